Context: an optimization exercise on an open-source flow, tuned for small area, a short achievable clock period and few clock cycles. The choices shown serve that exercise and are no tape-out recipe. RTL that was checked went through simulation tests only; none was proved equivalent to the original. The runs stand in the order in which they began. Some may have run side by side, so a run need not build on the results above it, and the first need not be the original design. The series may have gaps, and a smaller design here may also do less where the tests do not look. The RTL of runs 5, 6, 9, 11 to 13, 16, 17, 25, 28, 30, 31, 42 to 44 and 51 was laid out without a check of its function. The clock cells of runs 17 to 51 come from the design's own scripts or RTL, not from TritonCTS. The clock port is modelled as an ideal driver, which makes a skipped or thinned clock tree look cheaper than it is; a real chip needs a root buffer or a tree. Power is estimated from default activity; no workload was simulated.

File: run.sh
#!/bin/bash
# synth_recipe.tcl (not shown) runs the flow's synth.tcl, then flattens the netlist and writes it again
# the make line also repeats each setting of config.mk as NAME=value (left out here)
make -C /OpenROAD-flow-scripts/flow DESIGN_CONFIG=/design/flow/config.mk WORK_HOME=/design/flow/orfs CLKGATE_MAP_FILE= SYNTH_SCRIPT=/design/flow/synth_recipe.tcl finish
File: config.mk
export PLATFORM = sky130hd
export DESIGN_NAME = day3_part2_top
export DESIGN_NICKNAME = day3_part2_top
export VERILOG_FILES = /design/flow/design.v
export SDC_FILE = /design/flow/constraint.sdc
export NUM_CORES = 4
export LEC_CHECK = 0
export CAP_MARGIN = 20
export CORE_MARGIN = 2
export CORE_UTILIZATION = 40
export SLEW_MARGIN = 20
File: constraint.sdc
create_clock -name core_clock -period 4.0 [get_ports {clk}]
set_input_delay 0.8000 -clock core_clock [delete_from_list [all_inputs] [get_ports {clk}]]
set_output_delay 0.8000 -clock core_clock [all_outputs]
set_load 0.01 [all_outputs]
File: design.v
`timescale 1ns / 1ps
module day3_part2_top( clk, rst, rom_addr, rom_data, sum, done );
    input clk;
    input rst;
    output [13:0] rom_addr;
    input [7:0] rom_data;
    output [31:0] sum;
    output done;
    reg [13:0] addr;
    wire [7:0] rom_out;
    reg [63:0] sub_group1;
    reg [63:0] sub_group2;
    reg [63:0] sub_group3;
    reg [63:0] comparator;
    reg [7:0] value;
    reg [31:0] sum_triples;
    localparam READ_1 = 3'b000, READ_2 = 3'b001, READ_3 = 3'b010, COMPARE = 3'b011, GET_VAL = 3'b100, CHECK = 3'b101, DONE = 3'b110;
    reg [2:0] state;
    reg int_done;
    assign sum = sum_triples;
    assign done = int_done;
    assign rom_addr = addr;
    assign rom_out = rom_data;
    always @ (posedge clk)
    begin
    if (rst)
    begin
        addr <= 14'b0;
        sub_group1 <= 64'b0;
        sub_group2 <= 64'b0;
        sub_group3 <= 64'b0;
        comparator <= 64'b0;
        value <= 8'b0;
        sum_triples <= 32'b0;
        state <= READ_1;
        int_done <= 1'b0;
    end
    else
    case (state)
    READ_1:
    begin
        addr <= addr + 1;
        if (rom_out == 8'b0)
            state <= READ_2;
        else
            sub_group1[rom_out] <= 1'b1;
    end
    READ_2:
    begin
        addr <= addr + 1;
        if (rom_out == 8'b0)
            state <= READ_3;
        else
            sub_group2[rom_out] <= 1'b1;
    end
    READ_3:
    begin
        addr <= addr + 1;
        if (rom_out == 8'b0)
            state <= COMPARE;
        else
            sub_group3[rom_out] <= 1'b1;
    end
    COMPARE:
    begin
        comparator <= sub_group1 & sub_group2 & sub_group3;
        if ((sub_group1 & sub_group2 & sub_group3) != 64'b0)
        begin
            value <= 8'b0;
            state <= GET_VAL;
        end
        else
        begin
            state <= CHECK;
        end
    end
    GET_VAL:
    begin
        comparator <= comparator >> 1;
        value <= value + 1;
        if (comparator == 1'b1)
        begin
            state <= CHECK;
            sum_triples <= sum_triples + value;
        end
    end
    CHECK:
    begin
        if (rom_out == 8'b0)
            state <= DONE;
        else
        begin
            state <= READ_1;
            sub_group1 <= 64'b0;
            sub_group2 <= 64'b0;
            sub_group3 <= 64'b0;
            comparator <= 64'b0;
        end
    end
    DONE:
    begin
        int_done <= 1'b1;
    end
    endcase
    end
endmodule
==> load_flow_metrics.sql, run 1 <==
INSERT INTO impl_metrics (metric_group, metric, value, unit) VALUES
('yosys', 'synth_flop_cell', 'dfxtp_1', ''),
('detailed_routing', 'vias_per_cell', '5.78', ''),
('yosys', 'yosys-top-cells-area', 'dfxtp_1 49%, nor2_1 8.5%, a22o_1 5.5%', ''),
('grt', 'grt_pass1_vias', '10100', ''),
('sta', 'timing_hold_violations_final', '0', ''),
('setup_path', 'regToRegSetupSlack', '1.15', 'ns'),
('setup_path', 'crit_buf_inv', '2', ''),
('finish', 'layout_commonest_cell', 'dfxtp_1', ''),
('setup_path', 'r2r-end', 'sum_triples[25]', ''),
('pwr', 'p_leak', '5.40', 'nW'),
('setup_path', 'worstPathMaxFanout', '26', ''),
('detailed_routing', 'wl_met1', '17.5', 'mm'),
('finish', 'layout.cells.most_common_list', '314 x dfxtp_1, 292 x nor2_1, 134 x a21oi_1', ''),
('finish', 'layout.nets', '1548', ''),
('min_path', 'worstHoldPathType', 'reg -> reg', ''),
('placed_design', 'dpl.hpwl', '25.1', 'mm'),
('pwr', 'power_switching_share', '0.219', ''),
('sta', 'grt_setup_unrepaired', 'false', ''),
('cts', 'clkLatencyLatePin', '0.53', 'ns'),
('finish', 'final_layout_size_suffix_gt1_frac', '0.0818', ''),
('min_path', 'hold-path-endpoint', 'sub_group2[0]', ''),
('detailed_routing', 'top_layer_used', 'met4', ''),
('grt', 'grt_antenna_before_repair', '1', ''),
('pwr', 'comb_power_share', '0.032', ''),
('pwr', 'clock_power_share', '0.499', ''),
('yosys', 'postSynthRegisterBits', '314', ''),
('floorplan', 'floorplan.core_area', '31600', 'um2'),
('sta', 'achievable-frequency', '301', 'MHz'),
('cts', 'cts.htree.levels', '2', ''),
('grt', 'grt.total_usage', '0.214', ''),
('yosys', 'post_synth.cell_area_avg', '8.63', 'um2'),
('yosys', 'yosysSeqAreaShare', '0.488', ''),
('setup_path', 'crit_required', '4.44', 'ns'),
('yosys', 'asyncSetResetFlopFracSynth', '0', ''),
('placed_design', 'routabilityCongestion', '0.905', ''),
('cts', 'tritoncts.num_buffers', '36', ''),
('setup_path', 'timing.reg2reg.worst_path_depth', '7', ''),
('sta', 'totalNegativeSetupSlack', '0', 'ns'),
('yosys', 'synth_enable_flop_cells', '0', ''),
('sta', 'min_clock_period_post_route', '3.32', 'ns'),
('cts', 'clock_sink_count', '314', ''),
('status', 'run_status', 'no timing/DRC/antenna violations', ''),
('setup_path', 'element_type_at_the_critical_path_start', 'input pin', ''),
('pwr', 'ir_worst_vdd', '302', 'uV'),
('yosys', 'synthDistinctLibCells', '64', ''),
('cts', 'cts-resized-gates', '0', ''),
('placed_design', 'io_buffers', '56', ''),
('cts', 'holdBufCountCts', '0', ''),
('detailed_routing', 'num_vias', '11300', ''),
('sta', 'relative_slew_slack', '0.443', ''),
('floorplan', 'fp-row-count', '65', ''),
('yosys', 'netlist_instances', '1493', ''),
('cts', 'clk_path_buf_depth', '3', ''),
('setup_path', 'path_delay_family', 'simple AND/OR/NAND/NOR gates', ''),
('detailed_routing', 'first_pass_iteration_count_of_the_detailed_router', '5', ''),
('finish', 'synthToLayoutAreaGrowth', '17.2', '%'),
('detailed_routing', 'drt_drc_violations_left', '0', ''),
('grt', 'grt_max_degree', '86', ''),
('sta', 'final_count_of_pins_violating_max_slew', '0', ''),
('detailed_routing', 'detailedRoute.firstIterationViolations', '1217', ''),
('pwr', 'switchingPower', '1.47', 'mW'),
('setup_path', 'setup.worst_path.class', 'in -> reg', ''),
('detailed_routing', 'wl_met3', '1.77', 'mm'),
('setup_path', 'slowest_stage', 'nor2_1', ''),
('detailed_routing', 'routed_wl', '36.2', 'mm'),
('cts', 'clk_root_buffer_cell', 'clkbuf_16', ''),
('floorplan', 'die_width', '184', 'um'),
('min_path', 'worst_hold_startpoint', 'sub_group2[0]', ''),
('detailed_routing', 'detailroute.wirelength.met2', '16.3', 'mm'),
('yosys', 'mappedNetlistArea', '12900', 'um2'),
('detailed_routing', 'detail-route-antenna-nets', '0', '');
sequential cells by signal, summed over array words and instances, names as in the netlist:
register,count
addr,14
sub_group3,64
sub_group1,64
value,8
sub_group2,64
comparator,64
int_done,1
state,3
sum_triples,32
routing by layer:
layer | vias up | GRT usage
met5 | - | 0
met4 | 0 | 0.0557
met3 | 52 | 0.0303
met2 | 290 | 0.331
met1 | 5423 | 0.311
li1 | 5534 | -
cell families after synthesis:
group / after synthesis / share of synthesized area
buffers and inverters: 115 / 0.0363
multiplexers: 10 / 0.00796
AND/OR/NAND/NOR: 606 / 0.230
AO/OA/AOI/OAI: 411 / 0.209
adder cells (fa/ha/maj): 12 / 0.0122
XOR/XNOR: 25 / 0.0170
flip-flops: 314 / 0.488
how the worst max path moves through the flow:
stage,startpoint,to,slack (ns),cells after the start
floorplan,rom_data[0],sub_group1[44],0.88,10
global placement,rom_data[1],sub_group1[40],0.26,8
global route,rom_data[1],sub_group3[36],0.55,8
finish,rom_data[1],sub_group1[57],0.68,8
detailed placement,rom_data[1],sub_group1[44],0.22,8
CTS,rom_data[1],sub_group1[57],0.74,8
per-stage QoR:
step                hold slack, ns  instance area (um2)  std cells  setup WS (ns)  utilization
global placement             0.433                13900       1890          0.260        0.439
global route                 0.484                15100       1955          0.551        0.477
CTS                          0.460                15100       1955          0.741        0.477
finish                       0.458                15100       1956          0.682        0.477
detailed placement           0.446                13900       1890          0.224        0.439
floorplan                    0.425                12900       1493          0.884            -
cell type report:
cell class | count | area (um2)
well taps | 402 | 503
flip-flops and latches | 314 | 6290
inverters | 17 | 63.8
clock buffers | 48 | 1010
diodes | 1 | 2.50
multi-input cells | 1064 | 6170
fillers | 2987 | 16500
clock inverters | 17 | 210
repair buffers | 93 | 861
synth_stat cells, drive strengths merged, types with 6 or more instances:
cell type and instances:
a211oi 63, a21oi 134, a22o 81, a31oi 69, and2 9, and3 11, buf 25, clkbuf 73
dfxtp 314, ha 11, inv 17, mux2i 8, nand2 45, nand2b 8, nand3 87, nand4 30
nor2 292, nor3 27, nor3b 6, nor4 38, o21ai 41, or3 26, xnor2 12, xor2 13
power by group through the flow:
stage               clock [mW]  combinational (mW)  sequential [mW]
floorplan                    0               0.142             3.22
global placement             0               0.212             3.22
detailed placement           0               0.213             3.22
CTS                       3.41               0.213             3.15
global route              3.55               0.232             3.15
finish                    3.35               0.214             3.15
Testbench counts, summed over its fixed seeds: cycles 228,771.
==> run 2, diff against run 1 <==
==> design.v (replaced) <==
`timescale 1ns / 1ps
module day3_part2_top( clk, rst, rom_addr, rom_data, sum, done );
    input clk;
    input rst;
    output [13:0] rom_addr;
    input [7:0] rom_data;
    output [31:0] sum;
    output done;
    reg [13:0] addr;
    reg [5:0]  d;           
    reg        pz;          
    reg [1:0]  line;        
    reg [52:1] seen1;
    reg [52:1] seen2;
    reg [5:0]  badge;
    reg [5:0]  sum_lo;
    reg        carry;
    reg [11:0] sum_hi;
    reg        int_done;
    wire zero = (d == 6'd0);
    wire last = zero & (line == 2'd2);           
    wire [63:0] onehot = 64'd1 << d;
    wire found = |(seen1 & seen2 & onehot[52:1]);
    assign rom_addr = addr;
    assign sum = {14'd0, sum_hi, sum_lo};
    assign done = int_done;
    always @(posedge clk) begin
        addr <= rst ? 14'd0 : addr + 14'd1;
        d <= rst ? 6'd63 : rom_data[5:0];
        pz <= zero;
        if (rst)
            line <= 2'd0;
        else if (zero & ~pz)
            line <= last ? 2'd0 : line + 2'd1;
        if (rst | last) begin
            seen1 <= 52'd0;
            seen2 <= 52'd0;
        end else begin
            if (line == 2'd0) seen1 <= seen1 | onehot[52:1];
            if (line == 2'd1) seen2 <= seen2 | onehot[52:1];
        end
        if (line == 2'd2 && found)
            badge <= d;
        if (rst) begin
            sum_lo <= 6'd0;
            carry <= 1'b0;
            sum_hi <= 12'd0;
        end else begin
            if (last & ~int_done)
                {carry, sum_lo} <= {1'b0, sum_lo} + {1'b0, badge};
            else
                carry <= 1'b0;
            sum_hi <= sum_hi + {11'd0, carry};
        end
        int_done <= ~rst & (int_done | (zero & pz));
    end
endmodule
==> run 2 against run 1 <==
Routed wire length down 61%. Area after synthesis down 52%. Worst hold slack better by 0.00054 ns. Register-to-register slack worse by 0.17 ns. Die area down 51%. Utilization about the same. Combinational power down 51%. Critical path type is now reg -> reg. Largest cell class unchanged. Highest routed layer unchanged.
==> load_flow_metrics.sql, run 2 <==
INSERT INTO impl_metrics (metric_group, metric, value, unit) VALUES
('setup_path', 'crit_required', '4.14', 'ns'),
('cts', 'cts.htree.levels', '4', ''),
('yosys', 'post_synth.cell_area_avg', '8.81', 'um2'),
('yosys', 'yosys-top-cells-area', 'dfxtp_1 47%, a21oi_1 9.4%, nor2_1 8.0%', ''),
('placed_design', 'dpl.hpwl', '9.30', 'mm'),
('setup_path', 'worstPathMaxFanout', '25', ''),
('floorplan', 'fp-row-count', '45', ''),
('detailed_routing', 'num_vias', '4910', ''),
('cts', 'holdBufCountCts', '0', ''),
('cts', 'clock_sink_count', '153', ''),
('cts', 'clk_path_buf_depth', '2', ''),
('floorplan', 'floorplan.core_area', '15200', 'um2'),
('grt', 'grt_max_degree', '105', ''),
('finish', 'multi_input_area', '2750', 'um2'),
('finish', 'reg.largest.list', 'seen1: 52 flops, seen2: 52 flops, addr: 14 flops', ''),
('placed_design', 'routabilityCongestion', '0.753', ''),
('yosys', 'postSynthRegisterBits', '153', ''),
('min_path', 'worst_hold_startpoint', 'addr[0]', ''),
('pwr', 'clock_power_share', '0.482', ''),
('finish', 'instances_no_fill', '923', ''),
('finish', 'layout.cells.most_common_list', '147 x dfxtp_1, 132 x nor2_1, 117 x a21oi_1', ''),
('sta', 'holdWs', '0.459', 'ns'),
('detailed_routing', 'detail-route-antenna-nets', '0', ''),
('status', 'run_status', 'no timing/DRC/antenna violations', ''),
('cts', 'cts-resized-gates', '0', ''),
('placed_design', 'detailed_place.area', '6670', 'um2'),
('pwr', 'p_leak', '2.85', 'nW'),
('setup_path', 'setup.worst_path.class', 'reg -> reg', ''),
('setup_path', 'path_delay_family', 'flip-flops', ''),
('detailed_routing', 'detailedRoute.firstIterationViolations', '400', ''),
('grt', 'grt_pass1_vias', '4555', ''),
('setup_path', 'element_type_at_the_critical_path_start', 'register', ''),
('setup_path', 'slowest_stage', 'dfxtp_1', ''),
('setup_path', 'r2r-end', 'badge[5]', '');
==> run 2: cell types whose count changed in the layout (fill, tap and decap cells not counted), moves of 20 or more <==
cell | before | now
nor2_1 | 292 | 132
nand4_1 | 30 | 9
buf_4 | 36 | 14
o21ai_0 | 39 | 19
nand3_1 | 87 | 24
a31oi_1 | 68 | 2
a211oi_1 | 63 | 1
dfxtp_1 | 314 | 147
nor4_1 | 36 | 0
nand2_1 | 45 | 17
a22o_1 | 81 | 2
==> run 2: kinds of logic (layout without fill, tap and decap cells) <==
| group | Yosys count | after routing | synth area share |
|---|---|---|---|
| AO/OA/AOI/OAI | 164 | 164 | 0.147 |
| XOR/XNOR | 17 | 17 | 0.0240 |
| adder cells (fa/ha/maj) | 13 | 13 | 0.0274 |
| buffers and inverters | 81 | 99 | 0.0617 |
| flip-flops | 153 | 153 | 0.504 |
| multiplexers | 2 | 2 | 0.00323 |
| other | 1 | 14 | 0.000605 |
| AND/OR/NAND/NOR | 273 | 273 | 0.232 |
==> run 2: per-layer routing <==
| metal | vias up | global-route usage | share of wire |
|---|---|---|---|
| li1 | 2437 | - | - |
| met1 | 2328 | 0.230 | 0.46 |
| met2 | 126 | 0.292 | 0.48 |
| met3 | 19 | 0.0395 | 0.048 |
| met4 | 0 | 0.0729 | 0.015 |
| met5 | - | 0 | 0 |
==> run 2: power groups by stage <==
stage / clock [mW] / combinational [mW] / sequential, mW
after floorplan: 0 / 0.0887 / 1.59
after global placement: 0 / 0.100 / 1.60
after detailed placement: 0 / 0.103 / 1.60
after CTS: 1.59 / 0.103 / 1.56
after global routing: 1.66 / 0.114 / 1.57
final: 1.55 / 0.104 / 1.57
==> run 2: layout make-up <==
class                           count  share of cell area
Timing Repair Buffer               55              0.0724
Inverter                           12             0.00621
Tap cell                          188              0.0324
Clock inverter                     11              0.0153
Multi-Input combinational cell    483               0.378
Clock buffer                       21              0.0650
Sequential cell                   153               0.430
==> run 2: worst max path at each step <==
stage | start | to | slack [ns] | depth (start not counted)
after floorplan | d[3] | badge[0] | 1.69 | 6
after global placement | d[0] | badge[0] | 1.02 | 7
after detailed placement | d[2] | badge[0] | 1.01 | 6
after CTS | d[2] | badge[5] | 1.01 | 6
after global routing | d[3] | badge[5] | 0.85 | 5
final | d[2] | badge[5] | 0.98 | 6
Testbench counts for the RTL of run 2, summed over its fixed seeds: cycles 164,523.
==> run 3, diff against run 2 <==
--- a/config.mk
+++ b/config.mk
@@ -5,7 +5,9 @@
 export SDC_FILE = /design/flow/constraint.sdc
 export NUM_CORES = 4
 export LEC_CHECK = 0
+export ABC_CLOCK_PERIOD_IN_PS = 1500
 export CAP_MARGIN = 20
 export CORE_MARGIN = 2
 export CORE_UTILIZATION = 40
+export SETUP_SLACK_MARGIN = 2.5
 export SLEW_MARGIN = 20
==> run 3 against run 2 <==
Still clean on timing, DRC and antenna. Register-to-register slack better by 0.56 ns. Global-route usage is 4.8 points higher. Clock skew grew 0.0010 ns. Flip-flop and latch count stayed put. Maximum frequency rose by 23%. Die area is the same. Area after synthesis did not move. Clock power rose by 5%. Sequential share of layout area decreased by 9.7 points. Final cell count is 12% higher. Count of clock-buffer cells in the layout shrank 1.
==> load_flow_metrics.sql, run 3 <==
INSERT INTO impl_metrics (metric_group, metric, value, unit) VALUES
('status', 'run_status', 'no timing/DRC/antenna violations', ''),
('sta', 'achievable-frequency', '406', 'MHz'),
('yosys', 'yosys-top-cells-area', 'dfxtp_1 47%, a21oi_1 9.4%, nor2_1 8.0%', ''),
('detailed_routing', 'detailedRoute.firstIterationViolations', '498', ''),
('finish', 'finish.utilization', '0.634', ''),
('yosys', 'postSynthRegisterBits', '153', ''),
('detailed_routing', 'drt_drc_violations_left', '0', ''),
('detailed_routing', 'vias_per_cell', '5.73', ''),
('finish', 'layout_commonest_cell', 'a21oi_1', ''),
('grt', 'grt_antenna_before_repair', '0', ''),
('cts', 'clkLatencyLatePin', '0.44', 'ns'),
('floorplan', 'die_width', '129', 'um'),
('sta', 'final_count_of_pins_violating_max_slew', '0', ''),
('pwr', 'ir_worst_vdd', '308', 'uV'),
('sta', 'grt_setup_unrepaired', 'true', ''),
('detailed_routing', 'num_vias', '5922', ''),
('grt', 'grt.total_usage', '0.227', ''),
('floorplan', 'fp-row-count', '45', ''),
('finish', 'layout.nets', '855', ''),
('cts', 'clk_path_buf_depth', '2', ''),
('setup_path', 'element_type_at_the_critical_path_start', 'register', ''),
('yosys', 'asyncSetResetFlopFracSynth', '0', ''),
('yosys', 'post-synth-top-count-cell', 'dfxtp_1', ''),
('detailed_routing', 'routed_wl', '20.7', 'mm'),
('yosys', 'netlist_instances', '704', ''),
('setup_path', 'crit_required', '4.20', 'ns'),
('grt', 'grt_pass1_vias', '5555', ''),
('yosys', 'synth_enable_flop_cells', '6', ''),
('yosys', 'yosysSeqAreaShare', '0.504', ''),
('grt', 'grt_max_degree', '27', ''),
('floorplan', 'floorplan.core_area', '15200', 'um2'),
('sta', 'postLayoutSetupSlackWorst', '1.54', 'ns'),
('placed_design', 'dpl.hpwl', '9.23', 'mm'),
('detailed_routing', 'detail-route-antenna-nets', '0', '');
==> run 3: repair_timing <==
action	4_1_cts	5_1_grt
endpoints found under the setup margin	185	159
setup buffers	67	29
pin swaps	10	107
gates resized for setup	261	235
hold buffers	0	0
gates cloned	15	1
endpoints found under the hold margin	0	0
==> run 3: kinds of logic after synthesis <==
kind of cell	synth area share
compound gates	0.147
xor+xnor	0.0240
fa+ha+maj	0.0274
buf+inv	0.0617
flops	0.504
mux	0.00323
other cells	0.000605
simple gates	0.232
==> run 3: area by class of cell <==
type	instances	area, um2	share of cell area
tap	188	235	0.0244
clock inverter	12	139	0.0144
clock buffer	20	457	0.0474
timing repair buffer	165	1920	0.199
sequential	153	3210	0.333
inverter	12	47.5	0.00494
multi-input combinational	483	3630	0.377
==> run 3: routing by layer <==
layer / share of wire / GRT usage / up-vias / routed length [um]
met4: 0.042 / 0.102 / 0 / 872
li1: - / - / 2677 / -
met1: 0.39 / 0.283 / 2879 / 8160
met5: 0 / 0 / - / 0
met2: 0.49 / 0.383 / 294 / 10200
met3: 0.069 / 0.0437 / 72 / 1420
==> run 3: where the power goes <==
part | total [mW] | internal (mW) | switching (mW)
registers | 1.55 | 1.54 | 0.0148
clock network | 1.62 | 0.958 | 0.661
logic | 0.280 | 0.130 | 0.150
total | 3.45 | 2.63 | 0.826
==> run 3: worst paths after layout <==
path | start | to | slack (ns) | cells after the start
setup / recovery | d[4] | badge[3] | 1.54 | 8
hold / removal | seen2[29] | seen2[29] | 0.46 | 2
setup reg to reg | d[4] | badge[3] | 1.54 | 8
hold reg to reg | seen2[29] | seen2[29] | 0.46 | 2
==> run 3: stage by stage <==
stage | power [mW] | cell area [um2] | std cells
2_1_floorplan | 1.68 | 6360 | 717
3_3_place_gp | 1.70 | 6680 | 889
3_5_place_dp | 1.70 | 6680 | 889
4_1_cts | 3.40 | 8540 | 1003
5_1_grt | 3.54 | 9630 | 1033
6_report | 3.45 | 9630 | 1033
==> run 3: critical path: cells and delay by family, from the launching register on <==
kind | cells | cell delay (ns)
compound gates | 2 | 0.61
simple gates | 3 | 0.87
flops | 1 | 0.36
buf+inv | 3 | 0.38
==> run 4, diff against run 3 <==
--- a/config.mk
+++ b/config.mk
@@ -5,9 +5,9 @@
 export SDC_FILE = /design/flow/constraint.sdc
 export NUM_CORES = 4
 export LEC_CHECK = 0
-export ABC_CLOCK_PERIOD_IN_PS = 1500
+export ABC_CLOCK_PERIOD_IN_PS = 2000
 export CAP_MARGIN = 20
 export CORE_MARGIN = 2
 export CORE_UTILIZATION = 40
-export SETUP_SLACK_MARGIN = 2.5
+export SETUP_SLACK_MARGIN = 2.0
 export SLEW_MARGIN = 20
==> run 4 against run 3 <==
Maximum frequency up 1.4%. First-iteration DRC count down 2.2%. Worst hold slack worse by 0.0067 ns. Still clean on timing, DRC and antenna. Critical endpoint is now badge[0]. Global-route usage down 4.1 points. Utilization down 13 points. Final cell count down 7.6%. Count of clock-buffer cells in the layout up 2. Highest routed layer unchanged.
==> load_flow_metrics.sql, run 4 <==
INSERT INTO impl_metrics (metric_group, metric, value, unit) VALUES
('sta', 'relative_slew_slack', '0.559', ''),
('grt', 'grt.met3_usage', '0.0470', ''),
('placed_design', 'dpl.hpwl', '8.98', 'mm'),
('grt', 'grt.total_usage', '0.186', ''),
('setup_path', 'worstPathMaxFanout', '11', ''),
('cts', 'clk_root_buffer_cell', 'clkbuf_16', ''),
('finish', 'nFillCells', '1374', ''),
('finish', 'num_antenna_cells', '0', ''),
('placed_design', 'io_buffers', '40', ''),
('yosys', 'synth_flop_cell', 'dfxtp_1', ''),
('detailed_routing', 'detailedRoute.firstIterationViolations', '487', ''),
('yosys', 'yosysSeqAreaShare', '0.504', ''),
('cts', 'clk_path_buf_depth', '2', ''),
('finish', 'layout.cells.most_common_list', '137 x dfxtp_1, 132 x nor2_1, 117 x a21oi_1', ''),
('yosys', 'post-synth-top-count-cell', 'dfxtp_1', ''),
('grt', 'grt_antenna_before_repair', '0', ''),
('finish', 'reg.largest.list', 'seen1: 52 flops, seen2: 52 flops, addr: 14 flops', ''),
('placed_design', 'placed_cells_incl_taps', '887', ''),
('setup_path', 'crit_buf_inv', '1', ''),
('yosys', 'postSynthRegisterBits', '153', ''),
('pwr', 'p_leak', '3.23', 'nW'),
('yosys', 'asyncSetResetFlopFracSynth', '0', ''),
('setup_path', 'element_type_at_the_critical_path_start', 'register', ''),
('status', 'run_status', 'no timing/DRC/antenna violations', ''),
('cts', 'tritoncts.num_buffers', '17', ''),
('floorplan', 'fp-row-count', '45', ''),
('sta', 'achievable-frequency', '412', 'MHz'),
('floorplan', 'die_width', '129', 'um'),
('cts', 'holdBufCountCts', '0', ''),
('setup_path', 'path_delay_family', 'simple AND/OR/NAND/NOR gates', ''),
('grt', 'grt.met2_usage', '0.304', ''),
('finish', 'synthToLayoutAreaGrowth', '23.5', '%'),
('pwr', 'ir_worst_vdd', '305', 'uV'),
('pwr', 'power.sequential.fraction', '0.470', '');
## run 4: cell counts after synthesis
Identical to the previous run, type by type.
## run 4: logic make-up after synthesis
logic type,count (synthesis),synth area share
mux,2,0.00323
buf+inv,81,0.0617
flops,153,0.504
other cells,1,0.000605
fa+ha+maj,13,0.0274
compound gates,164,0.147
xor+xnor,17,0.0240
simple gates,273,0.232
## run 4: final timing paths
kind / end / startpoint / slack (ns) / cells past startpoint
setup / recovery: badge[0] / d[1] / 1.57 / 6
hold reg to reg: addr[0] / addr[0] / 0.46 / 1
hold / removal: addr[0] / addr[0] / 0.46 / 1
setup reg to reg: badge[0] / d[1] / 1.57 / 6
## run 4: final cells by class
type,instances,area [um2],share of cell area
multi-input combinational,483,2790,0.364
tap,188,235,0.0307
clock inverter,10,116,0.0152
timing repair buffer,86,852,0.111
clock buffer,22,474,0.0619
inverter,12,45.0,0.00588
sequential,153,3150,0.411
## run 4: timing repair
action                     CTS  global route
setup endpoints to repair  151           113
gates cloned                 0             5
buffers inserted            29             1
resized for setup           63            11
pin swaps                    7             7
## run 4: power by group through the flow
stage	combinational, mW	sequential, mW	clock (mW)
3_3_place_gp	0.0940	1.60	0
4_1_cts	0.136	1.55	1.62
5_1_grt	0.169	1.56	1.68
3_5_place_dp	0.0957	1.60	0
2_1_floorplan	0.0892	1.59	0
6_report	0.158	1.56	1.60
## run 4: routing by layer
| metal | routed length, um | up-vias | share of wire |
|---|---|---|---|
| li1 | - | 2509 | - |
| met1 | 7170 | 2542 | 0.45 |
| met2 | 7440 | 156 | 0.47 |
| met3 | 909 | 19 | 0.058 |
| met4 | 260 | 0 | 0.016 |
| met5 | 0 | - | 0 |
## run 4: metrics by stage
step	instance area, um2	power, mW	util	setup WS [ns]
after global placement	6650	1.70	0.437	0.922
after floorplan	6260	1.67	-	1.74
after detailed placement	6650	1.70	0.437	0.951
after global routing	7660	3.41	0.504	1.53
after CTS	7520	3.31	0.495	1.60
final	7660	3.31	0.504	1.57
==> run 5, diff against run 4 <==
==> design.v (replaced) <==
`timescale 1ns / 1ps
module day3_part2_top( clk, rst, rom_addr, rom_data, sum, done );
    input clk;
    input rst;
    output [13:0] rom_addr;
    input [7:0] rom_data;
    output [31:0] sum;
    output done;
    reg [13:0] addr;
    reg        pz;          
    reg [1:0]  line;        
    reg [52:1] seen1;
    reg [52:1] seen2;
    reg [5:0]  badge;
    reg        add;         
    reg [5:0]  sum_lo;
    reg        carry;
    reg [11:0] sum_hi;
    reg        fin;         
    reg        int_done;
    wire [5:0] v = rom_data[5:0];
    wire zero = (v == 6'd0);
    wire eol = zero & ~pz;                        
    wire last = eol & (line == 2'd2);             
    wire [63:0] onehot = 64'd1 << v;
    wire [52:1] hit = onehot[52:1];
    reg [5:0] enc;
    integer i;
    always @(*) begin
        enc = 6'd0;
        for (i = 1; i <= 52; i = i + 1)
            if (seen1[i]) enc = enc | i[5:0];
    end
    assign rom_addr = addr;
    assign sum = {14'd0, sum_hi, sum_lo};
    assign done = int_done;
    always @(posedge clk) begin
        addr <= rst ? 14'd0 : addr + 14'd1;
        pz <= zero;
        if (rst)
            line <= 2'd0;
        else if (eol)
            line <= last ? 2'd0 : line + 2'd1;
        if (rst | (eol & line[1]) | (eol & line[0]))
            seen1 <= 52'd0;
        else if (line == 2'd0)
            seen1 <= seen1 | hit;
        else if (line == 2'd2)
            seen1 <= seen1 | (hit & seen2);
        if (rst | last)
            seen2 <= 52'd0;
        else if (line == 2'd1)
            seen2 <= seen2 | (hit & seen1);
        badge <= enc;
        add <= ~rst & last & ~int_done;
        if (rst) begin
            sum_lo <= 6'd0;
            carry <= 1'b0;
            sum_hi <= 12'd0;
        end else begin
            if (add)
                {carry, sum_lo} <= {1'b0, sum_lo} + {1'b0, badge};
            else
                carry <= 1'b0;
            sum_hi <= sum_hi + {11'd0, carry};
        end
        fin <= ~rst & zero & pz;
        int_done <= ~rst & (int_done | fin);
    end
endmodule
--- a/config.mk
+++ b/config.mk
@@ -5,9 +5,9 @@
 export SDC_FILE = /design/flow/constraint.sdc
 export NUM_CORES = 4
 export LEC_CHECK = 0
-export ABC_CLOCK_PERIOD_IN_PS = 2000
+export ABC_CLOCK_PERIOD_IN_PS = 1800
 export CAP_MARGIN = 20
 export CORE_MARGIN = 2
 export CORE_UTILIZATION = 40
-export SETUP_SLACK_MARGIN = 2.0
+export SETUP_SLACK_MARGIN = 2.2
 export SLEW_MARGIN = 20
==> run 5 against run 4 <==
Via count rose by 10%. Power rose by 4.1%. Sequential share of layout area fell by 3.6 points. Area after synthesis fell by 0.71%. Final cell count rose by 2.0%. Global-route usage rose by 3.9 points. Flip-flop and latch count fell by 4. Non-clock buffer count rose by 15. Critical path depth rose by 1. Die area fell by 0.68%. Cell area rose by 5.9%. Worst setup slack improved by 0.59 ns. Critical path type is now in -> reg. Critical endpoint is now seen1[4]. Largest cell class is now multi-input combinational cells.
==> load_flow_metrics.sql, run 5 <==
INSERT INTO impl_metrics (metric_group, metric, value, unit) VALUES
('detailed_routing', 'wl_met3', '1.96', 'mm'),
('sta', 'min_clock_period_post_route', '1.84', 'ns'),
('sta', 'final_count_of_pins_violating_max_slew', '0', ''),
('cts', 'clkLatencyLatePin', '0.43', 'ns'),
('sta', 'achievable-frequency', '544', 'MHz'),
('detailed_routing', 'detail-route-antenna-nets', '0', ''),
('cts', 'clk_root_buffer_cell', 'clkbuf_16', ''),
('detailed_routing', 'first_pass_iteration_count_of_the_detailed_router', '6', ''),
('grt', 'grt_max_degree', '43', ''),
('cts', 'holdBufCountCts', '0', ''),
('sta', 'grt_setup_unrepaired', 'true', ''),
('cts', 'tritoncts.num_buffers', '17', ''),
('finish', 'reg.largest.list', 'seen1: 52 flops, seen2: 52 flops, addr: 14 flops', ''),
('sta', 'relative_slew_slack', '0.514', ''),
('setup_path', 'path_delay_family', 'simple AND/OR/NAND/NOR gates', ''),
('detailed_routing', 'num_vias', '5765', ''),
('yosys', 'post-synth-top-count-cell', 'dfxtp_1', ''),
('finish', 'synthToLayoutAreaGrowth', '31.7', '%'),
('detailed_routing', 'vias_per_cell', '5.92', ''),
('setup_path', 'element_type_at_the_critical_path_start', 'input pin', ''),
('setup_path', 'crit_required', '4.35', 'ns'),
('setup_path', 'worstPathMaxFanout', '9', ''),
('yosys', 'yosys-top-cells-area', 'dfxtp_1 48%, a31oi_1 10%, nor2_1 8.9%', ''),
('yosys', 'synth_enable_flop_cells', '0', ''),
('yosys', 'netlist_instances', '694', ''),
('placed_design', 'dpl.hpwl', '10.7', 'mm'),
('detailed_routing', 'top_layer_used', 'met4', ''),
('finish', 'multi_input_area', '3090', 'um2'),
('status', 'run_status', 'no timing/DRC/antenna violations', ''),
('detailed_routing', 'routed_wl', '19.3', 'mm'),
('setup_path', 'setup.worst_path.class', 'in -> reg', ''),
('grt', 'grt_antenna_before_repair', '0', ''),
('yosys', 'synth_flop_cell', 'dfxtp_1', ''),
('placed_design', 'routabilityCongestion', '0.870', '');
## run 5: changes by cell type in the layout (fill, tap and decap cells not counted), sizes merged, moves of 13 or more
cell,change
nand3,-16
nor2,+15
o21ai,-13
a31oi,+101
dlygate4sd2,-33
buf,+36
a21oi,-110
nor4,+16
nand2b,+54
## run 5: logic make-up after synthesis
logic type | Yosys count | share of synthesized area
buf+inv | 63 | 0.0577
flops | 149 | 0.484
xor+xnor | 19 | 0.0270
other cells | 1 | 0.000609
simple gates | 320 | 0.271
fa+ha+maj | 10 | 0.0215
mux | 3 | 0.00488
compound gates | 129 | 0.132
## run 5: metrics by stage
step / util / setup WS [ns] / power, mW / std cells / area, um2
after floorplan: - / 2.18 / 1.68 / 707 / 6240
after global placement: 0.435 / 0.978 / 1.71 / 887 / 6590
after detailed placement: 0.435 / 0.918 / 1.72 / 887 / 6590
after CTS: 0.525 / 2.20 / 3.42 / 964 / 7960
after global routing: 0.535 / 2.15 / 3.55 / 973 / 8110
final: 0.535 / 2.16 / 3.45 / 973 / 8110
## run 5: final timing paths
check / to / from / slack [ns] / cells past startpoint
worst min-delay path: addr[0] / addr[0] / 0.44 / 1
worst max-delay path: seen1[4] / rom_data[5] / 2.16 / 7
worst min register to register: addr[0] / addr[0] / 0.44 / 1
worst max register to register: badge[1] / seen1[19] / 2.22 / 3
## run 5: what timing repair did
action	4_1_cts	5_1_grt
setup buffers	38	2
gates resized for setup	229	43
pin swaps	8	4
setup endpoints to repair	143	125
endpoints found under the hold margin	0	0
cloned	7	7
## run 5: area by class of cell
type	instances	share of cell area
Sequential cell	149	0.375
Clock buffer	22	0.0585
Timing Repair Buffer	101	0.135
Tap cell	188	0.0290
Multi-Input combinational cell	495	0.381
Inverter	8	0.00370
Clock inverter	10	0.0179
## run 5: worst register-to-register path, stage by stage (launching register included)
cell,delay [ns]
dfxtp_1,0.35
or4_1,0.54
nor4_1,0.43
nand4_1,0.27
## run 5: power by group
part / leakage [nW] / internal, mW / switching (mW)
Combinational: 1.66 / 0.108 / 0.151
Clock: 0.297 / 1.04 / 0.632
Sequential: 1.22 / 1.50 / 0.0166
## run 5: routing by layer
| metal | vias to the layer above | global-route usage |
|---|---|---|
| li1 | 2607 | - |
| met3 | 72 | 0.0760 |
| met4 | 0 | 0.105 |
| met1 | 2774 | 0.282 |
| met2 | 312 | 0.350 |
| met5 | - | 0 |
==> run 6, diff against run 5 <==
--- a/config.mk
+++ b/config.mk
@@ -5,9 +5,9 @@
 export SDC_FILE = /design/flow/constraint.sdc
 export NUM_CORES = 4
 export LEC_CHECK = 0
-export ABC_CLOCK_PERIOD_IN_PS = 1800
+export ABC_CLOCK_PERIOD_IN_PS = 1600
 export CAP_MARGIN = 20
 export CORE_MARGIN = 2
 export CORE_UTILIZATION = 40
-export SETUP_SLACK_MARGIN = 2.2
+export SETUP_SLACK_MARGIN = 2.4
 export SLEW_MARGIN = 20
==> run 6 against run 5 <==
Still clean. Power grew 1.1%. Clock skew is 0.0011 ns lower. Combinational power increased by 22%.
==> load_flow_metrics.sql, run 6 <==
INSERT INTO impl_metrics (metric_group, metric, value, unit) VALUES
('sta', 'grt_setup_unrepaired', 'true', ''),
('placed_design', 'io_buffers', '40', ''),
('pwr', 'comb_power_share', '0.091', ''),
('pwr', 'clock_power_share', '0.473', ''),
('yosys', 'netlist_instances', '694', ''),
('cts', 'tritoncts.num_buffers', '17', ''),
('cts', 'clk_path_buf_depth', '2', ''),
('setup_path', 'r2r-end', 'badge[3]', ''),
('yosys', 'yosys-top-cells-count', '149 x dfxtp_1, 146 x nor2_1, 103 x a31oi_1', ''),
('grt', 'grt_max_degree', '36', ''),
('status', 'run_status', 'no timing/DRC/antenna violations', ''),
('detailed_routing', 'drt_drc_violations_left', '0', ''),
('sta', 'timing_hold_violations_final', '0', ''),
('cts', 'clkLatencyLatePin', '0.42', 'ns'),
('yosys', 'synthDistinctLibCells', '48', ''),
('sta', 'achievable-frequency', '576', 'MHz'),
('detailed_routing', 'num_vias', '5969', ''),
('sta', 'totalNegativeSetupSlack', '0', 'ns'),
('pwr', 'switchingPower', '0.798', 'mW'),
('pwr', 'power.sequential.fraction', '0.436', ''),
('finish', 'layout.nets', '816', ''),
('setup_path', 'timing.reg2reg.worst_path_depth', '3', ''),
('finish', 'layout_commonest_cell', 'dfxtp_1', ''),
('cts', 'cts.htree.levels', '4', ''),
('placed_design', 'dpl.hpwl', '10.6', 'mm'),
('setup_path', 'crit_required', '4.36', 'ns'),
('grt', 'grt_pass1_vias', '5666', ''),
('floorplan', 'floorplan.core_area', '15100', 'um2'),
('finish', 'final_layout_size_suffix_gt1_frac', '0.348', ''),
('sta', 'min_clock_period_post_route', '1.74', 'ns'),
('setup_path', 'timing.critical_path.to', 'seen1[27]', ''),
('finish', 'nFillCells', '1230', ''),
('setup_path', 'startpoint', 'rom_data[5]', ''),
('pwr', 'cellInternalPower', '2.69', 'mW');
run 6: timing repair:
action,in CTS,in global routing
gates resized for setup,320,78
gates cloned,11,4
pin swaps,11,23
hold buffers,0,0
buffers inserted,52,11
setup endpoints to repair,150,145
run 6: worst min-delay path, cell delays in order (launching register included):
cell     delay [ns]
dfxtp_1        0.31
nor2_1         0.04
nor2_1         0.07
run 6: through the flow:
stage | util | area, um2 | setup WS, ns | instances
after global routing | 0.582 | 8820 | 2.25 | 996
after floorplan | - | 6380 | 2.23 | 707
final | 0.582 | 8820 | 2.26 | 996
after detailed placement | 0.439 | 6660 | 0.922 | 887
after CTS | 0.550 | 8330 | 2.29 | 981
after global placement | 0.439 | 6660 | 0.971 | 887
run 6: cell type report:
class                   count  area [um2]  share of cell area
inverters                   8        30.0             0.00340
repair buffers            125        1570               0.178
clock buffers              22         484              0.0549
flip-flops and latches    149        3040               0.345
clock inverters             9         125              0.0142
multi-input cells         495        3330               0.377
well taps                 188         235              0.0267
run 6: worst min-delay path by stage:
| stage | to | startpoint | slack (ns) | depth (start not counted) |
|---|---|---|---|---|
| after global placement | int_done | fin | 0.43 | 2 |
| after detailed placement | int_done | fin | 0.44 | 2 |
| after CTS | int_done | fin | 0.46 | 2 |
| after floorplan | int_done | fin | 0.42 | 2 |
| after global routing | seen2[11] | seen2[11] | 0.49 | 2 |
| final | int_done | fin | 0.45 | 2 |
run 6: cells by family after synthesis:
group | synth area share
adders and majority gates | 0.0215
AOI/OAI and AO/OA | 0.132
buffers and inverters | 0.0577
xor gates and xnor gates | 0.0270
muxes | 0.00488
and+or+nand+nor | 0.271
DFF | 0.484
other | 0.000609
run 6: layer usage:
metal | part of all wire | GRT usage | up-vias
li1 | - | - | 2659
met1 | 0.41 | 0.288 | 2887
met2 | 0.47 | 0.399 | 329
met3 | 0.072 | 0.0501 | 94
met4 | 0.048 | 0.134 | 0
met5 | 0 | 0 | -
run 6: power by group through the flow:
| stage | logic [mW] | registers (mW) | clock network, mW |
|---|---|---|---|
| final | 0.317 | 1.52 | 1.65 |
| after global routing | 0.328 | 1.52 | 1.73 |
| after CTS | 0.260 | 1.52 | 1.65 |
| after detailed placement | 0.167 | 1.56 | 0 |
| after global placement | 0.162 | 1.55 | 0 |
| after floorplan | 0.139 | 1.55 | 0 |
==> run 7, diff against run 6 <==
--- a/design.v
+++ b/design.v
@@ -11,6 +11,8 @@
     reg [1:0]  line;        
     reg [52:1] seen1;
     reg [52:1] seen2;
+    reg        clr1;        
+    reg        clr2;        
     reg [5:0]  badge;
     reg        add;         
     reg [5:0]  sum_lo;
@@ -41,16 +43,11 @@
             line <= 2'd0;
         else if (eol)
             line <= last ? 2'd0 : line + 2'd1;
-        if (rst | (eol & line[1]) | (eol & line[0]))
-            seen1 <= 52'd0;
-        else if (line == 2'd0)
-            seen1 <= seen1 | hit;
-        else if (line == 2'd2)
-            seen1 <= seen1 | (hit & seen2);
-        if (rst | last)
-            seen2 <= 52'd0;
-        else if (line == 2'd1)
-            seen2 <= seen2 | (hit & seen1);
+        clr1 <= rst | (eol & (line != 2'd0));
+        clr2 <= rst | last;
+        seen1 <= (clr1 ? 52'd0 : seen1)
+               | (hit & (line == 2'd0 ? {52{1'b1}} : line == 2'd2 ? seen2 : 52'd0));
+        seen2 <= (clr2 ? 52'd0 : seen2) | (hit & (line == 2'd1 ? seen1 : 52'd0));
         badge <= enc;
         add <= ~rst & last & ~int_done;
         if (rst) begin
--- a/config.mk
+++ b/config.mk
@@ -5,9 +5,9 @@
 export SDC_FILE = /design/flow/constraint.sdc
 export NUM_CORES = 4
 export LEC_CHECK = 0
-export ABC_CLOCK_PERIOD_IN_PS = 1600
+export ABC_CLOCK_PERIOD_IN_PS = 1800
 export CAP_MARGIN = 20
 export CORE_MARGIN = 2
 export CORE_UTILIZATION = 40
-export SETUP_SLACK_MARGIN = 2.4
+export SETUP_SLACK_MARGIN = 2.2
 export SLEW_MARGIN = 20
==> run 7 against run 6 <==
Maximum frequency decreased by 2.2%. Largest power group is now sequential cells. Clock skew decreased by 0.0010 ns. Routed wire length decreased by 17%. Flip-flop and latch count increased by 2. Combinational power decreased by 35%. Global-route usage decreased by 2.8 points. Utilization decreased by 9.9 points. First-iteration DRC count decreased by 24%. Sequential power increased by 3%.
==> load_flow_metrics.sql, run 7 <==
INSERT INTO impl_metrics (metric_group, metric, value, unit) VALUES
('detailed_routing', 'drt_drc_violations_left', '0', ''),
('cts', 'cts.htree.levels', '4', ''),
('placed_design', 'routabilityCongestion', '0.902', ''),
('pwr', 'p_leak', '2.77', 'nW'),
('yosys', 'mappedNetlistArea', '6200', 'um2'),
('pwr', 'clock_power_share', '0.465', ''),
('sta', 'postLayoutSetupSlackWorst', '2.23', 'ns'),
('detailed_routing', 'vias_per_cell', '5.74', ''),
('detailed_routing', 'detailedRoute.firstIterationViolations', '410', ''),
('cts', 'clk_root_buffer_cell', 'clkbuf_16', ''),
('floorplan', 'die_width', '129', 'um'),
('yosys', 'synth_enable_flop_cells', '0', ''),
('finish', 'layout_commonest_cell', 'dfxtp_1', ''),
('setup_path', 'path_delay_family', 'simple AND/OR/NAND/NOR gates', ''),
('setup_path', 'element_type_at_the_critical_path_start', 'input pin', ''),
('yosys', 'asyncSetResetFlopFracSynth', '0', ''),
('grt', 'grt_util_met1', '0.275', ''),
('placed_design', 'dpl.hpwl', '11.1', 'mm'),
('detailed_routing', 'num_vias', '5369', ''),
('cts', 'clkLatencyLatePin', '0.43', 'ns'),
('floorplan', 'fp-row-count', '45', ''),
('finish', 'nFillCells', '1418', ''),
('grt', 'grt.met3_usage', '0.0603', ''),
('finish', 'area.sequential', '3080', 'um2'),
('pwr', 'power.total', '3.30', 'mW'),
('pwr', 'comb_power_share', '0.063', ''),
('floorplan', 'floorplan.core_area', '15200', 'um2'),
('pwr', 'cellInternalPower', '2.50', 'mW'),
('status', 'run_status', 'no timing/DRC/antenna violations', ''),
('sta', 'totalNegativeSetupSlack', '0', 'ns'),
('finish', 'synthToLayoutAreaGrowth', '18.4', '%'),
('finish', 'layout.nets', '755', ''),
('setup_path', 'slowest_stage', 'and3b_2', ''),
('detailed_routing', 'first_pass_iteration_count_of_the_detailed_router', '8', '');
==> run 7: changes by cell type after synthesis, sizes merged, moves of 33 or more <==
cell | previous run | this run
o32ai | 0 | 46
a31oi | 103 | 0
nand2b | 54 | 6
a32o | 0 | 33
nor2 | 147 | 86
inv | 8 | 75
==> run 7: area by class of cell <==
cell class | count | area share
clock buffers | 21 | 0.0641
clock inverters | 10 | 0.0133
inverters | 76 | 0.0392
multi-input cells | 422 | 0.373
flip-flops and latches | 151 | 0.420
well taps | 188 | 0.0320
repair buffers | 67 | 0.0588
==> run 7: cell families after synthesis <==
family / count (synthesis) / synth area share
AOI/OAI and AO/OA: 147 / 0.187
xor gates and xnor gates: 17 / 0.0240
adders and majority gates: 10 / 0.0214
buffers and inverters: 127 / 0.0876
DFF: 151 / 0.487
muxes: 5 / 0.00827
other: 1 / 0.000605
and+or+nand+nor: 229 / 0.183
==> run 7: repair_timing <==
action                                  CTS  global route
endpoints found under the setup margin  145            55
gates cloned                              0             0
pin swaps                                 1             0
gates resized for setup                 186            31
setup buffers                            21             0
==> run 7: power by group through the flow <==
stage | sequential, mW | combinational [mW] | clock (mW)
2_1_floorplan | 1.58 | 0.148 | 0
3_3_place_gp | 1.59 | 0.193 | 0
3_5_place_dp | 1.59 | 0.197 | 0
4_1_cts | 1.55 | 0.200 | 1.56
5_1_grt | 1.56 | 0.227 | 1.62
6_report | 1.56 | 0.207 | 1.53
==> run 7: routing by layer <==
layer / part of all wire / vias up
li1: - / 2540
met1: 0.45 / 2598
met2: 0.46 / 194
met3: 0.071 / 37
met4: 0.025 / 0
met5: 0 / -
==> run 7: worst paths after layout <==
kind                    start         to  slack [ns]  depth (start not counted)
setup / recovery  rom_data[5]  seen2[41]        2.23                          5
hold / removal       int_done        add        0.43                          1
setup reg to reg      line[0]  seen2[30]        2.31                          5
hold reg to reg      int_done        add        0.43                          1
==> run 7: worst register-to-register path: cells and delay by family, from the launching register on <==
| kind | cells | cell delay [ns] |
|---|---|---|
| flip-flops | 1 | 0.61 |
| buffers and inverters | 1 | 0.20 |
| AO/OA/AOI/OAI | 1 | 0.10 |
| AND/OR/NAND/NOR | 3 | 0.68 |
Testbench counts for the RTL of run 7, summed over its fixed seeds: cycles 164,523.
==> run 8, diff against run 7 <==
--- a/config.mk
+++ b/config.mk
@@ -8,6 +8,7 @@
 export ABC_CLOCK_PERIOD_IN_PS = 1800
 export CAP_MARGIN = 20
 export CORE_MARGIN = 2
-export CORE_UTILIZATION = 40
+export CORE_UTILIZATION = 65
+export CTS_BUF_LIST = sky130_fd_sc_hd__clkbuf_8
 export SETUP_SLACK_MARGIN = 2.2
 export SLEW_MARGIN = 20
==> run 8 against run 7 <==
Still clean on timing, DRC and antenna. First-iteration DRC count is 17% higher. Sequential power about the same. Power is 12% lower. Area after synthesis unchanged. Critical endpoint is now carry.
==> load_flow_metrics.sql, run 8 <==
INSERT INTO impl_metrics (metric_group, metric, value, unit) VALUES
('cts', 'clk_path_buf_depth', '2', ''),
('min_path', 'worstHoldPathType', 'reg -> reg', ''),
('setup_path', 'worstPathMaxFanout', '2', ''),
('detailed_routing', 'detailedRoute.firstIterationViolations', '478', ''),
('finish', 'num_antenna_cells', '0', ''),
('cts', 'clkLatencyLatePin', '0.45', 'ns'),
('status', 'run_status', 'no timing/DRC/antenna violations', ''),
('detailed_routing', 'first_pass_iteration_count_of_the_detailed_router', '6', ''),
('finish', 'final_layout_size_suffix_gt1_frac', '0.208', ''),
('sta', 'final_count_of_pins_violating_max_slew', '0', ''),
('detailed_routing', 'routed_wl', '16.0', 'mm'),
('sta', 'timing_hold_violations_final', '0', ''),
('yosys', 'yosys-top-cells-count', '151 x dfxtp_1, 86 x nor2_1, 75 x inv_1', ''),
('cts', 'clock_sink_count', '151', ''),
('finish', 'layout.nets', '766', ''),
('cts', 'holdBufCountCts', '0', ''),
('finish', 'layout.cells.most_common_list', '118 x dfxtp_1, 84 x nor2_1, 74 x inv_1', ''),
('finish', 'reg.largest.list', 'seen1: 52 flops, seen2: 52 flops, addr: 14 flops', ''),
('grt', 'grt_pass1_vias', '5242', ''),
('floorplan', 'die_width', '102', 'um'),
('placed_design', 'detailed_place.area', '6610', 'um2'),
('yosys', 'postSynthRegisterBits', '151', ''),
('yosys', 'post_synth.cell_area_avg', '9.03', 'um2'),
('yosys', 'yosys-top-cells-area', 'dfxtp_1 49%, o32ai_1 6.5%, a32o_1 5.3%', ''),
('yosys', 'asyncSetResetFlopFracSynth', '0', ''),
('placed_design', 'dpl.hpwl', '10.4', 'mm'),
('detailed_routing', 'num_vias', '5474', ''),
('yosys', 'synthDistinctLibCells', '51', ''),
('setup_path', 'crit_required', '4.37', 'ns'),
('placed_design', 'io_buffers', '40', ''),
('pwr', 'ir_worst_vdd', '344', 'uV'),
('yosys', 'synth_flop_cell', 'dfxtp_1', ''),
('grt', 'grt_antenna_before_repair', '0', ''),
('setup_path', 'slowest_stage', 'fa_2', '');
[run 8: per-layer routing]
| layer | vias up | GRT usage | part of all wire |
|---|---|---|---|
| li1 | 2562 | - | - |
| met1 | 2595 | 0.398 | 0.41 |
| met2 | 256 | 0.527 | 0.48 |
| met3 | 61 | 0.0718 | 0.070 |
| met4 | 0 | 0.142 | 0.041 |
| met5 | - | 0 | 0 |
[run 8: path summary, 6_finish.rpt]
check        endpoint       from  depth (start not counted)
max             carry  sum_lo[0]                          8
min          int_done        fin                          2
max reg2reg     carry  sum_lo[0]                          8
min reg2reg  int_done        fin                          2
[run 8: report_power, final]
part / internal (mW) / switching [mW] / total, mW
Clock: 0.524 / 0.617 / 1.14
Sequential: 1.53 / 0.0224 / 1.55
Combinational: 0.0678 / 0.136 / 0.203
[run 8: layout make-up]
class	instances	area, um2
clock buffer	18	248
sequential	151	3070
fill	696	2100
multi-input combinational	422	2730
clock inverter	14	140
inverter	76	285
tap	129	161
timing repair buffer	78	499
[run 8: kinds of logic after synthesis]
family | after synthesis | share of synthesized area
adder cells (fa/ha/maj) | 10 | 0.0214
multiplexers | 5 | 0.00827
buffers and inverters | 127 | 0.0876
other | 1 | 0.000605
XOR/XNOR | 17 | 0.0240
AO/OA/AOI/OAI | 147 | 0.187
AND/OR/NAND/NOR | 229 | 0.183
flip-flops | 151 | 0.487
[run 8: per-stage QoR]
step | std cells | util | power [mW] | setup slack [ns] | hold slack, ns
final | 888 | 0.772 | 2.90 | 2.23 | 0.455
after global routing | 888 | 0.772 | 2.99 | 2.11 | 0.478
after CTS | 888 | 0.778 | 2.90 | 2.20 | 0.451
after detailed placement | 823 | 0.716 | 1.78 | 1.03 | 0.428
after global placement | 823 | 0.716 | 1.78 | 1.05 | 0.416
after floorplan | 700 | - | 1.73 | 2.16 | 0.411
[run 8: repair_timing]
action	CTS	global route
buffers inserted	33	0
setup endpoints to repair	144	35
gates resized for setup	188	19
pin swaps	1	1
[run 8: critical path, delay by kind of cell (launching register included)]
| family | cells | cell delay [ns] |
|---|---|---|
| flip-flops | 1 | 0.34 |
| buffers and inverters | 2 | 0.19 |
| AO/OA/AOI/OAI | 3 | 0.49 |
| adder cells (fa/ha/maj) | 2 | 0.54 |
| AND/OR/NAND/NOR | 1 | 0.14 |
==> run 9, diff against run 8 <==
==> design.v (replaced) <==
`timescale 1ns / 1ps
module day3_part2_top( clk, rst, rom_addr, rom_data, sum, done );
    input clk;
    input rst;
    output [13:0] rom_addr;
    input [7:0] rom_data;
    output [31:0] sum;
    output done;
    reg [13:0] addr;
    reg        pz;          
    reg [1:0]  line;        
    reg [52:1] seen1;
    reg [52:1] seen2;
    reg        clr;         
    reg [5:0]  d;           
    reg        found;       
    reg        got;         
    reg [5:0]  sum_lo;
    reg        carry;
    reg [11:0] sum_hi;
    reg        int_done;
    wire [5:0] v = rom_data[5:0];
    wire zero = (v == 6'd0);
    wire eol = zero & ~pz;                        
    wire last = eol & (line == 2'd2);             
    wire [63:0] onehot = 64'd1 << v;
    wire [52:1] hit = onehot[52:1];
    assign rom_addr = addr;
    assign sum = {14'd0, sum_hi, sum_lo};
    assign done = int_done;
    always @(posedge clk) begin
        addr <= rst ? 14'd0 : addr + 14'd1;
        pz <= zero;
        d <= v;
        if (rst)
            line <= 2'd0;
        else if (eol)
            line <= last ? 2'd0 : line + 2'd1;
        clr <= rst | last;
        seen1 <= (clr ? 52'd0 : seen1) | (hit & {52{line == 2'd0}});
        seen2 <= (clr ? 52'd0 : seen2) | (hit & seen1 & {52{line == 2'd1}});
        found <= ~rst & ~int_done & (line == 2'd2) & (|(hit & seen2));
        got <= ~rst & ~clr & (got | found);
        if (rst) begin
            sum_lo <= 6'd0;
            carry <= 1'b0;
            sum_hi <= 12'd0;
        end else begin
            if (found & ~got)
                {carry, sum_lo} <= {1'b0, sum_lo} + {1'b0, d};
            else
                carry <= 1'b0;
            sum_hi <= sum_hi + {11'd0, carry};
        end
        int_done <= ~rst & (int_done | (zero & pz));
    end
endmodule
--- a/config.mk
+++ b/config.mk
@@ -8,7 +8,9 @@
 export ABC_CLOCK_PERIOD_IN_PS = 1800
 export CAP_MARGIN = 20
 export CORE_MARGIN = 2
-export CORE_UTILIZATION = 65
+export CORE_UTILIZATION = 40
 export CTS_BUF_LIST = sky130_fd_sc_hd__clkbuf_8
+export CTS_CLUSTER_DIAMETER = 60
+export CTS_CLUSTER_SIZE = 30
 export SETUP_SLACK_MARGIN = 2.2
 export SLEW_MARGIN = 20
==> run 9 against run 8 <==
Still clean on timing, DRC and antenna. Utilization is 27 points lower. Sequential share of layout area is 1.6 points lower. Worst hold slack worse by 0.0068 ns. Global-route usage is 12 points lower. Die area is 55% higher. Final cell count stayed put. Clock skew is 0.0045 ns lower. Power is 3.7% lower. Area after synthesis is 3.1% lower. Register-to-register slack better by 0.08 ns. Critical endpoint is now found. Highest routed layer unchanged.
==> load_flow_metrics.sql, run 9 <==
INSERT INTO impl_metrics (metric_group, metric, value, unit) VALUES
('cts', 'tritoncts.num_buffers', '17', ''),
('detailed_routing', 'num_vias', '4995', ''),
('min_path', 'worstHoldPathType', 'reg -> reg', ''),
('min_path', 'worst_hold_startpoint', 'seen1[8]', ''),
('grt', 'grt_antenna_before_repair', '0', ''),
('sta', 'timing_hold_violations_final', '0', ''),
('cts', 'clkLatencyLatePin', '0.46', 'ns'),
('yosys', 'post-synth-top-count-cell', 'dfxtp_1', ''),
('floorplan', 'fp-row-count', '44', ''),
('finish', 'layout.nets', '714', ''),
('placed_design', 'io_buffers', '40', ''),
('grt', 'grt.total_usage', '0.202', ''),
('setup_path', 'slowest_stage', 'or4_1', ''),
('finish', 'synthToLayoutAreaGrowth', '23.2', '%'),
('setup_path', 'setup.worst_path.class', 'in -> reg', ''),
('yosys', 'post_synth.cell_area_avg', '9.64', 'um2'),
('setup_path', 'element_type_at_the_critical_path_start', 'input pin', ''),
('cts', 'clk_path_buf_depth', '2', ''),
('setup_path', 'worstPathMaxFanout', '3', ''),
('yosys', 'synthDistinctLibCells', '59', ''),
('finish', 'area.sequential', '3070', 'um2'),
('grt', 'grt_pass1_vias', '4867', ''),
('setup_path', 'path_delay_family', 'compound AO/OA/AOI/OAI gates', ''),
('status', 'run_status', 'no timing/DRC/antenna violations', ''),
('yosys', 'yosys-top-cells-area', 'dfxtp_1 50%, o2bb2ai_1 9.3%, a32o_1 3.0%', ''),
('placed_design', 'routabilityCongestion', '0.803', ''),
('detailed_routing', 'detailedRoute.firstIterationViolations', '256', ''),
('sta', 'totalNegativeSetupSlack', '0', 'ns'),
('finish', 'layout.cells.most_common_list', '116 x dfxtp_1, 64 x o2bb2ai_1, 42 x nor2_1, 42 x buf_4, 37 x inv_1', ''),
('floorplan', 'floorplan.core_area', '14600', 'um2'),
('setup_path', 'crit_buf_inv', '2', ''),
('sta', 'achievable-frequency', '506', 'MHz'),
('yosys', 'yosys-top-cells-count', '150 x dfxtp_1, 64 x o2bb2ai_1, 44 x nor2_1', ''),
('setup_path', 'worst_r2r_startpoint', 'sum_lo[1]', '');
-- run 9: cell type report --
| cell class | count | area share |
|---|---|---|
| flip-flops and latches | 150 | 0.414 |
| clock inverters | 7 | 0.00761 |
| inverters | 37 | 0.0188 |
| well taps | 184 | 0.0311 |
| clock buffers | 22 | 0.0409 |
| multi-input cells | 394 | 0.378 |
| repair buffers | 94 | 0.109 |
-- run 9: final timing paths --
path                                   to  slack, ns  cells after the start
worst min-delay path             seen2[8]       0.45                      2
worst min register to register   seen2[8]       0.45                      2
worst max-delay path                found       2.03                      7
worst max register to register  sum_lo[5]       2.31                      7
-- run 9: worst register-to-register path: cells and delay by family (launching register included) --
| kind | cells | cell delay [ns] |
|---|---|---|
| AND/OR/NAND/NOR | 1 | 0.05 |
| adder cells (fa/ha/maj) | 1 | 0.23 |
| flip-flops | 1 | 0.37 |
| AO/OA/AOI/OAI | 5 | 0.93 |
-- run 9: cells by family after synthesis --
logic type / count (synthesis) / share of synthesized area
xor+xnor: 20 / 0.0292
mux: 10 / 0.0167
other cells: 1 / 0.000624
buf+inv: 92 / 0.0708
compound gates: 163 / 0.214
fa+ha+maj: 10 / 0.0221
simple gates: 177 / 0.146
flops: 150 / 0.500
-- run 9: per-stage QoR --
| stage | utilization | cells | power [mW] | area [um2] | setup slack (ns) |
|---|---|---|---|---|---|
| finish | 0.507 | 888 | 2.79 | 7400 | 2.03 |
| global route | 0.507 | 888 | 2.90 | 7400 | 2.01 |
| CTS | 0.500 | 886 | 2.81 | 7300 | 2.08 |
| detailed placement | 0.449 | 819 | 1.70 | 6560 | 0.654 |
| global placement | 0.449 | 819 | 1.70 | 6560 | 0.710 |
| floorplan | - | 636 | 1.67 | 6140 | 1.81 |
-- run 9: where the power goes --
part	total [mW]	internal, mW	switching, mW
clock network	1.08	0.554	0.529
logic	0.193	0.0718	0.121
registers	1.52	1.51	0.00906
-- run 9: routing by layer --
layer  GRT usage  vias to the layer above  routed length [um]
li1            -                     2382                   -
met1       0.256                     2433                7130
met2       0.330                      154                7460
met3      0.0527                       26                 838
met4      0.0769                        0                 290
met5           0                        -                   0
-- run 9: timing repair --
item / CTS / global route
hold buffers: 0 / 0
gates resized for setup: 235 / 22
endpoints found under the hold margin: 0 / 0
cloned: 4 / 0
endpoints found under the setup margin: 144 / 23
setup buffers: 34 / 2
pin swaps: 10 / 13
==> run 10, diff against run 9 <==
==> design.v (replaced) <==
`timescale 1ns / 1ps
module day3_part2_top( clk, rst, rom_addr, rom_data, sum, done );
    input clk;
    input rst;
    output [13:0] rom_addr;
    input [7:0] rom_data;
    output [31:0] sum;
    output done;
    reg [13:0] addr;
    reg        pz;          
    reg [1:0]  line;        
    reg [52:1] seen1;
    reg [52:1] seen2;
    reg        clr1;        
    reg        clr2;        
    reg [5:0]  badge;
    reg        add;         
    reg [5:0]  sum_lo;
    reg        carry;
    reg [11:0] sum_hi;
    reg        fin;         
    reg        int_done;
    wire [5:0] v = rom_data[5:0];
    wire zero = (v == 6'd0);
    wire eol = zero & ~pz;                        
    wire last = eol & (line == 2'd2);             
    wire [63:0] onehot = 64'd1 << v;
    wire [52:1] hit = onehot[52:1];
    reg [5:0] enc;
    integer i;
    always @(*) begin
        enc = 6'd0;
        for (i = 1; i <= 52; i = i + 1)
            if (seen1[i]) enc = enc | i[5:0];
    end
    assign rom_addr = addr;
    assign sum = {14'd0, sum_hi, sum_lo};
    assign done = int_done;
    always @(posedge clk) begin
        addr <= rst ? 14'd0 : addr + 14'd1;
        pz <= zero;
        if (rst)
            line <= 2'd0;
        else if (eol)
            line <= last ? 2'd0 : line + 2'd1;
        clr1 <= rst | (eol & (line != 2'd0));
        clr2 <= rst | last;
        seen1 <= (clr1 ? 52'd0 : seen1)
               | (hit & (line == 2'd0 ? {52{1'b1}} : line == 2'd2 ? seen2 : 52'd0));
        seen2 <= (clr2 ? 52'd0 : seen2) | (hit & (line == 2'd1 ? seen1 : 52'd0));
        badge <= enc;
        add <= ~rst & last & ~int_done;
        if (rst) begin
            sum_lo <= 6'd0;
            carry <= 1'b0;
            sum_hi <= 12'd0;
        end else begin
            if (add)
                {carry, sum_lo} <= {1'b0, sum_lo} + {1'b0, badge};
            else
                carry <= 1'b0;
            sum_hi <= sum_hi + {11'd0, carry};
        end
        fin <= ~rst & zero & pz;
        int_done <= ~rst & (int_done | fin);
    end
endmodule
==> run 10 against run 9 <==
Register-to-register slack about the same. Critical path depth decreased by 2. First-iteration DRC count increased by 110%. Worst setup slack improved by 0.22 ns. Flip-flop and latch count increased by 1. Final cell count increased by 6.4%. Clock skew decreased by 0.0013 ns. Power increased by 2.9%. Utilization decreased by 3.3 points. Synthesized cell count increased by 10%. Area after synthesis increased by 3.2%. Largest power group unchanged.
==> load_flow_metrics.sql, run 10 <==
INSERT INTO impl_metrics (metric_group, metric, value, unit) VALUES
('setup_path', 'worst_r2r_startpoint', 'sum_lo[2]', ''),
('detailed_routing', 'top_layer_used', 'met4', ''),
('sta', 'relative_slew_slack', '0.568', ''),
('setup_path', 'timing.critical_path.to', 'seen2[41]', ''),
('yosys', 'yosys-top-cells-count', '151 x dfxtp_1, 86 x nor2_1, 75 x inv_1', ''),
('detailed_routing', 'detail-route-antenna-nets', '0', ''),
('detailed_routing', 'wl_met3', '1.13', 'mm'),
('placed_design', 'dpl.hpwl', '11.1', 'mm'),
('placed_design', 'placed_cells_incl_taps', '883', ''),
('grt', 'grt.total_usage', '0.211', ''),
('yosys', 'netlist_instances', '687', ''),
('pwr', 'power_switching_share', '0.257', ''),
('finish', 'instances_no_fill', '945', ''),
('pwr', 'p_leak', '2.75', 'nW'),
('sta', 'holdWs', '0.441', 'ns'),
('sta', 'achievable-frequency', '569', 'MHz'),
('finish', 'layout.nets', '765', ''),
('placed_design', 'io_buffers', '40', ''),
('cts', 'cts.htree.levels', '4', ''),
('finish', 'layout.cells.most_common_list', '117 x dfxtp_1, 82 x nor2_1, 75 x inv_1', ''),
('cts', 'clock_sink_count', '151', ''),
('detailed_routing', 'detailedRoute.firstIterationViolations', '533', ''),
('yosys', 'mappedNetlistArea', '6200', 'um2'),
('pwr', 'switchingPower', '0.737', 'mW'),
('pwr', 'comb_power_share', '0.072', ''),
('finish', 'num_antenna_cells', '0', ''),
('yosys', 'post-synth-top-count-cell', 'dfxtp_1', ''),
('setup_path', 'timing.reg2reg.worst_path_depth', '6', ''),
('setup_path', 'startpoint', 'rom_data[5]', ''),
('status', 'run_status', 'no timing/DRC/antenna violations', ''),
('yosys', 'post_synth.cell_area_avg', '9.03', 'um2'),
('setup_path', 'path_delay_family', 'simple AND/OR/NAND/NOR gates', ''),
('cts', 'tritoncts.num_buffers', '17', ''),
('setup_path', 'worstPathMaxFanout', '11', '');
-- run 10: cell count changes after synthesis, moves of 15 or more --
cell,before,now
a32o_1,18,33
inv_1,36,75
nand2_1,41,26
nand3_1,32,16
nor2_1,44,86
o2bb2ai_1,64,6
o32ai_1,7,46
-- run 10: area by class of cell --
class,instances,area share
Clock inverter,11,0.0141
Timing Repair Buffer,77,0.0682
Inverter,76,0.0399
Clock buffer,20,0.0382
Multi-Input combinational cell,422,0.380
Sequential cell,151,0.427
Tap cell,188,0.0326
-- run 10: worst min path at each step --
stage / cells after the start / to / start / slack [ns]
final: 2 / int_done / fin / 0.44
after global routing: 2 / int_done / fin / 0.46
after CTS: 2 / int_done / fin / 0.45
after detailed placement: 2 / int_done / fin / 0.43
after global placement: 2 / int_done / fin / 0.42
after floorplan: 2 / int_done / fin / 0.41
-- run 10: repair_timing --
item / CTS / global route
buffers inserted: 29 / 2
gates resized for setup: 196 / 22
hold endpoints to repair: 0 / 0
endpoints found under the setup margin: 145 / 47
pin swaps: 1 / 0
-- run 10: layer usage --
metal | vias to the layer above | GRT usage
met1 | 2642 | 0.282
li1 | 2555 | -
met3 | 39 | 0.0520
met4 | 0 | 0.0895
met5 | - | 0
met2 | 171 | 0.329
-- run 10: cells by family (layout without fill, tap and decap cells) --
kind of cell | count (synthesis) | after routing | share of synthesized area
AOI/OAI and AO/OA | 147 | 147 | 0.187
xor gates and xnor gates | 17 | 17 | 0.0240
adders and majority gates | 10 | 10 | 0.0214
buffers and inverters | 127 | 184 | 0.0876
DFF | 151 | 151 | 0.487
muxes | 5 | 5 | 0.00827
other | 1 | 14 | 0.000605
and+or+nand+nor | 229 | 229 | 0.183
-- run 10: power by group through the flow --
stage / combinational (mW) / clock, mW / sequential (mW)
after floorplan: 0.148 / 0 / 1.58
after global placement: 0.193 / 0 / 1.59
after detailed placement: 0.197 / 0 / 1.59
after CTS: 0.200 / 1.14 / 1.55
after global routing: 0.227 / 1.20 / 1.56
final: 0.207 / 1.11 / 1.55
-- run 10: worst register-to-register path, cell delays in order, from the launching register on --
cell and delay [ns]:
dfxtp_2 0.32, buf_4 0.13, ha_1 0.35, nor2b_2 0.18, o31a_1 0.26, o21ai_0 0.21, a211oi_2 0.11
-- run 10: metrics by stage --
step	utilization	setup WS, ns	cell area (um2)
floorplan	-	2.16	6290
global route	0.474	2.21	7210
finish	0.474	2.24	7210
CTS	0.473	2.20	7190
detailed placement	0.440	1.16	6690
global placement	0.440	1.16	6690
Testbench counts for the RTL of run 10, summed over its fixed seeds: cycles 164,523.
==> run 11, diff against run 10 <==
==> design.v (replaced) <==
`timescale 1ns / 1ps
module day3_part2_top( clk, rst, rom_addr, rom_data, sum, done );
    input clk;
    input rst;
    output [13:0] rom_addr;
    input [7:0] rom_data;
    output [31:0] sum;
    output done;
    reg [13:0] addr;
    reg        pz;          
    reg [1:0]  line;        
    reg [52:1] seen1;
    reg [52:1] seen2;
    reg        keep1a;      
    reg        keep1b;      
    reg        keep2a;      
    reg        keep2b;      
    reg [5:0]  d;           
    reg        found;       
    reg        got;         
    reg [5:0]  sum_lo;
    reg        carry;
    reg [11:0] sum_hi;
    reg        int_done;
    wire [5:0] v = rom_data[5:0];
    wire zero = (v == 6'd0);
    wire eol = zero & ~pz;                        
    wire last = eol & (line == 2'd2);             
    wire [63:0] onehot = 64'd1 << v;
    wire [52:1] hit = onehot[52:1];
    wire [52:1] keep1 = {{26{keep1b}}, {26{keep1a}}};
    wire [52:1] keep2 = {{26{keep2b}}, {26{keep2a}}};
    assign rom_addr = addr;
    assign sum = {14'd0, sum_hi, sum_lo};
    assign done = int_done;
    always @(posedge clk) begin
        addr <= rst ? 14'd0 : addr + 14'd1;
        pz <= zero;
        d <= v;
        if (rst)
            line <= 2'd0;
        else if (eol)
            line <= last ? 2'd0 : line + 2'd1;
        keep1a <= ~rst & ~(eol & (line == 2'd1));
        keep1b <= ~rst & ~(eol & line[0]);
        keep2a <= ~rst & ~(eol & (line == 2'd0));
        keep2b <= ~rst & ~(eol & ~line[0]);
        seen1 <= (seen1 & keep1) | (hit & {52{line == 2'd0}});
        seen2 <= (seen2 & keep2) | (hit & seen1 & {52{line == 2'd1}});
        found <= ~rst & ~int_done & (line == 2'd2) & (|(hit & seen2));
        got <= ~rst & ~last & (got | found);
        if (rst) begin
            sum_lo <= 6'd0;
            carry <= 1'b0;
            sum_hi <= 12'd0;
        end else begin
            if (found & ~got)
                {carry, sum_lo} <= {1'b0, sum_lo} + {1'b0, d};
            else
                carry <= 1'b0;
            sum_hi <= sum_hi + {11'd0, carry};
        end
        int_done <= ~rst & (int_done | (zero & pz));
    end
endmodule
==> run 11 against run 10 <==
Clock power up 7%. Sequential power about the same. Maximum frequency shrank 6.0%. Critical path type unchanged. Highest routed layer unchanged.
==> load_flow_metrics.sql, run 11 <==
INSERT INTO impl_metrics (metric_group, metric, value, unit) VALUES
('finish', 'synthToLayoutAreaGrowth', '23.7', '%'),
('floorplan', 'fp-row-count', '45', ''),
('yosys', 'netlist_instances', '599', ''),
('setup_path', 'crit_buf_inv', '2', ''),
('finish', 'final_layout_size_suffix_gt1_frac', '0.300', ''),
('grt', 'grt_antenna_before_repair', '0', ''),
('sta', 'final_count_of_pins_violating_max_slew', '0', ''),
('finish', 'n_sequential_cell', '153', ''),
('cts', 'clk_root_buffer_cell', 'clkbuf_8', ''),
('finish', 'layout.cells.most_common_list', '117 x dfxtp_1, 57 x buf_4, 53 x nor2_1, 53 x a32o_1, 50 x a22o_1', ''),
('floorplan', 'die_width', '129', 'um'),
('status', 'run_status', 'no timing/DRC/antenna violations', ''),
('placed_design', 'io_buffers', '40', ''),
('yosys', 'post-synth-top-count-cell', 'dfxtp_1', ''),
('finish', 'multi_input_gates', '391', ''),
('sta', 'achievable-frequency', '535', 'MHz'),
('detailed_routing', 'vias_per_cell', '5.82', ''),
('cts', 'clkLatencyLatePin', '0.44', 'ns'),
('setup_path', 'worst_r2r_startpoint', 'sum_lo[2]', ''),
('floorplan', 'floorplan.core_area', '15200', 'um2'),
('min_path', 'worstHoldPathType', 'reg -> reg', ''),
('finish', 'layout.clock.cell_area_share', '0.0517', ''),
('finish', 'n_all_inverters', '11', ''),
('sta', 'totalNegativeSetupSlack', '0', 'ns'),
('grt', 'grt_pass1_vias', '4963', ''),
('setup_path', 'worstPathMaxFanout', '10', ''),
('setup_path', 'setup.worst_path.class', 'in -> reg', ''),
('setup_path', 'crit_required', '4.38', 'ns'),
('detailed_routing', 'detail-route-antenna-nets', '0', ''),
('detailed_routing', 'num_vias', '5131', ''),
('finish', 'nFillCells', '1382', ''),
('finish', 'largest_class', 'flip-flops and latches', ''),
('setup_path', 'startpoint', 'rom_data[1]', ''),
('detailed_routing', 'first_pass_iteration_count_of_the_detailed_router', '5', '');
[run 11: cell types whose count changed after synthesis, sizes merged, moves of 9 or more]
| cell | previous run | this run |
|---|---|---|
| a21oi | 7 | 19 |
| a22o | 1 | 50 |
| a32o | 33 | 53 |
| buf | 25 | 36 |
| inv | 75 | 11 |
| nand4 | 16 | 5 |
| nor2 | 86 | 55 |
| nor4 | 14 | 3 |
| o21ai | 25 | 9 |
| o22ai | 15 | 0 |
| o32ai | 46 | 1 |
| xor2 | 4 | 13 |
[run 11: how the worst min path moves through the flow]
stage	from	slack, ns	cells after the start	end
2_1_floorplan	seen2[39]	0.42	2	seen2[39]
4_1_cts	seen2[5]	0.47	1	seen2[5]
3_3_place_gp	seen2[39]	0.43	2	seen2[39]
3_5_place_dp	seen2[5]	0.45	1	seen2[5]
6_report	seen2[39]	0.46	2	seen2[39]
5_1_grt	seen2[39]	0.47	2	seen2[39]
[run 11: metal layers]
metal	vias to the layer above	global-route usage	part of all wire
li1	2383	-	-
met1	2558	0.269	0.46
met2	162	0.323	0.47
met3	28	0.0424	0.054
met4	0	0.0761	0.016
met5	-	0	0
[run 11: cells by family after synthesis]
kind of cell	Yosys count	synth area share
AND/OR/NAND/NOR	179	0.161
AO/OA/AOI/OAI	154	0.210
flip-flops	153	0.494
buffers and inverters	68	0.0587
XOR/XNOR	18	0.0254
multiplexers	16	0.0286
adder cells (fa/ha/maj)	10	0.0214
other	1	0.000604
[run 11: worst min-delay path, stage by stage, from the launching register on]
cell	delay [ns]
dfxtp_1	0.31
nand2_1	0.06
nand2_1	0.05
[run 11: power groups by stage]
stage          sequential, mW  clock, mW  combinational [mW]
2_1_floorplan            1.59          0               0.118
3_5_place_dp             1.61          0               0.135
3_3_place_gp             1.61          0               0.134
4_1_cts                  1.57       1.21               0.170
6_report                 1.57       1.19               0.185
5_1_grt                  1.57       1.28               0.199
[run 11: repair_timing]
action / 4_1_cts / 5_1_grt
pin swaps: 8 / 17
setup buffers: 36 / 11
setup endpoints to repair: 172 / 16
gates resized for setup: 236 / 30
cloned: 4 / 0
[run 11: stage by stage]
stage | instances | util | setup WS, ns | area, um2
after detailed placement | 800 | 0.441 | 0.674 | 6700
after global placement | 800 | 0.441 | 0.668 | 6700
final | 882 | 0.505 | 2.13 | 7670
after global routing | 882 | 0.505 | 2.13 | 7670
after CTS | 871 | 0.492 | 2.08 | 7480
after floorplan | 612 | - | 1.92 | 6290
==> run 12, diff against run 11 <==
==> design.v (replaced) <==
`timescale 1ns / 1ps
module day3_part2_top( clk, rst, rom_addr, rom_data, sum, done );
    input clk;
    input rst;
    output [13:0] rom_addr;
    input [7:0] rom_data;
    output [31:0] sum;
    output done;
    reg [13:0] addr;
    reg        pz;          
    reg [1:0]  line;        
    reg [52:1] seen1;
    reg [52:1] seen2;
    reg        keep1a;      
    reg        keep1b;      
    reg        keep2a;      
    reg        keep2b;      
    reg [5:0]  badge;
    reg        add;         
    reg [5:0]  sum_lo;
    reg        carry;
    reg [11:0] sum_hi;
    reg        fin;         
    reg        int_done;
    wire [5:0] v = rom_data[5:0];
    wire zero = (v == 6'd0);
    wire eol = zero & ~pz;                        
    wire last = eol & (line == 2'd2);             
    wire [63:0] onehot = 64'd1 << v;
    wire [52:1] hit = onehot[52:1];
    wire [52:1] keep1 = {{26{keep1b}}, {26{keep1a}}};
    wire [52:1] keep2 = {{26{keep2b}}, {26{keep2a}}};
    reg [5:0] enc;
    integer i;
    always @(*) begin
        enc = 6'd0;
        for (i = 1; i <= 52; i = i + 1)
            if (seen1[i]) enc = enc | i[5:0];
    end
    assign rom_addr = addr;
    assign sum = {14'd0, sum_hi, sum_lo};
    assign done = int_done;
    always @(posedge clk) begin
        addr <= rst ? 14'd0 : addr + 14'd1;
        pz <= zero;
        if (rst)
            line <= 2'd0;
        else if (eol)
            line <= last ? 2'd0 : line + 2'd1;
        keep1a <= ~rst & ~(eol & (line != 2'd0));
        keep1b <= ~rst & ~(eol & line[0]) & ~last;
        keep2a <= ~rst & ~last;
        keep2b <= ~rst & ~(eol & ~line[0]);
        seen1 <= (seen1 & keep1)
               | (hit & (line == 2'd0 ? {52{1'b1}} : line == 2'd2 ? seen2 : 52'd0));
        seen2 <= (seen2 & keep2) | (hit & (line == 2'd1 ? seen1 : 52'd0));
        badge <= enc;
        add <= ~rst & last & ~int_done;
        if (rst) begin
            sum_lo <= 6'd0;
            carry <= 1'b0;
            sum_hi <= 12'd0;
        end else begin
            if (add)
                {carry, sum_lo} <= {1'b0, sum_lo} + {1'b0, badge};
            else
                carry <= 1'b0;
            sum_hi <= sum_hi + {11'd0, carry};
        end
        fin <= ~rst & zero & pz;
        int_done <= ~rst & (int_done | fin);
    end
endmodule
==> run 12 against run 11 <==
Clock power increased by 12%. Power grew 5.6%. Sequential power about the same. Critical path depth is 3 lower. Cell area is 4.6% lower. Clock skew fell by 0.0013 ns. Utilization decreased by 2.2 points. Still clean. Worst hold slack worse by 0.0064 ns. Count of clock-buffer cells in the layout down 1. First-iteration DRC count grew 5.9%. Sequential share of layout area increased by 2.2 points. Largest cell class unchanged. Synthesized cell count rose by 0.17%.
==> load_flow_metrics.sql, run 12 <==
INSERT INTO impl_metrics (metric_group, metric, value, unit) VALUES
('placed_design', 'pre_cts_ws', '1.15', 'ns'),
('setup_path', 'path_delay_family', 'simple AND/OR/NAND/NOR gates', ''),
('sta', 'grt_setup_unrepaired', 'false', ''),
('setup_path', 'element_type_at_the_critical_path_start', 'input pin', ''),
('finish', 'layout_commonest_cell', 'dfxtp_1', ''),
('placed_design', 'dpl.hpwl', '10.9', 'mm'),
('grt', 'grt_max_degree', '41', ''),
('sta', 'achievable-frequency', '568', 'MHz'),
('setup_path', 'worstPathMaxFanout', '13', ''),
('setup_path', 'worst_r2r_startpoint', 'line[1]', ''),
('placed_design', 'io_buffers', '40', ''),
('yosys', 'netlist_instances', '600', ''),
('finish', 'nFillCells', '1421', ''),
('pwr', 'switchingPower', '0.736', 'mW'),
('status', 'run_status', 'no timing/DRC/antenna violations', ''),
('detailed_routing', 'detailedRoute.firstIterationViolations', '341', ''),
('detailed_routing', 'first_pass_iteration_count_of_the_detailed_router', '5', ''),
('cts', 'clock_sink_count', '153', ''),
('sta', 'postLayoutSetupSlackWorst', '2.24', 'ns'),
('cts', 'cts.htree.levels', '4', ''),
('yosys', 'synth_enable_flop_cells', '0', ''),
('yosys', 'post-synth-top-count-cell', 'dfxtp_1', ''),
('sta', 'min_clock_period_post_route', '1.76', 'ns'),
('yosys', 'post_synth.cell_area_avg', '10.3', 'um2'),
('pwr', 'cellInternalPower', '2.37', 'mW'),
('pwr', 'ir_worst_vdd', '262', 'uV'),
('setup_path', 'crit_buf_inv', '1', ''),
('yosys', 'postSynthRegisterBits', '153', ''),
('finish', 'layout.cells.most_common_list', '114 x dfxtp_1, 104 x a32o_1, 56 x nand2b_1', ''),
('floorplan', 'die_width', '128', 'um'),
('sta', 'timing_hold_violations_final', '0', ''),
('yosys', 'asyncSetResetFlopFracSynth', '0', ''),
('yosys', 'synth_flop_cell', 'dfxtp_1', ''),
('floorplan', 'floorplan.core_area', '15100', 'um2');
## run 12: cell types whose count changed in the layout (fill, tap and decap cells not counted), moves of 6 or more
| cell | delta |
|---|---|
| nand4_1 | +6 |
| nor2_1 | -9 |
| mux2i_1 | -6 |
| dfxtp_4 | +6 |
| a21oi_1 | -6 |
| nor4_1 | +18 |
| nand3_1 | -9 |
| nand2_1 | -13 |
| a22o_1 | -50 |
| buf_4 | -20 |
| nand2b_1 | +49 |
| a32o_1 | +51 |
| inv_1 | -6 |
## run 12: area by class of cell
cell class                      count  area, um2  share of cell area
Sequential cell                   153       3130               0.428
Multi-Input combinational cell    401       2960               0.404
Timing Repair Buffer               78        513              0.0701
Clock buffer                       18        248              0.0338
Tap cell                          188        235              0.0321
Clock inverter                     13        203              0.0277
Inverter                            7       26.3             0.00359
## run 12: routing by layer
layer / global-route usage / wire, um / vias to the layer above
li1: - / - / 2365
met1: 0.260 / 7330 / 2564
met2: 0.359 / 8280 / 181
met3: 0.0449 / 925 / 29
met4: 0.0892 / 344 / 0
met5: 0 / 0 / -
## run 12: stage by stage
step,cells,power [mW],util,area (um2),hold WS [ns]
4_1_cts,856,3.13,0.481,7280,0.460
5_1_grt,858,3.22,0.483,7320,0.471
6_report,858,3.11,0.483,7320,0.457
2_1_floorplan,613,1.74,-,6280,0.411
3_5_place_dp,794,1.80,0.442,6690,0.444
3_3_place_gp,794,1.80,0.442,6690,0.422
## run 12: power by group through the flow
stage	Clock (mW)	Sequential, mW	Combinational (mW)
3_3_place_gp	0	1.63	0.165
3_5_place_dp	0	1.64	0.168
5_1_grt	1.42	1.60	0.193
2_1_floorplan	0	1.61	0.138
6_report	1.33	1.60	0.178
4_1_cts	1.36	1.59	0.174
## run 12: worst max path at each step
stage	from	depth (start not counted)	end
finish	rom_data[4]	4	seen1[43]
floorplan	rom_data[1]	4	line[0]
global placement	rom_data[4]	4	seen1[27]
global route	int_done	1	done
CTS	rom_data[4]	4	seen1[25]
detailed placement	rom_data[4]	4	seen1[25]
## run 12: what timing repair did
action / 4_1_cts / 5_1_grt
cloned: 0 / 0
hold buffers: 0 / 0
resized for setup: 204 / 8
pin swaps: 2 / 2
endpoints found under the setup margin: 170 / 25
buffers inserted: 31 / 2
## run 12: logic make-up after synthesis
kind of cell	count (synthesis)	share of synthesized area
and+or+nand+nor	223	0.210
DFF	153	0.494
AOI/OAI and AO/OA	132	0.196
buffers and inverters	59	0.0456
xor gates and xnor gates	18	0.0254
adders and majority gates	10	0.0214
muxes	4	0.00646
other	1	0.000605
==> run 13, diff against run 12 <==
==> design.v (replaced) <==
`timescale 1ns / 1ps
module day3_part2_top( clk, rst, rom_addr, rom_data, sum, done );
    input clk;
    input rst;
    output [13:0] rom_addr;
    input [7:0] rom_data;
    output [31:0] sum;
    output done;
    reg [13:0] addr;
    reg [5:0]  d;           
    reg        pz;          
    reg [1:0]  line;        
    reg [52:1] seen1;
    reg [52:1] seen2;
    reg        keep1a;      
    reg        keep1b;      
    reg        keep2a;      
    reg        keep2b;      
    reg        got;         
    reg [5:0]  sum_lo;
    reg        carry;
    reg [11:0] sum_hi;
    reg        int_done;
    wire zero = (d == 6'd0);
    wire eol = zero & ~pz;                        
    wire last = eol & (line == 2'd2);             
    wire [63:0] onehot = 64'd1 << d;
    wire [52:1] hit = onehot[52:1];
    wire [52:1] keep1 = {{26{keep1b}}, {26{keep1a}}};
    wire [52:1] keep2 = {{26{keep2b}}, {26{keep2a}}};
    wire found = (line == 2'd2) & (|(hit & seen2)) & ~got & ~int_done;
    assign rom_addr = addr;
    assign sum = {14'd0, sum_hi, sum_lo};
    assign done = int_done;
    always @(posedge clk) begin
        addr <= rst ? 14'd0 : addr + 14'd1;
        d <= rst ? 6'd63 : rom_data[5:0];
        pz <= zero;
        if (rst)
            line <= 2'd0;
        else if (eol)
            line <= last ? 2'd0 : line + 2'd1;
        keep1a <= ~rst & ~(eol & (line == 2'd1));
        keep1b <= ~rst & ~(eol & line[0]);
        keep2a <= ~rst & ~(eol & (line == 2'd0));
        keep2b <= ~rst & ~(eol & ~line[0]);
        seen1 <= (seen1 & keep1) | (hit & {52{line == 2'd0}});
        seen2 <= (seen2 & keep2) | (hit & seen1 & {52{line == 2'd1}});
        got <= ~rst & ~last & (got | found);
        if (rst) begin
            sum_lo <= 6'd0;
            carry <= 1'b0;
            sum_hi <= 12'd0;
        end else begin
            if (found)
                {carry, sum_lo} <= {1'b0, sum_lo} + {1'b0, d};
            else
                carry <= 1'b0;
            sum_hi <= sum_hi + {11'd0, carry};
        end
        int_done <= ~rst & (int_done | (zero & pz));
    end
endmodule
==> run 13 against run 12 <==
Still clean. Die area is 4.9% higher. Synthesized cell count is 7.7% higher. Highest routed layer unchanged. Sequential power is 3% lower. Largest power group unchanged. Critical path depth is 5 higher. Cell area is 13% higher. Critical endpoint is now sum_lo[1]. Maximum frequency is 20% lower.
==> load_flow_metrics.sql, run 13 <==
INSERT INTO impl_metrics (metric_group, metric, value, unit) VALUES
('placed_design', 'dpl.hpwl', '10.6', 'mm'),
('sta', 'grt_setup_unrepaired', 'true', ''),
('finish', 'synthToLayoutAreaGrowth', '27.4', '%'),
('setup_path', 'r2r-end', 'sum_lo[1]', ''),
('floorplan', 'floorplan.core_area', '15900', 'um2'),
('setup_path', 'regToRegSetupSlack', '1.79', 'ns'),
('sta', 'achievable-frequency', '453', 'MHz'),
('sta', 'totalNegativeSetupSlack', '0', 'ns'),
('finish', 'finish.utilization', '0.522', ''),
('min_path', 'hold-path-endpoint', 'seen2[10]', ''),
('pwr', 'power.total', '2.87', 'mW'),
('cts', 'cts.htree.levels', '4', ''),
('finish', 'layout_commonest_cell', 'dfxtp_1', ''),
('setup_path', 'worstPathMaxFanout', '19', ''),
('pwr', 'ir_worst_vdd', '201', 'uV'),
('setup_path', 'setup.worst_path.class', 'reg -> reg', ''),
('sta', 'relative_slew_slack', '0.546', ''),
('setup_path', 'element_type_at_the_critical_path_start', 'register', ''),
('finish', 'layout.nets', '766', ''),
('detailed_routing', 'detailedRoute.firstIterationViolations', '371', ''),
('cts', 'clkLatencyLatePin', '0.46', 'ns'),
('placed_design', 'pre_cts_ws', '1.11', 'ns'),
('cts', 'clk_root_buffer_cell', 'clkbuf_8', ''),
('floorplan', 'fp-row-count', '46', ''),
('finish', 'final_layout_size_suffix_gt1_frac', '0.347', ''),
('grt', 'grt_antenna_before_repair', '0', ''),
('cts', 'clk_path_buf_depth', '2', ''),
('status', 'run_status', 'no timing/DRC/antenna violations', ''),
('grt', 'grt_pass1_vias', '5625', ''),
('detailed_routing', 'vias_per_cell', '5.77', ''),
('sta', 'postLayoutSetupSlackWorst', '1.79', 'ns'),
('detailed_routing', 'drt_drc_violations_left', '0', ''),
('min_path', 'worst_hold_startpoint', 'seen2[10]', ''),
('detailed_routing', 'num_vias', '5623', '');
==> run 13: changes by cell type after synthesis, sizes merged, moves of 7 or more <==
cell    before  now
a22o         0   49
a32o       104   55
nand2b      56   10
nand2       13   25
nand3       10   21
and3         6   16
nor4        20   10
buf         30   37
nor2b       10   17
==> run 13: where the power goes <==
part / switching, mW / internal [mW]
Clock: 0.591 / 0.518
Combinational: 0.117 / 0.0907
Sequential: 0.0357 / 1.52
Total: 0.743 / 2.13
==> run 13: metal layers <==
layer / up-vias / global-route usage / part of all wire
met1: 2776 / 0.286 / 0.45
met4: 0 / 0.0839 / 0.021
met3: 38 / 0.0471 / 0.060
li1: 2603 / - / -
met5: - / 0 / 0
met2: 206 / 0.355 / 0.47
==> run 13: cells by family after synthesis <==
group / Yosys count / synth area share
AO/OA/AOI/OAI: 156 / 0.207
multiplexers: 9 / 0.0148
buffers and inverters: 73 / 0.0656
AND/OR/NAND/NOR: 225 / 0.197
adder cells (fa/ha/maj): 10 / 0.0204
flip-flops: 152 / 0.468
XOR/XNOR: 20 / 0.0269
other: 1 / 0.000576
==> run 13: worst max-delay path by stage <==
stage	endpoint	slack, ns
2_1_floorplan	sum_lo[1]	2.06
3_3_place_gp	sum_lo[1]	1.20
3_5_place_dp	sum_lo[1]	1.11
4_1_cts	sum_lo[1]	1.81
5_1_grt	sum_lo[1]	1.71
6_report	sum_lo[1]	1.79
==> run 13: cell type report <==
| cell class | count | area (um2) | area share |
|---|---|---|---|
| well taps | 216 | 270 | 0.0326 |
| clock buffers | 19 | 262 | 0.0315 |
| inverters | 11 | 41.3 | 0.00498 |
| clock inverters | 13 | 106 | 0.0128 |
| multi-input cells | 434 | 3430 | 0.413 |
| flip-flops and latches | 152 | 3130 | 0.378 |
| repair buffers | 130 | 1060 | 0.127 |
==> run 13: through the flow <==
stage,hold WS [ns],instances
3_5_place_dp,0.432,862
4_1_cts,0.451,975
5_1_grt,0.475,975
3_3_place_gp,0.426,862
6_report,0.450,975
2_1_floorplan,0.411,659
==> run 13: what timing repair did <==
item                                    in CTS  in global routing
setup buffers                               81                  0
endpoints found under the setup margin     139                 59
pin swaps                                   17                  6
gates resized for setup                    238                 16
==> run 13: critical path, stage by stage, from the launching register on <==
cell      delay, ns
dfxtp_4        0.41
buf_12         0.18
nor4bb_1       0.07
buf_4          0.15
a32o_2         0.31
nor4_4         0.24
nand4_1        0.14
buf_6          0.16
o311a_1        0.28
a211oi_1       0.16
==> run 14, diff against run 13 <==
==> design.v (replaced) <==
`timescale 1ns / 1ps
module day3_part2_top( clk, rst, rom_addr, rom_data, sum, done );
    input clk;
    input rst;
    output [13:0] rom_addr;
    input [7:0] rom_data;
    output [31:0] sum;
    output done;
    reg [13:0] addr;
    reg        pz;          
    reg [1:0]  line;        
    reg [52:1] seen1;
    reg [52:1] seen2;
    reg        clr1;        
    reg        clr2;        
    reg [5:0]  badge;
    reg        add;         
    reg [5:0]  sum_lo;
    reg        carry;
    reg [11:0] sum_hi;
    reg        fin;         
    reg        int_done;
    wire [5:0] v = rom_data[5:0];
    wire zero = (v == 6'd0);
    wire eol = zero & ~pz;                        
    wire last = eol & (line == 2'd2);             
    wire [63:0] onehot = 64'd1 << v;
    wire [52:1] hit = onehot[52:1];
    reg [5:0] enc;
    integer i;
    always @(*) begin
        enc = 6'd0;
        for (i = 1; i <= 52; i = i + 1)
            if (seen1[i]) enc = enc | i[5:0];
    end
    assign rom_addr = addr;
    assign sum = {14'd0, sum_hi, sum_lo};
    assign done = int_done;
    always @(posedge clk) begin
        addr <= rst ? 14'd0 : addr + 14'd1;
        pz <= zero;
        if (rst)
            line <= 2'd0;
        else if (eol)
            line <= last ? 2'd0 : line + 2'd1;
        clr1 <= rst | (eol & (line != 2'd0));
        clr2 <= rst | last;
        seen1 <= (clr1 ? 52'd0 : seen1)
               | (hit & (line == 2'd0 ? {52{1'b1}} : line == 2'd2 ? seen2 : 52'd0));
        seen2 <= (clr2 ? 52'd0 : seen2) | (hit & (line == 2'd1 ? seen1 : 52'd0));
        badge <= enc;
        add <= ~rst & last & ~int_done;
        if (rst) begin
            sum_lo <= 6'd0;
            carry <= 1'b0;
            sum_hi <= 12'd0;
        end else begin
            if (add)
                {carry, sum_lo} <= {1'b0, sum_lo} + {1'b0, badge};
            else
                carry <= 1'b0;
            sum_hi <= sum_hi + {11'd0, carry};
        end
        fin <= ~rst & zero & pz;
        int_done <= ~rst & (int_done | fin);
    end
endmodule
==> config.mk (replaced) <==
export PLATFORM = sky130hd
export DESIGN_NAME = day3_part2_top
export DESIGN_NICKNAME = day3_part2_top
export VERILOG_FILES = /design/flow/design.v
export SDC_FILE = /design/flow/constraint.sdc
export NUM_CORES = 4
export LEC_CHECK = 0
export ABC_CLOCK_PERIOD_IN_PS = 2000
export CAP_MARGIN = 20
export CORE_MARGIN = 2
export CORE_UTILIZATION = 40
export CTS_BUF_LIST = sky130_fd_sc_hd__clkbuf_8
export SETUP_SLACK_MARGIN = 2.0
export SLEW_MARGIN = 20
==> run 14 against run 13 <==
Highest routed layer unchanged. Critical endpoint is now seen1[2]. Global-route usage is 1.4 points lower. Power grew 7.1%. Sequential share of layout area grew 4.8 points.
==> load_flow_metrics.sql, run 14 <==
INSERT INTO impl_metrics (metric_group, metric, value, unit) VALUES
('grt', 'grt.total_usage', '0.205', ''),
('yosys', 'synthDistinctLibCells', '51', ''),
('yosys', 'mappedNetlistArea', '6200', 'um2'),
('cts', 'clock_sink_count', '151', ''),
('cts', 'clkLatencyLatePin', '0.46', 'ns'),
('yosys', 'yosys-top-cells-count', '151 x dfxtp_1, 86 x nor2_1, 75 x inv_1', ''),
('status', 'run_status', 'no timing/DRC/antenna violations', ''),
('grt', 'grt_max_degree', '53', ''),
('cts', 'cts-resized-gates', '65', ''),
('setup_path', 'crit_required', '4.36', 'ns'),
('sta', 'achievable-frequency', '502', 'MHz'),
('yosys', 'synth_enable_flop_cells', '0', ''),
('detailed_routing', 'detailedRoute.firstIterationViolations', '517', ''),
('yosys', 'post_synth.cell_area_avg', '9.03', 'um2'),
('detailed_routing', 'top_layer_used', 'met4', ''),
('cts', 'clk_root_buffer_cell', 'clkbuf_8', ''),
('yosys', 'netlist_instances', '687', ''),
('finish', 'layout.nets', '735', ''),
('placed_design', 'dpl.hpwl', '11.4', 'mm'),
('sta', 'totalNegativeSetupSlack', '0', 'ns'),
('cts', 'clk_path_buf_depth', '2', ''),
('grt', 'grt_pass1_vias', '5059', ''),
('yosys', 'post-synth-top-count-cell', 'dfxtp_1', ''),
('placed_design', 'detailed_place.area', '6680', 'um2'),
('yosys', 'synth_flop_cell', 'dfxtp_1', ''),
('finish', 'synthToLayoutAreaGrowth', '15.1', '%'),
('detailed_routing', 'detail-route-antenna-nets', '0', ''),
('finish', 'multi_input_area', '2720', 'um2'),
('setup_path', 'worstPathMaxFanout', '15', ''),
('finish', 'num_antenna_cells', '0', ''),
('detailed_routing', 'first_pass_iteration_count_of_the_detailed_router', '5', ''),
('sta', 'final_count_of_pins_violating_max_slew', '0', ''),
('finish', 'final_layout_size_suffix_gt1_frac', '0.0934', ''),
('finish', 'nFillCells', '1472', '');
==> run 14: final timing paths <==
| kind | start | to | slack [ns] | depth (start not counted) |
|---|---|---|---|---|
| worst max-delay path | rom_data[1] | seen1[2] | 2.01 | 4 |
| worst min register to register | addr[0] | addr[0] | 0.44 | 1 |
| worst min-delay path | addr[0] | addr[0] | 0.44 | 1 |
| worst max register to register | clr2 | seen2[32] | 2.17 | 3 |
==> run 14: power breakdown <==
group,switching [mW],internal [mW]
Sequential,0.0290,1.53
Clock,0.568,0.753
Combinational,0.127,0.0658
==> run 14: kinds of logic (layout without fill, tap and decap cells) <==
kind of cell             after synthesis  count (layout)  synth area share
multiplexers                           5               5           0.00827
adder cells (fa/ha/maj)               10              10            0.0214
other                                  1              14          0.000605
flip-flops                           151             151             0.487
XOR/XNOR                              17              17            0.0240
AO/OA/AOI/OAI                        147             147             0.187
AND/OR/NAND/NOR                      229             229             0.183
buffers and inverters                127             155            0.0876
==> run 14: layout make-up <==
class	count	area share
clock inverters	14	0.0289
well taps	188	0.0330
repair buffers	47	0.0571
inverters	76	0.0400
clock buffers	18	0.0347
multi-input cells	422	0.381
flip-flops and latches	151	0.426
==> run 14: metrics by stage <==
step | total power [mW] | hold WS (ns) | utilization | std cells | setup slack [ns]
floorplan | 1.73 | 0.411 | - | 700 | 2.06
global placement | 1.78 | 0.413 | 0.439 | 884 | 0.967
detailed placement | 1.79 | 0.426 | 0.440 | 884 | 0.943
CTS | 3.09 | 0.445 | 0.470 | 916 | 1.93
global route | 3.19 | 0.452 | 0.470 | 916 | 1.96
finish | 3.08 | 0.441 | 0.470 | 916 | 2.01
==> run 14: worst max-delay path: stages <==
cell and delay [ns]:
dlygate4sd2_1 0.59, nor2b_1 0.34, nand2_1 0.27, o32ai_1 0.34
==> run 14: metal layers <==
metal | up-vias | global-route usage
li1 | 2500 | -
met1 | 2525 | 0.262
met2 | 210 | 0.325
met3 | 39 | 0.0482
met4 | 0 | 0.105
met5 | - | 0
Testbench counts for the RTL of run 14, summed over its fixed seeds: cycles 164,523.
==> run 15, diff against run 14 <==
--- a/config.mk
+++ b/config.mk
@@ -5,10 +5,10 @@
 export SDC_FILE = /design/flow/constraint.sdc
 export NUM_CORES = 4
 export LEC_CHECK = 0
-export ABC_CLOCK_PERIOD_IN_PS = 2000
+export ABC_CLOCK_PERIOD_IN_PS = 1650
 export CAP_MARGIN = 20
 export CORE_MARGIN = 2
 export CORE_UTILIZATION = 40
 export CTS_BUF_LIST = sky130_fd_sc_hd__clkbuf_8
-export SETUP_SLACK_MARGIN = 2.0
+export SETUP_SLACK_MARGIN = 2.35
 export SLEW_MARGIN = 20
==> run 15 against run 14 <==
Largest cell class unchanged. Combinational power increased by 18%. Register-to-register slack better by 0.17 ns. Critical path type is now reg -> out. Still clean. Worst hold slack improved by 0.0084 ns. Global-route usage is 1.0 points higher.
==> load_flow_metrics.sql, run 15 <==
INSERT INTO impl_metrics (metric_group, metric, value, unit) VALUES
('status', 'run_status', 'no timing/DRC/antenna violations', ''),
('finish', 'num_antenna_cells', '0', ''),
('setup_path', 'cp_cell_sequence', 'buf_6', ''),
('placed_design', 'dpl.hpwl', '11.2', 'mm'),
('pwr', 'p_leak', '2.87', 'nW'),
('cts', 'clkLatencyLatePin', '0.46', 'ns'),
('sta', 'timing_hold_violations_final', '0', ''),
('grt', 'grt_max_degree', '53', ''),
('yosys', 'synthDistinctLibCells', '51', ''),
('min_path', 'hold_path_depth', '2', ''),
('sta', 'grt_setup_unrepaired', 'true', ''),
('setup_path', 'worst_r2r_startpoint', 'sum_lo[0]', ''),
('detailed_routing', 'drt_drc_violations_left', '0', ''),
('grt', 'grt.total_usage', '0.215', ''),
('finish', 'layout.nets', '774', ''),
('setup_path', 'worstPathMaxFanout', '2', ''),
('cts', 'cts.htree.levels', '4', ''),
('yosys', 'netlist_instances', '687', ''),
('detailed_routing', 'vias_per_cell', '5.72', ''),
('yosys', 'yosys-top-cells-count', '151 x dfxtp_1, 86 x nor2_1, 75 x inv_1', ''),
('pwr', 'ir_worst_vdd', '203', 'uV'),
('setup_path', 'setup.worst_path.class', 'reg -> out', ''),
('finish', 'final_layout_size_suffix_gt1_frac', '0.250', ''),
('yosys', 'synth_flop_cell', 'dfxtp_1', ''),
('floorplan', 'floorplan.core_area', '15200', 'um2'),
('detailed_routing', 'detailedRoute.firstIterationViolations', '366', ''),
('finish', 'synthToLayoutAreaGrowth', '24.1', '%'),
('detailed_routing', 'routed_wl', '17.4', 'mm'),
('detailed_routing', 'detail-route-antenna-nets', '0', ''),
('finish', 'area.sequential', '3080', 'um2'),
('sta', 'achievable-frequency', '577', 'MHz'),
('min_path', 'worstHoldPathType', 'reg -> reg', ''),
('detailed_routing', 'first_pass_iteration_count_of_the_detailed_router', '5', ''),
('yosys', 'post_synth.cell_area_avg', '9.03', 'um2');
==> run 15: logic make-up after synthesis <==
kind of cell / after synthesis / share of synthesized area
xor gates and xnor gates: 17 / 0.0240
DFF: 151 / 0.487
buffers and inverters: 127 / 0.0876
and+or+nand+nor: 229 / 0.183
other: 1 / 0.000605
adders and majority gates: 10 / 0.0214
muxes: 5 / 0.00827
AOI/OAI and AO/OA: 147 / 0.187
==> run 15: layout make-up <==
cell class                 count  area share
clock inverter                15      0.0197
tap                          188      0.0306
sequential                   151       0.400
clock buffer                  17      0.0304
inverter                      76      0.0382
multi-input combinational    422       0.375
timing repair buffer          85       0.105
timing repair inverter         1    0.000976
==> run 15: per-layer routing <==
metal	wire (um)	global-route usage	share of wire	vias to the layer above
li1	-	-	-	2577
met4	380	0.0812	0.022	0
met2	8210	0.359	0.47	169
met5	0	0	0	-
met3	895	0.0482	0.051	34
met1	7940	0.272	0.46	2683
==> run 15: stage by stage <==
stage / power, mW / area, um2 / utilization / setup WS (ns)
2_1_floorplan: 1.74 / 6420 / - / 2.17
3_3_place_gp: 1.79 / 6770 / 0.445 / 1.02
3_5_place_dp: 1.80 / 6770 / 0.445 / 0.975
4_1_cts: 2.97 / 7610 / 0.501 / 2.24
5_1_grt: 3.05 / 7690 / 0.506 / 2.23
6_report: 2.95 / 7690 / 0.506 / 2.27
==> run 15: how the worst max path moves through the flow <==
stage | cells after the start | to | from | slack (ns)
4_1_cts | 1 | rom_addr[4] | addr[4] | 2.24
5_1_grt | 1 | rom_addr[4] | addr[4] | 2.23
3_5_place_dp | 5 | seen2[43] | rom_data[5] | 0.98
2_1_floorplan | 6 | seen1[30] | rom_data[5] | 2.17
3_3_place_gp | 5 | seen2[43] | rom_data[5] | 1.02
6_report | 1 | rom_addr[4] | addr[4] | 2.27
==> run 15: power by group <==
group,internal (mW),switching [mW],total [mW]
Combinational,0.0870,0.139,0.226
Sequential,1.53,0.0365,1.57
Clock,0.555,0.600,1.15
==> run 15: timing repair <==
action | in CTS | in global routing
hold endpoints to repair | 0 | 0
pin swaps | 4 | 6
setup endpoints to repair | 148 | 60
buffers inserted | 34 | 6
gates resized for setup | 258 | 14
cloned | 2 | 0
==> run 16, diff against run 15 <==
--- a/design.v
+++ b/design.v
@@ -7,12 +7,15 @@
     output [31:0] sum;
     output done;
     reg [13:0] addr;
+    reg [5:0]  d;           
     reg        pz;          
     reg [1:0]  line;        
     reg [52:1] seen1;
     reg [52:1] seen2;
-    reg        clr1;        
-    reg        clr2;        
+    reg        keep1a;      
+    reg        keep1b;      
+    reg        keep2a;      
+    reg        keep2b;      
     reg [5:0]  badge;
     reg        add;         
     reg [5:0]  sum_lo;
@@ -20,12 +23,13 @@
     reg [11:0] sum_hi;
     reg        fin;         
     reg        int_done;
-    wire [5:0] v = rom_data[5:0];
-    wire zero = (v == 6'd0);
+    wire zero = (d == 6'd0);
     wire eol = zero & ~pz;                        
     wire last = eol & (line == 2'd2);             
-    wire [63:0] onehot = 64'd1 << v;
+    wire [63:0] onehot = 64'd1 << d;
     wire [52:1] hit = onehot[52:1];
+    wire [52:1] keep1 = {{26{keep1b}}, {26{keep1a}}};
+    wire [52:1] keep2 = {{26{keep2b}}, {26{keep2a}}};
     reg [5:0] enc;
     integer i;
     always @(*) begin
@@ -38,16 +42,19 @@
     assign done = int_done;
     always @(posedge clk) begin
         addr <= rst ? 14'd0 : addr + 14'd1;
+        d <= rst ? 6'd63 : rom_data[5:0];
         pz <= zero;
         if (rst)
             line <= 2'd0;
         else if (eol)
             line <= last ? 2'd0 : line + 2'd1;
-        clr1 <= rst | (eol & (line != 2'd0));
-        clr2 <= rst | last;
-        seen1 <= (clr1 ? 52'd0 : seen1)
+        keep1a <= ~rst & ~(eol & (line != 2'd0));
+        keep1b <= ~rst & ~(eol & line[0]) & ~last;
+        keep2a <= ~rst & ~last;
+        keep2b <= ~rst & ~(eol & ~line[0]);
+        seen1 <= (seen1 & keep1)
                | (hit & (line == 2'd0 ? {52{1'b1}} : line == 2'd2 ? seen2 : 52'd0));
-        seen2 <= (clr2 ? 52'd0 : seen2) | (hit & (line == 2'd1 ? seen1 : 52'd0));
+        seen2 <= (seen2 & keep2) | (hit & (line == 2'd1 ? seen1 : 52'd0));
         badge <= enc;
         add <= ~rst & last & ~int_done;
         if (rst) begin
--- a/config.mk
+++ b/config.mk
@@ -5,10 +5,12 @@
 export SDC_FILE = /design/flow/constraint.sdc
 export NUM_CORES = 4
 export LEC_CHECK = 0
-export ABC_CLOCK_PERIOD_IN_PS = 1650
+export ABC_CLOCK_PERIOD_IN_PS = 1800
 export CAP_MARGIN = 20
 export CORE_MARGIN = 2
 export CORE_UTILIZATION = 40
 export CTS_BUF_LIST = sky130_fd_sc_hd__clkbuf_8
-export SETUP_SLACK_MARGIN = 2.35
+export CTS_CLUSTER_DIAMETER = 60
+export CTS_CLUSTER_SIZE = 30
+export SETUP_SLACK_MARGIN = 2.2
 export SLEW_MARGIN = 20
==> run 16 against run 15 <==
Synthesized cell count fell by 10%. Combinational power down 31%. Critical path depth up 3. Worst setup slack got worse by 0.12 ns. Count of clock-buffer cells in the layout increased by 2. Critical path type is now reg -> reg. Largest cell class unchanged. Largest power group unchanged.
==> load_flow_metrics.sql, run 16 <==
INSERT INTO impl_metrics (metric_group, metric, value, unit) VALUES
('setup_path', 'element_type_at_the_critical_path_start', 'register', ''),
('cts', 'holdBufCountCts', '0', ''),
('floorplan', 'die_width', '131', 'um'),
('yosys', 'asyncSetResetFlopFracSynth', '0', ''),
('detailed_routing', 'num_vias', '5150', ''),
('yosys', 'mappedNetlistArea', '6400', 'um2'),
('yosys', 'post-synth-top-count-cell', 'dfxtp_1', ''),
('pwr', 'ir_worst_vdd', '216', 'uV'),
('yosys', 'synth_flop_cell', 'dfxtp_1', ''),
('sta', 'holdWs', '0.449', 'ns'),
('grt', 'grt_antenna_before_repair', '0', ''),
('sta', 'timing_hold_violations_final', '0', ''),
('finish', 'reg.largest.list', 'seen1: 52 flops, seen2: 52 flops, addr: 14 flops', ''),
('detailed_routing', 'detail-route-antenna-nets', '0', ''),
('detailed_routing', 'drt_drc_violations_left', '0', ''),
('pwr', 'power.total', '3.32', 'mW'),
('placed_design', 'placed_cells_incl_taps', '836', ''),
('setup_path', 'setup.worst_path.class', 'reg -> reg', ''),
('yosys', 'yosysSeqAreaShare', '0.497', ''),
('placed_design', 'io_buffers', '40', ''),
('placed_design', 'dpl.hpwl', '11.0', 'mm'),
('finish', 'synthToLayoutAreaGrowth', '18.6', '%'),
('finish', 'instances_no_fill', '902', ''),
('setup_path', 'worstPathMaxFanout', '8', ''),
('cts', 'clkLatencyLatePin', '0.45', 'ns'),
('cts', 'clock_sink_count', '159', ''),
('yosys', 'synthDistinctLibCells', '52', ''),
('finish', 'fin_area', '7590', 'um2'),
('floorplan', 'floorplan.core_area', '15800', 'um2'),
('yosys', 'yosys-top-cells-area', 'dfxtp_1 50%, a32o_1 16%, nand2b_1 5.6%', ''),
('status', 'run_status', 'no timing/DRC/antenna violations', ''),
('sta', 'relative_slew_slack', '0.538', ''),
('sta', 'totalNegativeSetupSlack', '0', 'ns'),
('sta', 'final_count_of_pins_violating_max_slew', '0', '');
==> run 16: cell count changes in the layout (fill, tap and decap cells not counted), sizes merged, moves of 14 or more <==
cell and delta:
o22ai -15, nor2 -28, inv -69, a32o +71, nand2 -15, o32ai -45
o21ai -20, nand2b +51, buf -14
==> run 16: cell families (layout without fill, tap and decap cells) <==
kind of cell | count (synthesis) | in the layout | synth area share
xor gates and xnor gates | 20 | 20 | 0.0274
and+or+nand+nor | 234 | 234 | 0.212
other | 1 | 14 | 0.000586
DFF | 159 | 159 | 0.497
buffers and inverters | 61 | 118 | 0.0485
AOI/OAI and AO/OA | 127 | 127 | 0.187
adders and majority gates | 10 | 10 | 0.0207
muxes | 4 | 4 | 0.00626
==> run 16: timing repair <==
action | 4_1_cts | 5_1_grt
cloned | 0 | 0
setup buffers | 33 | 1
pin swaps | 0 | 1
resized for setup | 176 | 14
setup endpoints to repair | 70 | 30
==> run 16: layout make-up <==
class | instances | area (um2) | share of cell area
well taps | 216 | 270 | 0.0356
flip-flops and latches | 159 | 3260 | 0.429
multi-input cells | 409 | 2980 | 0.392
repair buffers | 76 | 526 | 0.0692
clock inverters | 13 | 258 | 0.0340
clock buffers | 19 | 262 | 0.0344
inverters | 10 | 41.3 | 0.00544
==> run 16: layer usage <==
layer	track usage	wire length, um	vias to the layer above
met2	0.338	8130	184
li1	-	-	2404
met1	0.258	7460	2539
met3	0.0468	1080	23
met4	0.0795	313	0
met5	0	0	-
==> run 16: report_power, final <==
group	switching (mW)	leakage (nW)	internal (mW)	total (mW)
sequential	0.0525	1.31	1.61	1.66
clock	0.596	0.262	0.907	1.50
combinational	0.0923	1.23	0.0632	0.155
==> run 16: path summary, 6_finish.rpt <==
check | end | slack (ns) | cells after the start
setup / recovery | seen1[47] | 2.15 | 4
setup reg to reg | seen1[47] | 2.15 | 4
hold / removal | int_done | 0.45 | 2
hold reg to reg | int_done | 0.45 | 2
==> run 16: worst reg2reg max path, stage by stage, from the launching register on <==
cell and delay, ns:
dfxtp_1 0.60, inv_1 0.21, nor3_2 0.50, and2_1 0.29, a32o_1 0.19
==> run 17, diff against run 16 <==
==> flow/run.sh (new file) <==
#!/bin/bash
# The standard layout, except that the clock tree is built by
# flow/mycts.tcl (run as ORFS's PRE_CTS_TCL hook, which then skips
# clock_tree_synthesis): the clock port drives one root clkbuf per column of
# leaf clkbufs, each leaf drives one equal-count grid cluster of flip-flops.
set -euo pipefail
export PRE_CTS_TCL=$PWD/flow/mycts.tcl
export MYCTS_COLS=4
export MYCTS_ROWS=2
export MYCTS_ROOT=sky130_fd_sc_hd__clkbuf_16
export MYCTS_LEAF=sky130_fd_sc_hd__clkbuf_16
bash standard.sh > standard.log 2>&1
==> flow/mycts.tcl (new file) <==
# Clock tree: the clock port drives one root clkbuf, which drives NLEAF leaf
# clkbufs; each leaf drives the clock pins of one cluster of flip-flops. The
# clusters split the flip-flops into a grid of equal-count regions, so every
# flip-flop sees the same two buffer levels. Replaces clock_tree_synthesis.
set nleaf_cols [expr {[info exists ::env(MYCTS_COLS)] ? $::env(MYCTS_COLS) : 2}]
set nleaf_rows [expr {[info exists ::env(MYCTS_ROWS)] ? $::env(MYCTS_ROWS) : 4}]
set root_master_name [expr {[info exists ::env(MYCTS_ROOT)] ? $::env(MYCTS_ROOT) : "sky130_fd_sc_hd__clkbuf_16"}]
set leaf_master_name [expr {[info exists ::env(MYCTS_LEAF)] ? $::env(MYCTS_LEAF) : "sky130_fd_sc_hd__clkbuf_16"}]

set db [ord::get_db]
set block [ord::get_db_block]
set clk_net [$block findNet clk]
set leaf_master [$db findMaster $leaf_master_name]

# flip-flop clock pins on the clock net
set sinks {}
foreach it [$clk_net getITerms] {
  set inst [$it getInst]
  set loc [$inst getLocation]
  set m [$inst getMaster]
  set x [expr {[lindex $loc 0] + [$m getWidth] / 2}]
  set y [expr {[lindex $loc 1] + [$m getHeight] / 2}]
  lappend sinks [list $x $y $it]
}
set n [llength $sinks]
puts "mycts: $n clock sinks, $nleaf_cols x $nleaf_rows leaves"

# grid partition with equal counts: columns by x, then rows by y
set sinks [lsort -integer -index 0 $sinks]
set clusters {}
for {set c 0} {$c < $nleaf_cols} {incr c} {
  set lo [expr {($c * $n) / $nleaf_cols}]
  set hi [expr {(($c + 1) * $n) / $nleaf_cols - 1}]
  set col [lsort -integer -index 1 [lrange $sinks $lo $hi]]
  set m [llength $col]
  for {set r 0} {$r < $nleaf_rows} {incr r} {
    set lo2 [expr {($r * $m) / $nleaf_rows}]
    set hi2 [expr {(($r + 1) * $m) / $nleaf_rows - 1}]
    lappend clusters [lrange $col $lo2 $hi2]
  }
}

proc centroid {pts} {
  set sx 0; set sy 0
  foreach p $pts { set sx [expr {$sx + [lindex $p 0]}]; set sy [expr {$sy + [lindex $p 1]}] }
  set k [llength $pts]
  return [list [expr {$sx / $k}] [expr {$sy / $k}]]
}

proc place_at {inst x y} {
  set m [$inst getMaster]
  set x0 [expr {$x - [$m getWidth] / 2}]
  set y0 [expr {$y - [$m getHeight] / 2}]
  $inst setLocation [expr {int($x0)}] [expr {int($y0)}]
  $inst setPlacementStatus PLACED
}

set leaf_pos {}
foreach cl $clusters { lappend leaf_pos [centroid $cl] }
set root_nets {}
for {set c 0} {$c < $nleaf_cols} {incr c} {
  if {$root_master_name eq "none"} {
    lappend root_nets $clk_net
    continue
  }
  set rp [centroid [lrange $leaf_pos [expr {$c * $nleaf_rows}] [expr {($c + 1) * $nleaf_rows - 1}]]]
  set root [odb::dbInst_create $block [$db findMaster $root_master_name] "mycts_root_$c"]
  place_at $root [lindex $rp 0] [lindex $rp 1]
  set rnet [odb::dbNet_create $block "mycts_root_net_$c"]
  $rnet setSigType CLOCK
  [$root findITerm A] connect $clk_net
  [$root findITerm X] connect $rnet
  lappend root_nets $rnet
}

set i 0
foreach cl $clusters pos $leaf_pos {
  set leaf [odb::dbInst_create $block $leaf_master "mycts_leaf_$i"]
  place_at $leaf [lindex $pos 0] [lindex $pos 1]
  set net [odb::dbNet_create $block "mycts_net_$i"]
  $net setSigType CLOCK
  [$leaf findITerm A] connect [lindex $root_nets [expr {$i / $nleaf_rows}]]
  [$leaf findITerm X] connect $net
  foreach p $cl {
    set it [lindex $p 2]
    $it disconnect
    $it connect $net
  }
  puts "mycts: leaf $i at $pos drives [llength $cl] sinks"
  incr i
}
$clk_net setSigType CLOCK

set_propagated_clock [all_clocks]

# the tree is built: make the flow's CTS call a no-op
rename clock_tree_synthesis orig_clock_tree_synthesis
proc clock_tree_synthesis {args} { puts "mycts: clock_tree_synthesis skipped" }
==> standard.sh (new file) <==
#!/bin/bash
# synth_recipe.tcl (not shown) runs the flow's synth.tcl, then flattens the netlist and writes it again
# the make line also repeats each setting of config.mk as NAME=value (left out here)
make -C /OpenROAD-flow-scripts/flow DESIGN_CONFIG=/design/flow/config.mk WORK_HOME=/design/flow/orfs CLKGATE_MAP_FILE= SYNTH_SCRIPT=/design/flow/synth_recipe.tcl "${@:-finish}"
==> config.mk (replaced) <==
export PLATFORM = sky130hd
export DESIGN_NAME = day3_part2_top
export DESIGN_NICKNAME = day3_part2_top
export VERILOG_FILES = /design/flow/design.v
export SDC_FILE = /design/flow/constraint.sdc
export NUM_CORES = 4
export LEC_CHECK = 0
export ABC_CLOCK_PERIOD_IN_PS = 1650
export CAP_MARGIN = 20
export CORE_MARGIN = 2
export CORE_UTILIZATION = 40
export SETUP_SLACK_MARGIN = 2.35
export SLEW_MARGIN = 20
removed: run.sh
==> run 17 against run 16 <==
Maximum frequency grew 13%. Largest cell class unchanged. Cell area fell by 0.89%. Clock skew is 0.0046 ns higher. Global-route usage shrank 0.86 points. Register-to-register slack gained 0.26 ns. Synthesized cell count stayed put. Utilization fell by 0.43 points. Critical endpoint is now sum[13]. Routed wire length is 0.60% higher. Still clean on timing, DRC and antenna. Area after synthesis did not move.
==> load_flow_metrics.sql, run 17 <==
INSERT INTO impl_metrics (metric_group, metric, value, unit) VALUES
('pwr', 'clock_power_share', '0.357', ''),
('detailed_routing', 'wl_met3', '998', 'um'),
('yosys', 'post-synth-top-count-cell', 'dfxtp_1', ''),
('finish', 'instances_no_fill', '882', ''),
('detailed_routing', 'routed_wl', '17.1', 'mm'),
('floorplan', 'fp-row-count', '46', ''),
('min_path', 'worst_hold_startpoint', 'fin', ''),
('placed_design', 'io_buffers', '40', ''),
('finish', 'layout.cells.most_common_list', '113 x dfxtp_1, 104 x a32o_1, 57 x nand2b_1', ''),
('floorplan', 'die_width', '131', 'um'),
('yosys', 'synth_flop_cell', 'dfxtp_1', ''),
('setup_path', 'slowest_stage', 'dfxtp_2', ''),
('setup_path', 'crit_required', '3.20', 'ns'),
('pwr', 'switchingPower', '0.633', 'mW'),
('pwr', 'p_leak', '2.72', 'nW'),
('pwr', 'ir_worst_vdd', '233', 'uV'),
('finish', 'final_layout_size_suffix_gt1_frac', '0.249', ''),
('setup_path', 'worstPathMaxFanout', '2', ''),
('setup_path', 'element_type_at_the_critical_path_start', 'register', ''),
('yosys', 'yosys-top-cells-count', '159 x dfxtp_1, 104 x a32o_1, 57 x nand2b_1', ''),
('pwr', 'comb_power_share', '0.059', ''),
('sta', 'final_count_of_pins_violating_max_slew', '0', ''),
('sta', 'min_clock_period_post_route', '1.64', 'ns'),
('placed_design', 'dpl.hpwl', '11.0', 'mm'),
('setup_path', 'setup.worst_path.class', 'reg -> out', ''),
('setup_path', 'crit_buf_inv', '1', ''),
('grt', 'grt_max_degree', '27', ''),
('status', 'run_status', 'no timing/DRC/antenna violations', ''),
('yosys', 'synth_enable_flop_cells', '0', ''),
('setup_path', 'cp_slowest_stage_delay', '0.34', 'ns'),
('placed_design', 'routabilityCongestion', '0.864', ''),
('pwr', 'cellInternalPower', '2.22', 'mW'),
('detailed_routing', 'drt_drc_violations_left', '0', ''),
('pwr', 'power.total', '2.85', 'mW');
run 17: what timing repair did:
action / 4_1_cts / 5_1_grt
endpoints found under the setup margin: 117 / 59
pin swaps: 2 / 5
gates cloned: 2 / 0
setup buffers: 27 / 5
gates resized for setup: 171 / 36
hold buffers: 0 / 0
run 17: cell families after synthesis:
kind of cell | count (synthesis) | share of synthesized area
AOI/OAI and AO/OA | 127 | 0.187
xor gates and xnor gates | 20 | 0.0274
adders and majority gates | 10 | 0.0207
buffers and inverters | 61 | 0.0485
DFF | 159 | 0.497
muxes | 4 | 0.00626
other | 1 | 0.000586
and+or+nand+nor | 234 | 0.212
run 17: path summary, 6_finish.rpt:
path                             endpoint  slack, ns  depth (start not counted)
worst max-delay path              sum[13]       2.36                          1
worst max register to register  seen2[41]       2.41                          4
worst min register to register   int_done       0.44                          2
worst min-delay path             int_done       0.44                          2
run 17: stage by stage:
stage,cell area (um2),utilization
6_report,7520,0.477
5_1_grt,7520,0.477
4_1_cts,7540,0.478
3_5_place_dp,6860,0.435
3_3_place_gp,6860,0.435
2_1_floorplan,6450,-
run 17: final cells by class:
cell class | count | area, um2 | area share
inverter | 10 | 41.3 | 0.00549
multi-input combinational | 409 | 3040 | 0.405
buffer | 12 | 300 | 0.0399
sequential | 159 | 3270 | 0.434
tap | 216 | 270 | 0.0359
timing repair buffer | 76 | 599 | 0.0797
run 17: routing by layer:
metal / track usage / vias to the layer above
met4: 0.0576 / 0
met1: 0.257 / 2533
met3: 0.0167 / 33
li1: - / 2391
met5: 0 / -
met2: 0.342 / 181
run 17: power groups by stage:
| stage | registers [mW] | logic, mW | clock network [mW] |
|---|---|---|---|
| finish | 1.66 | 0.168 | 1.02 |
| global route | 1.67 | 0.183 | 1.09 |
| CTS | 1.66 | 0.163 | 1.04 |
| detailed placement | 1.70 | 0.146 | 0 |
| global placement | 1.70 | 0.143 | 0 |
| floorplan | 1.66 | 0.134 | 0 |
==> run 18, diff against run 17 <==
--- a/design.v
+++ b/design.v
@@ -7,6 +7,7 @@
     output [31:0] sum;
     output done;
     reg [13:0] addr;
+    reg        rst_q;       
     reg [5:0]  d;           
     reg        pz;          
     reg [1:0]  line;        
@@ -41,23 +42,26 @@
     assign sum = {14'd0, sum_hi, sum_lo};
     assign done = int_done;
     always @(posedge clk) begin
-        addr <= rst ? 14'd0 : addr + 14'd1;
-        d <= rst ? 6'd63 : rom_data[5:0];
+        rst_q <= rst;
+        addr <= rst_q ? 14'd0 : addr + 14'd1;
+        d <= rom_data[5:0];
         pz <= zero;
-        if (rst)
+        if (rst_q)
+            line <= 2'd3;
+        else if (line == 2'd3)
             line <= 2'd0;
         else if (eol)
             line <= last ? 2'd0 : line + 2'd1;
-        keep1a <= ~rst & ~(eol & (line != 2'd0));
-        keep1b <= ~rst & ~(eol & line[0]) & ~last;
-        keep2a <= ~rst & ~last;
-        keep2b <= ~rst & ~(eol & ~line[0]);
+        keep1a <= ~rst_q & ~(eol & (line != 2'd0));
+        keep1b <= ~rst_q & ~(eol & line[0]) & ~last;
+        keep2a <= ~rst_q & ~last;
+        keep2b <= ~rst_q & ~(eol & ~line[0]);
         seen1 <= (seen1 & keep1)
                | (hit & (line == 2'd0 ? {52{1'b1}} : line == 2'd2 ? seen2 : 52'd0));
         seen2 <= (seen2 & keep2) | (hit & (line == 2'd1 ? seen1 : 52'd0));
         badge <= enc;
-        add <= ~rst & last & ~int_done;
-        if (rst) begin
+        add <= ~rst_q & last & ~int_done;
+        if (rst_q) begin
             sum_lo <= 6'd0;
             carry <= 1'b0;
             sum_hi <= 12'd0;
@@ -68,7 +72,7 @@
                 carry <= 1'b0;
             sum_hi <= sum_hi + {11'd0, carry};
         end
-        fin <= ~rst & zero & pz;
-        int_done <= ~rst & (int_done | fin);
+        fin <= ~rst_q & zero & pz & (line == 2'd0);
+        int_done <= ~rst & ~rst_q & (int_done | fin);
     end
 endmodule
==> run 18 against run 17 <==
Global-route usage is 0.82 points lower. Utilization is 1.0 points higher. First-iteration DRC count is 19% higher. Largest cell class unchanged. Clock power hardly changed. Register-to-register slack worse by 0.03 ns. Worst setup slack worse by 0.054 ns. Synthesized cell count is 1.1% lower. Via count is 2.7% lower.
==> load_flow_metrics.sql, run 18 <==
INSERT INTO impl_metrics (metric_group, metric, value, unit) VALUES
('cts', 'clkLatencyLatePin', '0.29', 'ns'),
('yosys', 'synthSimpleGateAreaFrac', '0.205', ''),
('sta', 'timing_hold_violations_final', '0', ''),
('yosys', 'mappedNetlistArea', '6330', 'um2'),
('yosys', 'post-synth-top-count-cell', 'dfxtp_1', ''),
('sta', 'postLayoutSetupSlackWorst', '2.30', 'ns'),
('sta', 'totalNegativeSetupSlack', '0', 'ns'),
('setup_path', 'setup.worst_path.class', 'reg -> out', ''),
('floorplan', 'die_width', '130', 'um'),
('status', 'run_status', 'no timing/DRC/antenna violations', ''),
('yosys', 'synth-xor-area-share', '0.0263', ''),
('setup_path', 'timing.reg2reg.worst_path_depth', '5', ''),
('sta', 'min_clock_period_post_route', '1.70', 'ns'),
('finish', 'final_layout_size_suffix_gt1_frac', '0.234', ''),
('yosys', 'netlist_instances', '609', ''),
('yosys', 'synth_enable_flop_cells', '0', ''),
('yosys', 'synthDistinctLibCells', '52', ''),
('placed_design', 'io_buffers', '40', ''),
('placed_design', 'routabilityCongestion', '0.906', ''),
('detailed_routing', 'detail-route-antenna-nets', '0', ''),
('setup_path', 'timing.critical_path.to', 'sum[0]', ''),
('setup_path', 'worstPathMaxFanout', '3', ''),
('yosys', 'yosys-top-cells-count', '160 x dfxtp_1, 104 x a32o_1, 59 x nand2b_1', ''),
('detailed_routing', 'detailedRoute.firstIterationViolations', '400', ''),
('setup_path', 'cp_cell_sequence', 'buf_4, buf_2', ''),
('placed_design', 'dpl.hpwl', '10.9', 'mm'),
('yosys', 'multiplexer_share_of_the_synthesized_area', '0.00316', ''),
('yosys', 'yosys-top-cells-area', 'dfxtp_1 51%, a32o_1 16%, nand2b_1 5.8%', ''),
('setup_path', 'worst_r2r_startpoint', 'sum_lo[3]', ''),
('floorplan', 'floorplan.core_area', '15300', 'um2'),
('pwr', 'p_leak', '2.85', 'nW'),
('finish', 'num_antenna_cells', '0', ''),
('min_path', 'worstHoldPathType', 'reg -> reg', ''),
('yosys', 'post_synth.cell_area_avg', '10.4', 'um2');
==> run 18: layer usage <==
| metal | GRT usage | up-vias | routed length [um] |
|---|---|---|---|
| li1 | - | 2386 | - |
| met1 | 0.265 | 2450 | 7300 |
| met2 | 0.311 | 134 | 7630 |
| met3 | 0.0115 | 28 | 721 |
| met4 | 0.0512 | 0 | 419 |
| met5 | 0 | - | 0 |
==> run 18: per-stage QoR <==
step | hold WS [ns] | std cells | area, um2 | power, mW
2_1_floorplan | 0.430 | 622 | 6380 | 1.80
5_1_grt | 0.474 | 874 | 7460 | 2.94
4_1_cts | 0.454 | 861 | 7400 | 2.86
3_3_place_gp | 0.435 | 829 | 6820 | 1.84
6_report | 0.448 | 874 | 7460 | 2.84
3_5_place_dp | 0.444 | 829 | 6820 | 1.84
==> run 18: how the worst min path moves through the flow <==
stage               startpoint         to  slack, ns  cells past startpoint
floorplan            seen2[12]  seen2[12]       0.43                      1
global placement     seen2[51]  seen2[51]       0.44                      1
detailed placement    seen2[4]   seen2[4]       0.44                      1
CTS                        fin   int_done       0.45                      2
global route          int_done        add       0.47                      1
finish                int_done        add       0.45                      1
==> run 18: repair_timing <==
action,4_1_cts,5_1_grt
pin swaps,2,8
endpoints found under the setup margin,121,76
resized for setup,159,42
hold buffers,0,0
setup buffers,20,13
==> run 18: final cells by class <==
cell class | instances | area, um2
buffer | 12 | 300
fill | 1421 | 7850
inverter | 12 | 45.0
multi-input combinational | 404 | 2990
sequential | 160 | 3290
tap | 211 | 264
timing repair buffer | 75 | 573
==> run 18: kinds of logic (layout without fill, tap and decap cells) <==
logic type,after synthesis,after routing
xor gates and xnor gates,19,19
DFF,160,160
AOI/OAI and AO/OA,132,132
and+or+nand+nor,227,227
muxes,2,2
adders and majority gates,10,10
other,1,14
buffers and inverters,58,99
==> run 18: worst reg2reg max path, stage by stage, from the launching register on <==
cell	delay [ns]
dfxtp_2	0.34
ha_1	0.36
a21o_1	0.19
a21oi_1	0.23
a2111oi_2	0.11
a311o_1	0.28
==> run 18: power by group <==
group,internal (mW),switching [mW],total (mW),leakage [nW]
Clock,0.536,0.487,1.02,0.148
Combinational,0.0590,0.0983,0.157,1.38
Sequential,1.61,0.0509,1.66,1.32
Total,2.20,0.636,2.84,2.85
Testbench counts for the RTL of run 18, summed over its fixed seeds: cycles 164,571.
==> run 19, diff against run 18 <==
--- a/flow/run.sh
+++ b/flow/run.sh
@@ -9,4 +9,5 @@
 export MYCTS_ROWS=2
 export MYCTS_ROOT=sky130_fd_sc_hd__clkbuf_16
 export MYCTS_LEAF=sky130_fd_sc_hd__clkbuf_16
+export MYCTS_OUTBUF=sky130_fd_sc_hd__buf_2
 bash standard.sh > standard.log 2>&1
--- a/flow/mycts.tcl
+++ b/flow/mycts.tcl
@@ -96,3 +96,17 @@
 # the tree is built: make the flow's CTS call a no-op
 rename clock_tree_synthesis orig_clock_tree_synthesis
 proc clock_tree_synthesis {args} { puts "mycts: clock_tree_synthesis skipped" }
+
+# Output ports: the flow's port buffers are slow delay cells; use buf_2.
+if {[info exists ::env(MYCTS_OUTBUF)] && $::env(MYCTS_OUTBUF) ne ""} {
+  foreach port [all_outputs] {
+    set net [get_nets [get_full_name $port]]
+    foreach pin [get_pins -of_objects $net -filter "direction == output"] {
+      set inst [get_cells -of_objects $pin]
+      set cell [get_property $inst ref_name]
+      if {[string match "sky130_fd_sc_hd__*buf*" $cell] || [string match "sky130_fd_sc_hd__dly*" $cell]} {
+        replace_cell [get_property $inst full_name] $::env(MYCTS_OUTBUF)
+      }
+    }
+  }
+}
==> run 19 against run 18 <==
Utilization decreased by 1.9 points. Combinational power is 3% lower. Via count decreased by 2.1%. Area after synthesis did not move. Sequential share of layout area rose by 1.2 points. Critical path type unchanged. Highest routed layer unchanged.
==> load_flow_metrics.sql, run 19 <==
INSERT INTO impl_metrics (metric_group, metric, value, unit) VALUES
('finish', 'final_layout_size_suffix_gt1_frac', '0.173', ''),
('grt', 'grt_max_degree', '47', ''),
('detailed_routing', 'detailedRoute.firstIterationViolations', '404', ''),
('yosys', 'synthDistinctLibCells', '52', ''),
('detailed_routing', 'drt_drc_violations_left', '0', ''),
('sta', 'achievable-frequency', '590', 'MHz'),
('finish', 'multi_input_area', '2990', 'um2'),
('yosys', 'yosys-top-cells-count', '160 x dfxtp_1, 104 x a32o_1, 59 x nand2b_1', ''),
('detailed_routing', 'vias_per_cell', '5.77', ''),
('pwr', 'ir_worst_vdd', '393', 'uV'),
('setup_path', 'slowest_stage', 'dfxtp_4', ''),
('finish', 'synthToLayoutAreaGrowth', '13.3', '%'),
('detailed_routing', 'detail-route-antenna-nets', '0', ''),
('yosys', 'asyncSetResetFlopFracSynth', '0', ''),
('yosys', 'netlist_instances', '609', ''),
('finish', 'reg.largest.list', 'seen1: 52 flops, seen2: 52 flops, addr: 14 flops', ''),
('setup_path', 'crit_required', '3.20', 'ns'),
('placed_design', 'dpl.hpwl', '10.9', 'mm'),
('yosys', 'yosysSeqAreaShare', '0.506', ''),
('setup_path', 'regToRegSetupSlack', '2.41', 'ns'),
('finish', 'nFillCells', '1446', ''),
('floorplan', 'floorplan.core_area', '15300', 'um2'),
('finish', 'instances_no_fill', '848', ''),
('sta', 'min_clock_period_post_route', '1.70', 'ns'),
('setup_path', 'element_type_at_the_critical_path_start', 'register', ''),
('finish', 'layout.nets', '659', ''),
('status', 'run_status', 'no timing/DRC/antenna violations', ''),
('finish', 'area.sequential', '3250', 'um2'),
('sta', 'relative_slew_slack', '0.292', ''),
('min_path', 'worstHoldPathType', 'reg -> reg', ''),
('setup_path', 'worstPathMaxFanout', '3', ''),
('sta', 'grt_setup_unrepaired', 'true', ''),
('yosys', 'postSynthRegisterBits', '160', ''),
('yosys', 'yosys-top-cells-area', 'dfxtp_1 51%, a32o_1 16%, nand2b_1 5.8%', '');
run 19: cell type report:
type                       instances  share of cell area
buffer                            12              0.0419
sequential                       160               0.453
inverter                          12             0.00628
tap                              211              0.0368
timing repair buffer              49              0.0457
multi-input combinational        404               0.416
run 19: timing repair:
action | in CTS | in global routing
resized for setup | 31 | 22
pin swaps | 2 | 7
setup buffers | 4 | 3
setup endpoints to repair | 95 | 63
run 19: report_power, final:
part | total (mW) | internal [mW] | switching, mW
clock network | 1.03 | 0.536 | 0.489
registers | 1.66 | 1.61 | 0.0522
logic | 0.153 | 0.0562 | 0.0968
run 19: final timing paths:
kind	depth (start not counted)	start	to
setup / recovery	2	sum_lo[0]	sum[0]
hold reg to reg	1	seen2[17]	seen2[17]
hold / removal	1	seen2[17]	seen2[17]
setup reg to reg	7	sum_lo[0]	sum_lo[4]
run 19: metrics by stage:
step	worst slack [ns]	power [mW]
final	2.30	2.84
after detailed placement	2.06	1.84
after global routing	2.27	2.94
after floorplan	2.39	1.80
after global placement	2.16	1.84
after CTS	2.34	2.86
run 19: kinds of logic (layout without fill, tap and decap cells):
kind of cell	count (synthesis)	count (layout)	synth area share
XOR/XNOR	19	19	0.0263
other	1	14	0.000592
adder cells (fa/ha/maj)	10	10	0.0209
AND/OR/NAND/NOR	227	227	0.205
flip-flops	160	160	0.506
AO/OA/AOI/OAI	132	132	0.194
buffers and inverters	58	73	0.0447
multiplexers	2	2	0.00316
run 19: worst reg2reg max path, cell delays in order (launching register included):
cell and delay (ns):
dfxtp_4 0.37, ha_4 0.13, inv_2 0.04, fa_2 0.38
nor2b_4 0.13, o31a_1 0.19, a211oi_2 0.05, o21ba_2 0.21
run 19: routing by layer:
| metal | vias to the layer above | wire (um) | track usage |
|---|---|---|---|
| met4 | 0 | 419 | 0.0512 |
| li1 | 2333 | - | - |
| met1 | 2396 | 7300 | 0.262 |
| met2 | 135 | 7320 | 0.303 |
| met5 | - | 0 | 0 |
| met3 | 29 | 713 | 0.0119 |
==> run 20, diff against run 19 <==
--- a/flow/run.sh
+++ b/flow/run.sh
@@ -10,4 +10,5 @@
 export MYCTS_ROOT=sky130_fd_sc_hd__clkbuf_16
 export MYCTS_LEAF=sky130_fd_sc_hd__clkbuf_16
 export MYCTS_OUTBUF=sky130_fd_sc_hd__buf_2
+export SETUP_MOVE_SEQUENCE=unbuffer,sizeup,swap
 bash standard.sh > standard.log 2>&1
==> run 20 against run 19 <==
Flip-flop and latch count did not move. Cell area fell by 1.1%. Via count fell by 0.53%. Largest cell class unchanged. Clock skew fell by 0.00055 ns. Maximum frequency rose by 0.83%. Worst setup slack improved by 0.014 ns. Power fell by 0.25%. Critical path type is now reg -> reg. Still clean. Critical endpoint is now line[1].
==> load_flow_metrics.sql, run 20 <==
INSERT INTO impl_metrics (metric_group, metric, value, unit) VALUES
('sta', 'totalNegativeSetupSlack', '0', 'ns'),
('grt', 'grt.total_usage', '0.184', ''),
('yosys', 'synthSimpleGateAreaFrac', '0.205', ''),
('setup_path', 'cp_slowest_stage_delay', '0.59', 'ns'),
('floorplan', 'fp-row-count', '45', ''),
('yosys', 'postSynthRegisterBits', '160', ''),
('setup_path', 'worstPathMaxFanout', '11', ''),
('finish', 'nFillCells', '1459', ''),
('setup_path', 'slowest_stage', 'or4_4', ''),
('detailed_routing', 'detailedRoute.firstIterationViolations', '457', ''),
('cts', 'clkLatencyLatePin', '0.29', 'ns'),
('yosys', 'yosysSeqAreaShare', '0.506', ''),
('finish', 'num_antenna_cells', '0', ''),
('yosys', 'synth_enable_flop_cells', '0', ''),
('yosys', 'post_synth.cell_area_avg', '10.4', 'um2'),
('detailed_routing', 'drt_drc_violations_left', '0', ''),
('detailed_routing', 'routed_wl', '15.6', 'mm'),
('finish', 'layout.nets', '652', ''),
('placed_design', 'routabilityCongestion', '0.906', ''),
('yosys', 'synth-xor-area-share', '0.0263', ''),
('yosys', 'complex_gate_fraction_of_the_synthesized_area', '0.194', ''),
('sta', 'postLayoutSetupSlackWorst', '2.32', 'ns'),
('grt', 'grt_max_degree', '47', ''),
('placed_design', 'placed_cells_incl_taps', '829', ''),
('setup_path', 'setup.worst_path.class', 'reg -> reg', ''),
('yosys', 'yosys-top-cells-count', '160 x dfxtp_1, 104 x a32o_1, 59 x nand2b_1', ''),
('status', 'run_status', 'no timing/DRC/antenna violations', ''),
('finish', 'reg.largest.list', 'seen1: 52 flops, seen2: 52 flops, addr: 14 flops', ''),
('detailed_routing', 'first_pass_iteration_count_of_the_detailed_router', '5', ''),
('setup_path', 'element_type_at_the_critical_path_start', 'register', ''),
('pwr', 'p_leak', '2.66', 'nW'),
('pwr', 'ir_worst_vdd', '394', 'uV'),
('yosys', 'post-synth-top-count-cell', 'dfxtp_1', ''),
('finish', 'layout_commonest_cell', 'dfxtp_1', '');
-- run 20: worst max-delay path, delay by kind of cell, from the launching register on --
kind | cells | cell delay, ns
AO/OA/AOI/OAI | 1 | 0.27
flip-flops | 1 | 0.39
AND/OR/NAND/NOR | 3 | 0.91
-- run 20: what timing repair did --
action | in CTS | in global routing
resized for setup | 30 | 25
buffers inserted | 0 | 0
pin swaps | 1 | 6
endpoints found under the setup margin | 95 | 83
-- run 20: final timing paths --
path | from | to | slack [ns] | cells after the start
worst min-delay path | seen2[17] | seen2[17] | 0.46 | 1
worst max-delay path | d[0] | line[1] | 2.32 | 4
worst min register to register | seen2[17] | seen2[17] | 0.46 | 1
worst max register to register | d[0] | line[1] | 2.32 | 4
-- run 20: area by class of cell --
cell class	count	area [um2]	area share
Sequential cell	160	3250	0.458
Multi-Input combinational cell	404	2990	0.421
Buffer	12	300	0.0423
Tap cell	211	264	0.0372
Timing Repair Buffer	42	250	0.0353
Inverter	12	45.0	0.00635
-- run 20: cell families (layout without fill, tap and decap cells) --
kind of cell / count (synthesis) / in the layout
XOR/XNOR: 19 / 19
buffers and inverters: 58 / 66
adder cells (fa/ha/maj): 10 / 10
flip-flops: 160 / 160
multiplexers: 2 / 2
AO/OA/AOI/OAI: 132 / 132
AND/OR/NAND/NOR: 227 / 227
other: 1 / 14
-- run 20: layer usage --
| metal | up-vias | share of wire | global-route usage |
|---|---|---|---|
| li1 | 2317 | - | - |
| met3 | 35 | 0.046 | 0.0107 |
| met4 | 0 | 0.028 | 0.0538 |
| met2 | 145 | 0.46 | 0.300 |
| met5 | - | 0 | 0 |
| met1 | 2370 | 0.46 | 0.264 |
-- run 20: per-stage QoR --
step                utilization  total power [mW]  hold slack [ns]
detailed placement        0.446              1.84            0.444
finish                    0.463              2.83            0.459
global placement          0.446              1.84            0.435
global route              0.463              2.93            0.475
CTS                       0.459              2.85            0.461
floorplan                     -              1.80            0.430
-- run 20: report_power, final --
part	internal [mW]	leakage [nW]	switching (mW)
sequential	1.61	1.30	0.0547
combinational	0.0510	1.21	0.0921
clock	0.536	0.148	0.489
total	2.20	2.66	0.636
==> run 21, diff against run 20 <==
==> design.v (replaced) <==
`timescale 1ns / 1ps
module day3_part2_top( clk, rst, rom_addr, rom_data, sum, done );
    input clk;
    input rst;
    output [13:0] rom_addr;
    input [7:0] rom_data;
    output [31:0] sum;
    output done;
    reg        rst_q;       
    reg [13:0] addr;
    reg [6:0]  hi;          
    reg [7:0]  lo;          
    reg        pz;          
    reg        l1, l2, l3;  
    reg [52:1] seen1;
    reg [52:1] seen2;
    reg        keep1a;      
    reg        keep1b;      
    reg        keep2a;      
    reg        keep2b;      
    reg [5:0]  badge;
    reg        add;         
    reg        add2;        
    reg        c3;
    reg [5:0]  sum_lo;
    reg        carry;
    reg [11:0] sum_hi;
    reg        fin;         
    reg        fin2;
    reg        int_done;
    wire zero = hi[0] & lo[0];
    wire eol = zero & ~pz;                        
    wire last = eol & l3;                         
    wire [52:1] keep1 = {{26{keep1b}}, {26{keep1a}}};
    wire [52:1] keep2 = {{26{keep2b}}, {26{keep2a}}};
    reg [52:1] hit;
    integer i;
    always @(*)
        for (i = 1; i <= 52; i = i + 1)
            hit[i] = hi[i / 8] & lo[i % 8];
    reg [5:0] enc;
    always @(*) begin
        enc = 6'd0;
        for (i = 1; i <= 52; i = i + 1)
            if (seen1[i]) enc = enc | i[5:0];
    end
    assign rom_addr = addr;
    assign sum = {14'd0, sum_hi, sum_lo};
    assign done = int_done;
    always @(posedge clk) begin
        rst_q <= rst;
        addr <= rst_q ? 14'd0 : addr + 14'd1;
        for (i = 0; i < 7; i = i + 1)
            hi[i] <= (rom_data[5:3] == i);
        for (i = 0; i < 8; i = i + 1)
            lo[i] <= (rom_data[2:0] == i);
        pz <= zero;
        l1 <= ~rst_q & ((~l1 & ~l2 & ~l3) | (l1 & ~eol) | last);
        l2 <= ~rst_q & ((l2 & ~eol) | (l1 & eol));
        l3 <= ~rst_q & ((l3 & ~eol) | (l2 & eol));
        keep1a <= ~rst_q & ~(eol & (l2 | l3));
        keep1b <= ~rst_q & ~(eol & l2) & ~last;
        keep2a <= ~rst_q & ~last;
        keep2b <= ~rst_q & ~(eol & (l1 | l3));
        seen1 <= (seen1 & keep1) | (hit & ({52{l1}} | ({52{l3}} & seen2)));
        seen2 <= (seen2 & keep2) | (hit & {52{l2}} & seen1);
        badge <= enc;
        add <= ~rst_q & last & ~int_done;
        add2 <= ~rst_q & add;
        if (rst_q) begin
            sum_lo <= 6'd0;
            c3 <= 1'b0;
            carry <= 1'b0;
            sum_hi <= 12'd0;
        end else begin
            if (add)
                {c3, sum_lo[2:0]} <= {1'b0, sum_lo[2:0]} + {1'b0, badge[2:0]};
            if (add2)
                {carry, sum_lo[5:3]} <= {1'b0, sum_lo[5:3]} + {1'b0, badge[5:3]} + {3'd0, c3};
            else
                carry <= 1'b0;
            sum_hi <= sum_hi + {11'd0, carry};
        end
        fin <= ~rst_q & zero & pz & l1;
        fin2 <= ~rst_q & fin;
        int_done <= ~rst & ~rst_q & (int_done | fin2);
    end
endmodule
--- a/config.mk
+++ b/config.mk
@@ -5,9 +5,9 @@
 export SDC_FILE = /design/flow/constraint.sdc
 export NUM_CORES = 4
 export LEC_CHECK = 0
-export ABC_CLOCK_PERIOD_IN_PS = 1650
+export ABC_CLOCK_PERIOD_IN_PS = 1550
 export CAP_MARGIN = 20
 export CORE_MARGIN = 2
 export CORE_UTILIZATION = 40
-export SETUP_SLACK_MARGIN = 2.35
+export SETUP_SLACK_MARGIN = 2.45
 export SLEW_MARGIN = 20
==> run 21 against run 20 <==
Still clean. Power increased by 2.8%. Register-to-register slack improved by 0.14 ns. Via count is 2.8% higher. Clock power is essentially flat. First-iteration DRC count is 11% lower. Flip-flop and latch count is 13 higher. Worst setup slack improved by 0.076 ns. Synthesized cell count increased by 8.0%. Maximum frequency up 4.8%. Critical endpoint is now sum[8].
==> load_flow_metrics.sql, run 21 <==
INSERT INTO impl_metrics (metric_group, metric, value, unit) VALUES
('setup_path', 'path_delay_family', 'flip-flops', ''),
('min_path', 'worstHoldPathType', 'reg -> reg', ''),
('cts', 'holdBufCountCts', '0', ''),
('finish', 'synthToLayoutAreaGrowth', '16.2', '%'),
('grt', 'grt.met3_usage', '0.0127', ''),
('yosys', 'netlist_instances', '658', ''),
('yosys', 'synthDistinctLibCells', '40', ''),
('status', 'run_status', 'no timing/DRC/antenna violations', ''),
('detailed_routing', 'detail-route-antenna-nets', '0', ''),
('yosys', 'complex_gate_fraction_of_the_synthesized_area', '0.198', ''),
('finish', 'reg.largest.list', 'seen1: 52 flops, seen2: 52 flops, addr: 14 flops', ''),
('placed_design', 'io_buffers', '40', ''),
('sta', 'relative_slew_slack', '0.289', ''),
('min_path', 'worst_hold_startpoint', 'fin', ''),
('placed_design', 'dpl.hpwl', '9.99', 'mm'),
('sta', 'grt_setup_unrepaired', 'true', ''),
('yosys', 'asyncSetResetFlopFracSynth', '0', ''),
('grt', 'grt_antenna_before_repair', '0', ''),
('pwr', 'ir_worst_vdd', '165', 'uV'),
('grt', 'grt.met2_usage', '0.300', ''),
('setup_path', 'crit_buf_inv', '1', ''),
('pwr', 'p_leak', '2.60', 'nW'),
('setup_path', 'r2r-end', 'sum_hi[10]', ''),
('grt', 'grt_max_degree', '58', ''),
('sta', 'final_count_of_pins_violating_max_slew', '0', ''),
('min_path', 'hold-path-endpoint', 'fin2', ''),
('yosys', 'yosysSeqAreaShare', '0.542', ''),
('yosys', 'synth-xor-area-share', '0.0110', ''),
('yosys', 'yosys-top-cells-count', '173 x dfxtp_1, 112 x o21ai_0, 69 x nand2_1', ''),
('cts', 'post-cts-setup-buffers', '0', ''),
('setup_path', 'slowest_stage', 'dfxtp_4', ''),
('yosys', 'mappedNetlistArea', '6390', 'um2'),
('yosys', 'synth_enable_flop_cells', '0', ''),
('finish', 'layout.cells.most_common_list', '135 x dfxtp_1, 112 x o21ai_0, 69 x nand2_1', '');
[run 21: changes by cell type in the layout (fill, tap and decap cells not counted), sizes merged, moves of 8 or more]
cell and delta:
a32o -52, xnor2 -11, nor4 -8, dfxtp +13, nand2b -57, a21oi +10
nor2 -32, o21ai +107, nor3 -12, nand2 +53
[run 21: how the worst max path moves through the flow]
stage	endpoint	slack, ns	depth (start not counted)
floorplan	sum_lo[4]	2.46	6
global placement	sum[8]	2.13	1
detailed placement	sum[8]	2.11	1
CTS	sum[8]	2.39	1
global route	sum[8]	2.36	1
finish	sum[8]	2.39	1
[run 21: routing by layer]
| metal | vias up | share of wire |
|---|---|---|
| met2 | 142 | 0.47 |
| met5 | - | 0 |
| met4 | 0 | 0.026 |
| li1 | 2396 | - |
| met1 | 2435 | 0.45 |
| met3 | 30 | 0.051 |
[run 21: cell families after synthesis]
| group | after synthesis |
|---|---|
| AO/OA/AOI/OAI | 195 |
| XOR/XNOR | 8 |
| adder cells (fa/ha/maj) | 11 |
| buffers and inverters | 66 |
| flip-flops | 173 |
| multiplexers | 8 |
| other | 1 |
| AND/OR/NAND/NOR | 196 |
[run 21: what timing repair did]
action,CTS,global route
resized for setup,95,18
endpoints found under the setup margin,93,88
pin swaps,2,4
hold endpoints to repair,0,0
[run 21: area by class of cell]
type / instances / area, um2
flip-flops and latches: 173 / 3570
plain buffers: 12 / 300
fillers: 1473 / 8350
well taps: 216 / 270
repair buffers: 43 / 477
multi-input cells: 432 / 2760
inverters: 11 / 41.3
[run 21: through the flow]
| stage | utilization | area, um2 | setup WS, ns |
|---|---|---|---|
| after floorplan | - | 6450 | 2.46 |
| after global placement | 0.437 | 6890 | 2.13 |
| after detailed placement | 0.437 | 6890 | 2.11 |
| after CTS | 0.466 | 7350 | 2.39 |
| after global routing | 0.471 | 7420 | 2.36 |
| final | 0.471 | 7420 | 2.39 |
[run 21: where the power goes]
part	switching, mW	leakage (nW)	internal, mW
sequential	0.0480	1.42	1.73
combinational	0.0632	1.03	0.0416
clock	0.495	0.148	0.537
total	0.606	2.60	2.31
Testbench counts for the RTL of run 21, summed over its fixed seeds: cycles 164,595.
==> run 22, diff against run 21 <==
--- a/config.mk
+++ b/config.mk
@@ -5,9 +5,9 @@
 export SDC_FILE = /design/flow/constraint.sdc
 export NUM_CORES = 4
 export LEC_CHECK = 0
-export ABC_CLOCK_PERIOD_IN_PS = 1550
+export ABC_CLOCK_PERIOD_IN_PS = 1600
 export CAP_MARGIN = 20
 export CORE_MARGIN = 2
 export CORE_UTILIZATION = 40
-export SETUP_SLACK_MARGIN = 2.45
+export SETUP_SLACK_MARGIN = 2.3
 export SLEW_MARGIN = 20
==> run 22 against run 21 <==
Maximum frequency fell by 3.0%. Critical path depth did not move. Die area did not move. First-iteration DRC count fell by 8.6%. Final cell count did not move. Flip-flop and latch count did not move. Routed wire length fell by 1.8%. Largest cell class unchanged. Highest routed layer unchanged.
==> load_flow_metrics.sql, run 22 <==
INSERT INTO impl_metrics (metric_group, metric, value, unit) VALUES
('setup_path', 'element_type_at_the_critical_path_start', 'register', ''),
('sta', 'timing_hold_violations_final', '0', ''),
('detailed_routing', 'detailedRoute.firstIterationViolations', '371', ''),
('setup_path', 'cp_slowest_stage_delay', '0.41', 'ns'),
('finish', 'final_layout_size_suffix_gt1_frac', '0.113', ''),
('setup_path', 'worst_r2r_startpoint', 'l1', ''),
('detailed_routing', 'detail-route-antenna-nets', '0', ''),
('setup_path', 'path_delay_family', 'flip-flops', ''),
('setup_path', 'slowest_stage', 'dfxtp_1', ''),
('detailed_routing', 'vias_per_cell', '5.62', ''),
('finish', 'reg.largest.list', 'seen1: 52 flops, seen2: 52 flops, addr: 14 flops', ''),
('yosys', 'post_synth.cell_area_avg', '9.71', 'um2'),
('min_path', 'hold-path-endpoint', 'fin2', ''),
('sta', 'grt_setup_unrepaired', 'true', ''),
('placed_design', 'detailed_place.area', '6870', 'um2'),
('sta', 'min_clock_period_post_route', '1.66', 'ns'),
('finish', 'nFillCells', '1531', ''),
('sta', 'relative_slew_slack', '0.283', ''),
('placed_design', 'pre_cts_ws', '2.13', 'ns'),
('placed_design', 'dpl.hpwl', '9.94', 'mm'),
('sta', 'holdWs', '0.453', 'ns'),
('finish', 'synthToLayoutAreaGrowth', '10.3', '%'),
('grt', 'grt_pass1_vias', '4627', ''),
('status', 'run_status', 'no timing/DRC/antenna violations', ''),
('sta', 'postLayoutSetupSlackWorst', '2.34', 'ns'),
('min_path', 'worstHoldPathType', 'reg -> reg', ''),
('min_path', 'hold_path_depth', '1', ''),
('floorplan', 'fp-row-count', '46', ''),
('yosys', 'synth_enable_flop_cells', '0', ''),
('yosys', 'yosysSeqAreaShare', '0.542', ''),
('finish', 'num_antenna_cells', '0', ''),
('setup_path', 'cp_cell_sequence', 'buf_2', ''),
('finish', 'multi_input_area', '2690', 'um2'),
('cts', 'post-cts-setup-buffers', '0', '');
==> run 22: cells by family (layout without fill, tap and decap cells) <==
kind of cell / count (synthesis) / after routing / synth area share
compound gates: 195 / 195 / 0.198
xor+xnor: 8 / 8 / 0.0110
fa+ha+maj: 11 / 11 / 0.0251
buf+inv: 66 / 66 / 0.0470
flops: 173 / 173 / 0.542
mux: 8 / 8 / 0.0131
other cells: 1 / 14 / 0.000587
simple gates: 196 / 196 / 0.163
==> run 22: area by class of cell <==
type                            instances  share of cell area
Buffer                                 12              0.0426
Timing Repair Buffer                   43              0.0375
Inverter                               11             0.00586
Sequential cell                       173               0.494
Multi-Input combinational cell        432               0.382
Tap cell                              216              0.0383
==> run 22: routing by layer <==
layer	vias up	share of wire	track usage
met5	-	0	0
met4	0	0.020	0.0375
met3	26	0.041	0.0111
met2	120	0.47	0.294
met1	2444	0.47	0.245
li1	2396	-	-
==> run 22: worst max-delay path by stage <==
stage                          from         end  slack, ns  cells after the start
after detailed placement  sum_hi[2]      sum[8]       2.13                      1
after floorplan           sum_lo[3]   sum_lo[4]       2.37                      6
after global placement    sum_hi[2]      sum[8]       2.14                      1
after global routing             l1   seen1[23]       2.28                      4
final                     sum_hi[8]     sum[14]       2.34                      1
after CTS                 sum_hi[0]  sum_hi[10]       2.25                      5
==> run 22: per-stage QoR <==
stage	std cells	util	power [mW]
floorplan	671	-	1.89
global placement	875	0.436	1.93
CTS	887	0.445	2.96
global route	887	0.447	3.03
finish	887	0.447	2.93
detailed placement	875	0.436	1.93
==> run 22: what timing repair did <==
action	in CTS	in global routing
gates resized for setup	8	12
endpoints found under the setup margin	9	15
pin swaps	0	1
==> run 22: power by group <==
group	total (mW)	switching (mW)	internal, mW	leakage, nW
Clock	1.04	0.505	0.537	0.148
Combinational	0.0970	0.0609	0.0361	0.994
Sequential	1.79	0.0477	1.74	1.41
Total	2.93	0.613	2.32	2.55
==> run 23, diff against run 22 <==
--- a/config.mk
+++ b/config.mk
@@ -5,9 +5,9 @@
 export SDC_FILE = /design/flow/constraint.sdc
 export NUM_CORES = 4
 export LEC_CHECK = 0
-export ABC_CLOCK_PERIOD_IN_PS = 1600
+export ABC_CLOCK_PERIOD_IN_PS = 1750
 export CAP_MARGIN = 20
 export CORE_MARGIN = 2
 export CORE_UTILIZATION = 40
-export SETUP_SLACK_MARGIN = 2.3
+export SETUP_SLACK_MARGIN = 2.4
 export SLEW_MARGIN = 20
==> run 23 against run 22 <==
Combinational power increased by 4%. Utilization increased by 1.7 points. Synthesized cell count unchanged. Critical endpoint is now sum[8]. Highest routed layer unchanged.
==> load_flow_metrics.sql, run 23 <==
INSERT INTO impl_metrics (metric_group, metric, value, unit) VALUES
('finish', 'area.sequential', '3560', 'um2'),
('yosys', 'yosys-top-cells-count', '173 x dfxtp_1, 112 x o21ai_0, 69 x nand2_1', ''),
('setup_path', 'element_type_at_the_critical_path_start', 'register', ''),
('setup_path', 'timing.reg2reg.worst_path_depth', '6', ''),
('setup_path', 'crit_buf_inv', '1', ''),
('yosys', 'asyncSetResetFlopFracSynth', '0', ''),
('finish', 'layout.nets', '694', ''),
('setup_path', 'crit_required', '3.20', 'ns'),
('placed_design', 'placed_cells_incl_taps', '875', ''),
('sta', 'achievable-frequency', '625', 'MHz'),
('setup_path', 'worst-path-stages', '1', ''),
('finish', 'reg.largest.list', 'seen1: 52 flops, seen2: 52 flops, addr: 14 flops', ''),
('yosys', 'mappedNetlistArea', '6390', 'um2'),
('finish', 'layout_commonest_cell', 'dfxtp_1', ''),
('status', 'run_status', 'no timing/DRC/antenna violations', ''),
('grt', 'grt_antenna_before_repair', '0', ''),
('detailed_routing', 'routed_wl', '15.4', 'mm'),
('yosys', 'yosysSeqAreaShare', '0.542', ''),
('min_path', 'hold_path_depth', '1', ''),
('floorplan', 'die_width', '130', 'um'),
('setup_path', 'cp_slowest_stage_delay', '0.40', 'ns'),
('detailed_routing', 'vias_per_cell', '5.67', ''),
('detailed_routing', 'first_pass_iteration_count_of_the_detailed_router', '5', ''),
('detailed_routing', 'detailedRoute.firstIterationViolations', '473', ''),
('sta', 'grt_setup_unrepaired', 'true', ''),
('cts', 'holdBufCountCts', '0', ''),
('grt', 'grt.total_usage', '0.180', ''),
('yosys', 'synth_flop_cell', 'dfxtp_1', ''),
('setup_path', 'setup.worst_path.class', 'reg -> out', ''),
('finish', 'num_antenna_cells', '0', ''),
('yosys', 'post_synth.cell_area_avg', '9.71', 'um2'),
('grt', 'grt_pass1_vias', '4670', ''),
('pwr', 'ir_worst_vdd', '164', 'uV'),
('setup_path', 'worstPathMaxFanout', '6', '');
==> run 23: power groups by stage <==
stage / logic (mW) / clock network [mW] / registers [mW]
final: 0.101 / 1.04 / 1.78
after global routing: 0.114 / 1.14 / 1.79
after CTS: 0.0977 / 1.08 / 1.79
after detailed placement: 0.0972 / 0 / 1.83
after global placement: 0.0950 / 0 / 1.83
after floorplan: 0.0911 / 0 / 1.80
==> run 23: cell type report <==
type | instances | share of cell area
Sequential cell | 173 | 0.486
Multi-Input combinational cell | 432 | 0.370
Timing Repair Buffer | 43 | 0.0600
Buffer | 12 | 0.0411
Tap cell | 216 | 0.0369
Inverter | 11 | 0.00564
==> run 23: worst paths after layout <==
kind	from	end	slack (ns)
setup / recovery	sum_hi[2]	sum[8]	2.40
hold reg to reg	fin	fin2	0.45
setup reg to reg	c3	sum_lo[4]	2.45
hold / removal	fin	fin2	0.45
==> run 23: repair_timing <==
item	4_1_cts	5_1_grt
cloned	0	0
setup endpoints to repair	80	82
gates resized for setup	58	34
buffers inserted	0	0
pin swaps	1	0
==> run 23: routing by layer <==
layer  track usage  vias up  part of all wire
met5             0        -                 0
met4        0.0482        0             0.031
met3        0.0107       31             0.053
met2         0.307      154              0.47
met1         0.251     2440              0.45
li1              -     2401                 -
==> run 23: logic make-up (layout without fill, tap and decap cells) <==
logic type      count (synthesis)  in the layout  synth area share
simple gates                  196            196             0.163
compound gates                195            195             0.198
flops                         173            173             0.542
buf+inv                        66             66            0.0470
fa+ha+maj                      11             11            0.0251
xor+xnor                        8              8            0.0110
mux                             8              8            0.0131
other cells                     1             14          0.000587
==> run 23: stage by stage <==
| step | hold slack [ns] | area (um2) | setup WS, ns | utilization |
|---|---|---|---|---|
| 2_1_floorplan | 0.414 | 6440 | 2.40 | - |
| 3_3_place_gp | 0.437 | 6870 | 2.14 | 0.436 |
| 3_5_place_dp | 0.432 | 6870 | 2.13 | 0.436 |
| 4_1_cts | 0.453 | 7170 | 2.36 | 0.454 |
| 5_1_grt | 0.470 | 7310 | 2.36 | 0.464 |
| 6_report | 0.446 | 7310 | 2.40 | 0.464 |
==> run 24, diff against run 23 <==
--- a/config.mk
+++ b/config.mk
@@ -5,9 +5,10 @@
 export SDC_FILE = /design/flow/constraint.sdc
 export NUM_CORES = 4
 export LEC_CHECK = 0
-export ABC_CLOCK_PERIOD_IN_PS = 1750
+export ABC_AREA = 1
+export ABC_CLOCK_PERIOD_IN_PS = 1550
 export CAP_MARGIN = 20
 export CORE_MARGIN = 2
 export CORE_UTILIZATION = 40
-export SETUP_SLACK_MARGIN = 2.4
+export SETUP_SLACK_MARGIN = 2.38
 export SLEW_MARGIN = 20
==> run 24 against run 23 <==
Clock power about the same. Via count up 11%. Final cell count is 21% higher. Worst setup slack improved by 0.0053 ns. Routed wire length rose by 2.5%. Critical path type unchanged. Maximum frequency up 0.33%. Sequential share of layout area fell by 1.7 points. Largest cell class unchanged.
==> load_flow_metrics.sql, run 24 <==
INSERT INTO impl_metrics (metric_group, metric, value, unit) VALUES
('finish', 'layout_commonest_cell', 'nand2_1', ''),
('yosys', 'netlist_instances', '840', ''),
('yosys', 'yosysSeqAreaShare', '0.508', ''),
('status', 'run_status', 'no timing/DRC/antenna violations', ''),
('cts', 'holdBufCountCts', '0', ''),
('yosys', 'yosys-top-cells-count', '173 x dfxtp_1, 155 x nand2_1, 103 x inv_1', ''),
('setup_path', 'crit_buf_inv', '1', ''),
('yosys', 'main_combinational_cell_family_by_area_after_synthesis', 'simple AND/OR/NAND/NOR gates', ''),
('yosys', 'complex_gate_fraction_of_the_synthesized_area', '0.173', ''),
('sta', 'grt_setup_unrepaired', 'false', ''),
('sta', 'final_count_of_pins_violating_max_slew', '0', ''),
('yosys', 'yosys-top-cells-area', 'dfxtp_1 51%, nand2_1 8.5%, o31ai_1 5.7%', ''),
('detailed_routing', 'first_pass_iteration_count_of_the_detailed_router', '5', ''),
('detailed_routing', 'routed_wl', '15.7', 'mm'),
('grt', 'grt_pass1_vias', '5020', ''),
('yosys', 'multiplexer_share_of_the_synthesized_area', '0', ''),
('detailed_routing', 'detailedRoute.firstIterationViolations', '365', ''),
('finish', 'num_antenna_cells', '0', ''),
('pwr', 'p_leak', '2.91', 'nW'),
('sta', 'totalNegativeSetupSlack', '0', 'ns'),
('setup_path', 'cp_slowest_stage_delay', '0.37', 'ns'),
('finish', 'area.sequential', '3540', 'um2'),
('sta', 'achievable-frequency', '627', 'MHz'),
('finish', 'layout.nets', '879', ''),
('yosys', 'mappedNetlistArea', '6810', 'um2'),
('min_path', 'worstHoldPathType', 'reg -> reg', ''),
('setup_path', 'element_type_at_the_critical_path_start', 'register', ''),
('pwr', 'ir_worst_vdd', '347', 'uV'),
('setup_path', 'crit_required', '3.20', 'ns'),
('cts', 'post-cts-setup-buffers', '0', ''),
('finish', 'instances_no_fill', '1076', ''),
('detailed_routing', 'detail-route-antenna-nets', '0', ''),
('finish', 'multi_input_area', '2730', 'um2'),
('cts', 'clkLatencyLatePin', '0.29', 'ns');
run 24: kinds of logic after synthesis:
logic type	count (synthesis)
compound gates	195
xor+xnor	4
fa+ha+maj	11
buf+inv	158
flops	173
other cells	1
simple gates	298
run 24: stage by stage:
step / total power [mW] / util / hold WS (ns)
final: 3.01 / 0.453 / 0.407
after global routing: 3.11 / 0.453 / 0.424
after CTS: 3.04 / 0.448 / 0.411
after detailed placement: 2.00 / 0.438 / 0.399
after global placement: 2.00 / 0.438 / 0.398
after floorplan: 1.95 / - / 0.388
run 24: area by class of cell:
type | count | area share
sequential | 173 | 0.469
inverter | 107 | 0.0548
tap | 220 | 0.0365
multi-input combinational | 522 | 0.362
buffer | 12 | 0.0398
timing repair buffer | 42 | 0.0373
run 24: power by group:
| part | internal [mW] | leakage, nW | switching, mW |
|---|---|---|---|
| registers | 1.74 | 1.42 | 0.0476 |
| logic | 0.0565 | 1.34 | 0.102 |
| clock network | 0.538 | 0.148 | 0.518 |
run 24: per-layer routing:
layer,GRT usage,vias up,share of wire
li1,-,2818,-
met1,0.247,2620,0.49
met2,0.286,123,0.46
met3,0.00826,22,0.037
met4,0.0327,0,0.021
met5,0,-,0
run 24: repair_timing:
action                     4_1_cts  5_1_grt
setup endpoints to repair       52       62
pin swaps                        0        0
resized for setup               26       29
run 24: final timing paths:
| path | cells past startpoint | endpoint | slack (ns) | from |
|---|---|---|---|---|
| setup / recovery | 1 | done | 2.40 | int_done |
| hold / removal | 2 | fin2 | 0.41 | fin |
| setup reg to reg | 6 | sum_lo[4] | 2.45 | sum_lo[3] |
| hold reg to reg | 2 | fin2 | 0.41 | fin |
==> run 25, diff against run 24 <==
--- a/design.v
+++ b/design.v
@@ -20,13 +20,10 @@
     reg        keep2b;      
     reg [5:0]  badge;
     reg        add;         
-    reg        add2;        
-    reg        c3;
     reg [5:0]  sum_lo;
     reg        carry;
     reg [11:0] sum_hi;
     reg        fin;         
-    reg        fin2;
     reg        int_done;
     wire zero = hi[0] & lo[0];
     wire eol = zero & ~pz;                        
@@ -66,23 +63,18 @@
         seen2 <= (seen2 & keep2) | (hit & {52{l2}} & seen1);
         badge <= enc;
         add <= ~rst_q & last & ~int_done;
-        add2 <= ~rst_q & add;
         if (rst_q) begin
             sum_lo <= 6'd0;
-            c3 <= 1'b0;
             carry <= 1'b0;
             sum_hi <= 12'd0;
         end else begin
             if (add)
-                {c3, sum_lo[2:0]} <= {1'b0, sum_lo[2:0]} + {1'b0, badge[2:0]};
-            if (add2)
-                {carry, sum_lo[5:3]} <= {1'b0, sum_lo[5:3]} + {1'b0, badge[5:3]} + {3'd0, c3};
+                {carry, sum_lo} <= {1'b0, sum_lo} + {1'b0, badge};
             else
                 carry <= 1'b0;
             sum_hi <= sum_hi + {11'd0, carry};
         end
         fin <= ~rst_q & zero & pz & l1;
-        fin2 <= ~rst_q & fin;
-        int_done <= ~rst & ~rst_q & (int_done | fin2);
+        int_done <= ~rst & ~rst_q & (int_done | fin);
     end
 endmodule
--- a/config.mk
+++ b/config.mk
@@ -5,7 +5,6 @@
 export SDC_FILE = /design/flow/constraint.sdc
 export NUM_CORES = 4
 export LEC_CHECK = 0
-export ABC_AREA = 1
 export ABC_CLOCK_PERIOD_IN_PS = 1550
 export CAP_MARGIN = 20
 export CORE_MARGIN = 2
==> run 25 against run 24 <==
Largest cell class unchanged. Die area shrank 6.8%. Final cell count shrank 17%. Synthesized cell count shrank 21%. Critical path depth grew 6. Clock skew grew 0.0049 ns. Worst setup slack lost 0.067 ns. Sequential share of layout area grew 1.9 points. Area after synthesis shrank 7.0%. Clock power is essentially flat. First-iteration DRC count grew 1.4%. Still clean. Utilization grew 0.22 points.
==> load_flow_metrics.sql, run 25 <==
INSERT INTO impl_metrics (metric_group, metric, value, unit) VALUES
('grt', 'grt.total_usage', '0.179', ''),
('pwr', 'p_leak', '2.55', 'nW'),
('detailed_routing', 'vias_per_cell', '5.62', ''),
('finish', 'final_layout_size_suffix_gt1_frac', '0.149', ''),
('cts', 'holdBufCountCts', '0', ''),
('detailed_routing', 'first_pass_iteration_count_of_the_detailed_router', '5', ''),
('finish', 'layout.cells.most_common_list', '138 x dfxtp_1, 102 x o21ai_0, 72 x nand2_1', ''),
('sta', 'achievable-frequency', '601', 'MHz'),
('placed_design', 'io_buffers', '40', ''),
('sta', 'totalNegativeSetupSlack', '0', 'ns'),
('sta', 'relative_slew_slack', '0.284', ''),
('yosys', 'yosys-top-cells-count', '170 x dfxtp_1, 103 x o21ai_0, 74 x nand2_1', ''),
('min_path', 'worstHoldPathType', 'reg -> reg', ''),
('cts', 'clkLatencyLatePin', '0.29', 'ns'),
('yosys', 'mappedNetlistArea', '6330', 'um2'),
('yosys', 'asyncSetResetFlopFracSynth', '0', ''),
('finish', 'layout_commonest_cell', 'dfxtp_1', ''),
('yosys', 'post-synth-top-count-cell', 'dfxtp_1', ''),
('setup_path', 'path_delay_family', 'adder cells', ''),
('floorplan', 'floorplan.core_area', '15700', 'um2'),
('finish', 'synthToLayoutAreaGrowth', '12.5', '%'),
('status', 'run_status', 'no timing/DRC/antenna violations', ''),
('setup_path', 'element_type_at_the_critical_path_start', 'register', ''),
('setup_path', 'crit_buf_inv', '1', ''),
('setup_path', 'crit_required', '4.19', 'ns'),
('yosys', 'netlist_instances', '663', ''),
('floorplan', 'fp-row-count', '46', ''),
('setup_path', 'cp_slowest_stage_delay', '0.38', 'ns'),
('sta', 'postLayoutSetupSlackWorst', '2.34', 'ns'),
('finish', 'num_antenna_cells', '0', ''),
('yosys', 'synth_flop_cell', 'dfxtp_1', ''),
('detailed_routing', 'drt_drc_violations_left', '0', ''),
('finish', 'instances_no_fill', '892', ''),
('yosys', 'postSynthRegisterBits', '170', '');
-- run 25: changes by cell type in the layout (fill, tap and decap cells not counted), sizes merged, moves of 9 or more --
cell,before,now
nand2,157,74
nor4,0,16
xnor2,3,13
o21ai,17,115
o22ai,52,0
a32o,0,52
a21oi,72,14
o31ai,52,0
inv,104,10
nor2,69,35
nand3,27,10
nor3,26,17
-- run 25: worst paths after layout --
check                               start    end  slack (ns)  depth (start not counted)
worst min register to register   int_done    add        0.43                          1
worst max register to register  sum_lo[0]  carry        2.34                          7
worst max-delay path            sum_lo[0]  carry        2.34                          7
worst min-delay path             int_done    add        0.43                          1
-- run 25: cells by family after synthesis --
logic type,synth area share
muxes,0.00316
DFF,0.537
AOI/OAI and AO/OA,0.198
adders and majority gates,0.0209
other,0.000592
buffers and inverters,0.0476
and+or+nand+nor,0.169
xor gates and xnor gates,0.0235
-- run 25: power by group --
group          internal [mW]  total (mW)  switching [mW]
Combinational         0.0381       0.104          0.0663
Sequential              1.70        1.75          0.0467
Clock                  0.537        1.04           0.498
Total                   2.28        2.89           0.611
-- run 25: final cells by class --
type,count,area [um2]
fill,1541,8530
sequential,170,3480
tap,216,270
buffer,12,300
timing repair buffer,42,314
multi-input combinational,442,2730
inverter,10,37.5
-- run 25: metrics by stage --
stage          cell area [um2]  power, mW
6_report                  7130       2.89
5_1_grt                   7130       2.99
4_1_cts                   7000       2.92
3_5_place_dp              6810       1.90
3_3_place_gp              6810       1.89
2_1_floorplan             6380       1.86
-- run 25: routing by layer --
layer / GRT usage / wire [um] / up-vias
met1: 0.255 / 7080 / 2472
met4: 0.0297 / 276 / 0
met2: 0.308 / 7440 / 135
met3: 0.00779 / 648 / 20
met5: 0 / 0 / -
li1: - / - / 2387
-- run 25: repair_timing --
| action | 4_1_cts | 5_1_grt |
|---|---|---|
| resized for setup | 33 | 39 |
| buffers inserted | 0 | 0 |
| cloned | 0 | 0 |
| setup endpoints to repair | 80 | 72 |
| pin swaps | 1 | 6 |
==> run 26, diff against run 25 <==
--- a/design.v
+++ b/design.v
@@ -20,10 +20,13 @@
     reg        keep2b;      
     reg [5:0]  badge;
     reg        add;         
+    reg        add2;        
+    reg        c3;
     reg [5:0]  sum_lo;
     reg        carry;
     reg [11:0] sum_hi;
     reg        fin;         
+    reg        fin2;
     reg        int_done;
     wire zero = hi[0] & lo[0];
     wire eol = zero & ~pz;                        
@@ -63,18 +66,23 @@
         seen2 <= (seen2 & keep2) | (hit & {52{l2}} & seen1);
         badge <= enc;
         add <= ~rst_q & last & ~int_done;
+        add2 <= ~rst_q & add;
         if (rst_q) begin
             sum_lo <= 6'd0;
+            c3 <= 1'b0;
             carry <= 1'b0;
             sum_hi <= 12'd0;
         end else begin
             if (add)
-                {carry, sum_lo} <= {1'b0, sum_lo} + {1'b0, badge};
+                {c3, sum_lo[2:0]} <= {1'b0, sum_lo[2:0]} + {1'b0, badge[2:0]};
+            if (add2)
+                {carry, sum_lo[5:3]} <= {1'b0, sum_lo[5:3]} + {1'b0, badge[5:3]} + {3'd0, c3};
             else
                 carry <= 1'b0;
             sum_hi <= sum_hi + {11'd0, carry};
         end
         fin <= ~rst_q & zero & pz & l1;
-        int_done <= ~rst & ~rst_q & (int_done | fin);
+        fin2 <= ~rst_q & fin;
+        int_done <= ~rst & ~rst_q & (int_done | fin2);
     end
 endmodule
==> run 26 against run 25 <==
Clock skew is 0.0067 ns lower. Area after synthesis is 0.83% higher. Register-to-register slack better by 0.10 ns. Maximum frequency is 2.9% higher. Highest routed layer unchanged. Utilization is 0.12 points higher. Via count is 1.4% lower. Sequential share of layout area is 0.28 points higher. Critical path type is now reg -> out.
==> load_flow_metrics.sql, run 26 <==
INSERT INTO impl_metrics (metric_group, metric, value, unit) VALUES
('sta', 'holdWs', '0.444', 'ns'),
('placed_design', 'routabilityCongestion', '0.815', ''),
('detailed_routing', 'drt_drc_violations_left', '0', ''),
('sta', 'grt_setup_unrepaired', 'true', ''),
('pwr', 'ir_worst_vdd', '202', 'uV'),
('setup_path', 'timing.reg2reg.worst_path_depth', '5', ''),
('sta', 'achievable-frequency', '619', 'MHz'),
('detailed_routing', 'wl_met3', '775', 'um'),
('setup_path', 'worst-path-stages', '1', ''),
('finish', 'layout.cells.most_common_list', '141 x dfxtp_1, 112 x o21ai_0, 67 x nand2_1', ''),
('yosys', 'yosys-top-cells-count', '173 x dfxtp_1, 112 x o21ai_0, 69 x nand2_1', ''),
('finish', 'instances_no_fill', '887', ''),
('detailed_routing', 'detailroute.wirelength.met2', '7.12', 'mm'),
('yosys', 'post-synth-top-count-cell', 'dfxtp_1', ''),
('status', 'run_status', 'no timing/DRC/antenna violations', ''),
('finish', 'layout_commonest_cell', 'dfxtp_1', ''),
('finish', 'finish.utilization', '0.456', ''),
('finish', 'layout.nets', '694', ''),
('finish', 'num_antenna_cells', '0', ''),
('placed_design', 'placed_cells_incl_taps', '875', ''),
('yosys', 'yosysSeqAreaShare', '0.542', ''),
('detailed_routing', 'detail-route-antenna-nets', '0', ''),
('yosys', 'synth_flop_cell', 'dfxtp_1', ''),
('finish', 'reg.largest.list', 'seen1: 52 flops, seen2: 52 flops, addr: 14 flops', ''),
('yosys', 'post_synth.cell_area_avg', '9.71', 'um2'),
('sta', 'totalNegativeSetupSlack', '0', 'ns'),
('yosys', 'synthDistinctLibCells', '40', ''),
('finish', 'fin_area', '7200', 'um2'),
('detailed_routing', 'first_pass_iteration_count_of_the_detailed_router', '5', ''),
('pwr', 'p_leak', '2.57', 'nW'),
('setup_path', 'element_type_at_the_critical_path_start', 'register', ''),
('sta', 'postLayoutSetupSlackWorst', '2.38', 'ns'),
('placed_design', 'io_buffers', '40', ''),
('finish', 'area.sequential', '3530', 'um2');
==> run 26: changes by cell type after synthesis, sizes merged, moves of 5 or more <==
| cell | delta |
|---|---|
| clkbuf | +8 |
| nor3 | -11 |
| xnor2 | -9 |
| a21oi | +5 |
| nand2 | -5 |
| buf | -7 |
| o31ai | +6 |
| nor2 | -11 |
| or4 | +8 |
==> run 26: kinds of logic (layout without fill, tap and decap cells) <==
logic type	after synthesis	count (layout)	share of synthesized area
simple gates	196	196	0.163
compound gates	195	195	0.198
flops	173	173	0.542
buf+inv	66	66	0.0470
fa+ha+maj	11	11	0.0251
xor+xnor	8	8	0.0110
mux	8	8	0.0131
other cells	1	14	0.000587
==> run 26: worst paths after layout <==
check / from / to / slack, ns
worst max-delay path: addr[1] / rom_addr[1] / 2.38
worst min-delay path: fin / fin2 / 0.44
worst max register to register: sum_hi[0] / sum_hi[10] / 2.44
worst min register to register: fin / fin2 / 0.44
==> run 26: report_power, final <==
| group | internal [mW] | total, mW | switching (mW) |
|---|---|---|---|
| Sequential | 1.74 | 1.79 | 0.0505 |
| Clock | 0.537 | 1.04 | 0.504 |
| Combinational | 0.0395 | 0.101 | 0.0614 |
| Total | 2.31 | 2.93 | 0.616 |
==> run 26: area by class of cell <==
cell class,instances,area share
flip-flops and latches,173,0.491
multi-input cells,432,0.379
repair buffers,43,0.0450
plain buffers,12,0.0417
well taps,216,0.0376
inverters,11,0.00574
==> run 26: layer usage <==
metal	vias up	GRT usage
met5	-	0
met4	0	0.0363
met3	20	0.0111
met2	143	0.297
met1	2391	0.244
li1	2390	-
==> run 26: what timing repair did <==
action | 4_1_cts | 5_1_grt
hold endpoints to repair | 0 | 0
resized for setup | 34 | 37
pin swaps | 0 | 4
endpoints found under the setup margin | 75 | 81
Testbench counts for the RTL of run 26, summed over its fixed seeds: cycles 164,595.
==> run 27, diff against run 26 <==
==> flow/run.sh (replaced) <==
#!/bin/bash
# The standard layout (standard.sh), except:
# - the clock tree is built by flow/mycts.tcl, run as ORFS's PRE_CTS_TCL hook,
#   which then skips clock_tree_synthesis: the clock port drives 4 root
#   inverters, each driving 2 leaf inverters, each driving an equal-count grid
#   cluster of flip-flops (two inversions: the flip-flops see the port clock);
# - the port buffers are buf_2 cells instead of delay cells;
# - setup repair does not insert buffers (unbuffer, sizeup, swap only).
# All tool output goes to standard.log and ORFS's own logs under orfs/logs.
set -euo pipefail
export PRE_CTS_TCL=$PWD/flow/mycts.tcl
export MYCTS_COLS=4
export MYCTS_ROWS=2
export MYCTS_ROOT=sky130_fd_sc_hd__clkinv_16
export MYCTS_LEAF=sky130_fd_sc_hd__clkinv_16
export MYCTS_OUTBUF=sky130_fd_sc_hd__buf_2
export MYCTS_INBUF=sky130_fd_sc_hd__buf_2
export SETUP_MOVE_SEQUENCE=unbuffer,sizeup,swap
bash standard.sh > standard.log 2>&1
--- a/flow/mycts.tcl
+++ b/flow/mycts.tcl
@@ -1,7 +1,3 @@
-# Clock tree: the clock port drives one root clkbuf, which drives NLEAF leaf
-# clkbufs; each leaf drives the clock pins of one cluster of flip-flops. The
-# clusters split the flip-flops into a grid of equal-count regions, so every
-# flip-flop sees the same two buffer levels. Replaces clock_tree_synthesis.
 set nleaf_cols [expr {[info exists ::env(MYCTS_COLS)] ? $::env(MYCTS_COLS) : 2}]
 set nleaf_rows [expr {[info exists ::env(MYCTS_ROWS)] ? $::env(MYCTS_ROWS) : 4}]
 set root_master_name [expr {[info exists ::env(MYCTS_ROOT)] ? $::env(MYCTS_ROOT) : "sky130_fd_sc_hd__clkbuf_16"}]
@@ -69,7 +65,7 @@
   set rnet [odb::dbNet_create $block "mycts_root_net_$c"]
   $rnet setSigType CLOCK
   [$root findITerm A] connect $clk_net
-  [$root findITerm X] connect $rnet
+  [$root findITerm [expr {[$root findITerm X] ne "NULL" ? "X" : "Y"}]] connect $rnet
   lappend root_nets $rnet
 }
 
@@ -80,7 +76,7 @@
   set net [odb::dbNet_create $block "mycts_net_$i"]
   $net setSigType CLOCK
   [$leaf findITerm A] connect [lindex $root_nets [expr {$i / $nleaf_rows}]]
-  [$leaf findITerm X] connect $net
+  [$leaf findITerm [expr {[$leaf findITerm X] ne "NULL" ? "X" : "Y"}]] connect $net
   foreach p $cl {
     set it [lindex $p 2]
     $it disconnect
@@ -93,9 +89,12 @@
 
 set_propagated_clock [all_clocks]
 
-# the tree is built: make the flow's CTS call a no-op
+# the tree is built: make the flow's CTS calls no-ops (repair_clock_inverters
+# would clone the root inverters for each of their loads)
 rename clock_tree_synthesis orig_clock_tree_synthesis
 proc clock_tree_synthesis {args} { puts "mycts: clock_tree_synthesis skipped" }
+rename repair_clock_inverters orig_repair_clock_inverters
+proc repair_clock_inverters {args} { puts "mycts: repair_clock_inverters skipped" }
 
 # Output ports: the flow's port buffers are slow delay cells; use buf_2.
 if {[info exists ::env(MYCTS_OUTBUF)] && $::env(MYCTS_OUTBUF) ne ""} {
@@ -110,3 +109,19 @@
     }
   }
 }
+
+# Input ports (but the clock): the flow's port buffers are slow delay cells.
+if {[info exists ::env(MYCTS_INBUF)] && $::env(MYCTS_INBUF) ne ""} {
+  foreach port [all_inputs] {
+    set pname [get_full_name $port]
+    if {$pname eq "clk"} { continue }
+    set net [get_nets $pname]
+    foreach pin [get_pins -of_objects $net -filter "direction == input"] {
+      set inst [get_cells -of_objects $pin]
+      set cell [get_property $inst ref_name]
+      if {[string match "sky130_fd_sc_hd__*buf*" $cell] || [string match "sky130_fd_sc_hd__dly*" $cell]} {
+        replace_cell [get_property $inst full_name] $::env(MYCTS_INBUF)
+      }
+    }
+  }
+}
--- a/config.mk
+++ b/config.mk
@@ -5,9 +5,9 @@
 export SDC_FILE = /design/flow/constraint.sdc
 export NUM_CORES = 4
 export LEC_CHECK = 0
-export ABC_CLOCK_PERIOD_IN_PS = 1550
+export ABC_CLOCK_PERIOD_IN_PS = 1500
 export CAP_MARGIN = 20
 export CORE_MARGIN = 2
 export CORE_UTILIZATION = 40
-export SETUP_SLACK_MARGIN = 2.38
+export SETUP_SLACK_MARGIN = 2.5
 export SLEW_MARGIN = 20
==> run 27 against run 26 <==
Flip-flop and latch count unchanged. Area after synthesis unchanged. Synthesized cell count unchanged. Utilization down 0.22 points. Combinational power about the same. Die area unchanged. Power down 2.9%. Largest power group unchanged. Critical path depth up 5. Still clean on timing, DRC and antenna. Clock skew down 0.0023 ns.
==> load_flow_metrics.sql, run 27 <==
INSERT INTO impl_metrics (metric_group, metric, value, unit) VALUES
('setup_path', 'cp_cell_sequence', 'inv_2, fa_2, inv_2, fa_1, mux2i_1, nor2_1', ''),
('sta', 'relative_slew_slack', '0.274', ''),
('finish', 'synthToLayoutAreaGrowth', '12.1', '%'),
('setup_path', 'crit_buf_inv', '2', ''),
('finish', 'fin_area', '7160', 'um2'),
('sta', 'totalNegativeSetupSlack', '0', 'ns'),
('placed_design', 'pre_cts_ws', '2.12', 'ns'),
('setup_path', 'setup.worst_path.class', 'reg -> reg', ''),
('cts', 'post-cts-setup-buffers', '0', ''),
('status', 'run_status', 'no timing/DRC/antenna violations', ''),
('setup_path', 'worst_r2r_startpoint', 'c3', ''),
('sta', 'min_clock_period_post_route', '1.54', 'ns'),
('setup_path', 'regToRegSetupSlack', '2.46', 'ns'),
('detailed_routing', 'num_vias', '4948', ''),
('finish', 'reg.largest.list', 'seen1: 52 flops, seen2: 52 flops, addr: 14 flops', ''),
('min_path', 'hold_path_depth', '1', ''),
('setup_path', 'crit_required', '4.02', 'ns'),
('setup_path', 'critical_path_most_common_cell', 'inv_2', ''),
('yosys', 'yosys-top-cells-area', 'dfxtp_1 54%, o21ai_0 8.8%, a32o_1 8.1%', ''),
('sta', 'final_count_of_pins_violating_max_slew', '0', ''),
('grt', 'grt_util_met1', '0.241', ''),
('setup_path', 'cp_slowest_stage_delay', '0.41', 'ns'),
('detailed_routing', 'first_pass_iteration_count_of_the_detailed_router', '5', ''),
('finish', 'finish.utilization', '0.454', ''),
('setup_path', 'r2r-end', 'sum_lo[4]', ''),
('yosys', 'post_synth.cell_area_avg', '9.71', 'um2'),
('yosys', 'asyncSetResetFlopFracSynth', '0', ''),
('yosys', 'yosys-top-cells-count', '173 x dfxtp_1, 112 x o21ai_0, 69 x nand2_1', ''),
('yosys', 'postSynthRegisterBits', '173', ''),
('detailed_routing', 'drt_drc_violations_left', '0', ''),
('yosys', 'netlist_instances', '658', ''),
('finish', 'layout_commonest_cell', 'dfxtp_1', ''),
('detailed_routing', 'detailedRoute.firstIterationViolations', '322', ''),
('yosys', 'synth_enable_flop_cells', '0', '');
run 27: cell type report:
| class | instances | area (um2) | area share |
|---|---|---|---|
| timing repair buffer | 43 | 244 | 0.0341 |
| multi-input combinational | 432 | 2750 | 0.383 |
| sequential | 173 | 3500 | 0.489 |
| tap | 216 | 270 | 0.0377 |
| inverter | 23 | 402 | 0.0561 |
run 27: worst max path at each step:
stage	startpoint	to	slack, ns	cells after the start
floorplan	sum_lo[3]	sum_lo[4]	2.48	6
global placement	sum_hi[2]	sum[8]	2.13	1
detailed placement	sum_hi[2]	sum[8]	2.12	1
CTS	c3	sum_lo[4]	2.44	6
global route	c3	sum_lo[4]	2.33	6
finish	c3	sum_lo[4]	2.46	6
run 27: per-layer routing:
metal,vias up,routed length (um)
met5,-,0
met4,0,416
met3,30,784
met2,150,7390
met1,2384,6730
li1,2384,-
run 27: kinds of logic (layout without fill, tap and decap cells):
group / count (synthesis) / count (layout) / share of synthesized area
AOI/OAI and AO/OA: 195 / 195 / 0.198
xor gates and xnor gates: 8 / 8 / 0.0110
adders and majority gates: 11 / 11 / 0.0251
buffers and inverters: 66 / 66 / 0.0470
DFF: 173 / 173 / 0.542
muxes: 8 / 8 / 0.0131
other: 1 / 14 / 0.000587
and+or+nand+nor: 196 / 196 / 0.163
run 27: power by group:
group	leakage [nW]	switching [mW]	internal, mW
combinational	1.00	0.0636	0.0353
sequential	1.41	0.0469	1.74
clock	0.137	0.707	0.247
total	2.55	0.818	2.03
run 27: per-stage QoR:
step | cells | power [mW]
floorplan | 671 | 1.89
detailed placement | 875 | 1.93
global placement | 875 | 1.93
global route | 887 | 2.97
CTS | 887 | 2.87
finish | 887 | 2.84
run 27: timing repair:
item	CTS	global route
pin swaps	7	7
hold buffers	0	0
setup endpoints to repair	76	59
resized for setup	25	20
==> run 28, diff against run 27 <==
--- a/design.v
+++ b/design.v
@@ -44,12 +44,31 @@
         for (i = 1; i <= 52; i = i + 1)
             if (seen1[i]) enc = enc | i[5:0];
     end
+    reg [13:0] addr_up;         
+    reg [11:0] hi_up;           
+    always @(*) begin
+        for (i = 0; i < 14; i = i + 1)
+            addr_up[i] = (i == 0) ? 1'b1 : &(addr | ~((14'd1 << i) - 14'd1));
+        for (i = 0; i < 12; i = i + 1)
+            hi_up[i] = carry & ((i == 0) ? 1'b1 : &(sum_hi | ~((12'd1 << i) - 12'd1)));
+    end
+    function [3:0] add3(input [2:0] a, input [2:0] b, input ci);
+        reg c1, c2;
+        begin
+            c1 = (a[0] & b[0]) | (ci & (a[0] ^ b[0]));
+            c2 = (a[1] & b[1]) | (c1 & (a[1] ^ b[1]));
+            add3 = {(a[2] & b[2]) | (c2 & (a[2] ^ b[2])),
+                    a[2] ^ b[2] ^ c2, a[1] ^ b[1] ^ c1, a[0] ^ b[0] ^ ci};
+        end
+    endfunction
+    wire [3:0] add_lo = add3(sum_lo[2:0], badge[2:0] & {3{add}}, 1'b0);
+    wire [3:0] add_hi = add3(sum_lo[5:3], badge[5:3] & {3{add2}}, c3);
     assign rom_addr = addr;
     assign sum = {14'd0, sum_hi, sum_lo};
     assign done = int_done;
     always @(posedge clk) begin
         rst_q <= rst;
-        addr <= rst_q ? 14'd0 : addr + 14'd1;
+        addr <= rst_q ? 14'd0 : addr ^ addr_up;
         for (i = 0; i < 7; i = i + 1)
             hi[i] <= (rom_data[5:3] == i);
         for (i = 0; i < 8; i = i + 1)
@@ -73,13 +92,9 @@
             carry <= 1'b0;
             sum_hi <= 12'd0;
         end else begin
-            if (add)
-                {c3, sum_lo[2:0]} <= {1'b0, sum_lo[2:0]} + {1'b0, badge[2:0]};
-            if (add2)
-                {carry, sum_lo[5:3]} <= {1'b0, sum_lo[5:3]} + {1'b0, badge[5:3]} + {3'd0, c3};
-            else
-                carry <= 1'b0;
-            sum_hi <= sum_hi + {11'd0, carry};
+            {c3, sum_lo[2:0]} <= add_lo;
+            {carry, sum_lo[5:3]} <= add_hi;
+            sum_hi <= sum_hi ^ hi_up;
         end
         fin <= ~rst_q & zero & pz & l1;
         fin2 <= ~rst_q & fin;
==> run 28 against run 27 <==
Cell area fell by 0.21%. Highest routed layer unchanged. Sequential power barely moved. Largest power group unchanged. Worst hold slack improved by 0.0041 ns.
==> load_flow_metrics.sql, run 28 <==
INSERT INTO impl_metrics (metric_group, metric, value, unit) VALUES
('floorplan', 'die_width', '129', 'um'),
('grt', 'grt_antenna_before_repair', '0', ''),
('yosys', 'post-synth-top-count-cell', 'dfxtp_1', ''),
('grt', 'grt_max_degree', '58', ''),
('detailed_routing', 'first_pass_iteration_count_of_the_detailed_router', '5', ''),
('setup_path', 'startpoint', 'sum_hi[1]', ''),
('yosys', 'synth_enable_flop_cells', '0', ''),
('finish', 'final_layout_size_suffix_gt1_frac', '0.202', ''),
('min_path', 'worstHoldPathType', 'reg -> reg', ''),
('placed_design', 'placed_cells_incl_taps', '854', ''),
('yosys', 'yosys-top-cells-area', 'dfxtp_1 55%, o21ai_0 8.7%, a32o_1 8.3%', ''),
('sta', 'holdWs', '0.442', 'ns'),
('yosys', 'yosys-top-cells-count', '173 x dfxtp_1, 109 x o21ai_0, 72 x nand2_1', ''),
('setup_path', 'worst_r2r_startpoint', 'sum_hi[1]', ''),
('finish', 'reg.largest.list', 'seen1: 52 flops, seen2: 52 flops, addr: 14 flops', ''),
('sta', 'min_clock_period_post_route', '1.71', 'ns'),
('detailed_routing', 'detailedRoute.firstIterationViolations', '480', ''),
('yosys', 'synthDistinctLibCells', '34', ''),
('cts', 'clkLatencyLatePin', '0.15', 'ns'),
('sta', 'timing_hold_violations_final', '0', ''),
('cts', 'holdBufCountCts', '0', ''),
('detailed_routing', 'vias_per_cell', '5.70', ''),
('finish', 'nFillCells', '1397', ''),
('detailed_routing', 'drt_drc_violations_left', '0', ''),
('status', 'run_status', 'no timing/DRC/antenna violations', ''),
('yosys', 'asyncSetResetFlopFracSynth', '0', ''),
('sta', 'grt_setup_unrepaired', 'true', ''),
('setup_path', 'cp_slowest_stage_delay', '0.69', 'ns'),
('detailed_routing', 'num_vias', '4933', ''),
('yosys', 'postSynthRegisterBits', '173', ''),
('setup_path', 'slowest_stage', 'or4_4', ''),
('placed_design', 'io_buffers', '40', ''),
('setup_path', 'element_type_at_the_critical_path_start', 'register', ''),
('min_path', 'worst_hold_startpoint', 'addr[0]', '');
-- run 28: cell count changes in the layout (fill, tap and decap cells not counted), sizes merged, moves of 3 or more --
cell / previous run / this run
a211oi: 4 / 0
a21oi: 19 / 16
mux2i: 5 / 2
nand2: 69 / 72
nand3: 10 / 6
nor2: 24 / 27
nor4: 18 / 15
o21ai: 112 / 109
or3: 9 / 6
or4: 12 / 17
xor2: 4 / 1
-- run 28: routing by layer --
layer / share of wire / track usage / wire [um]
met3: 0.044 / 0.00784 / 664
met1: 0.45 / 0.253 / 6740
met5: 0 / 0 / 0
met4: 0.034 / 0.0595 / 512
met2: 0.47 / 0.295 / 7140
-- run 28: worst max-delay path, delay by kind of cell (launching register included) --
family             cells  cell delay [ns]
AOI/OAI and AO/OA      1             0.12
and+or+nand+nor        2             1.18
DFF                    1             0.36
-- run 28: what timing repair did --
action / CTS / global route
endpoints found under the setup margin: 95 / 80
pin swaps: 19 / 12
gates resized for setup: 30 / 42
-- run 28: final cells by class --
type                    instances  area (um2)  area share
well taps                     211         264      0.0369
repair buffers                 42         228      0.0319
flip-flops and latches        173        3510       0.492
inverters                      24         405      0.0567
multi-input cells             416        2740       0.383
-- run 28: final timing paths --
kind	endpoint	cells after the start
max	sum_hi[6]	3
min	addr[0]	1
max reg2reg	sum_hi[6]	3
min reg2reg	addr[0]	1
-- run 28: where the power goes --
part	total, mW	switching (mW)	internal [mW]	leakage [nW]
sequential	1.79	0.0501	1.74	1.42
combinational	0.0889	0.0562	0.0327	0.998
clock	0.961	0.715	0.246	0.137
total	2.84	0.822	2.02	2.55
-- run 28: cell families after synthesis --
family / share of synthesized area
mux: 0.00679
buf+inv: 0.0491
xor+xnor: 0.00839
flops: 0.553
other cells: 0.000599
simple gates: 0.162
fa+ha+maj: 0.0280
compound gates: 0.192
-- run 28: stage by stage --
stage | area [um2] | util
detailed placement | 6750 | 0.443
global route | 7150 | 0.468
floorplan | 6350 | -
CTS | 7000 | 0.459
global placement | 6750 | 0.443
finish | 7150 | 0.468
==> run 29, diff against run 28 <==
--- a/design.v
+++ b/design.v
@@ -44,31 +44,12 @@
         for (i = 1; i <= 52; i = i + 1)
             if (seen1[i]) enc = enc | i[5:0];
     end
-    reg [13:0] addr_up;         
-    reg [11:0] hi_up;           
-    always @(*) begin
-        for (i = 0; i < 14; i = i + 1)
-            addr_up[i] = (i == 0) ? 1'b1 : &(addr | ~((14'd1 << i) - 14'd1));
-        for (i = 0; i < 12; i = i + 1)
-            hi_up[i] = carry & ((i == 0) ? 1'b1 : &(sum_hi | ~((12'd1 << i) - 12'd1)));
-    end
-    function [3:0] add3(input [2:0] a, input [2:0] b, input ci);
-        reg c1, c2;
-        begin
-            c1 = (a[0] & b[0]) | (ci & (a[0] ^ b[0]));
-            c2 = (a[1] & b[1]) | (c1 & (a[1] ^ b[1]));
-            add3 = {(a[2] & b[2]) | (c2 & (a[2] ^ b[2])),
-                    a[2] ^ b[2] ^ c2, a[1] ^ b[1] ^ c1, a[0] ^ b[0] ^ ci};
-        end
-    endfunction
-    wire [3:0] add_lo = add3(sum_lo[2:0], badge[2:0] & {3{add}}, 1'b0);
-    wire [3:0] add_hi = add3(sum_lo[5:3], badge[5:3] & {3{add2}}, c3);
     assign rom_addr = addr;
     assign sum = {14'd0, sum_hi, sum_lo};
     assign done = int_done;
     always @(posedge clk) begin
         rst_q <= rst;
-        addr <= rst_q ? 14'd0 : addr ^ addr_up;
+        addr <= rst_q ? 14'd0 : addr + 14'd1;
         for (i = 0; i < 7; i = i + 1)
             hi[i] <= (rom_data[5:3] == i);
         for (i = 0; i < 8; i = i + 1)
@@ -92,9 +73,13 @@
             carry <= 1'b0;
             sum_hi <= 12'd0;
         end else begin
-            {c3, sum_lo[2:0]} <= add_lo;
-            {carry, sum_lo[5:3]} <= add_hi;
-            sum_hi <= sum_hi ^ hi_up;
+            if (add)
+                {c3, sum_lo[2:0]} <= {1'b0, sum_lo[2:0]} + {1'b0, badge[2:0]};
+            if (add2)
+                {carry, sum_lo[5:3]} <= {1'b0, sum_lo[5:3]} + {1'b0, badge[5:3]} + {3'd0, c3};
+            else
+                carry <= 1'b0;
+            sum_hi <= sum_hi + {11'd0, carry};
         end
         fin <= ~rst_q & zero & pz & l1;
         fin2 <= ~rst_q & fin;
--- a/flow/run.sh
+++ b/flow/run.sh
@@ -5,7 +5,7 @@
 #   inverters, each driving 2 leaf inverters, each driving an equal-count grid
 #   cluster of flip-flops (two inversions: the flip-flops see the port clock);
 # - the port buffers are buf_2 cells instead of delay cells;
-# - setup repair does not insert buffers (unbuffer, sizeup, swap only).
+
 # All tool output goes to standard.log and ORFS's own logs under orfs/logs.
 set -euo pipefail
 export PRE_CTS_TCL=$PWD/flow/mycts.tcl
@@ -15,5 +15,4 @@
 export MYCTS_LEAF=sky130_fd_sc_hd__clkinv_16
 export MYCTS_OUTBUF=sky130_fd_sc_hd__buf_2
 export MYCTS_INBUF=sky130_fd_sc_hd__buf_2
-export SETUP_MOVE_SEQUENCE=unbuffer,sizeup,swap
 bash standard.sh > standard.log 2>&1
==> run 29 against run 28 <==
Maximum frequency rose by 11%. Utilization fell by 1.1 points. Combinational power rose by 11%. Largest power group unchanged.
==> load_flow_metrics.sql, run 29 <==
INSERT INTO impl_metrics (metric_group, metric, value, unit) VALUES
('finish', 'fin_area', '7210', 'um2'),
('finish', 'synthToLayoutAreaGrowth', '12.9', '%'),
('sta', 'holdWs', '0.438', 'ns'),
('min_path', 'worstHoldPathType', 'reg -> reg', ''),
('yosys', 'synth_flop_cell', 'dfxtp_1', ''),
('finish', 'layout_commonest_cell', 'dfxtp_1', ''),
('detailed_routing', 'drt_drc_violations_left', '0', ''),
('finish', 'instances_no_fill', '894', ''),
('finish', 'finish.utilization', '0.457', ''),
('status', 'run_status', 'no timing/DRC/antenna violations', ''),
('yosys', 'post_synth.cell_area_avg', '9.71', 'um2'),
('setup_path', 'critical_path_most_common_cell', 'inv_2', ''),
('sta', 'relative_slew_slack', '0.266', ''),
('setup_path', 'cp_slowest_stage_delay', '0.41', 'ns'),
('yosys', 'yosys-top-cells-area', 'dfxtp_1 54%, o21ai_0 8.8%, a32o_1 8.1%', ''),
('grt', 'grt_pass1_vias', '4666', ''),
('sta', 'timing_hold_violations_final', '0', ''),
('yosys', 'mappedNetlistArea', '6390', 'um2'),
('detailed_routing', 'routed_wl', '15.4', 'mm'),
('detailed_routing', 'detail-route-antenna-nets', '0', ''),
('finish', 'nFillCells', '1529', ''),
('sta', 'postLayoutSetupSlackWorst', '2.46', 'ns'),
('grt', 'grt.total_usage', '0.177', ''),
('finish', 'layout.nets', '701', ''),
('setup_path', 'worstPathMaxFanout', '2', ''),
('yosys', 'asyncSetResetFlopFracSynth', '0', ''),
('finish', 'layout.cells.most_common_list', '147 x dfxtp_1, 112 x o21ai_0, 66 x nand2_1', ''),
('grt', 'grt_max_degree', '58', ''),
('placed_design', 'placed_cells_incl_taps', '875', ''),
('yosys', 'post-synth-top-count-cell', 'dfxtp_1', ''),
('placed_design', 'pre_cts_ws', '2.12', 'ns'),
('pwr', 'power.total', '2.84', 'mW'),
('detailed_routing', 'vias_per_cell', '5.62', ''),
('cts', 'holdBufCountCts', '0', '');
-- run 29: what timing repair did --
action	4_1_cts	5_1_grt
pin swaps	6	6
buffers inserted	1	6
endpoints found under the setup margin	76	60
cloned	0	0
gates resized for setup	25	19
-- run 29: area by class of cell --
type,count,area [um2],share of cell area
inverter,23,402,0.0557
multi-input combinational,432,2750,0.381
sequential,173,3500,0.485
tap,216,270,0.0375
timing repair buffer,50,290,0.0403
-- run 29: cells by family after synthesis --
logic type                 Yosys count  share of synthesized area
other                                1                   0.000587
DFF                                173                      0.542
AOI/OAI and AO/OA                  195                      0.198
and+or+nand+nor                    196                      0.163
buffers and inverters               66                     0.0470
adders and majority gates           11                     0.0251
xor gates and xnor gates             8                     0.0110
muxes                                8                     0.0131
-- run 29: worst paths after layout --
| path | start | to | slack, ns | cells after the start |
|---|---|---|---|---|
| setup / recovery | c3 | sum_lo[4] | 2.46 | 6 |
| hold / removal | fin | fin2 | 0.44 | 1 |
| setup reg to reg | c3 | sum_lo[4] | 2.46 | 6 |
| hold reg to reg | fin | fin2 | 0.44 | 1 |
-- run 29: layer usage --
metal  part of all wire  routed length, um  GRT usage
met1               0.44               6750      0.241
met4              0.027                414     0.0426
met2               0.48               7450      0.310
met3              0.053                820     0.0111
met5                  0                  0          0
-- run 29: report_power, final --
| group | leakage (nW) | total (mW) | switching [mW] | internal [mW] |
|---|---|---|---|---|
| clock network | 0.137 | 0.953 | 0.706 | 0.247 |
| registers | 1.41 | 1.79 | 0.0474 | 1.74 |
| logic | 1.04 | 0.0991 | 0.0638 | 0.0353 |
| total | 2.59 | 2.84 | 0.818 | 2.03 |
-- run 29: critical path: cells and delay by family (launching register included) --
kind | cells | cell delay [ns]
and+or+nand+nor | 1 | 0.05
adders and majority gates | 2 | 0.79
buffers and inverters | 2 | 0.10
muxes | 1 | 0.15
DFF | 1 | 0.33
Testbench counts for the RTL of run 29, summed over its fixed seeds: cycles 164,595.
==> run 30, diff against run 29 <==
--- a/design.v
+++ b/design.v
@@ -44,12 +44,31 @@
         for (i = 1; i <= 52; i = i + 1)
             if (seen1[i]) enc = enc | i[5:0];
     end
+    reg [13:0] addr_up;         
+    reg [11:0] hi_up;           
+    always @(*) begin
+        for (i = 0; i < 14; i = i + 1)
+            addr_up[i] = (i == 0) ? 1'b1 : &(addr | ~((14'd1 << i) - 14'd1));
+        for (i = 0; i < 12; i = i + 1)
+            hi_up[i] = carry & ((i == 0) ? 1'b1 : &(sum_hi | ~((12'd1 << i) - 12'd1)));
+    end
+    function [3:0] add3(input [2:0] a, input [2:0] b, input ci);
+        reg c1, c2;
+        begin
+            c1 = (a[0] & b[0]) | (ci & (a[0] ^ b[0]));
+            c2 = (a[1] & b[1]) | (c1 & (a[1] ^ b[1]));
+            add3 = {(a[2] & b[2]) | (c2 & (a[2] ^ b[2])),
+                    a[2] ^ b[2] ^ c2, a[1] ^ b[1] ^ c1, a[0] ^ b[0] ^ ci};
+        end
+    endfunction
+    wire [3:0] add_lo = add3(sum_lo[2:0], badge[2:0] & {3{add}}, 1'b0);
+    wire [3:0] add_hi = add3(sum_lo[5:3], badge[5:3] & {3{add2}}, c3);
     assign rom_addr = addr;
     assign sum = {14'd0, sum_hi, sum_lo};
     assign done = int_done;
     always @(posedge clk) begin
         rst_q <= rst;
-        addr <= rst_q ? 14'd0 : addr + 14'd1;
+        addr <= rst_q ? 14'd0 : addr ^ addr_up;
         for (i = 0; i < 7; i = i + 1)
             hi[i] <= (rom_data[5:3] == i);
         for (i = 0; i < 8; i = i + 1)
@@ -73,13 +92,9 @@
             carry <= 1'b0;
             sum_hi <= 12'd0;
         end else begin
-            if (add)
-                {c3, sum_lo[2:0]} <= {1'b0, sum_lo[2:0]} + {1'b0, badge[2:0]};
-            if (add2)
-                {carry, sum_lo[5:3]} <= {1'b0, sum_lo[5:3]} + {1'b0, badge[5:3]} + {3'd0, c3};
-            else
-                carry <= 1'b0;
-            sum_hi <= sum_hi + {11'd0, carry};
+            {c3, sum_lo[2:0]} <= add_lo;
+            {carry, sum_lo[5:3]} <= add_hi;
+            sum_hi <= sum_hi ^ hi_up;
         end
         fin <= ~rst_q & zero & pz & l1;
         fin2 <= ~rst_q & fin;
==> run 30 against run 29 <==
Maximum frequency fell by 7.2%. Final cell count fell by 1.5%. Still clean on timing, DRC and antenna. Utilization rose by 1.8 points. Synthesized cell count fell by 2.1%. Critical path depth rose by 1. Clock power rose by 0.7%. Critical path type unchanged. Routed wire length fell by 0.14%.
==> load_flow_metrics.sql, run 30 <==
INSERT INTO impl_metrics (metric_group, metric, value, unit) VALUES
('setup_path', 'worstPathMaxFanout', '2', ''),
('yosys', 'yosysSeqAreaShare', '0.553', ''),
('sta', 'grt_setup_unrepaired', 'true', ''),
('placed_design', 'io_buffers', '40', ''),
('finish', 'layout.nets', '693', ''),
('sta', 'timing_hold_violations_final', '0', ''),
('status', 'run_status', 'no timing/DRC/antenna violations', ''),
('detailed_routing', 'top_layer_used', 'met4', ''),
('finish', 'final_layout_size_suffix_gt1_frac', '0.207', ''),
('sta', 'totalNegativeSetupSlack', '0', 'ns'),
('detailed_routing', 'num_vias', '4976', ''),
('min_path', 'worstHoldPathType', 'reg -> reg', ''),
('placed_design', 'detailed_place.area', '6750', 'um2'),
('grt', 'grt_antenna_before_repair', '0', ''),
('setup_path', 'cp_slowest_stage_delay', '0.47', 'ns'),
('cts', 'clkLatencyLatePin', '0.15', 'ns'),
('sta', 'relative_slew_slack', '0.230', ''),
('pwr', 'power.total', '2.84', 'mW'),
('finish', 'fin_area', '7250', 'um2'),
('pwr', 'comb_power_share', '0.032', ''),
('floorplan', 'floorplan.core_area', '15300', 'um2'),
('sta', 'holdWs', '0.451', 'ns'),
('sta', 'achievable-frequency', '601', 'MHz'),
('pwr', 'cellInternalPower', '2.02', 'mW'),
('yosys', 'asyncSetResetFlopFracSynth', '0', ''),
('detailed_routing', 'first_pass_iteration_count_of_the_detailed_router', '5', ''),
('detailed_routing', 'routed_wl', '15.4', 'mm'),
('grt', 'grt_pass1_vias', '4648', ''),
('yosys', 'postSynthRegisterBits', '173', ''),
('placed_design', 'routabilityCongestion', '0.849', ''),
('finish', 'layout_commonest_cell', 'dfxtp_1', ''),
('yosys', 'post-synth-top-count-cell', 'dfxtp_1', ''),
('detailed_routing', 'detail-route-antenna-nets', '0', ''),
('pwr', 'p_leak', '2.62', 'nW');
-- run 30: final timing paths --
kind / start / slack [ns] / endpoint / depth (start not counted)
max: sum_lo[3] / 2.34 / sum_lo[5] / 7
max reg2reg: sum_lo[3] / 2.34 / sum_lo[5] / 7
min reg2reg: fin / 0.45 / fin2 / 1
min: fin / 0.45 / fin2 / 1
-- run 30: routing by layer --
layer / GRT usage / vias to the layer above
met1: 0.254 / 2459
met5: 0 / -
met4: 0.0595 / 0
met3: 0.00784 / 29
li1: - / 2344
met2: 0.300 / 144
-- run 30: what timing repair did --
action	4_1_cts	5_1_grt
setup buffers	11	3
gates cloned	0	1
endpoints found under the setup margin	95	73
resized for setup	27	39
pin swaps	10	9
hold buffers	0	0
endpoints found under the hold margin	0	0
-- run 30: stage by stage --
step / utilization / setup slack (ns)
after floorplan: - / 2.37
after detailed placement: 0.443 / 2.22
after global placement: 0.443 / 2.23
after CTS: 0.464 / 2.31
final: 0.475 / 2.34
after global routing: 0.475 / 2.26
-- run 30: final cells by class --
cell class	count	area (um2)
sequential	173	3510
timing repair buffer	56	337
multi-input combinational	417	2730
fill	1386	8010
tap	211	264
inverter	24	405
-- run 30: kinds of logic after synthesis --
group           after synthesis  share of synthesized area
xor+xnor                      6                    0.00839
other cells                   1                   0.000599
mux                           4                    0.00679
compound gates              185                      0.192
buf+inv                      68                     0.0491
flops                       173                      0.553
fa+ha+maj                    11                     0.0280
simple gates                196                      0.162
-- run 30: power by group through the flow --
| stage | sequential [mW] | combinational [mW] | clock, mW |
|---|---|---|---|
| 2_1_floorplan | 1.79 | 0.0818 | 0 |
| 3_3_place_gp | 1.83 | 0.0822 | 0 |
| 3_5_place_dp | 1.83 | 0.0846 | 0 |
| 4_1_cts | 1.79 | 0.0845 | 0.995 |
| 5_1_grt | 1.80 | 0.100 | 1.06 |
| 6_report | 1.79 | 0.0897 | 0.960 |
-- run 30: critical path, delay by kind of cell, from the launching register on --
kind	cells	cell delay, ns
buffers and inverters	3	0.14
flip-flops	1	0.33
adder cells (fa/ha/maj)	3	1.03
AND/OR/NAND/NOR	1	0.04
==> run 31, diff against run 30 <==
--- a/design.v
+++ b/design.v
@@ -8,6 +8,7 @@
     output done;
     reg        rst_q;       
     reg [13:0] addr;
+    reg        addr_cy;     
     reg [6:0]  hi;          
     reg [7:0]  lo;          
     reg        pz;          
@@ -23,10 +24,12 @@
     reg        add2;        
     reg        c3;
     reg [5:0]  sum_lo;
-    reg        carry;
+    reg        carry;       
+    reg        carry2;      
     reg [11:0] sum_hi;
     reg        fin;         
     reg        fin2;
+    reg        fin3;
     reg        int_done;
     wire zero = hi[0] & lo[0];
     wire eol = zero & ~pz;                        
@@ -44,31 +47,19 @@
         for (i = 1; i <= 52; i = i + 1)
             if (seen1[i]) enc = enc | i[5:0];
     end
-    reg [13:0] addr_up;         
-    reg [11:0] hi_up;           
-    always @(*) begin
-        for (i = 0; i < 14; i = i + 1)
-            addr_up[i] = (i == 0) ? 1'b1 : &(addr | ~((14'd1 << i) - 14'd1));
-        for (i = 0; i < 12; i = i + 1)
-            hi_up[i] = carry & ((i == 0) ? 1'b1 : &(sum_hi | ~((12'd1 << i) - 12'd1)));
-    end
-    function [3:0] add3(input [2:0] a, input [2:0] b, input ci);
-        reg c1, c2;
-        begin
-            c1 = (a[0] & b[0]) | (ci & (a[0] ^ b[0]));
-            c2 = (a[1] & b[1]) | (c1 & (a[1] ^ b[1]));
-            add3 = {(a[2] & b[2]) | (c2 & (a[2] ^ b[2])),
-                    a[2] ^ b[2] ^ c2, a[1] ^ b[1] ^ c1, a[0] ^ b[0] ^ ci};
-        end
-    endfunction
-    wire [3:0] add_lo = add3(sum_lo[2:0], badge[2:0] & {3{add}}, 1'b0);
-    wire [3:0] add_hi = add3(sum_lo[5:3], badge[5:3] & {3{add2}}, c3);
     assign rom_addr = addr;
     assign sum = {14'd0, sum_hi, sum_lo};
     assign done = int_done;
     always @(posedge clk) begin
         rst_q <= rst;
-        addr <= rst_q ? 14'd0 : addr ^ addr_up;
+        if (rst_q) begin
+            addr <= 14'd0;
+            addr_cy <= 1'b0;
+        end else begin
+            addr[6:0] <= addr[6:0] + 7'd1;
+            addr[13:7] <= addr[13:7] + {6'd0, addr_cy};
+            addr_cy <= (addr[6:0] == 7'd126);
+        end
         for (i = 0; i < 7; i = i + 1)
             hi[i] <= (rom_data[5:3] == i);
         for (i = 0; i < 8; i = i + 1)
@@ -90,14 +81,17 @@
             sum_lo <= 6'd0;
             c3 <= 1'b0;
             carry <= 1'b0;
+            carry2 <= 1'b0;
             sum_hi <= 12'd0;
         end else begin
-            {c3, sum_lo[2:0]} <= add_lo;
-            {carry, sum_lo[5:3]} <= add_hi;
-            sum_hi <= sum_hi ^ hi_up;
+            {c3, sum_lo[2:0]} <= {1'b0, sum_lo[2:0]} + {1'b0, badge[2:0] & {3{add}}};
+            {carry, sum_lo[5:3]} <= {1'b0, sum_lo[5:3]} + {1'b0, badge[5:3] & {3{add2}}} + {3'd0, c3};
+            {carry2, sum_hi[5:0]} <= {1'b0, sum_hi[5:0]} + {6'd0, carry};
+            sum_hi[11:6] <= sum_hi[11:6] + {5'd0, carry2};
         end
         fin <= ~rst_q & zero & pz & l1;
         fin2 <= ~rst_q & fin;
-        int_done <= ~rst & ~rst_q & (int_done | fin2);
+        fin3 <= ~rst_q & fin2;
+        int_done <= ~rst & ~rst_q & (int_done | fin3);
     end
 endmodule
--- a/flow/run.sh
+++ b/flow/run.sh
@@ -5,7 +5,7 @@
 #   inverters, each driving 2 leaf inverters, each driving an equal-count grid
 #   cluster of flip-flops (two inversions: the flip-flops see the port clock);
 # - the port buffers are buf_2 cells instead of delay cells;
-
+# - setup repair does not insert buffers (unbuffer, sizeup, swap only).
 # All tool output goes to standard.log and ORFS's own logs under orfs/logs.
 set -euo pipefail
 export PRE_CTS_TCL=$PWD/flow/mycts.tcl
@@ -15,4 +15,5 @@
 export MYCTS_LEAF=sky130_fd_sc_hd__clkinv_16
 export MYCTS_OUTBUF=sky130_fd_sc_hd__buf_2
 export MYCTS_INBUF=sky130_fd_sc_hd__buf_2
+export SETUP_MOVE_SEQUENCE=unbuffer,sizeup,swap
 bash standard.sh > standard.log 2>&1
==> run 31 against run 30 <==
Die area increased by 1.7%. Maximum frequency increased by 6.2%. Utilization decreased by 1.9 points. First-iteration DRC count decreased by 14%.
==> load_flow_metrics.sql, run 31 <==
INSERT INTO impl_metrics (metric_group, metric, value, unit) VALUES
('status', 'run_status', 'no timing/DRC/antenna violations', ''),
('detailed_routing', 'routed_wl', '14.8', 'mm'),
('pwr', 'ir_worst_vdd', '267', 'uV'),
('setup_path', 'crit_required', '4.02', 'ns'),
('setup_path', 'crit_buf_inv', '0', ''),
('setup_path', 'critical_path_most_common_cell', 'or4_4', ''),
('yosys', 'yosys-top-cells-area', 'dfxtp_1 55%, a32o_1 8.0%, nand2_1 4.4%', ''),
('sta', 'achievable-frequency', '638', 'MHz'),
('finish', 'layout.nets', '693', ''),
('finish', 'synthToLayoutAreaGrowth', '12.4', '%'),
('grt', 'grt_max_degree', '58', ''),
('sta', 'min_clock_period_post_route', '1.57', 'ns'),
('min_path', 'worstHoldPathType', 'reg -> reg', ''),
('setup_path', 'cp_cell_sequence', 'or4_4, nand2b_4, or4_4', ''),
('finish', 'instances_no_fill', '881', ''),
('placed_design', 'routabilityCongestion', '0.867', ''),
('sta', 'relative_slew_slack', '0.286', ''),
('yosys', 'yosysSeqAreaShare', '0.553', ''),
('yosys', 'synth-xor-area-share', '0.0192', ''),
('cts', 'holdBufCountCts', '0', ''),
('placed_design', 'dpl.hpwl', '9.75', 'mm'),
('yosys', 'post-synth-top-count-cell', 'dfxtp_1', ''),
('yosys', 'synthDistinctLibCells', '38', ''),
('placed_design', 'placed_cells_incl_taps', '868', ''),
('cts', 'clkLatencyLatePin', '0.15', 'ns'),
('detailed_routing', 'num_vias', '4846', ''),
('yosys', 'synthSimpleGateAreaFrac', '0.164', ''),
('floorplan', 'fp-row-count', '46', ''),
('yosys', 'synthAdderAreaFrac', '0.0349', ''),
('finish', 'layout_commonest_cell', 'dfxtp_1', ''),
('sta', 'grt_setup_unrepaired', 'true', ''),
('yosys', 'netlist_instances', '651', ''),
('grt', 'grt_pass1_vias', '4571', ''),
('sta', 'totalNegativeSetupSlack', '0', 'ns');
[run 31: changes by cell type in the layout (fill, tap and decap cells not counted), moves of 9 or more]
cell / delta
buf_4: -12
ha_1: +9
nand4_1: -9
o21ai_0: -54
o21ai_1: +52
or4_1: -9
[run 31: kinds of logic after synthesis]
logic type	Yosys count
compound gates	174
xor+xnor	14
fa+ha+maj	16
buf+inv	63
flops	176
mux	2
other cells	1
simple gates	205
[run 31: power by group]
group	internal [mW]	switching [mW]	total, mW	leakage (nW)
registers	1.77	0.0472	1.82	1.44
logic	0.0340	0.0591	0.0931	1.12
clock network	0.247	0.718	0.965	0.137
total	2.05	0.824	2.88	2.69
[run 31: final cells by class]
class / count / area [um2]
inverter: 20 / 390
sequential: 176 / 3570
fill: 1483 / 8550
timing repair buffer: 44 / 250
tap: 216 / 270
multi-input combinational: 425 / 2680
[run 31: metal layers]
metal / GRT usage / routed length [um]
met2: 0.289 / 6910
met5: 0 / 0
met4: 0.0455 / 326
met1: 0.239 / 6680
met3: 0.00984 / 860
[run 31: worst paths after layout]
check / to / start / slack [ns] / cells past startpoint
setup / recovery: badge[2] / seen1[36] / 2.43 / 3
hold / removal: fin3 / fin2 / 0.44 / 1
setup reg to reg: badge[2] / seen1[36] / 2.43 / 3
hold reg to reg: fin3 / fin2 / 0.44 / 1
[run 31: worst register-to-register path, delay by kind of cell (launching register included)]
| family | cells | cell delay (ns) |
|---|---|---|
| simple gates | 3 | 1.12 |
| flops | 1 | 0.33 |
[run 31: stage by stage]
step	power, mW	area [um2]
after floorplan	1.91	6430
after global placement	1.95	6860
after detailed placement	1.95	6860
after CTS	2.90	7080
after global routing	3.00	7160
final	2.88	7160
[run 31: what timing repair did]
| item | in CTS | in global routing |
|---|---|---|
| resized for setup | 23 | 31 |
| buffers inserted | 0 | 0 |
| hold endpoints to repair | 0 | 0 |
| pin swaps | 3 | 7 |
| setup endpoints to repair | 85 | 69 |
==> run 32, diff against run 31 <==
--- a/design.v
+++ b/design.v
@@ -8,7 +8,6 @@
     output done;
     reg        rst_q;       
     reg [13:0] addr;
-    reg        addr_cy;     
     reg [6:0]  hi;          
     reg [7:0]  lo;          
     reg        pz;          
@@ -24,12 +23,10 @@
     reg        add2;        
     reg        c3;
     reg [5:0]  sum_lo;
-    reg        carry;       
-    reg        carry2;      
+    reg        carry;
     reg [11:0] sum_hi;
     reg        fin;         
     reg        fin2;
-    reg        fin3;
     reg        int_done;
     wire zero = hi[0] & lo[0];
     wire eol = zero & ~pz;                        
@@ -52,14 +49,7 @@
     assign done = int_done;
     always @(posedge clk) begin
         rst_q <= rst;
-        if (rst_q) begin
-            addr <= 14'd0;
-            addr_cy <= 1'b0;
-        end else begin
-            addr[6:0] <= addr[6:0] + 7'd1;
-            addr[13:7] <= addr[13:7] + {6'd0, addr_cy};
-            addr_cy <= (addr[6:0] == 7'd126);
-        end
+        addr <= rst_q ? 14'd0 : addr + 14'd1;
         for (i = 0; i < 7; i = i + 1)
             hi[i] <= (rom_data[5:3] == i);
         for (i = 0; i < 8; i = i + 1)
@@ -81,17 +71,18 @@
             sum_lo <= 6'd0;
             c3 <= 1'b0;
             carry <= 1'b0;
-            carry2 <= 1'b0;
             sum_hi <= 12'd0;
         end else begin
-            {c3, sum_lo[2:0]} <= {1'b0, sum_lo[2:0]} + {1'b0, badge[2:0] & {3{add}}};
-            {carry, sum_lo[5:3]} <= {1'b0, sum_lo[5:3]} + {1'b0, badge[5:3] & {3{add2}}} + {3'd0, c3};
-            {carry2, sum_hi[5:0]} <= {1'b0, sum_hi[5:0]} + {6'd0, carry};
-            sum_hi[11:6] <= sum_hi[11:6] + {5'd0, carry2};
+            if (add)
+                {c3, sum_lo[2:0]} <= {1'b0, sum_lo[2:0]} + {1'b0, badge[2:0]};
+            if (add2)
+                {carry, sum_lo[5:3]} <= {1'b0, sum_lo[5:3]} + {1'b0, badge[5:3]} + {3'd0, c3};
+            else
+                carry <= 1'b0;
+            sum_hi <= sum_hi + {11'd0, carry};
         end
         fin <= ~rst_q & zero & pz & l1;
         fin2 <= ~rst_q & fin;
-        fin3 <= ~rst_q & fin2;
-        int_done <= ~rst & ~rst_q & (int_done | fin3);
+        int_done <= ~rst & ~rst_q & (int_done | fin2);
     end
 endmodule
--- a/flow/run.sh
+++ b/flow/run.sh
@@ -11,8 +11,8 @@
 export PRE_CTS_TCL=$PWD/flow/mycts.tcl
 export MYCTS_COLS=4
 export MYCTS_ROWS=2
-export MYCTS_ROOT=sky130_fd_sc_hd__clkinv_16
-export MYCTS_LEAF=sky130_fd_sc_hd__clkinv_16
+export MYCTS_ROOT=sky130_fd_sc_hd__inv_12
+export MYCTS_LEAF=sky130_fd_sc_hd__inv_16
 export MYCTS_OUTBUF=sky130_fd_sc_hd__buf_2
 export MYCTS_INBUF=sky130_fd_sc_hd__buf_2
 export SETUP_MOVE_SEQUENCE=unbuffer,sizeup,swap
==> run 32 against run 31 <==
Critical path depth rose by 3. Flip-flop and latch count is 3 lower. Area after synthesis grew 0.18%. Die area up 0.17%. Sequential power hardly changed. Sequential share of layout area is essentially flat. Worst hold slack gained 0.0054 ns. Final cell count is 0.68% higher. Synthesized cell count is 1.1% higher. Clock skew fell by 0.0025 ns. Global-route usage is 0.68 points higher.
==> load_flow_metrics.sql, run 32 <==
INSERT INTO impl_metrics (metric_group, metric, value, unit) VALUES
('finish', 'final_layout_size_suffix_gt1_frac', '0.164', ''),
('setup_path', 'timing.reg2reg.worst_path_depth', '6', ''),
('cts', 'clkLatencyLatePin', '0.12', 'ns'),
('pwr', 'power_switching_share', '0.283', ''),
('detailed_routing', 'vias_per_cell', '5.66', ''),
('setup_path', 'worst_r2r_startpoint', 'c3', ''),
('setup_path', 'startpoint', 'c3', ''),
('setup_path', 'crit_required', '4.00', 'ns'),
('floorplan', 'fp-row-count', '46', ''),
('yosys', 'post_synth.cell_area_avg', '9.71', 'um2'),
('yosys', 'synth_enable_flop_cells', '0', ''),
('setup_path', 'setup.worst_path.class', 'reg -> reg', ''),
('yosys', 'yosysSeqAreaShare', '0.542', ''),
('setup_path', 'timing.critical_path.to', 'sum_lo[4]', ''),
('finish', 'layout_commonest_cell', 'dfxtp_1', ''),
('sta', 'timing_hold_violations_final', '0', ''),
('detailed_routing', 'drt_drc_violations_left', '0', ''),
('placed_design', 'routabilityCongestion', '0.859', ''),
('yosys', 'mappedNetlistArea', '6390', 'um2'),
('status', 'run_status', 'no timing/DRC/antenna violations', ''),
('detailed_routing', 'routed_wl', '15.3', 'mm'),
('setup_path', 'worstPathMaxFanout', '2', ''),
('yosys', 'synth_flop_cell', 'dfxtp_1', ''),
('finish', 'layout.nets', '694', ''),
('sta', 'grt_setup_unrepaired', 'true', ''),
('yosys', 'postSynthRegisterBits', '173', ''),
('pwr', 'clock_power_share', '0.317', ''),
('pwr', 'p_leak', '2.52', 'nW'),
('pwr', 'power.sequential.fraction', '0.647', ''),
('detailed_routing', 'num_vias', '5016', ''),
('sta', 'min_clock_period_post_route', '1.55', 'ns'),
('placed_design', 'dpl.hpwl', '10.1', 'mm'),
('setup_path', 'regToRegSetupSlack', '2.45', 'ns'),
('finish', 'finish.utilization', '0.445', '');
-- run 32: worst max-delay path, cell delays in order, from the launching register on --
cell	delay (ns)
dfxtp_2	0.33
inv_2	0.04
fa_2	0.38
inv_2	0.06
fa_1	0.41
mux2i_1	0.15
nor2_1	0.05
-- run 32: area by class of cell --
class | count | area [um2] | share of cell area
Multi-Input combinational cell | 432 | 2750 | 0.391
Tap cell | 216 | 270 | 0.0385
Timing Repair Buffer | 43 | 235 | 0.0335
Sequential cell | 173 | 3500 | 0.499
Inverter | 23 | 267 | 0.0380
-- run 32: cell families after synthesis --
kind of cell | Yosys count | share of synthesized area
mux | 8 | 0.0131
xor+xnor | 8 | 0.0110
buf+inv | 66 | 0.0470
simple gates | 196 | 0.163
other cells | 1 | 0.000587
flops | 173 | 0.542
compound gates | 195 | 0.198
fa+ha+maj | 11 | 0.0251
-- run 32: power by group through the flow --
stage               sequential (mW)  clock [mW]  combinational [mW]
finish                         1.79       0.879              0.0992
global route                   1.80       0.977               0.111
CTS                            1.79       0.913              0.0964
detailed placement             1.83           0              0.0994
global placement               1.83           0              0.0970
floorplan                      1.80           0              0.0912
-- run 32: how the worst min path moves through the flow --
stage	depth (start not counted)	start	slack [ns]	endpoint
after global routing	2	fin2	0.47	int_done
after floorplan	1	fin	0.41	fin2
after global placement	1	seen2[14]	0.44	seen2[14]
after detailed placement	1	fin	0.43	fin2
final	1	fin	0.44	fin2
after CTS	1	fin	0.45	fin2
-- run 32: timing repair --
action / CTS / global route
resized for setup: 23 / 22
endpoints found under the hold margin: 0 / 0
pin swaps: 7 / 8
buffers inserted: 0 / 0
setup endpoints to repair: 73 / 54
-- run 32: routing by layer --
metal | global-route usage | vias to the layer above | wire length, um
met5 | 0 | - | 0
met4 | 0.0457 | 0 | 425
met3 | 0.00779 | 31 | 695
met2 | 0.310 | 142 | 7320
met1 | 0.243 | 2446 | 6860
li1 | - | 2397 | -
-- run 32: metrics by stage --
stage | setup WS [ns] | power (mW) | hold slack, ns | std cells | instance area [um2]
3_5_place_dp | 2.12 | 1.93 | 0.434 | 875 | 6900
4_1_cts | 2.44 | 2.80 | 0.451 | 887 | 6970
6_report | 2.45 | 2.77 | 0.442 | 887 | 7020
5_1_grt | 2.33 | 2.89 | 0.472 | 887 | 7020
3_3_place_gp | 2.13 | 1.93 | 0.439 | 875 | 6900
2_1_floorplan | 2.48 | 1.89 | 0.414 | 671 | 6460
Testbench counts for the RTL of run 32, summed over its fixed seeds: cycles 164,595.
==> run 33, diff against run 32 <==
--- a/config.mk
+++ b/config.mk
@@ -5,7 +5,7 @@
 export SDC_FILE = /design/flow/constraint.sdc
 export NUM_CORES = 4
 export LEC_CHECK = 0
-export ABC_CLOCK_PERIOD_IN_PS = 1500
+export ABC_CLOCK_PERIOD_IN_PS = 1200
 export CAP_MARGIN = 20
 export CORE_MARGIN = 2
 export CORE_UTILIZATION = 40
==> run 33 against run 32 <==
Combinational power barely moved. Flip-flop and latch count unchanged. Power did not move. Maximum frequency stayed put. Final cell count did not move. Worst setup slack stayed put. Sequential power about the same. Critical endpoint unchanged. Routed wire length is the same. Sequential share of layout area unchanged. Via count stayed put. First-iteration DRC count is the same.
==> load_flow_metrics.sql, run 33 <==
INSERT INTO impl_metrics (metric_group, metric, value, unit) VALUES
('finish', 'num_antenna_cells', '0', ''),
('detailed_routing', 'num_vias', '5016', ''),
('finish', 'final_layout_size_suffix_gt1_frac', '0.164', ''),
('setup_path', 'worstPathMaxFanout', '2', ''),
('min_path', 'worstHoldPathType', 'reg -> reg', ''),
('grt', 'grt.met2_usage', '0.310', ''),
('floorplan', 'die_width', '130', 'um'),
('status', 'run_status', 'no timing/DRC/antenna violations', ''),
('min_path', 'hold_path_depth', '1', ''),
('placed_design', 'dpl.hpwl', '10.1', 'mm'),
('detailed_routing', 'drt_drc_violations_left', '0', ''),
('grt', 'busiest_layer', 'met2', ''),
('yosys', 'yosysSeqAreaShare', '0.542', ''),
('finish', 'synthToLayoutAreaGrowth', '9.93', '%'),
('sta', 'totalNegativeSetupSlack', '0', 'ns'),
('finish', 'layout.nets', '694', ''),
('pwr', 'switchingPower', '0.785', 'mW'),
('grt', 'grt_max_degree', '58', ''),
('yosys', 'yosys-top-cells-count', '173 x dfxtp_1, 112 x o21ai_0, 69 x nand2_1', ''),
('finish', 'reg.largest.list', 'seen1: 52 flops, seen2: 52 flops, addr: 14 flops', ''),
('detailed_routing', 'first_pass_iteration_count_of_the_detailed_router', '5', ''),
('sta', 'grt_setup_unrepaired', 'true', ''),
('grt', 'grt_pass1_vias', '4677', ''),
('grt', 'grt_antenna_before_repair', '0', ''),
('setup_path', 'crit_buf_inv', '2', ''),
('placed_design', 'io_buffers', '40', ''),
('sta', 'min_clock_period_post_route', '1.55', 'ns'),
('pwr', 'cellInternalPower', '1.99', 'mW'),
('placed_design', 'pre_cts_ws', '2.12', 'ns'),
('cts', 'post-cts-setup-buffers', '0', ''),
('finish', 'layout.cells.most_common_list', '145 x dfxtp_1, 112 x o21ai_0, 65 x nand2_1', ''),
('sta', 'final_count_of_pins_violating_max_slew', '0', ''),
('pwr', 'power.sequential.fraction', '0.647', ''),
('pwr', 'clock_power_share', '0.317', ''),
('setup_path', 'slowest_stage', 'fa_1', ''),
('floorplan', 'floorplan.core_area', '15800', 'um2'),
('placed_design', 'routabilityCongestion', '0.859', ''),
('setup_path', 'setup.worst_path.class', 'reg -> reg', ''),
('yosys', 'netlist_instances', '658', ''),
('sta', 'relative_slew_slack', '0.280', ''),
('sta', 'holdWs', '0.442', 'ns'),
('yosys', 'synth_flop_cell', 'dfxtp_1', ''),
('finish', 'fin_area', '7020', 'um2'),
('setup_path', 'element_type_at_the_critical_path_start', 'register', ''),
('cts', 'clkLatencyLatePin', '0.12', 'ns'),
('cts', 'holdBufCountCts', '0', ''),
('setup_path', 'cp_slowest_stage_delay', '0.41', 'ns'),
('sta', 'timing_hold_violations_final', '0', ''),
('yosys', 'yosys-top-cells-area', 'dfxtp_1 54%, o21ai_0 8.8%, a32o_1 8.1%', '');
-- run 33: path summary, 6_finish.rpt --
check	endpoint	slack, ns	start
max	sum_lo[4]	2.45	c3
min	fin2	0.44	fin
max reg2reg	sum_lo[4]	2.45	c3
min reg2reg	fin2	0.44	fin
-- run 33: cell families (layout without fill, tap and decap cells) --
kind of cell,count (synthesis),count (layout),share of synthesized area
other cells,1,14,0.000587
simple gates,196,196,0.163
flops,173,173,0.542
fa+ha+maj,11,11,0.0251
buf+inv,66,66,0.0470
xor+xnor,8,8,0.0110
mux,8,8,0.0131
compound gates,195,195,0.198
-- run 33: routing by layer --
metal	vias to the layer above	routed length [um]
met1	2446	6860
li1	2397	-
met4	0	425
met5	-	0
met2	142	7320
met3	31	695
-- run 33: repair_timing --
item | CTS | global route
endpoints found under the setup margin | 73 | 54
resized for setup | 23 | 22
hold endpoints to repair | 0 | 0
cloned | 0 | 0
pin swaps | 7 | 8
-- run 33: cell type report --
class                      instances  area [um2]
sequential                       173        3500
fill                            1556        8750
timing repair buffer              43         235
inverter                          23         267
tap                              216         270
multi-input combinational        432        2750
-- run 33: power by group through the flow --
stage | logic, mW | clock network [mW] | registers (mW)
2_1_floorplan | 0.0912 | 0 | 1.80
3_3_place_gp | 0.0970 | 0 | 1.83
3_5_place_dp | 0.0994 | 0 | 1.83
4_1_cts | 0.0964 | 0.913 | 1.79
5_1_grt | 0.111 | 0.977 | 1.80
6_report | 0.0992 | 0.879 | 1.79
==> run 34, diff against run 33 <==
--- a/config.mk
+++ b/config.mk
@@ -5,7 +5,7 @@
 export SDC_FILE = /design/flow/constraint.sdc
 export NUM_CORES = 4
 export LEC_CHECK = 0
-export ABC_CLOCK_PERIOD_IN_PS = 1200
+export ABC_CLOCK_PERIOD_IN_PS = 1000
 export CAP_MARGIN = 20
 export CORE_MARGIN = 2
 export CORE_UTILIZATION = 40
==> run 34 against run 33 <==
Final cell count unchanged. Worst setup slack did not move. Global-route usage did not move. Still clean. Area after synthesis unchanged. Die area unchanged. Combinational power is essentially flat. Critical endpoint unchanged. Synthesized cell count did not move. Largest cell class unchanged. Clock skew did not move. Worst hold slack is the same. Sequential power hardly changed.
==> load_flow_metrics.sql, run 34 <==
INSERT INTO impl_metrics (metric_group, metric, value, unit) VALUES
('status', 'run_status', 'no timing/DRC/antenna violations', ''),
('finish', 'num_antenna_cells', '0', ''),
('yosys', 'mappedNetlistArea', '6390', 'um2'),
('yosys', 'yosys-top-cells-count', '173 x dfxtp_1, 112 x o21ai_0, 69 x nand2_1', ''),
('min_path', 'hold_path_depth', '1', ''),
('sta', 'relative_slew_slack', '0.280', ''),
('detailed_routing', 'detailedRoute.firstIterationViolations', '407', ''),
('sta', 'timing_hold_violations_final', '0', ''),
('min_path', 'worstHoldPathType', 'reg -> reg', ''),
('setup_path', 'setup.worst_path.class', 'reg -> reg', ''),
('grt', 'grt_antenna_before_repair', '0', ''),
('grt', 'grt.total_usage', '0.177', ''),
('setup_path', 'crit_required', '4.00', 'ns'),
('finish', 'reg.largest.list', 'seen1: 52 flops, seen2: 52 flops, addr: 14 flops', ''),
('sta', 'achievable-frequency', '647', 'MHz'),
('setup_path', 'worstPathMaxFanout', '2', ''),
('finish', 'layout.nets', '694', ''),
('sta', 'totalNegativeSetupSlack', '0', 'ns'),
('placed_design', 'placed_cells_incl_taps', '875', ''),
('yosys', 'multiplexer_share_of_the_synthesized_area', '0.0131', ''),
('yosys', 'complex_gate_fraction_of_the_synthesized_area', '0.198', ''),
('setup_path', 'startpoint', 'c3', ''),
('finish', 'layout_commonest_cell', 'dfxtp_1', ''),
('sta', 'holdWs', '0.442', 'ns'),
('grt', 'grt_util_met1', '0.243', ''),
('floorplan', 'floorplan.core_area', '15800', 'um2'),
('sta', 'final_count_of_pins_violating_max_slew', '0', ''),
('detailed_routing', 'routed_wl', '15.3', 'mm'),
('setup_path', 'worst_r2r_startpoint', 'c3', ''),
('grt', 'grt_max_degree', '58', ''),
('yosys', 'synthAdderAreaFrac', '0.0251', ''),
('placed_design', 'dpl.hpwl', '10.1', 'mm'),
('finish', 'nFillCells', '1556', ''),
('finish', 'fin_area', '7020', 'um2');
run 34: cell counts after synthesis:
No cell type changed its count.
run 34: routing by layer:
metal,wire (um),vias to the layer above
met5,0,-
li1,-,2397
met3,695,31
met4,425,0
met1,6860,2446
met2,7320,142
run 34: through the flow:
step,utilization,power (mW)
2_1_floorplan,-,1.89
6_report,0.445,2.77
3_3_place_gp,0.437,1.93
4_1_cts,0.442,2.80
3_5_place_dp,0.437,1.93
5_1_grt,0.445,2.89
run 34: logic make-up after synthesis:
family / count (synthesis)
buf+inv: 66
other cells: 1
simple gates: 196
fa+ha+maj: 11
mux: 8
compound gates: 195
xor+xnor: 8
flops: 173
run 34: worst paths after layout:
check                                  to  slack [ns]
worst min-delay path                 fin2        0.44
worst min register to register       fin2        0.44
worst max-delay path            sum_lo[4]        2.45
worst max register to register  sum_lo[4]        2.45
run 34: critical path: stages, from the launching register on:
cell	delay (ns)
dfxtp_2	0.33
inv_2	0.04
fa_2	0.38
inv_2	0.06
fa_1	0.41
mux2i_1	0.15
nor2_1	0.05
run 34: timing repair:
item | in CTS | in global routing
pin swaps | 7 | 8
buffers inserted | 0 | 0
endpoints found under the setup margin | 73 | 54
gates cloned | 0 | 0
resized for setup | 23 | 22
run 34: cell type report:
class	count	area [um2]	share of cell area
flip-flops and latches	173	3500	0.499
multi-input cells	432	2750	0.391
well taps	216	270	0.0385
inverters	23	267	0.0380
repair buffers	43	235	0.0335
run 34: power by group:
part	switching [mW]	total [mW]	internal [mW]
sequential	0.0472	1.79	1.75
clock	0.674	0.879	0.204
combinational	0.0639	0.0992	0.0353
==> run 35, diff against run 34 <==
--- a/flow/run.sh
+++ b/flow/run.sh
@@ -16,4 +16,6 @@
 export MYCTS_OUTBUF=sky130_fd_sc_hd__buf_2
 export MYCTS_INBUF=sky130_fd_sc_hd__buf_2
 export SETUP_MOVE_SEQUENCE=unbuffer,sizeup,swap
+# slow wide OR gates are left out of synthesis and repair
+export DONT_USE_CELLS="sky130_fd_sc_hd__or4* sky130_fd_sc_hd__or3*"
 bash standard.sh > standard.log 2>&1
--- a/config.mk
+++ b/config.mk
@@ -5,7 +5,7 @@
 export SDC_FILE = /design/flow/constraint.sdc
 export NUM_CORES = 4
 export LEC_CHECK = 0
-export ABC_CLOCK_PERIOD_IN_PS = 1000
+export ABC_CLOCK_PERIOD_IN_PS = 1500
 export CAP_MARGIN = 20
 export CORE_MARGIN = 2
 export CORE_UTILIZATION = 40
==> run 35 against run 34 <==
Final cell count unchanged. Die area unchanged. Clock skew unchanged. Synthesized cell count unchanged. Critical path depth unchanged. Sequential share of layout area unchanged. Via count unchanged. Utilization unchanged. Combinational power about the same. Worst hold slack unchanged. Power unchanged. Maximum frequency unchanged. Critical path type unchanged. Highest routed layer unchanged.
==> load_flow_metrics.sql, run 35 <==
INSERT INTO impl_metrics (metric_group, metric, value, unit) VALUES
('yosys', 'synth_flop_cell', 'dfxtp_1', ''),
('finish', 'nFillCells', '1556', ''),
('finish', 'final_layout_size_suffix_gt1_frac', '0.164', ''),
('finish', 'reg.largest.list', 'seen1: 52 flops, seen2: 52 flops, addr: 14 flops', ''),
('yosys', 'postSynthRegisterBits', '173', ''),
('min_path', 'worstHoldPathType', 'reg -> reg', ''),
('yosys', 'netlist_instances', '658', ''),
('yosys', 'synth_enable_flop_cells', '0', ''),
('finish', 'fin_area', '7020', 'um2'),
('pwr', 'power_switching_share', '0.283', ''),
('detailed_routing', 'first_pass_iteration_count_of_the_detailed_router', '5', ''),
('yosys', 'yosys-top-cells-area', 'dfxtp_1 54%, o21ai_0 8.8%, a32o_1 8.1%', ''),
('sta', 'holdWs', '0.442', 'ns'),
('finish', 'finish.utilization', '0.445', ''),
('floorplan', 'die_width', '130', 'um'),
('detailed_routing', 'detail-route-antenna-nets', '0', ''),
('finish', 'layout_commonest_cell', 'dfxtp_1', ''),
('detailed_routing', 'num_vias', '5016', ''),
('detailed_routing', 'top_layer_used', 'met4', ''),
('sta', 'timing_hold_violations_final', '0', ''),
('pwr', 'cellInternalPower', '1.99', 'mW'),
('setup_path', 'setup.worst_path.class', 'reg -> reg', ''),
('pwr', 'switchingPower', '0.785', 'mW'),
('grt', 'grt_antenna_before_repair', '0', ''),
('sta', 'achievable-frequency', '647', 'MHz'),
('yosys', 'mappedNetlistArea', '6390', 'um2'),
('yosys', 'yosys-top-cells-count', '173 x dfxtp_1, 112 x o21ai_0, 69 x nand2_1', ''),
('detailed_routing', 'wl_met1', '6.86', 'mm'),
('grt', 'grt.total_usage', '0.177', ''),
('yosys', 'yosysSeqAreaShare', '0.542', ''),
('detailed_routing', 'detailedRoute.firstIterationViolations', '407', ''),
('finish', 'synthToLayoutAreaGrowth', '9.93', '%'),
('status', 'run_status', 'no timing/DRC/antenna violations', ''),
('detailed_routing', 'vias_per_cell', '5.66', '');
==> run 35: cell type report <==
type / count / area, um2 / share of cell area
inverters: 23 / 267 / 0.0380
flip-flops and latches: 173 / 3500 / 0.499
repair buffers: 43 / 235 / 0.0335
multi-input cells: 432 / 2750 / 0.391
well taps: 216 / 270 / 0.0385
==> run 35: power groups by stage <==
stage               combinational (mW)  sequential (mW)  clock [mW]
finish                          0.0992             1.79       0.879
global route                     0.111             1.80       0.977
CTS                             0.0964             1.79       0.913
detailed placement              0.0994             1.83           0
global placement                0.0970             1.83           0
floorplan                       0.0912             1.80           0
==> run 35: cell families (layout without fill, tap and decap cells) <==
| group | after synthesis | count (layout) | share of synthesized area |
|---|---|---|---|
| AND/OR/NAND/NOR | 196 | 196 | 0.163 |
| AO/OA/AOI/OAI | 195 | 195 | 0.198 |
| flip-flops | 173 | 173 | 0.542 |
| buffers and inverters | 66 | 66 | 0.0470 |
| adder cells (fa/ha/maj) | 11 | 11 | 0.0251 |
| XOR/XNOR | 8 | 8 | 0.0110 |
| multiplexers | 8 | 8 | 0.0131 |
| other | 1 | 14 | 0.000587 |
==> run 35: path summary, 6_finish.rpt <==
kind | startpoint | endpoint | slack (ns) | cells past startpoint
worst max-delay path | c3 | sum_lo[4] | 2.45 | 6
worst min-delay path | fin | fin2 | 0.44 | 1
worst max register to register | c3 | sum_lo[4] | 2.45 | 6
worst min register to register | fin | fin2 | 0.44 | 1
==> run 35: repair_timing <==
| action | 4_1_cts | 5_1_grt |
|---|---|---|
| setup endpoints to repair | 73 | 54 |
| resized for setup | 23 | 22 |
| gates cloned | 0 | 0 |
| hold endpoints to repair | 0 | 0 |
| pin swaps | 7 | 8 |
==> run 35: per-layer routing <==
metal | GRT usage | up-vias
met5 | 0 | -
met4 | 0.0457 | 0
met3 | 0.00779 | 31
met2 | 0.310 | 142
met1 | 0.243 | 2446
li1 | - | 2397
==> run 35: worst max-delay path: stages, from the launching register on <==
cell and delay (ns):
dfxtp_2 0.33, inv_2 0.04, fa_2 0.38, inv_2 0.06, fa_1 0.41, mux2i_1 0.15
nor2_1 0.05
==> run 36, diff against run 35 <==
--- a/flow/run.sh
+++ b/flow/run.sh
@@ -16,6 +16,46 @@
 export MYCTS_OUTBUF=sky130_fd_sc_hd__buf_2
 export MYCTS_INBUF=sky130_fd_sc_hd__buf_2
 export SETUP_MOVE_SEQUENCE=unbuffer,sizeup,swap
-# slow wide OR gates are left out of synthesis and repair
-export DONT_USE_CELLS="sky130_fd_sc_hd__or4* sky130_fd_sc_hd__or3*"
-bash standard.sh > standard.log 2>&1
+# slow wide OR gates are left out of synthesis and repair; adders are plain
+# gates for abc rather than full-adder cells
+export ADDER_MAP_FILE=
+# DONT_USE_CELLS must be given to make on its command line (which replaces the
+# platform's list, so this repeats it)
+DONT_USE="sky130_fd_sc_hd__or4* sky130_fd_sc_hd__or3* \
+  sky130_fd_sc_hd__lpflow_bleeder_1 \
+  sky130_fd_sc_hd__lpflow_clkbufkapwr_1 \
+  sky130_fd_sc_hd__lpflow_clkbufkapwr_16 \
+  sky130_fd_sc_hd__lpflow_clkbufkapwr_2 \
+  sky130_fd_sc_hd__lpflow_clkbufkapwr_4 \
+  sky130_fd_sc_hd__lpflow_clkbufkapwr_8 \
+  sky130_fd_sc_hd__lpflow_clkinvkapwr_1 \
+  sky130_fd_sc_hd__lpflow_clkinvkapwr_16 \
+  sky130_fd_sc_hd__lpflow_clkinvkapwr_2 \
+  sky130_fd_sc_hd__lpflow_clkinvkapwr_4 \
+  sky130_fd_sc_hd__lpflow_clkinvkapwr_8 \
+  sky130_fd_sc_hd__lpflow_decapkapwr_12 \
+  sky130_fd_sc_hd__lpflow_decapkapwr_3 \
+  sky130_fd_sc_hd__lpflow_decapkapwr_4 \
+  sky130_fd_sc_hd__lpflow_decapkapwr_6 \
+  sky130_fd_sc_hd__lpflow_decapkapwr_8 \
+  sky130_fd_sc_hd__lpflow_inputiso0n_1 \
+  sky130_fd_sc_hd__lpflow_inputiso0p_1 \
+  sky130_fd_sc_hd__lpflow_inputiso1n_1 \
+  sky130_fd_sc_hd__lpflow_inputiso1p_1 \
+  sky130_fd_sc_hd__lpflow_inputisolatch_1 \
+  sky130_fd_sc_hd__lpflow_isobufsrc_1 \
+  sky130_fd_sc_hd__lpflow_isobufsrc_16 \
+  sky130_fd_sc_hd__lpflow_isobufsrc_2 \
+  sky130_fd_sc_hd__lpflow_isobufsrc_4 \
+  sky130_fd_sc_hd__lpflow_isobufsrc_8 \
+  sky130_fd_sc_hd__lpflow_isobufsrckapwr_16 \
+  sky130_fd_sc_hd__lpflow_lsbuf_lh_hl_isowell_tap_1 \
+  sky130_fd_sc_hd__lpflow_lsbuf_lh_hl_isowell_tap_2 \
+  sky130_fd_sc_hd__lpflow_lsbuf_lh_hl_isowell_tap_4 \
+  sky130_fd_sc_hd__lpflow_lsbuf_lh_isowell_4 \
+  sky130_fd_sc_hd__lpflow_lsbuf_lh_isowell_tap_1 \
+  sky130_fd_sc_hd__lpflow_lsbuf_lh_isowell_tap_2 \
+  sky130_fd_sc_hd__lpflow_lsbuf_lh_isowell_tap_4 \
+  sky130_fd_sc_hd__probe_p_8 \
+  sky130_fd_sc_hd__probec_p_8"
+bash standard.sh "DONT_USE_CELLS=$DONT_USE" finish > standard.log 2>&1
==> run 36 against run 35 <==
Area after synthesis decreased by 0.49%. Clock skew grew 0.0012 ns. Sequential share of layout area rose by 0.68 points. First-iteration DRC count increased by 4.7%. Worst setup slack better by 0.018 ns. Power is 1.5% higher. Utilization shrank 0.36 points. Routed wire length is 2.0% lower. Die area shrank 0.47%. Register-to-register slack improved by 0.02 ns. Clock power increased by 2%. Critical path type unchanged. Largest power group unchanged. Highest routed layer unchanged.
==> load_flow_metrics.sql, run 36 <==
INSERT INTO impl_metrics (metric_group, metric, value, unit) VALUES
('finish', 'nFillCells', '1539', ''),
('detailed_routing', 'routed_wl', '15.0', 'mm'),
('min_path', 'worst_hold_startpoint', 'fin', ''),
('pwr', 'power_switching_share', '0.291', ''),
('yosys', 'synth_flop_cell', 'dfxtp_1', ''),
('sta', 'relative_slew_slack', '0.270', ''),
('sta', 'grt_setup_unrepaired', 'true', ''),
('yosys', 'post_synth.cell_area_avg', '9.50', 'um2'),
('yosys', 'yosysSeqAreaShare', '0.545', ''),
('pwr', 'clock_power_share', '0.319', ''),
('pwr', 'p_leak', '2.47', 'nW'),
('setup_path', 'setup.worst_path.class', 'reg -> reg', ''),
('finish', 'num_antenna_cells', '0', ''),
('pwr', 'cellInternalPower', '1.99', 'mW'),
('placed_design', 'io_buffers', '40', ''),
('finish', 'layout_commonest_cell', 'dfxtp_1', ''),
('yosys', 'mappedNetlistArea', '6360', 'um2'),
('detailed_routing', 'num_vias', '5037', ''),
('setup_path', 'worstPathMaxFanout', '4', ''),
('cts', 'clkLatencyLatePin', '0.12', 'ns'),
('finish', 'reg.largest.list', 'seen1: 52 flops, seen2: 52 flops, addr: 14 flops', ''),
('finish', 'layout.nets', '692', ''),
('yosys', 'synthDistinctLibCells', '43', ''),
('setup_path', 'worst_r2r_startpoint', 'c3', ''),
('floorplan', 'fp-row-count', '46', ''),
('grt', 'grt_max_degree', '57', ''),
('sta', 'final_count_of_pins_violating_max_slew', '0', ''),
('detailed_routing', 'drt_drc_violations_left', '0', ''),
('cts', 'holdBufCountCts', '0', ''),
('min_path', 'worstHoldPathType', 'reg -> reg', ''),
('status', 'run_status', 'no timing/DRC/antenna violations', ''),
('floorplan', 'floorplan.core_area', '15700', 'um2'),
('grt', 'grt_antenna_before_repair', '0', ''),
('sta', 'achievable-frequency', '654', 'MHz');
run 36: what timing repair did:
| action | 4_1_cts | 5_1_grt |
|---|---|---|
| pin swaps | 2 | 7 |
| endpoints found under the setup margin | 92 | 63 |
| hold endpoints to repair | 0 | 0 |
| gates resized for setup | 21 | 22 |
| setup buffers | 0 | 0 |
run 36: power by group through the flow:
| stage | registers (mW) | logic (mW) | clock network (mW) |
|---|---|---|---|
| final | 1.81 | 0.105 | 0.898 |
| after global routing | 1.82 | 0.116 | 0.979 |
| after CTS | 1.81 | 0.103 | 0.917 |
| after detailed placement | 1.85 | 0.109 | 0 |
| after global placement | 1.84 | 0.106 | 0 |
| after floorplan | 1.81 | 0.0968 | 0 |
run 36: area by class of cell:
type / count / share of cell area
Timing Repair Buffer: 42 / 0.0328
Multi-Input combinational cell: 448 / 0.388
Sequential cell: 173 / 0.505
Inverter: 17 / 0.0352
Tap cell: 216 / 0.0389
run 36: kinds of logic (layout without fill, tap and decap cells):
logic type                 Yosys count  count (layout)  synth area share
muxes                                4               4           0.00669
other                                1              14          0.000590
and+or+nand+nor                    215             215             0.170
adders and majority gates            4               4           0.00689
DFF                                173             173             0.545
xor gates and xnor gates            23              23            0.0317
AOI/OAI and AO/OA                  188             188             0.194
buffers and inverters               61              59            0.0445
run 36: worst max-delay path: cells and delay by family (launching register included):
family                   cells  cell delay, ns
flip-flops                   1            0.33
adder cells (fa/ha/maj)      3            0.94
AND/OR/NAND/NOR              1            0.15
run 36: worst max-delay path by stage:
stage / endpoint / from / slack, ns
final: carry / c3 / 2.47
after global routing: carry / sum_lo[3] / 2.43
after CTS: sum[5] / sum_lo[5] / 2.44
after detailed placement: seen1[28] / l1 / 2.12
after global placement: sum[4] / sum_lo[4] / 2.16
after floorplan: carry / sum_lo[3] / 2.50
run 36: metal layers:
layer / vias to the layer above / track usage / wire length, um
met3: 17 / 0.00738 / 772
li1: 2413 / - / -
met4: 0 / 0.0373 / 331
met2: 172 / 0.307 / 7410
met1: 2435 / 0.236 / 6490
met5: - / 0 / 0
run 36: through the flow:
stage | power (mW) | cell area [um2] | setup WS, ns | instances | util
detailed placement | 1.96 | 6830 | 2.12 | 884 | 0.435
global placement | 1.95 | 6830 | 2.16 | 884 | 0.435
floorplan | 1.90 | 6410 | 2.50 | 682 | -
finish | 2.81 | 6940 | 2.47 | 896 | 0.442
CTS | 2.83 | 6890 | 2.44 | 896 | 0.438
global route | 2.91 | 6940 | 2.43 | 896 | 0.442
==> run 37, diff against run 36 <==
==> flow/run.sh (replaced) <==
#!/bin/bash
# The standard layout (standard.sh), except:
# - the clock tree is built by flow/mycts.tcl, run as ORFS's PRE_CTS_TCL hook,
#   which then skips clock_tree_synthesis: the clock port drives 4 root
#   inverters, each driving 2 leaf inverters, each driving an equal-count grid
#   cluster of flip-flops (two inversions: the flip-flops see the port clock);
# - the port buffers are buf_2 cells instead of delay cells;
# - setup repair does not insert buffers (unbuffer, sizeup, swap only).
# All tool output goes to standard.log and ORFS's own logs under orfs/logs.
set -euo pipefail
export PRE_CTS_TCL=$PWD/flow/mycts.tcl
export MYCTS_COLS=4
export MYCTS_ROWS=2
export MYCTS_ROOT=sky130_fd_sc_hd__inv_12
export MYCTS_LEAF=sky130_fd_sc_hd__inv_16
export MYCTS_OUTBUF=sky130_fd_sc_hd__buf_2
export MYCTS_INBUF=sky130_fd_sc_hd__buf_2
export SETUP_MOVE_SEQUENCE=unbuffer,sizeup,swap
# slow wide OR gates are left out of synthesis and repair; adders are plain
# gates for abc rather than full-adder cells
export DONT_USE_CELLS="sky130_fd_sc_hd__or4* sky130_fd_sc_hd__or3*"
export ADDER_MAP_FILE=
bash standard.sh > standard.log 2>&1
==> run 37 against run 36 <==
Still clean. Area after synthesis rose by 0.28%. Critical path depth is 1 lower. Synthesized cell count rose by 0.15%. Combinational power rose by 5%. Global-route usage fell by 0.50 points. Critical endpoint is now badge[3]. Largest cell class unchanged.
==> load_flow_metrics.sql, run 37 <==
INSERT INTO impl_metrics (metric_group, metric, value, unit) VALUES
('yosys', 'synthDistinctLibCells', '41', ''),
('pwr', 'p_leak', '2.54', 'nW'),
('yosys', 'synthSimpleGateAreaFrac', '0.175', ''),
('pwr', 'power.sequential.fraction', '0.649', ''),
('sta', 'relative_slew_slack', '0.266', ''),
('setup_path', 'setup.worst_path.class', 'reg -> reg', ''),
('sta', 'achievable-frequency', '667', 'MHz'),
('yosys', 'yosys-top-cells-count', '173 x dfxtp_1, 114 x o21ai_0, 80 x nand2_1', ''),
('finish', 'num_antenna_cells', '0', ''),
('min_path', 'hold_path_depth', '1', ''),
('pwr', 'ir_worst_vdd', '325', 'uV'),
('yosys', 'postSynthRegisterBits', '173', ''),
('cts', 'clkLatencyLatePin', '0.12', 'ns'),
('pwr', 'power.total', '2.78', 'mW'),
('min_path', 'worstHoldPathType', 'reg -> reg', ''),
('status', 'run_status', 'no timing/DRC/antenna violations', ''),
('setup_path', 'timing.reg2reg.worst_path_depth', '3', ''),
('min_path', 'worst_hold_startpoint', 'fin', ''),
('finish', 'reg.largest.list', 'seen1: 52 flops, seen2: 52 flops, addr: 14 flops', ''),
('setup_path', 'r2r-end', 'badge[3]', ''),
('yosys', 'synthAdderAreaFrac', '0.00471', ''),
('pwr', 'power_switching_share', '0.284', ''),
('sta', 'timing_hold_violations_final', '0', ''),
('grt', 'grt.total_usage', '0.168', ''),
('yosys', 'synth_enable_flop_cells', '0', ''),
('pwr', 'switchingPower', '0.789', 'mW'),
('sta', 'final_count_of_pins_violating_max_slew', '0', ''),
('yosys', 'synth_flop_cell', 'dfxtp_1', ''),
('finish', 'synthToLayoutAreaGrowth', '8.95', '%'),
('yosys', 'post-synth-top-count-cell', 'dfxtp_1', ''),
('yosys', 'post_synth.cell_area_avg', '9.51', 'um2'),
('finish', 'layout.cells.most_common_list', '150 x dfxtp_1, 114 x o21ai_0, 80 x nand2_1', ''),
('setup_path', 'cp_cell_sequence', 'or4_1, nor4_1, nand4_1', ''),
('grt', 'grt_pass1_vias', '4607', '');
==> run 37: cell types whose count changed in the layout (fill, tap and decap cells not counted), sizes merged, moves of 3 or more <==
cell    before  now
or4          0   13
and3         5    2
nor4        20    8
nand4b       3    0
or3          0    5
nor2        35   40
and2        12    9
o21a         4    1
==> run 37: layout make-up <==
type,instances,area (um2)
timing repair buffer,42,219
sequential,173,3500
fill,1520,8770
tap,216,270
inverter,18,248
multi-input combinational,448,2710
==> run 37: critical path: cells and delay by family, from the launching register on <==
family	cells	cell delay [ns]
and+or+nand+nor	3	0.96
DFF	1	0.36
==> run 37: through the flow <==
stage | cell area [um2] | setup WS, ns | util | std cells
final | 6940 | 2.50 | 0.442 | 897
after global routing | 6940 | 2.42 | 0.442 | 897
after floorplan | 6430 | 2.50 | - | 683
after detailed placement | 6830 | 2.15 | 0.435 | 885
after CTS | 6890 | 2.50 | 0.439 | 897
after global placement | 6830 | 2.18 | 0.435 | 885
==> run 37: power by group through the flow <==
stage	Clock [mW]	Combinational, mW	Sequential [mW]
6_report	0.868	0.110	1.81
5_1_grt	0.960	0.121	1.81
4_1_cts	0.903	0.103	1.81
3_5_place_dp	0	0.110	1.84
3_3_place_gp	0	0.107	1.84
2_1_floorplan	0	0.0952	1.81
==> run 37: how the worst max path moves through the flow <==
stage,cells past startpoint,start,to
5_1_grt,4,addr[0],addr[10]
4_1_cts,3,seen1[47],badge[2]
2_1_floorplan,6,addr[2],addr[13]
6_report,3,seen1[11],badge[3]
3_5_place_dp,1,addr[4],rom_addr[4]
3_3_place_gp,1,addr[4],rom_addr[4]
==> run 37: timing repair <==
item,CTS,global route
endpoints found under the setup margin,26,23
pin swaps,5,9
gates resized for setup,19,20
gates cloned,0,0
==> run 37: cells by family after synthesis <==
group,after synthesis
AND/OR/NAND/NOR,218
multiplexers,4
AO/OA/AOI/OAI,186
adder cells (fa/ha/maj),3
flip-flops,173
other,1
buffers and inverters,62
XOR/XNOR,23
==> run 37: layer usage <==
metal | share of wire | vias to the layer above | global-route usage
met5 | 0 | - | 0
met4 | 0.020 | 0 | 0.0304
met3 | 0.051 | 28 | 0.00738
met2 | 0.49 | 165 | 0.299
met1 | 0.44 | 2403 | 0.231
li1 | - | 2413 | -
==> run 38, diff against run 37 <==
--- a/config.mk
+++ b/config.mk
@@ -9,5 +9,5 @@
 export CAP_MARGIN = 20
 export CORE_MARGIN = 2
 export CORE_UTILIZATION = 40
-export SETUP_SLACK_MARGIN = 2.5
+export SETUP_SLACK_MARGIN = 2.45
 export SLEW_MARGIN = 20
==> run 38 against run 37 <==
Worst hold slack improved by 0.013 ns. Power increased by 0.21%. Global-route usage increased by 1.0 points. Clock power increased by 1%. Flip-flop and latch count unchanged. Synthesized cell count unchanged. Routed wire length increased by 3.6%. Utilization decreased by 0.22 points. Critical endpoint is now badge[1].
==> load_flow_metrics.sql, run 38 <==
INSERT INTO impl_metrics (metric_group, metric, value, unit) VALUES
('yosys', 'netlist_instances', '670', ''),
('yosys', 'yosysSeqAreaShare', '0.543', ''),
('yosys', 'post-synth-top-count-cell', 'dfxtp_1', ''),
('floorplan', 'fp-row-count', '46', ''),
('pwr', 'power.sequential.fraction', '0.648', ''),
('finish', 'reg.largest.list', 'seen1: 52 flops, seen2: 52 flops, addr: 14 flops', ''),
('yosys', 'yosys-top-cells-count', '173 x dfxtp_1, 114 x o21ai_0, 80 x nand2_1', ''),
('pwr', 'cellInternalPower', '1.99', 'mW'),
('floorplan', 'floorplan.core_area', '15700', 'um2'),
('finish', 'multi_input_area', '2680', 'um2'),
('finish', 'layout_commonest_cell', 'dfxtp_1', ''),
('detailed_routing', 'drt_drc_violations_left', '0', ''),
('status', 'run_status', 'no timing/DRC/antenna violations', ''),
('yosys', 'synth_enable_flop_cells', '0', ''),
('min_path', 'worstHoldPathType', 'reg -> reg', ''),
('detailed_routing', 'routed_wl', '15.3', 'mm'),
('yosys', 'postSynthRegisterBits', '173', ''),
('yosys', 'synthAdderAreaFrac', '0.00471', ''),
('placed_design', 'io_buffers', '40', ''),
('cts', 'clkLatencyLatePin', '0.12', 'ns'),
('yosys', 'synthDistinctLibCells', '41', ''),
('grt', 'grt.total_usage', '0.178', ''),
('setup_path', 'crit_required', '3.97', 'ns'),
('placed_design', 'dpl.hpwl', '10.2', 'mm'),
('yosys', 'synthSimpleGateAreaFrac', '0.175', ''),
('pwr', 'ir_worst_vdd', '275', 'uV'),
('sta', 'totalNegativeSetupSlack', '0', 'ns'),
('detailed_routing', 'vias_per_cell', '5.65', ''),
('detailed_routing', 'detail-route-antenna-nets', '0', ''),
('pwr', 'clock_power_share', '0.314', ''),
('yosys', 'synth-xor-area-share', '0.0316', ''),
('finish', 'synthToLayoutAreaGrowth', '8.40', '%'),
('setup_path', 'worstPathMaxFanout', '3', ''),
('yosys', 'synth_flop_cell', 'dfxtp_1', '');
-- run 38: cell count changes in the layout (fill, tap and decap cells not counted), moves of 3 or more --
cell     previous run  this run
or4_1               9        13
or4_4               4         0
dfxtp_1           150       160
dfxtp_2            20        13
dfxtp_4             3         0
-- run 38: path summary, 6_finish.rpt --
path | start | end | slack [ns] | cells past startpoint
hold reg to reg | seen2[12] | seen2[12] | 0.46 | 1
setup / recovery | seen1[6] | badge[1] | 2.49 | 3
hold / removal | seen2[12] | seen2[12] | 0.46 | 1
setup reg to reg | seen1[6] | badge[1] | 2.49 | 3
-- run 38: repair_timing --
item                                    4_1_cts  5_1_grt
pin swaps                                     0        5
setup buffers                                 0        0
resized for setup                            11       13
endpoints found under the setup margin       66       24
-- run 38: final cells by class --
type,count,share of cell area
inverters,18,0.0359
flip-flops and latches,173,0.504
well taps,216,0.0391
multi-input cells,448,0.388
repair buffers,42,0.0330
-- run 38: power by group through the flow --
stage	logic, mW	registers, mW	clock network (mW)
3_5_place_dp	0.108	1.84	0
4_1_cts	0.102	1.81	0.904
3_3_place_gp	0.105	1.84	0
5_1_grt	0.116	1.81	0.974
6_report	0.104	1.81	0.877
2_1_floorplan	0.0952	1.81	0
-- run 38: cell families after synthesis --
kind of cell / count (synthesis)
simple gates: 218
compound gates: 186
flops: 173
buf+inv: 62
xor+xnor: 23
mux: 4
fa+ha+maj: 3
other cells: 1
-- run 38: worst max-delay path: stages (launching register included) --
cell and delay (ns):
dfxtp_1 0.33, or4_1 0.58, nor3_1 0.30, nand4_1 0.17
-- run 38: per-stage QoR --
| step | hold slack, ns | setup WS (ns) | util | cell area, um2 |
|---|---|---|---|---|
| 5_1_grt | 0.472 | 2.42 | 0.440 | 6910 |
| 3_3_place_gp | 0.439 | 2.18 | 0.435 | 6830 |
| 3_5_place_dp | 0.448 | 2.17 | 0.435 | 6830 |
| 4_1_cts | 0.464 | 2.47 | 0.438 | 6880 |
| 6_report | 0.460 | 2.49 | 0.440 | 6910 |
| 2_1_floorplan | 0.414 | 2.46 | - | 6420 |
-- run 38: per-layer routing --
metal	global-route usage	wire length, um	up-vias
met1	0.236	6600	2430
met3	0.0135	788	33
met2	0.314	7400	185
met4	0.0506	505	0
met5	0	0	-
li1	-	-	2417
==> run 39, diff against run 38 <==
--- a/config.mk
+++ b/config.mk
@@ -8,6 +8,6 @@
 export ABC_CLOCK_PERIOD_IN_PS = 1500
 export CAP_MARGIN = 20
 export CORE_MARGIN = 2
-export CORE_UTILIZATION = 40
-export SETUP_SLACK_MARGIN = 2.45
+export CORE_UTILIZATION = 55
+export SETUP_SLACK_MARGIN = 2.5
 export SLEW_MARGIN = 20
==> run 39 against run 38 <==
Still clean. Flip-flop and latch count did not move. Maximum frequency grew 0.41%. First-iteration DRC count grew 15%. Register-to-register slack is essentially flat. Clock power grew 0.6%. Critical path depth unchanged. Synthesized cell count stayed put. Die area fell by 26%. Largest cell class unchanged. Largest power group unchanged. Highest routed layer unchanged.
==> load_flow_metrics.sql, run 39 <==
INSERT INTO impl_metrics (metric_group, metric, value, unit) VALUES
('setup_path', 'cp_slowest_stage_delay', '0.59', 'ns'),
('cts', 'post-cts-setup-buffers', '0', ''),
('sta', 'relative_slew_slack', '0.303', ''),
('yosys', 'postSynthRegisterBits', '173', ''),
('yosys', 'asyncSetResetFlopFracSynth', '0', ''),
('setup_path', 'cp_cell_sequence', 'or4_1, nor2_1, nand4_1', ''),
('placed_design', 'io_buffers', '40', ''),
('status', 'run_status', 'no timing/DRC/antenna violations', ''),
('yosys', 'yosys-top-cells-count', '173 x dfxtp_1, 114 x o21ai_0, 80 x nand2_1', ''),
('yosys', 'yosysSeqAreaShare', '0.543', ''),
('placed_design', 'dpl.hpwl', '9.32', 'mm'),
('detailed_routing', 'routed_wl', '14.2', 'mm'),
('detailed_routing', 'detail-route-antenna-nets', '0', ''),
('sta', 'grt_setup_unrepaired', 'true', ''),
('sta', 'min_clock_period_post_route', '1.51', 'ns'),
('grt', 'grt.met2_usage', '0.385', ''),
('yosys', 'multiplexer_share_of_the_synthesized_area', '0.00667', ''),
('yosys', 'main_combinational_cell_family_by_area_after_synthesis', 'compound AO/OA/AOI/OAI gates', ''),
('grt', 'grt_antenna_before_repair', '0', ''),
('floorplan', 'floorplan.core_area', '11400', 'um2'),
('finish', 'synthToLayoutAreaGrowth', '7.75', '%'),
('setup_path', 'element_type_at_the_critical_path_start', 'register', ''),
('finish', 'final_layout_size_suffix_gt1_frac', '0.144', ''),
('yosys', 'mappedNetlistArea', '6370', 'um2'),
('sta', 'timing_hold_violations_final', '0', ''),
('grt', 'grt.met3_usage', '0.0114', ''),
('detailed_routing', 'vias_per_cell', '6.03', ''),
('grt', 'grt_pass1_vias', '4715', ''),
('setup_path', 'crit_required', '3.96', 'ns'),
('finish', 'num_antenna_cells', '0', ''),
('placed_design', 'pre_cts_ws', '2.16', 'ns'),
('setup_path', 'worstPathMaxFanout', '4', ''),
('yosys', 'synth_flop_cell', 'dfxtp_1', ''),
('yosys', 'netlist_instances', '670', '');
run 39: cell counts after synthesis:
Identical to the previous run, type by type.
run 39: logic make-up (layout without fill, tap and decap cells):
logic type / Yosys count / in the layout
AOI/OAI and AO/OA: 186 / 186
xor gates and xnor gates: 23 / 23
adders and majority gates: 3 / 3
buffers and inverters: 62 / 60
DFF: 173 / 173
muxes: 4 / 4
other: 1 / 14
and+or+nand+nor: 218 / 218
run 39: layer usage:
metal / up-vias / share of wire
met5: - / 0
met4: 0 / 0.023
met3: 23 / 0.046
met2: 141 / 0.47
met1: 2387 / 0.46
li1: 2420 / -
run 39: what timing repair did:
item | 4_1_cts | 5_1_grt
pin swaps | 2 | 8
gates resized for setup | 17 | 30
endpoints found under the setup margin | 76 | 69
run 39: final timing paths:
kind | slack (ns) | end | depth (start not counted) | from
worst max-delay path | 2.49 | badge[3] | 3 | seen1[47]
worst min-delay path | 0.44 | fin2 | 1 | fin
worst max register to register | 2.49 | badge[3] | 3 | seen1[47]
worst min register to register | 0.44 | fin2 | 1 | fin
run 39: final cells by class:
cell class / count / area, um2
Sequential cell: 173 / 3500
Inverter: 18 / 248
Tap cell: 143 / 179
Timing Repair Buffer: 42 / 231
Multi-Input combinational cell: 448 / 2710
Fill cell: 1021 / 4500
run 39: power by group:
group	internal, mW	switching [mW]
Combinational	0.0426	0.0673
Sequential	1.75	0.0558
Clock	0.205	0.677
Total	2.00	0.800
run 39: critical path, delay by kind of cell, from the launching register on:
family / cells / cell delay (ns)
DFF: 1 / 0.35
and+or+nand+nor: 3 / 1.01
run 39: stage by stage:
step                instances  area [um2]   util  hold WS (ns)
finish                    824        6870  0.604         0.438
global route              824        6870  0.604         0.469
CTS                       824        6800  0.598         0.444
global placement          812        6740  0.593         0.425
detailed placement        812        6740  0.593         0.427
floorplan                 683        6430      -         0.414
==> run 40, diff against run 39 <==
--- a/config.mk
+++ b/config.mk
@@ -8,6 +8,7 @@
 export ABC_CLOCK_PERIOD_IN_PS = 1500
 export CAP_MARGIN = 20
 export CORE_MARGIN = 2
-export CORE_UTILIZATION = 55
+export CORE_UTILIZATION = 40
+export GPL_TIMING_DRIVEN = 0
 export SETUP_SLACK_MARGIN = 2.5
 export SLEW_MARGIN = 20
==> run 40 against run 39 <==
Synthesized cell count stayed put. Worst hold slack hardly changed. Combinational power is 41% higher. Still clean on timing, DRC and antenna. Via count is 4.9% higher. Power is 0.54% higher. First-iteration DRC count is 8.7% lower. Clock skew is 0.0027 ns higher. Highest routed layer unchanged. Worst setup slack worse by 0.049 ns. Flip-flop and latch count stayed put. Register-to-register slack worse by 0.05 ns.
==> load_flow_metrics.sql, run 40 <==
INSERT INTO impl_metrics (metric_group, metric, value, unit) VALUES
('cts', 'post-cts-setup-buffers', '0', ''),
('pwr', 'cellInternalPower', '2.00', 'mW'),
('placed_design', 'dpl.hpwl', '11.1', 'mm'),
('pwr', 'power.sequential.fraction', '0.632', ''),
('setup_path', 'worstPathMaxFanout', '4', ''),
('min_path', 'worstHoldPathType', 'reg -> reg', ''),
('yosys', 'yosys-top-cells-count', '173 x dfxtp_1, 114 x o21ai_0, 80 x nand2_1', ''),
('setup_path', 'path_delay_family', 'simple AND/OR/NAND/NOR gates', ''),
('finish', 'nFillCells', '1505', ''),
('finish', 'layout.nets', '747', ''),
('finish', 'num_antenna_cells', '0', ''),
('pwr', 'switchingPower', '0.808', 'mW'),
('sta', 'final_count_of_pins_violating_max_slew', '0', ''),
('setup_path', 'element_type_at_the_critical_path_start', 'register', ''),
('detailed_routing', 'vias_per_cell', '5.48', ''),
('finish', 'layout_commonest_cell', 'dfxtp_1', ''),
('yosys', 'asyncSetResetFlopFracSynth', '0', ''),
('finish', 'layout.cells.most_common_list', '150 x dfxtp_1, 114 x o21ai_0, 80 x nand2_1', ''),
('finish', 'finish.utilization', '0.457', ''),
('pwr', 'power_switching_share', '0.287', ''),
('yosys', 'synth_enable_flop_cells', '0', ''),
('status', 'run_status', 'no timing/DRC/antenna violations', ''),
('yosys', 'yosys-top-cells-area', 'dfxtp_1 54%, o21ai_0 9.0%, a32o_1 8.2%', ''),
('setup_path', 'crit_buf_inv', '0', ''),
('sta', 'grt_setup_unrepaired', 'true', ''),
('yosys', 'postSynthRegisterBits', '173', ''),
('finish', 'synthToLayoutAreaGrowth', '12.7', '%'),
('min_path', 'worst_hold_startpoint', 'fin', ''),
('sta', 'achievable-frequency', '642', 'MHz'),
('detailed_routing', 'detail-route-antenna-nets', '0', ''),
('yosys', 'post_synth.cell_area_avg', '9.51', 'um2'),
('sta', 'timing_hold_violations_final', '0', ''),
('detailed_routing', 'first_pass_iteration_count_of_the_detailed_router', '5', ''),
('grt', 'grt_max_degree', '23', '');
## run 40: worst min path at each step
stage	end	slack, ns	cells after the start
after floorplan	fin2	0.41	1
after global placement	fin2	0.43	1
after detailed placement	fin2	0.43	1
after CTS	fin2	0.44	1
after global routing	fin2	0.47	1
final	fin2	0.44	1
## run 40: layer usage
metal,track usage,routed length (um),vias up
met1,0.249,7060,2496
met2,0.316,7490,163
met5,0,0,-
met4,0.0588,457,0
met3,0.0152,789,39
li1,-,-,2516
## run 40: cell type report
class	count	area [um2]	share of cell area
buffer	56	265	0.0369
timing repair buffer	40	200	0.0279
tap	216	270	0.0376
inverter	18	248	0.0345
multi-input combinational	448	2700	0.376
sequential	173	3500	0.487
## run 40: power groups by stage
stage | sequential (mW) | combinational (mW) | clock (mW)
finish | 1.78 | 0.155 | 0.881
global route | 1.78 | 0.169 | 0.985
CTS | 1.78 | 0.150 | 0.906
detailed placement | 1.81 | 0.161 | 0
global placement | 1.81 | 0.158 | 0
floorplan | 1.81 | 0.0952 | 0
## run 40: logic make-up after synthesis
family / after synthesis / synth area share
DFF: 173 / 0.543
and+or+nand+nor: 218 / 0.175
adders and majority gates: 3 / 0.00471
other: 1 / 0.000588
buffers and inverters: 62 / 0.0471
xor gates and xnor gates: 23 / 0.0316
AOI/OAI and AO/OA: 186 / 0.191
muxes: 4 / 0.00667
## run 40: stage by stage
step	total power, mW	hold slack, ns	instance area, um2	std cells
after global routing	2.93	0.465	7180	951
after floorplan	1.90	0.414	6430	683
final	2.81	0.438	7180	951
after CTS	2.83	0.442	7120	951
after global placement	1.97	0.426	7100	939
after detailed placement	1.97	0.427	7100	939
## run 40: repair_timing
action / in CTS / in global routing
hold endpoints to repair: 0 / 0
pin swaps: 7 / 11
gates resized for setup: 26 / 35
endpoints found under the setup margin: 123 / 46
==> run 41, diff against run 40 <==
--- a/flow/run.sh
+++ b/flow/run.sh
@@ -11,8 +11,8 @@
 export PRE_CTS_TCL=$PWD/flow/mycts.tcl
 export MYCTS_COLS=4
 export MYCTS_ROWS=2
-export MYCTS_ROOT=sky130_fd_sc_hd__inv_12
-export MYCTS_LEAF=sky130_fd_sc_hd__inv_16
+export MYCTS_ROOT=sky130_fd_sc_hd__inv_8
+export MYCTS_LEAF=sky130_fd_sc_hd__inv_12
 export MYCTS_OUTBUF=sky130_fd_sc_hd__buf_2
 export MYCTS_INBUF=sky130_fd_sc_hd__buf_2
 export SETUP_MOVE_SEQUENCE=unbuffer,sizeup,swap
--- a/config.mk
+++ b/config.mk
@@ -9,6 +9,5 @@
 export CAP_MARGIN = 20
 export CORE_MARGIN = 2
 export CORE_UTILIZATION = 40
-export GPL_TIMING_DRIVEN = 0
 export SETUP_SLACK_MARGIN = 2.5
 export SLEW_MARGIN = 20
==> run 41 against run 40 <==
Power down 4.6%. Clock skew increased by 0.0026 ns. Synthesized cell count is the same. Area after synthesis stayed put. Global-route usage down 1.6 points. First-iteration DRC count is 2.6% lower. Largest cell class unchanged. Utilization decreased by 1.8 points. Worst setup slack improved by 0.051 ns. Clock power down 13%. Cell area is 3.9% lower. Via count is 3.7% lower.
==> load_flow_metrics.sql, run 41 <==
INSERT INTO impl_metrics (metric_group, metric, value, unit) VALUES
('status', 'run_status', 'no timing/DRC/antenna violations', ''),
('detailed_routing', 'detail-route-antenna-nets', '0', ''),
('yosys', 'yosys-top-cells-area', 'dfxtp_1 54%, o21ai_0 9.0%, a32o_1 8.2%', ''),
('sta', 'min_clock_period_post_route', '1.51', 'ns'),
('placed_design', 'placed_cells_incl_taps', '885', ''),
('yosys', 'postSynthRegisterBits', '173', ''),
('setup_path', 'crit_required', '3.95', 'ns'),
('pwr', 'cellInternalPower', '1.94', 'mW'),
('finish', 'instances_no_fill', '897', ''),
('finish', 'final_layout_size_suffix_gt1_frac', '0.145', ''),
('finish', 'num_antenna_cells', '0', ''),
('grt', 'grt_pass1_vias', '4627', ''),
('finish', 'multi_input_area', '2710', 'um2'),
('cts', 'holdBufCountCts', '0', ''),
('floorplan', 'fp-row-count', '46', ''),
('detailed_routing', 'detailedRoute.firstIterationViolations', '411', ''),
('yosys', 'yosys-top-cells-count', '173 x dfxtp_1, 114 x o21ai_0, 80 x nand2_1', ''),
('setup_path', 'cp_cell_sequence', 'or4_1, nor4_1, nand4_1', ''),
('yosys', 'netlist_instances', '670', ''),
('setup_path', 'element_type_at_the_critical_path_start', 'register', ''),
('detailed_routing', 'drt_drc_violations_left', '0', ''),
('finish', 'layout.nets', '693', ''),
('grt', 'grt_antenna_before_repair', '0', ''),
('min_path', 'worstHoldPathType', 'reg -> reg', ''),
('yosys', 'synth_enable_flop_cells', '0', ''),
('cts', 'post-cts-setup-buffers', '0', ''),
('pwr', 'p_leak', '2.52', 'nW'),
('setup_path', 'setup.worst_path.class', 'reg -> reg', ''),
('sta', 'timing_hold_violations_final', '0', ''),
('yosys', 'synth_flop_cell', 'dfxtp_1', ''),
('placed_design', 'io_buffers', '40', ''),
('pwr', 'power.total', '2.68', 'mW'),
('yosys', 'mappedNetlistArea', '6370', 'um2'),
('placed_design', 'dpl.hpwl', '9.73', 'mm');
run 41: cells by family after synthesis:
group	Yosys count	synth area share
compound gates	186	0.191
xor+xnor	23	0.0316
fa+ha+maj	3	0.00471
buf+inv	62	0.0471
flops	173	0.543
mux	4	0.00667
other cells	1	0.000588
simple gates	218	0.175
run 41: through the flow:
step / cell area (um2) / hold slack [ns] / setup WS [ns]
final: 6900 / 0.450 / 2.49
after global routing: 6900 / 0.465 / 2.42
after CTS: 6850 / 0.454 / 2.50
after detailed placement: 6830 / 0.431 / 2.15
after global placement: 6830 / 0.424 / 2.18
after floorplan: 6430 / 0.414 / 2.50
run 41: power by group through the flow:
stage,combinational [mW],sequential [mW],clock [mW]
finish,0.109,1.81,0.770
global route,0.121,1.81,0.856
CTS,0.103,1.80,0.801
detailed placement,0.110,1.84,0
global placement,0.107,1.84,0
floorplan,0.0952,1.81,0
run 41: critical path: cells and delay by family, from the launching register on:
kind	cells	cell delay, ns
and+or+nand+nor	3	0.98
DFF	1	0.35
run 41: final timing paths:
path	startpoint	endpoint	slack (ns)	depth (start not counted)
setup / recovery	seen1[11]	badge[3]	2.49	3
hold / removal	fin	fin2	0.45	1
hold reg to reg	fin	fin2	0.45	1
setup reg to reg	seen1[11]	badge[3]	2.49	3
run 41: metal layers:
metal  up-vias  wire length [um]  part of all wire  GRT usage
li1       2418                 -                 -          -
met4         0               272             0.018     0.0297
met2       142              7260              0.49      0.303
met5         -                 0                 0          0
met1      2442              6500              0.44      0.228
met3        20               687             0.047    0.00738
run 41: timing repair:
| action | 4_1_cts | 5_1_grt |
|---|---|---|
| resized for setup | 24 | 20 |
| cloned | 0 | 0 |
| pin swaps | 5 | 10 |
| hold endpoints to repair | 0 | 0 |
| endpoints found under the setup margin | 30 | 22 |
run 41: final cells by class:
cell class	instances	share of cell area
multi-input combinational	448	0.392
sequential	173	0.508
timing repair buffer	42	0.0317
inverter	18	0.0286
tap	216	0.0392
==> run 42, diff against run 41 <==
--- a/design.v
+++ b/design.v
@@ -38,11 +38,14 @@
     always @(*)
         for (i = 1; i <= 52; i = i + 1)
             hit[i] = hi[i / 8] & lo[i % 8];
-    reg [5:0] enc;
+    wire found = l3 & (|(hit & seen2));
+    reg [5:0] value;
     always @(*) begin
-        enc = 6'd0;
-        for (i = 1; i <= 52; i = i + 1)
-            if (seen1[i]) enc = enc | i[5:0];
+        value = 6'd0;
+        for (i = 0; i < 7; i = i + 1)
+            if (hi[i]) value[5:3] = value[5:3] | i[2:0];
+        for (i = 0; i < 8; i = i + 1)
+            if (lo[i]) value[2:0] = value[2:0] | i[2:0];
     end
     assign rom_addr = addr;
     assign sum = {14'd0, sum_hi, sum_lo};
@@ -62,9 +65,10 @@
         keep1b <= ~rst_q & ~(eol & l2) & ~last;
         keep2a <= ~rst_q & ~last;
         keep2b <= ~rst_q & ~(eol & (l1 | l3));
-        seen1 <= (seen1 & keep1) | (hit & ({52{l1}} | ({52{l3}} & seen2)));
+        seen1 <= (seen1 & keep1) | (hit & {52{l1}});
         seen2 <= (seen2 & keep2) | (hit & {52{l2}} & seen1);
-        badge <= enc;
+        if (found)
+            badge <= value;
         add <= ~rst_q & last & ~int_done;
         add2 <= ~rst_q & add;
         if (rst_q) begin
--- a/flow/run.sh
+++ b/flow/run.sh
@@ -11,8 +11,8 @@
 export PRE_CTS_TCL=$PWD/flow/mycts.tcl
 export MYCTS_COLS=4
 export MYCTS_ROWS=2
-export MYCTS_ROOT=sky130_fd_sc_hd__inv_8
-export MYCTS_LEAF=sky130_fd_sc_hd__inv_12
+export MYCTS_ROOT=sky130_fd_sc_hd__inv_12
+export MYCTS_LEAF=sky130_fd_sc_hd__inv_16
 export MYCTS_OUTBUF=sky130_fd_sc_hd__buf_2
 export MYCTS_INBUF=sky130_fd_sc_hd__buf_2
 export SETUP_MOVE_SEQUENCE=unbuffer,sizeup,swap
==> run 42 against run 41 <==
Combinational power down 47%. Global-route usage about the same. Utilization up 1.4 points. Maximum frequency decreased by 18%. Area after synthesis down 1.2%. Final cell count down 11%.
==> load_flow_metrics.sql, run 42 <==
INSERT INTO impl_metrics (metric_group, metric, value, unit) VALUES
('detailed_routing', 'vias_per_cell', '5.80', ''),
('sta', 'grt_setup_unrepaired', 'true', ''),
('min_path', 'hold_path_depth', '1', ''),
('sta', 'totalNegativeSetupSlack', '0', 'ns'),
('yosys', 'yosys-top-cells-area', 'dfxtp_1 53%, a32o_1 9.1%, a22o_1 7.2%', ''),
('sta', 'achievable-frequency', '547', 'MHz'),
('finish', 'nFillCells', '1428', ''),
('floorplan', 'die_width', '129', 'um'),
('min_path', 'hold-path-endpoint', 'fin2', ''),
('yosys', 'synth_enable_flop_cells', '6', ''),
('setup_path', 'timing.reg2reg.worst_path_depth', '4', ''),
('yosys', 'post_synth.cell_area_avg', '10.9', 'um2'),
('cts', 'holdBufCountCts', '0', ''),
('sta', 'timing_hold_violations_final', '0', ''),
('yosys', 'synthSimpleGateAreaFrac', '0.116', ''),
('yosys', 'asyncSetResetFlopFracSynth', '0', ''),
('sta', 'relative_slew_slack', '0.266', ''),
('detailed_routing', 'drt_drc_violations_left', '0', ''),
('sta', 'postLayoutSetupSlackWorst', '2.17', 'ns'),
('placed_design', 'placed_cells_incl_taps', '787', ''),
('grt', 'grt_pass1_vias', '4501', ''),
('floorplan', 'floorplan.core_area', '15300', 'um2'),
('setup_path', 'r2r-end', 'badge[2]', ''),
('detailed_routing', 'first_pass_iteration_count_of_the_detailed_router', '5', ''),
('yosys', 'synth_flop_cell', 'dfxtp_1', ''),
('grt', 'grt_antenna_before_repair', '0', ''),
('detailed_routing', 'routed_wl', '14.4', 'mm'),
('sta', 'min_clock_period_post_route', '1.83', 'ns'),
('setup_path', 'crit_required', '3.84', 'ns'),
('placed_design', 'routabilityCongestion', '0.793', ''),
('setup_path', 'path_delay_family', 'compound AO/OA/AOI/OAI gates', ''),
('yosys', 'yosys-top-cells-count', '167 x dfxtp_1, 57 x a32o_1, 52 x a22o_1', ''),
('status', 'run_status', 'no timing/DRC/antenna violations', ''),
('min_path', 'worstHoldPathType', 'reg -> reg', '');
## run 42: cell type report
cell class | count | area, um2 | share of cell area
well taps | 211 | 264 | 0.0380
repair buffers | 44 | 230 | 0.0332
inverters | 25 | 274 | 0.0395
multi-input cells | 346 | 2580 | 0.372
flip-flops and latches | 173 | 3590 | 0.517
## run 42: worst register-to-register path: cells and delay by family (launching register included)
family             cells  cell delay [ns]
AOI/OAI and AO/OA      4             1.13
DFF                    1             0.41
## run 42: where the power goes
group	internal, mW	leakage [nW]	switching (mW)	total, mW
Clock	0.204	0.107	0.676	0.880
Combinational	0.0241	1.01	0.0342	0.0583
Sequential	1.75	1.42	0.0626	1.82
## run 42: per-layer routing
layer,part of all wire,wire length [um],track usage
met5,0,0,0
met3,0.045,640,0.0111
met1,0.45,6460,0.228
met2,0.48,6890,0.294
met4,0.025,364,0.0468
## run 42: per-stage QoR
| stage | area [um2] | hold slack [ns] | utilization |
|---|---|---|---|
| finish | 6940 | 0.440 | 0.453 |
| global route | 6940 | 0.461 | 0.453 |
| CTS | 6880 | 0.449 | 0.449 |
| detailed placement | 6770 | 0.430 | 0.442 |
| global placement | 6770 | 0.425 | 0.442 |
| floorplan | 6380 | 0.414 | - |
## run 42: worst max-delay path by stage
| stage | start | end |
|---|---|---|
| detailed placement | hi[4] | badge[3] |
| global route | hi[3] | badge[2] |
| CTS | hi[3] | badge[2] |
| global placement | hi[4] | badge[5] |
| finish | hi[3] | badge[2] |
| floorplan | hi[4] | badge[0] |
## run 42: kinds of logic after synthesis
logic type,count (synthesis)
other,1
AO/OA/AOI/OAI,175
AND/OR/NAND/NOR,131
XOR/XNOR,24
buffers and inverters,74
flip-flops,173
adder cells (fa/ha/maj),2
## run 42: repair_timing
item | in CTS | in global routing
pin swaps | 13 | 12
gates resized for setup | 43 | 22
setup buffers | 0 | 0
endpoints found under the setup margin | 53 | 37
==> run 43, diff against run 42 <==
--- a/design.v
+++ b/design.v
@@ -20,13 +20,10 @@
     reg        keep2b;      
     reg [5:0]  badge;
     reg        add;         
-    reg        add2;        
-    reg        c3;
     reg [5:0]  sum_lo;
     reg        carry;
     reg [11:0] sum_hi;
     reg        fin;         
-    reg        fin2;
     reg        int_done;
     wire zero = hi[0] & lo[0];
     wire eol = zero & ~pz;                        
@@ -38,14 +35,11 @@
     always @(*)
         for (i = 1; i <= 52; i = i + 1)
             hit[i] = hi[i / 8] & lo[i % 8];
-    wire found = l3 & (|(hit & seen2));
-    reg [5:0] value;
+    reg [5:0] enc;
     always @(*) begin
-        value = 6'd0;
-        for (i = 0; i < 7; i = i + 1)
-            if (hi[i]) value[5:3] = value[5:3] | i[2:0];
-        for (i = 0; i < 8; i = i + 1)
-            if (lo[i]) value[2:0] = value[2:0] | i[2:0];
+        enc = 6'd0;
+        for (i = 1; i <= 52; i = i + 1)
+            if (seen1[i]) enc = enc | i[5:0];
     end
     assign rom_addr = addr;
     assign sum = {14'd0, sum_hi, sum_lo};
@@ -65,28 +59,22 @@
         keep1b <= ~rst_q & ~(eol & l2) & ~last;
         keep2a <= ~rst_q & ~last;
         keep2b <= ~rst_q & ~(eol & (l1 | l3));
-        seen1 <= (seen1 & keep1) | (hit & {52{l1}});
+        seen1 <= (seen1 & keep1) | (hit & ({52{l1}} | ({52{l3}} & seen2)));
         seen2 <= (seen2 & keep2) | (hit & {52{l2}} & seen1);
-        if (found)
-            badge <= value;
+        badge <= enc;
         add <= ~rst_q & last & ~int_done;
-        add2 <= ~rst_q & add;
         if (rst_q) begin
             sum_lo <= 6'd0;
-            c3 <= 1'b0;
             carry <= 1'b0;
             sum_hi <= 12'd0;
         end else begin
             if (add)
-                {c3, sum_lo[2:0]} <= {1'b0, sum_lo[2:0]} + {1'b0, badge[2:0]};
-            if (add2)
-                {carry, sum_lo[5:3]} <= {1'b0, sum_lo[5:3]} + {1'b0, badge[5:3]} + {3'd0, c3};
+                {carry, sum_lo} <= {1'b0, sum_lo} + {1'b0, badge};
             else
                 carry <= 1'b0;
             sum_hi <= sum_hi + {11'd0, carry};
         end
         fin <= ~rst_q & zero & pz & l1;
-        fin2 <= ~rst_q & fin;
-        int_done <= ~rst & ~rst_q & (int_done | fin2);
+        int_done <= ~rst & ~rst_q & (int_done | fin);
     end
 endmodule
==> run 43 against run 42 <==
Still clean on timing, DRC and antenna. Cell area fell by 1.4%. Combinational power rose by 68%. Register-to-register slack improved by 0.17 ns. Sequential share of layout area fell by 1.2 points. Maximum frequency rose by 10%. Power fell by 0.33%. Worst hold slack improved by 0.011 ns. Critical path type unchanged. Largest power group unchanged.
==> load_flow_metrics.sql, run 43 <==
INSERT INTO impl_metrics (metric_group, metric, value, unit) VALUES
('status', 'run_status', 'no timing/DRC/antenna violations', ''),
('finish', 'multi_input_area', '2680', 'um2'),
('setup_path', 'worst_r2r_startpoint', 'badge[1]', ''),
('setup_path', 'timing.reg2reg.worst_path_depth', '5', ''),
('placed_design', 'detailed_place.area', '6700', 'um2'),
('cts', 'holdBufCountCts', '0', ''),
('yosys', 'asyncSetResetFlopFracSynth', '0', ''),
('detailed_routing', 'wl_met1', '6.74', 'mm'),
('sta', 'totalNegativeSetupSlack', '0', 'ns'),
('yosys', 'post-synth-top-count-cell', 'dfxtp_1', ''),
('detailed_routing', 'routed_wl', '15.0', 'mm'),
('grt', 'grt_antenna_before_repair', '0', ''),
('floorplan', 'floorplan.core_area', '15200', 'um2'),
('cts', 'post-cts-setup-buffers', '0', ''),
('yosys', 'post_synth.cell_area_avg', '9.51', 'um2'),
('detailed_routing', 'detail-route-antenna-nets', '0', ''),
('pwr', 'comb_power_share', '0.036', ''),
('placed_design', 'dpl.hpwl', '10.0', 'mm'),
('grt', 'grt.total_usage', '0.177', ''),
('setup_path', 'worstPathMaxFanout', '4', ''),
('placed_design', 'io_buffers', '40', ''),
('sta', 'grt_setup_unrepaired', 'true', ''),
('detailed_routing', 'top_layer_used', 'met4', ''),
('yosys', 'postSynthRegisterBits', '170', ''),
('yosys', 'synth_flop_cell', 'dfxtp_1', ''),
('finish', 'layout.cells.most_common_list', '141 x dfxtp_1, 109 x o21ai_0, 78 x nand2_1', ''),
('sta', 'timing_hold_violations_final', '0', ''),
('finish', 'synthToLayoutAreaGrowth', '9.89', '%'),
('pwr', 'clock_power_share', '0.319', ''),
('placed_design', 'placed_cells_incl_taps', '844', ''),
('finish', 'final_layout_size_suffix_gt1_frac', '0.169', ''),
('detailed_routing', 'detailroute.wirelength.met2', '7.18', 'mm'),
('detailed_routing', 'vias_per_cell', '5.70', ''),
('yosys', 'yosysSeqAreaShare', '0.547', '');
[run 43: cell types whose count changed in the layout (fill, tap and decap cells not counted), moves of 6 or more]
cell / before / now
edfxtp_1: 6 / 0
nor2_1: 30 / 41
nand2_2: 0 / 6
nand2_1: 19 / 78
nor4_1: 1 / 10
a22o_1: 52 / 0
dfxtp_1: 129 / 141
and2_1: 16 / 7
o21ai_0: 12 / 109
inv_1: 13 / 5
dfxtp_2: 31 / 23
a22oi_1: 13 / 0
xor2_1: 11 / 19
or3_1: 10 / 4
[run 43: worst max-delay path by stage]
stage	start	end	slack (ns)	depth (start not counted)
2_1_floorplan	sum_lo[1]	sum_lo[5]	2.42	5
3_3_place_gp	sum_lo[4]	sum[4]	2.19	1
3_5_place_dp	sum_lo[4]	sum[4]	2.14	1
4_1_cts	sum_lo[1]	sum_lo[5]	2.33	5
5_1_grt	badge[1]	sum_lo[5]	2.27	5
6_report	badge[1]	sum_lo[5]	2.34	5
[run 43: area by class of cell]
class / instances / area share
flip-flops and latches: 170 / 0.505
repair buffers: 42 / 0.0333
multi-input cells: 439 / 0.392
inverters: 17 / 0.0357
well taps: 188 / 0.0344
[run 43: cell families after synthesis]
| group | count (synthesis) | synth area share |
|---|---|---|
| flops | 170 | 0.547 |
| fa+ha+maj | 1 | 0.00181 |
| xor+xnor | 29 | 0.0408 |
| other cells | 1 | 0.000602 |
| buf+inv | 59 | 0.0440 |
| compound gates | 184 | 0.196 |
| mux | 2 | 0.00342 |
| simple gates | 209 | 0.167 |
[run 43: timing repair]
action                                  in CTS  in global routing
endpoints found under the setup margin      77                 67
gates resized for setup                     21                 28
pin swaps                                    5                  3
[run 43: power groups by stage]
| stage | sequential (mW) | clock, mW | combinational, mW |
|---|---|---|---|
| after detailed placement | 1.80 | 0 | 0.0973 |
| after CTS | 1.77 | 0.906 | 0.0951 |
| final | 1.77 | 0.877 | 0.0981 |
| after floorplan | 1.77 | 0 | 0.0896 |
| after global placement | 1.80 | 0 | 0.0949 |
| after global routing | 1.77 | 0.971 | 0.110 |
[run 43: through the flow]
stage / util / total power, mW / hold slack [ns]
5_1_grt: 0.450 / 2.85 / 0.473
4_1_cts: 0.445 / 2.77 / 0.464
2_1_floorplan: - / 1.86 / 0.434
3_3_place_gp: 0.440 / 1.90 / 0.439
6_report: 0.450 / 2.75 / 0.452
3_5_place_dp: 0.440 / 1.90 / 0.447
[run 43: worst max-delay path: stages, from the launching register on]
cell and delay (ns):
dfxtp_2 0.36, a22oi_2 0.11, o31ai_2 0.25, maj3_2 0.28, mux2i_1 0.21, mux2_2 0.34
==> run 44, diff against run 43 <==
--- a/design.v
+++ b/design.v
@@ -8,6 +8,7 @@
     output done;
     reg        rst_q;       
     reg [13:0] addr;
+    reg        addr_cy;     
     reg [6:0]  hi;          
     reg [7:0]  lo;          
     reg        pz;          
@@ -20,10 +21,15 @@
     reg        keep2b;      
     reg [5:0]  badge;
     reg        add;         
+    reg        add2;        
+    reg        c3;
     reg [5:0]  sum_lo;
-    reg        carry;
+    reg        carry;       
+    reg        carry2;      
     reg [11:0] sum_hi;
     reg        fin;         
+    reg        fin2;
+    reg        fin3;
     reg        int_done;
     wire zero = hi[0] & lo[0];
     wire eol = zero & ~pz;                        
@@ -46,7 +52,14 @@
     assign done = int_done;
     always @(posedge clk) begin
         rst_q <= rst;
-        addr <= rst_q ? 14'd0 : addr + 14'd1;
+        if (rst_q) begin
+            addr <= 14'd0;
+            addr_cy <= 1'b0;
+        end else begin
+            addr[6:0] <= addr[6:0] + 7'd1;
+            addr[13:7] <= addr[13:7] + {6'd0, addr_cy};
+            addr_cy <= (addr[6:0] == 7'd126);
+        end
         for (i = 0; i < 7; i = i + 1)
             hi[i] <= (rom_data[5:3] == i);
         for (i = 0; i < 8; i = i + 1)
@@ -63,18 +76,22 @@
         seen2 <= (seen2 & keep2) | (hit & {52{l2}} & seen1);
         badge <= enc;
         add <= ~rst_q & last & ~int_done;
+        add2 <= ~rst_q & add;
         if (rst_q) begin
             sum_lo <= 6'd0;
+            c3 <= 1'b0;
             carry <= 1'b0;
+            carry2 <= 1'b0;
             sum_hi <= 12'd0;
         end else begin
-            if (add)
-                {carry, sum_lo} <= {1'b0, sum_lo} + {1'b0, badge};
-            else
-                carry <= 1'b0;
-            sum_hi <= sum_hi + {11'd0, carry};
+            {c3, sum_lo[2:0]} <= {1'b0, sum_lo[2:0]} + {1'b0, badge[2:0] & {3{add}}};
+            {carry, sum_lo[5:3]} <= {1'b0, sum_lo[5:3]} + {1'b0, badge[5:3] & {3{add2}}} + {3'd0, c3};
+            {carry2, sum_hi[5:0]} <= {1'b0, sum_hi[5:0]} + {6'd0, carry};
+            sum_hi[11:6] <= sum_hi[11:6] + {5'd0, carry2};
         end
         fin <= ~rst_q & zero & pz & l1;
-        int_done <= ~rst & ~rst_q & (int_done | fin);
+        fin2 <= ~rst_q & fin;
+        fin3 <= ~rst_q & fin2;
+        int_done <= ~rst & ~rst_q & (int_done | fin3);
     end
 endmodule
==> run 44 against run 43 <==
Cell area is 0.88% higher. Critical path depth is 2 lower. Sequential power is 3% higher. Routed wire length is 1.4% lower. Utilization is 0.061 points higher. Sequential share of layout area is 1.1 points higher. Area after synthesis is 1.2% higher. Global-route usage is 0.47 points lower. Worst hold slack worse by 0.014 ns. Worst setup slack worse by 0.25 ns. Combinational power is 11% lower. First-iteration DRC count is 12% higher. Largest power group unchanged. Highest routed layer unchanged.
==> load_flow_metrics.sql, run 44 <==
INSERT INTO impl_metrics (metric_group, metric, value, unit) VALUES
('yosys', 'yosys-top-cells-count', '176 x dfxtp_1, 84 x nand2_1, 56 x o21ai_1', ''),
('detailed_routing', 'drt_drc_violations_left', '0', ''),
('finish', 'reg.largest.list', 'seen1: 52 flops, seen2: 52 flops, addr: 14 flops', ''),
('finish', 'layout.nets', '683', ''),
('setup_path', 'crit_required', '3.99', 'ns'),
('detailed_routing', 'detailedRoute.firstIterationViolations', '361', ''),
('sta', 'achievable-frequency', '524', 'MHz'),
('yosys', 'synth_flop_cell', 'dfxtp_1', ''),
('min_path', 'worst_hold_startpoint', 'fin', ''),
('setup_path', 'setup.worst_path.class', 'reg -> reg', ''),
('finish', 'num_antenna_cells', '0', ''),
('yosys', 'netlist_instances', '657', ''),
('detailed_routing', 'first_pass_iteration_count_of_the_detailed_router', '4', ''),
('pwr', 'ir_worst_vdd', '318', 'uV'),
('setup_path', 'critical_path_most_common_cell', 'or4_4', ''),
('yosys', 'synth_enable_flop_cells', '0', ''),
('status', 'run_status', 'no timing/DRC/antenna violations', ''),
('sta', 'holdWs', '0.438', 'ns'),
('setup_path', 'element_type_at_the_critical_path_start', 'register', ''),
('sta', 'min_clock_period_post_route', '1.91', 'ns'),
('min_path', 'worstHoldPathType', 'reg -> reg', ''),
('min_path', 'hold-path-endpoint', 'fin2', ''),
('setup_path', 'slowest_stage', 'or4_4', ''),
('min_path', 'hold_path_depth', '1', ''),
('cts', 'holdBufCountCts', '0', ''),
('detailed_routing', 'routed_wl', '14.8', 'mm'),
('finish', 'finish.utilization', '0.451', ''),
('grt', 'grt_antenna_before_repair', '0', ''),
('yosys', 'synthDistinctLibCells', '38', ''),
('yosys', 'mappedNetlistArea', '6300', 'um2'),
('pwr', 'p_leak', '2.50', 'nW'),
('placed_design', 'dpl.hpwl', '9.63', 'mm'),
('yosys', 'postSynthRegisterBits', '176', ''),
('setup_path', 'r2r-end', 'badge[1]', '');
[run 44: critical path, delay by kind of cell, from the launching register on]
family           cells  cell delay [ns]
DFF                  1             0.33
and+or+nand+nor      3             1.45
[run 44: worst max-delay path by stage]
stage               slack (ns)  depth (start not counted)      start  endpoint
global placement          2.03                          3  seen1[18]  badge[1]
CTS                       2.09                          3  seen1[18]  badge[1]
finish                    2.09                          3  seen1[18]  badge[1]
floorplan                 2.22                          3  seen1[18]  badge[1]
detailed placement        2.05                          3  seen1[18]  badge[1]
global route              2.07                          3  seen1[18]  badge[1]
[run 44: repair_timing]
action	CTS	global route
pin swaps	5	3
gates resized for setup	25	20
hold endpoints to repair	0	0
setup endpoints to repair	70	66
[run 44: routing by layer]
layer  routed length (um)  vias to the layer above  track usage
li1                     -                     2350            -
met1                 6770                     2370        0.235
met2                 6880                      162        0.299
met3                  765                       25       0.0103
met4                  344                        0       0.0462
met5                    0                        -            0
[run 44: where the power goes]
group	switching, mW	leakage (nW)	internal, mW	total [mW]
registers	0.0539	1.44	1.78	1.83
logic	0.0546	0.959	0.0324	0.0869
clock network	0.685	0.107	0.205	0.890
total	0.793	2.50	2.01	2.81
[run 44: area by class of cell]
class / instances / area [um2] / area share
multi-input cells: 439 / 2620 / 0.379
flip-flops and latches: 176 / 3560 / 0.516
well taps: 211 / 264 / 0.0382
inverters: 14 / 233 / 0.0337
repair buffers: 42 / 228 / 0.0330
[run 44: per-stage QoR]
step                cells  power [mW]  area, um2  worst slack, ns
floorplan             670        1.91       6350             2.22
finish                882        2.81       6900             2.09
global route          882        2.91       6900             2.07
CTS                   882        2.83       6860             2.09
global placement      870        1.95       6780             2.03
detailed placement    870        1.95       6780             2.05
[run 44: logic make-up after synthesis]
logic type                 share of synthesized area
and+or+nand+nor                                0.162
buffers and inverters                         0.0411
xor gates and xnor gates                      0.0431
AOI/OAI and AO/OA                              0.190
DFF                                            0.559
muxes                                        0.00179
adders and majority gates                    0.00159
other                                       0.000595
==> run 45, diff against run 44 <==
--- a/design.v
+++ b/design.v
@@ -8,7 +8,6 @@
     output done;
     reg        rst_q;       
     reg [13:0] addr;
-    reg        addr_cy;     
     reg [6:0]  hi;          
     reg [7:0]  lo;          
     reg        pz;          
@@ -24,12 +23,10 @@
     reg        add2;        
     reg        c3;
     reg [5:0]  sum_lo;
-    reg        carry;       
-    reg        carry2;      
+    reg        carry;
     reg [11:0] sum_hi;
     reg        fin;         
     reg        fin2;
-    reg        fin3;
     reg        int_done;
     wire zero = hi[0] & lo[0];
     wire eol = zero & ~pz;                        
@@ -52,14 +49,7 @@
     assign done = int_done;
     always @(posedge clk) begin
         rst_q <= rst;
-        if (rst_q) begin
-            addr <= 14'd0;
-            addr_cy <= 1'b0;
-        end else begin
-            addr[6:0] <= addr[6:0] + 7'd1;
-            addr[13:7] <= addr[13:7] + {6'd0, addr_cy};
-            addr_cy <= (addr[6:0] == 7'd126);
-        end
+        addr <= rst_q ? 14'd0 : addr + 14'd1;
         for (i = 0; i < 7; i = i + 1)
             hi[i] <= (rom_data[5:3] == i);
         for (i = 0; i < 8; i = i + 1)
@@ -81,17 +71,18 @@
             sum_lo <= 6'd0;
             c3 <= 1'b0;
             carry <= 1'b0;
-            carry2 <= 1'b0;
             sum_hi <= 12'd0;
         end else begin
-            {c3, sum_lo[2:0]} <= {1'b0, sum_lo[2:0]} + {1'b0, badge[2:0] & {3{add}}};
-            {carry, sum_lo[5:3]} <= {1'b0, sum_lo[5:3]} + {1'b0, badge[5:3] & {3{add2}}} + {3'd0, c3};
-            {carry2, sum_hi[5:0]} <= {1'b0, sum_hi[5:0]} + {6'd0, carry};
-            sum_hi[11:6] <= sum_hi[11:6] + {5'd0, carry2};
+            if (add)
+                {c3, sum_lo[2:0]} <= {1'b0, sum_lo[2:0]} + {1'b0, badge[2:0]};
+            if (add2)
+                {carry, sum_lo[5:3]} <= {1'b0, sum_lo[5:3]} + {1'b0, badge[5:3]} + {3'd0, c3};
+            else
+                carry <= 1'b0;
+            sum_hi <= sum_hi + {11'd0, carry};
         end
         fin <= ~rst_q & zero & pz & l1;
         fin2 <= ~rst_q & fin;
-        fin3 <= ~rst_q & fin2;
-        int_done <= ~rst & ~rst_q & (int_done | fin3);
+        int_done <= ~rst & ~rst_q & (int_done | fin2);
     end
 endmodule
--- a/flow/run.sh
+++ b/flow/run.sh
@@ -15,9 +15,48 @@
 export MYCTS_LEAF=sky130_fd_sc_hd__inv_16
 export MYCTS_OUTBUF=sky130_fd_sc_hd__buf_2
 export MYCTS_INBUF=sky130_fd_sc_hd__buf_2
+export MYCTS_OUTFF=sky130_fd_sc_hd__dfxtp_2
 export SETUP_MOVE_SEQUENCE=unbuffer,sizeup,swap
 # slow wide OR gates are left out of synthesis and repair; adders are plain
 # gates for abc rather than full-adder cells
-export DONT_USE_CELLS="sky130_fd_sc_hd__or4* sky130_fd_sc_hd__or3*"
 export ADDER_MAP_FILE=
-bash standard.sh > standard.log 2>&1
+# DONT_USE_CELLS must be given to make on its command line (which replaces the
+# platform's list, so this repeats it)
+DONT_USE="sky130_fd_sc_hd__or4* sky130_fd_sc_hd__or3* \
+  sky130_fd_sc_hd__lpflow_bleeder_1 \
+  sky130_fd_sc_hd__lpflow_clkbufkapwr_1 \
+  sky130_fd_sc_hd__lpflow_clkbufkapwr_16 \
+  sky130_fd_sc_hd__lpflow_clkbufkapwr_2 \
+  sky130_fd_sc_hd__lpflow_clkbufkapwr_4 \
+  sky130_fd_sc_hd__lpflow_clkbufkapwr_8 \
+  sky130_fd_sc_hd__lpflow_clkinvkapwr_1 \
+  sky130_fd_sc_hd__lpflow_clkinvkapwr_16 \
+  sky130_fd_sc_hd__lpflow_clkinvkapwr_2 \
+  sky130_fd_sc_hd__lpflow_clkinvkapwr_4 \
+  sky130_fd_sc_hd__lpflow_clkinvkapwr_8 \
+  sky130_fd_sc_hd__lpflow_decapkapwr_12 \
+  sky130_fd_sc_hd__lpflow_decapkapwr_3 \
+  sky130_fd_sc_hd__lpflow_decapkapwr_4 \
+  sky130_fd_sc_hd__lpflow_decapkapwr_6 \
+  sky130_fd_sc_hd__lpflow_decapkapwr_8 \
+  sky130_fd_sc_hd__lpflow_inputiso0n_1 \
+  sky130_fd_sc_hd__lpflow_inputiso0p_1 \
+  sky130_fd_sc_hd__lpflow_inputiso1n_1 \
+  sky130_fd_sc_hd__lpflow_inputiso1p_1 \
+  sky130_fd_sc_hd__lpflow_inputisolatch_1 \
+  sky130_fd_sc_hd__lpflow_isobufsrc_1 \
+  sky130_fd_sc_hd__lpflow_isobufsrc_16 \
+  sky130_fd_sc_hd__lpflow_isobufsrc_2 \
+  sky130_fd_sc_hd__lpflow_isobufsrc_4 \
+  sky130_fd_sc_hd__lpflow_isobufsrc_8 \
+  sky130_fd_sc_hd__lpflow_isobufsrckapwr_16 \
+  sky130_fd_sc_hd__lpflow_lsbuf_lh_hl_isowell_tap_1 \
+  sky130_fd_sc_hd__lpflow_lsbuf_lh_hl_isowell_tap_2 \
+  sky130_fd_sc_hd__lpflow_lsbuf_lh_hl_isowell_tap_4 \
+  sky130_fd_sc_hd__lpflow_lsbuf_lh_isowell_4 \
+  sky130_fd_sc_hd__lpflow_lsbuf_lh_isowell_tap_1 \
+  sky130_fd_sc_hd__lpflow_lsbuf_lh_isowell_tap_2 \
+  sky130_fd_sc_hd__lpflow_lsbuf_lh_isowell_tap_4 \
+  sky130_fd_sc_hd__probe_p_8 \
+  sky130_fd_sc_hd__probec_p_8"
+bash standard.sh "DONT_USE_CELLS=$DONT_USE" finish > standard.log 2>&1
--- a/flow/mycts.tcl
+++ b/flow/mycts.tcl
@@ -125,3 +125,23 @@
     }
   }
 }
+
+# Flip-flops that drive an output port's buffer: upsize to MYCTS_OUTFF (same
+# cell type, larger drive), so the path to the output is fast.
+if {[info exists ::env(MYCTS_OUTFF)] && $::env(MYCTS_OUTFF) ne ""} {
+  foreach port [all_outputs] {
+    set net [get_nets [get_full_name $port]]
+    foreach pin [get_pins -of_objects $net -filter "direction == output"] {
+      set buf [get_cells -of_objects $pin]
+      foreach in [get_pins -of_objects $buf -filter "direction == input"] {
+        set n2 [get_nets -of_objects $in]
+        foreach drv [get_pins -of_objects $n2 -filter "direction == output"] {
+          set ff [get_cells -of_objects $drv]
+          if {[get_property $ff ref_name] eq "sky130_fd_sc_hd__dfxtp_1"} {
+            replace_cell [get_property $ff full_name] $::env(MYCTS_OUTFF)
+          }
+        }
+      }
+    }
+  }
+}
==> run 45 against run 44 <==
Critical endpoint is now carry. Largest power group unchanged. Still clean on timing, DRC and antenna. Register-to-register slack gained 0.38 ns. Critical path depth is 1 higher. Final cell count up 1.6%. Clock power is 0.7% higher.
==> load_flow_metrics.sql, run 45 <==
INSERT INTO impl_metrics (metric_group, metric, value, unit) VALUES
('status', 'run_status', 'no timing/DRC/antenna violations', ''),
('setup_path', 'element_type_at_the_critical_path_start', 'register', ''),
('detailed_routing', 'drt_drc_violations_left', '0', ''),
('setup_path', 'setup.worst_path.class', 'reg -> reg', ''),
('cts', 'post-cts-setup-buffers', '0', ''),
('pwr', 'p_leak', '2.48', 'nW'),
('sta', 'timing_hold_violations_final', '0', ''),
('yosys', 'netlist_instances', '669', ''),
('yosys', 'post_synth.cell_area_avg', '9.50', 'um2'),
('pwr', 'comb_power_share', '0.038', ''),
('floorplan', 'die_width', '130', 'um'),
('pwr', 'cellInternalPower', '1.99', 'mW'),
('finish', 'synthToLayoutAreaGrowth', '9.41', '%'),
('sta', 'relative_slew_slack', '0.269', ''),
('sta', 'totalNegativeSetupSlack', '0', 'ns'),
('placed_design', 'io_buffers', '40', ''),
('sta', 'min_clock_period_post_route', '1.53', 'ns'),
('pwr', 'power.total', '2.81', 'mW'),
('yosys', 'post-synth-top-count-cell', 'dfxtp_1', ''),
('setup_path', 'r2r-end', 'carry', ''),
('cts', 'clkLatencyLatePin', '0.12', 'ns'),
('yosys', 'mappedNetlistArea', '6360', 'um2'),
('yosys', 'yosysSeqAreaShare', '0.545', ''),
('setup_path', 'timing.reg2reg.worst_path_depth', '4', ''),
('cts', 'holdBufCountCts', '0', ''),
('yosys', 'postSynthRegisterBits', '173', ''),
('finish', 'layout.cells.most_common_list', '134 x dfxtp_1, 102 x o21ai_0, 75 x nand2_1', ''),
('sta', 'postLayoutSetupSlackWorst', '2.47', 'ns'),
('grt', 'grt_pass1_vias', '4541', ''),
('setup_path', 'regToRegSetupSlack', '2.47', 'ns'),
('min_path', 'worstHoldPathType', 'reg -> reg', ''),
('detailed_routing', 'vias_per_cell', '5.59', ''),
('sta', 'achievable-frequency', '653', 'MHz'),
('yosys', 'yosys-top-cells-count', '173 x dfxtp_1, 102 x o21ai_0, 80 x nand2_1', '');
run 45: changes by cell type after synthesis, sizes merged, moves of 4 or more:
cell	delta
xnor2	-6
nor2	-6
or4	-11
nor4	+11
o21a	+4
nand2	-4
nand3	-6
clkbuf	+4
nand4	+9
run 45: per-layer routing:
metal,vias to the layer above,GRT usage,wire (um)
li1,2408,-,-
met1,2450,0.237,6610
met2,133,0.307,7480
met3,19,0.00738,607
met4,0,0.0373,343
met5,-,0,0
run 45: worst max-delay path by stage:
stage	start	end	slack (ns)
after floorplan	sum_lo[3]	carry	2.50
after global placement	sum_lo[4]	sum[4]	2.16
after detailed placement	l1	seen1[28]	2.12
after CTS	rst_q	sum_lo[5]	2.45
after global routing	sum_lo[3]	carry	2.43
final	sum_lo[3]	carry	2.47
run 45: cell type report:
cell class              count  area, um2
fillers                  1541       8760
inverters                  17        244
multi-input cells         448       2690
flip-flops and latches    173       3520
well taps                 216        270
repair buffers             42        228
run 45: cells by family (layout without fill, tap and decap cells):
group	after synthesis	count (layout)	synth area share
and+or+nand+nor	215	215	0.170
muxes	4	4	0.00669
AOI/OAI and AO/OA	188	188	0.194
adders and majority gates	4	4	0.00689
DFF	173	173	0.545
other	1	14	0.000590
buffers and inverters	61	59	0.0445
xor gates and xnor gates	23	23	0.0317
run 45: power by group through the flow:
| stage | Sequential, mW | Clock (mW) | Combinational, mW |
|---|---|---|---|
| floorplan | 1.81 | 0 | 0.0968 |
| global placement | 1.84 | 0 | 0.106 |
| detailed placement | 1.85 | 0 | 0.109 |
| CTS | 1.81 | 0.917 | 0.103 |
| global route | 1.82 | 0.979 | 0.116 |
| finish | 1.81 | 0.896 | 0.106 |
run 45: worst max-delay path: stages (launching register included):
cell and delay [ns]:
dfxtp_2 0.34, maj3_2 0.34, maj3_2 0.31, maj3_2 0.28, and3_1 0.15
run 45: metrics by stage:
stage / std cells / utilization
finish: 896 / 0.443
global route: 896 / 0.443
CTS: 896 / 0.440
detailed placement: 884 / 0.435
global placement: 884 / 0.435
floorplan: 682 / -
run 45: what timing repair did:
item / in CTS / in global routing
pin swaps: 2 / 7
cloned: 0 / 0
resized for setup: 8 / 15
setup endpoints to repair: 70 / 56
Testbench counts for the RTL of run 45, summed over its fixed seeds: cycles 164,595.
==> run 46, diff against run 45 <==
==> flow/run.sh (replaced) <==
#!/bin/bash
# The standard layout (standard.sh), except:
# - the clock tree is built by flow/mycts.tcl, run as ORFS's PRE_CTS_TCL hook,
#   which then skips clock_tree_synthesis: the clock port drives 4 root
#   inverters, each driving 2 leaf inverters, each driving an equal-count grid
#   cluster of flip-flops (two inversions: the flip-flops see the port clock);
# - the port buffers are buf_2 cells instead of delay cells;
# - setup repair does not insert buffers (unbuffer, sizeup, swap only).
# All tool output goes to standard.log and ORFS's own logs under orfs/logs.
set -euo pipefail
export PRE_CTS_TCL=$PWD/flow/mycts.tcl
export MYCTS_COLS=4
export MYCTS_ROWS=2
export MYCTS_ROOT=sky130_fd_sc_hd__inv_12
export MYCTS_LEAF=sky130_fd_sc_hd__inv_16
export MYCTS_OUTBUF=sky130_fd_sc_hd__buf_2
export MYCTS_INBUF=sky130_fd_sc_hd__buf_2
export MYCTS_OUTFF=sky130_fd_sc_hd__dfxtp_2
export SETUP_MOVE_SEQUENCE=unbuffer,sizeup,swap
# slow wide OR gates are left out of synthesis and repair; adders are plain
# gates for abc rather than full-adder cells
export DONT_USE_CELLS="sky130_fd_sc_hd__or4* sky130_fd_sc_hd__or3*"
export ADDER_MAP_FILE=
bash standard.sh > standard.log 2>&1
==> run 46 against run 45 <==
Still clean. Clock power down 2.3%. Via count is 0.74% lower. Clock skew hardly changed. Critical path type unchanged. Largest cell class unchanged.
==> load_flow_metrics.sql, run 46 <==
INSERT INTO impl_metrics (metric_group, metric, value, unit) VALUES
('yosys', 'postSynthRegisterBits', '173', ''),
('sta', 'timing_hold_violations_final', '0', ''),
('detailed_routing', 'detail-route-antenna-nets', '0', ''),
('pwr', 'power_switching_share', '0.285', ''),
('setup_path', 'regToRegSetupSlack', '2.53', 'ns'),
('yosys', 'synthAdderAreaFrac', '0.00471', ''),
('finish', 'final_layout_size_suffix_gt1_frac', '0.159', ''),
('yosys', 'post-synth-top-count-cell', 'dfxtp_1', ''),
('yosys', 'complex_gate_fraction_of_the_synthesized_area', '0.191', ''),
('finish', 'synthToLayoutAreaGrowth', '9.31', '%'),
('finish', 'layout.cells.most_common_list', '138 x dfxtp_1, 114 x o21ai_0, 80 x nand2_1', ''),
('finish', 'layout.nets', '693', ''),
('setup_path', 'cp_cell_sequence', 'or4_1, nor3_2, nand4_1', ''),
('detailed_routing', 'detailedRoute.firstIterationViolations', '451', ''),
('setup_path', 'slowest_stage', 'or4_1', ''),
('setup_path', 'worstPathMaxFanout', '4', ''),
('setup_path', 'startpoint', 'seen1[11]', ''),
('setup_path', 'crit_required', '3.97', 'ns'),
('pwr', 'ir_worst_vdd', '327', 'uV'),
('detailed_routing', 'top_layer_used', 'met4', ''),
('cts', 'holdBufCountCts', '0', ''),
('pwr', 'power.sequential.fraction', '0.647', ''),
('floorplan', 'die_width', '130', 'um'),
('status', 'run_status', 'no timing/DRC/antenna violations', ''),
('yosys', 'synth_flop_cell', 'dfxtp_1', ''),
('setup_path', 'timing.reg2reg.worst_path_depth', '3', ''),
('finish', 'layout_commonest_cell', 'dfxtp_1', ''),
('detailed_routing', 'wl_met1', '6.55', 'mm'),
('pwr', 'cellInternalPower', '1.99', 'mW'),
('detailed_routing', 'num_vias', '4973', ''),
('yosys', 'yosys-top-cells-count', '173 x dfxtp_1, 114 x o21ai_0, 80 x nand2_1', ''),
('finish', 'finish.utilization', '0.443', ''),
('setup_path', 'worst_r2r_startpoint', 'seen1[11]', ''),
('yosys', 'mappedNetlistArea', '6370', 'um2');
-- run 46: metrics by stage --
| stage | power (mW) | std cells | setup slack, ns |
|---|---|---|---|
| 2_1_floorplan | 1.90 | 683 | 2.50 |
| 3_3_place_gp | 1.95 | 885 | 2.18 |
| 3_5_place_dp | 1.95 | 885 | 2.15 |
| 4_1_cts | 2.81 | 897 | 2.50 |
| 5_1_grt | 2.89 | 897 | 2.43 |
| 6_report | 2.79 | 897 | 2.53 |
-- run 46: repair_timing --
action / 4_1_cts / 5_1_grt
resized for setup: 10 / 11
endpoints found under the setup margin: 18 / 13
pin swaps: 5 / 8
buffers inserted: 0 / 0
-- run 46: area by class of cell --
cell class	count	area [um2]
flip-flops and latches	173	3510
inverters	18	248
fillers	1520	8750
well taps	216	270
repair buffers	42	219
multi-input cells	448	2720
-- run 46: power by group through the flow --
stage | clock, mW | combinational [mW] | sequential, mW
after floorplan | 0 | 0.0952 | 1.81
after global placement | 0 | 0.107 | 1.84
after detailed placement | 0 | 0.110 | 1.84
after CTS | 0.903 | 0.103 | 1.81
after global routing | 0.960 | 0.121 | 1.81
final | 0.875 | 0.110 | 1.81
-- run 46: critical path, delay by kind of cell, from the launching register on --
family,cells,cell delay (ns)
DFF,1,0.35
and+or+nand+nor,3,0.96
-- run 46: logic make-up (layout without fill, tap and decap cells) --
family,count (synthesis),in the layout
mux,4,4
other cells,1,14
compound gates,186,186
fa+ha+maj,3,3
xor+xnor,23,23
flops,173,173
buf+inv,62,60
simple gates,218,218
-- run 46: layer usage --
| metal | up-vias | GRT usage |
|---|---|---|
| met4 | 0 | 0.0304 |
| met1 | 2392 | 0.231 |
| met5 | - | 0 |
| li1 | 2414 | - |
| met3 | 24 | 0.00738 |
| met2 | 143 | 0.299 |
-- run 46: worst max-delay path by stage --
stage	slack [ns]	to	depth (start not counted)
floorplan	2.50	addr[13]	6
global placement	2.18	rom_addr[4]	1
detailed placement	2.15	rom_addr[4]	1
CTS	2.50	badge[2]	3
global route	2.43	addr[10]	4
finish	2.53	badge[1]	3
==> run 47, diff against run 46 <==
--- a/config.mk
+++ b/config.mk
@@ -9,5 +9,5 @@
 export CAP_MARGIN = 20
 export CORE_MARGIN = 2
 export CORE_UTILIZATION = 40
-export SETUP_SLACK_MARGIN = 2.5
+export SETUP_SLACK_MARGIN = 2.6
 export SLEW_MARGIN = 20
==> run 47 against run 46 <==
Still clean on timing, DRC and antenna. Routed wire length increased by 1.8%. Maximum frequency increased by 0.71%. First-iteration DRC count decreased by 20%. Register-to-register slack about the same. Die area unchanged. Critical path type unchanged. Largest cell class unchanged.
==> load_flow_metrics.sql, run 47 <==
INSERT INTO impl_metrics (metric_group, metric, value, unit) VALUES
('status', 'run_status', 'no timing/DRC/antenna violations', ''),
('pwr', 'clock_power_share', '0.316', ''),
('yosys', 'post_synth.cell_area_avg', '9.51', 'um2'),
('sta', 'final_count_of_pins_violating_max_slew', '0', ''),
('grt', 'grt_max_degree', '58', ''),
('cts', 'holdBufCountCts', '0', ''),
('finish', 'layout_commonest_cell', 'dfxtp_1', ''),
('finish', 'synthToLayoutAreaGrowth', '15.2', '%'),
('floorplan', 'floorplan.core_area', '15700', 'um2'),
('detailed_routing', 'vias_per_cell', '5.59', ''),
('yosys', 'postSynthRegisterBits', '173', ''),
('cts', 'clkLatencyLatePin', '0.12', 'ns'),
('finish', 'instances_no_fill', '897', ''),
('yosys', 'yosys-top-cells-area', 'dfxtp_1 54%, o21ai_0 9.0%, a32o_1 8.2%', ''),
('detailed_routing', 'detail-route-antenna-nets', '0', ''),
('detailed_routing', 'detailedRoute.firstIterationViolations', '359', ''),
('pwr', 'comb_power_share', '0.045', ''),
('finish', 'layout.nets', '693', ''),
('placed_design', 'io_buffers', '40', ''),
('pwr', 'p_leak', '2.64', 'nW'),
('placed_design', 'routabilityCongestion', '0.810', ''),
('detailed_routing', 'first_pass_iteration_count_of_the_detailed_router', '5', ''),
('sta', 'timing_hold_violations_final', '0', ''),
('grt', 'grt_pass1_vias', '4670', ''),
('placed_design', 'placed_cells_incl_taps', '885', ''),
('finish', 'final_layout_size_suffix_gt1_frac', '0.194', ''),
('floorplan', 'fp-row-count', '46', ''),
('yosys', 'synthDistinctLibCells', '41', ''),
('yosys', 'mappedNetlistArea', '6370', 'um2'),
('finish', 'nFillCells', '1487', ''),
('yosys', 'yosysSeqAreaShare', '0.543', ''),
('setup_path', 'element_type_at_the_critical_path_start', 'register', ''),
('yosys', 'synth_enable_flop_cells', '0', ''),
('grt', 'grt_antenna_before_repair', '0', '');
==> run 47: path summary, 6_finish.rpt <==
kind	from	to	slack, ns	cells past startpoint
hold / removal	int_done	add	0.45	1
setup / recovery	addr[1]	addr[10]	2.54	4
hold reg to reg	int_done	add	0.45	1
setup reg to reg	addr[1]	addr[10]	2.54	4
==> run 47: worst max-delay path, cell delays in order, from the launching register on <==
cell and delay, ns:
dfxtp_4 0.37, and4_4 0.27, nand4_4 0.15, or4_4 0.46, a21oi_2 0.14
==> run 47: final cells by class <==
cell class	instances	area, um2	share of cell area
tap	216	270	0.0368
multi-input combinational	448	2830	0.385
inverter	18	248	0.0337
sequential	173	3580	0.488
timing repair buffer	42	413	0.0562
==> run 47: layer usage <==
metal	routed length, um	GRT usage
met1	6720	0.231
met2	7480	0.314
met3	576	0.0111
met4	279	0.0323
met5	0	0
==> run 47: metrics by stage <==
step                hold slack (ns)   util  worst slack [ns]  power [mW]  area, um2
finish                        0.453  0.467              2.54        2.81       7340
global route                  0.477  0.467              2.49        2.92       7340
CTS                           0.454  0.456              2.51        2.82       7170
detailed placement            0.442  0.436              2.16        1.95       6850
global placement              0.439  0.436              2.18        1.95       6850
floorplan                     0.414      -              2.58        1.90       6440
==> run 47: timing repair <==
item / CTS / global route
pin swaps: 3 / 7
resized for setup: 64 / 60
endpoints found under the setup margin: 99 / 77
hold endpoints to repair: 0 / 0
==> run 47: kinds of logic after synthesis <==
kind of cell | count (synthesis) | synth area share
mux | 4 | 0.00667
fa+ha+maj | 3 | 0.00471
other cells | 1 | 0.000588
simple gates | 218 | 0.175
compound gates | 186 | 0.191
flops | 173 | 0.543
xor+xnor | 23 | 0.0316
buf+inv | 62 | 0.0471
==> run 47: power by group through the flow <==
stage / combinational [mW] / clock [mW] / sequential [mW]
floorplan: 0.0959 / 0 / 1.81
global placement: 0.106 / 0 / 1.84
detailed placement: 0.110 / 0 / 1.84
CTS: 0.111 / 0.913 / 1.80
global route: 0.138 / 0.982 / 1.80
finish: 0.125 / 0.888 / 1.80
==> run 48, diff against run 47 <==
--- a/flow/run.sh
+++ b/flow/run.sh
@@ -11,8 +11,8 @@
 export PRE_CTS_TCL=$PWD/flow/mycts.tcl
 export MYCTS_COLS=4
 export MYCTS_ROWS=2
-export MYCTS_ROOT=sky130_fd_sc_hd__inv_12
-export MYCTS_LEAF=sky130_fd_sc_hd__inv_16
+export MYCTS_ROOT=sky130_fd_sc_hd__inv_8
+export MYCTS_LEAF=sky130_fd_sc_hd__inv_12
 export MYCTS_OUTBUF=sky130_fd_sc_hd__buf_2
 export MYCTS_INBUF=sky130_fd_sc_hd__buf_2
 export MYCTS_OUTFF=sky130_fd_sc_hd__dfxtp_2
--- a/config.mk
+++ b/config.mk
@@ -9,5 +9,5 @@
 export CAP_MARGIN = 20
 export CORE_MARGIN = 2
 export CORE_UTILIZATION = 40
-export SETUP_SLACK_MARGIN = 2.6
+export SETUP_SLACK_MARGIN = 2.5
 export SLEW_MARGIN = 20
==> run 48 against run 47 <==
Still clean on timing, DRC and antenna. Final cell count unchanged. Via count decreased by 0.86%. Area after synthesis unchanged. Clock skew increased by 0.0040 ns. Combinational power decreased by 12%. Sequential power about the same. Register-to-register slack got worse by 0.05 ns. Worst setup slack got worse by 0.045 ns. Critical path depth decreased by 1. Global-route usage decreased by 0.50 points. Critical endpoint is now badge[3]. Largest power group unchanged.
==> load_flow_metrics.sql, run 48 <==
INSERT INTO impl_metrics (metric_group, metric, value, unit) VALUES
('grt', 'grt_max_degree', '54', ''),
('setup_path', 'cp_slowest_stage_delay', '0.60', 'ns'),
('detailed_routing', 'vias_per_cell', '5.55', ''),
('pwr', 'p_leak', '2.52', 'nW'),
('grt', 'grt_pass1_vias', '4632', ''),
('sta', 'postLayoutSetupSlackWorst', '2.49', 'ns'),
('yosys', 'yosys-top-cells-area', 'dfxtp_1 54%, o21ai_0 9.0%, a32o_1 8.2%', ''),
('status', 'run_status', 'no timing/DRC/antenna violations', ''),
('yosys', 'postSynthRegisterBits', '173', ''),
('finish', 'num_antenna_cells', '0', ''),
('cts', 'clkLatencyLatePin', '0.13', 'ns'),
('sta', 'achievable-frequency', '664', 'MHz'),
('sta', 'min_clock_period_post_route', '1.51', 'ns'),
('yosys', 'synth_flop_cell', 'dfxtp_1', ''),
('finish', 'finish.utilization', '0.440', ''),
('sta', 'grt_setup_unrepaired', 'true', ''),
('setup_path', 'worstPathMaxFanout', '4', ''),
('yosys', 'synth_enable_flop_cells', '0', ''),
('setup_path', 'slowest_stage', 'or4_1', ''),
('floorplan', 'fp-row-count', '46', ''),
('setup_path', 'cp_cell_sequence', 'or4_1, nor2_2, nand4_1', ''),
('sta', 'totalNegativeSetupSlack', '0', 'ns'),
('yosys', 'mappedNetlistArea', '6370', 'um2'),
('placed_design', 'pre_cts_ws', '2.15', 'ns'),
('setup_path', 'path_delay_family', 'simple AND/OR/NAND/NOR gates', ''),
('floorplan', 'floorplan.core_area', '15700', 'um2'),
('yosys', 'netlist_instances', '670', ''),
('min_path', 'worstHoldPathType', 'reg -> reg', ''),
('yosys', 'yosysSeqAreaShare', '0.543', ''),
('setup_path', 'crit_buf_inv', '0', ''),
('yosys', 'synthDistinctLibCells', '41', ''),
('yosys', 'post-synth-top-count-cell', 'dfxtp_1', ''),
('pwr', 'ir_worst_vdd', '307', 'uV'),
('detailed_routing', 'detailedRoute.firstIterationViolations', '416', '');
run 48: metal layers:
layer  wire (um)  part of all wire  GRT usage  up-vias
met5           0                 0          0        -
met2        7380              0.50      0.304      142
met4         248             0.017     0.0297        0
met3         670             0.045    0.00738       18
met1        6460              0.44      0.228     2399
li1            -                 -          -     2415
run 48: through the flow:
stage,hold slack (ns),std cells,instance area [um2]
2_1_floorplan,0.414,683,6430
3_3_place_gp,0.424,885,6830
3_5_place_dp,0.431,885,6830
4_1_cts,0.436,897,6870
5_1_grt,0.452,897,6910
6_report,0.438,897,6910
run 48: layout make-up:
cell class,count,area [um2],share of cell area
flip-flops and latches,173,3520,0.509
multi-input cells,448,2710,0.392
well taps,216,270,0.0391
repair buffers,42,219,0.0317
inverters,18,198,0.0286
run 48: worst paths after layout:
kind	from	to	slack [ns]	cells past startpoint
worst min register to register	int_done	add	0.44	1
worst max register to register	seen1[47]	badge[3]	2.49	3
worst max-delay path	seen1[47]	badge[3]	2.49	3
worst min-delay path	int_done	add	0.44	1
run 48: logic make-up after synthesis:
logic type / Yosys count / share of synthesized area
adders and majority gates: 3 / 0.00471
AOI/OAI and AO/OA: 186 / 0.191
and+or+nand+nor: 218 / 0.175
DFF: 173 / 0.543
other: 1 / 0.000588
xor gates and xnor gates: 23 / 0.0316
muxes: 4 / 0.00667
buffers and inverters: 62 / 0.0471
run 48: repair_timing:
action | in CTS | in global routing
endpoints found under the setup margin | 18 | 15
cloned | 0 | 0
pin swaps | 5 | 9
resized for setup | 10 | 12
buffers inserted | 0 | 0
run 48: where the power goes:
group          switching (mW)  leakage, nW  total (mW)  internal, mW
logic                  0.0694         1.02       0.110        0.0402
registers              0.0556         1.42        1.80          1.75
clock network           0.617       0.0826       0.771         0.154
total                   0.742         2.52        2.69          1.94
==> run 49, diff against run 48 <==
--- a/flow/run.sh
+++ b/flow/run.sh
@@ -11,8 +11,8 @@
 export PRE_CTS_TCL=$PWD/flow/mycts.tcl
 export MYCTS_COLS=4
 export MYCTS_ROWS=2
-export MYCTS_ROOT=sky130_fd_sc_hd__inv_8
-export MYCTS_LEAF=sky130_fd_sc_hd__inv_12
+export MYCTS_ROOT=sky130_fd_sc_hd__inv_12
+export MYCTS_LEAF=sky130_fd_sc_hd__inv_16
 export MYCTS_OUTBUF=sky130_fd_sc_hd__buf_2
 export MYCTS_INBUF=sky130_fd_sc_hd__buf_2
 export MYCTS_OUTFF=sky130_fd_sc_hd__dfxtp_2
--- a/config.mk
+++ b/config.mk
@@ -8,6 +8,6 @@
 export ABC_CLOCK_PERIOD_IN_PS = 1500
 export CAP_MARGIN = 20
 export CORE_MARGIN = 2
-export CORE_UTILIZATION = 40
+export CORE_UTILIZATION = 55
 export SETUP_SLACK_MARGIN = 2.5
 export SLEW_MARGIN = 20
==> run 49 against run 48 <==
Still clean. Global-route usage increased by 5.8 points. Synthesized cell count did not move. First-iteration DRC count up 5.8%. Worst setup slack worse by 0.015 ns. Critical endpoint unchanged. Largest cell class unchanged. Highest routed layer unchanged.
==> load_flow_metrics.sql, run 49 <==
INSERT INTO impl_metrics (metric_group, metric, value, unit) VALUES
('sta', 'min_clock_period_post_route', '1.52', 'ns'),
('finish', 'layout.cells.most_common_list', '136 x dfxtp_1, 113 x o21ai_0, 74 x nand2_1', ''),
('pwr', 'switchingPower', '0.797', 'mW'),
('cts', 'post-cts-setup-buffers', '0', ''),
('grt', 'grt_pass1_vias', '4741', ''),
('floorplan', 'fp-row-count', '39', ''),
('finish', 'final_layout_size_suffix_gt1_frac', '0.163', ''),
('detailed_routing', 'detailedRoute.firstIterationViolations', '440', ''),
('sta', 'grt_setup_unrepaired', 'true', ''),
('pwr', 'comb_power_share', '0.039', ''),
('detailed_routing', 'vias_per_cell', '6.01', ''),
('finish', 'layout_commonest_cell', 'dfxtp_1', ''),
('setup_path', 'setup.worst_path.class', 'reg -> reg', ''),
('yosys', 'yosys-top-cells-area', 'dfxtp_1 54%, o21ai_0 9.0%, a32o_1 8.2%', ''),
('pwr', 'power_switching_share', '0.285', ''),
('setup_path', 'crit_buf_inv', '0', ''),
('sta', 'timing_hold_violations_final', '0', ''),
('pwr', 'ir_worst_vdd', '324', 'uV'),
('pwr', 'p_leak', '2.56', 'nW'),
('yosys', 'synthDistinctLibCells', '41', ''),
('finish', 'num_antenna_cells', '0', ''),
('pwr', 'power.total', '2.80', 'mW'),
('placed_design', 'dpl.hpwl', '9.32', 'mm'),
('finish', 'nFillCells', '1020', ''),
('sta', 'final_count_of_pins_violating_max_slew', '0', ''),
('detailed_routing', 'detail-route-antenna-nets', '0', ''),
('cts', 'holdBufCountCts', '0', ''),
('status', 'run_status', 'no timing/DRC/antenna violations', ''),
('setup_path', 'element_type_at_the_critical_path_start', 'register', ''),
('setup_path', 'cp_cell_sequence', 'or4_1, nor2_1, nand4_1', ''),
('yosys', 'yosysSeqAreaShare', '0.543', ''),
('detailed_routing', 'drt_drc_violations_left', '0', ''),
('yosys', 'yosys-top-cells-count', '173 x dfxtp_1, 114 x o21ai_0, 80 x nand2_1', ''),
('finish', 'instances_no_fill', '824', '');
-- run 49: changes by cell type in the layout (fill, tap and decap cells not counted), moves of 2 or more --
cell,delta
inv_16,+8
nand2_1,-6
nand2_2,+6
inv_12,-4
inv_8,-4
dfxtp_2,+3
or4_1,+3
or4_4,-3
dfxtp_1,-2
-- run 49: cells by family after synthesis --
kind of cell / share of synthesized area
AO/OA/AOI/OAI: 0.191
AND/OR/NAND/NOR: 0.175
adder cells (fa/ha/maj): 0.00471
other: 0.000588
multiplexers: 0.00667
flip-flops: 0.543
XOR/XNOR: 0.0316
buffers and inverters: 0.0471
-- run 49: worst paths after layout --
| kind | from | slack (ns) | endpoint | depth (start not counted) |
|---|---|---|---|---|
| worst max-delay path | seen1[47] | 2.48 | badge[3] | 3 |
| worst min-delay path | int_done | 0.43 | add | 1 |
| worst max register to register | seen1[47] | 2.48 | badge[3] | 3 |
| worst min register to register | int_done | 0.43 | add | 1 |
-- run 49: metrics by stage --
step	instance area, um2	hold WS [ns]	worst slack, ns	util
2_1_floorplan	6430	0.414	2.50	-
3_3_place_gp	6740	0.425	2.18	0.593
3_5_place_dp	6740	0.427	2.16	0.593
4_1_cts	6820	0.434	2.50	0.600
5_1_grt	6880	0.442	2.46	0.605
6_report	6880	0.427	2.48	0.605
-- run 49: what timing repair did --
item / in CTS / in global routing
setup endpoints to repair: 66 / 61
resized for setup: 7 / 22
pin swaps: 2 / 8
-- run 49: area by class of cell --
| type | instances | area share |
|---|---|---|
| Sequential cell | 173 | 0.511 |
| Inverter | 18 | 0.0360 |
| Multi-Input combinational cell | 448 | 0.393 |
| Tap cell | 143 | 0.0260 |
| Timing Repair Buffer | 42 | 0.0336 |
-- run 49: layer usage --
metal,GRT usage,vias up,wire length [um]
met2,0.386,141,6690
li1,-,2415,-
met3,0.0114,27,535
met4,0.0469,0,338
met5,0,-,0
met1,0.324,2366,6590
-- run 49: power groups by stage --
stage	Sequential [mW]	Clock, mW	Combinational (mW)
6_report	1.81	0.880	0.110
5_1_grt	1.81	0.975	0.123
4_1_cts	1.80	0.909	0.102
3_5_place_dp	1.84	0	0.108
3_3_place_gp	1.84	0	0.106
2_1_floorplan	1.81	0	0.0952
-- run 49: worst register-to-register path, cell delays in order, from the launching register on --
cell	delay, ns
dfxtp_1	0.35
or4_1	0.59
nor2_1	0.25
nand4_1	0.17
==> run 50, diff against run 49 <==
--- a/config.mk
+++ b/config.mk
@@ -8,6 +8,6 @@
 export ABC_CLOCK_PERIOD_IN_PS = 1500
 export CAP_MARGIN = 20
 export CORE_MARGIN = 2
-export CORE_UTILIZATION = 55
-export SETUP_SLACK_MARGIN = 2.5
+export CORE_UTILIZATION = 40
+export SETUP_SLACK_MARGIN = 2.55
 export SLEW_MARGIN = 20
==> run 50 against run 49 <==
Highest routed layer unchanged. Still clean. Largest cell class unchanged. Via count grew 1.5%. Register-to-register slack gained 0.08 ns. Worst setup slack gained 0.076 ns. Power grew 0.44%.
==> load_flow_metrics.sql, run 50 <==
INSERT INTO impl_metrics (metric_group, metric, value, unit) VALUES
('yosys', 'synthAdderAreaFrac', '0.00471', ''),
('status', 'run_status', 'no timing/DRC/antenna violations', ''),
('sta', 'final_count_of_pins_violating_max_slew', '0', ''),
('sta', 'achievable-frequency', '693', 'MHz'),
('yosys', 'complex_gate_fraction_of_the_synthesized_area', '0.191', ''),
('pwr', 'comb_power_share', '0.043', ''),
('setup_path', 'crit_required', '3.20', 'ns'),
('sta', 'relative_slew_slack', '0.292', ''),
('yosys', 'synth_enable_flop_cells', '0', ''),
('pwr', 'cellInternalPower', '2.00', 'mW'),
('sta', 'min_clock_period_post_route', '1.44', 'ns'),
('detailed_routing', 'first_pass_iteration_count_of_the_detailed_router', '5', ''),
('setup_path', 'cp_slowest_stage_delay', '0.38', 'ns'),
('yosys', 'yosys-top-cells-area', 'dfxtp_1 54%, o21ai_0 9.0%, a32o_1 8.2%', ''),
('finish', 'nFillCells', '1516', ''),
('detailed_routing', 'detail-route-antenna-nets', '0', ''),
('yosys', 'postSynthRegisterBits', '173', ''),
('sta', 'totalNegativeSetupSlack', '0', 'ns'),
('floorplan', 'die_width', '130', 'um'),
('finish', 'layout.nets', '693', ''),
('placed_design', 'io_buffers', '40', ''),
('yosys', 'yosys-top-cells-count', '173 x dfxtp_1, 114 x o21ai_0, 80 x nand2_1', ''),
('setup_path', 'worst-path-stages', '1', ''),
('detailed_routing', 'routed_wl', '15.2', 'mm'),
('yosys', 'multiplexer_share_of_the_synthesized_area', '0.00667', ''),
('setup_path', 'worstPathMaxFanout', '7', ''),
('placed_design', 'dpl.hpwl', '9.93', 'mm'),
('setup_path', 'timing.critical_path.to', 'rom_addr[9]', ''),
('yosys', 'post-synth-top-count-cell', 'dfxtp_1', ''),
('detailed_routing', 'drt_drc_violations_left', '0', ''),
('yosys', 'netlist_instances', '670', ''),
('yosys', 'synthDistinctLibCells', '41', ''),
('finish', 'synthToLayoutAreaGrowth', '11.9', '%'),
('setup_path', 'r2r-end', 'addr[10]', '');
## run 50: area by class of cell
| type | instances | area share |
|---|---|---|
| inverter | 18 | 0.0347 |
| multi-input combinational | 448 | 0.388 |
| sequential | 173 | 0.497 |
| tap | 216 | 0.0379 |
| timing repair buffer | 42 | 0.0416 |
## run 50: stage by stage
stage / power [mW] / setup WS (ns) / util / hold WS, ns / cells
global placement: 1.94 / 2.18 / 0.436 / 0.433 / 885
CTS: 2.83 / 2.52 / 0.444 / 0.447 / 897
detailed placement: 1.95 / 2.15 / 0.436 / 0.444 / 885
global route: 2.91 / 2.49 / 0.454 / 0.449 / 897
floorplan: 1.90 / 2.55 / - / 0.414 / 683
finish: 2.81 / 2.56 / 0.454 / 0.448 / 897
## run 50: repair_timing
action                     CTS  global route
hold buffers                 0             0
setup endpoints to repair   77            51
gates resized for setup     24            38
pin swaps                    6             7
## run 50: how the worst min path moves through the flow
stage,end,cells after the start
floorplan,fin2,1
finish,add,1
global placement,fin2,1
detailed placement,fin2,1
CTS,add,1
global route,add,1
## run 50: power by group through the flow
stage / Sequential [mW] / Clock [mW] / Combinational [mW]
2_1_floorplan: 1.81 / 0 / 0.0952
3_3_place_gp: 1.84 / 0 / 0.105
3_5_place_dp: 1.84 / 0 / 0.108
4_1_cts: 1.81 / 0.912 / 0.114
5_1_grt: 1.81 / 0.968 / 0.135
6_report: 1.80 / 0.885 / 0.122
## run 50: per-layer routing
metal,global-route usage,wire length (um),vias up
li1,-,-,2417
met4,0.0481,399,0
met1,0.239,6750,2427
met3,0.0131,761,28
met5,0,0,-
met2,0.312,7340,151
## run 50: cells by family after synthesis
family                   count (synthesis)
adder cells (fa/ha/maj)                  3
XOR/XNOR                                23
flip-flops                             173
buffers and inverters                   62
AND/OR/NAND/NOR                        218
AO/OA/AOI/OAI                          186
other                                    1
multiplexers                             4
==> run 51, diff against run 50 <==
--- a/design.v
+++ b/design.v
@@ -8,8 +8,7 @@
     output done;
     reg        rst_q;       
     reg [13:0] addr;
-    reg [6:0]  hi;          
-    reg [7:0]  lo;          
+    reg [5:0]  d;           
     reg        pz;          
     reg        l1, l2, l3;  
     reg [52:1] seen1;
@@ -28,7 +27,9 @@
     reg        fin;         
     reg        fin2;
     reg        int_done;
-    wire zero = hi[0] & lo[0];
+    wire [7:0] hi = 8'd1 << d[5:3];   
+    wire [7:0] lo = 8'd1 << d[2:0];   
+    wire zero = (d == 6'd0);
     wire eol = zero & ~pz;                        
     wire last = eol & l3;                         
     wire [52:1] keep1 = {{26{keep1b}}, {26{keep1a}}};
@@ -50,10 +51,7 @@
     always @(posedge clk) begin
         rst_q <= rst;
         addr <= rst_q ? 14'd0 : addr + 14'd1;
-        for (i = 0; i < 7; i = i + 1)
-            hi[i] <= (rom_data[5:3] == i);
-        for (i = 0; i < 8; i = i + 1)
-            lo[i] <= (rom_data[2:0] == i);
+        d <= rom_data[5:0];
         pz <= zero;
         l1 <= ~rst_q & ((~l1 & ~l2 & ~l3) | (l1 & ~eol) | last);
         l2 <= ~rst_q & ((l2 & ~eol) | (l1 & eol));
--- a/config.mk
+++ b/config.mk
@@ -9,5 +9,5 @@
 export CAP_MARGIN = 20
 export CORE_MARGIN = 2
 export CORE_UTILIZATION = 40
-export SETUP_SLACK_MARGIN = 2.55
+export SETUP_SLACK_MARGIN = 2.5
 export SLEW_MARGIN = 20
==> run 51 against run 50 <==
Still clean. Maximum frequency is 12% lower. First-iteration DRC count is 1.4% lower. Utilization is 0.086 points lower. Synthesized cell count is 1.6% higher. Combinational power is 39% higher. Sequential share of layout area is 2.6 points lower. Sequential power is 3% lower. Largest cell class unchanged. Largest power group unchanged. Highest routed layer unchanged.
==> load_flow_metrics.sql, run 51 <==
INSERT INTO impl_metrics (metric_group, metric, value, unit) VALUES
('detailed_routing', 'detail-route-antenna-nets', '0', ''),
('placed_design', 'dpl.hpwl', '11.1', 'mm'),
('setup_path', 'cp_cell_sequence', 'or3_4, nor3_4, mux2i_1, nor2_1', ''),
('setup_path', 'worstPathMaxFanout', '9', ''),
('floorplan', 'floorplan.core_area', '15800', 'um2'),
('sta', 'relative_slew_slack', '0.254', ''),
('yosys', 'mappedNetlistArea', '6400', 'um2'),
('yosys', 'yosys-top-cells-count', '164 x dfxtp_1, 83 x nand2_1, 65 x a21oi_1', ''),
('placed_design', 'routabilityCongestion', '0.895', ''),
('yosys', 'post_synth.cell_area_avg', '9.41', 'um2'),
('status', 'run_status', 'no timing/DRC/antenna violations', ''),
('pwr', 'ir_worst_vdd', '335', 'uV'),
('pwr', 'power.total', '2.78', 'mW'),
('sta', 'timing_hold_violations_final', '0', ''),
('finish', 'multi_input_area', '3020', 'um2'),
('min_path', 'worstHoldPathType', 'reg -> reg', ''),
('detailed_routing', 'vias_per_cell', '5.89', ''),
('yosys', 'synth_enable_flop_cells', '0', ''),
('setup_path', 'crit_buf_inv', '0', ''),
('setup_path', 'cp_slowest_stage_delay', '0.50', 'ns'),
('floorplan', 'fp-row-count', '46', ''),
('finish', 'layout.nets', '702', ''),
('grt', 'grt_max_degree', '59', ''),
('finish', 'reg.largest.list', 'seen1: 52 flops, seen2: 52 flops, addr: 14 flops', ''),
('detailed_routing', 'detailedRoute.firstIterationViolations', '415', ''),
('cts', 'clkLatencyLatePin', '0.12', 'ns'),
('detailed_routing', 'drt_drc_violations_left', '0', ''),
('setup_path', 'path_delay_family', 'simple AND/OR/NAND/NOR gates', ''),
('setup_path', 'element_type_at_the_critical_path_start', 'register', ''),
('yosys', 'asyncSetResetFlopFracSynth', '0', ''),
('finish', 'num_antenna_cells', '0', ''),
('yosys', 'yosys-top-cells-area', 'dfxtp_1 51%, a32o_1 8.1%, a21oi_1 5.1%', ''),
('finish', 'synthToLayoutAreaGrowth', '11.6', '%'),
('yosys', 'yosysSeqAreaShare', '0.513', '');
[run 51: cell types whose count changed after synthesis, sizes merged, moves of 5 or more]
| cell | change |
|---|---|
| a21oi | +53 |
| clkbuf | -7 |
| and2 | -5 |
| dfxtp | -9 |
| buf | +11 |
| o21ai | -101 |
| xor2 | -6 |
| nand4 | -5 |
| o31ai | +38 |
| o41ai | +8 |
| nor3b | -5 |
| nor2 | +8 |
[run 51: stage by stage]
step	utilization	cells	setup WS, ns	hold slack (ns)
2_1_floorplan	-	694	2.46	0.414
3_3_place_gp	0.435	894	1.88	0.418
3_5_place_dp	0.435	894	1.87	0.429
4_1_cts	0.448	906	2.35	0.444
5_1_grt	0.453	906	2.28	0.464
6_report	0.453	906	2.35	0.441
[run 51: area by class of cell]
| class | instances | share of cell area |
|---|---|---|
| inverter | 20 | 0.0357 |
| tap | 216 | 0.0378 |
| sequential | 164 | 0.471 |
| multi-input combinational | 462 | 0.422 |
| timing repair buffer | 44 | 0.0333 |
[run 51: cell families after synthesis]
logic type,Yosys count,synth area share
mux,6,0.00977
compound gates,186,0.210
xor+xnor,21,0.0287
simple gates,232,0.181
flops,164,0.513
buf+inv,68,0.0520
fa+ha+maj,3,0.00469
other cells,1,0.000585
[run 51: timing repair]
item,4_1_cts,5_1_grt
hold endpoints to repair,0,0
endpoints found under the setup margin,112,104
gates resized for setup,38,28
cloned,0,0
pin swaps,14,24
hold buffers,0,0
[run 51: per-layer routing]
metal | global-route usage | routed length [um]
met1 | 0.259 | 7320
met2 | 0.330 | 8060
met3 | 0.0130 | 1030
met4 | 0.0613 | 566
met5 | 0 | 0
[run 51: path summary, 6_finish.rpt]
kind	from	endpoint	slack, ns	depth (start not counted)
worst max register to register	d[3]	l3	2.35	4
worst min register to register	fin	fin2	0.44	1
worst max-delay path	d[3]	l3	2.35	4
worst min-delay path	fin	fin2	0.44	1
[run 51: power by group]
| part | internal [mW] | switching (mW) | leakage (nW) |
|---|---|---|---|
| logic | 0.0665 | 0.103 | 1.10 |
| registers | 1.67 | 0.0749 | 1.35 |
| clock network | 0.203 | 0.662 | 0.107 |

-- re-timing with driven ports --
The results above use ideal ports. As a check the final layouts listed here were re-extracted and re-timed, cells and wires unchanged.
Step 1 assumes that a clkbuf_16 drives the clock port and a buf_2 every other input.
Step 2, shift: input delay + t, output delay - t, t = (earliest + latest rising clock arrival at the registers) / 2. This alone moves slack from input paths to output paths.
Three values: no drivers, after step 1, after step 2; two values: the first two.
| run | t (ns) | setup WS [ns] | worst setup path after step 2 |
|---|---|---|---|
| run 1 | 0.565 | 0.682 / 0.714 / 0.149 | input to register |
| run 2 | 0.459 | 0.976 / 0.976 / 0.976 | register to register |
| run 3 | 0.472 | 1.538 / 1.538 / 1.538 | register to register |
| run 4 | 0.465 | 1.573 / 1.573 / 1.573 | register to register |
| run 5 | 0.465 | 2.162 / 2.171 / 1.707 | input to register |
| run 6 | 0.460 | 2.264 / 2.258 / 1.798 | input to register |
| run 7 | 0.464 | 2.226 / 2.195 / 1.765 | input to register |
| run 8 | 0.484 | 2.226 / 2.226 / 1.743 | input to register |
| run 9 | 0.486 | 2.025 / 2.019 / 1.532 | input to register |
| run 10 | 0.486 | 2.244 / 2.219 / 1.762 | input to register |
| run 11 | 0.472 | 2.132 / 2.115 / 1.644 | input to register |
| run 12 | 0.491 | 2.239 / 2.219 / 1.747 | input to register |
| run 13 | 0.493 | 1.795 / 1.795 / 1.795 | register to register |
| run 14 | 0.485 | 2.007 / 2.023 / 1.537 | input to register |
| run 15 | 0.491 | 2.267 / 2.230 / 1.893 | input to register |
| run 16 | 0.491 | 2.145 / 2.145 / 1.804 | input to register |
| run 17 | 0.356 | 2.358 / 2.279 / 2.130 | input to register |
| run 18 | 0.363 | 2.304 / 2.221 / 2.382 | register to register |
| run 19 | 0.364 | 2.304 / 2.221 / 2.405 | register to register |
| run 20 | 0.364 | 2.318 / 2.306 / 2.318 | register to register |
| run 21 | 0.351 | 2.394 / 2.320 / 2.268 | input to register |
| run 22 | 0.354 | 2.345 / 2.267 / 2.250 | input to register |
| run 23 | 0.357 | 2.399 / 2.323 / 2.229 | input to register |
| run 24 | 0.364 | 2.405 / 2.320 / 2.259 | input to register |
| run 25 | 0.359 | 2.337 / 2.334 / 2.237 | input to register |
| run 26 | 0.358 | 2.384 / 2.304 / 2.170 | input to register |
| run 27 | 0.338 | 2.455 / 2.286 / 2.455 | register to register |
| run 28 | 0.339 | 2.286 / 2.285 / 2.285 | register to register |
| run 29 | 0.338 | 2.456 / 2.285 / 2.455 | register to register |
| run 30 | 0.339 | 2.336 / 2.302 / 2.336 | register to register |
| run 31 | 0.338 | 2.433 / 2.319 / 2.432 | register to register |
| run 32 | 0.264 | 2.454 / 2.355 / 2.453 | register to register |
| run 33 | 0.264 | 2.454 / 2.355 / 2.453 | register to register |
| run 34 | 0.264 | 2.454 / 2.355 / 2.453 | register to register |
| run 35 | 0.264 | 2.454 / 2.355 / 2.453 | register to register |
| run 36 | 0.268 | 2.472 / 2.368 / 2.472 | register to register |
| run 37 | 0.268 | 2.501 / 2.349 / 2.500 | register to register |
| run 38 | 0.265 | 2.485 / 2.334 / 2.483 | register to register |
| run 39 | 0.267 | 2.491 / 2.352 / 2.492 | register to register |
| run 40 | 0.270 | 2.442 / 2.366 / 2.441 | register to register |
| run 41 | 0.247 | 2.493 / 2.407 / 2.493 | register to register |
| run 42 | 0.266 | 2.170 / 2.170 / 2.170 | register to register |
| run 43 | 0.268 | 2.339 / 2.339 / 2.339 | register to register |
| run 44 | 0.270 | 2.092 / 2.092 / 2.092 | register to register |
| run 45 | 0.267 | 2.469 / 2.375 / 2.469 | register to register |
| run 46 | 0.269 | 2.530 / 2.382 / 2.529 | register to register |
| run 47 | 0.271 | 2.540 / 2.418 / 2.540 | register to register |
| run 48 | 0.245 | 2.495 / 2.408 / 2.495 | register to register |
| run 49 | 0.268 | 2.480 / 2.390 / 2.481 | register to register |
| run 50 | 0.267 | 2.556 / 2.404 / 2.561 | register to register |
| run 51 | 0.267 | 2.353 / 2.352 / 2.352 | register to register |
After both steps every run listed still meets setup and hold. The setup slack of run 1, which loses most, moves by +0.032 ns with the drivers and by -0.533 ns with both steps.
